Context: an optimization exercise on an open-source flow, tuned for small area, a short achievable clock period and few clock cycles. The choices shown serve that exercise and are no tape-out recipe.
At most, simulation tests tie the RTL to the original design; equivalence was not proved.
Runs are listed by start time; runs that overlapped did not see each other's results, and the first one shown may already differ from the original design.
Some runs may be left out. An edit can pass the tests and still lose a function that they never use.
For runs 3 to 7, 13 to 16, 22, 23 and 25, only the layout was checked, not whether the RTL still works.

**design/flow/config.mk**
```make
export PLATFORM = sky130hd
export DESIGN_NAME = JAM
export DESIGN_NICKNAME = JAM
export VERILOG_FILES = /design/flow/design.v
export SDC_FILE = /design/flow/constraint.sdc
export NUM_CORES = 4
export LEC_CHECK = 0
export CAP_MARGIN = 20
export CORE_MARGIN = 2
export CORE_UTILIZATION = 40
export SLEW_MARGIN = 20
```
**design/flow/constraint.sdc**
```tcl
create_clock -name core_clock -period 7.0 [get_ports {CLK}]
set_input_delay 1.4000 -clock core_clock [delete_from_list [all_inputs] [get_ports {CLK}]]
set_output_delay 1.4000 -clock core_clock [all_outputs]
set_load 0.01 [all_outputs]
```
**design/flow/design.v**
```verilog
module JAM (
    input CLK,
    input RST,
    output [3:0] MatchCount,
    output [9:0] MinCost,
    output       Valid,
    output [2:0] W,
    output [2:0] J,
    input  [6:0] Cost
);
parameter S_FIND_LEFT   = 0;
parameter S_FIND_RIGHT  = 1;
parameter S_TURN_TO_END = 2;
parameter S_REVERSE     = 3;
parameter S_WAIT_ADDER  = 4;
parameter AS_WAIT_PERM  = 0;
parameter AS_ADD_COST   = 1;
parameter AS_UPDATE_MIN = 2;
parameter MAX_COST = 1023;
integer i;
reg  finished, next_finished;
reg  last_perm;
wire no_perm_left;
wire find_left_swap, find_right_swap;
reg [2:0] perm_state, next_perm_state;
reg [2:0] shift_count, next_shift_count;
reg [2:0] turn_count, next_turn_count;
reg [2:0] perm [0:7], next_perm [0:7];
reg [2:0] perm_ext [0:5], next_perm_ext [0:5];
reg [2:0] perm_turn [0:5], next_perm_turn [0:5];
reg [1:0] adder_state, next_adder_state;
reg [3:0] adder_count, next_adder_count;
reg [9:0] psum, next_psum;
reg [9:0] min_cost, next_min_cost;
reg [3:0] min_count, next_min_count;
reg [2:0] workers [0:7], next_workers [0:7];
reg [2:0] jobs    [0:7], next_jobs    [0:7];
assign MatchCount = min_count;
assign MinCost = min_cost;
assign Valid = finished;
assign W = workers[0];
assign J = jobs[0];
always @(*) begin
    case (perm_state)
        S_FIND_LEFT:   next_perm_state = (find_left_swap)  ? S_FIND_RIGHT : S_FIND_LEFT;
        S_FIND_RIGHT:  next_perm_state = (find_right_swap) ? S_TURN_TO_END : S_FIND_RIGHT;
        S_TURN_TO_END: next_perm_state = (turn_count == 0) ? S_REVERSE : S_TURN_TO_END;
        S_REVERSE: begin
            if (shift_count == 0) begin
                if (adder_state == AS_WAIT_PERM) begin
                    next_perm_state = S_FIND_LEFT;
                end
                else begin
                    next_perm_state = S_WAIT_ADDER;
                end
            end
            else begin
                next_perm_state = S_REVERSE;
            end
        end
        S_WAIT_ADDER: begin
            if (adder_state == AS_WAIT_PERM && !finished) begin
                next_perm_state = S_FIND_LEFT;
            end
            else begin
                next_perm_state = S_WAIT_ADDER;
            end
        end
        default: next_perm_state = S_FIND_LEFT;
    endcase
    case (perm_state)
        S_FIND_LEFT: begin
            if (find_left_swap) begin
                next_shift_count = shift_count;
                next_turn_count = turn_count;
            end
            else begin
                next_shift_count = shift_count + 1;
                next_turn_count = turn_count + 1;
            end
        end
        S_FIND_RIGHT: begin
            next_shift_count = shift_count;
            if (find_right_swap) begin
                next_turn_count = turn_count;
            end
            else begin
                next_turn_count = turn_count - 1;
            end
        end
        S_TURN_TO_END: begin
            next_shift_count = shift_count;
            if (turn_count == 0) begin
                next_turn_count = 0;
            end
            else begin
                next_turn_count = turn_count - 1;
            end
        end
        S_REVERSE: begin
            if (shift_count == 0) begin
                next_shift_count = 0;
            end
            else begin
                next_shift_count = shift_count - 1;
            end
            next_turn_count = turn_count;
        end
        S_WAIT_ADDER: begin
            next_shift_count = 0;
            next_turn_count = 0;
        end
        default: begin
            next_shift_count = 0;
            next_turn_count = 0;
        end
    endcase
end
always @(posedge CLK or posedge RST) begin
    if (RST) begin
        perm_state <= S_WAIT_ADDER;
        shift_count <= 0;
        turn_count <= 0;
    end
    else begin
        perm_state <= next_perm_state;
        shift_count <= next_shift_count;
        turn_count <= next_turn_count;
    end
end
always @(*) begin
    case (adder_state)
        AS_WAIT_PERM: begin
            if (perm_state == S_WAIT_ADDER 
                    || (perm_state == S_REVERSE && shift_count == 0)) begin
                next_adder_state = AS_ADD_COST;
            end
            else begin
                next_adder_state = AS_WAIT_PERM;
            end
        end
        AS_ADD_COST: begin
            if (adder_count == 8) begin
                next_adder_state = AS_UPDATE_MIN;
            end
            else begin
                next_adder_state = AS_ADD_COST;
            end
        end
        AS_UPDATE_MIN: next_adder_state = AS_WAIT_PERM;
        default: next_adder_state = AS_WAIT_PERM;
    endcase
    case (adder_state)
        AS_WAIT_PERM: next_adder_count = 0;
        AS_ADD_COST: begin
            if (adder_count == 8) begin
                next_adder_count = 0;
            end
            else begin
                next_adder_count = adder_count + 1;
            end
        end
        AS_UPDATE_MIN: next_adder_count = 0;
        default: next_adder_count = 0;
    endcase
end
always @(posedge CLK or posedge RST) begin
    if (RST) begin
        adder_state <= AS_WAIT_PERM;
        adder_count <= 0;
    end
    else begin
        adder_state <= next_adder_state;
        adder_count <= next_adder_count;
    end
end
assign no_perm_left = (perm_state == S_FIND_LEFT && shift_count == 6 && !find_left_swap);
assign find_left_swap = (perm[6] < perm[7]);
assign find_right_swap = (perm[6] >= perm_ext[0]);
always @(*) begin
    next_finished = (finished || ((last_perm || no_perm_left) && adder_state == AS_UPDATE_MIN));
    case (perm_state)
        S_FIND_LEFT  : begin
            if (find_left_swap) begin
                for (i = 0; i <= 7; i = i + 1) begin
                    next_perm[i] = perm[i];
                end
                for (i = 0; i <= 5; i = i + 1) begin
                    next_perm_ext[i] = perm_ext[i];
                    next_perm_turn[i] = perm_turn[i];
                end
            end
            else begin
                next_perm[0] = 0;
                for (i = 1; i <= 7; i = i + 1) begin
                    next_perm[i] = perm[i-1];
                end
                next_perm_ext[0] = perm[7];
                for (i = 1; i <= 5; i = i + 1) begin
                    next_perm_ext[i] = perm_ext[i-1];
                end
                for (i = 0; i <= 5; i = i + 1) begin
                    next_perm_turn[i] = perm_turn[i];
                end
            end
        end
        S_FIND_RIGHT : begin
            if (find_right_swap) begin
                for (i = 0; i <= 5; i = i + 1) begin
                    next_perm[i] = perm[i];
                end
                next_perm[6] = perm[7];   
                next_perm[7] = perm[6];   
                for (i = 0; i <= 5; i = i + 1) begin
                    next_perm_ext[i] = perm_ext[i];
                    next_perm_turn[i] = perm_turn[i];
                end
            end
            else begin
                for (i = 0; i <= 6; i = i + 1) begin
                    next_perm[i] = perm[i];
                end
                next_perm[7] = perm_ext[0];
                for (i = 0; i <= 4; i = i + 1) begin
                    next_perm_ext[i] = perm_ext[i+1];
                end
                next_perm_ext[5] = 0;
                next_perm_turn[0] = perm[7];
                for (i = 1; i <= 5; i = i + 1) begin
                    next_perm_turn[i] = perm_turn[i-1];
                end
            end
        end
        S_TURN_TO_END: begin
            for (i = 0; i <= 6; i = i + 1) begin
                next_perm[i] = perm[i];
            end
            if (turn_count == 0) begin
                next_perm[7] = perm[7];
                for (i = 0; i <= 5; i = i + 1) begin
                    next_perm_ext[i] = perm_ext[i];
                    next_perm_turn[i] = perm_turn[i];
                end
            end
            else begin
                next_perm[7] = perm_ext[0];
                for (i = 0; i <= 4; i = i + 1) begin
                    next_perm_ext[i] = perm_ext[i+1];
                end
                next_perm_ext[5] = 0;
                next_perm_turn[0] = perm[7];
                for (i = 1; i <= 5; i = i + 1) begin
                    next_perm_turn[i] = perm_turn[i-1];
                end
            end
        end
        S_REVERSE    : begin
            for (i = 0; i <= 5; i = i + 1) begin
                next_perm_ext[i] = perm_ext[i];
            end
            if (shift_count == 0) begin
                for (i = 0; i <= 7; i = i + 1) begin
                    next_perm[i] = perm[i];
                end
                for (i = 0; i <= 5; i = i + 1) begin
                    next_perm_turn[i] = 0;
                end
            end
            else begin
                for (i = 0; i <= 6; i = i + 1) begin
                    next_perm[i] = perm[i+1];
                end
                next_perm[7] = perm_turn[0];
                for (i = 0; i <= 4; i = i + 1) begin
                    next_perm_turn[i] = perm_turn[i+1];
                end
                next_perm_turn[5] = 0;
            end
        end
        S_WAIT_ADDER : begin
            for (i = 0; i <= 7; i = i + 1) begin
                next_perm[i] = perm[i];
            end
            for (i = 0; i <= 5; i = i + 1) begin
                next_perm_ext[i] = 0;
                next_perm_turn[i] = 0;
            end
        end
        default: begin
            for (i = 0; i <= 7; i = i + 1) begin
                next_perm[i] = perm[i];
            end
            for (i = 0; i <= 5; i = i + 1) begin
                next_perm_ext[i] = 0;
                next_perm_turn[i] = 0;
            end
        end
    endcase
    case (adder_state)
        AS_WAIT_PERM: begin
            if ((perm_state == S_WAIT_ADDER) || 
                    (perm_state == S_REVERSE && shift_count == 0)) begin
                for (i = 0; i <= 7; i = i + 1) begin
                    next_workers[i] = perm[i];
                    next_jobs[i] = i;
                end
            end
            else begin
                for (i = 0; i <= 7; i = i + 1) begin
                    next_workers[i] = workers[i];
                    next_jobs[i] = jobs[i];
                end
            end
        end
        AS_ADD_COST: begin
            for (i = 0; i <= 6; i = i + 1) begin
                next_workers[i] = workers[i+1];
                next_jobs[i] = jobs[i+1];
            end
            next_workers[7] = workers[0];
            next_jobs[7] = jobs[0];
        end
        AS_UPDATE_MIN: begin
            for (i = 0; i <= 7; i = i + 1) begin
                next_workers[i] = workers[i];
                next_jobs[i] = jobs[i];
            end
        end
        default: begin
            for (i = 0; i <= 7; i = i + 1) begin
                next_workers[i] = workers[i];
                next_jobs[i] = jobs[i];
            end
        end
    endcase
    case (adder_state)
        AS_WAIT_PERM:  next_psum = 0;
        AS_ADD_COST: begin
            if (adder_count == 0) begin
                next_psum = psum;
            end
            else begin
                next_psum = psum + Cost;
            end
        end
        AS_UPDATE_MIN: next_psum = psum;
        default: next_psum = 0;
    endcase
    if (adder_state == AS_UPDATE_MIN && !finished) begin
        if (psum < min_cost) begin
            next_min_cost = psum;
            next_min_count = 1;
        end
        else if (psum == min_cost) begin
            next_min_cost = min_cost;
            next_min_count = min_count + 1;
        end
        else begin
            next_min_cost = min_cost;
            next_min_count = min_count;
        end
    end
    else begin
        next_min_cost = min_cost;
        next_min_count = min_count;
    end
end
always @(posedge CLK or posedge RST) begin
    if (RST) begin
        finished <= 0;
        last_perm <= 0;
        for (i = 0; i <= 7; i = i + 1) begin
            perm[i] <= i;
        end
        for (i = 0; i <= 5; i = i + 1) begin
            perm_ext[i]  <= 0;
            perm_turn[i] <= 0;
        end
        for (i = 0; i <= 7; i = i + 1) begin
            workers[i] <= 0;
            jobs[i]    <= i;
        end
        psum <= 0;
        min_cost <= MAX_COST;
        min_count <= 1;
    end 
    else begin
        finished <= next_finished;
        last_perm <= last_perm || no_perm_left;
        for (i = 0; i <= 7; i = i + 1) begin
            perm[i] <= next_perm[i];
        end
        for (i = 0; i <= 5; i = i + 1) begin
            perm_ext[i]  <= next_perm_ext[i];
            perm_turn[i] <= next_perm_turn[i];
        end
        for (i = 0; i <= 7; i = i + 1) begin
            workers[i] <= next_workers[i];
            jobs[i]    <= next_jobs[i];
        end
        psum <= next_psum;
        min_cost <= next_min_cost;
        min_count <= next_min_count;
    end
end
endmodule
```
**design/flow/run.sh**
```bash
#!/bin/bash
# synth_recipe.tcl (not shown) runs the flow's synth.tcl, then flattens the netlist and writes it again
# the make line also repeats each setting of config.mk as NAME=value (left out here)
make -C /OpenROAD-flow-scripts/flow DESIGN_CONFIG=/design/flow/config.mk WORK_HOME=/design/flow/orfs CLKGATE_MAP_FILE= SYNTH_SCRIPT=/design/flow/synth_recipe.tcl finish
```
==> summary.txt, run 1 <==
Setup path
  – R2R Setup Slk: just under 4 ns
  – WP data arrival: about 3.6 ns
  – Setup crit start kind: input pin
  – Critical Path Sink Type: flop
  – Setup CP Type: input pin to flop
  – Crit Path Max Fanout: 3
  – Buffers & Inverters on Critical Path: 2
  – CP delay by family, top: compound AO/OA/AOI/OAI gates
  – CP max stage delay: 0.46 ns
  – Critical path cell sequence: clkdlybuf4s50_1 -> ha_1 -> inv_1 -> fa_1 -> nor2b_1 -> o31a_1 -> o31ai_1 -> a2111oi_0 -> a311o_1
  – Slowest-stage cell, CP: clkdlybuf4s50_1
  – Critical Path RT: between 7 and 8 ns

CTS
  – Num CTS Buffers: 17
  – Clock latency at the later pin of the worst-skew pair: about 0.43 ns
  – CTS root buf: clkbuf_16
  – # clock sinks: 149
  – Post-CTS resize count: 0
  – Post-CTS Setup Inserts: 0
  – Clock Tree Buf Depth: 2
  – Post-CTS Hold Fix Bufs: 0
  – H-tree Lvls: 4
  – Worst-path clk slew: 0.06 ns
  – CTS tree: done

Synthesis
  – Post-synth top area cell: dfrtp_1
  – EDFF count, synth: 0
  – Seq/Total Area, Yosys: roughly half
  – Synthesis Warnings: 11
  – Main synth FF type: dfrtp_1
  – Distinct cells, synth: between 60 and 70
  – Top cell type's share of synthesized area: 37.35%
  – Mean Syn Cell Area: between 9 and 10 sq um
  – Share of flip-flops with an asynchronous set or reset: 100.0%
  – Mapped Nets: roughly 800
  – Synthesis-stage register bit count: between 100 and 150
  – Mapped Area: ~0.0076 sq mm
  – Synth top area cells: dfrtp_1, dfstp_2, nand2_1
  – Synth Instances: around 760

Layout
  – Area Growth Syn to Fin: 13.42%
  – Ant diodes: 0
  – Non-filler cells in the finished layout: 1023
  – Leading cell type in the layout, fill and taps excluded: nand2_1
  – Fin util: approximately 46%
  – Nets: ~800
  – Fill cells: 1778
  – Commonest cells after routing, fill and taps aside: nand2_1, dfrtp_1, o21ai_0
  – Fraction of layout cells with a size suffix above 1: between 15 and 20%

Timing
  – Skew final: 0.008490 ns
  – TNS Setup: 0 ns
  – RSZ-0062 raised after global routing: false
  – Final min period: 3.189 ns
  – # setup viols final: 0
  – Fmax: roughly 0.31 GHz
  – Worst setup margin: between 3 and 4 ns
  – Slew Viols, Final: 0
  – Period utilisation layout: 45.56%
  – Worst rel slew slack: 32.58%
  – Actual slew at the worst max-slew pin: 0.9987 ns
  – Final Hold Fails: 0

Floorplanning
  – # IOs: 30
  – Rows: 50
  – Core area: ~0.019 sq mm
  – Chip height: 141.6 um
  – Die width: about 140 um
  – Initial Utilization: about 41%
  – Die area: roughly 0.02 sq mm

Run
  – Max Cap Viol: 0

Detailed routing
  – Final ANT Viol Nets: 0
  – Vias: 5629
  – Vias per cell: roughly 5.5
  – DR DRC count: 0
  – WL final: about 15000 um
  – Initial DRC Count: around 280
  – Pre-Repair DR Iteration Count: 5
  – WL per Instance: 15.04 um

Place
  – Inst Count DP: approximately 1000
  – RD Place Congestion: approximately 0.87
  – Dpl ws: between 3 and 4 ns
  – I/O Buffers: 29
  – Post-DP HPWL: about 10000 um

GRT
  – Grt total ovfl: 0
  – Largest net degree at the start of global routing: 90
  – Total global-route track usage: 16.32%
  – First-pass GRT wire length: around 26000 um
  – Vias in the first global route: roughly 5.6k
  – Antenna violations before repair: 0

Run status
  – Status: finished clean

Hold path
  – Hold Crit Class: flop to flop
[path summary, 6_finish.rpt]
| check | from | to | cells after the start |
|---|---|---|---|
| max | Cost[0] | psum[8]$_DFFE_PP0P_ | 9 |
| min | last_perm$_DFF_PP0_ | last_perm$_DFF_PP0_ | 1 |
| max reg2reg | perm_state[2]$_DFF_PP1_ | perm[2][2]$_DFFE_PP0P_ | 4 |
| min reg2reg | last_perm$_DFF_PP0_ | last_perm$_DFF_PP0_ | 1 |
| max in group asynchronous | RST | workers[2][2]$_DFFE_PP0P_ | 3 |
| min in group asynchronous | RST | jobs[0][0]$_DFFE_PP0P_ | 2 |
[synthesized netlist by cell type (all sizes together), types with 3 or more instances]
| cell | number |
|---|---|
| a211oi | 4 |
| a21o | 8 |
| a21oi | 21 |
| a22o | 32 |
| a22oi | 17 |
| a31o | 3 |
| a31oi | 32 |
| and2 | 4 |
| buf | 18 |
| clkbuf | 21 |
| dfrtp | 113 |
| dfstp | 36 |
| ha | 33 |
| inv | 39 |
| mux2 | 32 |
| mux2i | 11 |
| nand2 | 157 |
| nand2b | 6 |
| nand3 | 4 |
| nor2 | 45 |
| nor2b | 5 |
| nor3 | 5 |
| o211ai | 4 |
| o21ai | 59 |
| o22a | 13 |
| or2 | 3 |
[cell families (layout without fill, tap and decap cells)]
group	after synthesis	count (layout)	synth area share [%]
simple gates	240	240	13.54
compound gates	214	214	19.86
flops	149	149	49.84
buf+inv	78	106	4.479
mux	43	43	6.214
fa+ha+maj	34	34	5.718
xor+xnor	3	3	0.3471
[per-layer routing]
layer  vias to the layer above  track usage [%]  wire (um)
li1                       2721                -          -
met1                      2819            21.14       7347
met2                        71            26.98       7415
met3                        18            3.577        387
met4                         0            6.053        240
met5                         -                0          0
[flip-flops by register name, indices dropped and copies added (netlist names), 2 cells and up]
signal / cells
adder_state: 2
perm_state: 3
shift_count: 3
min_count: 4
turn_count: 3
perm_ext: 18
workers: 24
psum: 10
adder_count: 4
perm: 24
perm_turn: 18
min_cost: 10
jobs: 24
[metrics by stage]
step                hold WS [ns]  instance area, sq um
global placement          0.4583                  8026
global route              0.5003                  8587
CTS                       0.4727                  8587
detailed placement        0.4555                  8026
finish                    0.4673                  8587
floorplan                 0.4319                  7571
[cell type report]
class | instances | area, sq um | share of cell area, %
sequential | 149 | 3774 | 43.95
multi-input combinational | 534 | 3473 | 40.45
clock buffer | 20 | 456.7 | 5.318
inverter | 39 | 151.4 | 1.763
tap | 234 | 292.8 | 3.410
clock inverter | 12 | 103.9 | 1.209
timing repair buffer | 35 | 335.3 | 3.905
Testbench counts, summed over its fixed seeds: cycles 8,065,242.
Power of run 1 is not shown: the default activity estimate is doubtful for this run.
==> run 2: changes to the inputs <==
==> design/flow/design.v (replaced) <==
module JAM (
    input CLK,
    input RST,
    output [3:0] MatchCount,
    output [9:0] MinCost,
    output       Valid,
    output [2:0] W,
    output [2:0] J,
    input  [6:0] Cost
);
localparam ST_SCAN = 3'd0;
localparam ST_AUG  = 3'd1;
localparam ST_Z    = 3'd2;
localparam ST_RY   = 3'd3;
localparam ST_DONE = 3'd4;
integer k;
reg [2:0] st;
reg [7:0] cnt;
reg [2:0] wr;           
reg [2:0] r;            
reg       first;        
reg       pend;         
reg       pe;           
reg [6:0] dsum;         
reg [6:0] delta;        
reg [8:0] kofs;    
reg [9:0] xh;    
reg [6:0] cost_r;
reg [7:0] dmin;
reg [2:0] j1, j0, p1;
reg       m1;
reg [2:0] cpos;
reg       afirst;
reg [9:0] mincost;
reg [3:0] acc;
reg       valid;
reg [55:0] cNV;    
reg [63:0] cM;     
reg [23:0] cW;     
reg [7:0]  cU;     
reg [23:0] cP;     
reg [7:0]  cMt;    
reg [55:0] rU;     
reg [7:0]  rV;     
assign MatchCount = acc;
assign MinCost    = mincost;
assign Valid      = valid;
assign W          = wr;
assign J          = cnt[2:0];
wire scan = (st == ST_SCAN);
wire zp   = (st == ST_Z);
wire c_rot  = scan ? (cnt >= 8'd1 && cnt <= 8'd8) : zp ? (cnt >= 8'd1 && cnt <= 8'd64) : 1'b0;
wire c_proc = scan ? (cnt >= 8'd2 && cnt <= 8'd9) : zp ? (cnt >= 8'd2 && cnt <= 8'd65) : 1'b0;
wire r_rot  = scan ? (cnt >= 8'd1 && cnt <= 8'd8) : zp ? (cnt[2:0] == 3'd1 && cnt <= 8'd57) : 1'b0;
wire r_proc = scan && (cnt >= 8'd2 && cnt <= 8'd9);
wire [2:0] idx = cnt[2:0] - 3'd2;
wire force0 = scan && (r == 3'd0);
wire [6:0] nv_e = force0 ? 7'd0 : (cNV[13:7] + (cU[1] ? delta : 7'd0));
wire [6:0] u_e  = force0 ? 7'd0 : (rU[13:7]  + (rV[1] ? delta : 7'd0));
wire [9:0] xh_e = {3'b000, nv_e} + {kofs[8], kofs};
wire [9:0] cand = {3'b000, cost_r} + xh;
wire [7:0] sat   = (cand[9] | cand[8]) ? 8'hFF : cand[7:0];
wire usedh = first ? 1'b0 : cU[0];
wire isj0  = !first && (idx == j0);
wire elig  = !usedh && !isj0;
wire [7:0] mold = first ? 8'hFF : cM[7:0];
wire better = elig && (sat < mold);
wire [7:0] mnew = better ? sat : mold;
wire [7:0] din  = (cnt == 8'd2) ? 8'hFF : dmin;
wire take = elig && (mnew < din);
wire [7:0] dmin_n = take ? mnew : din;
wire [2:0] j1_n = take ? idx : j1;
wire [2:0] p1_n = take ? cP[2:0] : p1;
wire       m1_n = take ? cMt[0] : m1;
wire zbit = (cand == {3'b000, rU[6:0]});
wire [7:0]  cM_f  = zp ? {cM[6:0], zbit} : mnew;
wire [2:0]  cW_f  = better ? wr : cW[2:0];
wire        cU_f  = zp ? 1'b0 : (usedh | isj0);
wire        rV_f  = (first ? 1'b0 : rV[0]) | (idx == wr);
wire [2:0] j1pos = j1 + 3'd1;
wire [2:0] apos = afirst ? j1pos : cpos;
reg  [2:0] arw;
reg  [7:0] ahit;
reg  [2:0] aenc;
always @(*) begin
    arw = 3'd0;
    for (k = 0; k < 8; k = k + 1)
        if (apos == k) arw = cW[3*k +: 3];
    for (k = 0; k < 8; k = k + 1)
        ahit[k] = cMt[k] && (cP[3*k +: 3] == arw);
    aenc = 3'd0;
    for (k = 0; k < 8; k = k + 1)
        if (ahit[k]) aenc = k;
end
wire adone = (arw == r);
wire [2:0] wpos = wr + 3'd1;
reg [6:0] u_w;
always @(*) begin
    u_w = 7'd0;
    for (k = 0; k < 8; k = k + 1)
        if (wpos == k) u_w = rU[7*k +: 7];
end
function [3:0] mul4;
    input [3:0] a, b;
    mul4 = a * b;
endfunction
function [2:0] pc7;
    input [6:0] x;
    pc7 = x[0] + x[1] + x[2] + x[3] + x[4] + x[5] + x[6];
endfunction
reg [3:0] ra [0:7];
reg [3:0] rb [0:7];
always @(*) begin
    for (k = 0; k < 8; k = k + 1) begin
        ra[k] = {1'b0, pc7(cM[8*k +: 7] & cnt[6:0])};
        rb[k] = ra[k] + cM[8*k+7];
    end
end
reg [15:0] s1a, s1b;
reg        s1v, s1par;
wire [3:0] pa = mul4(mul4(s1a[3:0], s1a[7:4]), mul4(s1a[11:8], s1a[15:12]));
wire [3:0] pb = mul4(mul4(s1b[3:0], s1b[7:4]), mul4(s1b[11:8], s1b[15:12]));
wire [3:0] term = pa - pb;
always @(posedge CLK) begin
    s1a <= {mul4(ra[6], ra[7]), mul4(ra[4], ra[5]), mul4(ra[2], ra[3]), mul4(ra[0], ra[1])};
    s1b <= {mul4(rb[6], rb[7]), mul4(rb[4], rb[5]), mul4(rb[2], rb[3]), mul4(rb[0], rb[1])};
    s1par <= ^cnt[6:0];
end
always @(posedge CLK) begin
    cost_r <= Cost;
    if (c_rot) begin
        cNV <= {cNV[6:0], cNV[55:14], nv_e};
        cM  <= {(c_proc ? cM_f : cM[7:0]), cM[63:8]};
        cW  <= {(c_proc ? cW_f : cW[2:0]), cW[23:3]};
        cU  <= {(c_proc ? cU_f : cU[0]), cU[7:1]};
        cP  <= {cP[2:0], cP[23:3]};
        xh  <= xh_e;
    end else if (c_proc) begin
        cM[7:0] <= cM_f;
        cW[2:0] <= cW_f;
        cU[0]   <= cU_f;
    end
    if (st == ST_AUG) begin
        for (k = 0; k < 8; k = k + 1)
            if (apos == k) cP[3*k +: 3] <= arw;
    end
    if (r_rot) begin
        rU <= {rU[6:0], rU[55:14], u_e};
        rV <= {(r_proc ? rV_f : rV[0]), rV[7:1]};
    end else if (r_proc) begin
        rV[0] <= rV_f;
    end
    if (c_proc && scan) begin
        dmin <= dmin_n;
        j1 <= j1_n;
        p1 <= p1_n;
        m1 <= m1_n;
    end
    if (pend) begin
        delta <= dmin[6:0] - dsum;
        j0 <= j1;
    end
    if (st == ST_AUG) begin
        afirst <= 1'b0;
        cpos <= aenc;
    end else begin
        afirst <= 1'b1;
    end
end
always @(posedge CLK or posedge RST) begin
    if (RST) begin
        st <= ST_SCAN;
        cnt <= 8'd0;
        wr <= 3'd0;
        r <= 3'd0;
        first <= 1'b1;
        pend <= 1'b0;
        pe <= 1'b0;
        dsum <= 7'd0;
        kofs <= 9'd0;
        mincost <= 10'd0;
        acc <= 4'd0;
        valid <= 1'b0;
        s1v <= 1'b0;
        cMt <= 8'd0;
    end else begin
        pend <= 1'b0;
        s1v <= (st == ST_RY) && !cnt[7];
        if (pend) begin
            if (pe) begin
                dsum <= 7'd0;
                kofs <= 9'd0;
                first <= 1'b1;
                mincost <= mincost + dmin[6:0];
            end else begin
                dsum <= dmin[6:0];
                kofs <= {2'b00, dmin[6:0]} - {2'b00, u_w};
                first <= 1'b0;
            end
        end
        if (c_rot)
            cMt <= {cMt[0], cMt[7:1]};
        case (st)
            ST_SCAN: begin
                if (cnt == 8'd9) begin
                    pend <= 1'b1;
                    pe <= !m1_n;
                    cnt <= 8'd0;
                    if (m1_n) begin
                        wr <= p1_n;
                    end else if (r == 3'd7) begin
                        st <= ST_Z;
                        wr <= 3'd0;
                    end else begin
                        st <= ST_AUG;
                        wr <= r + 3'd1;
                    end
                end else begin
                    cnt <= cnt + 8'd1;
                end
            end
            ST_AUG: begin
                for (k = 0; k < 8; k = k + 1)
                    if (apos == k) cMt[k] <= 1'b1;
                if (adone) begin
                    st <= ST_SCAN;
                    cnt <= 8'd1;
                    r <= r + 3'd1;
                end
            end
            ST_Z: begin
                wr <= cnt[5:3] + {2'b00, (cnt[2:0] == 3'd7)};
                if (cnt == 8'd65) begin
                    st <= ST_RY;
                    cnt <= 8'd0;
                    acc <= 4'd0;
                end else begin
                    cnt <= cnt + 8'd1;
                end
            end
            ST_RY: begin
                if (s1v)
                    acc <= s1par ? (acc - term) : (acc + term);
                if (cnt == 8'd128) begin
                    st <= ST_DONE;
                    valid <= 1'b1;
                end
                cnt <= cnt + 8'd1;
            end
            default: ;
        endcase
    end
end
endmodule
==> run 2 against run 1 <==
Effect of this change: non-clock buffer count up 11; still clean on timing, DRC and antenna; highest routed layer unchanged; register-to-register slack worse by 3.4 ns; global-route usage rose by 0.51 points; critical endpoint is now wr[2]$_DFFE_PP0P_; via count up 130%; die area increased to 2.6 times the previous value; synthesized area rose to 2.7 times the previous value.
==> summary.txt, run 2 <==
Run status
  – Status: finished clean

Layout
  – Fraction of layout cells with a size suffix above 1: 9.286% (-6.3 points)
  – Regs by FF count: cM: 64 flops, cNV: 56 flops, rU: 56 flops
  – Leading cell type in the layout, fill and taps excluded: edfxtp_1
  – Nets: 1990 (+140%)
  – Max reg flops: between 60 and 70
  – Commonest cells after routing, fill and taps aside: edfxtp_1, nand2_1, ha_1
  – Ant diodes: 0 (unchanged)
  – Fill cells: 4534 (+160%)
  – Area Growth Syn to Fin: 12.18%
  – Biggest register: cM

Synthesis
  – Synthesis Warnings: 3 (-8)
  – Top cell type's share of synthesized area: 35.53% (-1.8 points)
  – Main synth FF type: edfxtp_1
  – Distinct cells, synth: 77 (+20%)
  – Most frequent cell after synthesis: edfxtp_1
  – Mapped Area: 0.02037 sq mm (+170%)
  – Synth top area cells: edfxtp_1, ha_1, dfxtp_1
  – Mapped Nets: 1946 (+140%)
  – Mean Syn Cell Area: 11.69 sq um (+18%)
  – Synth Instances: 1742 (+130%)
  – Seq/Total Area, Yosys: 50.45% (+0.60 points)
  – Synth top cells by count: edfxtp_1, nand2_1, ha_1
  – EDFF count, synth: 241 (+241)
  – Synthesis-stage register bit count: 378 (+150%)
  – Share of flip-flops with an asynchronous set or reset: 15.61% (-84 points)
  – Post-synth top area cell: edfxtp_1

Floorplanning
  – Chip height: 229.7 um (+62%)
  – Core area: 0.05017 sq mm (+170%)
  – # IOs: 30 (unchanged)
  – Die area: 0.05275 sq mm (+160%)
  – Rows: 82 (+64%)
  – Die width: 229.7 um (+62%)
  – Initial Utilization: 40.60% (about the same)

Detailed routing
  – Final ANT Viol Nets: 0 (unchanged)
  – DR DRC count: 0 (unchanged)
  – Vias per cell: 5.126 (-6.8%)
  – Pre-Repair DR Iteration Count: 5 (unchanged)
  – WL final: 43590 um (+180%)
  – Vias: 12.78k (+130%)
  – WL per Instance: 17.49 um (+16%)
  – Initial DRC Count: 827 (+190%)

Timing
  – Skew final: 0.01224 ns (+0.003747 ns)
  – WHS: 0.4143 ns (-0.05304 ns)
  – Period utilisation layout: 91.33% (+46 points)
  – TNS Setup: 0 ns (unchanged)
  – # setup viols final: 0 (unchanged)
  – Final Hold Fails: 0 (unchanged)
  – Final min period: 6.393 ns (+3.204 ns)
  – RSZ-0062 raised after global routing: false
  – Actual slew at the worst max-slew pin: 0.9094 ns (-0.08927 ns)
  – Fmax: 0.1564 GHz (-50%)
  – Slew Viols, Final: 0 (unchanged)
  – Worst rel slew slack: 39.37% (+6.8 points)

Setup path
  – CP delay by family, top: compound AO/OA/AOI/OAI gates
  – Critical Path Sink Type: flop
  – WP data arrival: 6.83 ns (+3.28 ns)
  – Setup CP Type: flop to flop
  – Slowest-stage cell, CP: a211oi_1
  – Crit Path Max Fanout: 10 (+7)
  – Setup crit start kind: flop
  – CP max stage delay: 0.43 ns (-0.03 ns)
  – Buffers & Inverters on Critical Path: 2 (unchanged)
  – Critical Path RT: 7.44 ns (+0.08 ns)
  – Crit-path most repeated cell: a21oi_1

CTS
  – Clock latency at the later pin of the worst-skew pair: 0.56 ns (+0.13 ns)
  – Worst-path clk slew: 0.06 ns (about the same)
  – Post-CTS Hold Fix Bufs: 0 (unchanged)
  – CTS root buf: clkbuf_16
  – Post-CTS resize count: 0 (unchanged)
  – Num CTS Buffers: 44 (+27)
  – CTS tree: done
  – Clock Tree Buf Depth: 3 (+1)
  – H-tree Lvls: 2 (-2)
  – Post-CTS Setup Inserts: 0 (unchanged)
  – # clock sinks: 378 (+150%)

GRT
  – Antenna violations before repair: 1 (+1)
  – Vias in the first global route: 12.76k (+130%)
  – First-pass GRT wire length: 70730 um (+170%)
  – Largest net degree at the start of global routing: 96 (+6.7%)
  – Total global-route track usage: 16.83% (+0.51 points)
  – Grt total ovfl: 0 (unchanged)

Place
  – I/O Buffers: 29 (unchanged)
  – RD Place Congestion: 0.8424 (-2.9%)
  – Post-DP HPWL: 31090 um (+200%)

Run
  – Max Cap Viol: 0 (unchanged)

Hold path
  – Hold Crit Class: flop to flop
run 2: area by class of cell:
type	instances	area (sq um)	area share (%)
sequential	378	10280	44.97
multi-input combinational	1199	9492	41.54
clock buffer	67	1269	5.552
tap	672	840.8	3.679
inverter	117	444.2	1.944
timing repair buffer	46	417.9	1.829
clock inverter	13	112.6	0.4928
run 2: through the flow:
stage          setup slack, ns  util (%)  area, sq um  cells
2_1_floorplan           0.9572         -        20370   1742
3_3_place_gp            0.3621     42.72        21430   2412
3_5_place_dp            0.2934     42.72        21430   2412
4_1_cts                 0.2443     45.47        22810   2492
5_1_grt                0.03225     45.55        22850   2492
6_report                0.6069     45.55        22850   2492
run 2: worst reg2reg max path: cells and delay by family (launching register included):
kind                     cells  cell delay, ns
buffers and inverters        2            0.27
adder cells (fa/ha/maj)      4            1.18
multiplexers                 2            0.76
flip-flops                   1            0.33
AO/OA/AOI/OAI               13            2.90
AND/OR/NAND/NOR              5            0.81
run 2: path summary, 6_finish.rpt:
path / from / to / slack [ns] / cells past startpoint
max in group asynchronous: RST / dsum[2]$_DFFE_PP0P_ / 4.97 / 3
max: xh[0]$_DFFE_PP_ / wr[2]$_DFFE_PP0P_ / 0.61 / 26
max reg2reg: xh[0]$_DFFE_PP_ / wr[2]$_DFFE_PP0P_ / 0.61 / 26
min: cNV[51]$_DFFE_PP_ / cNV[44]$_DFFE_PP_ / 0.41 / 0
min reg2reg: cNV[51]$_DFFE_PP_ / cNV[44]$_DFFE_PP_ / 0.41 / 0
min in group asynchronous: RST / cMt[4]$_DFF_PP0_ / 1.42 / 3
run 2: cell families after synthesis:
kind of cell	after synthesis	share of synthesized area (%)
simple gates	475	11.28
flops	378	50.45
compound gates	266	8.673
fa+ha+maj	195	13.75
xor+xnor	167	7.180
buf+inv	165	3.268
mux	96	5.411
run 2: layer usage:
metal | GRT usage [%] | vias to the layer above | part of all wire (%)
li1 | - | 6224 | -
met1 | 24.16 | 6270 | 49
met2 | 26.00 | 218 | 45
met3 | 3.113 | 63 | 4.5
met4 | 4.809 | 0 | 2.1
met5 | 0 | - | 0
Testbench counts for the RTL of run 2, summed over its fixed seeds: cycles 6,730.
Power of run 2 is not shown: default switching activity piles up to over one toggle a cycle in this logic, so the estimate is an artifact.
==> run 3: changes to the inputs <==
==> design/flow/design.v (replaced) <==
module JAM (
    input CLK,
    input RST,
    output [3:0] MatchCount,
    output [9:0] MinCost,
    output       Valid,
    output [2:0] W,
    output [2:0] J,
    input  [6:0] Cost
);
localparam ST_SCAN = 2'd0;
localparam ST_Z    = 2'd1;
localparam ST_FIN  = 2'd2;
localparam ST_DONE = 2'd3;
integer k;
reg [1:0] st;
reg [6:0] cnt;
reg [2:0] rc;           
reg [2:0] jr;           
reg [2:0] wr;           
reg [2:0] r;            
reg       first;        
reg       pend;         
reg       pe;           
reg [6:0] dsum;         
reg [6:0] delta;        
reg [8:0] kofs;         
reg [9:0] xh;           
reg [6:0] cost_r;
reg [7:0] dmin;
reg [2:0] j1, j0, p1;
reg       m1;
reg       aact, afirst;
reg [2:0] ac;
reg [9:0] mincost;
reg       valid;
reg [6:0] uz;
reg [3:0] nrdy;
reg [2:0] lvl;
reg [3:0] ds;
reg [7:0] dused;
reg [20:0] dch;
reg [3:0] dcnt;
reg [55:0] cNV;    
reg [63:0] cM;     
reg [23:0] cW;     
reg [7:0]  cU;     
reg [23:0] cP;     
reg [7:0]  cMt;    
reg [55:0] rU;     
reg [7:0]  rV;     
assign MatchCount = dcnt;
assign MinCost    = mincost;
assign Valid      = valid;
assign W          = wr;
assign J          = jr;
wire scan = (st == ST_SCAN);
wire zp   = (st == ST_Z);
wire hold1 = scan && (cnt == 7'd1) && aact && !adone;
wire s_ent  = scan && ((cnt >= 7'd2 && cnt <= 7'd8) || (cnt == 7'd1 && !hold1));
wire s_proc = scan && (cnt >= 7'd2 && cnt <= 7'd9);
wire z_ent  = zp && (cnt >= 7'd1 && cnt <= 7'd64);
wire z_proc = zp && (cnt >= 7'd2 && cnt <= 7'd65);
wire force0 = s_ent && first && (wr == 3'd0);
wire [6:0] nv_e = force0 ? 7'd0 : (cNV[13:7] + (((s_ent || z_ent) && cU[1]) ? delta : 7'd0));
wire [6:0] u_e  = force0 ? 7'd0 : (rU[13:7]  + ((s_ent && rV[1]) ? delta : 7'd0));
wire [9:0] xh_e = {3'b000, nv_e} + {kofs[8], kofs};
wire [9:0] cand = {3'b000, cost_r} + xh;
wire [7:0] sat   = (cand[9] | cand[8]) ? 8'hFF : cand[7:0];
wire usedh = first ? 1'b0 : cU[0];
wire isj0  = !first && (rc == j0);
wire elig  = !usedh && !isj0;
wire [7:0] mold = first ? 8'hFF : cM[7:0];
wire better = elig && (sat < mold);
wire [7:0] mnew = better ? sat : mold;
wire [7:0] din  = (cnt == 7'd2) ? 8'hFF : dmin;
wire take = elig && (mnew < din);
wire [7:0] dmin_n = take ? mnew : din;
wire [2:0] j1_n = take ? rc : j1;
wire [2:0] p1_n = take ? cP[2:0] : p1;
wire       m1_n = take ? cMt[0] : m1;
wire [6:0] zc = cnt - 7'd2;
wire zbit = (cand == {3'b000, uz});
reg  [7:0] mz;
always @(*) begin
    mz = cM[7:0];
    for (k = 0; k < 8; k = k + 1)
        if (zc[5:3] == k) mz[k] = zbit;
end
wire [7:0] cM_h = z_proc ? mz : s_proc ? mnew : cM[7:0];
wire [2:0] cW_h = (s_proc && better) ? wr : cW[2:0];
wire       cU_h = z_proc ? 1'b0 : s_proc ? (usedh | isj0) : cU[0];
wire       rV_h = s_proc ? ((first ? 1'b0 : rV[0]) | (rc == wr)) : rV[0];
wire [2:0] acol = afirst ? j1 : ac;
wire [2:0] apos = acol - rc;
wire [2:0] rm1  = r - 3'd1;
reg  [2:0] arw;
reg  [2:0] aenc;
always @(*) begin
    arw = 3'd0;
    for (k = 0; k < 8; k = k + 1)
        if (apos == k) arw = cW[3*k +: 3];
    aenc = 3'd0;
    for (k = 0; k < 8; k = k + 1)
        if (cMt[k] && (cP[3*k +: 3] == arw)) aenc = k;
end
wire adone = (arw == rm1);
wire [2:0] awp = apos - 3'd1;    
wire [6:0] zr = cnt - 7'd1;
wire [2:0] usel = (zp ? zr[5:3] : wr) - rc;
reg [6:0] u_w;
reg       v_w;
always @(*) begin
    u_w = 7'd0;
    v_w = 1'b0;
    for (k = 0; k < 8; k = k + 1)
        if (usel == k) begin
            u_w = rU[7*k +: 7];
            v_w = rV[k];
        end
end
reg [7:0] zpos;
always @(*) begin
    for (k = 0; k < 8; k = k + 1)
        zpos[k] = cM[8*k + lvl];
end
wire [7:0] zrot1 = rc[0] ? {zpos[6:0], zpos[7]}   : zpos;
wire [7:0] zrot2 = rc[1] ? {zrot1[5:0], zrot1[7:6]} : zrot1;
wire [7:0] zcol  = rc[2] ? {zrot2[3:0], zrot2[7:4]} : zrot2;
reg  [7:0] gtm;
always @(*) begin
    for (k = 0; k < 8; k = k + 1)
        gtm[k] = ds[3] || (k > ds[2:0]);
end
wire [7:0] dc = zcol & ~dused & gtm;
reg  [2:0] dj;
always @(*) begin
    dj = 3'd0;
    for (k = 7; k >= 0; k = k - 1)
        if (dc[k]) dj = k;
end
wire [2:0] lm1 = lvl - 3'd1;
reg  [2:0] dback;
always @(*) begin
    dback = 3'd0;
    for (k = 0; k < 7; k = k + 1)
        if (lm1 == k) dback = dch[3*k +: 3];
end
wire dgo = (st == ST_Z || st == ST_FIN) && (nrdy > {1'b0, lvl});
wire dhave = (dc != 8'd0);
wire ddesc = dhave && (lvl != 3'd7);
wire dfin  = !ddesc && (lvl == 3'd0);
always @(posedge CLK) begin
    cost_r <= Cost;
    xh <= xh_e;
    cNV <= {cNV[6:0], cNV[55:14], nv_e};
    cM  <= {cM_h, cM[63:8]};
    cW  <= {cW_h, cW[23:3]};
    cU  <= {cU_h, cU[7:1]};
    cP  <= {cP[2:0], cP[23:3]};
    if (aact) begin
        for (k = 0; k < 8; k = k + 1)
            if (awp == k) cP[3*k +: 3] <= arw;
    end
    rU <= {rU[6:0], rU[55:14], u_e};
    rV <= {rV_h, rV[7:1]};
    if (s_proc) begin
        dmin <= dmin_n;
        j1 <= j1_n;
        p1 <= p1_n;
        m1 <= m1_n;
    end
    if (pend) begin
        delta <= dmin[6:0] - dsum;
        j0 <= j1;
    end
    if (aact) begin
        afirst <= 1'b0;
        ac <= aenc + rc;
    end else begin
        afirst <= 1'b1;
    end
    if (zp && zc[2:0] == 3'd7)
        uz <= u_w + (v_w ? delta : 7'd0);
    if (dgo) begin
        if (ddesc) begin
            for (k = 0; k < 7; k = k + 1)
                if (lvl == k) dch[3*k +: 3] <= dj;
        end
    end
end
always @(posedge CLK or posedge RST) begin
    if (RST) begin
        st <= ST_SCAN;
        cnt <= 7'd0;
        rc <= 3'd0;
        jr <= 3'd2;
        wr <= 3'd0;
        r <= 3'd0;
        first <= 1'b1;
        pend <= 1'b0;
        pe <= 1'b0;
        dsum <= 7'd0;
        kofs <= 9'd0;
        mincost <= 10'd0;
        valid <= 1'b0;
        aact <= 1'b0;
        cMt <= 8'd0;
        nrdy <= 4'd0;
        lvl <= 3'd0;
        ds <= 4'hF;
        dused <= 8'd0;
        dcnt <= 4'd0;
    end else begin
        rc <= rc + 3'd1;
        jr <= jr + 3'd1;
        pend <= 1'b0;
        cMt <= {cMt[0], cMt[7:1]};
        if (aact) begin
            for (k = 0; k < 8; k = k + 1)
                if (awp == k) cMt[k] <= 1'b1;
            if (adone)
                aact <= 1'b0;
        end
        if (pend) begin
            if (pe) begin
                dsum <= 7'd0;
                kofs <= 9'd0;
                first <= 1'b1;
                mincost <= mincost + dmin[6:0];
            end else begin
                dsum <= dmin[6:0];
                kofs <= {2'b00, dmin[6:0]} - {2'b00, u_w};
                first <= 1'b0;
            end
        end
        case (st)
            ST_SCAN: begin
                if (cnt == 7'd9) begin
                    pend <= 1'b1;
                    pe <= !m1_n;
                    cnt <= 7'd0;
                    if (m1_n) begin
                        wr <= p1_n;
                    end else if (r == 3'd7) begin
                        st <= ST_Z;
                        wr <= 3'd0;
                    end else begin
                        aact <= 1'b1;
                        r <= r + 3'd1;
                        wr <= r + 3'd1;
                    end
                end else if (!hold1) begin
                    cnt <= cnt + 7'd1;
                end
            end
            ST_Z: begin
                wr <= cnt[5:3] + {2'b00, (cnt[2:0] == 3'd7)};
                if (cnt >= 7'd9 && cnt[2:0] == 3'd1)
                    nrdy <= nrdy + 4'd1;
                if (cnt == 7'd65)
                    st <= ST_FIN;
                cnt <= cnt + 7'd1;
            end
            default: ;
        endcase
        if (dgo) begin
            if (ddesc) begin
                dused <= dused | (8'd1 << dj);
                lvl <= lvl + 3'd1;
                ds <= 4'hF;
            end else if (lvl == 3'd0) begin
                valid <= 1'b1;
                st <= ST_DONE;
            end else begin
                if (lvl == 3'd7 && dhave)
                    dcnt <= dcnt + 4'd1;
                dused <= dused & ~(8'd1 << dback);
                lvl <= lm1;
                ds <= {1'b0, dback};
            end
        end
    end
end
endmodule
==> run 3 against run 2 <==
Effect of this change: synthesized cell count fell by 9.5%; final area fell by 12%; flip-flop and latch count rose by 18; synthesized area fell by 13%; first-iteration DRC count fell by 36%; register-to-register slack improved by 0.05 ns; core utilization rose by 0.59 points; hold slack got worse by 0.091 ns; via count fell by 9.3%; global-route usage rose by 0.17 points; clock-buffer cell count fell by 5; critical endpoint is now r[2]$_DFFE_PP0P_.
==> summary.txt, run 3 <==
Run status
  – Status: finished clean

Layout
  – Multi-input gate area: 0.008110 sq mm (-15%)
  – Area Growth Syn to Fin: 13.25%
  – Leading cell type in the layout, fill and taps excluded: dfxtp_1
  – Sequential cell area: 0.008907 sq mm (-13%)
  – Max reg flops: 64 (unchanged)
  – Ant diodes: 0 (unchanged)
  – Fill cells: 4015 (-11%)
  – Fraction of layout cells with a size suffix above 1: 11.38% (+2.1 points)
  – Regs by FF count: cM: 64 flops, cNV: 56 flops, rU: 56 flops
  – Biggest register: cM
  – Nets: 1738 (-13%)
  – Commonest cells after routing, fill and taps aside: dfxtp_1, nor2_1, ha_1

Synthesis
  – Post-synth top area cell: dfxtp_1
  – Synthesis-stage register bit count: 396 (+4.8%)
  – Main synth FF type: dfxtp_1
  – Top cell type's share of synthesized area: 29.24% (-6.3 points)
  – Mapped Area: 0.01766 sq mm (-13%)
  – Seq/Total Area, Yosys: 50.42% (about the same)
  – Share of flip-flops with an asynchronous set or reset: 20.71% (+5.1 points)
  – Synth top area cells: dfxtp_1, dfrtp_1, edfxtp_1
  – EDFF count, synth: 56 (-77%)
  – Most frequent cell after synthesis: dfxtp_1
  – Synth Instances: 1577 (-9.5%)
  – Mapped Nets: 1696 (-13%)
  – Synthesis Warnings: 1 (-2)
  – Distinct cells, synth: 92 (+19%)
  – Synth top cells by count: dfxtp_1, nor2_1, ha_1, inv_1, nand2_1
  – Mean Syn Cell Area: 11.20 sq um (-4.2%)

Floorplanning
  – Rows: 76 (-7.3%)
  – Initial Utilization: 40.73% (+0.13 points)
  – Core area: 0.04336 sq mm (-14%)
  – Chip height: 214.1 um (-6.8%)
  – # IOs: 30 (unchanged)
  – Die area: 0.04585 sq mm (-13%)
  – Die width: 214.1 um (-6.8%)

GRT
  – GR peak layer: met2
  – Vias in the first global route: 11.64k (-8.8%)
  – Met1 global-route usage: 23.53% (-0.64 points)
  – First-pass GRT wire length: 62760 um (-11%)
  – Met2 usage: 27.00% (+1.0 points)
  – Grt met3 use: 2.965% (-0.15 points)
  – Grt total ovfl: 0 (unchanged)
  – Largest net degree at the start of global routing: 43 (-55%)
  – Total global-route track usage: 17.00% (+0.17 points)
  – Antenna violations before repair: 0 (-1)

CTS
  – CTS tree: done
  – CTS root buf: clkbuf_16
  – Clock latency at the later pin of the worst-skew pair: 0.57 ns (about the same)
  – Clock Tree Buf Depth: 3 (unchanged)
  – Post-CTS resize count: 0 (unchanged)
  – # clock sinks: 396 (+4.8%)
  – Num CTS Buffers: 44 (unchanged)
  – Post-CTS Setup Inserts: 0 (unchanged)
  – H-tree Lvls: 2 (unchanged)
  – Worst-path clk slew: 0.06 ns (about the same)
  – Post-CTS Hold Fix Bufs: 0 (unchanged)

Timing
  – # setup viols final: 0 (unchanged)
  – Slew Viols, Final: 0 (unchanged)
  – Actual slew at the worst max-slew pin: 0.8758 ns (-0.03358 ns)
  – RSZ-0062 raised after global routing: false
  – Skew final: 0.02085 ns (+0.008609 ns)
  – TNS Setup: 0 ns (unchanged)
  – Worst rel slew slack: 41.61% (+2.2 points)
  – Final Hold Fails: 0 (unchanged)
  – Period utilisation layout: 90.69% (-0.64 points)
  – Fmax: 0.1575 GHz (+0.71%)
  – Final min period: 6.348 ns (-0.04501 ns)

Setup path
  – Crit Path Max Fanout: 10 (unchanged)
  – WP data arrival: 6.78 ns (-0.05 ns)
  – Critical Path Sink Type: flop
  – Reg2reg start: xh[0]$_DFF_P_
  – Setup CP Type: flop to flop
  – Setup crit start kind: flop
  – Critical Path RT: 7.43 ns (about the same)
  – Worst setup path start: xh[0]$_DFF_P_

Detailed routing
  – DR DRC count: 0 (unchanged)
  – Final ANT Viol Nets: 0 (unchanged)
  – Initial DRC Count: 527 (-36%)
  – WL per Instance: 17.17 um (-1.9%)
  – Vias per cell: 5.182 (+1.1%)
  – Vias: 11.59k (-9.3%)
  – WL final: 38410 um (-12%)
  – Pre-Repair DR Iteration Count: 5 (unchanged)

Hold path
  – Hold Crit Class: flop to flop
  – Hold_sp: cNV[19]$_DFF_P_

Run
  – Max Cap Viol: 0 (unchanged)

Place
  – I/O Buffers: 29 (unchanged)
  – Post-DP HPWL: 28180 um (-9.4%)
  – RD Place Congestion: 0.8678 (+3.0%)
-- run 3: critical path, stage by stage, from the launching register on --
cell,delay [ns]
dfxtp_1,0.31
ha_1,0.19
inv_1,0.07
fa_1,0.42
nor2b_1,0.17
o31a_1,0.19
o211a_1,0.16
o21ai_0,0.10
a2bb2oi_2,0.37
nor2_1,0.11
inv_1,0.07
ha_1,0.25
a21o_1,0.19
a21oi_1,0.16
o211ai_1,0.18
nor4b_1,0.31
o21bai_1,0.39
mux2i_1,0.37
inv_1,0.08
ha_1,0.32
a21o_1,0.18
a21oi_1,0.15
o21ai_0,0.09
or3_1,0.40
or2_1,0.27
mux2i_1,0.35
mux2_2,0.39
-- run 3: per-layer routing --
layer | vias to the layer above | share of wire, %
met3 | 60 | 4.3
li1 | 5711 | -
met2 | 209 | 45
met4 | 0 | 2.5
met5 | - | 0
met1 | 5612 | 48
-- run 3: layout make-up --
cell class	count	area share [%]
clock buffers	62	6.355
flip-flops and latches	396	44.53
repair buffers	47	2.127
multi-input cells	1029	40.54
clock inverters	17	0.8882
well taps	585	3.659
inverters	101	1.901
-- run 3: final timing paths --
path	endpoint	slack, ns	cells after the start
max in group asynchronous	kofs[1]$_DFFE_PP0P_	4.64	3
worst max-delay path	r[2]$_DFFE_PP0P_	0.65	26
worst min register to register	cNV[12]$_DFF_P_	0.32	0
min in group asynchronous	cMt[5]$_DFF_PP0_	1.27	2
worst max register to register	r[2]$_DFFE_PP0P_	0.65	26
worst min-delay path	cNV[12]$_DFF_P_	0.32	0
-- run 3: kinds of logic (layout without fill, tap and decap cells) --
| logic type | Yosys count | in the layout | share of synthesized area, % |
|---|---|---|---|
| fa+ha+maj | 110 | 110 | 8.260 |
| buf+inv | 152 | 227 | 3.705 |
| xor+xnor | 107 | 107 | 5.391 |
| flops | 396 | 396 | 50.42 |
| compound gates | 325 | 325 | 12.20 |
| mux | 125 | 125 | 9.825 |
| simple gates | 362 | 362 | 10.20 |
-- run 3: metrics by stage --
stage	instance area (sq um)	cells	utilization (%)	setup WS (ns)	hold slack, ns
after floorplan	17660	1577	-	1.200	0.3096
after global placement	18560	2158	42.79	0.8957	0.3100
after detailed placement	18560	2158	42.79	0.7414	0.3121
after CTS	20000	2237	46.13	0.7189	0.3245
after global routing	20000	2237	46.13	0.2189	0.3264
final	20000	2237	46.13	0.6519	0.3229
Power of run 3 is not shown: the default activity estimate is doubtful for this run.
==> run 4: changes to the inputs <==
--- a/design/flow/design.v
+++ b/design/flow/design.v
@@ -28,7 +28,8 @@
 reg [9:0] xh;           
 reg [6:0] cost_r;
 reg [7:0] dmin;
-reg [2:0] j1, j0, p1;
+reg [2:0] j1p, j0p, p1;    
+reg [2:0] wp;           
 reg       m1;
 reg       aact, afirst;
 reg [2:0] ac;
@@ -45,10 +46,12 @@
 reg [63:0] cM;     
 reg [23:0] cW;     
 reg [7:0]  cU;     
+reg [7:0]  cPd;    
 reg [23:0] cP;     
 reg [7:0]  cMt;    
 reg [55:0] rU;     
 reg [7:0]  rV;     
+reg [7:0]  rPd;    
 assign MatchCount = dcnt;
 assign MinCost    = mincost;
 assign Valid      = valid;
@@ -56,29 +59,53 @@
 assign J          = jr;
 wire scan = (st == ST_SCAN);
 wire zp   = (st == ST_Z);
-wire hold1 = scan && (cnt == 7'd1) && aact && !adone;
-wire s_ent  = scan && ((cnt >= 7'd2 && cnt <= 7'd8) || (cnt == 7'd1 && !hold1));
+wire hold1 = scan && (cnt == 7'd1) && aact;
 wire s_proc = scan && (cnt >= 7'd2 && cnt <= 7'd9);
-wire z_ent  = zp && (cnt >= 7'd1 && cnt <= 7'd64);
 wire z_proc = zp && (cnt >= 7'd2 && cnt <= 7'd65);
-wire force0 = s_ent && first && (wr == 3'd0);
-wire [6:0] nv_e = force0 ? 7'd0 : (cNV[13:7] + (((s_ent || z_ent) && cU[1]) ? delta : 7'd0));
-wire [6:0] u_e  = force0 ? 7'd0 : (rU[13:7]  + ((s_ent && rV[1]) ? delta : 7'd0));
-wire [9:0] xh_e = {3'b000, nv_e} + {kofs[8], kofs};
+wire force0 = scan && (r == 3'd0);
+wire [6:0] dsel = cPd[1] ? delta : 7'd0;
+wire [6:0] nv_e = force0 ? 7'd0 : (cNV[13:7] + dsel);
+wire [6:0] u_e  = force0 ? 7'd0 : (rU[13:7]  + (rPd[1] ? delta : 7'd0));
+wire [9:0] xa = force0 ? 10'd0 : {3'b000, cNV[13:7]};
+wire [9:0] xb = force0 ? 10'd0 : {3'b000, dsel};
+wire [9:0] xc = {kofs[8], kofs};
+wire [9:0] xh_e = (xa ^ xb ^ xc) + {((xa[8:0] & xb[8:0]) | (xa[8:0] & xc[8:0]) | (xb[8:0] & xc[8:0])), 1'b0};
 wire [9:0] cand = {3'b000, cost_r} + xh;
-wire [7:0] sat   = (cand[9] | cand[8]) ? 8'hFF : cand[7:0];
 wire usedh = first ? 1'b0 : cU[0];
-wire isj0  = !first && (rc == j0);
+wire isj0  = !first && (j0p == 3'd0);
 wire elig  = !usedh && !isj0;
 wire [7:0] mold = first ? 8'hFF : cM[7:0];
-wire better = elig && (sat < mold);
-wire [7:0] mnew = better ? sat : mold;
-wire [7:0] din  = (cnt == 7'd2) ? 8'hFF : dmin;
-wire take = elig && (mnew < din);
+wire [7:0] din  = dmin;
+function sgn3;
+    input [6:0] a;
+    input [9:0] b;
+    input [7:0] x;
+    reg [10:0] p, q, y, sm, cy;
+    begin
+        p = {4'b0000, a};
+        q = {b[9], b};
+        y = ~{3'b000, x};
+        sm = p ^ q ^ y;
+        cy = {((p[9:0] & q[9:0]) | (p[9:0] & y[9:0]) | (q[9:0] & y[9:0])), 1'b1};
+        sgn3 = (sm + cy) >> 10;
+    end
+endfunction
+wire c1 = sgn3(cost_r, xh, mold);
+wire c2 = sgn3(cost_r, xh, din);
+wire c3 = (mold < din);
+wire better = elig && c1;
+wire [7:0] mnew = better ? cand[7:0] : mold;
+wire take = elig && (c1 ? c2 : c3);
 wire [7:0] dmin_n = take ? mnew : din;
-wire [2:0] j1_n = take ? rc : j1;
 wire [2:0] p1_n = take ? cP[2:0] : p1;
 wire       m1_n = take ? cMt[0] : m1;
+wire [2:0] r1 = r + 3'd1;
+wire [2:0] wnx_t = cMt[0] ? cP[2:0] : r1;
+wire [2:0] wnx_f = m1 ? p1 : r1;
+wire [2:0] wnx = take ? wnx_t : wnx_f;
+wire [2:0] wpx_t = wnx_t - rc - 3'd1;
+wire [2:0] wpx_f = wnx_f - rc - 3'd1;
+wire [2:0] wpx = take ? wpx_t : wpx_f;
 wire [6:0] zc = cnt - 7'd2;
 wire zbit = (cand == {3'b000, uz});
 reg  [7:0] mz;
@@ -90,9 +117,8 @@
 wire [7:0] cM_h = z_proc ? mz : s_proc ? mnew : cM[7:0];
 wire [2:0] cW_h = (s_proc && better) ? wr : cW[2:0];
 wire       cU_h = z_proc ? 1'b0 : s_proc ? (usedh | isj0) : cU[0];
-wire       rV_h = s_proc ? ((first ? 1'b0 : rV[0]) | (rc == wr)) : rV[0];
-wire [2:0] acol = afirst ? j1 : ac;
-wire [2:0] apos = acol - rc;
+wire       rV_h = s_proc ? ((first ? 1'b0 : rV[0]) | (wp == 3'd0)) : rV[0];
+wire [2:0] apos = afirst ? j1p : ac;
 wire [2:0] rm1  = r - 3'd1;
 reg  [2:0] arw;
 reg  [2:0] aenc;
@@ -106,8 +132,7 @@
 end
 wire adone = (arw == rm1);
 wire [2:0] awp = apos - 3'd1;    
-wire [6:0] zr = cnt - 7'd1;
-wire [2:0] usel = (zp ? zr[5:3] : wr) - rc;
+wire [2:0] usel = wp;
 reg [6:0] u_w;
 reg       v_w;
 always @(*) begin
@@ -116,7 +141,7 @@
     for (k = 0; k < 8; k = k + 1)
         if (usel == k) begin
             u_w = rU[7*k +: 7];
-            v_w = rV[k];
+            v_w = rPd[k];
         end
 end
 reg [7:0] zpos;
@@ -164,19 +189,33 @@
     end
     rU <= {rU[6:0], rU[55:14], u_e};
     rV <= {rV_h, rV[7:1]};
+    if (pend) begin
+        cPd <= {cU[0], cU[7:1]};
+        rPd <= {rV[0], rV[7:1]};
+    end else begin
+        cPd <= {cPd[0], cPd[7:2], 1'b0};
+        rPd <= {rPd[0], rPd[7:2], 1'b0};
+    end
+    if (scan && cnt == 7'd1)
+        dmin <= 8'hFF;
     if (s_proc) begin
         dmin <= dmin_n;
-        j1 <= j1_n;
         p1 <= p1_n;
         m1 <= m1_n;
     end
-    if (pend) begin
+    if (s_proc && take)
+        j1p <= 3'd7;
+    else
+        j1p <= j1p - 3'd1;
+    if (pend)
+        j0p <= j1p - 3'd1;
+    else
+        j0p <= j0p - 3'd1;
+    if (pend)
         delta <= dmin[6:0] - dsum;
-        j0 <= j1;
-    end
     if (aact) begin
         afirst <= 1'b0;
-        ac <= aenc + rc;
+        ac <= aenc - 3'd1;
     end else begin
         afirst <= 1'b1;
     end
@@ -196,6 +235,7 @@
         rc <= 3'd0;
         jr <= 3'd2;
         wr <= 3'd0;
+        wp <= 3'd0;
         r <= 3'd0;
         first <= 1'b1;
         pend <= 1'b0;
@@ -213,6 +253,7 @@
         dcnt <= 4'd0;
     end else begin
         rc <= rc + 3'd1;
+        wp <= wp - 3'd1;
         jr <= jr + 3'd1;
         pend <= 1'b0;
         cMt <= {cMt[0], cMt[7:1]};
@@ -240,15 +281,15 @@
                     pend <= 1'b1;
                     pe <= !m1_n;
                     cnt <= 7'd0;
-                    if (m1_n) begin
-                        wr <= p1_n;
-                    end else if (r == 3'd7) begin
-                        st <= ST_Z;
-                        wr <= 3'd0;
-                    end else begin
-                        aact <= 1'b1;
-                        r <= r + 3'd1;
-                        wr <= r + 3'd1;
+                    wr <= wnx;
+                    wp <= wpx;
+                    if (!m1_n) begin
+                        if (r == 3'd7) begin
+                            st <= ST_Z;
+                        end else begin
+                            aact <= 1'b1;
+                            r <= r1;
+                        end
                     end
                 end else if (!hold1) begin
                     cnt <= cnt + 7'd1;
@@ -256,6 +297,7 @@
             end
             ST_Z: begin
                 wr <= cnt[5:3] + {2'b00, (cnt[2:0] == 3'd7)};
+                if (cnt[2:0] == 3'd7) wp <= wp;
                 if (cnt >= 7'd9 && cnt[2:0] == 3'd1)
                     nrdy <= nrdy + 4'd1;
                 if (cnt == 7'd65)
==> run 4 against run 3 <==
Effect of this change: die area up 4.2%; worst setup slack improved by 2.1 ns; register-to-register slack improved by 2.1 ns; final area rose by 3.5%; clock skew increased by 0.0048 ns; non-clock buffer count shrank 5; cell count increased by 6.5%; synthesized area rose by 4.3%; critical path depth decreased by 13; flip-flop and latch count up 19; critical path type unchanged; critical endpoint is now dmin[6]$_SDFFCE_PN1P_; largest cell class unchanged.
==> summary.txt, run 4 <==
Setup path
  – CP max stage delay: 0.57 ns (+0.15 ns)
  – Critical Path Sink Type: flop
  – CP delay by family, top: compound AO/OA/AOI/OAI gates
  – Crit Path Max Fanout: 16 (+6)
  – R2R depth: 13 (-50%)
  – Slowest-stage cell, CP: and3b_1
  – Setup CP Type: flop to flop
  – WP data arrival: 4.42 ns (-2.36 ns)
  – WP depth: 13 (-50%)
  – Reg2reg start: first$_DFFE_PP1P_
  – R2R Setup Slk: 2.78 ns (+2.13 ns)
  – Setup crit start kind: flop
  – Reg2reg end: dmin[6]$_SDFFCE_PN1P_
  – Critical Path RT: 7.20 ns (-0.23 ns)
  – Buffers & Inverters on Critical Path: 1 (-2)
  – Critical path cell sequence: or2_2 -> fa_1 -> inv_1 -> ha_1 -> o21a_1 -> o21a_1 -> o21ai_0 -> a311o_1 -> and3b_1 -> o21ai_0 -> nand2_1 -> nand2_1 -> o21ai_1

GRT
  – Total global-route track usage: 17.79% (+0.78 points)
  – Vias in the first global route: 12.45k (+6.9%)
  – Largest net degree at the start of global routing: 57 (+33%)
  – Antenna violations before repair: 1 (+1)
  – First-pass GRT wire length: 66790 um (+6.4%)
  – Grt total ovfl: 0 (unchanged)

CTS
  – H-tree Lvls: 2 (unchanged)
  – Clock latency at the later pin of the worst-skew pair: 0.58 ns (about the same)
  – Num CTS Buffers: 45 (+2.3%)
  – CTS tree: done
  – Worst-path clk slew: 0.06 ns (about the same)
  – Post-CTS resize count: 0 (unchanged)
  – # clock sinks: 415 (+4.8%)
  – Post-CTS Setup Inserts: 0 (unchanged)
  – Post-CTS Hold Fix Bufs: 0 (unchanged)
  – Clock Tree Buf Depth: 3 (unchanged)
  – CTS root buf: clkbuf_16

Synthesis
  – Seq/Total Area, Yosys: 50.16% (-0.26 points)
  – Most frequent cell after synthesis: dfxtp_1
  – Synth top area cells: dfxtp_1, dfrtp_1, edfxtp_1
  – EDFF count, synth: 50 (-11%)
  – Synthesis-stage register bit count: 415 (+4.8%)
  – Post-synth top area cell: dfxtp_1
  – Mapped Area: 0.01842 sq mm (+4.3%)
  – Top cell type's share of synthesized area: 30.43% (+1.2 points)
  – Synthesis Warnings: 1 (unchanged)
  – Distinct cells, synth: 80 (-13%)
  – Synth top cells by count: dfxtp_1, inv_1, ha_1
  – Share of flip-flops with an asynchronous set or reset: 20.48% (-0.23 points)
  – Mapped Nets: 1869 (+10%)
  – Main synth FF type: dfxtp_1
  – Mean Syn Cell Area: 10.78 sq um (-3.8%)
  – Synth Instances: 1709 (+8.4%)

Detailed routing
  – Vias per cell: 5.186 (about the same)
  – Final ANT Viol Nets: 0 (unchanged)
  – WL per Instance: 17.51 um (+2.0%)
  – DR DRC count: 0 (unchanged)
  – Pre-Repair DR Iteration Count: 5 (unchanged)
  – Vias: 12.35k (+6.6%)
  – WL final: 41700 um (+8.6%)
  – Initial DRC Count: 856 (+62%)

Floorplanning
  – Core area: 0.04538 sq mm (+4.7%)
  – Rows: 78 (+2.6%)
  – # IOs: 30 (unchanged)
  – Chip height: 218.6 um (+2.1%)
  – Initial Utilization: 40.60% (-0.14 points)
  – Die area: 0.04779 sq mm (+4.2%)
  – Die width: 218.6 um (+2.1%)

Hold path
  – Hold Path Depth: 0 (unchanged)
  – Destination of the worst hold path: cNV[26]$_DFF_P_
  – Hold Crit Class: flop to flop
  – Hold_sp: cNV[33]$_DFF_P_

Timing
  – RSZ-0062 raised after global routing: false
  – TNS Setup: 0 ns (unchanged)
  – Skew final: 0.02563 ns (+0.004787 ns)
  – Fmax: 0.2369 GHz (+50%)
  – Period utilisation layout: 60.30% (-30 points)
  – Actual slew at the worst max-slew pin: 0.8162 ns (-0.05963 ns)
  – Worst rel slew slack: 45.01% (+3.4 points)
  – # setup viols final: 0 (unchanged)
  – Final min period: 4.221 ns (-2.127 ns)
  – Final Hold Fails: 0 (unchanged)
  – Slew Viols, Final: 0 (unchanged)

Place
  – Post-DP HPWL: 30260 um (+7.4%)
  – RD Place Congestion: 0.8485 (-2.2%)
  – I/O Buffers: 29 (unchanged)

Layout
  – Fraction of layout cells with a size suffix above 1: 7.692% (-3.7 points)
  – Leading cell type in the layout, fill and taps excluded: dfxtp_1
  – Commonest cells after routing, fill and taps aside: dfxtp_1, inv_1, ha_1
  – Fin util: 45.64% (-0.50 points)
  – Area Growth Syn to Fin: 12.42%
  – Biggest register: cM
  – Nets: 1905 (+9.6%)
  – Fill cells: 4207 (+4.8%)
  – Regs by FF count: cM: 64 flops, cNV: 56 flops, rU: 56 flops
  – Max reg flops: 64 (unchanged)

Run
  – Max Cap Viol: 0 (unchanged)

Run status
  – Status: finished clean
-- run 4: cell types whose count changed after synthesis, sizes merged, moves of 22 or more --
cell,previous run,this run
nand3,15,48
and2,7,41
a22oi,6,35
nor2,108,79
dfxtp,258,280
mux4,35,6
inv,99,138
nand2,91,115
-- run 4: routing by layer --
layer  wire length, um  track usage (%)  part of all wire, %  vias to the layer above
met4              1113            5.828                  2.7                        0
met2             18560            28.33                   45                      241
met1             20050            24.22                   48                     5977
met3              1984            3.479                  4.8                       78
li1                  -                -                    -                     6056
met5                 0                0                    0                        -
-- run 4: per-stage QoR --
stage                     cell area, sq um  setup WS (ns)  hold WS (ns)  cells
after floorplan                      18420          3.391        0.3096   1709
after global placement               19320          2.789        0.3105   2298
after detailed placement             19320          2.699        0.3121   2298
after CTS                            20710          2.687        0.3253   2381
after global routing                 20710          2.439        0.3295   2381
final                                20710          2.779        0.3238   2382
-- run 4: cell type report --
cell class,instances,area (sq um),share of cell area (%)
Multi-Input combinational cell,1101,8414,40.63
Tap cell,600,750.7,3.625
Timing Repair Buffer,42,387.9,1.873
Inverter,140,528.0,2.550
Antenna cell,1,2.502,0.01208
Sequential cell,415,9243,44.63
Clock buffer,65,1274,6.150
Clock inverter,18,110.1,0.5317
-- run 4: worst max-delay path by stage --
stage / startpoint / endpoint
after floorplan: first$_DFFE_PP1P_ / dmin[0]$_SDFFCE_PN1P_
after global placement: dmin[1]$_SDFFCE_PN1P_ / dmin[4]$_SDFFCE_PN1P_
after detailed placement: dmin[1]$_SDFFCE_PN1P_ / dmin[2]$_SDFFCE_PN1P_
after CTS: dmin[1]$_SDFFCE_PN1P_ / dmin[6]$_SDFFCE_PN1P_
after global routing: first$_DFFE_PP1P_ / dmin[6]$_SDFFCE_PN1P_
final: first$_DFFE_PP1P_ / dmin[6]$_SDFFCE_PN1P_
-- run 4: cell families (layout without fill, tap and decap cells) --
kind of cell,Yosys count,in the layout,synth area share (%)
simple gates,415,415,11.26
compound gates,349,349,12.86
fa+ha+maj,151,151,11.52
xor+xnor,101,101,4.802
flops,415,415,50.16
mux,85,85,5.202
other cells,0,1,0
buf+inv,193,265,4.190
Power of run 4 is not shown: the default activity estimate is doubtful for this run.
==> run 5: changes to the inputs <==
--- a/design/flow/design.v
+++ b/design/flow/design.v
@@ -31,7 +31,8 @@
 reg [2:0] j1p, j0p, p1;    
 reg [2:0] wp;           
 reg       m1;
-reg       aact, afirst;
+reg       aact;
+reg [2:0] ar;            
 reg [2:0] ac;
 reg [9:0] mincost;
 reg       valid;
@@ -61,8 +62,9 @@
 wire zp   = (st == ST_Z);
 wire hold1 = scan && (cnt == 7'd1) && aact;
 wire s_proc = scan && (cnt >= 7'd2 && cnt <= 7'd9);
+wire fclr = first && scan && (cnt >= 7'd1 && cnt <= 7'd8);   
 wire z_proc = zp && (cnt >= 7'd2 && cnt <= 7'd65);
-wire force0 = scan && (r == 3'd0);
+wire force0 = scan && (r == 3'd0) && !pend;
 wire [6:0] dsel = cPd[1] ? delta : 7'd0;
 wire [6:0] nv_e = force0 ? 7'd0 : (cNV[13:7] + dsel);
 wire [6:0] u_e  = force0 ? 7'd0 : (rU[13:7]  + (rPd[1] ? delta : 7'd0));
@@ -71,10 +73,10 @@
 wire [9:0] xc = {kofs[8], kofs};
 wire [9:0] xh_e = (xa ^ xb ^ xc) + {((xa[8:0] & xb[8:0]) | (xa[8:0] & xc[8:0]) | (xb[8:0] & xc[8:0])), 1'b0};
 wire [9:0] cand = {3'b000, cost_r} + xh;
-wire usedh = first ? 1'b0 : cU[0];
+wire usedh = cU[0];
 wire isj0  = !first && (j0p == 3'd0);
 wire elig  = !usedh && !isj0;
-wire [7:0] mold = first ? 8'hFF : cM[7:0];
+wire [7:0] mold = cM[7:0];
 wire [7:0] din  = dmin;
 function sgn3;
     input [6:0] a;
@@ -117,8 +119,8 @@
 wire [7:0] cM_h = z_proc ? mz : s_proc ? mnew : cM[7:0];
 wire [2:0] cW_h = (s_proc && better) ? wr : cW[2:0];
 wire       cU_h = z_proc ? 1'b0 : s_proc ? (usedh | isj0) : cU[0];
-wire       rV_h = s_proc ? ((first ? 1'b0 : rV[0]) | (wp == 3'd0)) : rV[0];
-wire [2:0] apos = afirst ? j1p : ac;
+wire       rV_h = s_proc ? (rV[0] | (wp == 3'd0)) : rV[0];
+wire [2:0] apos = ac;
 wire [2:0] rm1  = r - 3'd1;
 reg  [2:0] arw;
 reg  [2:0] aenc;
@@ -130,7 +132,7 @@
     for (k = 0; k < 8; k = k + 1)
         if (cMt[k] && (cP[3*k +: 3] == arw)) aenc = k;
 end
-wire adone = (arw == rm1);
+wire adone = (arw == ar);
 wire [2:0] awp = apos - 3'd1;    
 wire [2:0] usel = wp;
 reg [6:0] u_w;
@@ -179,16 +181,16 @@
     cost_r <= Cost;
     xh <= xh_e;
     cNV <= {cNV[6:0], cNV[55:14], nv_e};
-    cM  <= {cM_h, cM[63:8]};
+    cM  <= {cM_h, cM[63:16], (fclr ? 8'hFF : cM[15:8])};
     cW  <= {cW_h, cW[23:3]};
-    cU  <= {cU_h, cU[7:1]};
+    cU  <= {cU_h, cU[7:2], (cU[1] & !fclr)};
     cP  <= {cP[2:0], cP[23:3]};
     if (aact) begin
         for (k = 0; k < 8; k = k + 1)
             if (awp == k) cP[3*k +: 3] <= arw;
     end
     rU <= {rU[6:0], rU[55:14], u_e};
-    rV <= {rV_h, rV[7:1]};
+    rV <= {rV_h, rV[7:2], (rV[1] & !fclr)};
     if (pend) begin
         cPd <= {cU[0], cU[7:1]};
         rPd <= {rV[0], rV[7:1]};
@@ -213,11 +215,11 @@
         j0p <= j0p - 3'd1;
     if (pend)
         delta <= dmin[6:0] - dsum;
-    if (aact) begin
-        afirst <= 1'b0;
-        ac <= aenc - 3'd1;
+    if (s_proc && cnt == 7'd9) begin
+        ac <= take ? 3'd7 : (j1p - 3'd1);
+        ar <= r;
     end else begin
-        afirst <= 1'b1;
+        ac <= aenc - 3'd1;
     end
     if (zp && zc[2:0] == 3'd7)
         uz <= u_w + (v_w ? delta : 7'd0);
@@ -265,6 +267,11 @@
         end
         if (pend) begin
             if (pe) begin
+                if (r == 3'd7) begin
+                    st <= ST_Z;
+                    cnt <= 7'd1;
+                end
+                r <= r1;
                 dsum <= 7'd0;
                 kofs <= 9'd0;
                 first <= 1'b1;
@@ -283,14 +290,8 @@
                     cnt <= 7'd0;
                     wr <= wnx;
                     wp <= wpx;
-                    if (!m1_n) begin
-                        if (r == 3'd7) begin
-                            st <= ST_Z;
-                        end else begin
-                            aact <= 1'b1;
-                            r <= r1;
-                        end
-                    end
+                    if (!m1_n && r != 3'd7)
+                        aact <= 1'b1;
                 end else if (!hold1) begin
                     cnt <= cnt + 7'd1;
                 end
==> run 5 against run 4 <==
Effect of this change: die area increased by 0.57%; fmax decreased by 5.9%; via count decreased by 0.70%; synthesized cell count increased by 2.9%; non-clock buffer count decreased by 2; clock-buffer cell count increased by 2; worst setup slack got worse by 0.27 ns; sequential share of layout area decreased by 0.37 points; critical path depth unchanged; register-to-register slack got worse by 0.27 ns; flip-flop and latch count increased by 2; critical endpoint is now dmin[2]$_SDFFCE_PN1P_.
==> summary.txt, run 5 <==
Run status
  – Status: finished clean

Place
  – I/O Buffers: 29 (unchanged)
  – RD Place Congestion: 0.8500 (+0.18%)
  – Post-DP HPWL: 28970 um (-4.3%)
  – Inst Count DP: 2340 (+1.8%)

Setup path
  – Setup crit start kind: flop
  – Setup CP Type: flop to flop
  – Critical Path Sink Type: flop
  – WP data arrival: 4.67 ns (+0.25 ns)
  – Critical Path RT: 7.19 ns (about the same)
  – Crit Path Max Fanout: 17 (+1)

Synthesis
  – Mean Syn Cell Area: 10.53 sq um (-2.3%)
  – EDFF count, synth: 50 (unchanged)
  – Synth top area cells: dfxtp_1, dfrtp_1, edfxtp_1
  – Mapped Area: 0.01853 sq mm (+0.58%)
  – Top cell type's share of synthesized area: 30.47% (+0.039 points)
  – Synthesis-stage register bit count: 417 (+0.48%)
  – Most frequent cell after synthesis: dfxtp_1
  – Synthesis Warnings: 1 (unchanged)
  – Distinct cells, synth: 74 (-7.5%)
  – Mapped Nets: 1919 (+2.7%)
  – Synth top cells by count: dfxtp_1, inv_1, nand2_1
  – Post-synth top area cell: dfxtp_1
  – Synth Instances: 1759 (+2.9%)
  – Share of flip-flops with an asynchronous set or reset: 20.38% (-0.098 points)
  – Main synth FF type: dfxtp_1
  – Seq/Total Area, Yosys: 50.09% (-0.075 points)

CTS
  – Clock latency at the later pin of the worst-skew pair: 0.59 ns (about the same)
  – Post-CTS Setup Inserts: 0 (unchanged)
  – CTS root buf: clkbuf_16
  – H-tree Lvls: 2 (unchanged)
  – Post-CTS Hold Fix Bufs: 0 (unchanged)
  – CTS tree: done
  – Num CTS Buffers: 45 (unchanged)
  – Worst-path clk slew: 0.06 ns (about the same)
  – # clock sinks: 417 (+0.48%)
  – Clock Tree Buf Depth: 3 (unchanged)
  – Post-CTS resize count: 0 (unchanged)

Layout
  – Fin util: 46.02% (+0.38 points)
  – Area Growth Syn to Fin: 13.18%
  – Fill cells: 4238 (+0.74%)
  – Biggest register: cM
  – Fraction of layout cells with a size suffix above 1: 8.393% (+0.70 points)
  – Ant diodes: 0 (-1)
  – Commonest cells after routing, fill and taps aside: dfxtp_1, inv_1, nand2_1
  – Regs by FF count: cM: 64 flops, cNV: 56 flops, rU: 56 flops
  – Nets: 1947 (+2.2%)
  – Non-filler cells in the finished layout: 2423 (+1.7%)
  – Leading cell type in the layout, fill and taps excluded: dfxtp_1
  – Max reg flops: 64 (unchanged)

GRT
  – Total global-route track usage: 17.32% (-0.47 points)
  – Grt total ovfl: 0 (unchanged)
  – Largest net degree at the start of global routing: 54 (-5.3%)
  – First-pass GRT wire length: 65650 um (-1.7%)
  – Antenna violations before repair: 0 (-1)
  – Vias in the first global route: 12.33k (-0.93%)

Timing
  – Skew final: 0.03253 ns (+0.006897 ns)
  – Actual slew at the worst max-slew pin: 1.044 ns (+0.2275 ns)
  – RSZ-0062 raised after global routing: false
  – # setup viols final: 0 (unchanged)
  – TNS Setup: 0 ns (unchanged)
  – Final Hold Fails: 0 (unchanged)
  – Worst rel slew slack: 30.42% (-15 points)
  – Fmax: 0.2229 GHz (-5.9%)
  – Slew Viols, Final: 0 (unchanged)
  – Final min period: 4.487 ns (+0.2658 ns)
  – Period utilisation layout: 64.10% (+3.8 points)

Detailed routing
  – Vias: 12.27k (-0.70%)
  – Final ANT Viol Nets: 0 (unchanged)
  – Initial DRC Count: 743 (-13%)
  – Vias per cell: 5.062 (-2.4%)
  – Pre-Repair DR Iteration Count: 5 (unchanged)
  – WL final: 40310 um (-3.3%)
  – DR DRC count: 0 (unchanged)
  – WL per Instance: 16.63 um (-5.0%)

Floorplanning
  – Chip height: 219.2 um (+0.29%)
  – Initial Utilization: 40.66% (+0.062 points)
  – Core area: 0.04558 sq mm (+0.43%)
  – Rows: 78 (unchanged)
  – Die width: 219.2 um (+0.29%)
  – Die area: 0.04806 sq mm (+0.57%)
  – # IOs: 30 (unchanged)

Hold path
  – Hold Crit Class: flop to flop

Run
  – Max Cap Viol: 0 (unchanged)
[run 5: cell types whose count changed after synthesis, moves of 11 or more]
cell / before / now
a21oi_1: 64 / 112
inv_1: 138 / 159
nand2_1: 115 / 135
nand3_1: 48 / 29
xor2_1: 52 / 38
nor2_1: 78 / 89
xnor2_1: 49 / 60
[run 5: cell families after synthesis]
family	synth area share, %
AO/OA/AOI/OAI	12.43
XOR/XNOR	4.754
adder cells (fa/ha/maj)	11.45
buffers and inverters	4.693
flip-flops	50.09
multiplexers	5.550
AND/OR/NAND/NOR	11.03
[run 5: worst paths after layout]
path                            startpoint                     to  slack, ns  depth (start not counted)
setup / recovery             xh[1]$_DFF_P_  dmin[2]$_SDFFCE_PN1P_       2.51                         13
hold / removal             cNV[30]$_DFF_P_        cNV[23]$_DFF_P_       0.32                          0
setup reg to reg             xh[1]$_DFF_P_  dmin[2]$_SDFFCE_PN1P_       2.51                         13
hold reg to reg            cNV[30]$_DFF_P_        cNV[23]$_DFF_P_       0.32                          0
max in group asynchronous              RST      wp[2]$_DFFE_PP0P_       4.66                          3
min in group asynchronous              RST    nrdy[2]$_DFFE_PP0P_       1.19                          2
[run 5: critical path, stage by stage (launching register included)]
cell and delay [ns]:
dfxtp_1 0.38, inv_1 0.11, fa_1 0.54, inv_1 0.04
ha_1 0.25, nor2b_1 0.13, o21a_1 0.16, o211ai_1 0.16
a311oi_1 0.13, a211oi_1 0.50, nand2_1 0.42, o2bb2a_1 0.59
nand2b_1 0.30, o21ai_0 0.42
[run 5: area by class of cell]
class                   count  area, sq um  area share (%)
flip-flops and latches    417         9283           44.26
multi-input cells        1121         8379           39.95
clock buffers              67         1425           6.795
well taps                 600        750.7           3.580
inverters                 162        609.3           2.905
repair buffers             40        372.9           1.778
clock inverters            16        152.6          0.7278
[run 5: metal layers]
metal,global-route usage [%],vias to the layer above,share of wire (%)
met3,2.703,65,4.6
li1,-,6115,-
met4,5.383,0,2.2
met2,27.56,218,45
met1,24.22,5867,48
met5,0,-,0
[run 5: metrics by stage]
step                      cell area, sq um  hold slack (ns)  worst slack, ns
after global routing                 20970           0.3280            2.067
final                                20970           0.3244            2.513
after global placement               19390           0.3096            2.614
after floorplan                      18530           0.3096            3.204
after CTS                            20970           0.3261            2.494
after detailed placement             19390           0.3121            2.510
Power of run 5 is not shown: the default activity estimate is doubtful for this run.
==> run 6: changes to the inputs <==
--- a/design/flow/config.mk
+++ b/design/flow/config.mk
@@ -8,4 +8,5 @@
 export CAP_MARGIN = 20
 export CORE_MARGIN = 2
 export CORE_UTILIZATION = 40
+export SETUP_SLACK_MARGIN = 4.0
 export SLEW_MARGIN = 20
==> run 6 against run 5 <==
Effect of this change: via count up 5.8%; clock skew down 0.0071 ns; synthesized area is the same; flip-flop and latch count stayed put; cell count up 3.9%; worst setup slack improved by 1.2 ns; synthesized cell count unchanged; critical endpoint is now wp[2]$_DFFE_PP0P_; fmax rose by 35%.
==> summary.txt, run 6 <==
Run status
  – Status: finished clean

Layout
  – Fin util: 50.20% (+4.2 points)
  – Sequential cell area: 0.009301 sq mm (+0.20%)
  – Regs by FF count: cM: 64 flops, cNV: 56 flops, rU: 56 flops
  – Biggest register: cM
  – Multi-input gate area: 0.009278 sq mm (+11%)
  – Fill cells: 3952 (-6.7%)
  – Max reg flops: 64 (unchanged)
  – Leading cell type in the layout, fill and taps excluded: dfxtp_1
  – Fraction of layout cells with a size suffix above 1: 21.74% (+13 points)
  – Ant diodes: 0 (unchanged)
  – Area Growth Syn to Fin: 23.47%
  – Nets: 2044 (+5.0%)
  – Commonest cells after routing, fill and taps aside: dfxtp_1, inv_1, nand2_1

CTS
  – Num CTS Buffers: 45 (unchanged)
  – Clock Tree Buf Depth: 3 (unchanged)
  – # clock sinks: 417 (unchanged)
  – Clock latency at the later pin of the worst-skew pair: 0.58 ns (about the same)
  – Worst-path clk slew: 0.06 ns (about the same)
  – CTS tree: done
  – Post-CTS Hold Fix Bufs: 0 (unchanged)
  – H-tree Lvls: 2 (unchanged)
  – CTS root buf: clkbuf_16

Synthesis
  – Share of flip-flops with an asynchronous set or reset: 20.38% (unchanged)
  – Synth top area cells: dfxtp_1, dfrtp_1, edfxtp_1
  – Synthesis Warnings: 1 (unchanged)
  – Post-synth top area cell: dfxtp_1
  – Mapped Area: 0.01853 sq mm (unchanged)
  – Most frequent cell after synthesis: dfxtp_1
  – Mapped Nets: 1919 (unchanged)
  – Main synth FF type: dfxtp_1
  – Synthesis-stage register bit count: 417 (unchanged)
  – Top cell type's share of synthesized area: 30.47% (unchanged)
  – Synth Instances: 1759 (unchanged)
  – Mean Syn Cell Area: 10.53 sq um (unchanged)
  – EDFF count, synth: 50 (unchanged)
  – Distinct cells, synth: 74 (unchanged)
  – Seq/Total Area, Yosys: 50.09% (unchanged)
  – Synth top cells by count: dfxtp_1, inv_1, nand2_1

Detailed routing
  – Final ANT Viol Nets: 0 (unchanged)
  – Max layer used: met4
  – M1 WL: 20210 um (+3.6%)
  – WL per Instance: 17.42 um (+4.7%)
  – Met2 WL: 20630 um (+14%)
  – WL final: 43870 um (+8.8%)
  – Vias per cell: 5.155 (+1.8%)
  – Vias: 12.98k (+5.8%)
  – Initial DRC Count: 740 (-0.40%)
  – Pre-Repair DR Iteration Count: 5 (unchanged)
  – DR DRC count: 0 (unchanged)
  – WL met3: 1820 um (-2.0%)

Floorplanning
  – Core area: 0.04558 sq mm (unchanged)
  – # IOs: 30 (unchanged)
  – Initial Utilization: 40.66% (unchanged)
  – Die area: 0.04806 sq mm (unchanged)
  – Die width: 219.2 um (unchanged)
  – Chip height: 219.2 um (unchanged)
  – Rows: 78 (unchanged)

Run
  – Max Cap Viol: 0 (unchanged)

Timing
  – Worst setup margin: 3.665 ns (+1.152 ns)
  – Final min period: 3.335 ns (-1.152 ns)
  – Slew Viols, Final: 0 (unchanged)
  – Final Hold Fails: 0 (unchanged)
  – RSZ-0062 raised after global routing: true
  – TNS Setup: 0 ns (unchanged)
  – Actual slew at the worst max-slew pin: 0.8097 ns (-0.2340 ns)
  – Skew final: 0.02541 ns (-0.007121 ns)
  – Worst rel slew slack: 45.91% (+15 points)
  – # setup viols final: 0 (unchanged)
  – Period utilisation layout: 47.64% (-16 points)
  – Fmax: 0.2999 GHz (+35%)

GRT
  – Vias in the first global route: 13.27k (+7.6%)
  – First-pass GRT wire length: 70750 um (+7.8%)
  – Grt total ovfl: 0 (unchanged)
  – Total global-route track usage: 18.59% (+1.3 points)
  – Largest net degree at the start of global routing: 50 (-7.4%)
  – Antenna violations before repair: 1 (+1)

Setup path
  – R2R Setup Slk: 3.67 ns (+1.15 ns)
  – Critical Path Sink Type: flop
  – Crit-path most repeated cell: o21a_1
  – CP delay by family, top: compound AO/OA/AOI/OAI gates
  – Buffers & Inverters on Critical Path: 3 (+1)
  – Critical Path RT: 7.46 ns (+0.27 ns)
  – WP data arrival: 3.80 ns (-0.87 ns)
  – Setup crit start kind: flop
  – CP max stage delay: 0.51 ns (-0.08 ns)
  – Critical path cell sequence: fa_1 -> inv_1 -> ha_1 -> o21a_1 -> o21a_1 -> o21ai_0 -> a311oi_2 -> a211oi_2 -> buf_4 -> a21oi_4 -> o2bb2a_4 -> buf_6 -> mux2i_2 -> xnor2_1 -> o31ai_1
  – Setup CP Type: flop to flop
  – Crit Path Max Fanout: 5 (-12)
  – Slowest-stage cell, CP: dfxtp_1

Place
  – Dpl ws: 3.013 ns (+0.5032 ns)
  – I/O Buffers: 29 (unchanged)
  – Post-DP HPWL: 28970 um (about the same)
  – RD Place Congestion: 0.8530 (+0.35%)

Hold path
  – Hold Crit Class: flop to flop
-- run 6: cell counts after synthesis --
No cell type changed its count.
-- run 6: per-stage QoR --
step / area [sq um] / cells / hold slack [ns]
6_report: 22880 / 2518 / 0.3233
5_1_grt: 22880 / 2518 / 0.3320
4_1_cts: 22250 / 2490 / 0.3250
3_5_place_dp: 19510 / 2336 / 0.3121
3_3_place_gp: 19510 / 2336 / 0.3095
2_1_floorplan: 18750 / 1759 / 0.3096
-- run 6: routing by layer --
layer  GRT usage [%]  vias up
met5               0        -
met4           5.856        0
met3           2.952       80
met2           30.93      262
met1           24.79     6330
li1                -     6308
-- run 6: area by class of cell --
class	count	share of cell area, %
clock buffer	64	5.868
sequential	417	40.65
timing repair buffer	137	6.109
clock inverter	17	0.8094
multi-input combinational	1121	40.55
tap	600	3.281
inverter	162	2.729
-- run 6: kinds of logic after synthesis --
family	count (synthesis)	share of synthesized area, %
multiplexers	84	5.550
XOR/XNOR	99	4.754
AO/OA/AOI/OAI	370	12.43
AND/OR/NAND/NOR	417	11.03
flip-flops	417	50.09
adder cells (fa/ha/maj)	151	11.45
buffers and inverters	221	4.693
-- run 6: path summary, 6_finish.rpt --
path | startpoint | endpoint | depth (start not counted)
worst max-delay path | cM[5]$_SDFF_PP1_ | wp[2]$_DFFE_PP0P_ | 15
worst min-delay path | cNV[2]$_SDFF_PP0_ | cNV[51]$_DFF_P_ | 0
worst max register to register | cM[5]$_SDFF_PP1_ | wp[2]$_DFFE_PP0P_ | 15
worst min register to register | cNV[2]$_SDFF_PP0_ | cNV[51]$_DFF_P_ | 0
max in group asynchronous | RST | r[0]$_DFFE_PP0P_ | 3
min in group asynchronous | RST | jr[2]$_DFF_PP0_ | 2
-- run 6: repair_timing --
| item | CTS | global route |
|---|---|---|
| gates resized for setup | 137 | 97 |
| cloned | 2 | 2 |
| pin swaps | 58 | 54 |
| setup buffers | 71 | 26 |
| endpoints found under the setup margin | 128 | 124 |
Power of run 6 is not shown: the default activity estimate is doubtful for this run.
==> run 7: changes to the inputs <==
--- a/design/flow/config.mk
+++ b/design/flow/config.mk
@@ -7,6 +7,6 @@
 export LEC_CHECK = 0
 export CAP_MARGIN = 20
 export CORE_MARGIN = 2
-export CORE_UTILIZATION = 40
+export CORE_UTILIZATION = 65
 export SETUP_SLACK_MARGIN = 4.0
 export SLEW_MARGIN = 20
==> run 7 against run 6 <==
Effect of this change: critical path type unchanged; fmax shrank 4.0%; sequential share of layout area shrank 0.42 points; final area up 1.1%; wire length is 6.7% higher; critical endpoint is now dch[7]$_DFFE_PP_; highest routed layer unchanged; via count up 6.9%.
==> summary.txt, run 7 <==
Layout
  – Fraction of layout cells with a size suffix above 1: 24.92% (+3.2 points)
  – Area Growth Syn to Fin: 24.84%
  – Leading cell type in the layout, fill and taps excluded: dfxtp_1
  – Max reg flops: 64 (unchanged)
  – Biggest register: cM
  – Commonest cells after routing, fill and taps aside: dfxtp_1, inv_1, nand2_1
  – Regs by FF count: cM: 64 flops, cNV: 56 flops, rU: 56 flops
  – Nets: 2089 (+2.2%)

Setup path
  – Reg2reg start: lvl[0]$_DFFE_PP0P_
  – Setup CP Type: flop to flop
  – R2R depth: 13 (-2)
  – Setup crit start kind: flop
  – Critical Path RT: 7.25 ns (-0.21 ns)
  – Worst Setup EP: dch[7]$_DFFE_PP_
  – WP data arrival: 3.72 ns (-0.08 ns)
  – Critical path cell sequence: buf_12 -> mux2i_1 -> a22oi_1 -> nand2_1 -> mux4_2 -> o22ai_2 -> o21bai_4 -> nor4_4 -> buf_4 -> buf_6 -> or2_4 -> inv_4 -> and3_4
  – Worst setup path start: lvl[0]$_DFFE_PP0P_
  – R2R Setup Slk: 3.53 ns (-0.14 ns)
  – Critical Path Sink Type: flop
  – Reg2reg end: dch[7]$_DFFE_PP_
  – Slowest-stage cell, CP: dfrtp_4
  – Crit Path Max Fanout: 6 (+1)
  – CP max stage delay: 0.58 ns (+0.07 ns)

Synthesis
  – Synth Instances: 1759 (unchanged)
  – Synthesis-stage register bit count: 417 (unchanged)
  – Post-synth top area cell: dfxtp_1
  – Synth top cells by count: dfxtp_1, inv_1, nand2_1
  – Main synth FF type: dfxtp_1
  – Distinct cells, synth: 74 (unchanged)
  – Top cell type's share of synthesized area: 30.47% (unchanged)
  – Mapped Area: 0.01853 sq mm (unchanged)
  – Mean Syn Cell Area: 10.53 sq um (unchanged)
  – EDFF count, synth: 50 (unchanged)
  – Synth top area cells: dfxtp_1, dfrtp_1, edfxtp_1
  – Share of flip-flops with an asynchronous set or reset: 20.38% (unchanged)
  – Synthesis Warnings: 1 (unchanged)
  – Most frequent cell after synthesis: dfxtp_1
  – Mapped Nets: 1919 (unchanged)
  – Seq/Total Area, Yosys: 50.09% (unchanged)

Floorplanning
  – Rows: 61 (-22%)
  – Initial Utilization: 66.34% (+26 points)
  – Die width: 172.8 um (-21%)
  – Core area: 0.02793 sq mm (-39%)
  – Chip height: 172.8 um (-21%)
  – Die area: 0.02988 sq mm (-38%)
  – # IOs: 30 (unchanged)

GRT
  – Vias in the first global route: 13.45k (+1.3%)
  – Grt total ovfl: 0 (unchanged)
  – Antenna violations before repair: 1 (unchanged)
  – Total global-route track usage: 29.09% (+11 points)
  – Largest net degree at the start of global routing: 54 (+8.0%)
  – First-pass GRT wire length: 69740 um (-1.4%)

CTS
  – Num CTS Buffers: 42 (-6.7%)
  – H-tree Lvls: 2 (unchanged)
  – Clock latency at the later pin of the worst-skew pair: 0.53 ns (-0.05 ns)
  – CTS tree: done
  – Worst-path clk slew: 0.06 ns (about the same)
  – Post-CTS Hold Fix Bufs: 0 (unchanged)
  – CTS root buf: clkbuf_16
  – Clock Tree Buf Depth: 3 (unchanged)
  – # clock sinks: 417 (unchanged)

Place
  – I/O Buffers: 29 (unchanged)
  – RD Place Congestion: 0.8956 (+5.0%)
  – Post-DP HPWL: 27990 um (-3.4%)

Timing
  – TNS Setup: 0 ns (unchanged)
  – Skew final: 0.01328 ns (-0.01213 ns)
  – Final min period: 3.473 ns (+0.1386 ns)
  – RSZ-0062 raised after global routing: true
  – Period utilisation layout: 49.62% (+2.0 points)
  – Worst rel slew slack: 44.56% (-1.3 points)
  – Actual slew at the worst max-slew pin: 0.8257 ns (+0.01599 ns)
  – # setup viols final: 0 (unchanged)
  – Fmax: 0.2879 GHz (-4.0%)
  – Slew Viols, Final: 0 (unchanged)
  – Final Hold Fails: 0 (unchanged)

Run
  – Max Cap Viol: 0 (unchanged)

Detailed routing
  – WL final: 46810 um (+6.7%)
  – Vias per cell: 5.927 (+15%)
  – Final ANT Viol Nets: 0 (unchanged)
  – Vias: 13.88k (+6.9%)
  – DR DRC count: 0 (unchanged)
  – Pre-Repair DR Iteration Count: 6 (+1)
  – Initial DRC Count: 1166 (+58%)
  – WL per Instance: 20.00 um (+15%)

Hold path
  – Hold Crit Class: flop to flop

Run status
  – Status: finished clean
==> run 7: cell counts after synthesis <==
No cell type changed its count.
==> run 7: logic make-up after synthesis <==
family,Yosys count,synth area share (%)
adder cells (fa/ha/maj),151,11.45
XOR/XNOR,99,4.754
AO/OA/AOI/OAI,370,12.43
flip-flops,417,50.09
multiplexers,84,5.550
AND/OR/NAND/NOR,417,11.03
buffers and inverters,221,4.693
==> run 7: per-stage QoR <==
| step | utilization, % | std cells | hold WS [ns] | cell area, sq um | setup slack, ns |
|---|---|---|---|---|---|
| detailed placement | 68.86 | 2114 | 0.3121 | 19230 | 3.040 |
| finish | 82.81 | 2341 | 0.3213 | 23130 | 3.527 |
| CTS | 78.71 | 2286 | 0.3234 | 21990 | 3.615 |
| global placement | 68.86 | 2114 | 0.3096 | 19230 | 3.149 |
| floorplan | - | 1759 | 0.3096 | 18750 | 3.797 |
| global route | 82.80 | 2340 | 0.3278 | 23130 | 3.449 |
==> run 7: critical path: cells and delay by family, from the launching register on <==
family	cells	cell delay [ns]
AOI/OAI and AO/OA	3	0.73
buffers and inverters	4	0.51
DFF	1	0.58
muxes	2	0.67
and+or+nand+nor	4	0.70
==> run 7: final cells by class <==
type | instances | area [sq um]
multi-input cells | 1121 | 9487
flip-flops and latches | 417 | 9306
fillers | 1575 | 4801
repair buffers | 185 | 1859
clock buffers | 58 | 1205
inverters | 162 | 621.8
well taps | 378 | 473.0
clock inverters | 19 | 178.9
diodes | 1 | 2.502
==> run 7: what timing repair did <==
item                       4_1_cts  5_1_grt
resized for setup              133      157
pin swaps                       57       77
buffers inserted                92       50
setup endpoints to repair      124      130
cloned                           3        4
==> run 7: layer usage <==
layer	wire, um	global-route usage, %	share of wire [%]	up-vias
met1	19960	40.43	43	6794
met4	1606	9.746	3.4	0
met3	3225	5.563	6.9	153
li1	-	-	-	6410
met5	0	0	0	-
met2	22020	46.17	47	518
==> run 7: how the worst min path moves through the flow <==
stage                    start         endpoint  slack (ns)  depth (start not counted)
2_1_floorplan  cNV[17]$_DFF_P_  cNV[10]$_DFF_P_        0.31                          0
3_3_place_gp   cNV[46]$_DFF_P_  cNV[39]$_DFF_P_        0.31                          0
3_5_place_dp   cNV[17]$_DFF_P_  cNV[10]$_DFF_P_        0.31                          0
4_1_cts        cNV[19]$_DFF_P_  cNV[12]$_DFF_P_        0.32                          0
5_1_grt        cNV[33]$_DFF_P_  cNV[26]$_DFF_P_        0.33                          0
6_report       cNV[19]$_DFF_P_  cNV[12]$_DFF_P_        0.32                          0
Power of run 7 is not shown: the default activity estimate is doubtful for this run.
==> run 8: changes to the inputs <==
--- a/design/flow/design.v
+++ b/design/flow/design.v
@@ -37,7 +37,7 @@
 reg [9:0] mincost;
 reg       valid;
 reg [6:0] uz;
-reg [3:0] nrdy;
+reg [6:0] dmore;        
 reg [2:0] lvl;
 reg [3:0] ds;
 reg [7:0] dused;
@@ -116,7 +116,7 @@
     for (k = 0; k < 8; k = k + 1)
         if (zc[5:3] == k) mz[k] = zbit;
 end
-wire [7:0] cM_h = z_proc ? mz : s_proc ? mnew : cM[7:0];
+wire [7:0] cM_h = z_proc ? mz : s_proc ? mnew : pM[7:0];
 wire [2:0] cW_h = (s_proc && better) ? wr : cW[2:0];
 wire       cU_h = z_proc ? 1'b0 : s_proc ? (usedh | isj0) : cU[0];
 wire       rV_h = s_proc ? (rV[0] | (wp == 3'd0)) : rV[0];
@@ -166,22 +166,59 @@
     for (k = 7; k >= 0; k = k - 1)
         if (dc[k]) dj = k;
 end
-wire [2:0] lm1 = lvl - 3'd1;
+wire dgo = (st == ST_FIN);
+wire dhave = (dc != 8'd0);
+wire ddesc = dhave && (lvl != 3'd7);
+wire dtwo  = dhave && !one8(dc);
+reg  [6:0] dlt;
+reg  [2:0] dtl;
+reg        dany;
 reg  [2:0] dback;
+reg  [7:0] dkeep;
 always @(*) begin
-    dback = 3'd0;
     for (k = 0; k < 7; k = k + 1)
-        if (lm1 == k) dback = dch[3*k +: 3];
+        dlt[k] = dmore[k] && (k < lvl);
+    dany = (dlt != 7'd0);
+    dtl = 3'd0;
+    for (k = 0; k < 7; k = k + 1)
+        if (dlt[k]) dtl = k;
+    dback = 3'd0;
+    dkeep = 8'd0;
+    for (k = 0; k < 7; k = k + 1) begin
+        if (dtl == k) dback = dch[3*k +: 3];
+        if (k < dtl) dkeep = dkeep | (8'd1 << dch[3*k +: 3]);
+    end
 end
-wire dgo = (st == ST_Z || st == ST_FIN) && (nrdy > {1'b0, lvl});
-wire dhave = (dc != 8'd0);
-wire ddesc = dhave && (lvl != 3'd7);
-wire dfin  = !ddesc && (lvl == 3'd0);
+reg [7:0] rf;
+reg [7:0] ctk;
+reg [63:0] pM;
+function one8;    
+    input [7:0] x;
+    reg [3:0] o1, t1;
+    reg [1:0] o2, t2;
+    begin
+        o1 = x[7:4] | x[3:0];
+        t1 = x[7:4] & x[3:0];
+        o2 = o1[3:2] | o1[1:0];
+        t2 = (o1[3:2] & o1[1:0]) | t1[3:2] | t1[1:0];
+        one8 = (o2[1] ^ o2[0]) && !(o2[1] & o2[0]) && (t2 == 2'b00)
+            || ((o2[1] ^ o2[0]) && (t2 == 2'b00));
+    end
+endfunction
+always @(*) begin
+    for (k = 0; k < 8; k = k + 1)
+        rf[k] = one8({cM[56+k], cM[48+k], cM[40+k], cM[32+k], cM[24+k], cM[16+k], cM[8+k], cM[k]});
+    for (k = 0; k < 8; k = k + 1)
+        ctk[k] = dgo && ((cM[8*k +: 8] & rf) != 8'd0);
+    for (k = 0; k < 64; k = k + 1)
+        pM[k] = cM[k] && (rf[k % 8] || !ctk[k / 8]);
+end
+wire allf = (rf == 8'hFF);
 always @(posedge CLK) begin
     cost_r <= Cost;
     xh <= xh_e;
     cNV <= {cNV[6:0], cNV[55:14], nv_e};
-    cM  <= {cM_h, cM[63:16], (fclr ? 8'hFF : cM[15:8])};
+    cM  <= {cM_h, pM[63:16], (fclr ? 8'hFF : pM[15:8])};
     cW  <= {cW_h, cW[23:3]};
     cU  <= {cU_h, cU[7:2], (cU[1] & !fclr)};
     cP  <= {cP[2:0], cP[23:3]};
@@ -248,7 +285,7 @@
         valid <= 1'b0;
         aact <= 1'b0;
         cMt <= 8'd0;
-        nrdy <= 4'd0;
+        dmore <= 7'd0;
         lvl <= 3'd0;
         ds <= 4'hF;
         dused <= 8'd0;
@@ -299,8 +336,6 @@
             ST_Z: begin
                 wr <= cnt[5:3] + {2'b00, (cnt[2:0] == 3'd7)};
                 if (cnt[2:0] == 3'd7) wp <= wp;
-                if (cnt >= 7'd9 && cnt[2:0] == 3'd1)
-                    nrdy <= nrdy + 4'd1;
                 if (cnt == 7'd65)
                     st <= ST_FIN;
                 cnt <= cnt + 7'd1;
@@ -308,18 +343,25 @@
             default: ;
         endcase
         if (dgo) begin
-            if (ddesc) begin
+            if (allf) begin
+                dcnt <= 4'd1;
+                valid <= 1'b1;
+                st <= ST_DONE;
+            end else if (ddesc) begin
                 dused <= dused | (8'd1 << dj);
                 lvl <= lvl + 3'd1;
                 ds <= 4'hF;
-            end else if (lvl == 3'd0) begin
-                valid <= 1'b1;
-                st <= ST_DONE;
+                for (k = 0; k < 7; k = k + 1)
+                    if (lvl == k) dmore[k] <= dtwo;
             end else begin
                 if (lvl == 3'd7 && dhave)
                     dcnt <= dcnt + 4'd1;
-                dused <= dused & ~(8'd1 << dback);
-                lvl <= lm1;
+                if (!dany) begin
+                    valid <= 1'b1;
+                    st <= ST_DONE;
+                end
+                dused <= dkeep;
+                lvl <= dtl;
                 ds <= {1'b0, dback};
             end
         end
--- a/design/flow/config.mk
+++ b/design/flow/config.mk
@@ -7,6 +7,6 @@
 export LEC_CHECK = 0
 export CAP_MARGIN = 20
 export CORE_MARGIN = 2
-export CORE_UTILIZATION = 65
+export CORE_UTILIZATION = 40
 export SETUP_SLACK_MARGIN = 4.0
 export SLEW_MARGIN = 20
==> run 8 against run 7 <==
Effect of this change: still clean; hold slack about the same; final area increased by 16%; via count increased by 23%; cell count increased by 30%; synthesized area increased by 15%; core utilization decreased by 32 points; synthesized cell count increased by 23%; worst setup slack got worse by 0.046 ns; clock-buffer cell count increased by 7; non-clock buffer count increased by 22; global-route usage decreased by 7.9 points; critical endpoint is now dmore[1]$_DFFE_PP0P_.
==> summary.txt, run 8 <==
Run status
  – Status: finished clean

Synthesis
  – Mux contribution to synthesized area: 6.923% (+1.4 points)
  – Distinct cells, synth: 98 (+32%)
  – EDFF count, synth: 50 (unchanged)
  – Post-synthesis compound-gate area fraction: 16.49% (+4.1 points)
  – Mapped Nets: 2310 (+20%)
  – Most frequent cell after synthesis: dfxtp_1
  – Top cell type's share of synthesized area: 26.45% (-4.0 points)
  – Synthesis-stage register bit count: 420 (+0.72%)
  – Synth Instances: 2160 (+23%)
  – Share of flip-flops with an asynchronous set or reset: 20.95% (+0.57 points)
  – Synth top area cells: dfxtp_1, dfrtp_1, edfxtp_1
  – Synth top cells by count: dfxtp_1, inv_1, nand2_1
  – Main synth FF type: dfxtp_1
  – Main combinational cell family by area after synthesis: compound AO/OA/AOI/OAI gates
  – Post-synth top area cell: dfxtp_1
  – Synth Area in XOR/XNOR: 4.209% (-0.54 points)
  – Synthesis Warnings: 1 (unchanged)
  – Mapped Area: 0.02134 sq mm (+15%)
  – Adder-cell area share of the yosys netlist: 9.778% (-1.7 points)
  – Post-synthesis simple-gate area fraction: 13.88% (+2.8 points)
  – Seq/Total Area, Yosys: 43.84% (-6.3 points)
  – Mean Syn Cell Area: 9.882 sq um (-6.2%)

CTS
  – CTS root buf: clkbuf_16
  – H-tree Lvls: 2 (unchanged)
  – Clock Tree Buf Depth: 3 (unchanged)
  – Worst-path clk slew: 0.06 ns (about the same)
  – CTS tree: done
  – # clock sinks: 420 (+0.72%)
  – Num CTS Buffers: 47 (+12%)
  – Post-CTS Hold Fix Bufs: 0 (unchanged)
  – Clock latency at the later pin of the worst-skew pair: 0.62 ns (+0.09 ns)

Layout
  – Regs by FF count: cM: 64 flops, cNV: 56 flops, rU: 56 flops
  – Commonest cells after routing, fill and taps aside: dfxtp_1, inv_1, nand2_1
  – Max reg flops: 64 (unchanged)
  – Ant diodes: 0 (-1)
  – Fill cells: 4659 (+200%)
  – Leading cell type in the layout, fill and taps excluded: dfxtp_1
  – Fraction of layout cells with a size suffix above 1: 24.64% (-0.28 points)
  – Nets: 2480 (+19%)
  – Fin util: 50.94% (-32 points)
  – Area Growth Syn to Fin: 25.66%
  – Post-route cell area: 0.02682 sq mm (+16%)
  – Biggest register: cM

Setup path
  – Worst Setup EP: dmore[1]$_DFFE_PP0P_
  – Crit Path Max Fanout: 8 (+2)
  – R2R depth: 12 (-1)
  – Critical Path RT: 7.45 ns (+0.20 ns)
  – Critical Path Sink Type: flop
  – Setup CP Type: flop to flop
  – Worst setup path start: lvl[1]$_DFFE_PP0P_
  – Reg2reg start: lvl[1]$_DFFE_PP0P_
  – R2R Setup Slk: 3.48 ns (-0.05 ns)
  – Setup crit start kind: flop
  – Reg2reg end: dmore[1]$_DFFE_PP0P_
  – WP data arrival: 3.97 ns (+0.25 ns)

Place
  – I/O Buffers: 29 (unchanged)
  – Post-DP HPWL: 39300 um (+40%)
  – Area after DPL: 0.02240 sq mm (+16%)
  – RD Place Congestion: 0.8971 (+0.17%)

Timing
  – TNS Setup: 0 ns (unchanged)
  – Actual slew at the worst max-slew pin: 0.9557 ns (+0.1300 ns)
  – Slew Viols, Final: 0 (unchanged)
  – Worst rel slew slack: 36.29% (-8.3 points)
  – Fmax: 0.2842 GHz (-1.3%)
  – # setup viols final: 0 (unchanged)
  – Final Hold Fails: 0 (unchanged)
  – Skew final: 0.04959 ns (+0.03630 ns)
  – RSZ-0062 raised after global routing: true
  – Final min period: 3.519 ns (+0.04569 ns)
  – Period utilisation layout: 50.27% (+0.65 points)

Floorplanning
  – Rows: 84 (+38%)
  – Die area: 0.05523 sq mm (+85%)
  – # IOs: 30 (unchanged)
  – Initial Utilization: 40.54% (-26 points)
  – Core area: 0.05266 sq mm (+88%)
  – Die width: 235 um (+36%)
  – Chip height: 235 um (+36%)

Run
  – Max Cap Viol: 0 (unchanged)

Detailed routing
  – Vias: 17.03k (+23%)
  – WL final: 60670 um (+30%)
  – Vias per cell: 5.575 (-5.9%)
  – WL per Instance: 19.87 um (-0.65%)
  – Final ANT Viol Nets: 0 (unchanged)
  – Initial DRC Count: 1105 (-5.2%)
  – Pre-Repair DR Iteration Count: 7 (+1)
  – DR DRC count: 0 (unchanged)

GRT
  – Vias in the first global route: 17.06k (+27%)
  – First-pass GRT wire length: 94630 um (+36%)
  – Grt total ovfl: 0 (unchanged)
  – Largest net degree at the start of global routing: 63 (+17%)
  – Antenna violations before repair: 0 (-1)
  – Total global-route track usage: 21.22% (-7.9 points)

Hold path
  – Hold Crit Class: flop to flop
run 8: repair_timing:
action	in CTS	in global routing
cloned	8	2
buffers inserted	101	53
pin swaps	79	61
resized for setup	196	112
endpoints found under the setup margin	186	173
run 8: worst min-delay path by stage:
stage | start | to | slack (ns) | cells after the start
6_report | cNV[30]$_DFF_P_ | cNV[23]$_DFF_P_ | 0.32 | 0
5_1_grt | cNV[33]$_DFF_P_ | cNV[26]$_DFF_P_ | 0.33 | 0
4_1_cts | cNV[30]$_DFF_P_ | cNV[23]$_DFF_P_ | 0.32 | 0
3_5_place_dp | cNV[17]$_DFF_P_ | cNV[10]$_DFF_P_ | 0.31 | 0
3_3_place_gp | cNV[0]$_SDFF_PP0_ | cNV[49]$_DFF_P_ | 0.31 | 0
2_1_floorplan | cNV[17]$_DFF_P_ | cNV[10]$_DFF_P_ | 0.31 | 0
run 8: cell type report:
cell class | count | area, sq um | share of cell area (%)
clock buffer | 65 | 1376 | 5.132
clock inverter | 20 | 227.7 | 0.8490
inverter | 169 | 668.1 | 2.491
multi-input combinational | 1485 | 12180 | 45.42
sequential | 420 | 9390 | 35.01
tap | 688 | 860.8 | 3.210
timing repair buffer | 207 | 2116 | 7.889
run 8: kinds of logic after synthesis:
kind of cell,Yosys count
xor gates and xnor gates,101
DFF,420
and+or+nand+nor,594
adders and majority gates,150
muxes,112
AOI/OAI and AO/OA,526
buffers and inverters,257
run 8: critical path, stage by stage (launching register included):
cell and delay, ns:
dfrtp_4 0.57, buf_12 0.17, mux2i_1 0.16, mux4_2 0.53
nor2b_4 0.15, or4_4 0.52, a31oi_4 0.18, a211oi_4 0.08
a41oi_2 0.23, buf_6 0.18, nor3b_4 0.24, nand2_1 0.08
mux2_2 0.28
run 8: stage by stage:
step | std cells | worst slack, ns | hold slack [ns]
final | 3054 | 3.481 | 0.3217
after detailed placement | 2804 | 2.694 | 0.3121
after CTS | 2998 | 3.531 | 0.3210
after global routing | 3054 | 3.398 | 0.3266
after floorplan | 2160 | 3.731 | 0.3096
after global placement | 2804 | 2.691 | 0.3112
run 8: metal layers:
metal  vias up  GRT usage (%)  wire length [um]
li1       8027              -                 -
met5         -              0                 0
met2       548          34.92             28530
met1      8283          27.56             25710
met4         0          9.609              2709
met3       169          3.207              3716
Testbench counts for the RTL of run 8, summed over its fixed seeds: cycles 4,694.
Power of run 8 is not shown: the default activity estimate is doubtful for this run.
==> run 9: changes to the inputs <==
--- a/design/flow/config.mk
+++ b/design/flow/config.mk
@@ -8,5 +8,5 @@
 export CAP_MARGIN = 20
 export CORE_MARGIN = 2
 export CORE_UTILIZATION = 40
-export SETUP_SLACK_MARGIN = 4.0
+export SETUP_SLACK_MARGIN = 4.5
 export SLEW_MARGIN = 20
==> run 9 against run 8 <==
Effect of this change: final area grew 3.4%; wire length grew 1.5%; first-iteration DRC count grew 11%; clock skew shrank 0.022 ns; critical path type unchanged; critical endpoint is now dused[4]$_DFFE_PP0P_.
==> summary.txt, run 9 <==
Setup path
  – Reg2reg end: dused[4]$_DFFE_PP0P_
  – R2R depth: 14 (+2)
  – Critical Path RT: 7.49 ns (+0.04 ns)
  – Setup CP Type: flop to flop
  – Reg2reg start: lvl[1]$_DFFE_PP0P_
  – R2R Setup Slk: 3.55 ns (+0.07 ns)
  – Critical Path Sink Type: flop
  – WP data arrival: 3.94 ns (-0.03 ns)
  – Setup crit start kind: flop
  – Crit Path Max Fanout: 11 (+3)

Timing
  – Slew Viols, Final: 0 (unchanged)
  – Final min period: 3.451 ns (-0.06848 ns)
  – Skew final: 0.02761 ns (-0.02198 ns)
  – # setup viols final: 0 (unchanged)
  – Final Hold Fails: 0 (unchanged)
  – Fmax: 0.2898 GHz (+2.0%)
  – Actual slew at the worst max-slew pin: 0.8892 ns (-0.06648 ns)
  – TNS Setup: 0 ns (unchanged)
  – RSZ-0062 raised after global routing: true
  – Worst rel slew slack: 40.09% (+3.8 points)
  – Period utilisation layout: 49.29% (-0.98 points)

GRT
  – Total global-route track usage: 21.50% (+0.28 points)
  – Largest net degree at the start of global routing: 54 (-14%)
  – Antenna violations before repair: 1 (+1)
  – Vias in the first global route: 17.08k (+0.11%)
  – First-pass GRT wire length: 95680 um (+1.1%)
  – Grt total ovfl: 0 (unchanged)

CTS
  – Worst-path clk slew: 0.06 ns (about the same)
  – # clock sinks: 420 (unchanged)
  – Clock Tree Buf Depth: 3 (unchanged)
  – CTS tree: done
  – Post-CTS Hold Fix Bufs: 0 (unchanged)
  – Num CTS Buffers: 46 (-2.1%)
  – Clock latency at the later pin of the worst-skew pair: 0.61 ns (about the same)
  – CTS root buf: clkbuf_16
  – H-tree Lvls: 2 (unchanged)

Run
  – Max Cap Viol: 0 (unchanged)

Layout
  – Multi-input gate area: 0.01268 sq mm (+4.1%)
  – Fill cells: 4585 (-1.6%)
  – Commonest cells after routing, fill and taps aside: dfxtp_1, buf_4, inv_1
  – Sequential cell area: 0.009404 sq mm (+0.15%)
  – Biggest register: cM
  – Nets: 2540 (+2.4%)
  – Non-filler cells in the finished layout: 3116 (+2.0%)
  – Leading cell type in the layout, fill and taps excluded: dfxtp_1
  – Ant diodes: 0 (unchanged)
  – Regs by FF count: cM: 64 flops, cNV: 56 flops, rU: 56 flops
  – Fraction of layout cells with a size suffix above 1: 30.23% (+5.6 points)
  – Area Growth Syn to Fin: 29.93%
  – Max reg flops: 64 (unchanged)

Hold path
  – Destination of the worst hold path: cNV[26]$_DFF_P_
  – Hold Path Depth: 0 (unchanged)
  – Hold Crit Class: flop to flop
  – Hold_sp: cNV[33]$_DFF_P_

Floorplanning
  – Rows: 84 (unchanged)
  – Die width: 235 um (unchanged)
  – Die area: 0.05523 sq mm (unchanged)
  – Initial Utilization: 40.54% (unchanged)
  – Core area: 0.05266 sq mm (unchanged)
  – # IOs: 30 (unchanged)
  – Chip height: 235 um (unchanged)

Run status
  – Status: finished clean

Synthesis
  – Top cell type's share of synthesized area: 26.45% (unchanged)
  – Seq/Total Area, Yosys: 43.84% (unchanged)
  – Distinct cells, synth: 98 (unchanged)
  – Mapped Area: 0.02134 sq mm (unchanged)
  – EDFF count, synth: 50 (unchanged)
  – Main synth FF type: dfxtp_1
  – Synthesis-stage register bit count: 420 (unchanged)
  – Synth top area cells: dfxtp_1, dfrtp_1, edfxtp_1
  – Post-synth top area cell: dfxtp_1
  – Most frequent cell after synthesis: dfxtp_1
  – Mean Syn Cell Area: 9.882 sq um (unchanged)
  – Mapped Nets: 2310 (unchanged)
  – Synth top cells by count: dfxtp_1, inv_1, nand2_1
  – Synthesis Warnings: 1 (unchanged)
  – Share of flip-flops with an asynchronous set or reset: 20.95% (unchanged)
  – Synth Instances: 2160 (unchanged)

Detailed routing
  – DR DRC count: 0 (unchanged)
  – Vias per cell: 5.589 (+0.24%)
  – Vias: 17.42k (+2.3%)
  – WL final: 61570 um (+1.5%)
  – WL per Instance: 19.76 um (-0.54%)
  – Final ANT Viol Nets: 0 (unchanged)
  – Pre-Repair DR Iteration Count: 6 (-1)
  – Initial DRC Count: 1223 (+11%)

Place
  – RD Place Congestion: 0.8977 (about the same)
  – Inst Count DP: 2809 (+0.18%)
  – Post-DP HPWL: 39920 um (+1.6%)
  – I/O Buffers: 29 (unchanged)
==> run 9: cell counts after synthesis <==
Identical to the previous run, type by type.
==> run 9: final cells by class <==
cell class	count	share of cell area, %
Multi-Input combinational cell	1486	45.74
Sequential cell	420	33.91
Timing Repair Buffer	267	9.249
Clock buffer	58	4.422
Tap cell	688	3.104
Inverter	169	2.405
Clock inverter	28	1.173
==> run 9: timing repair <==
item                                    in CTS  in global routing
endpoints found under the setup margin     230                224
pin swaps                                  102                 90
gates resized for setup                    339                164
buffers inserted                           153                 59
gates cloned                                 6                  3
==> run 9: worst max-delay path by stage <==
stage                           end  slack [ns]  depth (start not counted)          startpoint
4_1_cts        dmore[2]$_DFFE_PP0P_        3.61                         13  lvl[1]$_DFFE_PP0P_
5_1_grt        dmore[2]$_DFFE_PP0P_        3.46                         13  lvl[1]$_DFFE_PP0P_
6_report       dused[4]$_DFFE_PP0P_        3.55                         14  lvl[1]$_DFFE_PP0P_
3_3_place_gp        st[1]$_DFF_PP0_        2.73                         11  lvl[0]$_DFFE_PP0P_
2_1_floorplan     dch[15]$_DFFE_PP_        3.73                         13  lvl[1]$_DFFE_PP0P_
3_5_place_dp   dused[4]$_DFFE_PP0P_        2.65                         11  lvl[0]$_DFFE_PP0P_
==> run 9: cell families (layout without fill, tap and decap cells) <==
group	Yosys count	after routing	synth area share, %
AO/OA/AOI/OAI	526	527	16.49
XOR/XNOR	101	101	4.209
adder cells (fa/ha/maj)	150	150	9.778
buffers and inverters	257	522	4.883
flip-flops	420	420	43.84
multiplexers	112	112	6.923
AND/OR/NAND/NOR	594	596	13.88
==> run 9: stage by stage <==
stage | worst slack (ns) | util (%) | instance area [sq um] | hold WS [ns]
final | 3.549 | 52.67 | 27730 | 0.3243
after global routing | 3.464 | 52.67 | 27730 | 0.3273
after CTS | 3.606 | 50.29 | 26480 | 0.3264
after detailed placement | 2.649 | 42.87 | 22580 | 0.3121
after global placement | 2.733 | 42.86 | 22570 | 0.3106
after floorplan | 3.731 | - | 21750 | 0.3096
==> run 9: routing by layer <==
layer,wire (um),global-route usage (%)
met2,29500,36.24
met5,0,0
met4,2568,9.455
met1,25890,27.40
met3,3608,3.113
==> run 9: critical path, stage by stage (launching register included) <==
cell and delay [ns]:
dfrtp_2 0.49, buf_6 0.17, buf_16 0.13, mux4_2 0.29, a22o_4 0.25, or3_4 0.38
o211a_4 0.27, a31oi_4 0.21, and3_4 0.23, a41oi_4 0.14, buf_12 0.17, buf_6 0.16
nor2_8 0.15, o311ai_1 0.14, o21a_1 0.14
Power of run 9 is not shown: the default activity estimate is doubtful for this run.
==> run 10: changes to the inputs <==
--- a/design/flow/design.v
+++ b/design/flow/design.v
@@ -30,6 +30,7 @@
 reg [7:0] dmin;
 reg [2:0] j1p, j0p, p1;    
 reg [2:0] wp;           
+reg [2:0] wro, wpo;     
 reg       m1;
 reg       aact;
 reg [2:0] ar;            
@@ -37,6 +38,8 @@
 reg [9:0] mincost;
 reg       valid;
 reg [6:0] uz;
+reg [6:0] ut;
+reg       vt;
 reg [6:0] dmore;        
 reg [2:0] lvl;
 reg [3:0] ds;
@@ -60,14 +63,14 @@
 assign J          = jr;
 wire scan = (st == ST_SCAN);
 wire zp   = (st == ST_Z);
-wire hold1 = scan && (cnt == 7'd1) && aact;
+wire hold1 = scan && (cnt == 7'd1) && aact && !adone;
 wire s_proc = scan && (cnt >= 7'd2 && cnt <= 7'd9);
 wire fclr = first && scan && (cnt >= 7'd1 && cnt <= 7'd8);   
 wire z_proc = zp && (cnt >= 7'd2 && cnt <= 7'd65);
 wire force0 = scan && (r == 3'd0) && !pend;
-wire [6:0] dsel = cPd[1] ? delta : 7'd0;
+wire [6:0] dsel = (cPd[1] && !pend) ? delta : 7'd0;
 wire [6:0] nv_e = force0 ? 7'd0 : (cNV[13:7] + dsel);
-wire [6:0] u_e  = force0 ? 7'd0 : (rU[13:7]  + (rPd[1] ? delta : 7'd0));
+wire [6:0] u_e  = force0 ? 7'd0 : (rU[13:7]  + ((rPd[1] && !pend) ? delta : 7'd0));
 wire [9:0] xa = force0 ? 10'd0 : {3'b000, cNV[13:7]};
 wire [9:0] xb = force0 ? 10'd0 : {3'b000, dsel};
 wire [9:0] xc = {kofs[8], kofs};
@@ -97,11 +100,12 @@
 wire c3 = (mold < din);
 wire better = elig && c1;
 wire [7:0] mnew = better ? cand[7:0] : mold;
-wire take = elig && (c1 ? c2 : c3);
+wire take = elig && (c2 || c3);
 wire [7:0] dmin_n = take ? mnew : din;
 wire [2:0] p1_n = take ? cP[2:0] : p1;
 wire       m1_n = take ? cMt[0] : m1;
 wire [2:0] r1 = r + 3'd1;
+wire pcommit = !(s_proc && (cnt == 7'd9) && take);
 wire [2:0] wnx_t = cMt[0] ? cP[2:0] : r1;
 wire [2:0] wnx_f = m1 ? p1 : r1;
 wire [2:0] wnx = take ? wnx_t : wnx_f;
@@ -117,9 +121,9 @@
         if (zc[5:3] == k) mz[k] = zbit;
 end
 wire [7:0] cM_h = z_proc ? mz : s_proc ? mnew : pM[7:0];
-wire [2:0] cW_h = (s_proc && better) ? wr : cW[2:0];
+wire [2:0] cW_h = (s_proc && better) ? wro : cW[2:0];
 wire       cU_h = z_proc ? 1'b0 : s_proc ? (usedh | isj0) : cU[0];
-wire       rV_h = s_proc ? (rV[0] | (wp == 3'd0)) : rV[0];
+wire       rV_h = s_proc ? (rV[0] | (wpo == 3'd0)) : rV[0];
 wire [2:0] apos = ac;
 wire [2:0] rm1  = r - 3'd1;
 reg  [2:0] arw;
@@ -137,13 +141,16 @@
 wire [2:0] usel = wp;
 reg [6:0] u_w;
 reg       v_w;
+reg       rV_w;
 always @(*) begin
     u_w = 7'd0;
     v_w = 1'b0;
+    rV_w = 1'b0;
     for (k = 0; k < 8; k = k + 1)
         if (usel == k) begin
             u_w = rU[7*k +: 7];
             v_w = rPd[k];
+            rV_w = rV[k];
         end
 end
 reg [7:0] zpos;
@@ -229,8 +236,8 @@
     rU <= {rU[6:0], rU[55:14], u_e};
     rV <= {rV_h, rV[7:2], (rV[1] & !fclr)};
     if (pend) begin
-        cPd <= {cU[0], cU[7:1]};
-        rPd <= {rV[0], rV[7:1]};
+        cPd <= {cU_h, cU[7:1]};
+        rPd <= {rV_h, rV[7:1]};
     end else begin
         cPd <= {cPd[0], cPd[7:2], 1'b0};
         rPd <= {rPd[0], rPd[7:2], 1'b0};
@@ -252,14 +259,18 @@
         j0p <= j0p - 3'd1;
     if (pend)
         delta <= dmin[6:0] - dsum;
-    if (s_proc && cnt == 7'd9) begin
-        ac <= take ? 3'd7 : (j1p - 3'd1);
-        ar <= r;
-    end else begin
+    if (aact) begin
         ac <= aenc - 3'd1;
+    end else begin
+        ac <= (s_proc && take) ? 3'd7 : (j1p - 3'd1);
+        ar <= r;
     end
+    ut <= u_w;
+    wro <= wr;
+    wpo <= wp - 3'd1;
+    vt <= pend ? ((wp == 3'd0) ? rV_h : rV_w) : v_w;
     if (zp && zc[2:0] == 3'd7)
-        uz <= u_w + (v_w ? delta : 7'd0);
+        uz <= ut + (vt ? delta : 7'd0);
     if (dgo) begin
         if (ddesc) begin
             for (k = 0; k < 7; k = k + 1)
@@ -304,31 +315,37 @@
         end
         if (pend) begin
             if (pe) begin
-                if (r == 3'd7) begin
-                    st <= ST_Z;
-                    cnt <= 7'd1;
+                if (pcommit) begin
+                    if (r == 3'd7) begin
+                        st <= ST_Z;
+                        cnt <= 7'd1;
+                    end else begin
+                        aact <= 1'b1;
+                    end
+                    r <= r1;
+                    mincost <= mincost + dmin[6:0];
                 end
-                r <= r1;
-                dsum <= 7'd0;
+                if (pcommit)
+                    dsum <= 7'd0;
                 kofs <= 9'd0;
                 first <= 1'b1;
-                mincost <= mincost + dmin[6:0];
             end else begin
-                dsum <= dmin[6:0];
+                if (pcommit)
+                    dsum <= dmin[6:0];
                 kofs <= {2'b00, dmin[6:0]} - {2'b00, u_w};
                 first <= 1'b0;
             end
         end
         case (st)
             ST_SCAN: begin
-                if (cnt == 7'd9) begin
+                if (cnt == 7'd8 || (cnt == 7'd9 && take)) begin
                     pend <= 1'b1;
                     pe <= !m1_n;
-                    cnt <= 7'd0;
+                    cnt <= (cnt == 7'd8) ? 7'd9 : 7'd0;
                     wr <= wnx;
                     wp <= wpx;
-                    if (!m1_n && r != 3'd7)
-                        aact <= 1'b1;
+                end else if (cnt == 7'd9) begin
+                    cnt <= 7'd1;
                 end else if (!hold1) begin
                     cnt <= cnt + 7'd1;
                 end
--- a/design/flow/config.mk
+++ b/design/flow/config.mk
@@ -8,5 +8,5 @@
 export CAP_MARGIN = 20
 export CORE_MARGIN = 2
 export CORE_UTILIZATION = 40
-export SETUP_SLACK_MARGIN = 4.5
+export SETUP_SLACK_MARGIN = 4.0
 export SLEW_MARGIN = 20
==> run 10 against run 9 <==
Effect of this change: critical path depth down 2; core utilization is 1.1 points lower; fmax barely moved; via count shrank 1.4%; register-to-register slack barely moved; sequential share of layout area rose by 1.6 points; clock skew grew 0.0048 ns; worst setup slack gained 0.00057 ns; final area down 1.7%; critical path type unchanged; largest cell class unchanged.
==> summary.txt, run 10 <==
Layout
  – Ant diodes: 0 (unchanged)
  – Sequential cell area: 0.009672 sq mm (+2.8%)
  – Fraction of layout cells with a size suffix above 1: 25.14% (-5.1 points)
  – Max reg flops: 64 (unchanged)
  – Biggest register: cM
  – Leading cell type in the layout, fill and taps excluded: dfxtp_1
  – Post-route cell area: 0.02726 sq mm (-1.7%)
  – Commonest cells after routing, fill and taps aside: dfxtp_1, nand2_1, inv_1
  – Area Growth Syn to Fin: 26.83%
  – Regs by FF count: cM: 64 flops, cNV: 56 flops, rU: 56 flops
  – Nets: 2461 (-3.1%)
  – Fill cells: 4652 (+1.5%)
  – Non-filler cells in the finished layout: 3039 (-2.5%)
  – Multi-input gate area: 0.01248 sq mm (-1.6%)

Floorplanning
  – # IOs: 30 (unchanged)
  – Core area: 0.05287 sq mm (+0.40%)
  – Die area: 0.05561 sq mm (+0.70%)
  – Initial Utilization: 40.66% (+0.13 points)
  – Rows: 84 (unchanged)
  – Die width: 235.8 um (+0.35%)
  – Chip height: 235.8 um (+0.35%)

Timing
  – Actual slew at the worst max-slew pin: 1.098 ns (+0.2083 ns)
  – Slew Viols, Final: 0 (unchanged)
  – WHS: 0.3203 ns (-0.004042 ns)
  – Skew final: 0.03246 ns (+0.004849 ns)
  – RSZ-0062 raised after global routing: true
  – Final min period: 3.450 ns (-0.0005700 ns)
  – Final Hold Fails: 0 (unchanged)
  – Worst rel slew slack: 26.83% (-13 points)
  – Fmax: 0.2898 GHz (about the same)
  – # setup viols final: 0 (unchanged)
  – TNS Setup: 0 ns (unchanged)
  – Period utilisation layout: 49.29% (about the same)

Setup path
  – Reg2reg end: dmore[2]$_DFFE_PP0P_
  – Slowest-stage cell, CP: mux4_2
  – R2R Setup Slk: 3.55 ns (about the same)
  – WP data arrival: 3.93 ns (about the same)
  – Crit-path most repeated cell: mux4_2
  – CP delay by family, top: multiplexers
  – Critical Path RT: 7.48 ns (about the same)
  – Setup CP Type: flop to flop
  – R2R depth: 12 (-2)
  – Setup crit start kind: flop
  – Reg2reg start: lvl[0]$_DFFE_PP0P_
  – Crit Path Max Fanout: 7 (-4)
  – Buffers & Inverters on Critical Path: 2 (-2)
  – CP max stage delay: 0.54 ns (+0.05 ns)
  – Critical Path Sink Type: flop
  – Critical path cell sequence: buf_8 -> buf_6 -> mux4_2 -> mux2_4 -> o22ai_4 -> mux4_2 -> a311oi_4 -> nor2_4 -> a31oi_4 -> nand2_4 -> nor3b_2 -> mux2_1

Synthesis
  – Synthesis-stage register bit count: 434 (+3.3%)
  – Main synth FF type: dfxtp_1
  – Mean Syn Cell Area: 9.999 sq um (+1.2%)
  – EDFF count, synth: 50 (unchanged)
  – Synth top area cells: dfxtp_1, dfrtp_1, edfxtp_1
  – Synth top cells by count: dfxtp_1, nand2_1, inv_1
  – Most frequent cell after synthesis: dfxtp_1
  – Distinct cells, synth: 95 (-3.1%)
  – Mapped Area: 0.02150 sq mm (+0.72%)
  – Synthesis Warnings: 1 (unchanged)
  – Post-synth top area cell: dfxtp_1
  – Top cell type's share of synthesized area: 27.57% (+1.1 points)
  – Mapped Nets: 2300 (-0.43%)
  – Synth Instances: 2150 (-0.46%)
  – Seq/Total Area, Yosys: 44.83% (+0.99 points)
  – Share of flip-flops with an asynchronous set or reset: 20.28% (-0.68 points)

GRT
  – Largest net degree at the start of global routing: 50 (-7.4%)
  – First-pass GRT wire length: 93630 um (-2.1%)
  – Vias in the first global route: 16.92k (-0.92%)
  – Total global-route track usage: 20.99% (-0.52 points)
  – Grt total ovfl: 0 (unchanged)
  – Antenna violations before repair: 1 (unchanged)

Detailed routing
  – Vias per cell: 5.650 (+1.1%)
  – Initial DRC Count: 1233 (+0.82%)
  – Final ANT Viol Nets: 0 (unchanged)
  – WL per Instance: 19.89 um (+0.68%)
  – WL final: 60450 um (-1.8%)
  – Vias: 17.17k (-1.4%)
  – DR DRC count: 0 (unchanged)
  – Pre-Repair DR Iteration Count: 7 (+1)

CTS
  – Post-CTS Hold Fix Bufs: 0 (unchanged)
  – Clock latency at the later pin of the worst-skew pair: 0.62 ns (about the same)
  – Worst-path clk slew: 0.06 ns (about the same)
  – # clock sinks: 434 (+3.3%)
  – H-tree Lvls: 2 (unchanged)
  – Clock Tree Buf Depth: 3 (unchanged)
  – CTS tree: done
  – Num CTS Buffers: 48 (+4.3%)
  – CTS root buf: clkbuf_16

Run status
  – Status: finished clean

Place
  – Inst Count DP: 2796 (-0.46%)
  – Post-DP HPWL: 39190 um (-1.8%)
  – I/O Buffers: 29 (unchanged)
  – Area after DPL: 0.02252 sq mm (-0.23%)
  – RD Place Congestion: 0.9247 (+3.0%)

Hold path
  – Hold_sp: cNV[41]$_DFF_P_
  – Destination of the worst hold path: cNV[34]$_DFF_P_
  – Hold Crit Class: flop to flop
  – Hold Path Depth: 0 (unchanged)

Run
  – Max Cap Viol: 0 (unchanged)
## run 10: layout make-up
type	instances	share of cell area, %
flip-flops and latches	434	35.47
clock buffers	65	5.236
repair buffers	194	7.141
inverters	145	2.106
clock inverters	25	1.101
multi-input cells	1488	45.78
well taps	688	3.157
## run 10: what timing repair did
action / CTS / global route
gates cloned: 8 / 4
setup endpoints to repair: 203 / 187
gates resized for setup: 239 / 173
setup buffers: 93 / 47
pin swaps: 73 / 77
## run 10: kinds of logic (layout without fill, tap and decap cells)
| family | Yosys count | in the layout | synth area share [%] |
|---|---|---|---|
| AO/OA/AOI/OAI | 508 | 510 | 15.85 |
| XOR/XNOR | 98 | 98 | 3.993 |
| adder cells (fa/ha/maj) | 149 | 149 | 9.662 |
| buffers and inverters | 234 | 429 | 4.319 |
| flip-flops | 434 | 434 | 44.83 |
| multiplexers | 112 | 112 | 6.734 |
| AND/OR/NAND/NOR | 615 | 619 | 14.61 |
## run 10: per-layer routing
layer	wire [um]	vias to the layer above	track usage, %	share of wire (%)
met1	26220	8362	27.69	43
met3	3775	166	4.014	6.2
li1	-	8003	-	-
met4	2062	2	7.373	3.4
met5	15	-	0	0.025
met2	28380	637	34.37	47
## run 10: stage by stage
| stage | util [%] | setup slack, ns |
|---|---|---|
| global placement | 42.60 | 2.541 |
| finish | 51.57 | 3.550 |
| floorplan | - | 3.700 |
| global route | 51.57 | 3.468 |
| CTS | 49.28 | 3.577 |
| detailed placement | 42.60 | 2.410 |
## run 10: worst max path at each step
stage / startpoint / to / depth (start not counted)
2_1_floorplan: lvl[0]$_DFFE_PP0P_ / dch[3]$_DFFE_PP_ / 13
3_3_place_gp: lvl[0]$_DFFE_PP0P_ / dmore[0]$_DFFE_PP0P_ / 10
3_5_place_dp: lvl[0]$_DFFE_PP0P_ / dmore[0]$_DFFE_PP0P_ / 10
4_1_cts: lvl[0]$_DFFE_PP0P_ / dmore[3]$_DFFE_PP0P_ / 12
5_1_grt: cM[6]$_SDFF_PP1_ / dmore[2]$_DFFE_PP0P_ / 10
6_report: lvl[0]$_DFFE_PP0P_ / dmore[2]$_DFFE_PP0P_ / 12
Testbench counts for the RTL of run 10, summed over its fixed seeds: cycles 4,374.
Power of run 10 is not shown: the default activity estimate is doubtful for this run.
==> run 11: changes to the inputs <==
--- a/design/flow/config.mk
+++ b/design/flow/config.mk
@@ -8,5 +8,5 @@
 export CAP_MARGIN = 20
 export CORE_MARGIN = 2
 export CORE_UTILIZATION = 40
-export SETUP_SLACK_MARGIN = 4.0
+export SETUP_SLACK_MARGIN = 3.5
 export SLEW_MARGIN = 20
==> run 11 against run 10 <==
Effect of this change: synthesized area unchanged; final area fell by 8.1%; register-to-register slack worse by 0.05 ns; global-route usage decreased by 0.67 points; fmax down 1.3%; cell count down 3.4%; core utilization is 4.2 points lower; flip-flop and latch count unchanged; critical endpoint is now dch[1]$_DFFE_PP_.
==> summary.txt, run 11 <==
Setup path
  – Critical path cell sequence: clkbuf_16 -> mux4_2 -> and2_1 -> o22ai_2 -> mux4_2 -> a311oi_4 -> nor2_4 -> a31oi_4 -> nand2_4 -> nor3b_4
  – Reg2reg end: dch[1]$_DFFE_PP_
  – CP delay by family, top: multiplexers
  – Buffers & Inverters on Critical Path: 1 (-1)
  – Worst Setup EP: dch[1]$_DFFE_PP_
  – R2R depth: 10 (-2)
  – Reg2reg start: lvl[0]$_DFFE_PP0P_
  – Critical Path RT: 7.29 ns (-0.19 ns)
  – Worst setup path start: lvl[0]$_DFFE_PP0P_
  – Slowest-stage cell, CP: dfrtp_4
  – R2R Setup Slk: 3.50 ns (-0.05 ns)
  – Crit-path most repeated cell: mux4_2
  – Critical Path Sink Type: flop
  – Setup crit start kind: flop
  – Crit Path Max Fanout: 7 (unchanged)
  – WP data arrival: 3.79 ns (-0.14 ns)
  – WP depth: 10 (-2)
  – CP max stage delay: 0.52 ns (-0.02 ns)
  – Setup CP Type: flop to flop

GRT
  – Grt total ovfl: 0 (unchanged)
  – Vias in the first global route: 16.10k (-4.9%)
  – Antenna violations before repair: 1 (unchanged)
  – Total global-route track usage: 20.32% (-0.67 points)
  – First-pass GRT wire length: 90180 um (-3.7%)
  – Largest net degree at the start of global routing: 62 (+24%)

Synthesis
  – Synthesis-stage register bit count: 434 (unchanged)
  – Post-synth top area cell: dfxtp_1
  – Synth top cells by count: dfxtp_1, nand2_1, inv_1
  – Mean Syn Cell Area: 9.999 sq um (unchanged)
  – Share of flip-flops with an asynchronous set or reset: 20.28% (unchanged)
  – Most frequent cell after synthesis: dfxtp_1
  – Main synth FF type: dfxtp_1
  – Top cell type's share of synthesized area: 27.57% (unchanged)
  – Mapped Nets: 2300 (unchanged)
  – Synth Instances: 2150 (unchanged)
  – Mapped Area: 0.02150 sq mm (unchanged)
  – Seq/Total Area, Yosys: 44.83% (unchanged)
  – Synth top area cells: dfxtp_1, dfrtp_1, edfxtp_1
  – Synthesis Warnings: 1 (unchanged)
  – EDFF count, synth: 50 (unchanged)
  – Distinct cells, synth: 95 (unchanged)

Layout
  – Area Growth Syn to Fin: 16.58%
  – Fraction of layout cells with a size suffix above 1: 15.49% (-9.7 points)
  – Multi-input gate area: 0.01150 sq mm (-7.8%)
  – Sequential cell area: 0.009657 sq mm (-0.16%)
  – Nets: 2358 (-4.2%)
  – Ant diodes: 0 (unchanged)
  – Leading cell type in the layout, fill and taps excluded: dfxtp_1
  – Commonest cells after routing, fill and taps aside: dfxtp_1, nand2_1, inv_1
  – Fill cells: 4840 (+4.0%)
  – Regs by FF count: cM: 64 flops, cNV: 56 flops, rU: 56 flops
  – Biggest register: cM
  – Max reg flops: 64 (unchanged)

Detailed routing
  – DR DRC count: 0 (unchanged)
  – Vias: 16.48k (-4.0%)
  – WL per Instance: 19.63 um (-1.3%)
  – Final ANT Viol Nets: 0 (unchanged)
  – Vias per cell: 5.614 (-0.63%)
  – Pre-Repair DR Iteration Count: 7 (unchanged)
  – WL final: 57620 um (-4.7%)
  – Initial DRC Count: 1056 (-14%)

CTS
  – Num CTS Buffers: 47 (-2.1%)
  – # clock sinks: 434 (unchanged)
  – CTS tree: done
  – CTS root buf: clkbuf_16
  – Clock latency at the later pin of the worst-skew pair: 0.61 ns (about the same)
  – Clock Tree Buf Depth: 3 (unchanged)
  – H-tree Lvls: 2 (unchanged)
  – Post-CTS Hold Fix Bufs: 0 (unchanged)
  – Worst-path clk slew: 0.06 ns (about the same)

Timing
  – Worst rel slew slack: 28.40% (+1.6 points)
  – Final min period: 3.497 ns (+0.04678 ns)
  – RSZ-0062 raised after global routing: true
  – WHS: 0.3163 ns (-0.003989 ns)
  – Actual slew at the worst max-slew pin: 1.069 ns (-0.02847 ns)
  – Slew Viols, Final: 0 (unchanged)
  – TNS Setup: 0 ns (unchanged)
  – Fmax: 0.2860 GHz (-1.3%)
  – Skew final: 0.02402 ns (-0.008442 ns)
  – Worst setup margin: 3.503 ns (-0.04678 ns)
  – Final Hold Fails: 0 (unchanged)
  – # setup viols final: 0 (unchanged)
  – Period utilisation layout: 49.96% (+0.67 points)

Place
  – RD Place Congestion: 0.9144 (-1.1%)
  – I/O Buffers: 29 (unchanged)
  – Post-DP HPWL: 40490 um (+3.3%)
  – Dpl ws: 2.171 ns (-0.2390 ns)

Floorplanning
  – # IOs: 30 (unchanged)
  – Rows: 84 (unchanged)
  – Die width: 235.8 um (unchanged)
  – Core area: 0.05287 sq mm (unchanged)
  – Initial Utilization: 40.66% (unchanged)
  – Die area: 0.05561 sq mm (unchanged)
  – Chip height: 235.8 um (unchanged)

Hold path
  – Hold Crit Class: flop to flop

Run status
  – Status: finished clean

Run
  – Max Cap Viol: 0 (unchanged)
run 11: kinds of logic after synthesis:
family	count (synthesis)	synth area share, %
xor gates and xnor gates	98	3.993
adders and majority gates	149	9.662
buffers and inverters	234	4.319
muxes	112	6.734
and+or+nand+nor	615	14.61
DFF	434	44.83
AOI/OAI and AO/OA	508	15.85
run 11: per-stage QoR:
stage          instance area [sq um]  utilization (%)  std cells
3_3_place_gp                   22390            42.36       2794
2_1_floorplan                  21500                -       2150
4_1_cts                        24410            46.17       2902
5_1_grt                        25060            47.41       2935
6_report                       25060            47.41       2935
3_5_place_dp                   22390            42.36       2794
run 11: timing repair:
item | in CTS | in global routing
resized for setup | 60 | 94
gates cloned | 2 | 1
pin swaps | 6 | 24
endpoints found under the setup margin | 153 | 125
buffers inserted | 18 | 32
run 11: worst min path at each step:
stage / from / end / slack [ns] / depth (start not counted)
2_1_floorplan: cNV[17]$_DFF_P_ / cNV[10]$_DFF_P_ / 0.31 / 0
3_3_place_gp: cNV[36]$_DFF_P_ / cNV[29]$_DFF_P_ / 0.31 / 0
3_5_place_dp: cNV[14]$_DFF_P_ / cNV[7]$_DFF_P_ / 0.31 / 0
4_1_cts: cNV[22]$_DFF_P_ / cNV[15]$_DFF_P_ / 0.32 / 0
5_1_grt: cNV[22]$_DFF_P_ / cNV[15]$_DFF_P_ / 0.32 / 0
6_report: cNV[22]$_DFF_P_ / cNV[15]$_DFF_P_ / 0.32 / 0
run 11: cell type report:
type | instances | area share [%]
Inverter | 145 | 2.212
Sequential cell | 434 | 38.53
Multi-Input combinational cell | 1483 | 45.91
Clock inverter | 16 | 0.6990
Clock buffer | 72 | 5.751
Tap cell | 688 | 3.435
Timing Repair Buffer | 97 | 3.465
run 11: layer usage:
| layer | vias to the layer above | track usage, % | wire length (um) |
|---|---|---|---|
| li1 | 7785 | - | - |
| met1 | 8094 | 27.48 | 26000 |
| met2 | 489 | 33.10 | 27000 |
| met3 | 110 | 2.598 | 2800 |
| met4 | 0 | 7.894 | 1825 |
| met5 | - | 0 | 0 |
Power of run 11 is not shown: the default activity estimate is doubtful for this run.
==> run 12: changes to the inputs <==
--- a/design/flow/config.mk
+++ b/design/flow/config.mk
@@ -8,5 +8,5 @@
 export CAP_MARGIN = 20
 export CORE_MARGIN = 2
 export CORE_UTILIZATION = 40
-export SETUP_SLACK_MARGIN = 3.5
+export SETUP_SLACK_MARGIN = 3.0
 export SLEW_MARGIN = 20
==> run 12 against run 11 <==
Effect of this change: still clean; critical path type unchanged; register-to-register slack worse by 0.34 ns; critical path depth rose by 2; die area is the same.
==> summary.txt, run 12 <==
Layout
  – Biggest register: cM
  – Nets: 2315 (-1.8%)
  – Fill cells: 4902 (+1.3%)
  – Max reg flops: 64 (unchanged)
  – Area Growth Syn to Fin: 12.57%
  – Ant diodes: 0 (unchanged)
  – Regs by FF count: cM: 64 flops, cNV: 56 flops, rU: 56 flops
  – Commonest cells after routing, fill and taps aside: dfxtp_1, nand2_1, inv_1
  – Fraction of layout cells with a size suffix above 1: 10.31% (-5.2 points)
  – Leading cell type in the layout, fill and taps excluded: dfxtp_1

Detailed routing
  – DR DRC count: 0 (unchanged)
  – Vias per cell: 5.537 (-1.4%)
  – Vias: 16.00k (-2.9%)
  – Final ANT Viol Nets: 0 (unchanged)
  – Initial DRC Count: 1179 (+12%)
  – WL per Instance: 19.15 um (-2.5%)
  – Pre-Repair DR Iteration Count: 6 (-1)
  – WL final: 55340 um (-4.0%)

Synthesis
  – Mapped Nets: 2300 (unchanged)
  – Mapped Area: 0.02150 sq mm (unchanged)
  – Synth top cells by count: dfxtp_1, nand2_1, inv_1
  – Post-synth top area cell: dfxtp_1
  – EDFF count, synth: 50 (unchanged)
  – Share of flip-flops with an asynchronous set or reset: 20.28% (unchanged)
  – Distinct cells, synth: 95 (unchanged)
  – Mean Syn Cell Area: 9.999 sq um (unchanged)
  – Synthesis-stage register bit count: 434 (unchanged)
  – Synth Instances: 2150 (unchanged)
  – Main synth FF type: dfxtp_1
  – Seq/Total Area, Yosys: 44.83% (unchanged)
  – Synth top area cells: dfxtp_1, dfrtp_1, edfxtp_1
  – Top cell type's share of synthesized area: 27.57% (unchanged)
  – Synthesis Warnings: 1 (unchanged)
  – Most frequent cell after synthesis: dfxtp_1

CTS
  – Num CTS Buffers: 47 (unchanged)
  – Clock latency at the later pin of the worst-skew pair: 0.61 ns (about the same)
  – H-tree Lvls: 2 (unchanged)
  – CTS tree: done
  – # clock sinks: 434 (unchanged)
  – Post-CTS Hold Fix Bufs: 0 (unchanged)
  – Worst-path clk slew: 0.06 ns (about the same)
  – CTS root buf: clkbuf_16
  – Clock Tree Buf Depth: 3 (unchanged)

Timing
  – TNS Setup: 0 ns (unchanged)
  – RSZ-0062 raised after global routing: false
  – Period utilisation layout: 54.81% (+4.9 points)
  – Fmax: 0.2606 GHz (-8.9%)
  – Actual slew at the worst max-slew pin: 1.125 ns (+0.05620 ns)
  – Worst rel slew slack: 24.63% (-3.8 points)
  – Final min period: 3.837 ns (+0.3399 ns)
  – Skew final: 0.03471 ns (+0.01069 ns)
  – WHS: 0.3175 ns (+0.001209 ns)
  – Slew Viols, Final: 0 (unchanged)
  – # setup viols final: 0 (unchanged)
  – Final Hold Fails: 0 (unchanged)

Floorplanning
  – Die area: 0.05561 sq mm (unchanged)
  – Core area: 0.05287 sq mm (unchanged)
  – Rows: 84 (unchanged)
  – Chip height: 235.8 um (unchanged)
  – Initial Utilization: 40.66% (unchanged)
  – Die width: 235.8 um (unchanged)
  – # IOs: 30 (unchanged)

Run status
  – Status: finished clean

Run
  – Max Cap Viol: 0 (unchanged)

Hold path
  – Hold Crit Class: flop to flop

GRT
  – Vias in the first global route: 15.93k (-1.0%)
  – First-pass GRT wire length: 88440 um (-1.9%)
  – Largest net degree at the start of global routing: 61 (-1.6%)
  – Grt total ovfl: 0 (unchanged)
  – Antenna violations before repair: 0 (-1)
  – Total global-route track usage: 19.82% (-0.49 points)

Setup path
  – Setup CP Type: flop to flop
  – Setup crit start kind: flop
  – Crit Path Max Fanout: 15 (+8)
  – Critical Path RT: 7.46 ns (+0.17 ns)
  – WP data arrival: 4.30 ns (+0.51 ns)
  – Critical Path Sink Type: flop

Place
  – RD Place Congestion: 0.9256 (+1.2%)
  – I/O Buffers: 29 (unchanged)
  – Post-DP HPWL: 39860 um (-1.6%)
==> run 12: metrics by stage <==
stage / area (sq um) / setup WS [ns] / cells / utilization, %
finish: 24200 / 3.163 / 2890 / 45.78
global route: 24200 / 3.002 / 2890 / 45.78
CTS: 24080 / 3.028 / 2885 / 45.56
detailed placement: 22400 / 2.161 / 2796 / 42.37
global placement: 22400 / 2.378 / 2796 / 42.37
floorplan: 21500 / 3.331 / 2150 / -
==> run 12: layer usage <==
layer / track usage [%] / routed length [um] / vias to the layer above
li1: - / - / 7697
met1: 26.49 / 25120 / 7733
met2: 32.48 / 25640 / 449
met3: 2.984 / 2719 / 123
met4: 7.392 / 1860 / 0
met5: 0 / 0 / -
==> run 12: worst max-delay path, stage by stage (launching register included) <==
cell and delay (ns):
dfxtp_1 0.30, buf_4 0.19, nor4_1 0.63, nand2b_1 0.17, nor4b_1 0.59, o22a_2 0.46, and2_1 0.17, and4_1 0.35
nor2_2 0.05, buf_4 0.22, nand2_4 0.15, nor3b_2 0.06, mux2_1 0.33
==> run 12: final timing paths <==
check | from | endpoint | slack, ns | cells past startpoint
min | cNV[18]$_DFF_P_ | cNV[11]$_DFF_P_ | 0.32 | 0
min reg2reg | cNV[18]$_DFF_P_ | cNV[11]$_DFF_P_ | 0.32 | 0
min in group asynchronous | RST | dmore[1]$_DFFE_PP0P_ | 1.17 | 2
max reg2reg | cM[4]$_SDFF_PP1_ | dmore[3]$_DFFE_PP0P_ | 3.16 | 12
max in group asynchronous | RST | mincost[7]$_DFFE_PP0P_ | 4.59 | 3
max | cM[4]$_SDFF_PP1_ | dmore[3]$_DFFE_PP0P_ | 3.16 | 12
==> run 12: kinds of logic (layout without fill, tap and decap cells) <==
| logic type | Yosys count | after routing | synth area share, % |
|---|---|---|---|
| AND/OR/NAND/NOR | 615 | 615 | 14.61 |
| AO/OA/AOI/OAI | 508 | 509 | 15.85 |
| flip-flops | 434 | 434 | 44.83 |
| buffers and inverters | 234 | 285 | 4.319 |
| adder cells (fa/ha/maj) | 149 | 149 | 9.662 |
| multiplexers | 112 | 112 | 6.734 |
| XOR/XNOR | 98 | 98 | 3.993 |
==> run 12: timing repair <==
item	CTS	global route
buffers inserted	2	4
endpoints found under the setup margin	107	76
cloned	1	0
pin swaps	1	1
resized for setup	14	17
==> run 12: layout make-up <==
class	instances	area, sq um	share of cell area, %
clock buffer	63	1359	5.615
clock inverter	23	255.2	1.055
inverter	145	550.5	2.275
multi-input combinational	1483	11050	45.66
sequential	434	9642	39.84
tap	688	860.8	3.557
timing repair buffer	54	481.7	1.991
Power of run 12 is not shown: the default activity estimate is doubtful for this run.
==> run 13: changes to the inputs <==
--- a/design/flow/design.v
+++ b/design/flow/design.v
@@ -37,9 +37,8 @@
 reg [2:0] ac;
 reg [9:0] mincost;
 reg       valid;
-reg [6:0] uz;
-reg [6:0] ut;
-reg       vt;
+reg [6:0] xz;           
+reg [2:0] lp;           
 reg [6:0] dmore;        
 reg [2:0] lvl;
 reg [3:0] ds;
@@ -106,19 +105,28 @@
 wire       m1_n = take ? cMt[0] : m1;
 wire [2:0] r1 = r + 3'd1;
 wire pcommit = !(s_proc && (cnt == 7'd9) && take);
-wire [2:0] wnx_t = cMt[0] ? cP[2:0] : r1;
-wire [2:0] wnx_f = m1 ? p1 : r1;
+wire [2:0] rn = (r == 3'd7) ? (rc + 3'd3) : r1;
+wire [2:0] wnx_t = cMt[0] ? cP[2:0] : rn;
+wire [2:0] wnx_f = m1 ? p1 : rn;
 wire [2:0] wnx = take ? wnx_t : wnx_f;
 wire [2:0] wpx_t = wnx_t - rc - 3'd1;
 wire [2:0] wpx_f = wnx_f - rc - 3'd1;
 wire [2:0] wpx = take ? wpx_t : wpx_f;
 wire [6:0] zc = cnt - 7'd2;
-wire zbit = (cand == {3'b000, uz});
+wire [6:0] zn = cnt - 7'd1;
+wire [7:0] zs = {1'b0, cost_r} + {1'b0, xz};
+wire zbit = (zs == {1'b0, rU[6:0]});
+wire [2:0] zcol = rc + zc[5:3];
 reg  [7:0] mz;
+reg  [6:0] nv_z;
+wire [2:0] zsel = zn[5:3] + 3'd1;
 always @(*) begin
     mz = cM[7:0];
     for (k = 0; k < 8; k = k + 1)
-        if (zc[5:3] == k) mz[k] = zbit;
+        if (zcol == k) mz[k] = zbit;
+    nv_z = 7'd0;
+    for (k = 0; k < 8; k = k + 1)
+        if (zsel == k) nv_z = cNV[7*k +: 7];
 end
 wire [7:0] cM_h = z_proc ? mz : s_proc ? mnew : pM[7:0];
 wire [2:0] cW_h = (s_proc && better) ? wro : cW[2:0];
@@ -153,20 +161,18 @@
             rV_w = rV[k];
         end
 end
-reg [7:0] zpos;
+reg [7:0] zrow;
 always @(*) begin
+    zrow = 8'd0;
     for (k = 0; k < 8; k = k + 1)
-        zpos[k] = cM[8*k + lvl];
+        if (lp == k) zrow = cM[8*k +: 8];
 end
-wire [7:0] zrot1 = rc[0] ? {zpos[6:0], zpos[7]}   : zpos;
-wire [7:0] zrot2 = rc[1] ? {zrot1[5:0], zrot1[7:6]} : zrot1;
-wire [7:0] zcol  = rc[2] ? {zrot2[3:0], zrot2[7:4]} : zrot2;
 reg  [7:0] gtm;
 always @(*) begin
     for (k = 0; k < 8; k = k + 1)
         gtm[k] = ds[3] || (k > ds[2:0]);
 end
-wire [7:0] dc = zcol & ~dused & gtm;
+wire [7:0] dc = zrow & ~dused & gtm;
 reg  [2:0] dj;
 always @(*) begin
     dj = 3'd0;
@@ -214,11 +220,11 @@
 endfunction
 always @(*) begin
     for (k = 0; k < 8; k = k + 1)
-        rf[k] = one8({cM[56+k], cM[48+k], cM[40+k], cM[32+k], cM[24+k], cM[16+k], cM[8+k], cM[k]});
+        rf[k] = one8(cM[8*k +: 8]);
     for (k = 0; k < 8; k = k + 1)
-        ctk[k] = dgo && ((cM[8*k +: 8] & rf) != 8'd0);
+        ctk[k] = dgo && ({cM[56+k], cM[48+k], cM[40+k], cM[32+k], cM[24+k], cM[16+k], cM[8+k], cM[k]} & rf) != 8'd0;
     for (k = 0; k < 64; k = k + 1)
-        pM[k] = cM[k] && (rf[k % 8] || !ctk[k / 8]);
+        pM[k] = cM[k] && (rf[k / 8] || !ctk[k % 8]);
 end
 wire allf = (rf == 8'hFF);
 always @(posedge CLK) begin
@@ -265,12 +271,9 @@
         ac <= (s_proc && take) ? 3'd7 : (j1p - 3'd1);
         ar <= r;
     end
-    ut <= u_w;
+    xz <= (zn[5:3] == 3'd0) ? nv_e : nv_z;
     wro <= wr;
     wpo <= wp - 3'd1;
-    vt <= pend ? ((wp == 3'd0) ? rV_h : rV_w) : v_w;
-    if (zp && zc[2:0] == 3'd7)
-        uz <= ut + (vt ? delta : 7'd0);
     if (dgo) begin
         if (ddesc) begin
             for (k = 0; k < 7; k = k + 1)
@@ -298,6 +301,7 @@
         cMt <= 8'd0;
         dmore <= 7'd0;
         lvl <= 3'd0;
+        lp <= 3'd0;
         ds <= 4'hF;
         dused <= 8'd0;
         dcnt <= 4'd0;
@@ -305,6 +309,7 @@
         rc <= rc + 3'd1;
         wp <= wp - 3'd1;
         jr <= jr + 3'd1;
+        lp <= lp - 3'd1;
         pend <= 1'b0;
         cMt <= {cMt[0], cMt[7:1]};
         if (aact) begin
@@ -319,6 +324,7 @@
                     if (r == 3'd7) begin
                         st <= ST_Z;
                         cnt <= 7'd1;
+                        wr <= rc + 3'd3;
                     end else begin
                         aact <= 1'b1;
                     end
@@ -351,8 +357,9 @@
                 end
             end
             ST_Z: begin
-                wr <= cnt[5:3] + {2'b00, (cnt[2:0] == 3'd7)};
-                if (cnt[2:0] == 3'd7) wp <= wp;
+                wr <= rc + 3'd3;
+                if (cnt[2:0] == 3'd7)
+                    jr <= jr + 3'd2;
                 if (cnt == 7'd65)
                     st <= ST_FIN;
                 cnt <= cnt + 7'd1;
@@ -367,6 +374,7 @@
             end else if (ddesc) begin
                 dused <= dused | (8'd1 << dj);
                 lvl <= lvl + 3'd1;
+                lp <= lp;
                 ds <= 4'hF;
                 for (k = 0; k < 7; k = k + 1)
                     if (lvl == k) dmore[k] <= dtwo;
@@ -379,6 +387,7 @@
                 end
                 dused <= dkeep;
                 lvl <= dtl;
+                lp <= dtl - rc - 3'd1;
                 ds <= {1'b0, dback};
             end
         end
--- a/design/flow/config.mk
+++ b/design/flow/config.mk
@@ -8,5 +8,5 @@
 export CAP_MARGIN = 20
 export CORE_MARGIN = 2
 export CORE_UTILIZATION = 40
-export SETUP_SLACK_MARGIN = 3.0
+export SETUP_SLACK_MARGIN = 3.5
 export SLEW_MARGIN = 20
==> run 13 against run 12 <==
Effect of this change: sequential share of layout area is 1.5 points lower; critical path depth stayed put; wire length is 7.3% higher; synthesized area is 0.62% higher; still clean on timing, DRC and antenna; clock skew is 0.0096 ns lower; core utilization is 0.39 points higher.
==> summary.txt, run 13 <==
Run status
  – Status: finished clean

Floorplanning
  – Die width: 236.5 um (+0.30%)
  – Die area: 0.05595 sq mm (+0.60%)
  – Rows: 85 (+1.2%)
  – Core area: 0.05360 sq mm (+1.4%)
  – # IOs: 30 (unchanged)
  – Chip height: 236.5 um (+0.30%)
  – Initial Utilization: 40.35% (-0.31 points)

Detailed routing
  – WL per Instance: 19.72 um (+3.0%)
  – DR DRC count: 0 (unchanged)
  – Vias per cell: 5.614 (+1.4%)
  – Pre-Repair DR Iteration Count: 6 (unchanged)
  – WL final: 59390 um (+7.3%)
  – Final ANT Viol Nets: 0 (unchanged)
  – Vias: 16.91k (+5.7%)
  – Initial DRC Count: 1491 (+26%)

Layout
  – Area Growth Syn to Fin: 14.41%
  – Biggest register: cM
  – Regs by FF count: cM: 64 flops, cNV: 56 flops, rU: 56 flops
  – Non-filler cells in the finished layout: 3012 (+4.2%)
  – Ant diodes: 0 (unchanged)
  – Nets: 2432 (+5.1%)
  – Fill cells: 5066 (+3.3%)
  – Max reg flops: 64 (unchanged)
  – Fraction of layout cells with a size suffix above 1: 11.40% (+1.1 points)
  – Leading cell type in the layout, fill and taps excluded: dfxtp_1
  – Commonest cells after routing, fill and taps aside: dfxtp_1, nand2_1, a21oi_1

GRT
  – Antenna violations before repair: 0 (unchanged)
  – Total global-route track usage: 20.99% (+1.2 points)
  – Vias in the first global route: 16.53k (+3.7%)
  – First-pass GRT wire length: 93470 um (+5.7%)
  – Grt total ovfl: 0 (unchanged)
  – Largest net degree at the start of global routing: 79 (+30%)

CTS
  – # clock sinks: 429 (-1.2%)
  – Post-CTS Hold Fix Bufs: 0 (unchanged)
  – H-tree Lvls: 2 (unchanged)
  – Num CTS Buffers: 48 (+2.1%)
  – CTS tree: done
  – Clock Tree Buf Depth: 3 (unchanged)
  – Worst-path clk slew: 0.06 ns (about the same)
  – CTS root buf: clkbuf_16
  – Clock latency at the later pin of the worst-skew pair: 0.61 ns (about the same)

Setup path
  – WP data arrival: 3.88 ns (-0.42 ns)
  – R2R Setup Slk: 3.59 ns (+0.43 ns)
  – Worst setup path start: lp[0]$_DFFE_PP0P_
  – Critical Path Sink Type: flop
  – Critical Path RT: 7.46 ns (about the same)
  – Critical path cell sequence: inv_1 -> ha_1 -> buf_8 -> nor4bb_1 -> or4_4 -> a211oi_4 -> buf_4 -> o22ai_1 -> a311oi_1 -> nor2_2 -> a31oi_1 -> mux2i_1
  – CP max stage delay: 0.54 ns (-0.09 ns)
  – Crit Path Max Fanout: 37 (+22)
  – Slowest-stage cell, CP: or4_4
  – Reg2reg start: lp[0]$_DFFE_PP0P_
  – Setup crit start kind: flop
  – Setup CP Type: flop to flop

Synthesis
  – EDFF count, synth: 43 (-14%)
  – Seq/Total Area, Yosys: 43.84% (-0.99 points)
  – Synth Instances: 2241 (+4.2%)
  – Mux contribution to synthesized area: 3.835% (-2.9 points)
  – Adder-cell area share of the yosys netlist: 9.788% (+0.13 points)
  – Synth top cells by count: dfxtp_1, nand2_1, a21oi_1
  – Synthesis Warnings: 1 (unchanged)
  – Mapped Nets: 2397 (+4.2%)
  – Top cell type's share of synthesized area: 27.30% (-0.26 points)
  – Synthesis-stage register bit count: 429 (-1.2%)
  – Synth top area cells: dfxtp_1, dfrtp_1, ha_1
  – Most frequent cell after synthesis: dfxtp_1
  – Synth Area in XOR/XNOR: 4.171% (+0.18 points)
  – Share of flip-flops with an asynchronous set or reset: 21.21% (+0.94 points)
  – Mean Syn Cell Area: 9.652 sq um (-3.5%)
  – Post-synth top area cell: dfxtp_1
  – Post-synthesis compound-gate area fraction: 19.15% (+3.3 points)
  – Main synth FF type: dfxtp_1
  – Distinct cells, synth: 101 (+6.3%)
  – Main combinational cell family by area after synthesis: compound AO/OA/AOI/OAI gates
  – Mapped Area: 0.02163 sq mm (+0.62%)
  – Post-synthesis simple-gate area fraction: 14.52% (-0.090 points)

Hold path
  – Hold Crit Class: flop to flop
  – Hold_sp: cNV[23]$_DFF_P_

Timing
  – Worst rel slew slack: 34.27% (+9.6 points)
  – Fmax: 0.2931 GHz (+12%)
  – # setup viols final: 0 (unchanged)
  – TNS Setup: 0 ns (unchanged)
  – RSZ-0062 raised after global routing: true
  – Final min period: 3.412 ns (-0.4252 ns)
  – Slew Viols, Final: 0 (unchanged)
  – Actual slew at the worst max-slew pin: 0.9826 ns (-0.1427 ns)
  – Final Hold Fails: 0 (unchanged)
  – Skew final: 0.02507 ns (-0.009639 ns)
  – Period utilisation layout: 48.74% (-6.1 points)

Place
  – RD Place Congestion: 0.9381 (+1.4%)
  – I/O Buffers: 29 (unchanged)
  – Post-DP HPWL: 42930 um (+7.7%)
  – Inst Count DP: 2890 (+3.4%)

Run
  – Max Cap Viol: 0 (unchanged)
-- run 13: path summary, 6_finish.rpt --
check                                            end  cells past startpoint
worst max-delay path            dused[1]$_DFFE_PP0P_                     12
worst max register to register  dused[1]$_DFFE_PP0P_                     12
max in group asynchronous             pend$_DFF_PP0_                      3
worst min register to register       cNV[16]$_DFF_P_                      0
worst min-delay path                 cNV[16]$_DFF_P_                      0
min in group asynchronous           cMt[6]$_DFF_PP0_                      2
-- run 13: logic make-up after synthesis --
| group | after synthesis |
|---|---|
| and+or+nand+nor | 623 |
| AOI/OAI and AO/OA | 613 |
| DFF | 429 |
| buffers and inverters | 251 |
| adders and majority gates | 150 |
| xor gates and xnor gates | 103 |
| muxes | 72 |
-- run 13: metal layers --
metal / GRT usage [%] / wire length [um]
met1: 28.74 / 27190
met2: 33.69 / 27140
met3: 2.821 / 3172
met4: 8.189 / 1879
met5: 0 / 0
-- run 13: final cells by class --
| cell class | instances | area [sq um] | share of cell area (%) |
|---|---|---|---|
| inverters | 157 | 596.8 | 2.412 |
| multi-input cells | 1561 | 11470 | 46.34 |
| clock buffers | 74 | 1455 | 5.880 |
| repair buffers | 79 | 709.4 | 2.867 |
| well taps | 696 | 870.8 | 3.519 |
| clock inverters | 16 | 151.4 | 0.6118 |
| flip-flops and latches | 429 | 9494 | 38.37 |
-- run 13: timing repair --
item / in CTS / in global routing
endpoints found under the hold margin: 0 / 0
setup buffers: 9 / 23
resized for setup: 38 / 46
endpoints found under the setup margin: 123 / 112
pin swaps: 3 / 8
-- run 13: critical path, delay by kind of cell (launching register included) --
kind | cells | cell delay, ns
compound gates | 4 | 1.09
fa+ha+maj | 1 | 0.23
buf+inv | 3 | 0.51
flops | 1 | 0.41
mux | 1 | 0.09
simple gates | 3 | 0.93
-- run 13: through the flow --
step | util, % | cell area [sq um] | setup slack (ns) | hold slack, ns
floorplan | - | 21640 | 3.610 | 0.3226
global placement | 42.02 | 22520 | 2.859 | 0.3269
detailed placement | 42.02 | 22520 | 2.761 | 0.3340
CTS | 45.44 | 24360 | 3.334 | 0.3455
global route | 46.17 | 24750 | 3.395 | 0.3504
finish | 46.17 | 24750 | 3.588 | 0.3410
Power of run 13 is not shown: the default activity estimate is doubtful for this run.
==> run 14: changes to the inputs <==
--- a/design/flow/design.v
+++ b/design/flow/design.v
@@ -40,6 +40,11 @@
 reg [6:0] xz;           
 reg [2:0] lp;           
 reg [6:0] dmore;        
+reg [7:0] zr;
+reg [2:0] tpos;         
+reg       dst;          
+reg       pendc;        
+reg       ph1;          
 reg [2:0] lvl;
 reg [3:0] ds;
 reg [7:0] dused;
@@ -66,7 +71,7 @@
 wire s_proc = scan && (cnt >= 7'd2 && cnt <= 7'd9);
 wire fclr = first && scan && (cnt >= 7'd1 && cnt <= 7'd8);   
 wire z_proc = zp && (cnt >= 7'd2 && cnt <= 7'd65);
-wire force0 = scan && (r == 3'd0) && !pend;
+wire force0 = ph1 && !pend;
 wire [6:0] dsel = (cPd[1] && !pend) ? delta : 7'd0;
 wire [6:0] nv_e = force0 ? 7'd0 : (cNV[13:7] + dsel);
 wire [6:0] u_e  = force0 ? 7'd0 : (rU[13:7]  + ((rPd[1] && !pend) ? delta : 7'd0));
@@ -161,12 +166,18 @@
             rV_w = rV[k];
         end
 end
-reg [7:0] zrow;
+wire [2:0] lpd = dgo ? (lp + 3'd1) : lp;
+wire [2:0] lpb = tpos;
+reg [7:0] gd, gb;
 always @(*) begin
-    zrow = 8'd0;
-    for (k = 0; k < 8; k = k + 1)
-        if (lp == k) zrow = cM[8*k +: 8];
+    gd = 8'd0;
+    gb = 8'd0;
+    for (k = 0; k < 8; k = k + 1) begin
+        if (lpd == k) gd = cM[8*k +: 8];
+        if (lpb == k) gb = cM[8*k +: 8];
+    end
 end
+wire [7:0] zrow = zr;
 reg  [7:0] gtm;
 always @(*) begin
     for (k = 0; k < 8; k = k + 1)
@@ -179,12 +190,12 @@
     for (k = 7; k >= 0; k = k - 1)
         if (dc[k]) dj = k;
 end
-wire dgo = (st == ST_FIN);
+wire dgo = (st == ST_FIN) && dst;
 wire dhave = (dc != 8'd0);
 wire ddesc = dhave && (lvl != 3'd7);
 wire dtwo  = dhave && !one8(dc);
-reg  [6:0] dlt;
-reg  [2:0] dtl;
+reg  [6:0] dlt, dlt2;
+reg  [2:0] dtl, dtl2;
 reg        dany;
 reg  [2:0] dback;
 reg  [7:0] dkeep;
@@ -195,6 +206,12 @@
     dtl = 3'd0;
     for (k = 0; k < 7; k = k + 1)
         if (dlt[k]) dtl = k;
+    dlt2 = 7'd0;
+    for (k = 0; k < 7; k = k + 1)
+        dlt2[k] = dmore[k] && (k < dtl);
+    dtl2 = 3'd0;
+    for (k = 0; k < 7; k = k + 1)
+        if (dlt2[k]) dtl2 = k;
     dback = 3'd0;
     dkeep = 8'd0;
     for (k = 0; k < 7; k = k + 1) begin
@@ -222,7 +239,7 @@
     for (k = 0; k < 8; k = k + 1)
         rf[k] = one8(cM[8*k +: 8]);
     for (k = 0; k < 8; k = k + 1)
-        ctk[k] = dgo && ({cM[56+k], cM[48+k], cM[40+k], cM[32+k], cM[24+k], cM[16+k], cM[8+k], cM[k]} & rf) != 8'd0;
+        ctk[k] = (st == ST_FIN) && ({cM[56+k], cM[48+k], cM[40+k], cM[32+k], cM[24+k], cM[16+k], cM[8+k], cM[k]} & rf) != 8'd0;
     for (k = 0; k < 64; k = k + 1)
         pM[k] = cM[k] && (rf[k / 8] || !ctk[k % 8]);
 end
@@ -280,6 +297,8 @@
                 if (lvl == k) dch[3*k +: 3] <= dj;
         end
     end
+    zr <= (!dgo || ddesc) ? gd : gb;
+    tpos <= (!dgo || ddesc) ? (((dtwo && dgo) ? lvl : dtl) - rc - 3'd1) : (dtl2 - rc - 3'd1);
 end
 always @(posedge CLK or posedge RST) begin
     if (RST) begin
@@ -305,6 +324,9 @@
         ds <= 4'hF;
         dused <= 8'd0;
         dcnt <= 4'd0;
+        dst <= 1'b0;
+        pendc <= 1'b0;
+        ph1 <= 1'b1;
     end else begin
         rc <= rc + 3'd1;
         wp <= wp - 3'd1;
@@ -318,30 +340,35 @@
             if (adone)
                 aact <= 1'b0;
         end
+        pendc <= pend && pcommit;
+        if (pend)
+            ph1 <= 1'b0;
         if (pend) begin
             if (pe) begin
-                if (pcommit) begin
-                    if (r == 3'd7) begin
-                        st <= ST_Z;
-                        cnt <= 7'd1;
-                        wr <= rc + 3'd3;
-                    end else begin
-                        aact <= 1'b1;
-                    end
-                    r <= r1;
-                    mincost <= mincost + dmin[6:0];
-                end
-                if (pcommit)
-                    dsum <= 7'd0;
+                if (pcommit && r != 3'd7)
+                    aact <= 1'b1;
+                if (r == 3'd7)
+                    wr <= rc + 3'd3;
                 kofs <= 9'd0;
                 first <= 1'b1;
             end else begin
-                if (pcommit)
-                    dsum <= dmin[6:0];
                 kofs <= {2'b00, dmin[6:0]} - {2'b00, u_w};
                 first <= 1'b0;
             end
         end
+        if (pendc) begin
+            if (pe) begin
+                if (r == 3'd7) begin
+                    st <= ST_Z;
+                    wr <= rc + 3'd3;
+                end
+                r <= r1;
+                mincost <= mincost + dmin[6:0];
+                dsum <= 7'd0;
+            end else begin
+                dsum <= dmin[6:0];
+            end
+        end
         case (st)
             ST_SCAN: begin
                 if (cnt == 7'd8 || (cnt == 7'd9 && take)) begin
@@ -366,12 +393,14 @@
             end
             default: ;
         endcase
-        if (dgo) begin
-            if (allf) begin
-                dcnt <= 4'd1;
-                valid <= 1'b1;
-                st <= ST_DONE;
-            end else if (ddesc) begin
+        if (st == ST_FIN)
+            dst <= 1'b1;
+        if (st == ST_FIN && allf) begin
+            dcnt <= 4'd1;
+            valid <= 1'b1;
+            st <= ST_DONE;
+        end else if (dgo) begin
+            if (ddesc) begin
                 dused <= dused | (8'd1 << dj);
                 lvl <= lvl + 3'd1;
                 lp <= lp;
==> run 14 against run 13 <==
Effect of this change: still clean; via count rose by 7.2%; first-iteration DRC count is 14% lower; synthesized cell count grew 7.2%; flip-flop and latch count is 14 higher; wire length grew 6.4%; sequential share of layout area down 0.70 points.
==> summary.txt, run 14 <==
Timing
  – Period utilisation layout: 50.16% (+1.4 points)
  – Actual slew at the worst max-slew pin: 1.090 ns (+0.1075 ns)
  – Skew final: 0.03825 ns (+0.01318 ns)
  – Final min period: 3.511 ns (+0.09936 ns)
  – Fmax: 0.2848 GHz (-2.8%)
  – Final Hold Fails: 0 (unchanged)
  – Worst rel slew slack: 26.89% (-7.4 points)
  – # setup viols final: 0 (unchanged)
  – Slew Viols, Final: 0 (unchanged)
  – RSZ-0062 raised after global routing: true
  – TNS Setup: 0 ns (unchanged)

Layout
  – Fraction of layout cells with a size suffix above 1: 10.45% (-0.95 points)
  – Commonest cells after routing, fill and taps aside: dfxtp_1, nand2_1, a21oi_1
  – Area Growth Syn to Fin: 13.39%
  – Multi-input gate area: 0.01223 sq mm (+6.6%)
  – Leading cell type in the layout, fill and taps excluded: dfxtp_1
  – Ant diodes: 0 (unchanged)
  – Biggest register: cM
  – Max reg flops: 64 (unchanged)
  – Sequential cell area: 0.009779 sq mm (+3.0%)
  – Fill cells: 5343 (+5.5%)
  – Nets: 2581 (+6.1%)
  – Regs by FF count: cM: 64 flops, cNV: 56 flops, rU: 56 flops

Detailed routing
  – Vias: 18.12k (+7.2%)
  – WL final: 63170 um (+6.4%)
  – Final ANT Viol Nets: 0 (unchanged)
  – Vias per cell: 5.618 (about the same)
  – DR DRC count: 0 (unchanged)
  – Initial DRC Count: 1280 (-14%)
  – Pre-Repair DR Iteration Count: 8 (+2)
  – WL per Instance: 19.59 um (-0.66%)

CTS
  – Num CTS Buffers: 51 (+6.3%)
  – Clock Tree Buf Depth: 3 (unchanged)
  – CTS tree: done
  – CTS root buf: clkbuf_16
  – H-tree Lvls: 2 (unchanged)
  – Worst-path clk slew: 0.06 ns (about the same)
  – # clock sinks: 443 (+3.3%)
  – Post-CTS Hold Fix Bufs: 0 (unchanged)
  – Clock latency at the later pin of the worst-skew pair: 0.62 ns (about the same)

Hold path
  – Hold Crit Class: flop to flop
  – Hold_sp: cU[2]$_DFF_P_
  – Destination of the worst hold path: cU[1]$_DFF_P_
  – Hold Path Depth: 0 (unchanged)

Run
  – Max Cap Viol: 0 (unchanged)

Synthesis
  – Most frequent cell after synthesis: dfxtp_1
  – Post-synthesis compound-gate area fraction: 18.11% (-1.0 points)
  – Main combinational cell family by area after synthesis: compound AO/OA/AOI/OAI gates
  – Top cell type's share of synthesized area: 26.75% (-0.55 points)
  – Synth top cells by count: dfxtp_1, nand2_1, a21oi_1
  – Post-synthesis simple-gate area fraction: 15.51% (+0.99 points)
  – Synthesis-stage register bit count: 443 (+3.3%)
  – Mapped Nets: 2557 (+6.7%)
  – Distinct cells, synth: 101 (unchanged)
  – Synthesis Warnings: 1 (unchanged)
  – Synth top area cells: dfxtp_1, dfrtp_1, ha_1
  – Seq/Total Area, Yosys: 42.70% (-1.1 points)
  – Adder-cell area share of the yosys netlist: 9.126% (-0.66 points)
  – Share of flip-flops with an asynchronous set or reset: 21.22% (about the same)
  – Main synth FF type: dfxtp_1
  – Synth Area in XOR/XNOR: 4.016% (-0.15 points)
  – Synth Instances: 2402 (+7.2%)
  – Mapped Area: 0.02290 sq mm (+5.9%)
  – Mux contribution to synthesized area: 6.044% (+2.2 points)
  – Mean Syn Cell Area: 9.532 sq um (-1.2%)
  – Post-synth top area cell: dfxtp_1
  – EDFF count, synth: 43 (unchanged)

Floorplanning
  – Die area: 0.05917 sq mm (+5.8%)
  – Initial Utilization: 40.53% (+0.18 points)
  – # IOs: 30 (unchanged)
  – Chip height: 243.3 um (+2.8%)
  – Core area: 0.05650 sq mm (+5.4%)
  – Die width: 243.3 um (+2.8%)
  – Rows: 87 (+2.4%)

Setup path
  – R2R Setup Slk: 3.49 ns (-0.10 ns)
  – Setup crit start kind: flop
  – Buffers & Inverters on Critical Path: 0 (-3)
  – Slowest-stage cell, CP: dfstp_2
  – CP delay by family, top: simple AND/OR/NAND/NOR gates
  – Crit-path most repeated cell: a41o_1
  – WP data arrival: 4.05 ns (+0.17 ns)
  – Reg2reg end: tpos[2]$_DFF_P_
  – Critical Path Sink Type: flop
  – Setup CP Type: flop to flop
  – Critical Path RT: 7.54 ns (+0.08 ns)
  – Crit Path Max Fanout: 6 (-84%)
  – Reg2reg start: ds[3]$_DFFE_PP1P_
  – CP max stage delay: 0.57 ns (+0.03 ns)
  – R2R depth: 12 (unchanged)
  – Critical path cell sequence: and3b_2 -> or2_4 -> a41o_1 -> a41o_1 -> o21ai_4 -> and2_4 -> mux2_4 -> ha_4 -> fa_2 -> or3_1 -> a221o_1 -> nand4_1

GRT
  – Grt total ovfl: 0 (unchanged)
  – Largest net degree at the start of global routing: 53 (-33%)
  – First-pass GRT wire length: 100100 um (+7.1%)
  – Antenna violations before repair: 0 (unchanged)
  – Total global-route track usage: 21.14% (+0.15 points)
  – Vias in the first global route: 17.65k (+6.8%)

Run status
  – Status: finished clean

Place
  – Post-DP HPWL: 44700 um (+4.1%)
  – RD Place Congestion: 0.9148 (-2.5%)
  – I/O Buffers: 29 (unchanged)
-- run 14: changes by cell type after synthesis, moves of 9 or more --
cell	delta
a21boi_0	-16
a22o_1	-10
dfxtp_1	+11
mux2_1	+13
mux2i_1	+24
nand2_1	+43
nand3_1	+10
nand4_1	+13
nor2_1	-17
nor3_1	+10
o21a_1	+24
o21ai_1	+23
o221ai_1	-11
o31ai_1	-9
-- run 14: timing repair --
action,4_1_cts,5_1_grt
setup buffers,1,22
setup endpoints to repair,15,22
pin swaps,1,5
resized for setup,8,15
cloned,0,0
-- run 14: how the worst max path moves through the flow --
stage	from	cells past startpoint	slack, ns	end
after floorplan	ds[3]$_DFFE_PP1P_	12	3.52	tpos[2]$_DFF_P_
after global placement	ds[3]$_DFFE_PP1P_	12	3.29	tpos[2]$_DFF_P_
after detailed placement	ds[3]$_DFFE_PP1P_	12	3.24	tpos[2]$_DFF_P_
after CTS	ds[3]$_DFFE_PP1P_	12	3.46	tpos[2]$_DFF_P_
after global routing	ds[3]$_DFFE_PP1P_	12	3.37	tpos[2]$_DFF_P_
final	ds[3]$_DFFE_PP1P_	12	3.49	tpos[2]$_DFF_P_
-- run 14: layer usage --
layer,wire (um),vias to the layer above,global-route usage [%]
li1,-,8651,-
met1,28900,8790,29.15
met2,29110,558,34.26
met3,3357,119,3.029
met4,1798,0,6.622
met5,0,-,0
-- run 14: area by class of cell --
cell class,count,area share [%]
tap,756,3.643
timing repair buffer,71,2.395
clock inverter,18,0.8337
inverter,160,2.342
sequential,443,37.67
clock buffer,78,6.014
multi-input combinational,1699,47.11
-- run 14: cell families after synthesis --
logic type	after synthesis
compound gates	630
mux	120
fa+ha+maj	146
simple gates	698
flops	443
xor+xnor	105
buf+inv	260
-- run 14: through the flow --
stage | hold WS [ns] | instance area, sq um | worst slack [ns] | instances | utilization [%]
after global placement | 0.3282 | 23880 | 3.288 | 3104 | 42.27
after floorplan | 0.3241 | 22930 | 3.518 | 2402 | -
after detailed placement | 0.3361 | 23900 | 3.239 | 3105 | 42.30
after global routing | 0.3266 | 25960 | 3.368 | 3225 | 45.96
final | 0.3210 | 25960 | 3.489 | 3225 | 45.96
after CTS | 0.3145 | 25710 | 3.459 | 3202 | 45.50
Power of run 14 is not shown: the default activity estimate is doubtful for this run.
==> run 15: changes to the inputs <==
--- a/design/flow/config.mk
+++ b/design/flow/config.mk
@@ -8,5 +8,5 @@
 export CAP_MARGIN = 20
 export CORE_MARGIN = 2
 export CORE_UTILIZATION = 40
-export SETUP_SLACK_MARGIN = 3.5
+export SETUP_SLACK_MARGIN = 4.0
 export SLEW_MARGIN = 20
==> run 15 against run 14 <==
Effect of this change: still clean; hold slack better by 0.010 ns; critical path depth unchanged; fmax up 1.2%; core utilization up 1.6 points; synthesized cell count unchanged; register-to-register slack better by 0.04 ns; die area unchanged; global-route usage up 0.22 points; clock-buffer cell count down 13; non-clock buffer count up 68; flip-flop and latch count unchanged; worst setup slack better by 0.043 ns; critical path type unchanged.
==> summary.txt, run 15 <==
Run status
  – Status: finished clean

GRT
  – First-pass GRT wire length: 101600 um (+1.5%)
  – Vias in the first global route: 18.12k (+2.6%)
  – Grt total ovfl: 0 (unchanged)
  – Total global-route track usage: 21.36% (+0.22 points)
  – Antenna violations before repair: 0 (unchanged)
  – Largest net degree at the start of global routing: 63 (+19%)

Layout
  – Fill cells: 5174 (-3.2%)
  – Max reg flops: 64 (unchanged)
  – Nets: 2648 (+2.6%)
  – Fraction of layout cells with a size suffix above 1: 16.63% (+6.2 points)
  – Area Growth Syn to Fin: 17.40%
  – Regs by FF count: cM: 64 flops, cNV: 56 flops, rU: 56 flops
  – Non-filler cells in the finished layout: 3288 (+2.0%)
  – Ant diodes: 0 (unchanged)
  – Biggest register: cM
  – Commonest cells after routing, fill and taps aside: dfxtp_1, nand2_1, inv_1
  – Sequential cell area: 0.009818 sq mm (+0.40%)
  – Multi-input gate area: 0.01255 sq mm (+2.6%)
  – Leading cell type in the layout, fill and taps excluded: dfxtp_1

Setup path
  – Critical Path RT: 7.54 ns (about the same)
  – Setup CP Type: flop to flop
  – R2R Setup Slk: 3.53 ns (+0.04 ns)
  – R2R depth: 12 (unchanged)
  – Critical Path Sink Type: flop
  – CP delay by family, top: simple AND/OR/NAND/NOR gates
  – Critical path cell sequence: and3b_2 -> or2_1 -> a41o_1 -> a41o_1 -> o21ai_4 -> and2_4 -> mux2_4 -> ha_4 -> fa_2 -> or3_1 -> a221o_1 -> nand4_1
  – Slowest-stage cell, CP: dfstp_2
  – WP data arrival: 4.01 ns (-0.04 ns)
  – Crit-path most repeated cell: a41o_1
  – Crit Path Max Fanout: 4 (-2)
  – Reg2reg end: tpos[2]$_DFF_P_
  – CP max stage delay: 0.58 ns (about the same)
  – Buffers & Inverters on Critical Path: 0 (unchanged)
  – Setup crit start kind: flop
  – Worst setup path start: ds[3]$_DFFE_PP1P_
  – Reg2reg start: ds[3]$_DFFE_PP1P_

Floorplanning
  – Die area: 0.05917 sq mm (unchanged)
  – Rows: 87 (unchanged)
  – # IOs: 30 (unchanged)
  – Chip height: 243.3 um (unchanged)
  – Die width: 243.3 um (unchanged)
  – Core area: 0.05650 sq mm (unchanged)
  – Initial Utilization: 40.53% (unchanged)

Hold path
  – Hold Path Depth: 0 (unchanged)
  – Hold Crit Class: flop to flop
  – Destination of the worst hold path: rV[2]$_DFF_P_
  – Hold_sp: rV[3]$_DFF_P_

Synthesis
  – Distinct cells, synth: 101 (unchanged)
  – Top cell type's share of synthesized area: 26.75% (unchanged)
  – Synthesis Warnings: 1 (unchanged)
  – Synth top area cells: dfxtp_1, dfrtp_1, ha_1
  – Share of flip-flops with an asynchronous set or reset: 21.22% (unchanged)
  – Mapped Nets: 2557 (unchanged)
  – EDFF count, synth: 43 (unchanged)
  – Synth Instances: 2402 (unchanged)
  – Mean Syn Cell Area: 9.532 sq um (unchanged)
  – Mapped Area: 0.02290 sq mm (unchanged)
  – Synthesis-stage register bit count: 443 (unchanged)
  – Seq/Total Area, Yosys: 42.70% (unchanged)
  – Post-synth top area cell: dfxtp_1
  – Most frequent cell after synthesis: dfxtp_1
  – Synth top cells by count: dfxtp_1, nand2_1, a21oi_1
  – Main synth FF type: dfxtp_1

CTS
  – Worst-path clk slew: 0.06 ns (about the same)
  – CTS tree: done
  – H-tree Lvls: 2 (unchanged)
  – Post-CTS Hold Fix Bufs: 0 (unchanged)
  – Clock Tree Buf Depth: 3 (unchanged)
  – Clock latency at the later pin of the worst-skew pair: 0.61 ns (about the same)
  – # clock sinks: 443 (unchanged)
  – Num CTS Buffers: 49 (-3.9%)
  – CTS root buf: clkbuf_16

Place
  – Dpl ws: 3.276 ns (+0.03737 ns)
  – RD Place Congestion: 0.9525 (+4.1%)
  – Inst Count DP: 3106 (+0.032%)
  – I/O Buffers: 29 (unchanged)
  – Post-DP HPWL: 44110 um (-1.3%)

Timing
  – Final min period: 3.468 ns (-0.04320 ns)
  – Period utilisation layout: 49.54% (-0.62 points)
  – WHS: 0.3314 ns (+0.01034 ns)
  – RSZ-0062 raised after global routing: true
  – Worst setup margin: 3.532 ns (+0.04320 ns)
  – Skew final: 0.02688 ns (-0.01137 ns)
  – Worst rel slew slack: 28.53% (+1.6 points)
  – TNS Setup: 0 ns (unchanged)
  – Final Hold Fails: 0 (unchanged)
  – Actual slew at the worst max-slew pin: 1.071 ns (-0.01951 ns)
  – # setup viols final: 0 (unchanged)
  – Fmax: 0.2884 GHz (+1.2%)
  – Slew Viols, Final: 0 (unchanged)

Detailed routing
  – Vias: 18.51k (+2.2%)
  – DR DRC count: 0 (unchanged)
  – WL final: 64300 um (+1.8%)
  – Initial DRC Count: 1385 (+8.2%)
  – WL per Instance: 19.56 um (-0.15%)
  – Pre-Repair DR Iteration Count: 8 (unchanged)
  – Vias per cell: 5.631 (+0.23%)
  – Final ANT Viol Nets: 0 (unchanged)

Run
  – Max Cap Viol: 0 (unchanged)
## run 15: cell families (layout without fill, tap and decap cells)
| group | after synthesis | count (layout) | share of synthesized area, % |
|---|---|---|---|
| buffers and inverters | 260 | 389 | 4.492 |
| and+or+nand+nor | 698 | 699 | 15.51 |
| AOI/OAI and AO/OA | 630 | 630 | 18.11 |
| xor gates and xnor gates | 105 | 105 | 4.016 |
| muxes | 120 | 120 | 6.044 |
| adders and majority gates | 146 | 146 | 9.126 |
| DFF | 443 | 443 | 42.70 |
## run 15: how the worst max path moves through the flow
stage	cells past startpoint	slack, ns	endpoint
floorplan	12	3.54	tpos[2]$_DFF_P_
global placement	12	3.35	tpos[2]$_DFF_P_
detailed placement	12	3.28	tpos[2]$_DFF_P_
CTS	12	3.56	tpos[2]$_DFF_P_
global route	12	3.46	tpos[2]$_DFF_P_
finish	12	3.53	tpos[2]$_DFF_P_
## run 15: cell type report
cell class | instances | share of cell area (%)
Multi-Input combinational cell | 1700 | 46.68
Inverter | 160 | 2.346
Tap cell | 756 | 3.519
Timing Repair Buffer | 139 | 4.599
Clock inverter | 25 | 1.029
Sequential cell | 443 | 36.52
Clock buffer | 65 | 5.306
## run 15: what timing repair did
item                       in CTS  in global routing
setup endpoints to repair     102                 79
setup buffers                  50                 39
gates resized for setup        83                 90
pin swaps                      14                 38
cloned                          2                  1
## run 15: metal layers
layer	track usage [%]	part of all wire [%]	vias up
li1	-	-	8763
met1	29.22	45	8969
met2	34.27	46	648
met3	3.139	6.1	134
met4	7.813	3.2	0
met5	0	0	-
## run 15: through the flow
step | instance area [sq um] | util, %
final | 26880 | 47.58
after detailed placement | 23920 | 42.33
after floorplan | 22960 | -
after CTS | 26270 | 46.49
after global placement | 23920 | 42.33
after global routing | 26880 | 47.58
Power of run 15 is not shown: the default activity estimate is doubtful for this run.
==> run 16: changes to the inputs <==
--- a/design/flow/design.v
+++ b/design/flow/design.v
@@ -168,6 +168,9 @@
 end
 wire [2:0] lpd = dgo ? (lp + 3'd1) : lp;
 wire [2:0] lpb = tpos;
+wire [2:0] tp_l = lvl - rc - 3'd1;
+wire [2:0] tp_1 = dtl - rc - 3'd1;
+wire [2:0] tp_2 = dtl2 - rc - 3'd1;
 reg [7:0] gd, gb;
 always @(*) begin
     gd = 8'd0;
@@ -298,7 +301,7 @@
         end
     end
     zr <= (!dgo || ddesc) ? gd : gb;
-    tpos <= (!dgo || ddesc) ? (((dtwo && dgo) ? lvl : dtl) - rc - 3'd1) : (dtl2 - rc - 3'd1);
+    tpos <= (!dgo || ddesc) ? ((dtwo && dgo) ? tp_l : tp_1) : tp_2;
 end
 always @(posedge CLK or posedge RST) begin
     if (RST) begin
==> run 16 against run 15 <==
Effect of this change: core utilization about the same; final area is 0.40% lower; clock skew grew 0.011 ns; critical endpoint unchanged; worst setup slack improved by 0.45 ns; synthesized area down 0.91%; still clean; critical path depth increased by 3; sequential share of layout area up 0.15 points; hold slack lost 0.0014 ns; synthesized cell count down 1.5%; fmax up 15%.
==> summary.txt, run 16 <==
Hold path
  – Hold Path Depth: 0 (unchanged)
  – Hold Crit Class: flop to flop

Timing
  – RSZ-0062 raised after global routing: true
  – Slew Viols, Final: 0 (unchanged)
  – # setup viols final: 0 (unchanged)
  – Fmax: 0.3318 GHz (+15%)
  – Period utilisation layout: 43.06% (-6.5 points)
  – Skew final: 0.03790 ns (+0.01103 ns)
  – TNS Setup: 0 ns (unchanged)
  – Final Hold Fails: 0 (unchanged)
  – Worst rel slew slack: 33.88% (+5.3 points)
  – Final min period: 3.014 ns (-0.4538 ns)
  – Actual slew at the worst max-slew pin: 0.9918 ns (-0.07877 ns)

GRT
  – Met2 usage: 35.03% (+0.76 points)
  – Vias in the first global route: 17.92k (-1.1%)
  – Total global-route track usage: 21.45% (+0.090 points)
  – Met1 global-route usage: 29.09% (-0.13 points)
  – Grt met3 use: 3.135% (-0.0044 points)
  – Grt total ovfl: 0 (unchanged)
  – Antenna violations before repair: 0 (unchanged)
  – First-pass GRT wire length: 101200 um (-0.38%)
  – Largest net degree at the start of global routing: 57 (-9.5%)
  – GR peak layer: met2

CTS
  – H-tree Lvls: 2 (unchanged)
  – Clock Tree Buf Depth: 3 (unchanged)
  – Clock latency at the later pin of the worst-skew pair: 0.62 ns (about the same)
  – # clock sinks: 443 (unchanged)
  – Worst-path clk slew: 0.06 ns (about the same)
  – Num CTS Buffers: 50 (+2.0%)
  – CTS root buf: clkbuf_16
  – CTS tree: done

Setup path
  – R2R Setup Slk: 3.99 ns (+0.45 ns)
  – WP depth: 15 (+3)
  – Crit-path most repeated cell: nand2_1
  – Critical Path RT: 7.53 ns (about the same)
  – Critical path cell sequence: or2_2 -> a32oi_2 -> o21a_2 -> o21ai_4 -> nand2_1 -> nand2_1 -> a221oi_1 -> a21o_1 -> ha_1 -> fa_1 -> xor2_1 -> xnor2_1 -> nor2_1 -> a31oi_1 -> a2bb2oi_1
  – CP max stage delay: 0.47 ns (-0.11 ns)
  – Slowest-stage cell, CP: dfrtp_2
  – Setup CP Type: flop to flop
  – Setup crit start kind: flop
  – R2R depth: 15 (+3)
  – Critical Path Sink Type: flop
  – CP delay by family, top: compound AO/OA/AOI/OAI gates
  – Buffers & Inverters on Critical Path: 0 (unchanged)
  – Crit Path Max Fanout: 8 (+4)
  – WP data arrival: 3.54 ns (-0.47 ns)

Layout
  – Leading cell type in the layout, fill and taps excluded: dfxtp_1
  – Sequential cell area: 0.009818 sq mm (unchanged)
  – Area Growth Syn to Fin: 18.00%
  – Max reg flops: 64 (unchanged)
  – Fraction of layout cells with a size suffix above 1: 16.41% (-0.22 points)
  – Multi-input gate area: 0.01241 sq mm (-1.1%)
  – Regs by FF count: cM: 64 flops, cNV: 56 flops, rU: 56 flops
  – Fill cells: 5224 (+0.97%)
  – Nets: 2619 (-1.1%)
  – Biggest register: cM
  – Commonest cells after routing, fill and taps aside: dfxtp_1, nand2_1, nor2_1

Synthesis
  – Mapped Area: 0.02269 sq mm (-0.91%)
  – Synth top area cells: dfxtp_1, dfrtp_1, ha_1
  – Share of flip-flops with an asynchronous set or reset: 21.22% (unchanged)
  – EDFF count, synth: 43 (unchanged)
  – Top cell type's share of synthesized area: 27.00% (+0.24 points)
  – Synthesis-stage register bit count: 443 (unchanged)
  – Synth Instances: 2366 (-1.5%)
  – Seq/Total Area, Yosys: 43.10% (+0.39 points)
  – Mean Syn Cell Area: 9.590 sq um (+0.60%)
  – Main synth FF type: dfxtp_1
  – Distinct cells, synth: 97 (-4.0%)
  – Synthesis Warnings: 1 (unchanged)
  – Mapped Nets: 2522 (-1.4%)
  – Synth top cells by count: dfxtp_1, nand2_1, nor2_1
  – Most frequent cell after synthesis: dfxtp_1
  – Post-synth top area cell: dfxtp_1

Floorplanning
  – Initial Utilization: 40.32% (-0.21 points)
  – Die width: 242.2 um (-0.45%)
  – Core area: 0.05628 sq mm (-0.39%)
  – Rows: 87 (unchanged)
  – Die area: 0.05864 sq mm (-0.89%)
  – # IOs: 30 (unchanged)
  – Chip height: 242.2 um (-0.45%)

Detailed routing
  – WL per Instance: 19.84 um (+1.5%)
  – DR DRC count: 0 (unchanged)
  – Pre-Repair DR Iteration Count: 7 (-1)
  – Final ANT Viol Nets: 0 (unchanged)
  – WL final: 64720 um (+0.65%)
  – Vias per cell: 5.618 (-0.23%)
  – Initial DRC Count: 1603 (+16%)
  – Vias: 18.33k (-1.0%)

Run
  – Max Cap Viol: 0 (unchanged)

Place
  – Post-DP HPWL: 44380 um (+0.60%)
  – I/O Buffers: 29 (unchanged)
  – RD Place Congestion: 0.9166 (-3.8%)

Run status
  – Status: finished clean
[run 16: cell types whose count changed after synthesis, moves of 9 or more]
cell,previous run,this run
mux2i_1,57,44
nand2_1,232,220
o21ai_1,28,18
xnor2_1,66,79
o21ai_0,102,122
o31ai_1,6,20
nand4_1,24,13
nor2_1,137,157
a31o_2,10,1
a21oi_1,162,139
and2_1,38,48
[run 16: per-stage QoR]
step | setup WS [ns] | util [%] | instances | cell area [sq um] | hold WS, ns
floorplan | 4.007 | - | 2366 | 22720 | 0.3231
global placement | 3.367 | 42.26 | 3081 | 23780 | 0.3273
detailed placement | 3.253 | 42.26 | 3081 | 23780 | 0.3307
CTS | 3.924 | 46.33 | 3212 | 26080 | 0.3168
global route | 3.809 | 47.57 | 3261 | 26770 | 0.3210
finish | 3.986 | 47.57 | 3262 | 26770 | 0.3300
[run 16: path summary, 6_finish.rpt]
path	start	to
max	lvl[1]$_DFFE_PP0P_	tpos[2]$_DFF_P_
min in group asynchronous	RST	dmore[3]$_DFFE_PP0P_
min	cNV[22]$_DFF_P_	cNV[15]$_DFF_P_
max reg2reg	lvl[1]$_DFFE_PP0P_	tpos[2]$_DFF_P_
min reg2reg	cNV[22]$_DFF_P_	cNV[15]$_DFF_P_
max in group asynchronous	RST	wp[1]$_DFF_PP0_
[run 16: cell type report]
cell class	instances	area share [%]
repair buffers	143	4.617
flip-flops and latches	443	36.67
clock inverters	30	1.402
well taps	756	3.533
clock buffers	64	5.248
diodes	1	0.009347
multi-input cells	1674	46.34
inverters	151	2.178
[run 16: kinds of logic after synthesis]
logic type / after synthesis / share of synthesized area (%)
fa+ha+maj: 148 / 9.308
xor+xnor: 117 / 4.549
flops: 443 / 43.10
buf+inv: 249 / 4.274
simple gates: 665 / 14.45
compound gates: 643 / 18.79
mux: 101 / 5.531
[run 16: routing by layer]
metal | vias up | wire length, um
met5 | - | 0
met4 | 0 | 1965
met3 | 146 | 3849
met2 | 581 | 29990
met1 | 8947 | 28920
li1 | 8651 | -
[run 16: timing repair]
action,4_1_cts,5_1_grt
setup endpoints to repair,98,108
resized for setup,88,79
hold buffers,0,0
gates cloned,1,1
pin swaps,6,27
buffers inserted,36,48
[run 16: worst reg2reg max path: stages, from the launching register on]
cell       delay, ns
dfrtp_2         0.47
or2_2           0.34
a32oi_2         0.23
o21a_2          0.23
o21ai_4         0.07
nand2_1         0.10
nand2_1         0.06
a221oi_1        0.27
a21o_1          0.13
ha_1            0.17
fa_1            0.19
xor2_1          0.16
xnor2_1         0.13
nor2_1          0.06
a31oi_1         0.15
a2bb2oi_1       0.18
Power of run 16 is not shown: the default activity estimate is doubtful for this run.
==> run 17: changes to the inputs <==
--- a/design/flow/design.v
+++ b/design/flow/design.v
@@ -288,7 +288,7 @@
     if (aact) begin
         ac <= aenc - 3'd1;
     end else begin
-        ac <= (s_proc && take) ? 3'd7 : (j1p - 3'd1);
+        ac <= j1p - 3'd1;    
         ar <= r;
     end
     xz <= (zn[5:3] == 3'd0) ? nv_e : nv_z;
==> run 17 against run 16 <==
Effect of this change: first-iteration DRC count decreased by 1.4%; synthesized area shrank 0.73%; wire length decreased by 0.69%; core utilization down 0.16 points; worst setup slack worse by 0.032 ns; fmax down 1.0%; via count is 0.77% lower; critical path depth fell by 4; register-to-register slack worse by 0.03 ns; clock skew shrank 0.016 ns; critical endpoint is now wr[1]$_DFF_PP0_.
==> summary.txt, run 17 <==
Timing
  – Slew Viols, Final: 0 (unchanged)
  – # setup viols final: 0 (unchanged)
  – Period utilisation layout: 43.51% (+0.46 points)
  – Worst rel slew slack: 34.45% (+0.57 points)
  – TNS Setup: 0 ns (unchanged)
  – Fmax: 0.3283 GHz (-1.0%)
  – RSZ-0062 raised after global routing: true
  – Skew final: 0.02209 ns (-0.01581 ns)
  – Final min period: 3.046 ns (+0.03191 ns)
  – Actual slew at the worst max-slew pin: 0.9763 ns (-0.01552 ns)
  – Final Hold Fails: 0 (unchanged)

Floorplanning
  – # IOs: 30 (unchanged)
  – Die width: 241.3 um (-0.36%)
  – Rows: 86 (-1.1%)
  – Die area: 0.05822 sq mm (-0.72%)
  – Chip height: 241.3 um (-0.36%)
  – Core area: 0.05542 sq mm (-1.5%)
  – Initial Utilization: 40.65% (+0.33 points)

Synthesis
  – Post-synth top area cell: dfxtp_1
  – Distinct cells, synth: 82 (-15%)
  – Seq/Total Area, Yosys: 43.41% (+0.32 points)
  – Synth top cells by count: dfxtp_1, nand2_1, a21oi_1
  – Share of flip-flops with an asynchronous set or reset: 21.22% (unchanged)
  – Synthesis-stage register bit count: 443 (unchanged)
  – Main synth FF type: dfxtp_1
  – Mean Syn Cell Area: 9.440 sq um (-1.6%)
  – EDFF count, synth: 43 (unchanged)
  – Most frequent cell after synthesis: dfxtp_1
  – Mapped Nets: 2542 (+0.79%)
  – Synthesis Warnings: 1 (unchanged)
  – Mapped Area: 0.02252 sq mm (-0.73%)
  – Synth top area cells: dfxtp_1, dfrtp_1, ha_1
  – Top cell type's share of synthesized area: 27.20% (+0.20 points)
  – Synth Instances: 2386 (+0.85%)

CTS
  – CTS tree: done
  – Clock latency at the later pin of the worst-skew pair: 0.61 ns (about the same)
  – CTS root buf: clkbuf_16
  – H-tree Lvls: 2 (unchanged)
  – # clock sinks: 443 (unchanged)
  – Num CTS Buffers: 48 (-4.0%)
  – Post-CTS Hold Fix Bufs: 0 (unchanged)
  – Worst-path clk slew: 0.06 ns (about the same)
  – Clock Tree Buf Depth: 3 (unchanged)

Setup path
  – Crit Path Max Fanout: 3 (-5)
  – Slowest-stage cell, CP: fa_1
  – Setup CP Type: flop to flop
  – Critical Path Sink Type: flop
  – Critical Path RT: 7.51 ns (-0.02 ns)
  – WP data arrival: 3.55 ns (about the same)
  – Critical path cell sequence: fa_1 -> inv_1 -> ha_1 -> nor2b_4 -> nor3_2 -> o21ai_1 -> a2111o_1 -> a21o_1 -> a221o_1 -> a32o_1 -> a21oi_1
  – CP max stage delay: 0.50 ns (+0.03 ns)
  – Setup crit start kind: flop
  – R2R depth: 11 (-4)

GRT
  – Grt total ovfl: 0 (unchanged)
  – First-pass GRT wire length: 100500 um (-0.70%)
  – Largest net degree at the start of global routing: 70 (+23%)
  – Total global-route track usage: 22.09% (+0.64 points)
  – Vias in the first global route: 17.69k (-1.3%)
  – Antenna violations before repair: 2 (+2)

Layout
  – Max reg flops: 64 (unchanged)
  – Ant diodes: 0 (-1)
  – Nets: 2618 (-0.038%)
  – Regs by FF count: cM: 64 flops, cNV: 56 flops, rU: 56 flops
  – Leading cell type in the layout, fill and taps excluded: dfxtp_1
  – Non-filler cells in the finished layout: 3250 (-0.37%)
  – Area Growth Syn to Fin: 16.65%
  – Commonest cells after routing, fill and taps aside: dfxtp_1, nand2_1, a21oi_1
  – Fin util: 47.41% (-0.16 points)
  – Biggest register: cM
  – Fill cells: 5158 (-1.3%)
  – Fraction of layout cells with a size suffix above 1: 14.79% (-1.6 points)

Detailed routing
  – WL per Instance: 19.78 um (-0.32%)
  – Vias: 18.18k (-0.77%)
  – DR DRC count: 0 (unchanged)
  – Initial DRC Count: 1581 (-1.4%)
  – Final ANT Viol Nets: 0 (unchanged)
  – Vias per cell: 5.595 (-0.41%)
  – Pre-Repair DR Iteration Count: 5 (-2)
  – WL final: 64280 um (-0.69%)

Run status
  – Status: finished clean

Hold path
  – Hold Crit Class: flop to flop
  – Hold Path Depth: 0 (unchanged)

Place
  – Inst Count DP: 3085 (+0.13%)
  – I/O Buffers: 29 (unchanged)
  – RD Place Congestion: 0.9386 (+2.4%)
  – Post-DP HPWL: 45160 um (+1.8%)

Run
  – Max Cap Viol: 0 (unchanged)
[run 17: changes by cell type after synthesis, moves of 10 or more]
cell,change
clkbuf_1,+18
nand2b_1,+10
nand2_1,+16
o21ai_1,-17
o21a_1,-48
a222oi_1,-11
and2_1,-13
a21boi_0,+44
a22oi_1,+33
a21oi_1,+44
o31ai_1,-13
[run 17: worst paths after layout]
path / slack (ns) / startpoint / endpoint
max: 3.95 / dmin[1]$_SDFFCE_PN1P_ / wr[1]$_DFF_PP0_
min reg2reg: 0.34 / rV[7]$_DFF_P_ / rV[6]$_DFF_P_
min: 0.34 / rV[7]$_DFF_P_ / rV[6]$_DFF_P_
min in group asynchronous: 1.40 / RST / dcnt[0]$_DFFE_PP0P_
max reg2reg: 3.95 / dmin[1]$_SDFFCE_PN1P_ / wr[1]$_DFF_PP0_
max in group asynchronous: 4.50 / RST / wp[0]$_DFF_PP0_
[run 17: what timing repair did]
action / 4_1_cts / 5_1_grt
buffers inserted: 40 / 34
gates resized for setup: 64 / 82
setup endpoints to repair: 91 / 120
gates cloned: 0 / 1
pin swaps: 12 / 33
[run 17: kinds of logic (layout without fill, tap and decap cells)]
family          after synthesis  after routing  synth area share (%)
compound gates              654            654                 18.67
xor+xnor                    116            117                 4.511
fa+ha+maj                   148            148                 9.377
buf+inv                     254            369                 4.322
flops                       443            443                 43.41
mux                          97             97                 5.066
simple gates                674            674                 14.64
[run 17: per-layer routing]
layer / vias up / share of wire [%] / track usage, %
met5: - / 0 / 0
li1: 8633 / - / -
met2: 616 / 45 / 34.74
met4: 0 / 2.9 / 7.015
met3: 120 / 6.3 / 3.191
met1: 8814 / 46 / 31.31
[run 17: critical path: cells and delay by family (launching register included)]
kind	cells	cell delay [ns]
compound gates	6	1.47
simple gates	2	0.24
fa+ha+maj	2	0.77
flops	1	0.44
buf+inv	1	0.04
[run 17: layout make-up]
cell class / instances / area, sq um / share of cell area (%)
Inverter: 150 / 578.1 / 2.200
Clock buffer: 69 / 1403 / 5.338
Multi-Input combinational cell: 1690 / 12200 / 46.43
Tap cell: 748 / 935.9 / 3.562
Clock inverter: 21 / 229.0 / 0.8714
Timing Repair Buffer: 129 / 1109 / 4.219
Sequential cell: 443 / 9822 / 37.38
[run 17: per-stage QoR]
| step | instance area [sq um] | hold WS (ns) | setup WS (ns) |
|---|---|---|---|
| final | 26280 | 0.3410 | 3.954 |
| after global routing | 26280 | 0.3472 | 3.875 |
| after CTS | 25700 | 0.3432 | 3.900 |
| after detailed placement | 23580 | 0.3325 | 3.130 |
| after global placement | 23570 | 0.3265 | 3.254 |
| after floorplan | 22590 | 0.3226 | 4.007 |
Testbench counts for the RTL of run 17, summed over its fixed seeds: cycles 4,380.
Power of run 17 is not shown: the default activity estimate is doubtful for this run.
==> run 18: changes to the inputs <==
--- a/design/flow/config.mk
+++ b/design/flow/config.mk
@@ -8,5 +8,5 @@
 export CAP_MARGIN = 20
 export CORE_MARGIN = 2
 export CORE_UTILIZATION = 40
-export SETUP_SLACK_MARGIN = 4.0
+export SETUP_SLACK_MARGIN = 4.3
 export SLEW_MARGIN = 20
==> run 18 against run 17 <==
Effect of this change: cell count increased by 2.6%; global-route usage grew 0.93 points; largest cell class unchanged; core utilization rose by 2.7 points; clock-buffer cell count is 1 higher.
==> summary.txt, run 18 <==
Setup path
  – R2R Setup Slk: 3.83 ns (-0.12 ns)
  – Crit Path Max Fanout: 3 (unchanged)
  – Reg2reg end: wr[0]$_DFF_PP0_
  – Setup CP Type: flop to flop
  – Critical Path Sink Type: flop
  – Setup crit start kind: flop
  – WP data arrival: 3.68 ns (+0.13 ns)
  – Worst setup path start: dmin[1]$_SDFFCE_PN1P_
  – Critical Path RT: 7.51 ns (about the same)
  – Reg2reg start: dmin[1]$_SDFFCE_PN1P_
  – R2R depth: 11 (unchanged)

Timing
  – RSZ-0062 raised after global routing: true
  – Final Hold Fails: 0 (unchanged)
  – Slew Viols, Final: 0 (unchanged)
  – WHS: 0.3406 ns (-0.0003440 ns)
  – Fmax: 0.3154 GHz (-3.9%)
  – Skew final: 0.03331 ns (+0.01121 ns)
  – # setup viols final: 0 (unchanged)
  – Worst rel slew slack: 38.45% (+4.0 points)
  – Actual slew at the worst max-slew pin: 0.9167 ns (-0.05954 ns)
  – TNS Setup: 0 ns (unchanged)
  – Final min period: 3.170 ns (+0.1246 ns)
  – Period utilisation layout: 45.29% (+1.8 points)

Layout
  – Ant diodes: 0 (unchanged)
  – Leading cell type in the layout, fill and taps excluded: dfxtp_1
  – Biggest register: cM
  – Max reg flops: 64 (unchanged)
  – Commonest cells after routing, fill and taps aside: dfxtp_1, nand2_1, a21oi_1
  – Nets: 2702 (+3.2%)
  – Multi-input gate area: 0.01285 sq mm (+5.4%)
  – Regs by FF count: cM: 64 flops, cNV: 56 flops, rU: 56 flops
  – Sequential cell area: 0.009864 sq mm (+0.43%)
  – Fraction of layout cells with a size suffix above 1: 22.81% (+8.0 points)
  – Area Growth Syn to Fin: 23.30%
  – Fill cells: 5055 (-2.0%)

GRT
  – Vias in the first global route: 18.31k (+3.5%)
  – First-pass GRT wire length: 104500 um (+4.0%)
  – Antenna violations before repair: 0 (-2)
  – Total global-route track usage: 23.02% (+0.93 points)
  – Largest net degree at the start of global routing: 62 (-11%)
  – Grt total ovfl: 0 (unchanged)

Synthesis
  – Synth top area cells: dfxtp_1, dfrtp_1, ha_1
  – Mapped Area: 0.02252 sq mm (unchanged)
  – Synthesis Warnings: 1 (unchanged)
  – Seq/Total Area, Yosys: 43.41% (unchanged)
  – Main synth FF type: dfxtp_1
  – Most frequent cell after synthesis: dfxtp_1
  – Distinct cells, synth: 82 (unchanged)
  – Synth Instances: 2386 (unchanged)
  – Post-synth top area cell: dfxtp_1
  – Synthesis-stage register bit count: 443 (unchanged)
  – Share of flip-flops with an asynchronous set or reset: 21.22% (unchanged)
  – Top cell type's share of synthesized area: 27.20% (unchanged)
  – Mean Syn Cell Area: 9.440 sq um (unchanged)
  – Synth top cells by count: dfxtp_1, nand2_1, a21oi_1
  – EDFF count, synth: 43 (unchanged)
  – Mapped Nets: 2542 (unchanged)

Detailed routing
  – DR DRC count: 0 (unchanged)
  – WL per Instance: 20.34 um (+2.9%)
  – Vias: 18.66k (+2.6%)
  – Initial DRC Count: 1529 (-3.3%)
  – Final ANT Viol Nets: 0 (unchanged)
  – WL final: 67850 um (+5.6%)
  – Pre-Repair DR Iteration Count: 6 (+1)
  – Vias per cell: 5.594 (about the same)

Floorplanning
  – # IOs: 30 (unchanged)
  – Core area: 0.05542 sq mm (unchanged)
  – Chip height: 241.3 um (unchanged)
  – Rows: 86 (unchanged)
  – Die area: 0.05822 sq mm (unchanged)
  – Initial Utilization: 40.65% (unchanged)
  – Die width: 241.3 um (unchanged)

CTS
  – # clock sinks: 443 (unchanged)
  – Clock Tree Buf Depth: 3 (unchanged)
  – Num CTS Buffers: 49 (+2.1%)
  – Post-CTS Hold Fix Bufs: 0 (unchanged)
  – CTS tree: done
  – CTS root buf: clkbuf_16
  – Clock latency at the later pin of the worst-skew pair: 0.62 ns (about the same)
  – Worst-path clk slew: 0.06 ns (about the same)
  – H-tree Lvls: 2 (unchanged)

Place
  – RD Place Congestion: 0.9724 (+3.6%)
  – I/O Buffers: 29 (unchanged)
  – Post-DP HPWL: 45940 um (+1.7%)

Run
  – Max Cap Viol: 0 (unchanged)

Hold path
  – Hold_sp: cW[18]$_DFF_P_
  – Hold Path Depth: 0 (unchanged)
  – Destination of the worst hold path: cW[15]$_DFF_P_
  – Hold Crit Class: flop to flop

Run status
  – Status: finished clean
run 18: repair_timing:
action / in CTS / in global routing
resized for setup: 189 / 169
setup buffers: 123 / 30
endpoints found under the setup margin: 212 / 201
cloned: 0 / 3
hold endpoints to repair: 0 / 0
pin swaps: 50 / 83
run 18: cell type report:
type	count	area share [%]
inverters	150	2.090
repair buffers	212	6.578
multi-input cells	1690	46.28
flip-flops and latches	443	35.52
clock inverters	22	0.9146
well taps	748	3.370
clock buffers	70	5.249
run 18: stage by stage:
step | worst slack [ns] | utilization [%] | cell area, sq um | cells
after floorplan | 4.062 | - | 22800 | 2386
after global placement | 3.372 | 42.82 | 23730 | 3087
after detailed placement | 3.227 | 42.82 | 23730 | 3087
after CTS | 3.889 | 48.43 | 26840 | 3302
after global routing | 3.724 | 50.12 | 27770 | 3335
final | 3.830 | 50.12 | 27770 | 3335
run 18: worst max-delay path, cell delays in order, from the launching register on:
cell and delay [ns]:
edfxtp_1 0.45, fa_1 0.52, inv_1 0.04, ha_1 0.25, nor2b_1 0.15, nor3_2 0.17, o21ai_2 0.08, a2111o_1 0.52
a21o_1 0.24, a221o_1 0.32, a32o_1 0.21, a21oi_1 0.12
run 18: cell families (layout without fill, tap and decap cells):
group	count (synthesis)	in the layout	synth area share, %
flip-flops	443	443	43.41
adder cells (fa/ha/maj)	148	148	9.377
AO/OA/AOI/OAI	654	655	18.67
buffers and inverters	254	454	4.322
multiplexers	97	97	5.066
AND/OR/NAND/NOR	674	674	14.64
XOR/XNOR	116	116	4.511
run 18: how the worst max path moves through the flow:
| stage | to | slack (ns) | cells after the start |
|---|---|---|---|
| floorplan | xh[9]$_DFF_P_ | 4.06 | 16 |
| global placement | dmore[6]$_DFFE_PP0P_ | 3.37 | 8 |
| detailed placement | ac[2]$_DFF_P_ | 3.23 | 11 |
| CTS | wr[0]$_DFF_PP0_ | 3.89 | 11 |
| global route | wr[0]$_DFF_PP0_ | 3.72 | 11 |
| finish | wr[0]$_DFF_PP0_ | 3.83 | 11 |
run 18: layer usage:
| layer | track usage (%) | share of wire [%] |
|---|---|---|
| met5 | 0 | 0 |
| met4 | 8.043 | 3.1 |
| met3 | 4.490 | 6.6 |
| met2 | 36.01 | 45 |
| met1 | 31.78 | 45 |
Power of run 18 is not shown: the default activity estimate is doubtful for this run.
==> run 19: changes to the inputs <==
--- a/design/flow/config.mk
+++ b/design/flow/config.mk
@@ -8,5 +8,6 @@
 export CAP_MARGIN = 20
 export CORE_MARGIN = 2
 export CORE_UTILIZATION = 40
-export SETUP_SLACK_MARGIN = 4.3
+export PLACE_DENSITY = 0.8
+export SETUP_SLACK_MARGIN = 4.0
 export SLEW_MARGIN = 20
==> run 19 against run 18 <==
Effect of this change: largest cell class unchanged; die area is the same; sequential share of layout area grew 1.6 points; hold slack gained 0.0047 ns; via count shrank 0.93%.
==> summary.txt, run 19 <==
Run status
  – Status: finished clean

Synthesis
  – Mapped Nets: 2542 (unchanged)
  – Post-synth top area cell: dfxtp_1
  – Top cell type's share of synthesized area: 27.20% (unchanged)
  – Synth Instances: 2386 (unchanged)
  – Synthesis Warnings: 1 (unchanged)
  – Main synth FF type: dfxtp_1
  – Mapped Area: 0.02252 sq mm (unchanged)
  – Distinct cells, synth: 82 (unchanged)
  – Mean Syn Cell Area: 9.440 sq um (unchanged)
  – Synth top area cells: dfxtp_1, dfrtp_1, ha_1
  – Synthesis-stage register bit count: 443 (unchanged)
  – Synth top cells by count: dfxtp_1, nand2_1, a21oi_1
  – Share of flip-flops with an asynchronous set or reset: 21.22% (unchanged)
  – EDFF count, synth: 43 (unchanged)
  – Most frequent cell after synthesis: dfxtp_1
  – Seq/Total Area, Yosys: 43.41% (unchanged)

GRT
  – Vias in the first global route: 17.65k (-3.6%)
  – First-pass GRT wire length: 95170 um (-8.9%)
  – Total global-route track usage: 20.54% (-2.5 points)
  – Grt total ovfl: 0 (unchanged)
  – Antenna violations before repair: 1 (+1)
  – Largest net degree at the start of global routing: 71 (+15%)

Detailed routing
  – WL per Instance: 18.75 um (-7.8%)
  – WL final: 61070 um (-10%)
  – Final ANT Viol Nets: 0 (unchanged)
  – DR DRC count: 0 (unchanged)
  – Vias per cell: 5.677 (+1.5%)
  – Vias: 18.48k (-0.93%)
  – Initial DRC Count: 1748 (+14%)
  – Pre-Repair DR Iteration Count: 9 (+3)

Timing
  – Worst setup margin: 3.971 ns (+0.1413 ns)
  – Worst rel slew slack: 30.09% (-8.4 points)
  – Slew Viols, Final: 0 (unchanged)
  – Final Hold Fails: 0 (unchanged)
  – RSZ-0062 raised after global routing: true
  – Final min period: 3.029 ns (-0.1413 ns)
  – Skew final: 0.02373 ns (-0.009577 ns)
  – Fmax: 0.3301 GHz (+4.7%)
  – # setup viols final: 0 (unchanged)
  – TNS Setup: 0 ns (unchanged)
  – Actual slew at the worst max-slew pin: 1.047 ns (+0.1303 ns)
  – Period utilisation layout: 43.27% (-2.0 points)

Place
  – I/O Buffers: 29 (unchanged)
  – Post-DP HPWL: 40980 um (-11%)
  – RD Place Congestion: 1.010 (+3.9%)
  – Inst Count DP: 3081 (-0.19%)
  – Dpl ws: 3.153 ns (-0.07403 ns)

Run
  – Max Cap Viol: 0 (unchanged)

Floorplanning
  – Initial Utilization: 40.65% (unchanged)
  – Rows: 86 (unchanged)
  – Die area: 0.05822 sq mm (unchanged)
  – Chip height: 241.3 um (unchanged)
  – # IOs: 30 (unchanged)
  – Core area: 0.05542 sq mm (unchanged)
  – Die width: 241.3 um (unchanged)

Setup path
  – WP data arrival: 3.54 ns (-0.14 ns)
  – R2R depth: 11 (unchanged)
  – Reg2reg start: xh[2]$_DFF_P_
  – Setup CP Type: flop to flop
  – Critical Path Sink Type: flop
  – Critical Path RT: 7.52 ns (about the same)
  – Crit Path Max Fanout: 3 (unchanged)
  – Reg2reg end: wr[0]$_DFF_PP0_
  – R2R Setup Slk: 3.97 ns (+0.14 ns)
  – Setup crit start kind: flop

Layout
  – Biggest register: cM
  – Nets: 2626 (-2.8%)
  – Fraction of layout cells with a size suffix above 1: 15.95% (-6.9 points)
  – Fin util: 47.77% (-2.3 points)
  – Multi-input gate area: 0.01231 sq mm (-4.2%)
  – Max reg flops: 64 (unchanged)
  – Area Growth Syn to Fin: 17.52%
  – Regs by FF count: cM: 64 flops, cNV: 56 flops, rU: 56 flops
  – Commonest cells after routing, fill and taps aside: dfxtp_1, nand2_1, a21oi_1
  – Ant diodes: 0 (unchanged)
  – Sequential cell area: 0.009828 sq mm (-0.37%)
  – Leading cell type in the layout, fill and taps excluded: dfxtp_1
  – Fill cells: 4872 (-3.6%)
  – Non-filler cells in the finished layout: 3256 (-2.4%)

CTS
  – Clock Tree Buf Depth: 3 (unchanged)
  – # clock sinks: 443 (unchanged)
  – Clock latency at the later pin of the worst-skew pair: 0.61 ns (about the same)
  – CTS tree: done
  – Num CTS Buffers: 47 (-4.1%)
  – CTS root buf: clkbuf_16
  – Worst-path clk slew: 0.06 ns (about the same)
  – H-tree Lvls: 2 (unchanged)
  – Post-CTS Hold Fix Bufs: 0 (unchanged)

Hold path
  – Hold Crit Class: flop to flop
  – Hold Path Depth: 0 (unchanged)
  – Destination of the worst hold path: rV[3]$_DFF_P_
  – Hold_sp: rV[4]$_DFF_P_
run 19: cell counts after synthesis:
No cell type changed its count.
run 19: how the worst max path moves through the flow:
stage | start | end | slack (ns) | cells past startpoint
floorplan | wp[0]$_DFF_PP0_ | kofs[6]$_DFFE_PP0P_ | 4.01 | 17
global placement | ac[0]$_DFF_P_ | ac[2]$_DFF_P_ | 3.32 | 11
detailed placement | ac[0]$_DFF_P_ | ac[2]$_DFF_P_ | 3.15 | 11
CTS | xh[1]$_DFF_P_ | wr[0]$_DFF_PP0_ | 3.88 | 12
global route | pend$_DFF_PP0_ | xh[7]$_DFF_P_ | 3.85 | 15
finish | xh[2]$_DFF_P_ | wr[0]$_DFF_PP0_ | 3.97 | 11
run 19: what timing repair did:
action,4_1_cts,5_1_grt
endpoints found under the setup margin,126,74
gates resized for setup,65,105
buffers inserted,41,45
pin swaps,12,46
hold endpoints to repair,0,0
gates cloned,1,1
run 19: cells by family (layout without fill, tap and decap cells):
group           after synthesis  in the layout  synth area share (%)
compound gates              654            654                 18.67
xor+xnor                    116            117                 4.511
fa+ha+maj                   148            148                 9.377
buf+inv                     254            375                 4.322
flops                       443            443                 43.41
mux                          97             97                 5.066
simple gates                674            674                 14.64
run 19: stage by stage:
step	hold WS [ns]	area, sq um
global placement	0.3291	23560
global route	0.3440	26470
floorplan	0.3226	22590
CTS	0.3401	25740
detailed placement	0.3306	23560
finish	0.3454	26470
run 19: cell type report:
class                      instances  area share [%]
multi-input combinational       1690           46.50
clock buffer                      60           4.973
clock inverter                    27           1.286
sequential                       443           37.13
inverter                         150           2.203
timing repair buffer             138           4.372
tap                              748           3.536
run 19: metal layers:
layer	routed length (um)	part of all wire, %	global-route usage, %	vias to the layer above
met2	27340	45	32.41	889
met1	26120	43	27.74	8783
li1	-	-	-	8627
met5	0	0	0	-
met3	5296	8.7	3.874	184
met4	2315	3.8	8.343	0
run 19: critical path, cell delays in order (launching register included):
cell      delay (ns)
dfxtp_1         0.38
inv_2           0.08
fa_1            0.55
inv_1           0.06
ha_1            0.28
o21ai_2         0.14
o21ai_2         0.09
a2111o_1        0.45
a21o_1          0.22
a221o_1         0.35
a32o_1          0.22
a21oi_1         0.12
Power of run 19 is not shown: the default activity estimate is doubtful for this run.
==> run 20: changes to the inputs <==
--- a/design/flow/config.mk
+++ b/design/flow/config.mk
@@ -8,6 +8,7 @@
 export CAP_MARGIN = 20
 export CORE_MARGIN = 2
 export CORE_UTILIZATION = 40
-export PLACE_DENSITY = 0.8
+export CTS_CLUSTER_DIAMETER = 100
+export CTS_CLUSTER_SIZE = 30
 export SETUP_SLACK_MARGIN = 4.0
 export SLEW_MARGIN = 20
==> run 20 against run 19 <==
Effect of this change: via count fell by 3.2%; largest cell class unchanged; flip-flop and latch count did not move; clock skew fell by 0.0023 ns; wire length rose by 3.9%; cell count fell by 1.5%; still clean.
==> summary.txt, run 20 <==
Run status
  – Status: finished clean

GRT
  – Grt total ovfl: 0 (unchanged)
  – Vias in the first global route: 17.38k (-1.5%)
  – Largest net degree at the start of global routing: 70 (-1.4%)
  – Antenna violations before repair: 1 (unchanged)
  – First-pass GRT wire length: 99250 um (+4.3%)
  – Total global-route track usage: 21.69% (+1.1 points)

Floorplanning
  – # IOs: 30 (unchanged)
  – Die width: 241.3 um (unchanged)
  – Chip height: 241.3 um (unchanged)
  – Initial Utilization: 40.65% (unchanged)
  – Die area: 0.05822 sq mm (unchanged)
  – Rows: 86 (unchanged)
  – Core area: 0.05542 sq mm (unchanged)

CTS
  – Clock latency at the later pin of the worst-skew pair: 0.59 ns (-0.02 ns)
  – # clock sinks: 443 (unchanged)
  – Clock Tree Buf Depth: 3 (unchanged)
  – CTS root buf: clkbuf_16
  – Num CTS Buffers: 21 (-55%)
  – CTS tree: done
  – H-tree Lvls: 1 (-1)
  – Worst-path clk slew: 0.12 ns (+0.06 ns)

Detailed routing
  – Vias: 17.89k (-3.2%)
  – Vias per cell: 5.576 (-1.8%)
  – Initial DRC Count: 1389 (-21%)
  – Final ANT Viol Nets: 0 (unchanged)
  – WL per Instance: 19.78 um (+5.5%)
  – Pre-Repair DR Iteration Count: 6 (-3)
  – DR DRC count: 0 (unchanged)
  – WL final: 63470 um (+3.9%)

Setup path
  – Reg2reg start: dmin[1]$_SDFFCE_PN1P_
  – Critical Path Sink Type: flop
  – Reg2reg end: wr[1]$_DFF_PP0_
  – Crit Path Max Fanout: 3 (unchanged)
  – R2R depth: 11 (unchanged)
  – Worst setup path start: dmin[1]$_SDFFCE_PN1P_
  – Worst Setup EP: wr[1]$_DFF_PP0_
  – R2R Setup Slk: 3.95 ns (-0.02 ns)
  – Setup crit start kind: flop
  – WP data arrival: 3.56 ns (+0.02 ns)
  – Critical Path RT: 7.51 ns (about the same)
  – Setup CP Type: flop to flop

Timing
  – # setup viols final: 0 (unchanged)
  – Slew Viols, Final: 0 (unchanged)
  – Fmax: 0.3279 GHz (-0.68%)
  – Period utilisation layout: 43.57% (+0.29 points)
  – Skew final: 0.02144 ns (-0.002295 ns)
  – RSZ-0062 raised after global routing: true
  – Actual slew at the worst max-slew pin: 0.9789 ns (-0.06817 ns)
  – Final Hold Fails: 0 (unchanged)
  – Final min period: 3.050 ns (+0.02062 ns)
  – Worst rel slew slack: 34.27% (+4.2 points)
  – TNS Setup: 0 ns (unchanged)

Synthesis
  – Seq/Total Area, Yosys: 43.41% (unchanged)
  – Synth top area cells: dfxtp_1, dfrtp_1, ha_1
  – Distinct cells, synth: 82 (unchanged)
  – Mapped Nets: 2542 (unchanged)
  – Top cell type's share of synthesized area: 27.20% (unchanged)
  – Share of flip-flops with an asynchronous set or reset: 21.22% (unchanged)
  – Post-synth top area cell: dfxtp_1
  – Main synth FF type: dfxtp_1
  – Most frequent cell after synthesis: dfxtp_1
  – Synthesis Warnings: 1 (unchanged)
  – Synthesis-stage register bit count: 443 (unchanged)
  – EDFF count, synth: 43 (unchanged)
  – Synth top cells by count: dfxtp_1, nand2_1, a21oi_1
  – Mapped Area: 0.02252 sq mm (unchanged)
  – Mean Syn Cell Area: 9.440 sq um (unchanged)
  – Synth Instances: 2386 (unchanged)

Layout
  – Fraction of layout cells with a size suffix above 1: 13.37% (-2.6 points)
  – Ant diodes: 0 (unchanged)
  – Regs by FF count: cM: 64 flops, cNV: 56 flops, rU: 56 flops
  – Max reg flops: 64 (unchanged)
  – Nets: 2602 (-0.91%)
  – Commonest cells after routing, fill and taps aside: dfxtp_1, nand2_1, a21oi_1
  – Biggest register: cM
  – Fill cells: 5277 (+8.3%)
  – Leading cell type in the layout, fill and taps excluded: dfxtp_1
  – Area Growth Syn to Fin: 12.82%
  – Post-route cell area: 0.02541 sq mm (-4.0%)

Hold path
  – Hold Crit Class: flop to flop
  – Hold Path Depth: 0 (unchanged)

Place
  – I/O Buffers: 29 (unchanged)
  – Area after DPL: 0.02358 sq mm (about the same)
  – Post-DP HPWL: 45160 um (+10%)
  – RD Place Congestion: 0.9386 (-7.1%)

Run
  – Max Cap Viol: 0 (unchanged)
## run 20: worst min path at each step
stage,startpoint,endpoint,slack [ns]
after global routing,cW[17]$_DFF_P_,cW[14]$_DFF_P_,0.36
after floorplan,cNV[3]$_DFF_P_,cNV[52]$_DFF_P_,0.32
after CTS,cW[17]$_DFF_P_,cW[14]$_DFF_P_,0.35
after global placement,rV[5]$_DFF_P_,rV[4]$_DFF_P_,0.33
final,cW[17]$_DFF_P_,cW[14]$_DFF_P_,0.34
after detailed placement,cU[7]$_DFF_P_,cU[6]$_DFF_P_,0.33
## run 20: repair_timing
action	in CTS	in global routing
gates cloned	0	2
gates resized for setup	57	86
pin swaps	10	41
hold buffers	0	0
setup buffers	45	39
setup endpoints to repair	93	120
## run 20: metrics by stage
step	instances	setup WS [ns]	hold slack [ns]	util [%]
after floorplan	2386	4.007	0.3226	-
after global placement	3085	3.254	0.3265	42.54
after detailed placement	3085	3.130	0.3325	42.55
after CTS	3167	3.875	0.3503	44.76
after global routing	3208	3.871	0.3554	45.86
final	3208	3.950	0.3429	45.86
## run 20: final cells by class
type | count | area, sq um | share of cell area [%]
Sequential cell | 443 | 9822 | 38.65
Multi-Input combinational cell | 1690 | 12170 | 47.88
Clock buffer | 26 | 544.3 | 2.142
Tap cell | 748 | 935.9 | 3.683
Clock inverter | 11 | 151.4 | 0.5958
Inverter | 150 | 575.6 | 2.265
Timing Repair Buffer | 140 | 1215 | 4.781
## run 20: critical path, cell delays in order (launching register included)
cell and delay, ns:
edfxtp_1 0.46, fa_1 0.50, inv_1 0.04, ha_1 0.25
nor2b_1 0.13, nor3_2 0.11, o21ai_1 0.09, a2111o_1 0.47
a21o_1 0.23, a221o_1 0.34, a32o_1 0.22, a21oi_1 0.12
## run 20: cell families after synthesis
| family | Yosys count | share of synthesized area (%) |
|---|---|---|
| AND/OR/NAND/NOR | 674 | 14.64 |
| AO/OA/AOI/OAI | 654 | 18.67 |
| flip-flops | 443 | 43.41 |
| buffers and inverters | 254 | 4.322 |
| adder cells (fa/ha/maj) | 148 | 9.377 |
| XOR/XNOR | 116 | 4.511 |
| multiplexers | 97 | 5.066 |
## run 20: metal layers
metal  share of wire [%]  track usage (%)  wire length, um
met5                   0                0                0
met4                 2.7            5.387             1725
met3                 5.9            2.587             3714
met2                  45            34.61            28570
met1                  46            31.24            29460
Power of run 20 is not shown: the default activity estimate is doubtful for this run.
==> run 21: changes to the inputs <==
--- a/design/flow/config.mk
+++ b/design/flow/config.mk
@@ -8,7 +8,8 @@
 export CAP_MARGIN = 20
 export CORE_MARGIN = 2
 export CORE_UTILIZATION = 40
+export CTS_BUF_LIST = sky130_fd_sc_hd__clkbuf_8 sky130_fd_sc_hd__clkbuf_16
 export CTS_CLUSTER_DIAMETER = 100
-export CTS_CLUSTER_SIZE = 30
+export CTS_CLUSTER_SIZE = 24
 export SETUP_SLACK_MARGIN = 4.0
 export SLEW_MARGIN = 20
==> run 21 against run 20 <==
Effect of this change: non-clock buffer count increased by 8; critical path depth unchanged; hold slack got worse by 0.011 ns; synthesized cell count unchanged; clock-buffer cell count unchanged; first-iteration DRC count increased by 2.6%; via count increased by 0.28%; critical path type unchanged.
==> summary.txt, run 21 <==
CTS
  – Clock latency at the later pin of the worst-skew pair: 0.60 ns (about the same)
  – Num CTS Buffers: 25 (+19%)
  – # clock sinks: 443 (unchanged)
  – Clock Tree Buf Depth: 3 (unchanged)
  – H-tree Lvls: 1 (unchanged)
  – Worst-path clk slew: 0.10 ns (-0.02 ns)
  – CTS root buf: clkbuf_16
  – CTS tree: done

Place
  – I/O Buffers: 29 (unchanged)
  – RD Place Congestion: 0.9386 (unchanged)
  – Post-DP HPWL: 45160 um (unchanged)
  – Inst Count DP: 3085 (unchanged)

Detailed routing
  – WL final: 63840 um (+0.59%)
  – WL per Instance: 19.80 um (about the same)
  – Final ANT Viol Nets: 0 (unchanged)
  – DR DRC count: 0 (unchanged)
  – Pre-Repair DR Iteration Count: 5 (-1)
  – Initial DRC Count: 1425 (+2.6%)
  – Vias per cell: 5.562 (-0.25%)
  – Vias: 17.94k (+0.28%)

Synthesis
  – Share of flip-flops with an asynchronous set or reset: 21.22% (unchanged)
  – Mapped Area: 0.02252 sq mm (unchanged)
  – Main synth FF type: dfxtp_1
  – Synthesis-stage register bit count: 443 (unchanged)
  – Seq/Total Area, Yosys: 43.41% (unchanged)
  – Most frequent cell after synthesis: dfxtp_1
  – Synthesis Warnings: 1 (unchanged)
  – Synth top cells by count: dfxtp_1, nand2_1, a21oi_1
  – Top cell type's share of synthesized area: 27.20% (unchanged)
  – Mean Syn Cell Area: 9.440 sq um (unchanged)
  – Post-synth top area cell: dfxtp_1
  – EDFF count, synth: 43 (unchanged)
  – Synth Instances: 2386 (unchanged)
  – Mapped Nets: 2542 (unchanged)
  – Synth top area cells: dfxtp_1, dfrtp_1, ha_1
  – Distinct cells, synth: 82 (unchanged)

Layout
  – Leading cell type in the layout, fill and taps excluded: dfxtp_1
  – Fin util: 46.14% (+0.28 points)
  – Area Growth Syn to Fin: 13.51%
  – Biggest register: cM
  – Fraction of layout cells with a size suffix above 1: 13.81% (+0.44 points)
  – Nets: 2614 (+0.46%)
  – Regs by FF count: cM: 64 flops, cNV: 56 flops, rU: 56 flops
  – Non-filler cells in the finished layout: 3225 (+0.53%)
  – Max reg flops: 64 (unchanged)
  – Commonest cells after routing, fill and taps aside: dfxtp_1, nand2_1, a21oi_1

Hold path
  – Hold Crit Class: flop to flop

Timing
  – # setup viols final: 0 (unchanged)
  – Slew Viols, Final: 0 (unchanged)
  – Worst rel slew slack: 32.54% (-1.7 points)
  – Actual slew at the worst max-slew pin: 1.005 ns (+0.02582 ns)
  – Final Hold Fails: 0 (unchanged)
  – WHS: 0.3316 ns (-0.01128 ns)
  – RSZ-0062 raised after global routing: true
  – Skew final: 0.01899 ns (-0.002445 ns)
  – Final min period: 3.068 ns (+0.01829 ns)
  – TNS Setup: 0 ns (unchanged)
  – Period utilisation layout: 43.83% (+0.26 points)
  – Fmax: 0.3259 GHz (-0.60%)

Floorplanning
  – Die width: 241.3 um (unchanged)
  – Die area: 0.05822 sq mm (unchanged)
  – Initial Utilization: 40.65% (unchanged)
  – Core area: 0.05542 sq mm (unchanged)
  – Rows: 86 (unchanged)
  – Chip height: 241.3 um (unchanged)
  – # IOs: 30 (unchanged)

GRT
  – Antenna violations before repair: 2 (+1)
  – Total global-route track usage: 21.75% (+0.062 points)
  – First-pass GRT wire length: 99530 um (+0.28%)
  – Vias in the first global route: 17.36k (-0.16%)
  – Largest net degree at the start of global routing: 70 (unchanged)
  – Grt total ovfl: 0 (unchanged)

Setup path
  – Critical Path Sink Type: flop
  – Crit Path Max Fanout: 3 (unchanged)
  – Setup crit start kind: flop
  – Setup CP Type: flop to flop
  – Critical Path RT: 7.52 ns (about the same)
  – WP data arrival: 3.59 ns (+0.03 ns)

Run
  – Max Cap Viol: 0 (unchanged)

Run status
  – Status: finished clean
[run 21: cell counts after synthesis]
No cell type changed its count.
[run 21: path summary, 6_finish.rpt]
kind,start,slack [ns],cells past startpoint,endpoint
worst max-delay path,dmin[1]$_SDFFCE_PN1P_,3.93,11,wr[1]$_DFF_PP0_
worst max register to register,dmin[1]$_SDFFCE_PN1P_,3.93,11,wr[1]$_DFF_PP0_
worst min register to register,rV[7]$_DFF_P_,0.33,0,rV[6]$_DFF_P_
max in group asynchronous,RST,4.51,3,pend$_DFF_PP0_
min in group asynchronous,RST,1.39,2,lvl[1]$_DFFE_PP0P_
worst min-delay path,rV[7]$_DFF_P_,0.33,0,rV[6]$_DFF_P_
[run 21: cell type report]
type,count,area (sq um)
fill,5253,29850
multi-input combinational,1690,12180
sequential,443,9821
timing repair buffer,148,1255
tap,748,935.9
clock buffer,26,639.4
inverter,150,573.1
clock inverter,19,158.9
antenna,1,2.502
[run 21: metal layers]
layer	vias to the layer above	GRT usage (%)	routed length, um	share of wire [%]
li1	8579	-	-	-
met1	8730	31.50	29760	47
met2	544	34.72	28760	45
met3	86	2.325	3747	5.9
met4	0	5.406	1574	2.5
met5	-	0	0	0
[run 21: logic make-up (layout without fill, tap and decap cells)]
logic type	count (synthesis)	in the layout	synth area share (%)
flip-flops	443	443	43.41
other	0	1	0
buffers and inverters	254	343	4.322
XOR/XNOR	116	117	4.511
AO/OA/AOI/OAI	654	654	18.67
AND/OR/NAND/NOR	674	674	14.64
adder cells (fa/ha/maj)	148	148	9.377
multiplexers	97	97	5.066
[run 21: through the flow]
| step | worst slack, ns | instance area, sq um |
|---|---|---|
| after detailed placement | 3.130 | 23580 |
| after global placement | 3.254 | 23570 |
| after floorplan | 4.007 | 22590 |
| after CTS | 3.903 | 24910 |
| final | 3.932 | 25570 |
| after global routing | 3.868 | 25560 |
[run 21: worst max-delay path, cell delays in order (launching register included)]
cell	delay (ns)
edfxtp_1	0.45
fa_1	0.50
inv_1	0.04
ha_1	0.27
nor2b_4	0.13
nor3_2	0.11
o21ai_1	0.10
a2111o_1	0.47
a21o_1	0.23
a221o_1	0.35
a32o_1	0.22
a21oi_1	0.12
[run 21: what timing repair did]
| action | CTS | global route |
|---|---|---|
| hold buffers | 0 | 0 |
| endpoints found under the setup margin | 91 | 120 |
| cloned | 0 | 1 |
| pin swaps | 12 | 39 |
| gates resized for setup | 62 | 83 |
| buffers inserted | 46 | 47 |
Power of run 21 is not shown: the default activity estimate is doubtful for this run.
==> run 22: changes to the inputs <==
--- a/design/flow/design.v
+++ b/design/flow/design.v
@@ -48,7 +48,6 @@
 reg [2:0] lvl;
 reg [3:0] ds;
 reg [7:0] dused;
-reg [20:0] dch;
 reg [3:0] dcnt;
 reg [55:0] cNV;    
 reg [63:0] cM;     
@@ -194,6 +193,14 @@
         if (dc[k]) dj = k;
 end
 wire dgo = (st == ST_FIN) && dst;
+wire [20:0] dch = {dsum[5:0], delta, dmin};
+reg  [20:0] dch_n;
+always @(*) begin
+    dch_n = dch;
+    for (k = 0; k < 7; k = k + 1)
+        if (lvl == k) dch_n[3*k +: 3] = dj;
+end
+wire dchwe = dgo && ddesc;
 wire dhave = (dc != 8'd0);
 wire ddesc = dhave && (lvl != 3'd7);
 wire dtwo  = dhave && !one8(dc);
@@ -294,11 +301,9 @@
     xz <= (zn[5:3] == 3'd0) ? nv_e : nv_z;
     wro <= wr;
     wpo <= wp - 3'd1;
-    if (dgo) begin
-        if (ddesc) begin
-            for (k = 0; k < 7; k = k + 1)
-                if (lvl == k) dch[3*k +: 3] <= dj;
-        end
+    if (dchwe) begin
+        dmin <= dch_n[7:0];
+        delta <= dch_n[14:8];
     end
     zr <= (!dgo || ddesc) ? gd : gb;
     tpos <= (!dgo || ddesc) ? ((dtwo && dgo) ? tp_l : tp_1) : tp_2;
@@ -398,6 +403,8 @@
         endcase
         if (st == ST_FIN)
             dst <= 1'b1;
+        if (dchwe)
+            dsum[5:0] <= dch_n[20:15];
         if (st == ST_FIN && allf) begin
             dcnt <= 4'd1;
             valid <= 1'b1;
==> design/flow/config.mk (replaced) <==
export PLATFORM = sky130hd
export DESIGN_NAME = JAM
export DESIGN_NICKNAME = JAM
export VERILOG_FILES = /design/flow/design.v
export SDC_FILE = /design/flow/constraint.sdc
export NUM_CORES = 4
export LEC_CHECK = 0
export CAP_MARGIN = 20
export CORE_MARGIN = 2
export CORE_UTILIZATION = 40
export CTS_CLUSTER_DIAMETER = 90
export CTS_CLUSTER_SIZE = 25
export SETUP_SLACK_MARGIN = 4.0
export SLEW_MARGIN = 20
==> run 22 against run 21 <==
Effect of this change: still clean; clock skew increased by 0.025 ns; flip-flop and latch count decreased by 21; register-to-register slack lost 0.03 ns; cell count shrank 3.3%; first-iteration DRC count rose by 12%; critical endpoint is now dmin[0]$_DFFE_PP_.
==> summary.txt, run 22 <==
Synthesis
  – Synth top area cells: dfxtp_1, dfrtp_1, ha_1
  – Main synth FF type: dfxtp_1
  – EDFF count, synth: 22 (-49%)
  – Distinct cells, synth: 88 (+7.3%)
  – Share of flip-flops with an asynchronous set or reset: 22.27% (+1.1 points)
  – Mapped Area: 0.02202 sq mm (-2.2%)
  – Synthesis Warnings: 1 (unchanged)
  – Synth top cells by count: dfxtp_1, nand2_1, nor2_1
  – Mapped Nets: 2460 (-3.2%)
  – Synth Instances: 2305 (-3.4%)
  – Most frequent cell after synthesis: dfxtp_1
  – Seq/Total Area, Yosys: 41.53% (-1.9 points)
  – Synthesis-stage register bit count: 422 (-4.7%)
  – Mean Syn Cell Area: 9.555 sq um (+1.2%)
  – Top cell type's share of synthesized area: 27.81% (+0.62 points)
  – Post-synth top area cell: dfxtp_1

Layout
  – Max reg flops: 64 (unchanged)
  – Area Growth Syn to Fin: 15.84%
  – Fill cells: 5150 (-2.0%)
  – Commonest cells after routing, fill and taps aside: dfxtp_1, nand2_1, nor2_1
  – Regs by FF count: cM: 64 flops, cNV: 56 flops, rU: 56 flops
  – Nets: 2550 (-2.4%)
  – Leading cell type in the layout, fill and taps excluded: dfxtp_1
  – Biggest register: cM
  – Ant diodes: 0 (-1)
  – Fraction of layout cells with a size suffix above 1: 16.86% (+3.0 points)

GRT
  – Vias in the first global route: 17.69k (+1.9%)
  – Grt total ovfl: 0 (unchanged)
  – Largest net degree at the start of global routing: 55 (-21%)
  – Total global-route track usage: 22.70% (+0.95 points)
  – Antenna violations before repair: 0 (-2)
  – First-pass GRT wire length: 101800 um (+2.3%)

Floorplanning
  – Initial Utilization: 40.21% (-0.43 points)
  – Die width: 238.7 um (-1.1%)
  – # IOs: 30 (unchanged)
  – Rows: 86 (unchanged)
  – Core area: 0.05477 sq mm (-1.2%)
  – Chip height: 238.7 um (-1.1%)
  – Die area: 0.05696 sq mm (-2.2%)

Detailed routing
  – Pre-Repair DR Iteration Count: 6 (+1)
  – DR DRC count: 0 (unchanged)
  – Final ANT Viol Nets: 0 (unchanged)
  – Initial DRC Count: 1601 (+12%)
  – Vias: 17.94k (+0.017%)
  – WL per Instance: 21.07 um (+6.4%)
  – Vias per cell: 5.754 (+3.4%)
  – WL final: 65700 um (+2.9%)

CTS
  – CTS tree: done
  – Worst-path clk slew: 0.10 ns (about the same)
  – Num CTS Buffers: 26 (+4.0%)
  – Clock Tree Buf Depth: 3 (unchanged)
  – # clock sinks: 422 (-4.7%)
  – CTS root buf: clkbuf_16
  – Post-CTS Hold Fix Bufs: 0 (unchanged)
  – Clock latency at the later pin of the worst-skew pair: 0.60 ns (about the same)
  – H-tree Lvls: 1 (unchanged)

Setup path
  – Setup CP Type: flop to flop
  – Buffers & Inverters on Critical Path: 4 (+3)
  – WP data arrival: 3.44 ns (-0.15 ns)
  – Critical path cell sequence: inv_2 -> fa_1 -> inv_1 -> ha_1 -> nor2b_4 -> o21a_1 -> o21a_1 -> o211ai_1 -> a21oi_2 -> nor2_4 -> buf_12 -> buf_4 -> mux2i_2 -> a21oi_1
  – Crit Path Max Fanout: 8 (+5)
  – Crit-path most repeated cell: o21a_1
  – Setup crit start kind: flop
  – Critical Path RT: 7.34 ns (-0.18 ns)
  – Critical Path Sink Type: flop
  – CP delay by family, top: adder cells
  – Slowest-stage cell, CP: fa_1
  – CP max stage delay: 0.54 ns (+0.04 ns)

Timing
  – Fmax: 0.3224 GHz (-1.1%)
  – # setup viols final: 0 (unchanged)
  – Period utilisation layout: 44.31% (+0.48 points)
  – Worst rel slew slack: 37.83% (+5.3 points)
  – Slew Viols, Final: 0 (unchanged)
  – TNS Setup: 0 ns (unchanged)
  – Actual slew at the worst max-slew pin: 0.9285 ns (-0.07617 ns)
  – RSZ-0062 raised after global routing: true
  – Skew final: 0.04424 ns (+0.02524 ns)
  – Final Hold Fails: 0 (unchanged)
  – Final min period: 3.102 ns (+0.03375 ns)

Place
  – Post-DP HPWL: 45710 um (+1.2%)
  – I/O Buffers: 29 (unchanged)
  – RD Place Congestion: 0.9274 (-1.2%)

Hold path
  – Hold Crit Class: flop to flop

Run
  – Max Cap Viol: 0 (unchanged)

Run status
  – Status: finished clean
## run 22: worst paths after layout
| path | startpoint | end | slack (ns) | cells after the start |
|---|---|---|---|---|
| max | xh[1]$_DFF_P_ | dmin[0]$_DFFE_PP_ | 3.90 | 14 |
| max reg2reg | xh[1]$_DFF_P_ | dmin[0]$_DFFE_PP_ | 3.90 | 14 |
| min in group asynchronous | RST | dmore[3]$_DFFE_PP0P_ | 1.13 | 2 |
| min | rU[50]$_DFF_P_ | rU[43]$_DFF_P_ | 0.32 | 0 |
| max in group asynchronous | RST | pend$_DFF_PP0_ | 4.76 | 3 |
| min reg2reg | rU[50]$_DFF_P_ | rU[43]$_DFF_P_ | 0.32 | 0 |
## run 22: area by class of cell
class / instances / area (sq um) / share of cell area [%]
timing repair buffer: 167 / 1481 / 5.806
tap: 704 / 880.8 / 3.453
clock buffer: 36 / 760.7 / 2.982
inverter: 130 / 499.2 / 1.957
sequential: 422 / 9188 / 36.01
clock inverter: 11 / 128.9 / 0.5051
multi-input combinational: 1648 / 12570 / 49.29
## run 22: worst reg2reg max path, cell delays in order (launching register included)
cell      delay, ns
dfxtp_2        0.34
inv_2          0.07
fa_1           0.54
inv_1          0.04
ha_1           0.27
nor2b_4        0.12
o21a_1         0.18
o21a_1         0.19
o211ai_1       0.21
a21oi_2        0.12
nor2_4         0.15
buf_12         0.16
buf_4          0.13
mux2i_2        0.25
a21oi_1        0.10
## run 22: logic make-up after synthesis
group | count (synthesis) | synth area share (%)
AOI/OAI and AO/OA | 625 | 18.74
and+or+nand+nor | 643 | 14.22
muxes | 118 | 7.164
xor gates and xnor gates | 113 | 4.579
adders and majority gates | 148 | 9.578
buffers and inverters | 236 | 4.181
DFF | 422 | 41.53
## run 22: stage by stage
step,util (%),area [sq um],instances,hold WS (ns),setup slack (ns)
after floorplan,-,22040,2305,0.3226,3.968
after global placement,41.97,22990,2959,0.3281,3.295
after detailed placement,41.99,23000,2959,0.3325,3.214
after CTS,45.20,24760,3067,0.3061,3.881
after global routing,46.58,25510,3118,0.3233,3.765
final,46.58,25510,3118,0.3150,3.898
## run 22: timing repair
| item | 4_1_cts | 5_1_grt |
|---|---|---|
| gates resized for setup | 109 | 95 |
| gates cloned | 1 | 1 |
| pin swaps | 25 | 46 |
| setup endpoints to repair | 127 | 97 |
| setup buffers | 60 | 49 |
## run 22: layer usage
metal  vias to the layer above  share of wire (%)  global-route usage, %  wire length [um]
met2                       619                 47                  37.93             30820
met5                         -                  0                      0                 0
met1                      8768                 44                  31.19             29080
met3                       123                5.9                  2.529              3875
met4                         0                2.9                  6.098              1918
li1                       8432                  -                      -                 -
Power of run 22 is not shown: the default activity estimate is doubtful for this run.
==> run 23: changes to the inputs <==
--- a/design/flow/config.mk
+++ b/design/flow/config.mk
@@ -8,7 +8,7 @@
 export CAP_MARGIN = 20
 export CORE_MARGIN = 2
 export CORE_UTILIZATION = 40
-export CTS_CLUSTER_DIAMETER = 90
-export CTS_CLUSTER_SIZE = 25
+export CTS_CLUSTER_DIAMETER = 80
+export CTS_CLUSTER_SIZE = 20
 export SETUP_SLACK_MARGIN = 4.0
 export SLEW_MARGIN = 20
==> run 23 against run 22 <==
Effect of this change: non-clock buffer count decreased by 5; die area unchanged; core utilization about the same; critical path type unchanged.
==> summary.txt, run 23 <==
Layout
  – Post-route cell area: 0.02552 sq mm (about the same)
  – Fill cells: 5134 (-0.31%)
  – Fraction of layout cells with a size suffix above 1: 16.46% (-0.40 points)
  – Biggest register: cM
  – Regs by FF count: cM: 64 flops, cNV: 56 flops, rU: 56 flops
  – Max reg flops: 64 (unchanged)
  – Commonest cells after routing, fill and taps aside: dfxtp_1, nand2_1, nor2_1
  – Area Growth Syn to Fin: 15.88% (about the same)
  – Nets: 2548 (-0.078%)
  – Leading cell type in the layout, fill and taps excluded: dfxtp_1
  – Fin util: 46.60% (about the same)

Floorplanning
  – Die area: 0.05696 sq mm (unchanged)
  – Core area: 0.05477 sq mm (unchanged)
  – Initial Utilization: 40.21% (unchanged)
  – Die width: 238.7 um (unchanged)
  – Chip height: 238.7 um (unchanged)
  – Rows: 86 (unchanged)
  – # IOs: 30 (unchanged)

Synthesis
  – EDFF count, synth: 22 (unchanged)
  – Seq/Total Area, Yosys: 41.53% (unchanged)
  – Synthesis Warnings: 1 (unchanged)
  – Most frequent cell after synthesis: dfxtp_1
  – Mapped Nets: 2460 (unchanged)
  – Post-synth top area cell: dfxtp_1
  – Main synth FF type: dfxtp_1
  – Synthesis-stage register bit count: 422 (unchanged)
  – Mapped Area: 0.02202 sq mm (unchanged)
  – Top cell type's share of synthesized area: 27.81% (unchanged)
  – Synth top cells by count: dfxtp_1, nand2_1, nor2_1
  – Share of flip-flops with an asynchronous set or reset: 22.27% (unchanged)
  – Synth top area cells: dfxtp_1, dfrtp_1, ha_1
  – Distinct cells, synth: 88 (unchanged)
  – Synth Instances: 2305 (unchanged)
  – Mean Syn Cell Area: 9.555 sq um (unchanged)

Timing
  – Final Hold Fails: 0 (unchanged)
  – Actual slew at the worst max-slew pin: 0.9987 ns (+0.07017 ns)
  – Skew final: 0.03232 ns (-0.01192 ns)
  – Period utilisation layout: 44.03% (-0.28 points)
  – WHS: 0.3317 ns (+0.01666 ns)
  – RSZ-0062 raised after global routing: true
  – TNS Setup: 0 ns (unchanged)
  – Final min period: 3.082 ns (-0.01968 ns)
  – # setup viols final: 0 (unchanged)
  – Fmax: 0.3245 GHz (+0.64%)
  – Slew Viols, Final: 0 (unchanged)
  – Worst rel slew slack: 33.13% (-4.7 points)

Place
  – Post-DP HPWL: 45710 um (unchanged)
  – I/O Buffers: 29 (unchanged)
  – RD Place Congestion: 0.9274 (unchanged)
  – Area after DPL: 0.02300 sq mm (unchanged)

CTS
  – Post-CTS Hold Fix Bufs: 0 (unchanged)
  – CTS root buf: clkbuf_16
  – H-tree Lvls: 1 (unchanged)
  – Worst-path clk slew: 0.09 ns (about the same)
  – # clock sinks: 422 (unchanged)
  – Clock Tree Buf Depth: 3 (unchanged)
  – Num CTS Buffers: 29 (+12%)
  – Clock latency at the later pin of the worst-skew pair: 0.62 ns (+0.02 ns)
  – CTS tree: done

GRT
  – Vias in the first global route: 17.74k (+0.27%)
  – Largest net degree at the start of global routing: 55 (unchanged)
  – Grt total ovfl: 0 (unchanged)
  – Antenna violations before repair: 0 (unchanged)
  – Total global-route track usage: 22.70% (about the same)
  – First-pass GRT wire length: 101900 um (about the same)

Detailed routing
  – Vias: 17.89k (-0.28%)
  – WL met3: 3724 um (-3.9%)
  – Max layer used: met4
  – Initial DRC Count: 1575 (-1.6%)
  – WL per Instance: 20.99 um (-0.37%)
  – Met2 WL: 30810 um (about the same)
  – WL final: 65430 um (-0.40%)
  – Pre-Repair DR Iteration Count: 8 (+2)
  – M1 WL: 29130 um (+0.19%)
  – DR DRC count: 0 (unchanged)
  – Vias per cell: 5.740 (-0.25%)
  – Final ANT Viol Nets: 0 (unchanged)

Setup path
  – Setup crit start kind: flop
  – Crit Path Max Fanout: 5 (-3)
  – Worst setup path start: dmin[1]$_DFFE_PP_
  – Critical Path Sink Type: flop
  – Reg2reg start: dmin[1]$_DFFE_PP_
  – WP data arrival: 3.62 ns (+0.18 ns)
  – Critical Path RT: 7.54 ns (+0.20 ns)
  – Setup CP Type: flop to flop

Hold path
  – Hold Crit Class: flop to flop
  – Hold_sp: rU[50]$_DFF_P_

Run status
  – Status: finished clean

Run
  – Max Cap Viol: 0 (unchanged)
-- run 23: kinds of logic (layout without fill, tap and decap cells) --
logic type / Yosys count / count (layout) / share of synthesized area [%]
flip-flops: 422 / 422 / 41.53
other: 0 / 1 / 0
multiplexers: 118 / 118 / 7.164
AND/OR/NAND/NOR: 643 / 643 / 14.22
XOR/XNOR: 113 / 113 / 4.579
buffers and inverters: 236 / 342 / 4.181
adder cells (fa/ha/maj): 148 / 148 / 9.578
AO/OA/AOI/OAI: 625 / 626 / 18.74
-- run 23: per-layer routing --
metal | track usage, % | up-vias
met5 | 0 | -
met4 | 5.966 | 0
met3 | 2.898 | 119
met2 | 37.92 | 605
met1 | 31.01 | 8735
li1 | - | 8433
-- run 23: worst paths after layout --
check,end,slack (ns),cells past startpoint
worst max-delay path,wr[0]$_DFF_PP0_,3.92,11
worst min-delay path,rU[43]$_DFF_P_,0.33,0
worst max register to register,wr[0]$_DFF_PP0_,3.92,11
worst min register to register,rU[43]$_DFF_P_,0.33,0
max in group asynchronous,cnt[5]$_DFFE_PP0P_,4.77,3
min in group asynchronous,dmore[3]$_DFFE_PP0P_,1.10,2
-- run 23: layout make-up --
type                    instances  area, sq um  share of cell area (%)
inverters                     130        498.0                   1.951
flip-flops and latches        422         9190                   36.01
repair buffers                162         1443                   5.652
clock inverters                 9        116.4                  0.4559
clock buffers                  41        792.0                   3.103
diodes                          1        2.502                0.009804
multi-input cells            1648        12600                   49.37
well taps                     704        880.8                   3.451
-- run 23: metrics by stage --
| step | instances | worst slack, ns |
|---|---|---|
| after floorplan | 2305 | 3.968 |
| after detailed placement | 2959 | 3.214 |
| after global placement | 2959 | 3.295 |
| after CTS | 3075 | 3.884 |
| final | 3117 | 3.918 |
| after global routing | 3116 | 3.761 |
-- run 23: worst max-delay path, stage by stage (launching register included) --
cell and delay [ns]:
edfxtp_1 0.51, buf_4 0.21, inv_1 0.32, ha_1 0.32, a21o_1 0.15, a21o_1 0.17, a21oi_1 0.21, o21bai_1 0.21
a21o_1 0.28, a211oi_4 0.26, buf_6 0.15, mux2i_1 0.21
-- run 23: repair_timing --
action                                  4_1_cts  5_1_grt
cloned                                        1        1
endpoints found under the setup margin      132      103
pin swaps                                    26       36
gates resized for setup                     112       96
buffers inserted                             65       39
Power of run 23 is not shown: the default activity estimate is doubtful for this run.
==> run 24: changes to the inputs <==
--- a/design/flow/design.v
+++ b/design/flow/design.v
@@ -48,6 +48,7 @@
 reg [2:0] lvl;
 reg [3:0] ds;
 reg [7:0] dused;
+reg [20:0] dch;
 reg [3:0] dcnt;
 reg [55:0] cNV;    
 reg [63:0] cM;     
@@ -193,14 +194,6 @@
         if (dc[k]) dj = k;
 end
 wire dgo = (st == ST_FIN) && dst;
-wire [20:0] dch = {dsum[5:0], delta, dmin};
-reg  [20:0] dch_n;
-always @(*) begin
-    dch_n = dch;
-    for (k = 0; k < 7; k = k + 1)
-        if (lvl == k) dch_n[3*k +: 3] = dj;
-end
-wire dchwe = dgo && ddesc;
 wire dhave = (dc != 8'd0);
 wire ddesc = dhave && (lvl != 3'd7);
 wire dtwo  = dhave && !one8(dc);
@@ -301,9 +294,11 @@
     xz <= (zn[5:3] == 3'd0) ? nv_e : nv_z;
     wro <= wr;
     wpo <= wp - 3'd1;
-    if (dchwe) begin
-        dmin <= dch_n[7:0];
-        delta <= dch_n[14:8];
+    if (dgo) begin
+        if (ddesc) begin
+            for (k = 0; k < 7; k = k + 1)
+                if (lvl == k) dch[3*k +: 3] <= dj;
+        end
     end
     zr <= (!dgo || ddesc) ? gd : gb;
     tpos <= (!dgo || ddesc) ? ((dtwo && dgo) ? tp_l : tp_1) : tp_2;
@@ -403,8 +398,6 @@
         endcase
         if (st == ST_FIN)
             dst <= 1'b1;
-        if (dchwe)
-            dsum[5:0] <= dch_n[20:15];
         if (st == ST_FIN && allf) begin
             dcnt <= 4'd1;
             valid <= 1'b1;
==> run 24 against run 23 <==
Effect of this change: critical path type unchanged; synthesized area grew 2.3%; critical path depth is the same; still clean; worst setup slack gained 0.028 ns; fmax grew 0.92%; critical endpoint is now wr[1]$_DFF_PP0_; clock skew shrank 0.0072 ns; die area grew 2.2%; register-to-register slack gained 0.03 ns; synthesized cell count grew 3.5%; clock-buffer cell count shrank 2.
==> summary.txt, run 24 <==
Run status
  – Status: finished clean

Hold path
  – Hold_sp: rV[7]$_DFF_P_
  – Hold Crit Class: flop to flop

Timing
  – TNS Setup: 0 ns (unchanged)
  – Final Hold Fails: 0 (unchanged)
  – Final min period: 3.054 ns (-0.02808 ns)
  – Skew final: 0.02517 ns (-0.007152 ns)
  – Actual slew at the worst max-slew pin: 0.9551 ns (-0.04355 ns)
  – Worst rel slew slack: 35.87% (+2.7 points)
  – RSZ-0062 raised after global routing: true
  – # setup viols final: 0 (unchanged)
  – Period utilisation layout: 43.63% (-0.40 points)
  – Fmax: 0.3274 GHz (+0.92%)
  – Slew Viols, Final: 0 (unchanged)

Setup path
  – WP depth: 11 (unchanged)
  – WP data arrival: 3.57 ns (-0.05 ns)
  – Critical path cell sequence: fa_1 -> inv_1 -> ha_1 -> nor2b_4 -> nor3_2 -> o21ai_1 -> a2111o_1 -> a21o_1 -> a221o_1 -> a32o_1 -> a21oi_1
  – Worst Setup EP: wr[1]$_DFF_PP0_
  – CP max stage delay: 0.50 ns (about the same)
  – Reg2reg start: dmin[1]$_SDFFCE_PN1P_
  – Reg2reg end: wr[1]$_DFF_PP0_
  – Slowest-stage cell, CP: fa_1
  – Setup CP Type: flop to flop
  – Setup crit start kind: flop
  – Buffers & Inverters on Critical Path: 1 (-2)
  – Critical Path RT: 7.52 ns (-0.02 ns)
  – Worst setup path start: dmin[1]$_SDFFCE_PN1P_
  – Crit Path Max Fanout: 3 (-2)
  – CP delay by family, top: compound AO/OA/AOI/OAI gates
  – R2R depth: 11 (unchanged)
  – R2R Setup Slk: 3.95 ns (+0.03 ns)
  – Critical Path Sink Type: flop

Synthesis
  – Synth top area cells: dfxtp_1, dfrtp_1, ha_1
  – Synthesis-stage register bit count: 443 (+5.0%)
  – EDFF count, synth: 43 (+95%)
  – Top cell type's share of synthesized area: 27.20% (-0.62 points)
  – Synth top cells by count: dfxtp_1, nand2_1, a21oi_1
  – Main synth FF type: dfxtp_1
  – Mapped Area: 0.02252 sq mm (+2.3%)
  – Synth Instances: 2386 (+3.5%)
  – Distinct cells, synth: 82 (-6.8%)
  – Share of flip-flops with an asynchronous set or reset: 21.22% (-1.1 points)
  – Seq/Total Area, Yosys: 43.41% (+1.9 points)
  – Synthesis Warnings: 1 (unchanged)
  – Most frequent cell after synthesis: dfxtp_1
  – Post-synth top area cell: dfxtp_1
  – Mean Syn Cell Area: 9.440 sq um (-1.2%)
  – Mapped Nets: 2542 (+3.3%)

CTS
  – Worst-path clk slew: 0.09 ns (about the same)
  – Num CTS Buffers: 30 (+3.4%)
  – CTS root buf: clkbuf_16
  – CTS tree: done
  – Clock latency at the later pin of the worst-skew pair: 0.61 ns (about the same)
  – Clock Tree Buf Depth: 3 (unchanged)
  – H-tree Lvls: 1 (unchanged)
  – # clock sinks: 443 (+5.0%)

Floorplanning
  – Chip height: 241.3 um (+1.1%)
  – Rows: 86 (unchanged)
  – # IOs: 30 (unchanged)
  – Die width: 241.3 um (+1.1%)
  – Die area: 0.05822 sq mm (+2.2%)
  – Core area: 0.05542 sq mm (+1.2%)
  – Initial Utilization: 40.65% (+0.43 points)

Layout
  – Leading cell type in the layout, fill and taps excluded: dfxtp_1
  – Post-route cell area: 0.02571 sq mm (+0.75%)
  – Biggest register: cM
  – Commonest cells after routing, fill and taps aside: dfxtp_1, nand2_1, a21oi_1
  – Max reg flops: 64 (unchanged)
  – Area Growth Syn to Fin: 14.16%
  – Regs by FF count: cM: 64 flops, cNV: 56 flops, rU: 56 flops
  – Fraction of layout cells with a size suffix above 1: 14.22% (-2.2 points)
  – Nets: 2612 (+2.5%)

Detailed routing
  – Vias per cell: 5.576 (-2.9%)
  – DR DRC count: 0 (unchanged)
  – Pre-Repair DR Iteration Count: 8 (unchanged)
  – WL final: 63920 um (-2.3%)
  – WL per Instance: 19.82 um (-5.6%)
  – Initial DRC Count: 1575 (unchanged)
  – Vias: 17.98k (+0.50%)
  – Final ANT Viol Nets: 0 (unchanged)

GRT
  – Antenna violations before repair: 2 (+2)
  – Largest net degree at the start of global routing: 70 (+27%)
  – Vias in the first global route: 17.56k (-1.0%)
  – First-pass GRT wire length: 99800 um (-2.0%)
  – Grt total ovfl: 0 (unchanged)
  – Total global-route track usage: 21.77% (-0.93 points)

Place
  – RD Place Congestion: 0.9386 (+1.2%)
  – Area after DPL: 0.02358 sq mm (+2.5%)
  – I/O Buffers: 29 (unchanged)
  – Post-DP HPWL: 45160 um (-1.2%)

Run
  – Max Cap Viol: 0 (unchanged)
-- run 24: routing by layer --
metal	wire length, um	global-route usage [%]	up-vias
met5	0	0	-
met4	1871	5.630	0
met3	4039	3.065	112
met2	28670	34.72	562
met1	29340	31.01	8736
li1	-	-	8571
-- run 24: through the flow --
| step | hold slack, ns | util (%) | instances | worst slack, ns |
|---|---|---|---|---|
| 2_1_floorplan | 0.3226 | - | 2386 | 4.007 |
| 3_3_place_gp | 0.3265 | 42.54 | 3085 | 3.254 |
| 3_5_place_dp | 0.3325 | 42.55 | 3085 | 3.130 |
| 4_1_cts | 0.3417 | 45.28 | 3186 | 3.886 |
| 5_1_grt | 0.3504 | 46.40 | 3224 | 3.844 |
| 6_report | 0.3346 | 46.40 | 3225 | 3.946 |
-- run 24: layout make-up --
type,instances,area [sq um]
clock buffer,39,837.1
timing repair buffer,141,1214
tap,748,935.9
antenna,1,2.502
multi-input combinational,1690,12210
fill,5239,29700
clock inverter,13,117.6
sequential,443,9818
inverter,150,578.1
-- run 24: how the worst min path moves through the flow --
stage,to,depth (start not counted)
global route,cNV[48]$_DFF_P_,0
CTS,rV[6]$_DFF_P_,0
floorplan,cNV[52]$_DFF_P_,0
global placement,rV[4]$_DFF_P_,0
finish,rV[6]$_DFF_P_,0
detailed placement,cU[6]$_DFF_P_,0
-- run 24: cell families after synthesis --
| group | synth area share (%) |
|---|---|
| AND/OR/NAND/NOR | 14.64 |
| AO/OA/AOI/OAI | 18.67 |
| flip-flops | 43.41 |
| buffers and inverters | 4.322 |
| adder cells (fa/ha/maj) | 9.377 |
| XOR/XNOR | 4.511 |
| multiplexers | 5.066 |
-- run 24: timing repair --
| item | 4_1_cts | 5_1_grt |
|---|---|---|
| pin swaps | 12 | 37 |
| buffers inserted | 49 | 37 |
| gates resized for setup | 62 | 88 |
| hold buffers | 0 | 0 |
| cloned | 0 | 1 |
| endpoints found under the setup margin | 93 | 91 |
Testbench counts for the RTL of run 24, summed over its fixed seeds: cycles 4,380.
Power of run 24 is not shown: the default activity estimate is doubtful for this run.
==> run 25: changes to the inputs <==
--- a/design/flow/design.v
+++ b/design/flow/design.v
@@ -110,6 +110,12 @@
 wire       m1_n = take ? cMt[0] : m1;
 wire [2:0] r1 = r + 3'd1;
 wire pcommit = !(s_proc && (cnt == 7'd9) && take);
+wire c8 = scan && (cnt == 7'd8);
+wire tkc = take && scan && (cnt == 7'd8 || cnt == 7'd9);
+wire zw = (pend && pe && r == 3'd7) || (pendc && pe && r == 3'd7) || zp;
+wire [2:0] wr_b = c8 ? wnx_f : zw ? (rc + 3'd3) : wr;
+wire [2:0] wp_b = c8 ? wpx_f : (wp - 3'd1);
+wire       pe_b = c8 ? !m1 : pe;
 wire [2:0] rn = (r == 3'd7) ? (rc + 3'd3) : r1;
 wire [2:0] wnx_t = cMt[0] ? cP[2:0] : rn;
 wire [2:0] wnx_f = m1 ? p1 : rn;
@@ -374,14 +380,12 @@
         end
         case (st)
             ST_SCAN: begin
-                if (cnt == 7'd8 || (cnt == 7'd9 && take)) begin
+                if (cnt == 7'd8) begin
                     pend <= 1'b1;
-                    pe <= !m1_n;
-                    cnt <= (cnt == 7'd8) ? 7'd9 : 7'd0;
-                    wr <= wnx;
-                    wp <= wpx;
+                    cnt <= 7'd9;
                 end else if (cnt == 7'd9) begin
-                    cnt <= 7'd1;
+                    pend <= take;
+                    cnt <= take ? 7'd0 : 7'd1;
                 end else if (!hold1) begin
                     cnt <= cnt + 7'd1;
                 end
@@ -396,6 +400,9 @@
             end
             default: ;
         endcase
+        wr <= tkc ? wnx_t : wr_b;
+        wp <= tkc ? wpx_t : wp_b;
+        pe <= tkc ? !cMt[0] : pe_b;
         if (st == ST_FIN)
             dst <= 1'b1;
         if (st == ST_FIN && allf) begin
==> run 25 against run 24 <==
Effect of this change: critical path depth is 3 higher; die area is 0.52% higher; wire length is 3.7% lower; cell count is 2.1% lower; final area is 0.86% higher; clock skew is 0.010 ns higher; first-iteration DRC count is 1.1% higher; worst setup slack worse by 0.14 ns; non-clock buffer count is 4 higher; hold slack better by 0.010 ns; synthesized cell count is 3.6% lower; flip-flop and latch count stayed put; highest routed layer unchanged.
==> summary.txt, run 25 <==
Detailed routing
  – Vias: 17.62k (-2.0%)
  – Pre-Repair DR Iteration Count: 7 (-1)
  – Vias per cell: 5.581 (about the same)
  – Initial DRC Count: 1593 (+1.1%)
  – DR DRC count: 0 (unchanged)
  – WL per Instance: 19.51 um (-1.6%)
  – WL final: 61590 um (-3.7%)
  – Final ANT Viol Nets: 0 (unchanged)

Layout
  – Fraction of layout cells with a size suffix above 1: 16.08% (+1.9 points)
  – Fill cells: 5286 (+0.90%)
  – Area Growth Syn to Fin: 14.54%
  – Commonest cells after routing, fill and taps aside: dfxtp_1, nand2_1, nor2_1
  – Max reg flops: 64 (unchanged)
  – Biggest register: cM
  – Ant diodes: 0 (-1)
  – Leading cell type in the layout, fill and taps excluded: dfxtp_1
  – Regs by FF count: cM: 64 flops, cNV: 56 flops, rU: 56 flops
  – Nets: 2535 (-2.9%)

Timing
  – Final min period: 3.192 ns (+0.1375 ns)
  – Slew Viols, Final: 0 (unchanged)
  – WHS: 0.3450 ns (+0.01031 ns)
  – Final Hold Fails: 0 (unchanged)
  – Period utilisation layout: 45.59% (+2.0 points)
  – Skew final: 0.03529 ns (+0.01013 ns)
  – Worst rel slew slack: 42.44% (+6.6 points)
  – RSZ-0062 raised after global routing: true
  – # setup viols final: 0 (unchanged)
  – Fmax: 0.3133 GHz (-4.3%)
  – TNS Setup: 0 ns (unchanged)
  – Actual slew at the worst max-slew pin: 0.8602 ns (-0.09494 ns)

Setup path
  – Crit Path Max Fanout: 6 (+3)
  – WP data arrival: 3.70 ns (+0.13 ns)
  – R2R depth: 14 (+3)
  – Critical Path Sink Type: flop
  – Critical Path RT: 7.51 ns (about the same)
  – Setup CP Type: flop to flop
  – Setup crit start kind: flop

Synthesis
  – Seq/Total Area, Yosys: 43.18% (-0.23 points)
  – Synthesis-stage register bit count: 443 (unchanged)
  – Mean Syn Cell Area: 9.840 sq um (+4.2%)
  – Synthesis Warnings: 1 (unchanged)
  – Distinct cells, synth: 93 (+13%)
  – Share of flip-flops with an asynchronous set or reset: 21.22% (unchanged)
  – Most frequent cell after synthesis: dfxtp_1
  – Synth Area in XOR/XNOR: 4.758% (+0.25 points)
  – Top cell type's share of synthesized area: 27.05% (-0.14 points)
  – Post-synthesis simple-gate area fraction: 14.18% (-0.46 points)
  – Synth Instances: 2301 (-3.6%)
  – Post-synth top area cell: dfxtp_1
  – Synth top area cells: dfxtp_1, dfrtp_1, ha_1
  – Synth top cells by count: dfxtp_1, nand2_1, inv_1
  – Main synth FF type: dfxtp_1
  – Mapped Nets: 2457 (-3.3%)
  – Mux contribution to synthesized area: 6.438% (+1.4 points)
  – EDFF count, synth: 43 (unchanged)
  – Mapped Area: 0.02264 sq mm (+0.53%)
  – Main combinational cell family by area after synthesis: compound AO/OA/AOI/OAI gates
  – Post-synthesis compound-gate area fraction: 17.76% (-0.91 points)
  – Adder-cell area share of the yosys netlist: 9.328% (-0.049 points)

CTS
  – Post-CTS Hold Fix Bufs: 0 (unchanged)
  – CTS root buf: clkbuf_16
  – Worst-path clk slew: 0.08 ns (about the same)
  – Num CTS Buffers: 30 (unchanged)
  – Clock Tree Buf Depth: 3 (unchanged)
  – # clock sinks: 443 (unchanged)
  – Clock latency at the later pin of the worst-skew pair: 0.62 ns (about the same)
  – H-tree Lvls: 1 (unchanged)
  – CTS tree: done

Run
  – Max Cap Viol: 0 (unchanged)

GRT
  – Vias in the first global route: 17.40k (-0.89%)
  – Grt total ovfl: 0 (unchanged)
  – Largest net degree at the start of global routing: 58 (-17%)
  – First-pass GRT wire length: 98420 um (-1.4%)
  – Total global-route track usage: 20.67% (-1.1 points)
  – Antenna violations before repair: 0 (-2)

Place
  – RD Place Congestion: 0.9461 (+0.80%)
  – Post-DP HPWL: 43240 um (-4.2%)
  – I/O Buffers: 29 (unchanged)

Floorplanning
  – Core area: 0.05617 sq mm (+1.4%)
  – Rows: 87 (+1.2%)
  – Die area: 0.05853 sq mm (+0.52%)
  – Chip height: 241.9 um (+0.26%)
  – Die width: 241.9 um (+0.26%)
  – Initial Utilization: 40.31% (-0.33 points)
  – # IOs: 30 (unchanged)

Run status
  – Status: finished clean

Hold path
  – Hold Path Depth: 0 (unchanged)
  – Hold Crit Class: flop to flop
-- run 25: cell types whose count changed after synthesis, moves of 13 or more --
| cell | change |
|---|---|
| a21oi_1 | -66 |
| nand2_1 | -35 |
| clkbuf_1 | -28 |
| o21ai_1 | +20 |
| mux2_2 | +17 |
| buf_2 | +16 |
| mux2i_1 | -13 |
-- run 25: layout make-up --
| type | count | area (sq um) | area share, % |
|---|---|---|---|
| Clock buffer | 40 | 819.5 | 3.160 |
| Inverter | 148 | 571.8 | 2.205 |
| Clock inverter | 14 | 130.1 | 0.5017 |
| Multi-Input combinational cell | 1611 | 12410 | 47.83 |
| Tap cell | 756 | 945.9 | 3.647 |
| Sequential cell | 443 | 9813 | 37.84 |
| Timing Repair Buffer | 145 | 1249 | 4.815 |
-- run 25: per-layer routing --
layer  vias to the layer above  GRT usage [%]  wire length, um
li1                       8357              -                -
met1                      8534          29.06            28030
met2                       583          33.33            28280
met3                       145          2.404             3229
met4                         0          6.427             2049
met5                         -              0                0
-- run 25: through the flow --
| step | worst slack (ns) | area, sq um | std cells | util, % |
|---|---|---|---|---|
| floorplan | 3.910 | 22700 | 2301 | - |
| global placement | 3.141 | 23600 | 3003 | 42.01 |
| detailed placement | 3.056 | 23600 | 3003 | 42.01 |
| CTS | 3.768 | 25230 | 3110 | 44.91 |
| global route | 3.747 | 25930 | 3157 | 46.17 |
| finish | 3.808 | 25930 | 3157 | 46.17 |
-- run 25: worst max-delay path, cell delays in order (launching register included) --
cell and delay [ns]:
edfxtp_1 0.45, buf_4 0.17, buf_4 0.16, inv_1 0.27
ha_1 0.30, a21o_1 0.15, a21o_1 0.18, a41oi_1 0.24
o21ai_1 0.21, nand2_1 0.15, and3_4 0.23, buf_6 0.10
buf_6 0.11, mux2i_1 0.09, mux2_4 0.28
-- run 25: cells by family (layout without fill, tap and decap cells) --
family	count (synthesis)	after routing
buf+inv	247	347
xor+xnor	120	120
compound gates	595	595
flops	443	443
fa+ha+maj	148	148
mux	115	115
simple gates	633	633
-- run 25: what timing repair did --
| action | CTS | global route |
|---|---|---|
| gates cloned | 0 | 0 |
| setup endpoints to repair | 111 | 90 |
| hold endpoints to repair | 0 | 0 |
| setup buffers | 53 | 47 |
| resized for setup | 82 | 79 |
| pin swaps | 20 | 27 |
-- run 25: final timing paths --
check,from,endpoint,slack [ns]
min in group asynchronous,RST,cMt[2]$_DFF_PP0_,1.29
min reg2reg,cNV[46]$_DFF_P_,cNV[39]$_DFF_P_,0.34
max reg2reg,dmin[1]$_SDFFCE_PN1P_,wr[2]$_DFFE_PP0P_,3.81
min,cNV[46]$_DFF_P_,cNV[39]$_DFF_P_,0.34
max in group asynchronous,RST,wp[0]$_DFF_PP0_,5.06
max,dmin[1]$_SDFFCE_PN1P_,wr[2]$_DFFE_PP0P_,3.81
Power of run 25 is not shown: the default activity estimate is doubtful for this run.
==> run 26: changes to the inputs <==
--- a/design/flow/design.v
+++ b/design/flow/design.v
@@ -110,12 +110,6 @@
 wire       m1_n = take ? cMt[0] : m1;
 wire [2:0] r1 = r + 3'd1;
 wire pcommit = !(s_proc && (cnt == 7'd9) && take);
-wire c8 = scan && (cnt == 7'd8);
-wire tkc = take && scan && (cnt == 7'd8 || cnt == 7'd9);
-wire zw = (pend && pe && r == 3'd7) || (pendc && pe && r == 3'd7) || zp;
-wire [2:0] wr_b = c8 ? wnx_f : zw ? (rc + 3'd3) : wr;
-wire [2:0] wp_b = c8 ? wpx_f : (wp - 3'd1);
-wire       pe_b = c8 ? !m1 : pe;
 wire [2:0] rn = (r == 3'd7) ? (rc + 3'd3) : r1;
 wire [2:0] wnx_t = cMt[0] ? cP[2:0] : rn;
 wire [2:0] wnx_f = m1 ? p1 : rn;
@@ -380,12 +374,14 @@
         end
         case (st)
             ST_SCAN: begin
-                if (cnt == 7'd8) begin
+                if (cnt == 7'd8 || (cnt == 7'd9 && take)) begin
                     pend <= 1'b1;
-                    cnt <= 7'd9;
+                    pe <= !m1_n;
+                    cnt <= (cnt == 7'd8) ? 7'd9 : 7'd0;
+                    wr <= wnx;
+                    wp <= wpx;
                 end else if (cnt == 7'd9) begin
-                    pend <= take;
-                    cnt <= take ? 7'd0 : 7'd1;
+                    cnt <= 7'd1;
                 end else if (!hold1) begin
                     cnt <= cnt + 7'd1;
                 end
@@ -400,9 +396,6 @@
             end
             default: ;
         endcase
-        wr <= tkc ? wnx_t : wr_b;
-        wp <= tkc ? wpx_t : wp_b;
-        pe <= tkc ? !cMt[0] : pe_b;
         if (st == ST_FIN)
             dst <= 1'b1;
         if (st == ST_FIN && allf) begin
--- a/design/flow/config.mk
+++ b/design/flow/config.mk
@@ -10,5 +10,5 @@
 export CORE_UTILIZATION = 40
 export CTS_CLUSTER_DIAMETER = 80
 export CTS_CLUSTER_SIZE = 20
-export SETUP_SLACK_MARGIN = 4.0
+export SETUP_SLACK_MARGIN = 3.8
 export SLEW_MARGIN = 20
==> run 26 against run 25 <==
Effect of this change: global-route usage is 1.2 points higher; critical path type unchanged; non-clock buffer count is 43 lower; hold slack worse by 0.0041 ns; critical path depth is 3 lower; still clean; cell count is 0.73% higher; first-iteration DRC count is 6.2% higher; worst setup slack better by 0.025 ns.
==> summary.txt, run 26 <==
Run status
  – Status: finished clean

Synthesis
  – Synth top area cells: dfxtp_1, dfrtp_1, ha_1
  – Synthesis Warnings: 1 (unchanged)
  – Mapped Area: 0.02252 sq mm (-0.52%)
  – Post-synth top area cell: dfxtp_1
  – Synth top cells by count: dfxtp_1, nand2_1, a21oi_1
  – Synth Instances: 2386 (+3.7%)
  – Top cell type's share of synthesized area: 27.20% (+0.14 points)
  – Share of flip-flops with an asynchronous set or reset: 21.22% (unchanged)
  – Distinct cells, synth: 82 (-12%)
  – Main synth FF type: dfxtp_1
  – Synthesis-stage register bit count: 443 (unchanged)
  – Seq/Total Area, Yosys: 43.41% (+0.23 points)
  – Mean Syn Cell Area: 9.440 sq um (-4.1%)
  – Most frequent cell after synthesis: dfxtp_1
  – Mapped Nets: 2542 (+3.5%)
  – EDFF count, synth: 43 (unchanged)

Floorplanning
  – Core area: 0.05542 sq mm (-1.3%)
  – Rows: 86 (-1.1%)
  – Chip height: 241.3 um (-0.26%)
  – Die width: 241.3 um (-0.26%)
  – Die area: 0.05822 sq mm (-0.52%)
  – Initial Utilization: 40.65% (+0.33 points)
  – # IOs: 30 (unchanged)

Timing
  – Final Hold Fails: 0 (unchanged)
  – Final min period: 3.166 ns (-0.02543 ns)
  – Slew Viols, Final: 0 (unchanged)
  – Skew final: 0.02263 ns (-0.01266 ns)
  – WHS: 0.3409 ns (-0.004092 ns)
  – Worst setup margin: 3.834 ns (+0.02543 ns)
  – Actual slew at the worst max-slew pin: 0.8714 ns (+0.01123 ns)
  – TNS Setup: 0 ns (unchanged)
  – Fmax: 0.3158 GHz (+0.80%)
  – Worst rel slew slack: 41.46% (-0.98 points)
  – # setup viols final: 0 (unchanged)
  – RSZ-0062 raised after global routing: true
  – Period utilisation layout: 45.23% (-0.36 points)

Place
  – I/O Buffers: 29 (unchanged)
  – Post-DP HPWL: 45390 um (+5.0%)
  – RD Place Congestion: 0.9361 (-1.1%)
  – Dpl ws: 3.195 ns (+0.1390 ns)

Detailed routing
  – Initial DRC Count: 1691 (+6.2%)
  – WL per Instance: 20.15 um (+3.3%)
  – WL final: 64070 um (+4.0%)
  – Final ANT Viol Nets: 0 (unchanged)
  – DR DRC count: 0 (unchanged)
  – Vias: 17.91k (+1.6%)
  – Pre-Repair DR Iteration Count: 6 (-1)
  – Vias per cell: 5.631 (+0.89%)

Layout
  – Fin util: 45.48% (-0.70 points)
  – Sequential cell area: 0.009802 sq mm (-0.11%)
  – Fraction of layout cells with a size suffix above 1: 10.90% (-5.2 points)
  – Ant diodes: 0 (unchanged)
  – Area Growth Syn to Fin: 11.89%
  – Max reg flops: 64 (unchanged)
  – Fill cells: 5298 (+0.23%)
  – Nets: 2571 (+1.4%)
  – Multi-input gate area: 0.01202 sq mm (-3.1%)
  – Regs by FF count: cM: 64 flops, cNV: 56 flops, rU: 56 flops
  – Biggest register: cM
  – Leading cell type in the layout, fill and taps excluded: dfxtp_1
  – Commonest cells after routing, fill and taps aside: dfxtp_1, nand2_1, a21oi_1

Hold path
  – Hold_sp: rV[3]$_DFF_P_
  – Hold Crit Class: flop to flop

Setup path
  – Worst setup path start: dmin[1]$_SDFFCE_PN1P_
  – Critical path cell sequence: fa_1 -> inv_1 -> ha_1 -> nor2b_4 -> nor3_2 -> o21ai_1 -> a2111o_1 -> a21o_1 -> a221o_1 -> a32o_2 -> a21oi_2
  – Reg2reg start: dmin[1]$_SDFFCE_PN1P_
  – Setup CP Type: flop to flop
  – CP delay by family, top: compound AO/OA/AOI/OAI gates
  – Crit Path Max Fanout: 4 (-2)
  – Buffers & Inverters on Critical Path: 1 (-4)
  – Slowest-stage cell, CP: fa_1
  – WP data arrival: 3.70 ns (about the same)
  – Critical Path RT: 7.53 ns (+0.02 ns)
  – Setup crit start kind: flop
  – CP max stage delay: 0.54 ns (+0.09 ns)
  – Critical Path Sink Type: flop

GRT
  – Grt met3 use: 3.236% (+0.83 points)
  – Grt total ovfl: 0 (unchanged)
  – GR peak layer: met2
  – Antenna violations before repair: 0 (unchanged)
  – Total global-route track usage: 21.88% (+1.2 points)
  – Met1 global-route usage: 31.18% (+2.1 points)
  – Largest net degree at the start of global routing: 64 (+10%)
  – Met2 usage: 34.24% (+0.91 points)
  – First-pass GRT wire length: 100000 um (+1.6%)
  – Vias in the first global route: 17.47k (+0.43%)

CTS
  – CTS root buf: clkbuf_16
  – Clock latency at the later pin of the worst-skew pair: 0.60 ns (-0.02 ns)
  – Clock Tree Buf Depth: 3 (unchanged)
  – # clock sinks: 443 (unchanged)
  – H-tree Lvls: 1 (unchanged)
  – Worst-path clk slew: 0.09 ns (about the same)
  – Num CTS Buffers: 29 (-3.3%)
  – CTS tree: done

Run
  – Max Cap Viol: 0 (unchanged)
## run 26: cells by family after synthesis
family	count (synthesis)	share of synthesized area [%]
buffers and inverters	254	4.322
xor gates and xnor gates	116	4.511
and+or+nand+nor	674	14.64
AOI/OAI and AO/OA	654	18.67
adders and majority gates	148	9.377
DFF	443	43.41
muxes	97	5.066
## run 26: repair_timing
action,in CTS,in global routing
hold buffers,0,0
cloned,0,1
resized for setup,35,49
setup endpoints to repair,55,46
buffers inserted,17,25
pin swaps,3,13
## run 26: area by class of cell
cell class,count,area share (%)
clock buffer,43,3.540
sequential,443,38.89
inverter,150,2.259
multi-input combinational,1689,47.71
timing repair buffer,102,3.614
tap,748,3.714
clock inverter,5,0.2731
## run 26: routing by layer
metal	share of wire, %	up-vias	wire length (um)
met4	3.2	0	2055
met3	5.9	124	3770
met5	0	-	0
li1	-	8485	-
met1	46	8721	29720
met2	45	576	28520
## run 26: final timing paths
check | endpoint | slack [ns] | cells after the start
setup / recovery | wr[1]$_DFF_PP0_ | 3.83 | 11
hold reg to reg | rV[2]$_DFF_P_ | 0.34 | 0
hold / removal | rV[2]$_DFF_P_ | 0.34 | 0
max in group asynchronous | pend$_DFF_PP0_ | 4.22 | 3
setup reg to reg | wr[1]$_DFF_PP0_ | 3.83 | 11
min in group asynchronous | dcnt[2]$_DFFE_PP0P_ | 1.41 | 2
## run 26: through the flow
stage / area [sq um] / std cells
after floorplan: 22530 / 2386
after global placement: 23570 / 3088
after detailed placement: 23580 / 3088
after CTS: 24820 / 3153
after global routing: 25200 / 3180
final: 25200 / 3180
Testbench counts for the RTL of run 26, summed over its fixed seeds: cycles 4,380.
Power of run 26 is not shown: the default activity estimate is doubtful for this run.
==> run 27: changes to the inputs <==
--- a/design/flow/config.mk
+++ b/design/flow/config.mk
@@ -7,8 +7,8 @@
 export LEC_CHECK = 0
 export CAP_MARGIN = 20
 export CORE_MARGIN = 2
-export CORE_UTILIZATION = 40
+export CORE_UTILIZATION = 50
 export CTS_CLUSTER_DIAMETER = 80
 export CTS_CLUSTER_SIZE = 20
-export SETUP_SLACK_MARGIN = 3.8
+export SETUP_SLACK_MARGIN = 4.0
 export SLEW_MARGIN = 20
==> run 27 against run 26 <==
Effect of this change: via count is 2.0% higher; critical path depth stayed put; worst setup slack better by 0.0072 ns; clock skew is 0.0038 ns higher; first-iteration DRC count is 5.6% lower; die area is 20% lower; final area is 1.7% higher; cell count is 3.2% lower; fmax is 0.23% higher; flip-flop and latch count stayed put; synthesized area stayed put; sequential share of layout area is 0.57 points lower; critical path type unchanged.
==> summary.txt, run 27 <==
Run status
  – Status: finished clean

Setup path
  – Worst Setup EP: wr[0]$_DFF_PP0_
  – Critical Path RT: 7.54 ns (about the same)
  – Setup crit start kind: flop
  – Reg2reg start: cost_r[4]$_DFF_P_
  – R2R Setup Slk: 3.84 ns (about the same)
  – Critical path cell sequence: inv_1 -> fa_1 -> inv_1 -> ha_1 -> nor3_1 -> nor2_1 -> a2111o_1 -> a21o_1 -> a221o_1 -> a32o_1 -> a21oi_1
  – Reg2reg end: wr[0]$_DFF_PP0_
  – R2R depth: 11 (unchanged)
  – Crit Path Max Fanout: 3 (-1)
  – Critical Path Sink Type: flop
  – Worst setup path start: cost_r[4]$_DFF_P_
  – WP data arrival: 3.70 ns (about the same)
  – Setup CP Type: flop to flop
  – CP max stage delay: 0.51 ns (-0.03 ns)
  – Crit-path most repeated cell: inv_1
  – Slowest-stage cell, CP: fa_1

Synthesis
  – Mean Syn Cell Area: 9.440 sq um (unchanged)
  – Main synth FF type: dfxtp_1
  – Post-synth top area cell: dfxtp_1
  – Mapped Area: 0.02252 sq mm (unchanged)
  – Mapped Nets: 2542 (unchanged)
  – EDFF count, synth: 43 (unchanged)
  – Seq/Total Area, Yosys: 43.41% (unchanged)
  – Synthesis-stage register bit count: 443 (unchanged)
  – Synthesis Warnings: 1 (unchanged)
  – Share of flip-flops with an asynchronous set or reset: 21.22% (unchanged)
  – Most frequent cell after synthesis: dfxtp_1
  – Distinct cells, synth: 82 (unchanged)
  – Synth top area cells: dfxtp_1, dfrtp_1, ha_1
  – Synth top cells by count: dfxtp_1, nand2_1, a21oi_1
  – Top cell type's share of synthesized area: 27.20% (unchanged)
  – Synth Instances: 2386 (unchanged)

Timing
  – Skew final: 0.02641 ns (+0.003778 ns)
  – Slew Viols, Final: 0 (unchanged)
  – Final Hold Fails: 0 (unchanged)
  – Period utilisation layout: 45.13% (-0.10 points)
  – Worst rel slew slack: 35.99% (-5.5 points)
  – # setup viols final: 0 (unchanged)
  – Fmax: 0.3166 GHz (+0.23%)
  – RSZ-0062 raised after global routing: true
  – TNS Setup: 0 ns (unchanged)
  – WHS: 0.3419 ns (+0.001055 ns)
  – Actual slew at the worst max-slew pin: 0.9601 ns (+0.08872 ns)
  – Final min period: 3.159 ns (-0.007180 ns)

CTS
  – CTS tree: done
  – # clock sinks: 443 (unchanged)
  – Clock latency at the later pin of the worst-skew pair: 0.62 ns (+0.02 ns)
  – Worst-path clk slew: 0.09 ns (about the same)
  – Num CTS Buffers: 30 (+3.4%)
  – CTS root buf: clkbuf_16
  – H-tree Lvls: 1 (unchanged)
  – Post-CTS Hold Fix Bufs: 0 (unchanged)
  – Clock Tree Buf Depth: 3 (unchanged)

Layout
  – Nets: 2623 (+2.0%)
  – Non-filler cells in the finished layout: 3078 (-3.2%)
  – Ant diodes: 0 (unchanged)
  – Area Growth Syn to Fin: 13.75%
  – Fin util: 57.81% (+12 points)
  – Fill cells: 3935 (-26%)
  – Max reg flops: 64 (unchanged)
  – Biggest register: cM
  – Regs by FF count: cM: 64 flops, cNV: 56 flops, rU: 56 flops
  – Fraction of layout cells with a size suffix above 1: 14.28% (+3.4 points)
  – Leading cell type in the layout, fill and taps excluded: dfxtp_1
  – Commonest cells after routing, fill and taps aside: dfxtp_1, nand2_1, a21oi_1

Hold path
  – Hold Crit Class: flop to flop

Detailed routing
  – Vias: 18.26k (+2.0%)
  – Initial DRC Count: 1597 (-5.6%)
  – Final ANT Viol Nets: 0 (unchanged)
  – Pre-Repair DR Iteration Count: 6 (unchanged)
  – Vias per cell: 5.932 (+5.3%)
  – DR DRC count: 0 (unchanged)
  – WL per Instance: 20.70 um (+2.8%)
  – WL final: 63720 um (-0.54%)

Floorplanning
  – Initial Utilization: 50.82% (+10 points)
  – Die area: 0.04676 sq mm (-20%)
  – Chip height: 216.2 um (-10%)
  – Core area: 0.04432 sq mm (-20%)
  – Rows: 77 (-10%)
  – # IOs: 30 (unchanged)
  – Die width: 216.2 um (-10%)

Place
  – RD Place Congestion: 0.9660 (+3.2%)
  – Inst Count DP: 2927 (-5.2%)
  – I/O Buffers: 29 (unchanged)
  – Post-DP HPWL: 44580 um (-1.8%)

GRT
  – First-pass GRT wire length: 100100 um (about the same)
  – Largest net degree at the start of global routing: 51 (-20%)
  – Grt met3 use: 3.495% (+0.26 points)
  – Grt total ovfl: 0 (unchanged)
  – Total global-route track usage: 26.94% (+5.1 points)
  – GR peak layer: met2
  – Antenna violations before repair: 0 (unchanged)
  – Met1 global-route usage: 38.69% (+7.5 points)
  – Met2 usage: 42.77% (+8.5 points)
  – Vias in the first global route: 17.71k (+1.3%)

Run
  – Max Cap Viol: 0 (unchanged)
[run 27: through the flow]
step                area, sq um  setup slack, ns
finish                    25620            3.841
global route              25620            3.737
CTS                       24950            3.853
detailed placement        23360            3.146
global placement          23350            3.341
floorplan                 22590            4.007
[run 27: worst min-delay path by stage]
stage,startpoint,to,slack (ns),cells after the start
2_1_floorplan,cNV[3]$_DFF_P_,cNV[52]$_DFF_P_,0.32,0
3_3_place_gp,cU[5]$_DFF_P_,cU[4]$_DFF_P_,0.33,0
3_5_place_dp,cNV[3]$_DFF_P_,cNV[52]$_DFF_P_,0.33,0
4_1_cts,cU[4]$_DFF_P_,cU[3]$_DFF_P_,0.34,0
5_1_grt,cU[4]$_DFF_P_,cU[3]$_DFF_P_,0.35,0
6_report,cU[4]$_DFF_P_,cU[3]$_DFF_P_,0.34,0
[run 27: area by class of cell]
class                           count  area (sq um)  share of cell area (%)
Sequential cell                   443          9818                   38.32
Tap cell                          592         740.7                   2.891
Timing Repair Buffer              153          1289                   5.030
Clock buffer                       40         830.8                   3.243
Clock inverter                     11         152.6                  0.5958
Inverter                          150         575.6                   2.246
Multi-Input combinational cell   1689         12220                   47.68
[run 27: timing repair]
item / in CTS / in global routing
pin swaps: 9 / 32
setup endpoints to repair: 113 / 89
resized for setup: 69 / 88
hold endpoints to repair: 0 / 0
setup buffers: 47 / 53
cloned: 0 / 0
[run 27: metal layers]
| layer | up-vias | wire (um) |
|---|---|---|
| met3 | 142 | 4048 |
| met1 | 8906 | 29390 |
| met2 | 602 | 28640 |
| met5 | - | 0 |
| met4 | 0 | 1643 |
| li1 | 8608 | - |
[run 27: logic make-up after synthesis]
group	Yosys count	share of synthesized area, %
DFF	443	43.41
xor gates and xnor gates	116	4.511
adders and majority gates	148	9.377
buffers and inverters	254	4.322
and+or+nand+nor	674	14.64
muxes	97	5.066
AOI/OAI and AO/OA	654	18.67
[run 27: critical path: cells and delay by family, from the launching register on]
family / cells / cell delay [ns]
compound gates: 5 / 1.42
fa+ha+maj: 2 / 0.77
flops: 1 / 0.44
simple gates: 2 / 0.27
buf+inv: 2 / 0.17
Power of run 27 is not shown: the default activity estimate is doubtful for this run.
==> run 28: changes to the inputs <==
--- a/design/flow/config.mk
+++ b/design/flow/config.mk
@@ -7,8 +7,8 @@
 export LEC_CHECK = 0
 export CAP_MARGIN = 20
 export CORE_MARGIN = 2
-export CORE_UTILIZATION = 50
+export CORE_UTILIZATION = 40
 export CTS_CLUSTER_DIAMETER = 80
 export CTS_CLUSTER_SIZE = 20
-export SETUP_SLACK_MARGIN = 4.0
+export SETUP_SLACK_MARGIN = 4.1
 export SLEW_MARGIN = 20
==> run 28 against run 27 <==
Effect of this change: wire length grew 3.1%; synthesized area is the same; die area grew 25%; first-iteration DRC count shrank 9.0%; worst setup slack lost 0.014 ns; fmax shrank 0.45%; cell count grew 5.4%.
==> summary.txt, run 28 <==
Place
  – RD Place Congestion: 0.9555 (-1.1%)
  – I/O Buffers: 29 (unchanged)
  – Post-DP HPWL: 45720 um (+2.6%)

Synthesis
  – EDFF count, synth: 43 (unchanged)
  – Synthesis-stage register bit count: 443 (unchanged)
  – Synth top area cells: dfxtp_1, dfrtp_1, ha_1
  – Synthesis Warnings: 1 (unchanged)
  – Share of flip-flops with an asynchronous set or reset: 21.22% (unchanged)
  – Mean Syn Cell Area: 9.440 sq um (unchanged)
  – Mapped Area: 0.02252 sq mm (unchanged)
  – Top cell type's share of synthesized area: 27.20% (unchanged)
  – Main synth FF type: dfxtp_1
  – Mapped Nets: 2542 (unchanged)
  – Post-synth top area cell: dfxtp_1
  – Synth Instances: 2386 (unchanged)
  – Synth top cells by count: dfxtp_1, nand2_1, a21oi_1
  – Most frequent cell after synthesis: dfxtp_1
  – Distinct cells, synth: 82 (unchanged)
  – Seq/Total Area, Yosys: 43.41% (unchanged)

Setup path
  – Critical Path RT: 7.56 ns (+0.02 ns)
  – WP data arrival: 3.74 ns (+0.04 ns)
  – CP delay by family, top: compound AO/OA/AOI/OAI gates
  – Critical Path Sink Type: flop
  – CP max stage delay: 0.51 ns (about the same)
  – Setup CP Type: flop to flop
  – Crit Path Max Fanout: 3 (unchanged)
  – Buffers & Inverters on Critical Path: 1 (-1)
  – Slowest-stage cell, CP: fa_1
  – Setup crit start kind: flop
  – Critical path cell sequence: fa_1 -> inv_1 -> ha_1 -> nor2b_4 -> nor3_2 -> o21ai_1 -> a2111o_1 -> a21o_1 -> a221o_1 -> a32o_2 -> a21oi_2

Timing
  – Final Hold Fails: 0 (unchanged)
  – Skew final: 0.02409 ns (-0.002325 ns)
  – Period utilisation layout: 45.33% (+0.21 points)
  – # setup viols final: 0 (unchanged)
  – Fmax: 0.3151 GHz (-0.45%)
  – Actual slew at the worst max-slew pin: 0.8398 ns (-0.1204 ns)
  – Slew Viols, Final: 0 (unchanged)
  – TNS Setup: 0 ns (unchanged)
  – RSZ-0062 raised after global routing: true
  – Worst rel slew slack: 43.50% (+7.5 points)
  – Final min period: 3.173 ns (+0.01444 ns)

GRT
  – First-pass GRT wire length: 100400 um (+0.28%)
  – Grt total ovfl: 0 (unchanged)
  – Total global-route track usage: 22.06% (-4.9 points)
  – Largest net degree at the start of global routing: 61 (+20%)
  – Vias in the first global route: 17.42k (-1.6%)
  – Antenna violations before repair: 0 (unchanged)

Hold path
  – Hold Crit Class: flop to flop

CTS
  – Num CTS Buffers: 31 (+3.3%)
  – Clock latency at the later pin of the worst-skew pair: 0.64 ns (+0.02 ns)
  – Post-CTS Hold Fix Bufs: 0 (unchanged)
  – H-tree Lvls: 1 (unchanged)
  – Clock Tree Buf Depth: 3 (unchanged)
  – CTS root buf: clkbuf_16
  – # clock sinks: 443 (unchanged)
  – CTS tree: done
  – Worst-path clk slew: 0.09 ns (about the same)

Run status
  – Status: finished clean

Detailed routing
  – WL met3: 4111 um (+1.6%)
  – Max layer used: met4
  – DR DRC count: 0 (unchanged)
  – Initial DRC Count: 1454 (-9.0%)
  – Vias: 18.18k (-0.41%)
  – Met2 WL: 29860 um (+4.3%)
  – M1 WL: 30340 um (+3.2%)
  – WL final: 65710 um (+3.1%)
  – Pre-Repair DR Iteration Count: 6 (unchanged)
  – Vias per cell: 5.605 (-5.5%)
  – WL per Instance: 20.26 um (-2.2%)
  – Final ANT Viol Nets: 0 (unchanged)

Layout
  – Nets: 2630 (+0.27%)
  – Ant diodes: 0 (unchanged)
  – Fraction of layout cells with a size suffix above 1: 16.55% (+2.3 points)
  – Max reg flops: 64 (unchanged)
  – Leading cell type in the layout, fill and taps excluded: dfxtp_1
  – Area Growth Syn to Fin: 16.24%
  – Fill cells: 5142 (+31%)
  – Regs by FF count: cM: 64 flops, cNV: 56 flops, rU: 56 flops
  – Commonest cells after routing, fill and taps aside: dfxtp_1, nand2_1, a21oi_1
  – Biggest register: cM

Floorplanning
  – Initial Utilization: 40.65% (-10 points)
  – Chip height: 241.3 um (+12%)
  – # IOs: 30 (unchanged)
  – Die width: 241.3 um (+12%)
  – Core area: 0.05542 sq mm (+25%)
  – Die area: 0.05822 sq mm (+25%)
  – Rows: 86 (+12%)

Run
  – Max Cap Viol: 0 (unchanged)
-- run 28: repair_timing --
| action | 4_1_cts | 5_1_grt |
|---|---|---|
| endpoints found under the setup margin | 126 | 144 |
| resized for setup | 97 | 124 |
| cloned | 0 | 2 |
| setup buffers | 52 | 50 |
| pin swaps | 20 | 56 |
-- run 28: logic make-up after synthesis --
| family | after synthesis | share of synthesized area (%) |
|---|---|---|
| XOR/XNOR | 116 | 4.511 |
| AND/OR/NAND/NOR | 674 | 14.64 |
| AO/OA/AOI/OAI | 654 | 18.67 |
| multiplexers | 97 | 5.066 |
| buffers and inverters | 254 | 4.322 |
| adder cells (fa/ha/maj) | 148 | 9.377 |
| flip-flops | 443 | 43.41 |
-- run 28: through the flow --
step	utilization, %	area [sq um]	cells	setup slack [ns]	hold WS, ns
floorplan	-	22610	2386	4.070	0.3226
global placement	42.56	23590	3085	3.319	0.3266
detailed placement	42.59	23600	3085	3.156	0.3353
CTS	45.64	25290	3192	3.838	0.3419
global route	47.25	26180	3244	3.745	0.3417
finish	47.25	26180	3244	3.827	0.3388
-- run 28: area by class of cell --
type                            instances  area (sq um)  area share, %
Clock buffer                           40         852.1          3.254
Inverter                              150         578.1          2.208
Tap cell                              748         935.9          3.575
Clock inverter                         15         148.9         0.5687
Sequential cell                       443          9821          37.51
Timing Repair Buffer                  157          1341          5.123
Multi-Input combinational cell       1691         12500          47.76
-- run 28: final timing paths --
path                                       start               to  slack, ns  cells past startpoint
max                        dmin[1]$_SDFFCE_PN1P_  wr[1]$_DFF_PP0_       3.83                     11
min                                rV[4]$_DFF_P_    rV[3]$_DFF_P_       0.34                      0
max reg2reg                dmin[1]$_SDFFCE_PN1P_  wr[1]$_DFF_PP0_       3.83                     11
min reg2reg                        rV[4]$_DFF_P_    rV[3]$_DFF_P_       0.34                      0
max in group asynchronous                    RST   pend$_DFF_PP0_       4.49                      3
min in group asynchronous                    RST  dst$_DFFE_PP0N_       1.46                      2
-- run 28: metal layers --
| metal | global-route usage [%] | vias to the layer above |
|---|---|---|
| li1 | - | 8604 |
| met1 | 31.59 | 8883 |
| met2 | 35.48 | 589 |
| met3 | 2.758 | 108 |
| met4 | 5.200 | 0 |
| met5 | 0 | - |
Power of run 28 is not shown: the default activity estimate is doubtful for this run.
==> run 29: changes to the inputs <==
--- a/design/flow/config.mk
+++ b/design/flow/config.mk
@@ -10,5 +10,5 @@
 export CORE_UTILIZATION = 40
 export CTS_CLUSTER_DIAMETER = 80
 export CTS_CLUSTER_SIZE = 20
-export SETUP_SLACK_MARGIN = 4.1
+export SETUP_SLACK_MARGIN = 3.9
 export SLEW_MARGIN = 20
==> run 29 against run 28 <==
Effect of this change: register-to-register slack better by 0.08 ns; die area stayed put; clock skew is 0.0077 ns lower; via count is 0.99% lower; still clean; highest routed layer unchanged; fmax is 2.7% higher; critical endpoint is now wp[2]$_DFF_PP0_; synthesized cell count stayed put; critical path depth stayed put; final area is 2.8% lower.
==> summary.txt, run 29 <==
Run status
  – Status: finished clean

CTS
  – # clock sinks: 443 (unchanged)
  – Worst-path clk slew: 0.08 ns (about the same)
  – H-tree Lvls: 1 (unchanged)
  – CTS root buf: clkbuf_16
  – Post-CTS Hold Fix Bufs: 0 (unchanged)
  – Clock latency at the later pin of the worst-skew pair: 0.61 ns (-0.03 ns)
  – Clock Tree Buf Depth: 3 (unchanged)
  – CTS tree: done
  – Num CTS Buffers: 30 (-3.2%)

Timing
  – Worst rel slew slack: 25.97% (-18 points)
  – Slew Viols, Final: 0 (unchanged)
  – Skew final: 0.01637 ns (-0.007713 ns)
  – TNS Setup: 0 ns (unchanged)
  – # setup viols final: 0 (unchanged)
  – Fmax: 0.3238 GHz (+2.7%)
  – Actual slew at the worst max-slew pin: 1.110 ns (+0.2707 ns)
  – Final min period: 3.089 ns (-0.08470 ns)
  – Period utilisation layout: 44.12% (-1.2 points)
  – RSZ-0062 raised after global routing: true
  – Final Hold Fails: 0 (unchanged)

Setup path
  – Setup CP Type: flop to flop
  – WP data arrival: 3.58 ns (-0.16 ns)
  – Reg2reg end: wp[2]$_DFF_PP0_
  – R2R depth: 11 (unchanged)
  – R2R Setup Slk: 3.91 ns (+0.08 ns)
  – Critical Path RT: 7.49 ns (-0.07 ns)
  – Worst setup path start: dmin[6]$_SDFFCE_PN1P_
  – Setup crit start kind: flop
  – Crit Path Max Fanout: 6 (+3)
  – Reg2reg start: dmin[6]$_SDFFCE_PN1P_
  – Critical Path Sink Type: flop

Synthesis
  – EDFF count, synth: 43 (unchanged)
  – Distinct cells, synth: 82 (unchanged)
  – Synth Area in XOR/XNOR: 4.511% (unchanged)
  – Post-synth top area cell: dfxtp_1
  – Synth top cells by count: dfxtp_1, nand2_1, a21oi_1
  – Mux contribution to synthesized area: 5.066% (unchanged)
  – Synth Instances: 2386 (unchanged)
  – Adder-cell area share of the yosys netlist: 9.377% (unchanged)
  – Top cell type's share of synthesized area: 27.20% (unchanged)
  – Main synth FF type: dfxtp_1
  – Synthesis Warnings: 1 (unchanged)
  – Seq/Total Area, Yosys: 43.41% (unchanged)
  – Mapped Nets: 2542 (unchanged)
  – Mean Syn Cell Area: 9.440 sq um (unchanged)
  – Mapped Area: 0.02252 sq mm (unchanged)
  – Synth top area cells: dfxtp_1, dfrtp_1, ha_1
  – Synthesis-stage register bit count: 443 (unchanged)
  – Most frequent cell after synthesis: dfxtp_1
  – Main combinational cell family by area after synthesis: compound AO/OA/AOI/OAI gates
  – Share of flip-flops with an asynchronous set or reset: 21.22% (unchanged)
  – Post-synthesis compound-gate area fraction: 18.67% (unchanged)
  – Post-synthesis simple-gate area fraction: 14.64% (unchanged)

Layout
  – Area Growth Syn to Fin: 13.02%
  – Commonest cells after routing, fill and taps aside: dfxtp_1, nand2_1, a21oi_1
  – Leading cell type in the layout, fill and taps excluded: dfxtp_1
  – Sequential cell area: 0.009814 sq mm (about the same)
  – Regs by FF count: cM: 64 flops, cNV: 56 flops, rU: 56 flops
  – Fraction of layout cells with a size suffix above 1: 12.23% (-4.3 points)
  – Max reg flops: 64 (unchanged)
  – Nets: 2588 (-1.6%)
  – Multi-input gate area: 0.01210 sq mm (-3.3%)
  – Fill cells: 5194 (+1.0%)
  – Biggest register: cM

Run
  – Max Cap Viol: 0 (unchanged)

Detailed routing
  – Pre-Repair DR Iteration Count: 8 (+2)
  – WL per Instance: 20.12 um (-0.69%)
  – Final ANT Viol Nets: 0 (unchanged)
  – DR DRC count: 0 (unchanged)
  – Initial DRC Count: 1483 (+2.0%)
  – WL final: 64420 um (-2.0%)
  – Vias: 18.00k (-0.99%)
  – Vias per cell: 5.623 (+0.31%)

Hold path
  – Hold Path Depth: 0 (unchanged)
  – Hold Crit Class: flop to flop
  – Hold_sp: rV[4]$_DFF_P_
  – Destination of the worst hold path: rV[3]$_DFF_P_

GRT
  – First-pass GRT wire length: 100100 um (-0.27%)
  – Antenna violations before repair: 0 (unchanged)
  – Vias in the first global route: 17.56k (+0.83%)
  – Grt total ovfl: 0 (unchanged)
  – Total global-route track usage: 21.94% (-0.12 points)
  – Largest net degree at the start of global routing: 64 (+4.9%)

Floorplanning
  – Rows: 86 (unchanged)
  – Chip height: 241.3 um (unchanged)
  – Die width: 241.3 um (unchanged)
  – Die area: 0.05822 sq mm (unchanged)
  – Core area: 0.05542 sq mm (unchanged)
  – # IOs: 30 (unchanged)
  – Initial Utilization: 40.65% (unchanged)

Place
  – RD Place Congestion: 0.9197 (-3.7%)
  – I/O Buffers: 29 (unchanged)
  – Post-DP HPWL: 45610 um (-0.25%)
run 29: cell counts after synthesis:
Identical to the previous run, type by type.
run 29: layer usage:
layer | routed length, um | track usage [%] | part of all wire (%)
met1 | 29540 | 30.51 | 46
met4 | 1748 | 5.948 | 2.7
met5 | 0 | 0 | 0
met2 | 29380 | 35.62 | 46
met3 | 3745 | 3.270 | 5.8
run 29: how the worst max path moves through the flow:
stage	end	slack (ns)	cells after the start
after floorplan	xh[9]$_DFF_P_	3.91	16
after detailed placement	ac[2]$_DFF_P_	3.21	11
final	wp[2]$_DFF_PP0_	3.91	11
after CTS	ac[2]$_DFF_P_	3.85	10
after global routing	wp[2]$_DFF_PP0_	3.79	12
after global placement	ac[2]$_DFF_P_	3.29	11
run 29: cell type report:
| class | count | share of cell area, % |
|---|---|---|
| Clock buffer | 42 | 3.450 |
| Antenna cell | 1 | 0.009830 |
| Multi-Input combinational cell | 1689 | 47.52 |
| Sequential cell | 443 | 38.55 |
| Inverter | 150 | 2.236 |
| Timing Repair Buffer | 118 | 4.040 |
| Clock inverter | 11 | 0.5161 |
| Tap cell | 748 | 3.676 |
run 29: what timing repair did:
action,in CTS,in global routing
gates resized for setup,51,55
cloned,0,1
pin swaps,12,14
buffers inserted,37,23
setup endpoints to repair,98,65
run 29: critical path, cell delays in order (launching register included):
cell and delay, ns:
edfxtp_1 0.59, fa_1 0.56, inv_1 0.04, ha_1 0.26, o2111ai_1 0.10, nor2_1 0.07, a2111o_1 0.49, a21o_1 0.23
buf_4 0.15, nand2_4 0.09, nand2_4 0.09, mux2_2 0.30
run 29: stage by stage:
stage               utilization, %  hold WS, ns  std cells  area (sq um)  setup slack, ns
global placement             42.53       0.3264       3087         23570            3.292
detailed placement           42.57       0.3330       3087         23590            3.214
CTS                          45.25       0.3464       3177         25080            3.853
global route                 45.93       0.3551       3201         25450            3.785
finish                       45.94       0.3400       3202         25460            3.911
floorplan                        -       0.3226       2386         22540            3.913
run 29: cell families after synthesis:
logic type	after synthesis
AO/OA/AOI/OAI	654
XOR/XNOR	116
adder cells (fa/ha/maj)	148
buffers and inverters	254
flip-flops	443
multiplexers	97
AND/OR/NAND/NOR	674
Power of run 29 is not shown: the default activity estimate is doubtful for this run.
==> run 30: changes to the inputs <==
--- a/design/flow/config.mk
+++ b/design/flow/config.mk
@@ -5,10 +5,11 @@
 export SDC_FILE = /design/flow/constraint.sdc
 export NUM_CORES = 4
 export LEC_CHECK = 0
+export ABC_AREA = 1
 export CAP_MARGIN = 20
 export CORE_MARGIN = 2
 export CORE_UTILIZATION = 40
 export CTS_CLUSTER_DIAMETER = 80
 export CTS_CLUSTER_SIZE = 20
-export SETUP_SLACK_MARGIN = 3.9
+export SETUP_SLACK_MARGIN = 4.0
 export SLEW_MARGIN = 20
==> run 30 against run 29 <==
Effect of this change: wire length increased by 3.0%; synthesized cell count increased by 14%; synthesized area decreased by 1.5%; flip-flop and latch count unchanged; final area increased by 0.65%; largest cell class unchanged; highest routed layer unchanged.
==> summary.txt, run 30 <==
Run status
  – Status: finished clean

Synthesis
  – Mean Syn Cell Area: 8.138 sq um (-14%)
  – Post-synthesis simple-gate area fraction: 19.38% (+4.7 points)
  – Mux contribution to synthesized area: 0.6202% (-4.4 points)
  – Post-synthesis compound-gate area fraction: 14.81% (-3.9 points)
  – Synth top area cells: dfxtp_1, dfrtp_1, nand2_1
  – Synthesis-stage register bit count: 443 (unchanged)
  – Top cell type's share of synthesized area: 27.60% (+0.41 points)
  – Synthesis Warnings: 1 (unchanged)
  – Main combinational cell family by area after synthesis: simple AND/OR/NAND/NOR gates
  – Distinct cells, synth: 66 (-20%)
  – Synth Area in XOR/XNOR: 3.468% (-1.0 points)
  – Seq/Total Area, Yosys: 44.06% (+0.65 points)
  – Post-synth top area cell: dfxtp_1
  – Synth top cells by count: nand2_1, inv_1, dfxtp_1
  – Share of flip-flops with an asynchronous set or reset: 21.22% (unchanged)
  – Adder-cell area share of the yosys netlist: 9.517% (+0.14 points)
  – Mapped Nets: 2883 (+13%)
  – Most frequent cell after synthesis: nand2_1
  – EDFF count, synth: 43 (unchanged)
  – Mapped Area: 0.02219 sq mm (-1.5%)
  – Main synth FF type: dfxtp_1
  – Synth Instances: 2727 (+14%)

CTS
  – Clock latency at the later pin of the worst-skew pair: 0.61 ns (about the same)
  – Post-CTS Hold Fix Bufs: 0 (unchanged)
  – Clock Tree Buf Depth: 3 (unchanged)
  – # clock sinks: 443 (unchanged)
  – Num CTS Buffers: 29 (-3.3%)
  – CTS tree: done
  – H-tree Lvls: 1 (unchanged)
  – CTS root buf: clkbuf_16
  – Worst-path clk slew: 0.09 ns (about the same)

Timing
  – Skew final: 0.02459 ns (+0.008216 ns)
  – Worst rel slew slack: 31.59% (+5.6 points)
  – Actual slew at the worst max-slew pin: 1.018 ns (-0.09214 ns)
  – RSZ-0062 raised after global routing: true
  – Final min period: 3.279 ns (+0.1899 ns)
  – Period utilisation layout: 46.84% (+2.7 points)
  – Final Hold Fails: 0 (unchanged)
  – TNS Setup: 0 ns (unchanged)
  – Slew Viols, Final: 0 (unchanged)
  – Fmax: 0.3050 GHz (-5.8%)
  – # setup viols final: 0 (unchanged)

Layout
  – Fraction of layout cells with a size suffix above 1: 11.89% (-0.34 points)
  – Regs by FF count: cM: 64 flops, cNV: 56 flops, rU: 56 flops
  – Max reg flops: 64 (unchanged)
  – Ant diodes: 0 (-1)
  – Nets: 3002 (+16%)
  – Area Growth Syn to Fin: 15.46%
  – Leading cell type in the layout, fill and taps excluded: nand2_1
  – Multi-input gate area: 0.01117 sq mm (-7.7%)
  – Commonest cells after routing, fill and taps aside: nand2_1, inv_1, dfxtp_1
  – Fill cells: 5337 (+2.8%)
  – Sequential cell area: 0.009806 sq mm (about the same)
  – Biggest register: cM

Detailed routing
  – Final ANT Viol Nets: 0 (unchanged)
  – DR DRC count: 0 (unchanged)
  – WL final: 66330 um (+3.0%)
  – Pre-Repair DR Iteration Count: 5 (-3)
  – Vias: 19.10k (+6.1%)
  – Vias per cell: 5.283 (-6.0%)
  – Initial DRC Count: 1300 (-12%)
  – WL per Instance: 18.35 um (-8.8%)

Floorplanning
  – Chip height: 239.5 um (-0.73%)
  – Initial Utilization: 40.36% (-0.29 points)
  – # IOs: 30 (unchanged)
  – Rows: 86 (unchanged)
  – Core area: 0.05499 sq mm (-0.78%)
  – Die area: 0.05738 sq mm (-1.4%)
  – Die width: 239.5 um (-0.73%)

GRT
  – Antenna violations before repair: 1 (+1)
  – Grt total ovfl: 0 (unchanged)
  – Largest net degree at the start of global routing: 73 (+14%)
  – Total global-route track usage: 22.68% (+0.74 points)
  – Vias in the first global route: 18.55k (+5.6%)
  – First-pass GRT wire length: 102500 um (+2.4%)

Setup path
  – Critical Path Sink Type: flop
  – Crit Path Max Fanout: 7 (+1)
  – Setup crit start kind: flop
  – Setup CP Type: flop to flop
  – Critical Path RT: 7.52 ns (+0.03 ns)
  – WP data arrival: 3.79 ns (+0.21 ns)

Place
  – RD Place Congestion: 0.9533 (+3.7%)
  – I/O Buffers: 29 (unchanged)
  – Post-DP HPWL: 49070 um (+7.6%)

Hold path
  – Hold Crit Class: flop to flop

Run
  – Max Cap Viol: 0 (unchanged)
-- run 30: changes by cell type after synthesis, sizes merged, moves of 47 or more --
cell    change
xnor2      -55
a21boi     -47
inv       +269
o21ai      +65
a22oi      -61
nand3      +59
nand2     +305
clkbuf     -62
nor2       +64
nand4      +48
-- run 30: logic make-up (layout without fill, tap and decap cells) --
| group | count (synthesis) | after routing |
|---|---|---|
| buffers and inverters | 466 | 605 |
| AOI/OAI and AO/OA | 567 | 567 |
| muxes | 13 | 13 |
| and+or+nand+nor | 1003 | 1004 |
| adders and majority gates | 148 | 148 |
| DFF | 443 | 443 |
| xor gates and xnor gates | 87 | 87 |
-- run 30: final cells by class --
class	count	share of cell area (%)
Multi-Input combinational cell	1819	43.58
Timing Repair Buffer	129	4.463
Timing Repair inverter	1	0.01465
Inverter	423	6.397
Clock buffer	42	3.023
Sequential cell	443	38.27
Tap cell	748	3.653
Clock inverter	10	0.5958
-- run 30: layer usage --
| metal | share of wire [%] | vias up | global-route usage (%) |
|---|---|---|---|
| li1 | - | 9324 | - |
| met1 | 46 | 9070 | 31.41 |
| met2 | 45 | 572 | 36.25 |
| met3 | 5.3 | 131 | 2.766 |
| met4 | 3.7 | 0 | 8.466 |
| met5 | 0 | - | 0 |
-- run 30: repair_timing --
action,CTS,global route
gates cloned,1,4
pin swaps,12,49
endpoints found under the setup margin,86,95
gates resized for setup,98,133
buffers inserted,48,43
-- run 30: stage by stage --
stage / util, % / setup WS, ns / instance area, sq um / hold WS (ns) / cells
2_1_floorplan: - / 3.997 / 22220 / 0.3241 / 2727
3_3_place_gp: 42.27 / 3.334 / 23240 / 0.3301 / 3465
3_5_place_dp: 42.27 / 3.214 / 23240 / 0.3330 / 3465
4_1_cts: 45.02 / 3.760 / 24760 / 0.3353 / 3566
5_1_grt: 46.60 / 3.494 / 25620 / 0.3515 / 3615
6_report: 46.60 / 3.721 / 25620 / 0.3489 / 3615
-- run 30: final timing paths --
check / start / to / slack (ns) / cells after the start
max in group asynchronous: RST / ph1$_DFFE_PP1P_ / 4.59 / 4
min reg2reg: cNV[21]$_DFF_P_ / cNV[14]$_DFF_P_ / 0.35 / 0
max: wp[0]$_DFF_PP0_ / kofs[7]$_DFFE_PP0P_ / 3.72 / 22
min in group asynchronous: RST / cMt[1]$_DFF_PP0_ / 1.23 / 2
max reg2reg: wp[0]$_DFF_PP0_ / kofs[7]$_DFFE_PP0P_ / 3.72 / 22
min: cNV[21]$_DFF_P_ / cNV[14]$_DFF_P_ / 0.35 / 0
-- run 30: worst max-delay path, stage by stage (launching register included) --
cell      delay (ns)
dfrtp_2         0.47
inv_4           0.10
ha_2            0.22
nand2_4         0.09
buf_4           0.17
a31oi_1         0.20
a21oi_1         0.06
nand3_1         0.07
o211ai_1        0.10
nand3_1         0.12
o21ai_2         0.11
ha_1            0.32
inv_1           0.14
nor2_1          0.07
nor2_1          0.16
nor2_2          0.06
nor2_1          0.10
inv_1           0.06
a21oi_2         0.15
nor2_1          0.07
inv_1           0.11
a21oi_2         0.07
o31ai_2         0.18
Power of run 30 is not shown: the default activity estimate is doubtful for this run.
==> run 31: changes to the inputs <==
--- a/design/flow/design.v
+++ b/design/flow/design.v
@@ -54,12 +54,11 @@
 reg [63:0] cM;     
 reg [23:0] cW;     
 reg [7:0]  cU;     
-reg [7:0]  cPd;    
 reg [23:0] cP;     
 reg [7:0]  cMt;    
 reg [55:0] rU;     
 reg [7:0]  rV;     
-reg [7:0]  rPd;    
+reg [3:0]  win;    
 assign MatchCount = dcnt;
 assign MinCost    = mincost;
 assign Valid      = valid;
@@ -72,9 +71,10 @@
 wire fclr = first && scan && (cnt >= 7'd1 && cnt <= 7'd8);   
 wire z_proc = zp && (cnt >= 7'd2 && cnt <= 7'd65);
 wire force0 = ph1 && !pend;
-wire [6:0] dsel = (cPd[1] && !pend) ? delta : 7'd0;
+wire dwin = (win != 4'd0) && !pend;
+wire [6:0] dsel = (dwin && cU[1]) ? delta : 7'd0;
 wire [6:0] nv_e = force0 ? 7'd0 : (cNV[13:7] + dsel);
-wire [6:0] u_e  = force0 ? 7'd0 : (rU[13:7]  + ((rPd[1] && !pend) ? delta : 7'd0));
+wire [6:0] u_e  = force0 ? 7'd0 : (rU[13:7]  + ((dwin && rV[1]) ? delta : 7'd0));
 wire [9:0] xa = force0 ? 10'd0 : {3'b000, cNV[13:7]};
 wire [9:0] xb = force0 ? 10'd0 : {3'b000, dsel};
 wire [9:0] xc = {kofs[8], kofs};
@@ -162,7 +162,6 @@
     for (k = 0; k < 8; k = k + 1)
         if (usel == k) begin
             u_w = rU[7*k +: 7];
-            v_w = rPd[k];
             rV_w = rV[k];
         end
 end
@@ -261,13 +260,6 @@
     end
     rU <= {rU[6:0], rU[55:14], u_e};
     rV <= {rV_h, rV[7:2], (rV[1] & !fclr)};
-    if (pend) begin
-        cPd <= {cU_h, cU[7:1]};
-        rPd <= {rV_h, rV[7:1]};
-    end else begin
-        cPd <= {cPd[0], cPd[7:2], 1'b0};
-        rPd <= {rPd[0], rPd[7:2], 1'b0};
-    end
     if (scan && cnt == 7'd1)
         dmin <= 8'hFF;
     if (s_proc) begin
@@ -314,6 +306,7 @@
         r <= 3'd0;
         first <= 1'b1;
         pend <= 1'b0;
+        win <= 4'd0;
         pe <= 1'b0;
         dsum <= 7'd0;
         kofs <= 9'd0;
@@ -337,6 +330,7 @@
         lp <= lp - 3'd1;
         pend <= 1'b0;
         cMt <= {cMt[0], cMt[7:1]};
+        win <= pend ? 4'd8 : (dwin ? win - 4'd1 : 4'd0);
         if (aact) begin
             for (k = 0; k < 8; k = k + 1)
                 if (awp == k) cMt[k] <= 1'b1;
--- a/design/flow/config.mk
+++ b/design/flow/config.mk
@@ -5,7 +5,6 @@
 export SDC_FILE = /design/flow/constraint.sdc
 export NUM_CORES = 4
 export LEC_CHECK = 0
-export ABC_AREA = 1
 export CAP_MARGIN = 20
 export CORE_MARGIN = 2
 export CORE_UTILIZATION = 40
==> run 31 against run 30 <==
Effect of this change: still clean; worst setup slack improved by 0.19 ns; hold slack got worse by 0.063 ns; sequential share of layout area fell by 0.47 points; die area fell by 0.55%; synthesized area fell by 0.55%; flip-flop and latch count fell by 12; critical path depth fell by 6; core utilization fell by 0.21 points; final area fell by 0.84%; register-to-register slack improved by 0.19 ns; clock skew rose by 0.054 ns; critical endpoint is now xh[9]$_DFF_P_.
==> summary.txt, run 31 <==
Run status
  – Status: finished clean

Synthesis
  – Synth top cells by count: dfxtp_1, nand2_1, inv_1
  – Distinct cells, synth: 89 (+35%)
  – Synthesis-stage register bit count: 431 (-2.7%)
  – Most frequent cell after synthesis: dfxtp_1
  – EDFF count, synth: 43 (unchanged)
  – Mapped Area: 0.02207 sq mm (-0.55%)
  – Seq/Total Area, Yosys: 43.31% (-0.75 points)
  – Synth Instances: 2191 (-20%)
  – Synthesis Warnings: 1 (unchanged)
  – Top cell type's share of synthesized area: 26.31% (-1.3 points)
  – Share of flip-flops with an asynchronous set or reset: 22.74% (+1.5 points)
  – Mapped Nets: 2349 (-19%)
  – Post-synth top area cell: dfxtp_1
  – Mean Syn Cell Area: 10.07 sq um (+24%)
  – Main synth FF type: dfxtp_1
  – Synth top area cells: dfxtp_1, dfrtp_1, ha_1

GRT
  – Total global-route track usage: 20.98% (-1.7 points)
  – Antenna violations before repair: 1 (unchanged)
  – Vias in the first global route: 16.65k (-10%)
  – First-pass GRT wire length: 94990 um (-7.3%)
  – Grt total ovfl: 0 (unchanged)
  – Largest net degree at the start of global routing: 62 (-15%)

Floorplanning
  – Rows: 86 (unchanged)
  – Initial Utilization: 40.29% (-0.065 points)
  – Core area: 0.05477 sq mm (-0.39%)
  – # IOs: 30 (unchanged)
  – Die width: 238.9 um (-0.27%)
  – Chip height: 238.9 um (-0.27%)
  – Die area: 0.05707 sq mm (-0.55%)

CTS
  – Num CTS Buffers: 28 (-3.4%)
  – H-tree Lvls: 1 (unchanged)
  – CTS tree: done
  – CTS root buf: clkbuf_16
  – Clock latency at the later pin of the worst-skew pair: 0.65 ns (+0.04 ns)
  – # clock sinks: 431 (-2.7%)
  – Post-CTS Hold Fix Bufs: 0 (unchanged)
  – Worst-path clk slew: 0.09 ns (about the same)
  – Clock Tree Buf Depth: 3 (unchanged)

Timing
  – Fmax: 0.3236 GHz (+6.1%)
  – # setup viols final: 0 (unchanged)
  – TNS Setup: 0 ns (unchanged)
  – Skew final: 0.07826 ns (+0.05367 ns)
  – RSZ-0062 raised after global routing: true
  – Worst rel slew slack: 28.35% (-3.2 points)
  – Final Hold Fails: 0 (unchanged)
  – Final min period: 3.091 ns (-0.1879 ns)
  – Actual slew at the worst max-slew pin: 1.074 ns (+0.05531 ns)
  – Period utilisation layout: 44.15% (-2.7 points)
  – Slew Viols, Final: 0 (unchanged)

Layout
  – Nets: 2430 (-19%)
  – Biggest register: cM
  – Sequential cell area: 0.009604 sq mm (-2.1%)
  – Ant diodes: 0 (unchanged)
  – Fraction of layout cells with a size suffix above 1: 16.62% (+4.7 points)
  – Max reg flops: 64 (unchanged)
  – Commonest cells after routing, fill and taps aside: dfxtp_1, nand2_1, inv_1
  – Regs by FF count: cM: 64 flops, cNV: 56 flops, rU: 56 flops
  – Area Growth Syn to Fin: 15.13%
  – Fill cells: 5085 (-4.7%)
  – Multi-input gate area: 0.01221 sq mm (+9.4%)
  – Leading cell type in the layout, fill and taps excluded: dfxtp_1

Setup path
  – Critical Path RT: 7.53 ns (about the same)
  – Critical path cell sequence: inv_2 -> ha_4 -> a21oi_4 -> buf_4 -> and3_4 -> nand2_2 -> fa_1 -> buf_4 -> fa_2 -> inv_2 -> a21oi_2 -> o21bai_1 -> a21oi_1 -> o21bai_1 -> a21oi_2 -> xnor2_1
  – WP depth: 16 (-27%)
  – Setup CP Type: flop to flop
  – Setup crit start kind: flop
  – Buffers & Inverters on Critical Path: 4 (-1)
  – CP max stage delay: 0.46 ns (about the same)
  – WP data arrival: 3.62 ns (-0.17 ns)
  – Slowest-stage cell, CP: fa_1
  – Critical Path Sink Type: flop
  – R2R depth: 16 (-27%)
  – Crit Path Max Fanout: 3 (-4)
  – CP delay by family, top: adder cells
  – R2R Setup Slk: 3.91 ns (+0.19 ns)

Hold path
  – Hold Crit Class: flop to flop
  – Hold Path Depth: 0 (unchanged)

Detailed routing
  – DR DRC count: 0 (unchanged)
  – Final ANT Viol Nets: 0 (unchanged)
  – WL final: 60840 um (-8.3%)
  – Vias: 17.14k (-10%)
  – Pre-Repair DR Iteration Count: 6 (+1)
  – Initial DRC Count: 1514 (+16%)
  – Vias per cell: 5.718 (+8.2%)
  – WL per Instance: 20.30 um (+11%)

Place
  – RD Place Congestion: 0.9487 (-0.48%)
  – Post-DP HPWL: 42750 um (-13%)
  – I/O Buffers: 29 (unchanged)

Run
  – Max Cap Viol: 0 (unchanged)
[run 31: cell count changes after synthesis, sizes merged, moves of 42 or more]
cell	change
nor2	-119
nand4	-42
xnor2	+54
nand3	-66
nand2	-357
mux2i	+46
a21boi	+52
a21oi	-85
inv	-263
o21ai	-89
a22oi	+49
[run 31: cell families (layout without fill, tap and decap cells)]
| group | Yosys count | after routing | share of synthesized area, % |
|---|---|---|---|
| compound gates | 571 | 571 | 18.10 |
| xor+xnor | 110 | 110 | 4.400 |
| fa+ha+maj | 150 | 150 | 9.684 |
| buf+inv | 245 | 346 | 4.411 |
| flops | 431 | 431 | 43.31 |
| mux | 116 | 116 | 7.155 |
| simple gates | 568 | 569 | 12.94 |
[run 31: final timing paths]
path	start	to
setup / recovery	win[0]$_DFF_PP0_	xh[9]$_DFF_P_
hold / removal	cU[6]$_DFF_P_	cU[5]$_DFF_P_
setup reg to reg	win[0]$_DFF_PP0_	xh[9]$_DFF_P_
hold reg to reg	cU[6]$_DFF_P_	cU[5]$_DFF_P_
max in group asynchronous	RST	pend$_DFF_PP0_
min in group asynchronous	RST	cMt[6]$_DFF_PP0_
[run 31: repair_timing]
| action | in CTS | in global routing |
|---|---|---|
| setup buffers | 33 | 55 |
| cloned | 0 | 1 |
| pin swaps | 20 | 54 |
| setup endpoints to repair | 117 | 112 |
| gates resized for setup | 87 | 107 |
[run 31: cell type report]
cell class              instances  area share, %
multi-input cells            1516          48.06
flip-flops and latches        431          37.80
repair buffers                138          4.787
well taps                     704          3.467
clock buffers                  41          3.078
inverters                     157          2.349
clock inverters                10         0.4580
[run 31: metrics by stage]
step | std cells | utilization, % | area (sq um) | worst slack, ns | hold WS [ns]
finish | 2997 | 46.39 | 25410 | 3.909 | 0.2862
detailed placement | 2857 | 42.14 | 23080 | 3.135 | 0.3121
global placement | 2857 | 42.14 | 23080 | 3.151 | 0.3120
CTS | 2941 | 44.80 | 24530 | 3.867 | 0.2927
global route | 2997 | 46.39 | 25410 | 3.742 | 0.3074
floorplan | 2191 | - | 22120 | 4.017 | 0.3096
[run 31: worst reg2reg max path, delay by kind of cell, from the launching register on]
family	cells	cell delay (ns)
compound gates	6	0.83
xor+xnor	1	0.12
fa+ha+maj	3	0.98
buf+inv	4	0.43
flops	1	0.36
simple gates	2	0.25
[run 31: metal layers]
metal  part of all wire, %  global-route usage (%)  routed length (um)
met3                   5.2                   2.067                3167
met5                     0                       0                   0
met4                   3.1                   6.515                1887
met2                    45                   33.60               27670
met1                    46                   29.92               28110
Testbench counts for the RTL of run 31, summed over its fixed seeds: cycles 4,380.
Power of run 31 is not shown: the default activity estimate is doubtful for this run.
==> run 32: changes to the inputs <==
--- a/design/flow/config.mk
+++ b/design/flow/config.mk
@@ -8,7 +8,7 @@
 export CAP_MARGIN = 20
 export CORE_MARGIN = 2
 export CORE_UTILIZATION = 40
-export CTS_CLUSTER_DIAMETER = 80
-export CTS_CLUSTER_SIZE = 20
+export CTS_CLUSTER_DIAMETER = 90
+export CTS_CLUSTER_SIZE = 22
 export SETUP_SLACK_MARGIN = 4.0
 export SLEW_MARGIN = 20
==> run 32 against run 31 <==
Effect of this change: non-clock buffer count increased by 3; synthesized cell count unchanged; critical path depth unchanged; via count decreased by 0.44%; fmax increased by 0.11%.
==> summary.txt, run 32 <==
Synthesis
  – Synthesis-stage register bit count: 431 (unchanged)
  – Mux contribution to synthesized area: 7.155% (unchanged)
  – Post-synthesis compound-gate area fraction: 18.10% (unchanged)
  – Synth top area cells: dfxtp_1, dfrtp_1, ha_1
  – Synth Area in XOR/XNOR: 4.400% (unchanged)
  – Main combinational cell family by area after synthesis: compound AO/OA/AOI/OAI gates
  – Most frequent cell after synthesis: dfxtp_1
  – Post-synth top area cell: dfxtp_1
  – Adder-cell area share of the yosys netlist: 9.684% (unchanged)
  – Top cell type's share of synthesized area: 26.31% (unchanged)
  – Distinct cells, synth: 89 (unchanged)
  – EDFF count, synth: 43 (unchanged)
  – Share of flip-flops with an asynchronous set or reset: 22.74% (unchanged)
  – Synth Instances: 2191 (unchanged)
  – Main synth FF type: dfxtp_1
  – Mapped Nets: 2349 (unchanged)
  – Mapped Area: 0.02207 sq mm (unchanged)
  – Seq/Total Area, Yosys: 43.31% (unchanged)
  – Mean Syn Cell Area: 10.07 sq um (unchanged)
  – Synthesis Warnings: 1 (unchanged)
  – Post-synthesis simple-gate area fraction: 12.94% (unchanged)
  – Synth top cells by count: dfxtp_1, nand2_1, inv_1

Place
  – I/O Buffers: 29 (unchanged)
  – RD Place Congestion: 0.9487 (unchanged)
  – Post-DP HPWL: 42750 um (unchanged)
  – Inst Count DP: 2857 (unchanged)

Setup path
  – Critical path cell sequence: inv_2 -> ha_4 -> a21oi_4 -> buf_4 -> and3_4 -> nand2_2 -> fa_1 -> buf_4 -> fa_2 -> inv_2 -> a21oi_2 -> o21bai_1 -> a21oi_1 -> o21bai_1 -> a21oi_2 -> xnor2_1
  – Setup crit start kind: flop
  – Setup CP Type: flop to flop
  – Slowest-stage cell, CP: fa_1
  – WP data arrival: 3.58 ns (-0.04 ns)
  – Reg2reg end: xh[9]$_DFF_P_
  – R2R Setup Slk: 3.91 ns (about the same)
  – Critical Path Sink Type: flop
  – Crit Path Max Fanout: 3 (unchanged)
  – Critical Path RT: 7.49 ns (-0.04 ns)
  – CP max stage delay: 0.46 ns (about the same)
  – Reg2reg start: win[0]$_DFF_PP0_
  – R2R depth: 16 (unchanged)

CTS
  – # clock sinks: 431 (unchanged)
  – Num CTS Buffers: 26 (-7.1%)
  – Clock latency at the later pin of the worst-skew pair: 0.60 ns (-0.05 ns)
  – CTS root buf: clkbuf_16
  – Clock Tree Buf Depth: 3 (unchanged)
  – Worst-path clk slew: 0.09 ns (about the same)
  – H-tree Lvls: 1 (unchanged)
  – CTS tree: done

Detailed routing
  – Final ANT Viol Nets: 0 (unchanged)
  – Vias: 17.06k (-0.44%)
  – Initial DRC Count: 1471 (-2.8%)
  – DR DRC count: 0 (unchanged)
  – Pre-Repair DR Iteration Count: 6 (unchanged)
  – WL final: 61080 um (+0.39%)
  – Vias per cell: 5.690 (-0.48%)
  – WL per Instance: 20.37 um (+0.36%)

Layout
  – Max reg flops: 64 (unchanged)
  – Non-filler cells in the finished layout: 2998 (+0.033%)
  – Leading cell type in the layout, fill and taps excluded: dfxtp_1
  – Commonest cells after routing, fill and taps aside: dfxtp_1, nand2_1, inv_1
  – Fraction of layout cells with a size suffix above 1: 16.74% (+0.12 points)
  – Biggest register: cM
  – Nets: 2433 (+0.12%)
  – Regs by FF count: cM: 64 flops, cNV: 56 flops, rU: 56 flops
  – Ant diodes: 0 (unchanged)
  – Fill cells: 5054 (-0.61%)
  – Area Growth Syn to Fin: 15.17% (about the same)

Run status
  – Status: finished clean

Timing
  – Worst rel slew slack: 26.28% (-2.1 points)
  – RSZ-0062 raised after global routing: true
  – Fmax: 0.3239 GHz (+0.11%)
  – TNS Setup: 0 ns (unchanged)
  – Actual slew at the worst max-slew pin: 1.105 ns (+0.03113 ns)
  – Slew Viols, Final: 0 (unchanged)
  – Final Hold Fails: 0 (unchanged)
  – Skew final: 0.02389 ns (-0.05437 ns)
  – Final min period: 3.087 ns (-0.003550 ns)
  – # setup viols final: 0 (unchanged)
  – Period utilisation layout: 44.10% (-0.051 points)

GRT
  – Vias in the first global route: 16.60k (-0.33%)
  – Antenna violations before repair: 1 (unchanged)
  – First-pass GRT wire length: 95670 um (+0.71%)
  – Largest net degree at the start of global routing: 62 (unchanged)
  – Grt total ovfl: 0 (unchanged)
  – Total global-route track usage: 21.13% (+0.15 points)

Floorplanning
  – Chip height: 238.9 um (unchanged)
  – Rows: 86 (unchanged)
  – Initial Utilization: 40.29% (unchanged)
  – # IOs: 30 (unchanged)
  – Die width: 238.9 um (unchanged)
  – Die area: 0.05707 sq mm (unchanged)
  – Core area: 0.05477 sq mm (unchanged)

Hold path
  – Hold Crit Class: flop to flop
  – Hold Path Depth: 0 (unchanged)
  – Destination of the worst hold path: cU[5]$_DFF_P_
  – Hold_sp: cU[6]$_DFF_P_

Run
  – Max Cap Viol: 0 (unchanged)
-- run 32: cell counts after synthesis --
Identical to the previous run, type by type.
-- run 32: worst max path at each step --
stage                     startpoint               to  depth (start not counted)
2_1_floorplan         pend$_DFF_PP0_    xh[8]$_DFF_P_                         14
3_3_place_gp   dmin[1]$_SDFFCE_PN1P_  wp[2]$_DFF_PP0_                         11
3_5_place_dp   dmin[1]$_SDFFCE_PN1P_  wp[2]$_DFF_PP0_                         11
4_1_cts        dmin[1]$_SDFFCE_PN1P_  wp[2]$_DFF_PP0_                         12
5_1_grt             win[0]$_DFF_PP0_    xh[9]$_DFF_P_                         17
6_report            win[0]$_DFF_PP0_    xh[9]$_DFF_P_                         16
-- run 32: metrics by stage --
stage                     util [%]  hold slack [ns]  setup WS (ns)  cell area, sq um
after global routing         46.41           0.3246          3.732             25420
final                        46.41           0.3239          3.913             25420
after CTS                    44.96           0.3194          3.873             24620
after detailed placement     42.14           0.3121          3.135             23080
after global placement       42.14           0.3120          3.151             23080
after floorplan                  -           0.3096          4.017             22120
-- run 32: kinds of logic (layout without fill, tap and decap cells) --
logic type | count (synthesis) | in the layout
AND/OR/NAND/NOR | 568 | 570
adder cells (fa/ha/maj) | 150 | 150
XOR/XNOR | 110 | 110
flip-flops | 431 | 431
AO/OA/AOI/OAI | 571 | 572
multiplexers | 116 | 116
buffers and inverters | 245 | 345
-- run 32: worst max-delay path: cells and delay by family (launching register included) --
family	cells	cell delay, ns
fa+ha+maj	3	0.98
buf+inv	4	0.43
compound gates	6	0.83
flops	1	0.36
simple gates	2	0.25
xor+xnor	1	0.13
-- run 32: cell type report --
| class | instances | area (sq um) | share of cell area (%) |
|---|---|---|---|
| sequential | 431 | 9605 | 37.79 |
| timing repair buffer | 141 | 1224 | 4.814 |
| tap | 704 | 880.8 | 3.466 |
| clock inverter | 8 | 120.1 | 0.4726 |
| multi-input combinational | 1518 | 12240 | 48.16 |
| inverter | 157 | 603.1 | 2.373 |
| clock buffer | 39 | 742.0 | 2.919 |
-- run 32: routing by layer --
| layer | global-route usage [%] | vias up | share of wire [%] |
|---|---|---|---|
| met1 | 30.14 | 8348 | 47 |
| met5 | 0 | - | 0 |
| met2 | 34.01 | 507 | 46 |
| met4 | 6.174 | 0 | 2.8 |
| li1 | - | 8099 | - |
| met3 | 2.090 | 106 | 4.6 |
-- run 32: repair_timing --
item                       in CTS  in global routing
resized for setup              94                106
hold buffers                    0                  0
setup endpoints to repair     110                114
pin swaps                      26                 49
cloned                          0                  3
buffers inserted               42                 49
Power of run 32 is not shown: the default activity estimate is doubtful for this run.
==> run 33: changes to the inputs <==
--- a/design/flow/config.mk
+++ b/design/flow/config.mk
@@ -8,7 +8,7 @@
 export CAP_MARGIN = 20
 export CORE_MARGIN = 2
 export CORE_UTILIZATION = 40
-export CTS_CLUSTER_DIAMETER = 90
-export CTS_CLUSTER_SIZE = 22
-export SETUP_SLACK_MARGIN = 4.0
+export CTS_CLUSTER_DIAMETER = 80
+export CTS_CLUSTER_SIZE = 20
+export SETUP_SLACK_MARGIN = 3.9
 export SLEW_MARGIN = 20
==> run 33 against run 32 <==
Effect of this change: critical endpoint is now wr[1]$_DFF_PP0_; critical path depth shrank 4; highest routed layer unchanged; critical path type unchanged; wire length shrank 0.72%; cell count shrank 0.93%; synthesized cell count is the same.
==> summary.txt, run 33 <==
Floorplanning
  – Initial Utilization: 40.29% (unchanged)
  – Chip height: 238.9 um (unchanged)
  – Die width: 238.9 um (unchanged)
  – Die area: 0.05707 sq mm (unchanged)
  – Rows: 86 (unchanged)
  – # IOs: 30 (unchanged)
  – Core area: 0.05477 sq mm (unchanged)

Run
  – Max Cap Viol: 0 (unchanged)

Synthesis
  – Distinct cells, synth: 89 (unchanged)
  – Share of flip-flops with an asynchronous set or reset: 22.74% (unchanged)
  – Main synth FF type: dfxtp_1
  – Mean Syn Cell Area: 10.07 sq um (unchanged)
  – Seq/Total Area, Yosys: 43.31% (unchanged)
  – Synthesis Warnings: 1 (unchanged)
  – EDFF count, synth: 43 (unchanged)
  – Mapped Area: 0.02207 sq mm (unchanged)
  – Mapped Nets: 2349 (unchanged)
  – Post-synth top area cell: dfxtp_1
  – Synth top cells by count: dfxtp_1, nand2_1, inv_1
  – Synth Instances: 2191 (unchanged)
  – Top cell type's share of synthesized area: 26.31% (unchanged)
  – Synth top area cells: dfxtp_1, dfrtp_1, ha_1
  – Synthesis-stage register bit count: 431 (unchanged)
  – Most frequent cell after synthesis: dfxtp_1

Hold path
  – Hold Crit Class: flop to flop
  – Hold Path Depth: 0 (unchanged)
  – Destination of the worst hold path: rU[36]$_DFF_P_
  – Hold_sp: rU[43]$_DFF_P_

Setup path
  – Setup crit start kind: flop
  – WP data arrival: 3.59 ns (about the same)
  – Slowest-stage cell, CP: fa_1
  – CP max stage delay: 0.51 ns (+0.05 ns)
  – R2R Setup Slk: 3.92 ns (about the same)
  – Crit Path Max Fanout: 8 (+5)
  – Setup CP Type: flop to flop
  – Critical Path Sink Type: flop
  – Critical path cell sequence: fa_1 -> inv_1 -> ha_1 -> nor2b_2 -> o21a_1 -> o21a_1 -> o21ai_2 -> a311oi_4 -> buf_6 -> o21a_4 -> a21bo_2 -> a32o_1
  – Crit-path most repeated cell: o21a_1
  – Reg2reg end: wr[1]$_DFF_PP0_
  – R2R depth: 12 (-4)
  – Reg2reg start: dmin[1]$_SDFFCE_PN1P_
  – Critical Path RT: 7.51 ns (+0.02 ns)

Timing
  – Slew Viols, Final: 0 (unchanged)
  – TNS Setup: 0 ns (unchanged)
  – Final min period: 3.078 ns (-0.009270 ns)
  – RSZ-0062 raised after global routing: true
  – Fmax: 0.3249 GHz (+0.30%)
  – WHS: 0.3291 ns (+0.005185 ns)
  – Worst rel slew slack: 24.71% (-1.6 points)
  – Actual slew at the worst max-slew pin: 1.128 ns (+0.02300 ns)
  – # setup viols final: 0 (unchanged)
  – Period utilisation layout: 43.97% (-0.13 points)
  – Final Hold Fails: 0 (unchanged)
  – Skew final: 0.03607 ns (+0.01217 ns)

Place
  – Post-DP HPWL: 43160 um (+0.96%)
  – Inst Count DP: 2855 (-0.070%)
  – RD Place Congestion: 0.9291 (-2.1%)
  – I/O Buffers: 29 (unchanged)

GRT
  – First-pass GRT wire length: 95550 um (-0.12%)
  – Largest net degree at the start of global routing: 62 (unchanged)
  – Grt total ovfl: 0 (unchanged)
  – Total global-route track usage: 21.04% (-0.091 points)
  – Antenna violations before repair: 0 (-1)
  – Vias in the first global route: 16.85k (+1.5%)

CTS
  – H-tree Lvls: 1 (unchanged)
  – # clock sinks: 431 (unchanged)
  – Worst-path clk slew: 0.09 ns (about the same)
  – Clock Tree Buf Depth: 3 (unchanged)
  – Post-CTS Hold Fix Bufs: 0 (unchanged)
  – Clock latency at the later pin of the worst-skew pair: 0.62 ns (+0.02 ns)
  – CTS root buf: clkbuf_16
  – Num CTS Buffers: 31 (+19%)
  – CTS tree: done

Layout
  – Regs by FF count: cM: 64 flops, cNV: 56 flops, rU: 56 flops
  – Non-filler cells in the finished layout: 2970 (-0.93%)
  – Fill cells: 5129 (+1.5%)
  – Max reg flops: 64 (unchanged)
  – Leading cell type in the layout, fill and taps excluded: dfxtp_1
  – Commonest cells after routing, fill and taps aside: dfxtp_1, nand2_1, inv_1
  – Ant diodes: 0 (unchanged)
  – Biggest register: cM
  – Fraction of layout cells with a size suffix above 1: 14.87% (-1.9 points)
  – Area Growth Syn to Fin: 13.53%
  – Nets: 2401 (-1.3%)
  – Fin util: 45.74% (-0.66 points)

Detailed routing
  – Initial DRC Count: 1532 (+4.1%)
  – WL met3: 3268 um (+17%)
  – WL final: 60640 um (-0.72%)
  – Met2 WL: 27410 um (-2.0%)
  – Pre-Repair DR Iteration Count: 6 (unchanged)
  – M1 WL: 28310 um (-0.88%)
  – Vias: 17.05k (-0.088%)
  – DR DRC count: 0 (unchanged)
  – Max layer used: met4
  – WL per Instance: 20.42 um (+0.22%)
  – Vias per cell: 5.739 (+0.85%)
  – Final ANT Viol Nets: 0 (unchanged)

Run status
  – Status: finished clean
==> run 33: cell counts after synthesis <==
No cell type changed its count.
==> run 33: final cells by class <==
class / count / area, sq um / share of cell area (%)
sequential: 431 / 9592 / 38.28
clock buffer: 42 / 828.3 / 3.306
multi-input combinational: 1515 / 12050 / 48.10
clock inverter: 14 / 186.4 / 0.7441
timing repair buffer: 107 / 918.4 / 3.666
tap: 704 / 880.8 / 3.516
inverter: 157 / 596.8 / 2.382
==> run 33: worst max-delay path: cells and delay by family (launching register included) <==
kind / cells / cell delay [ns]
adders and majority gates: 2 / 0.76
buffers and inverters: 2 / 0.25
and+or+nand+nor: 1 / 0.15
DFF: 1 / 0.46
AOI/OAI and AO/OA: 7 / 1.36
==> run 33: how the worst max path moves through the flow <==
stage                                startpoint              end
after floorplan                  pend$_DFF_PP0_    xh[9]$_DFF_P_
after global placement    dmin[1]$_SDFFCE_PN1P_  wp[2]$_DFF_PP0_
after detailed placement  dmin[1]$_SDFFCE_PN1P_  wp[2]$_DFF_PP0_
after CTS                 dmin[6]$_SDFFCE_PN1P_  wp[2]$_DFF_PP0_
after global routing           win[1]$_DFF_PP0_    xh[9]$_DFF_P_
final                     dmin[1]$_SDFFCE_PN1P_  wr[1]$_DFF_PP0_
==> run 33: kinds of logic after synthesis <==
group                      share of synthesized area (%)
DFF                                                43.31
AOI/OAI and AO/OA                                  18.10
xor gates and xnor gates                           4.400
adders and majority gates                          9.684
and+or+nand+nor                                    12.94
muxes                                              7.155
buffers and inverters                              4.411
==> run 33: metrics by stage <==
stage | instance area (sq um) | setup WS, ns
6_report | 25050 | 3.922
5_1_grt | 25050 | 3.800
4_1_cts | 24420 | 3.850
3_5_place_dp | 23040 | 3.062
3_3_place_gp | 23030 | 3.095
2_1_floorplan | 22080 | 3.900
==> run 33: repair_timing <==
item | CTS | global route
gates resized for setup | 56 | 80
endpoints found under the setup margin | 92 | 84
setup buffers | 22 | 37
endpoints found under the hold margin | 0 | 0
pin swaps | 9 | 35
==> run 33: metal layers <==
layer  GRT usage (%)  vias to the layer above
met3           2.794                      105
met1           29.87                     8389
li1                -                     8046
met5               0                        -
met2           33.77                      505
met4           5.511                        0
Power of run 33 is not shown: the default activity estimate is doubtful for this run.
==> run 34: changes to the inputs <==
--- a/design/flow/config.mk
+++ b/design/flow/config.mk
@@ -10,5 +10,5 @@
 export CORE_UTILIZATION = 40
 export CTS_CLUSTER_DIAMETER = 80
 export CTS_CLUSTER_SIZE = 20
-export SETUP_SLACK_MARGIN = 3.9
+export SETUP_SLACK_MARGIN = 3.95
 export SLEW_MARGIN = 20
==> run 34 against run 33 <==
Effect of this change: critical path depth up 3; register-to-register slack improved by 0.07 ns; clock skew is 0.010 ns lower; global-route usage up 0.45 points; first-iteration DRC count shrank 9.5%; worst setup slack better by 0.072 ns; core utilization grew 0.61 points.
==> summary.txt, run 34 <==
Setup path
  – CP max stage delay: 0.47 ns (-0.04 ns)
  – Reg2reg end: kofs[6]$_DFFE_PP0P_
  – Critical Path Sink Type: flop
  – WP data arrival: 3.49 ns (-0.10 ns)
  – Critical Path RT: 7.48 ns (-0.03 ns)
  – Slowest-stage cell, CP: dfrtp_2
  – CP delay by family, top: compound AO/OA/AOI/OAI gates
  – Reg2reg start: wp[0]$_DFF_PP0_
  – Setup crit start kind: flop
  – R2R depth: 15 (+3)
  – Setup CP Type: flop to flop
  – R2R Setup Slk: 3.99 ns (+0.07 ns)
  – Critical path cell sequence: inv_2 -> ha_1 -> nor2b_4 -> buf_4 -> buf_4 -> a22oi_1 -> o22ai_1 -> a22oi_1 -> ha_1 -> a21o_1 -> a21oi_2 -> o21bai_1 -> a21oi_1 -> xor2_1 -> o22ai_1
  – Crit Path Max Fanout: 6 (-2)
  – Buffers & Inverters on Critical Path: 3 (+1)

Synthesis
  – EDFF count, synth: 43 (unchanged)
  – Seq/Total Area, Yosys: 43.31% (unchanged)
  – Synth top cells by count: dfxtp_1, nand2_1, inv_1
  – Synth Instances: 2191 (unchanged)
  – Mapped Nets: 2349 (unchanged)
  – Synthesis-stage register bit count: 431 (unchanged)
  – Most frequent cell after synthesis: dfxtp_1
  – Top cell type's share of synthesized area: 26.31% (unchanged)
  – Synthesis Warnings: 1 (unchanged)
  – Main synth FF type: dfxtp_1
  – Mapped Area: 0.02207 sq mm (unchanged)
  – Share of flip-flops with an asynchronous set or reset: 22.74% (unchanged)
  – Mean Syn Cell Area: 10.07 sq um (unchanged)
  – Post-synth top area cell: dfxtp_1
  – Synth top area cells: dfxtp_1, dfrtp_1, ha_1
  – Distinct cells, synth: 89 (unchanged)

Layout
  – Commonest cells after routing, fill and taps aside: dfxtp_1, nand2_1, inv_1
  – Area Growth Syn to Fin: 15.04%
  – Leading cell type in the layout, fill and taps excluded: dfxtp_1
  – Fill cells: 5051 (-1.5%)
  – Ant diodes: 0 (unchanged)
  – Non-filler cells in the finished layout: 2993 (+0.77%)
  – Max reg flops: 64 (unchanged)
  – Multi-input gate area: 0.01217 sq mm (+0.94%)
  – Biggest register: cM
  – Fraction of layout cells with a size suffix above 1: 16.21% (+1.3 points)
  – Nets: 2427 (+1.1%)
  – Sequential cell area: 0.009603 sq mm (+0.12%)
  – Regs by FF count: cM: 64 flops, cNV: 56 flops, rU: 56 flops

Timing
  – Actual slew at the worst max-slew pin: 1.068 ns (-0.05938 ns)
  – Fmax: 0.3326 GHz (+2.4%)
  – Period utilisation layout: 42.95% (-1.0 points)
  – Final min period: 3.006 ns (-0.07164 ns)
  – TNS Setup: 0 ns (unchanged)
  – WHS: 0.3301 ns (+0.0009920 ns)
  – # setup viols final: 0 (unchanged)
  – Worst rel slew slack: 28.78% (+4.1 points)
  – Skew final: 0.02592 ns (-0.01015 ns)
  – RSZ-0062 raised after global routing: true
  – Slew Viols, Final: 0 (unchanged)
  – Final Hold Fails: 0 (unchanged)

GRT
  – Antenna violations before repair: 1 (+1)
  – First-pass GRT wire length: 96990 um (+1.5%)
  – Grt total ovfl: 0 (unchanged)
  – Total global-route track usage: 21.50% (+0.45 points)
  – Vias in the first global route: 16.94k (+0.50%)
  – Largest net degree at the start of global routing: 61 (-1.6%)

Detailed routing
  – DR DRC count: 0 (unchanged)
  – WL per Instance: 20.69 um (+1.3%)
  – Vias: 17.08k (+0.22%)
  – Vias per cell: 5.708 (-0.55%)
  – WL final: 61930 um (+2.1%)
  – Pre-Repair DR Iteration Count: 5 (-1)
  – Initial DRC Count: 1387 (-9.5%)
  – Final ANT Viol Nets: 0 (unchanged)

Floorplanning
  – Chip height: 238.9 um (unchanged)
  – # IOs: 30 (unchanged)
  – Rows: 86 (unchanged)
  – Initial Utilization: 40.29% (unchanged)
  – Die width: 238.9 um (unchanged)
  – Core area: 0.05477 sq mm (unchanged)
  – Die area: 0.05707 sq mm (unchanged)

Place
  – Inst Count DP: 2855 (unchanged)
  – RD Place Congestion: 0.9285 (about the same)
  – I/O Buffers: 29 (unchanged)
  – Post-DP HPWL: 43190 um (about the same)

Run status
  – Status: finished clean

CTS
  – Clock latency at the later pin of the worst-skew pair: 0.61 ns (about the same)
  – CTS root buf: clkbuf_16
  – Num CTS Buffers: 31 (unchanged)
  – # clock sinks: 431 (unchanged)
  – Post-CTS Hold Fix Bufs: 0 (unchanged)
  – CTS tree: done
  – Worst-path clk slew: 0.09 ns (about the same)
  – Clock Tree Buf Depth: 3 (unchanged)
  – H-tree Lvls: 1 (unchanged)

Hold path
  – Destination of the worst hold path: cU[4]$_DFF_P_
  – Hold Path Depth: 0 (unchanged)
  – Hold Crit Class: flop to flop
  – Hold_sp: cU[5]$_DFF_P_

Run
  – Max Cap Viol: 0 (unchanged)
==> run 34: cell types whose count changed in the layout (fill, tap and decap cells not counted), sizes merged <==
cell / delta
clkdlybuf4s50: -5
clkbuf: -1
dlygate4sd2: +3
bufinv: -1
buf: +23
dlymetal6s2s: +2
inv: +1
a22oi: +1
==> run 34: cells by family (layout without fill, tap and decap cells) <==
logic type | Yosys count | count (layout) | share of synthesized area (%)
flip-flops | 431 | 431 | 43.31
multiplexers | 116 | 116 | 7.155
AO/OA/AOI/OAI | 571 | 572 | 18.10
AND/OR/NAND/NOR | 568 | 568 | 12.94
buffers and inverters | 245 | 342 | 4.411
XOR/XNOR | 110 | 110 | 4.400
adder cells (fa/ha/maj) | 150 | 150 | 9.684
==> run 34: worst max-delay path by stage <==
stage | start | to | slack, ns | cells past startpoint
after floorplan | pend$_DFF_PP0_ | xh[9]$_DFF_P_ | 3.97 | 16
after global placement | wp[1]$_DFF_PP0_ | kofs[6]$_DFFE_PP0P_ | 3.15 | 15
after detailed placement | wp[1]$_DFF_PP0_ | kofs[6]$_DFFE_PP0P_ | 3.01 | 15
after CTS | wp[0]$_DFF_PP0_ | kofs[6]$_DFFE_PP0P_ | 3.86 | 14
after global routing | wp[0]$_DFF_PP0_ | kofs[6]$_DFFE_PP0P_ | 3.81 | 15
final | wp[0]$_DFF_PP0_ | kofs[6]$_DFFE_PP0P_ | 3.99 | 15
==> run 34: area by class of cell <==
cell class / count / area share, %
Tap cell: 704 / 3.470
Clock buffer: 39 / 3.297
Inverter: 157 / 2.351
Timing Repair Buffer: 132 / 4.539
Multi-Input combinational cell: 1516 / 47.92
Sequential cell: 431 / 37.82
Clock inverter: 14 / 0.6013
==> run 34: metal layers <==
metal	vias to the layer above	part of all wire, %	GRT usage [%]
li1	8087	-	-
met1	8416	46	30.40
met2	461	46	35.14
met3	119	4.8	2.102
met4	0	2.8	5.795
met5	-	0	0
==> run 34: stage by stage <==
step,utilization [%],worst slack [ns],area (sq um)
after floorplan,-,3.973,22100
after global placement,42.07,3.150,23040
final,46.35,3.994,25390
after global routing,46.35,3.807,25390
after CTS,44.89,3.863,24580
after detailed placement,42.08,3.006,23050
==> run 34: timing repair <==
action | CTS | global route
hold endpoints to repair | 0 | 0
gates resized for setup | 77 | 88
pin swaps | 11 | 34
buffers inserted | 38 | 45
endpoints found under the setup margin | 114 | 87
cloned | 0 | 1
Power of run 34 is not shown: the default activity estimate is doubtful for this run.
==> run 35: changes to the inputs <==
--- a/design/flow/design.v
+++ b/design/flow/design.v
@@ -99,12 +99,28 @@
         sgn3 = (sm + cy) >> 10;
     end
 endfunction
+function le3;
+    input [6:0] a;
+    input [9:0] b;
+    input [7:0] x;
+    reg [10:0] p, q, y, sm, cy;
+    begin
+        p = {4'b0000, a};
+        q = {b[9], b};
+        y = ~{3'b000, x};
+        sm = p ^ q ^ y;
+        cy = {((p[9:0] & q[9:0]) | (p[9:0] & y[9:0]) | (q[9:0] & y[9:0])), 1'b0};
+        le3 = (sm + cy) >> 10;
+    end
+endfunction
 wire c1 = sgn3(cost_r, xh, mold);
 wire c2 = sgn3(cost_r, xh, din);
 wire c3 = (mold < din);
 wire better = elig && c1;
 wire [7:0] mnew = better ? cand[7:0] : mold;
-wire take = elig && (c2 || c3);
+wire e2 = le3(cost_r, xh, din);
+wire e3 = (mold <= din);
+wire take = elig && (c2 || c3 || ((e2 || e3) && !cMt[0] && m1));
 wire [7:0] dmin_n = take ? mnew : din;
 wire [2:0] p1_n = take ? cP[2:0] : p1;
 wire       m1_n = take ? cMt[0] : m1;
==> run 35 against run 34 <==
Effect of this change: largest cell class unchanged; die area increased by 1.7%; via count up 4.1%; hold slack lost 0.0051 ns; synthesized area increased by 1.7%; non-clock buffer count rose by 26; register-to-register slack lost 0.16 ns; global-route usage grew 0.46 points; still clean on timing, DRC and antenna; wire length is 4.1% higher; fmax fell by 4.9%; critical path depth shrank 1; synthesized cell count rose by 5.5%.
==> summary.txt, run 35 <==
CTS
  – Clock Tree Buf Depth: 3 (unchanged)
  – Post-CTS Hold Fix Bufs: 0 (unchanged)
  – # clock sinks: 431 (unchanged)
  – Worst-path clk slew: 0.08 ns (about the same)
  – Clock latency at the later pin of the worst-skew pair: 0.62 ns (about the same)
  – CTS root buf: clkbuf_16
  – H-tree Lvls: 1 (unchanged)
  – CTS tree: done
  – Num CTS Buffers: 29 (-6.5%)

GRT
  – Grt met3 use: 3.386% (+1.3 points)
  – Grt total ovfl: 0 (unchanged)
  – First-pass GRT wire length: 99930 um (+3.0%)
  – GR peak layer: met2
  – Vias in the first global route: 17.37k (+2.6%)
  – Met2 usage: 35.14% (about the same)
  – Antenna violations before repair: 0 (-1)
  – Total global-route track usage: 21.96% (+0.46 points)
  – Met1 global-route usage: 30.70% (+0.30 points)
  – Largest net degree at the start of global routing: 52 (-15%)

Detailed routing
  – WL per Instance: 20.31 um (-1.8%)
  – Pre-Repair DR Iteration Count: 5 (unchanged)
  – Final ANT Viol Nets: 0 (unchanged)
  – WL final: 64470 um (+4.1%)
  – Vias: 17.79k (+4.1%)
  – Initial DRC Count: 1628 (+17%)
  – DR DRC count: 0 (unchanged)
  – Vias per cell: 5.605 (-1.8%)

Synthesis
  – Mean Syn Cell Area: 9.713 sq um (-3.6%)
  – Distinct cells, synth: 96 (+7.9%)
  – Seq/Total Area, Yosys: 42.58% (-0.73 points)
  – Most frequent cell after synthesis: dfxtp_1
  – Synth top cells by count: dfxtp_1, nand2_1, inv_1
  – Post-synth top area cell: dfxtp_1
  – Mapped Area: 0.02245 sq mm (+1.7%)
  – Synth top area cells: dfxtp_1, dfrtp_1, ha_1
  – Synthesis-stage register bit count: 431 (unchanged)
  – EDFF count, synth: 43 (unchanged)
  – Synthesis Warnings: 1 (unchanged)
  – Share of flip-flops with an asynchronous set or reset: 22.74% (unchanged)
  – Main synth FF type: dfxtp_1
  – Top cell type's share of synthesized area: 25.86% (-0.44 points)
  – Mapped Nets: 2470 (+5.2%)
  – Synth Instances: 2311 (+5.5%)

Layout
  – Ant diodes: 0 (unchanged)
  – Fraction of layout cells with a size suffix above 1: 16.57% (+0.36 points)
  – Regs by FF count: cM: 64 flops, cNV: 56 flops, rU: 56 flops
  – Fill cells: 5204 (+3.0%)
  – Nets: 2565 (+5.7%)
  – Leading cell type in the layout, fill and taps excluded: dfxtp_1
  – Biggest register: cM
  – Non-filler cells in the finished layout: 3174 (+6.0%)
  – Area Growth Syn to Fin: 15.10% (about the same)
  – Max reg flops: 64 (unchanged)
  – Commonest cells after routing, fill and taps aside: dfxtp_1, nand2_1, inv_1

Setup path
  – Reg2reg end: xz[4]$_DFF_P_
  – R2R depth: 14 (-1)
  – Critical Path RT: 7.51 ns (+0.03 ns)
  – Crit Path Max Fanout: 5 (-1)
  – CP max stage delay: 0.45 ns (-0.02 ns)
  – Setup crit start kind: flop
  – Setup CP Type: flop to flop
  – Reg2reg start: win[0]$_DFF_PP0_
  – Slowest-stage cell, CP: mux4_2
  – Critical path cell sequence: inv_2 -> ha_4 -> a21oi_4 -> buf_4 -> buf_8 -> and3_4 -> ha_4 -> fa_2 -> a21o_1 -> a21oi_2 -> xnor2_1 -> nor2_2 -> mux4_2 -> mux2_4
  – Critical Path Sink Type: flop
  – Crit-path most repeated cell: ha_4
  – R2R Setup Slk: 3.84 ns (-0.16 ns)
  – WP data arrival: 3.67 ns (+0.18 ns)

Hold path
  – Destination of the worst hold path: rV[1]$_DFF_P_
  – Hold Path Depth: 0 (unchanged)
  – Hold_sp: rV[2]$_DFF_P_
  – Hold Crit Class: flop to flop

Timing
  – Fmax: 0.3162 GHz (-4.9%)
  – Final Hold Fails: 0 (unchanged)
  – RSZ-0062 raised after global routing: true
  – Slew Viols, Final: 0 (unchanged)
  – Worst setup margin: 3.837 ns (-0.1565 ns)
  – Final min period: 3.163 ns (+0.1565 ns)
  – TNS Setup: 0 ns (unchanged)
  – Worst rel slew slack: 25.04% (-3.7 points)
  – Skew final: 0.01449 ns (-0.01143 ns)
  – Actual slew at the worst max-slew pin: 1.119 ns (+0.05111 ns)
  – Period utilisation layout: 45.18% (+2.2 points)
  – # setup viols final: 0 (unchanged)

Floorplanning
  – Rows: 86 (unchanged)
  – Initial Utilization: 40.59% (+0.29 points)
  – # IOs: 30 (unchanged)
  – Die area: 0.05803 sq mm (+1.7%)
  – Chip height: 240.9 um (+0.84%)
  – Core area: 0.05531 sq mm (+0.98%)
  – Die width: 240.9 um (+0.84%)

Place
  – Post-DP HPWL: 44970 um (+4.1%)
  – Inst Count DP: 3009 (+5.4%)
  – Dpl ws: 3.256 ns (+0.2500 ns)
  – I/O Buffers: 29 (unchanged)
  – RD Place Congestion: 0.9095 (-2.0%)

Run
  – Max Cap Viol: 0 (unchanged)

Run status
  – Status: finished clean
-- run 35: cell types whose count changed in the layout (fill, tap and decap cells not counted), sizes merged, moves of 13 or more --
cell | previous run | this run
a21oi | 93 | 146
nor2 | 101 | 148
nand2 | 184 | 226
buf | 101 | 129
o21ai | 99 | 123
a221oi | 28 | 9
a22o | 18 | 5
nor3 | 43 | 56
-- run 35: per-layer routing --
layer / part of all wire, % / vias to the layer above
met5: 0 / -
met4: 2.5 / 0
met3: 5.5 / 100
met2: 46 / 491
met1: 46 / 8753
li1: - / 8446
-- run 35: cell type report --
type                            instances  area (sq um)  area share (%)
Sequential cell                       431          9610           37.20
Timing Repair Buffer                  158          1409           5.453
Multi-Input combinational cell       1627         12350           47.79
Clock buffer                           37         797.0           3.085
Clock inverter                         14         130.1          0.5036
Inverter                              159         606.8           2.349
Tap cell                              748         935.9           3.622
-- run 35: through the flow --
| step | hold WS [ns] | utilization [%] | instance area, sq um |
|---|---|---|---|
| floorplan | 0.3096 | - | 22500 |
| detailed placement | 0.3143 | 42.33 | 23410 |
| finish | 0.3249 | 46.72 | 25840 |
| global placement | 0.3107 | 42.33 | 23410 |
| global route | 0.3388 | 46.72 | 25840 |
| CTS | 0.3313 | 45.47 | 25150 |
-- run 35: worst max-delay path: cells and delay by family (launching register included) --
| family | cells | cell delay, ns |
|---|---|---|
| multiplexers | 2 | 0.72 |
| adder cells (fa/ha/maj) | 3 | 0.67 |
| AO/OA/AOI/OAI | 3 | 0.48 |
| flip-flops | 1 | 0.39 |
| buffers and inverters | 3 | 0.36 |
| AND/OR/NAND/NOR | 2 | 0.27 |
| XOR/XNOR | 1 | 0.15 |
-- run 35: logic make-up after synthesis --
| kind of cell | Yosys count | share of synthesized area, % |
|---|---|---|
| xor gates and xnor gates | 114 | 4.481 |
| and+or+nand+nor | 660 | 14.98 |
| buffers and inverters | 254 | 4.609 |
| DFF | 431 | 42.58 |
| AOI/OAI and AO/OA | 605 | 17.91 |
| muxes | 97 | 5.908 |
| adders and majority gates | 150 | 9.531 |
-- run 35: repair_timing --
item                       in CTS  in global routing
setup buffers                  67                 46
gates cloned                    0                  1
resized for setup              75                 85
setup endpoints to repair     105                 91
pin swaps                      24                 34
-- run 35: worst max path at each step --
stage	slack (ns)	depth (start not counted)	start	to
after detailed placement	3.26	16	wp[1]$_DFF_PP0_	kofs[7]$_DFFE_PP0P_
after floorplan	3.95	16	pend$_DFF_PP0_	xh[9]$_DFF_P_
after global routing	3.72	16	win[0]$_DFF_PP0_	xh[7]$_DFF_P_
after global placement	3.37	16	wp[1]$_DFF_PP0_	kofs[7]$_DFFE_PP0P_
after CTS	3.92	8	cM[31]$_DFF_P_	cM[57]$_DFF_P_
final	3.84	14	win[0]$_DFF_PP0_	xz[4]$_DFF_P_
Testbench counts for the RTL of run 35, summed over its fixed seeds: cycles 4,191.
Power of run 35 is not shown: the default activity estimate is doubtful for this run.
==> run 36: changes to the inputs <==
--- a/design/flow/config.mk
+++ b/design/flow/config.mk
@@ -10,5 +10,5 @@
 export CORE_UTILIZATION = 40
 export CTS_CLUSTER_DIAMETER = 80
 export CTS_CLUSTER_SIZE = 20
-export SETUP_SLACK_MARGIN = 3.95
+export SETUP_SLACK_MARGIN = 4.0
 export SLEW_MARGIN = 20
==> run 36 against run 35 <==
Effect of this change: core utilization increased by 0.65 points; global-route usage decreased by 0.071 points; die area unchanged; critical path depth unchanged; sequential share of layout area decreased by 0.48 points; flip-flop and latch count unchanged; wire length increased by 0.28%; via count increased by 0.29%; critical endpoint is now xh[7]$_DFF_P_; highest routed layer unchanged.
==> summary.txt, run 36 <==
Layout
  – Ant diodes: 0 (unchanged)
  – Nets: 2578 (+0.51%)
  – Leading cell type in the layout, fill and taps excluded: dfxtp_1
  – Commonest cells after routing, fill and taps aside: dfxtp_1, nand2_1, inv_1
  – Area Growth Syn to Fin: 16.71%
  – Max reg flops: 64 (unchanged)
  – Regs by FF count: cM: 64 flops, cNV: 56 flops, rU: 56 flops
  – Biggest register: cM
  – Fraction of layout cells with a size suffix above 1: 18.16% (+1.6 points)

Synthesis
  – Synthesis-stage register bit count: 431 (unchanged)
  – Mapped Nets: 2470 (unchanged)
  – Post-synth top area cell: dfxtp_1
  – Synth top area cells: dfxtp_1, dfrtp_1, ha_1
  – Share of flip-flops with an asynchronous set or reset: 22.74% (unchanged)
  – Synth Instances: 2311 (unchanged)
  – Synth top cells by count: dfxtp_1, nand2_1, inv_1
  – Most frequent cell after synthesis: dfxtp_1
  – Distinct cells, synth: 96 (unchanged)
  – EDFF count, synth: 43 (unchanged)
  – Seq/Total Area, Yosys: 42.58% (unchanged)
  – Synthesis Warnings: 1 (unchanged)
  – Main synth FF type: dfxtp_1
  – Top cell type's share of synthesized area: 25.86% (unchanged)
  – Mean Syn Cell Area: 9.713 sq um (unchanged)
  – Mapped Area: 0.02245 sq mm (unchanged)

Timing
  – Period utilisation layout: 44.98% (-0.21 points)
  – TNS Setup: 0 ns (unchanged)
  – Slew Viols, Final: 0 (unchanged)
  – Worst rel slew slack: 29.79% (+4.7 points)
  – Final Hold Fails: 0 (unchanged)
  – RSZ-0062 raised after global routing: true
  – Final min period: 3.148 ns (-0.01451 ns)
  – Fmax: 0.3176 GHz (+0.46%)
  – # setup viols final: 0 (unchanged)
  – Skew final: 0.02163 ns (+0.007138 ns)
  – Actual slew at the worst max-slew pin: 1.049 ns (-0.07091 ns)

CTS
  – Clock Tree Buf Depth: 3 (unchanged)
  – Num CTS Buffers: 29 (unchanged)
  – H-tree Lvls: 1 (unchanged)
  – Post-CTS Hold Fix Bufs: 0 (unchanged)
  – CTS tree: done
  – Clock latency at the later pin of the worst-skew pair: 0.61 ns (about the same)
  – CTS root buf: clkbuf_16
  – Worst-path clk slew: 0.08 ns (about the same)
  – # clock sinks: 431 (unchanged)

GRT
  – Total global-route track usage: 21.89% (-0.071 points)
  – Antenna violations before repair: 0 (unchanged)
  – Grt total ovfl: 0 (unchanged)
  – Vias in the first global route: 17.46k (+0.51%)
  – Largest net degree at the start of global routing: 52 (unchanged)
  – First-pass GRT wire length: 99720 um (-0.21%)

Detailed routing
  – Pre-Repair DR Iteration Count: 6 (+1)
  – Vias: 17.84k (+0.29%)
  – Vias per cell: 5.596 (-0.15%)
  – WL per Instance: 20.28 um (-0.16%)
  – Final ANT Viol Nets: 0 (unchanged)
  – WL final: 64650 um (+0.28%)
  – Initial DRC Count: 1408 (-14%)
  – DR DRC count: 0 (unchanged)

Setup path
  – Crit Path Max Fanout: 4 (-1)
  – Worst setup path start: pend$_DFF_PP0_
  – R2R Setup Slk: 3.85 ns (about the same)
  – R2R depth: 14 (unchanged)
  – Critical Path RT: 7.53 ns (+0.02 ns)
  – WP data arrival: 3.68 ns (about the same)
  – Setup crit start kind: flop
  – Reg2reg end: xh[7]$_DFF_P_
  – Reg2reg start: pend$_DFF_PP0_
  – Setup CP Type: flop to flop
  – Critical Path Sink Type: flop

Floorplanning
  – # IOs: 30 (unchanged)
  – Rows: 86 (unchanged)
  – Initial Utilization: 40.59% (unchanged)
  – Core area: 0.05531 sq mm (unchanged)
  – Die width: 240.9 um (unchanged)
  – Chip height: 240.9 um (unchanged)
  – Die area: 0.05803 sq mm (unchanged)

Hold path
  – Hold Crit Class: flop to flop
  – Hold Path Depth: 0 (unchanged)
  – Destination of the worst hold path: cU[1]$_DFF_P_
  – Hold_sp: cU[2]$_DFF_P_

Place
  – I/O Buffers: 29 (unchanged)
  – Post-DP HPWL: 44830 um (-0.29%)
  – RD Place Congestion: 0.9276 (+2.0%)

Run
  – Max Cap Viol: 0 (unchanged)

Run status
  – Status: finished clean
## run 36: worst max path at each step
stage | slack (ns) | cells past startpoint | end
5_1_grt | 3.67 | 16 | xh[7]$_DFF_P_
4_1_cts | 3.98 | 15 | xh[7]$_DFF_P_
6_report | 3.85 | 14 | xh[7]$_DFF_P_
3_3_place_gp | 3.38 | 16 | kofs[7]$_DFFE_PP0P_
2_1_floorplan | 3.96 | 16 | xh[9]$_DFF_P_
3_5_place_dp | 3.26 | 16 | kofs[7]$_DFFE_PP0P_
## run 36: cell type report
class                      instances  area [sq um]
clock buffer                      41         854.6
multi-input combinational       1626         12530
tap                              748         935.9
inverter                         159         606.8
fill                            5224         29110
clock inverter                    11         95.09
timing repair buffer             172          1560
sequential                       431          9618
## run 36: cells by family after synthesis
logic type	share of synthesized area (%)
XOR/XNOR	4.481
multiplexers	5.908
buffers and inverters	4.609
AND/OR/NAND/NOR	14.98
AO/OA/AOI/OAI	17.91
flip-flops	42.58
adder cells (fa/ha/maj)	9.531
## run 36: layer usage
| metal | up-vias | GRT usage [%] | routed length (um) | part of all wire, % |
|---|---|---|---|---|
| li1 | 8460 | - | - | - |
| met1 | 8723 | 30.99 | 29800 | 46 |
| met2 | 542 | 34.83 | 29310 | 45 |
| met3 | 116 | 2.756 | 3461 | 5.4 |
| met4 | 0 | 6.790 | 2080 | 3.2 |
| met5 | - | 0 | 0 | 0 |
## run 36: timing repair
item                                    4_1_cts  5_1_grt
pin swaps                                    25       66
gates cloned                                  0        1
endpoints found under the hold margin         0        0
resized for setup                            89      114
buffers inserted                             73       54
endpoints found under the setup margin      120       95
## run 36: critical path: stages (launching register included)
cell      delay, ns
dfrtp_4        0.52
buf_12         0.14
a21oi_4        0.20
and3_4         0.24
nand2_2        0.06
fa_1           0.48
buf_4          0.16
fa_2           0.36
inv_2          0.06
a21oi_2        0.04
o21bai_1       0.19
a21oi_1        0.11
o21bai_2       0.22
buf_4          0.15
xor2_1         0.14
## run 36: metrics by stage
stage                     utilization [%]  std cells  hold slack (ns)  setup WS [ns]  cell area, sq um
final                               47.37       3188           0.3217          3.852             26200
after global routing                47.37       3188           0.3363          3.673             26200
after CTS                           45.67       3133           0.3275          3.975             25260
after detailed placement            42.33       3008           0.3132          3.256             23410
after global placement              42.33       3008           0.3100          3.381             23410
after floorplan                         -       2311           0.3096          3.955             22510
Power of run 36 is not shown: the default activity estimate is doubtful for this run.
==> run 37: changes to the inputs <==
--- a/design/flow/design.v
+++ b/design/flow/design.v
@@ -89,38 +89,24 @@
     input [6:0] a;
     input [9:0] b;
     input [7:0] x;
+    input       ci;
     reg [10:0] p, q, y, sm, cy;
     begin
         p = {4'b0000, a};
         q = {b[9], b};
         y = ~{3'b000, x};
         sm = p ^ q ^ y;
-        cy = {((p[9:0] & q[9:0]) | (p[9:0] & y[9:0]) | (q[9:0] & y[9:0])), 1'b1};
+        cy = {((p[9:0] & q[9:0]) | (p[9:0] & y[9:0]) | (q[9:0] & y[9:0])), ci};
         sgn3 = (sm + cy) >> 10;
     end
 endfunction
-function le3;
-    input [6:0] a;
-    input [9:0] b;
-    input [7:0] x;
-    reg [10:0] p, q, y, sm, cy;
-    begin
-        p = {4'b0000, a};
-        q = {b[9], b};
-        y = ~{3'b000, x};
-        sm = p ^ q ^ y;
-        cy = {((p[9:0] & q[9:0]) | (p[9:0] & y[9:0]) | (q[9:0] & y[9:0])), 1'b0};
-        le3 = (sm + cy) >> 10;
-    end
-endfunction
-wire c1 = sgn3(cost_r, xh, mold);
-wire c2 = sgn3(cost_r, xh, din);
-wire c3 = (mold < din);
+wire c1 = sgn3(cost_r, xh, mold, 1'b1);
+wire tie = !cMt[0] && m1;
+wire c2 = sgn3(cost_r, xh, din, !tie);
+wire c3 = tie ? (mold <= din) : (mold < din);
 wire better = elig && c1;
 wire [7:0] mnew = better ? cand[7:0] : mold;
-wire e2 = le3(cost_r, xh, din);
-wire e3 = (mold <= din);
-wire take = elig && (c2 || c3 || ((e2 || e3) && !cMt[0] && m1));
+wire take = elig && (c2 || c3);
 wire [7:0] dmin_n = take ? mnew : din;
 wire [2:0] p1_n = take ? cP[2:0] : p1;
 wire       m1_n = take ? cMt[0] : m1;
--- a/design/flow/config.mk
+++ b/design/flow/config.mk
@@ -10,5 +10,5 @@
 export CORE_UTILIZATION = 40
 export CTS_CLUSTER_DIAMETER = 80
 export CTS_CLUSTER_SIZE = 20
-export SETUP_SLACK_MARGIN = 4.0
+export SETUP_SLACK_MARGIN = 3.95
 export SLEW_MARGIN = 20
==> run 37 against run 36 <==
Effect of this change: still clean; first-iteration DRC count down 3.7%; via count down 1.6%; global-route usage down 0.20 points; sequential share of layout area up 1.0 points; synthesized cell count up 0.17%; critical endpoint is now m1$_DFFE_PP_; largest cell class unchanged; highest routed layer unchanged.
==> summary.txt, run 37 <==
Run status
  – Status: finished clean

Place
  – RD Place Congestion: 0.9604 (+3.5%)
  – I/O Buffers: 29 (unchanged)
  – Post-DP HPWL: 44360 um (-1.1%)
  – Dpl ws: 3.162 ns (-0.09405 ns)

Layout
  – Nets: 2554 (-0.93%)
  – Regs by FF count: cM: 64 flops, cNV: 56 flops, rU: 56 flops
  – Ant diodes: 0 (unchanged)
  – Biggest register: cM
  – Fraction of layout cells with a size suffix above 1: 15.29% (-2.9 points)
  – Commonest cells after routing, fill and taps aside: dfxtp_1, nand2_1, inv_1
  – Area Growth Syn to Fin: 14.89%
  – Max reg flops: 64 (unchanged)
  – Leading cell type in the layout, fill and taps excluded: dfxtp_1
  – Fill cells: 5222 (-0.038%)

Synthesis
  – Top cell type's share of synthesized area: 26.22% (+0.35 points)
  – Main combinational cell family by area after synthesis: compound AO/OA/AOI/OAI gates
  – Post-synthesis compound-gate area fraction: 17.42% (-0.49 points)
  – Mux contribution to synthesized area: 5.396% (-0.51 points)
  – Adder-cell area share of the yosys netlist: 9.707% (+0.18 points)
  – Mapped Nets: 2474 (+0.16%)
  – Synth top cells by count: dfxtp_1, nand2_1, inv_1
  – Synthesis-stage register bit count: 431 (unchanged)
  – Mapped Area: 0.02214 sq mm (-1.3%)
  – Synthesis Warnings: 1 (unchanged)
  – Post-synthesis simple-gate area fraction: 15.10% (+0.12 points)
  – Synth top area cells: dfxtp_1, dfrtp_1, ha_1
  – Mean Syn Cell Area: 9.566 sq um (-1.5%)
  – Main synth FF type: dfxtp_1
  – Seq/Total Area, Yosys: 43.16% (+0.58 points)
  – Most frequent cell after synthesis: dfxtp_1
  – EDFF count, synth: 43 (unchanged)
  – Share of flip-flops with an asynchronous set or reset: 22.74% (unchanged)
  – Distinct cells, synth: 85 (-11%)
  – Post-synth top area cell: dfxtp_1
  – Synth Instances: 2315 (+0.17%)
  – Synth Area in XOR/XNOR: 4.865% (+0.38 points)

Floorplanning
  – # IOs: 30 (unchanged)
  – Initial Utilization: 40.35% (-0.23 points)
  – Die area: 0.05726 sq mm (-1.3%)
  – Chip height: 239.3 um (-0.67%)
  – Die width: 239.3 um (-0.67%)
  – Core area: 0.05488 sq mm (-0.78%)
  – Rows: 86 (unchanged)

CTS
  – Num CTS Buffers: 28 (-3.4%)
  – # clock sinks: 431 (unchanged)
  – CTS tree: done
  – Clock Tree Buf Depth: 3 (unchanged)
  – CTS root buf: clkbuf_16
  – Clock latency at the later pin of the worst-skew pair: 0.64 ns (+0.03 ns)
  – Worst-path clk slew: 0.08 ns (about the same)
  – H-tree Lvls: 1 (unchanged)
  – Post-CTS Hold Fix Bufs: 0 (unchanged)

Setup path
  – Reg2reg start: dmin[1]$_SDFFCE_PN1P_
  – Crit-path most repeated cell: buf_4
  – Buffers & Inverters on Critical Path: 3 (-1)
  – Reg2reg end: m1$_DFFE_PP_
  – Setup crit start kind: flop
  – Crit Path Max Fanout: 2 (-2)
  – Critical path cell sequence: fa_1 -> inv_2 -> ha_4 -> a311oi_1 -> o311a_1 -> o21ai_2 -> a21oi_4 -> o31a_4 -> buf_4 -> buf_4 -> mux2_2
  – Critical Path RT: 7.38 ns (-0.15 ns)
  – CP delay by family, top: compound AO/OA/AOI/OAI gates
  – Critical Path Sink Type: flop
  – Slowest-stage cell, CP: fa_1
  – R2R depth: 11 (-3)
  – Setup CP Type: flop to flop
  – CP max stage delay: 0.58 ns (+0.06 ns)
  – R2R Setup Slk: 3.84 ns (about the same)
  – WP data arrival: 3.54 ns (-0.14 ns)

Detailed routing
  – Pre-Repair DR Iteration Count: 5 (-1)
  – Vias: 17.55k (-1.6%)
  – WL final: 62620 um (-3.1%)
  – Initial DRC Count: 1356 (-3.7%)
  – WL per Instance: 20.08 um (-0.96%)
  – Vias per cell: 5.628 (+0.57%)
  – DR DRC count: 0 (unchanged)
  – Final ANT Viol Nets: 0 (unchanged)

Timing
  – Slew Viols, Final: 0 (unchanged)
  – Fmax: 0.3169 GHz (-0.23%)
  – RSZ-0062 raised after global routing: true
  – Actual slew at the worst max-slew pin: 1.042 ns (-0.006547 ns)
  – TNS Setup: 0 ns (unchanged)
  – # setup viols final: 0 (unchanged)
  – Period utilisation layout: 45.08% (+0.10 points)
  – Skew final: 0.05714 ns (+0.03551 ns)
  – Worst rel slew slack: 30.03% (+0.25 points)
  – Final min period: 3.155 ns (+0.007150 ns)
  – Final Hold Fails: 0 (unchanged)
  – Worst setup margin: 3.845 ns (-0.007150 ns)

GRT
  – First-pass GRT wire length: 98550 um (-1.2%)
  – Total global-route track usage: 21.68% (-0.20 points)
  – Vias in the first global route: 17.13k (-1.9%)
  – Antenna violations before repair: 0 (unchanged)
  – Grt total ovfl: 0 (unchanged)
  – Largest net degree at the start of global routing: 57 (+9.6%)

Hold path
  – Destination of the worst hold path: cNV[29]$_DFF_P_
  – Hold Path Depth: 0 (unchanged)
  – Hold Crit Class: flop to flop
  – Hold_sp: cNV[36]$_DFF_P_

Run
  – Max Cap Viol: 0 (unchanged)
-- run 37: cell count changes in the layout (fill, tap and decap cells not counted), sizes merged, moves of 6 or more --
cell    delta
nand2     +23
buf       -22
a21oi     -17
o311ai    -10
a22oi      +9
nor2       -9
a31oi      -8
inv        -8
mux4       -8
nor3       +8
a221o      +7
o21a       +6
o21ai      +6
xor2       +6
-- run 37: repair_timing --
action | 4_1_cts | 5_1_grt
cloned | 1 | 0
setup endpoints to repair | 103 | 85
setup buffers | 51 | 44
gates resized for setup | 99 | 89
pin swaps | 28 | 51
-- run 37: worst max path at each step --
stage                           from             endpoint  slack (ns)  depth (start not counted)
2_1_floorplan        wp[1]$_DFF_PP0_  kofs[7]$_DFFE_PP0P_        3.96                         18
3_3_place_gp           ac[0]$_DFF_P_        ac[2]$_DFF_P_        3.23                         11
3_5_place_dp           ac[0]$_DFF_P_        ac[2]$_DFF_P_        3.16                         11
4_1_cts             win[0]$_DFF_PP0_        xh[9]$_DFF_P_        3.90                         17
5_1_grt                xh[2]$_DFF_P_      wp[2]$_DFF_PP0_        3.74                         14
6_report       dmin[1]$_SDFFCE_PN1P_         m1$_DFFE_PP_        3.84                         11
-- run 37: cell type report --
class,instances,area [sq um],share of cell area (%)
inverter,152,585.6,2.301
timing repair buffer,147,1292,5.080
tap,704,880.8,3.462
clock inverter,10,126.4,0.4967
multi-input combinational,1635,12190,47.91
sequential,431,9605,37.75
clock buffer,39,762.0,2.995
-- run 37: through the flow --
| stage | util, % | hold WS (ns) | area [sq um] | std cells |
|---|---|---|---|---|
| after floorplan | - | 0.3096 | 22160 | 2315 |
| after detailed placement | 42.15 | 0.3121 | 23130 | 2972 |
| final | 46.36 | 0.3208 | 25440 | 3118 |
| after global placement | 42.12 | 0.3111 | 23120 | 2972 |
| after global routing | 46.36 | 0.3190 | 25440 | 3118 |
| after CTS | 45.12 | 0.3091 | 24760 | 3073 |
-- run 37: cells by family after synthesis --
group	Yosys count
buf+inv	250
compound gates	589
flops	431
xor+xnor	123
simple gates	675
fa+ha+maj	151
mux	96
-- run 37: layer usage --
layer	global-route usage, %	part of all wire (%)
met5	0	0
met1	30.13	46
met4	6.875	3.2
met2	35.37	46
met3	2.363	4.8
Testbench counts for the RTL of run 37, summed over its fixed seeds: cycles 4,191.
Power of run 37 is not shown: the default activity estimate is doubtful for this run.
==> run 38: changes to the inputs <==
--- a/design/flow/config.mk
+++ b/design/flow/config.mk
@@ -10,5 +10,5 @@
 export CORE_UTILIZATION = 40
 export CTS_CLUSTER_DIAMETER = 80
 export CTS_CLUSTER_SIZE = 20
-export SETUP_SLACK_MARGIN = 3.95
+export SETUP_SLACK_MARGIN = 4.0
 export SLEW_MARGIN = 20
==> run 38 against run 37 <==
Effect of this change: still clean on timing, DRC and antenna; hold slack better by 0.0061 ns; synthesized cell count unchanged; fmax up 3.5%; clock skew down 0.031 ns; critical path type unchanged; highest routed layer unchanged.
==> summary.txt, run 38 <==
CTS
  – Num CTS Buffers: 29 (+3.6%)
  – Worst-path clk slew: 0.08 ns (about the same)
  – Clock Tree Buf Depth: 3 (unchanged)
  – Clock latency at the later pin of the worst-skew pair: 0.60 ns (-0.04 ns)
  – Post-CTS Hold Fix Bufs: 0 (unchanged)
  – CTS root buf: clkbuf_16
  – CTS tree: done
  – H-tree Lvls: 1 (unchanged)
  – # clock sinks: 431 (unchanged)

Synthesis
  – Most frequent cell after synthesis: dfxtp_1
  – EDFF count, synth: 43 (unchanged)
  – Mapped Area: 0.02214 sq mm (unchanged)
  – Distinct cells, synth: 85 (unchanged)
  – Synthesis Warnings: 1 (unchanged)
  – Post-synth top area cell: dfxtp_1
  – Synth top area cells: dfxtp_1, dfrtp_1, ha_1
  – Share of flip-flops with an asynchronous set or reset: 22.74% (unchanged)
  – Synthesis-stage register bit count: 431 (unchanged)
  – Seq/Total Area, Yosys: 43.16% (unchanged)
  – Main synth FF type: dfxtp_1
  – Top cell type's share of synthesized area: 26.22% (unchanged)
  – Synth Instances: 2315 (unchanged)
  – Mapped Nets: 2474 (unchanged)
  – Synth top cells by count: dfxtp_1, nand2_1, inv_1
  – Mean Syn Cell Area: 9.566 sq um (unchanged)

Place
  – Post-DP HPWL: 43400 um (-2.2%)
  – I/O Buffers: 29 (unchanged)
  – Area after DPL: 0.02315 sq mm (about the same)
  – Dpl ws: 3.306 ns (+0.1446 ns)
  – Inst Count DP: 2972 (unchanged)
  – RD Place Congestion: 0.9387 (-2.3%)

Layout
  – Commonest cells after routing, fill and taps aside: dfxtp_1, nand2_1, inv_1
  – Ant diodes: 0 (unchanged)
  – Multi-input gate area: 0.01227 sq mm (+0.69%)
  – Sequential cell area: 0.009615 sq mm (+0.10%)
  – Nets: 2559 (+0.20%)
  – Area Growth Syn to Fin: 15.76%
  – Max reg flops: 64 (unchanged)
  – Biggest register: cM
  – Post-route cell area: 0.02564 sq mm (+0.76%)
  – Fraction of layout cells with a size suffix above 1: 16.45% (+1.2 points)
  – Leading cell type in the layout, fill and taps excluded: dfxtp_1
  – Non-filler cells in the finished layout: 3124 (+0.19%)
  – Fill cells: 5174 (-0.92%)
  – Regs by FF count: cM: 64 flops, cNV: 56 flops, rU: 56 flops

GRT
  – Largest net degree at the start of global routing: 62 (+8.8%)
  – Grt total ovfl: 0 (unchanged)
  – Antenna violations before repair: 0 (unchanged)
  – Vias in the first global route: 17.17k (+0.27%)
  – First-pass GRT wire length: 97430 um (-1.1%)
  – Total global-route track usage: 21.45% (-0.24 points)

Detailed routing
  – Vias: 17.48k (-0.42%)
  – Initial DRC Count: 1542 (+14%)
  – DR DRC count: 0 (unchanged)
  – WL per Instance: 19.80 um (-1.4%)
  – Vias per cell: 5.594 (-0.61%)
  – Pre-Repair DR Iteration Count: 8 (+3)
  – WL final: 61870 um (-1.2%)
  – Final ANT Viol Nets: 0 (unchanged)

Timing
  – Fmax: 0.3280 GHz (+3.5%)
  – Final Hold Fails: 0 (unchanged)
  – TNS Setup: 0 ns (unchanged)
  – # setup viols final: 0 (unchanged)
  – Period utilisation layout: 43.55% (-1.5 points)
  – Slew Viols, Final: 0 (unchanged)
  – Worst setup margin: 3.952 ns (+0.1071 ns)
  – Skew final: 0.02599 ns (-0.03116 ns)
  – RSZ-0062 raised after global routing: true
  – Final min period: 3.048 ns (-0.1071 ns)
  – Actual slew at the worst max-slew pin: 1.054 ns (+0.01190 ns)
  – Worst rel slew slack: 29.74% (-0.29 points)

Floorplanning
  – Core area: 0.05488 sq mm (unchanged)
  – Initial Utilization: 40.35% (unchanged)
  – Die area: 0.05726 sq mm (unchanged)
  – # IOs: 30 (unchanged)
  – Die width: 239.3 um (unchanged)
  – Rows: 86 (unchanged)
  – Chip height: 239.3 um (unchanged)

Setup path
  – Setup crit start kind: flop
  – Critical Path RT: 7.50 ns (+0.12 ns)
  – Setup CP Type: flop to flop
  – CP max stage delay: 0.51 ns (-0.07 ns)
  – Critical path cell sequence: fa_1 -> inv_1 -> ha_1 -> nand2_1 -> o311a_1 -> o21ai_2 -> a21oi_2 -> o31a_2 -> buf_6 -> buf_4 -> nand4_1 -> o21ai_1 -> nor3_1
  – Slowest-stage cell, CP: fa_1
  – Buffers & Inverters on Critical Path: 3 (unchanged)
  – Crit Path Max Fanout: 7 (+5)
  – CP delay by family, top: compound AO/OA/AOI/OAI gates
  – WP data arrival: 3.55 ns (about the same)
  – Critical Path Sink Type: flop

Run
  – Max Cap Viol: 0 (unchanged)

Run status
  – Status: finished clean

Hold path
  – Hold Crit Class: flop to flop
run 38: cell types whose count changed in the layout (fill, tap and decap cells not counted), sizes merged:
cell / before / now
inv: 154 / 155
clkdlybuf4s50: 20 / 15
nand2b: 27 / 28
clkinvlp: 2 / 5
clkinv: 5 / 3
dlymetal6s2s: 3 / 8
buf: 118 / 121
run 38: cells by family (layout without fill, tap and decap cells):
family / after synthesis / after routing / synth area share [%]
flip-flops: 431 / 431 / 43.16
multiplexers: 96 / 96 / 5.396
AO/OA/AOI/OAI: 589 / 590 / 17.42
adder cells (fa/ha/maj): 151 / 151 / 9.707
buffers and inverters: 250 / 353 / 4.351
XOR/XNOR: 123 / 123 / 4.865
AND/OR/NAND/NOR: 675 / 676 / 15.10
run 38: layer usage:
layer / GRT usage [%] / vias to the layer above / wire, um
li1: - / 8373 / -
met1: 29.69 / 8478 / 28380
met2: 34.85 / 508 / 28570
met3: 2.766 / 116 / 3182
met4: 6.705 / 0 / 1741
met5: 0 / - / 0
run 38: final cells by class:
cell class              instances  share of cell area (%)
multi-input cells            1636                   47.88
inverters                     152                   2.274
repair buffers                150                   5.217
flip-flops and latches        431                   37.51
clock inverters                12                  0.5466
well taps                     704                   3.436
clock buffers                  39                   3.138
run 38: path summary, 6_finish.rpt:
kind | slack, ns | endpoint | cells past startpoint | start
max | 3.95 | wr[2]$_DFF_PP0_ | 13 | dmin[4]$_SDFFCE_PN1P_
min | 0.33 | cU[3]$_DFF_P_ | 0 | cU[4]$_DFF_P_
min reg2reg | 0.33 | cU[3]$_DFF_P_ | 0 | cU[4]$_DFF_P_
min in group asynchronous | 1.43 | dcnt[3]$_DFFE_PP0P_ | 3 | RST
max in group asynchronous | 4.53 | wp[0]$_DFF_PP0_ | 4 | RST
max reg2reg | 3.95 | wr[2]$_DFF_PP0_ | 13 | dmin[4]$_SDFFCE_PN1P_
run 38: stage by stage:
stage	utilization [%]	hold slack, ns
after floorplan	-	0.3096
after global placement	42.14	0.3096
after detailed placement	42.18	0.3135
after CTS	45.47	0.3279
after global routing	46.71	0.3367
final	46.71	0.3270
run 38: what timing repair did:
| action | 4_1_cts | 5_1_grt |
|---|---|---|
| resized for setup | 133 | 87 |
| gates cloned | 2 | 0 |
| endpoints found under the setup margin | 115 | 86 |
| hold endpoints to repair | 0 | 0 |
| pin swaps | 38 | 61 |
| buffers inserted | 59 | 40 |
Power of run 38 is not shown: the default activity estimate is doubtful for this run.
==> run 39: changes to the inputs <==
--- a/design/flow/config.mk
+++ b/design/flow/config.mk
@@ -10,5 +10,5 @@
 export CORE_UTILIZATION = 40
 export CTS_CLUSTER_DIAMETER = 80
 export CTS_CLUSTER_SIZE = 20
-export SETUP_SLACK_MARGIN = 4.0
+export SETUP_SLACK_MARGIN = 3.9
 export SLEW_MARGIN = 20
==> run 39 against run 38 <==
Effect of this change: first-iteration DRC count shrank 4.9%; still clean on timing, DRC and antenna; global-route usage is essentially flat; synthesized cell count is the same; core utilization shrank 0.46 points; worst setup slack lost 0.046 ns; clock skew shrank 0.00090 ns; via count grew 0.71%; largest cell class unchanged.
==> summary.txt, run 39 <==
Detailed routing
  – DR DRC count: 0 (unchanged)
  – Pre-Repair DR Iteration Count: 6 (-2)
  – WL per Instance: 19.77 um (-0.15%)
  – Vias: 17.60k (+0.71%)
  – WL final: 61460 um (-0.66%)
  – Final ANT Viol Nets: 0 (unchanged)
  – Initial DRC Count: 1467 (-4.9%)
  – Vias per cell: 5.662 (+1.2%)

Place
  – I/O Buffers: 29 (unchanged)
  – Post-DP HPWL: 43510 um (+0.25%)
  – RD Place Congestion: 0.9497 (+1.2%)

Floorplanning
  – Core area: 0.05488 sq mm (unchanged)
  – Rows: 86 (unchanged)
  – Die area: 0.05726 sq mm (unchanged)
  – Initial Utilization: 40.35% (unchanged)
  – Die width: 239.3 um (unchanged)
  – Chip height: 239.3 um (unchanged)
  – # IOs: 30 (unchanged)

Synthesis
  – EDFF count, synth: 43 (unchanged)
  – Mapped Nets: 2474 (unchanged)
  – Seq/Total Area, Yosys: 43.16% (unchanged)
  – Most frequent cell after synthesis: dfxtp_1
  – Main synth FF type: dfxtp_1
  – Distinct cells, synth: 85 (unchanged)
  – Mean Syn Cell Area: 9.566 sq um (unchanged)
  – Synthesis-stage register bit count: 431 (unchanged)
  – Top cell type's share of synthesized area: 26.22% (unchanged)
  – Share of flip-flops with an asynchronous set or reset: 22.74% (unchanged)
  – Post-synth top area cell: dfxtp_1
  – Synth top area cells: dfxtp_1, dfrtp_1, ha_1
  – Synth top cells by count: dfxtp_1, nand2_1, inv_1
  – Synth Instances: 2315 (unchanged)
  – Synthesis Warnings: 1 (unchanged)
  – Mapped Area: 0.02214 sq mm (unchanged)

Setup path
  – Buffers & Inverters on Critical Path: 4 (+1)
  – Setup crit start kind: flop
  – Critical path cell sequence: inv_2 -> ha_4 -> a21oi_4 -> and3_4 -> nand2_2 -> fa_1 -> inv_2 -> ha_4 -> inv_2 -> fa_2 -> inv_2 -> a21oi_2 -> o21bai_1 -> a21oi_1 -> o21bai_1 -> a21oi_1 -> xnor2_1
  – Crit-path most repeated cell: inv_2
  – Crit Path Max Fanout: 5 (-2)
  – CP max stage delay: 0.48 ns (-0.03 ns)
  – Critical Path Sink Type: flop
  – Critical Path RT: 7.48 ns (-0.02 ns)
  – WP data arrival: 3.58 ns (+0.03 ns)
  – CP delay by family, top: adder cells
  – Slowest-stage cell, CP: fa_1
  – Setup CP Type: flop to flop

Timing
  – Worst rel slew slack: 29.21% (-0.53 points)
  – Final Hold Fails: 0 (unchanged)
  – Final min period: 3.094 ns (+0.04610 ns)
  – Period utilisation layout: 44.21% (+0.66 points)
  – Slew Viols, Final: 0 (unchanged)
  – Fmax: 0.3232 GHz (-1.5%)
  – WHS: 0.3240 ns (-0.002918 ns)
  – Skew final: 0.02509 ns (-0.0008987 ns)
  – Actual slew at the worst max-slew pin: 1.062 ns (+0.007941 ns)
  – RSZ-0062 raised after global routing: true
  – TNS Setup: 0 ns (unchanged)
  – # setup viols final: 0 (unchanged)

CTS
  – Worst-path clk slew: 0.08 ns (about the same)
  – CTS tree: done
  – H-tree Lvls: 1 (unchanged)
  – Post-CTS Hold Fix Bufs: 0 (unchanged)
  – Num CTS Buffers: 30 (+3.4%)
  – # clock sinks: 431 (unchanged)
  – Clock latency at the later pin of the worst-skew pair: 0.61 ns (about the same)
  – Clock Tree Buf Depth: 3 (unchanged)
  – CTS root buf: clkbuf_16

Run
  – Max Cap Viol: 0 (unchanged)

GRT
  – Antenna violations before repair: 0 (unchanged)
  – Total global-route track usage: 21.41% (-0.031 points)
  – Grt total ovfl: 0 (unchanged)
  – Vias in the first global route: 17.10k (-0.45%)
  – Largest net degree at the start of global routing: 69 (+11%)
  – First-pass GRT wire length: 97720 um (+0.30%)

Layout
  – Leading cell type in the layout, fill and taps excluded: dfxtp_1
  – Area Growth Syn to Fin: 14.62%
  – Fraction of layout cells with a size suffix above 1: 15.14% (-1.3 points)
  – Biggest register: cM
  – Regs by FF count: cM: 64 flops, cNV: 56 flops, rU: 56 flops
  – Ant diodes: 0 (unchanged)
  – Max reg flops: 64 (unchanged)
  – Commonest cells after routing, fill and taps aside: dfxtp_1, nand2_1, inv_1
  – Nets: 2540 (-0.74%)
  – Fill cells: 5173 (-0.019%)
  – Fin util: 46.25% (-0.46 points)

Hold path
  – Hold Crit Class: flop to flop

Run status
  – Status: finished clean
-- run 39: metrics by stage --
step                      instance area [sq um]  cells  setup slack [ns]
after global placement                    23140   2975             3.287
after floorplan                           22150   2315             3.940
after detailed placement                  23150   2975             3.148
final                                     25380   3108             3.906
after CTS                                 24740   3065             3.896
after global routing                      25380   3108             3.733
-- run 39: what timing repair did --
action	4_1_cts	5_1_grt
pin swaps	14	37
endpoints found under the setup margin	98	69
cloned	0	1
hold endpoints to repair	0	0
resized for setup	83	95
setup buffers	35	42
-- run 39: layout make-up --
class / count / area, sq um / share of cell area, %
multi-input combinational: 1635 / 12100 / 47.68
tap: 704 / 880.8 / 3.470
sequential: 431 / 9624 / 37.92
clock inverter: 13 / 115.1 / 0.4535
clock buffer: 42 / 922.1 / 3.633
timing repair buffer: 131 / 1150 / 4.530
inverter: 152 / 588.1 / 2.317
-- run 39: routing by layer --
metal	vias to the layer above	routed length (um)	share of wire (%)	GRT usage, %
met5	-	0	0	0
met1	8615	28790	47	30.83
met3	83	3356	5.5	2.812
met2	561	27950	45	34.10
met4	0	1360	2.2	5.019
li1	8340	-	-	-
-- run 39: final timing paths --
kind	startpoint	to	slack [ns]	depth (start not counted)
worst max-delay path	win[0]$_DFF_PP0_	xh[9]$_DFF_P_	3.91	17
worst min-delay path	rV[7]$_DFF_P_	rV[6]$_DFF_P_	0.32	0
worst max register to register	win[0]$_DFF_PP0_	xh[9]$_DFF_P_	3.91	17
worst min register to register	rV[7]$_DFF_P_	rV[6]$_DFF_P_	0.32	0
max in group asynchronous	RST	lvl[2]$_DFFE_PP0P_	4.52	3
min in group asynchronous	RST	dcnt[3]$_DFFE_PP0P_	1.28	2
-- run 39: logic make-up after synthesis --
logic type	synth area share (%)
mux	5.396
xor+xnor	4.865
compound gates	17.42
flops	43.16
simple gates	15.10
fa+ha+maj	9.707
buf+inv	4.351
Power of run 39 is not shown: the default activity estimate is doubtful for this run.
==> run 40: changes to the inputs <==
--- a/design/flow/config.mk
+++ b/design/flow/config.mk
@@ -8,7 +8,7 @@
 export CAP_MARGIN = 20
 export CORE_MARGIN = 2
 export CORE_UTILIZATION = 40
-export CTS_CLUSTER_DIAMETER = 80
-export CTS_CLUSTER_SIZE = 20
-export SETUP_SLACK_MARGIN = 3.9
+export CTS_CLUSTER_DIAMETER = 90
+export CTS_CLUSTER_SIZE = 22
+export SETUP_SLACK_MARGIN = 4.0
 export SLEW_MARGIN = 20
==> run 40 against run 39 <==
Effect of this change: final area up 1.0%; via count down 0.60%; synthesized cell count unchanged; register-to-register slack about the same; clock-buffer cell count down 8; clock skew up 0.014 ns; non-clock buffer count up 23; critical path type unchanged.
==> summary.txt, run 40 <==
Synthesis
  – Synth Instances: 2315 (unchanged)
  – Synthesis Warnings: 1 (unchanged)
  – Mapped Nets: 2474 (unchanged)
  – Synthesis-stage register bit count: 431 (unchanged)
  – Main synth FF type: dfxtp_1
  – Post-synth top area cell: dfxtp_1
  – Mapped Area: 0.02214 sq mm (unchanged)
  – Top cell type's share of synthesized area: 26.22% (unchanged)
  – Synth top cells by count: dfxtp_1, nand2_1, inv_1
  – Most frequent cell after synthesis: dfxtp_1
  – Share of flip-flops with an asynchronous set or reset: 22.74% (unchanged)
  – Synth top area cells: dfxtp_1, dfrtp_1, ha_1
  – Distinct cells, synth: 85 (unchanged)
  – Mean Syn Cell Area: 9.566 sq um (unchanged)
  – Seq/Total Area, Yosys: 43.16% (unchanged)
  – EDFF count, synth: 43 (unchanged)

Setup path
  – CP max stage delay: 0.51 ns (+0.03 ns)
  – Setup CP Type: flop to flop
  – Crit Path Max Fanout: 8 (+3)
  – Critical Path RT: 7.47 ns (about the same)
  – Setup crit start kind: flop
  – WP data arrival: 3.56 ns (-0.02 ns)
  – Critical Path Sink Type: flop
  – Slowest-stage cell, CP: fa_1
  – Critical path cell sequence: fa_1 -> inv_1 -> ha_1 -> nand2_1 -> o311a_1 -> o21ai_2 -> a21oi_4 -> o31a_4 -> buf_12 -> nand3_4 -> o21ai_2 -> a221o_1
  – Crit-path most repeated cell: o21ai_2

Run status
  – Status: finished clean

Timing
  – Final Hold Fails: 0 (unchanged)
  – Actual slew at the worst max-slew pin: 1.043 ns (-0.01890 ns)
  – Final min period: 3.082 ns (-0.01278 ns)
  – Fmax: 0.3245 GHz (+0.41%)
  – RSZ-0062 raised after global routing: true
  – Worst rel slew slack: 30.47% (+1.3 points)
  – Period utilisation layout: 44.02% (-0.18 points)
  – Skew final: 0.03903 ns (+0.01394 ns)
  – TNS Setup: 0 ns (unchanged)
  – # setup viols final: 0 (unchanged)
  – Slew Viols, Final: 0 (unchanged)

CTS
  – Post-CTS Hold Fix Bufs: 0 (unchanged)
  – Clock latency at the later pin of the worst-skew pair: 0.61 ns (about the same)
  – H-tree Lvls: 1 (unchanged)
  – CTS root buf: clkbuf_16
  – Num CTS Buffers: 27 (-10%)
  – CTS tree: done
  – Worst-path clk slew: 0.09 ns (about the same)
  – Clock Tree Buf Depth: 3 (unchanged)
  – # clock sinks: 431 (unchanged)

Layout
  – Leading cell type in the layout, fill and taps excluded: dfxtp_1
  – Ant diodes: 0 (unchanged)
  – Area Growth Syn to Fin: 15.82%
  – Fill cells: 5135 (-0.73%)
  – Fraction of layout cells with a size suffix above 1: 16.86% (+1.7 points)
  – Multi-input gate area: 0.01233 sq mm (+1.9%)
  – Nets: 2561 (+0.83%)
  – Max reg flops: 64 (unchanged)
  – Regs by FF count: cM: 64 flops, cNV: 56 flops, rU: 56 flops
  – Commonest cells after routing, fill and taps aside: dfxtp_1, nand2_1, inv_1
  – Sequential cell area: 0.009619 sq mm (about the same)
  – Biggest register: cM

GRT
  – Antenna violations before repair: 0 (unchanged)
  – First-pass GRT wire length: 96770 um (-0.98%)
  – Total global-route track usage: 21.31% (-0.11 points)
  – Vias in the first global route: 17.13k (+0.22%)
  – Grt total ovfl: 0 (unchanged)
  – Largest net degree at the start of global routing: 62 (-10%)

Detailed routing
  – Pre-Repair DR Iteration Count: 5 (-1)
  – DR DRC count: 0 (unchanged)
  – Final ANT Viol Nets: 0 (unchanged)
  – WL final: 61880 um (+0.69%)
  – Vias per cell: 5.600 (-1.1%)
  – Vias: 17.49k (-0.60%)
  – Initial DRC Count: 1400 (-4.6%)
  – WL per Instance: 19.81 um (+0.17%)

Place
  – I/O Buffers: 29 (unchanged)
  – Post-DP HPWL: 43400 um (-0.25%)
  – RD Place Congestion: 0.9387 (-1.2%)

Floorplanning
  – Die area: 0.05726 sq mm (unchanged)
  – # IOs: 30 (unchanged)
  – Chip height: 239.3 um (unchanged)
  – Rows: 86 (unchanged)
  – Die width: 239.3 um (unchanged)
  – Initial Utilization: 40.35% (unchanged)
  – Core area: 0.05488 sq mm (unchanged)

Run
  – Max Cap Viol: 0 (unchanged)

Hold path
  – Hold Crit Class: flop to flop
## run 40: what timing repair did
action,CTS,global route
pin swaps,34,62
endpoints found under the setup margin,115,82
buffers inserted,57,46
resized for setup,127,101
cloned,1,1
## run 40: worst max-delay path: cells and delay by family (launching register included)
kind	cells	cell delay [ns]
AO/OA/AOI/OAI	6	1.37
adder cells (fa/ha/maj)	2	0.81
flip-flops	1	0.45
buffers and inverters	2	0.20
AND/OR/NAND/NOR	2	0.12
## run 40: worst paths after layout
kind	startpoint	endpoint	slack, ns	cells past startpoint
worst max-delay path	dmin[4]$_SDFFCE_PN1P_	wr[0]$_DFF_PP0_	3.92	12
min in group asynchronous	RST	dcnt[3]$_DFFE_PP0P_	1.43	3
worst max register to register	dmin[4]$_SDFFCE_PN1P_	wr[0]$_DFF_PP0_	3.92	12
worst min register to register	cU[4]$_DFF_P_	cU[3]$_DFF_P_	0.32	0
max in group asynchronous	RST	wp[0]$_DFF_PP0_	4.52	4
worst min-delay path	cU[4]$_DFF_P_	cU[3]$_DFF_P_	0.32	0
## run 40: metrics by stage
stage          setup WS (ns)  hold WS, ns  cells  utilization (%)  cell area (sq um)
3_3_place_gp           3.300       0.3096   2972            42.14              23120
5_1_grt                3.809       0.3199   3124            46.74              25650
6_report               3.918       0.3163   3124            46.74              25650
3_5_place_dp           3.306       0.3135   2972            42.18              23150
2_1_floorplan          4.000       0.3096   2315                -              22170
4_1_cts                3.953       0.3173   3077            45.35              24890
## run 40: cell families (layout without fill, tap and decap cells)
family | Yosys count | after routing | share of synthesized area (%)
fa+ha+maj | 151 | 151 | 9.707
flops | 431 | 431 | 43.16
buf+inv | 250 | 353 | 4.351
xor+xnor | 123 | 123 | 4.865
simple gates | 675 | 676 | 15.10
mux | 96 | 96 | 5.396
compound gates | 589 | 590 | 17.42
## run 40: layout make-up
| cell class | count | area share [%] |
|---|---|---|
| Clock buffer | 34 | 2.820 |
| Clock inverter | 13 | 0.5171 |
| Inverter | 152 | 2.273 |
| Multi-Input combinational cell | 1636 | 48.06 |
| Sequential cell | 431 | 37.50 |
| Tap cell | 704 | 3.434 |
| Timing Repair Buffer | 154 | 5.391 |
## run 40: layer usage
metal	vias up	global-route usage, %	wire length, um
met5	-	0	0
met1	8471	29.48	28030
met4	0	6.686	1737
li1	8375	-	-
met2	536	34.73	28700
met3	111	2.639	3411
Power of run 40 is not shown: the default activity estimate is doubtful for this run.
==> run 41: changes to the inputs <==
--- a/design/flow/config.mk
+++ b/design/flow/config.mk
@@ -8,7 +8,7 @@
 export CAP_MARGIN = 20
 export CORE_MARGIN = 2
 export CORE_UTILIZATION = 40
-export CTS_CLUSTER_DIAMETER = 90
-export CTS_CLUSTER_SIZE = 22
-export SETUP_SLACK_MARGIN = 4.0
+export CTS_CLUSTER_DIAMETER = 80
+export CTS_CLUSTER_SIZE = 20
+export SETUP_SLACK_MARGIN = 4.05
 export SLEW_MARGIN = 20
==> run 41 against run 40 <==
Effect of this change: still clean; synthesized cell count unchanged; hold slack improved by 0.017 ns; worst setup slack lost 0.029 ns; largest cell class unchanged; highest routed layer unchanged.
==> summary.txt, run 41 <==
Setup path
  – Reg2reg end: cM[57]$_DFF_P_
  – Buffers & Inverters on Critical Path: 2 (unchanged)
  – WP data arrival: 3.55 ns (about the same)
  – R2R depth: 12 (unchanged)
  – Critical Path RT: 7.44 ns (-0.03 ns)
  – Slowest-stage cell, CP: dfxtp_2
  – Reg2reg start: cM[6]$_SDFF_PP1_
  – Critical path cell sequence: fa_1 -> inv_1 -> ha_1 -> o21a_1 -> o21a_1 -> o211ai_1 -> o211a_1 -> o31ai_4 -> buf_4 -> or2_4 -> a311oi_2 -> a21oi_1
  – Critical Path Sink Type: flop
  – CP max stage delay: 0.53 ns (+0.02 ns)
  – Setup CP Type: flop to flop
  – Crit-path most repeated cell: o21a_1
  – CP delay by family, top: compound AO/OA/AOI/OAI gates
  – Setup crit start kind: flop
  – Crit Path Max Fanout: 11 (+3)
  – R2R Setup Slk: 3.89 ns (-0.03 ns)

GRT
  – Vias in the first global route: 17.45k (+1.8%)
  – Antenna violations before repair: 0 (unchanged)
  – Met2 usage: 35.78% (+1.1 points)
  – Total global-route track usage: 21.99% (+0.68 points)
  – Grt met3 use: 2.316% (-0.32 points)
  – Largest net degree at the start of global routing: 56 (-9.7%)
  – First-pass GRT wire length: 99740 um (+3.1%)
  – Grt total ovfl: 0 (unchanged)
  – Met1 global-route usage: 31.03% (+1.5 points)
  – GR peak layer: met2

Timing
  – Worst rel slew slack: 25.84% (-4.6 points)
  – Period utilisation layout: 44.44% (+0.42 points)
  – WHS: 0.3332 ns (+0.01696 ns)
  – Fmax: 0.3214 GHz (-0.94%)
  – Final min period: 3.111 ns (+0.02934 ns)
  – RSZ-0062 raised after global routing: true
  – Slew Viols, Final: 0 (unchanged)
  – Final Hold Fails: 0 (unchanged)
  – Actual slew at the worst max-slew pin: 1.112 ns (+0.06950 ns)
  – Worst setup margin: 3.889 ns (-0.02934 ns)
  – TNS Setup: 0 ns (unchanged)
  – # setup viols final: 0 (unchanged)
  – Skew final: 0.02157 ns (-0.01745 ns)

Detailed routing
  – Final ANT Viol Nets: 0 (unchanged)
  – DR DRC count: 0 (unchanged)
  – WL final: 63130 um (+2.0%)
  – Vias: 17.84k (+2.0%)
  – WL per Instance: 20.09 um (+1.4%)
  – Initial DRC Count: 1515 (+8.2%)
  – Vias per cell: 5.677 (+1.4%)
  – Pre-Repair DR Iteration Count: 6 (+1)

Synthesis
  – Seq/Total Area, Yosys: 43.16% (unchanged)
  – Most frequent cell after synthesis: dfxtp_1
  – Post-synthesis compound-gate area fraction: 17.42% (unchanged)
  – Synth top cells by count: dfxtp_1, nand2_1, inv_1
  – Mean Syn Cell Area: 9.566 sq um (unchanged)
  – Adder-cell area share of the yosys netlist: 9.707% (unchanged)
  – Synthesis-stage register bit count: 431 (unchanged)
  – Main synth FF type: dfxtp_1
  – Synth Instances: 2315 (unchanged)
  – Synthesis Warnings: 1 (unchanged)
  – Mapped Nets: 2474 (unchanged)
  – Distinct cells, synth: 85 (unchanged)
  – Synth Area in XOR/XNOR: 4.865% (unchanged)
  – Synth top area cells: dfxtp_1, dfrtp_1, ha_1
  – Post-synthesis simple-gate area fraction: 15.10% (unchanged)
  – Post-synth top area cell: dfxtp_1
  – Mux contribution to synthesized area: 5.396% (unchanged)
  – Main combinational cell family by area after synthesis: compound AO/OA/AOI/OAI gates
  – EDFF count, synth: 43 (unchanged)
  – Mapped Area: 0.02214 sq mm (unchanged)
  – Share of flip-flops with an asynchronous set or reset: 22.74% (unchanged)
  – Top cell type's share of synthesized area: 26.22% (unchanged)

Layout
  – Fraction of layout cells with a size suffix above 1: 18.33% (+1.5 points)
  – Fill cells: 5090 (-0.88%)
  – Biggest register: cM
  – Max reg flops: 64 (unchanged)
  – Leading cell type in the layout, fill and taps excluded: dfxtp_1
  – Ant diodes: 0 (unchanged)
  – Non-filler cells in the finished layout: 3142 (+0.58%)
  – Area Growth Syn to Fin: 17.37%
  – Nets: 2577 (+0.62%)
  – Regs by FF count: cM: 64 flops, cNV: 56 flops, rU: 56 flops
  – Sequential cell area: 0.009622 sq mm (about the same)
  – Commonest cells after routing, fill and taps aside: dfxtp_1, nand2_1, inv_1
  – Multi-input gate area: 0.01253 sq mm (+1.7%)

Place
  – Post-DP HPWL: 43660 um (+0.59%)
  – I/O Buffers: 29 (unchanged)
  – RD Place Congestion: 0.9498 (+1.2%)
  – Inst Count DP: 2970 (-0.067%)
  – Dpl ws: 3.160 ns (-0.1462 ns)

Hold path
  – Hold_sp: cU[6]$_DFF_P_
  – Destination of the worst hold path: cU[5]$_DFF_P_
  – Hold Path Depth: 0 (unchanged)
  – Hold Crit Class: flop to flop

Floorplanning
  – Die area: 0.05726 sq mm (unchanged)
  – # IOs: 30 (unchanged)
  – Chip height: 239.3 um (unchanged)
  – Die width: 239.3 um (unchanged)
  – Initial Utilization: 40.35% (unchanged)
  – Rows: 86 (unchanged)
  – Core area: 0.05488 sq mm (unchanged)

CTS
  – Num CTS Buffers: 28 (+3.7%)
  – H-tree Lvls: 1 (unchanged)
  – CTS root buf: clkbuf_16
  – Worst-path clk slew: 0.08 ns (about the same)
  – Clock Tree Buf Depth: 3 (unchanged)
  – Clock latency at the later pin of the worst-skew pair: 0.61 ns (about the same)
  – CTS tree: done
  – # clock sinks: 431 (unchanged)
  – Post-CTS Hold Fix Bufs: 0 (unchanged)

Run status
  – Status: finished clean

Run
  – Max Cap Viol: 0 (unchanged)
## run 41: worst reg2reg max path, delay by kind of cell (launching register included)
family / cells / cell delay, ns
AOI/OAI and AO/OA: 7 / 1.23
adders and majority gates: 2 / 0.69
buffers and inverters: 2 / 0.24
DFF: 1 / 0.53
and+or+nand+nor: 1 / 0.26
## run 41: logic make-up after synthesis
logic type	count (synthesis)
flops	431
xor+xnor	123
mux	96
simple gates	675
compound gates	589
buf+inv	250
fa+ha+maj	151
## run 41: per-stage QoR
step           util (%)  instance area [sq um]
6_report          47.36                  25990
5_1_grt           47.36                  25990
4_1_cts           45.87                  25170
3_5_place_dp      42.19                  23150
3_3_place_gp      42.16                  23130
2_1_floorplan         -                  22200
## run 41: repair_timing
action | 4_1_cts | 5_1_grt
cloned | 3 | 0
buffers inserted | 75 | 44
resized for setup | 156 | 111
endpoints found under the setup margin | 135 | 94
pin swaps | 39 | 58
## run 41: how the worst max path moves through the flow
stage,from,to,cells after the start
after CTS,win[1]$_DFF_PP0_,xh[7]$_DFF_P_,17
after global placement,ac[0]$_DFF_P_,ac[2]$_DFF_P_,11
after detailed placement,ac[0]$_DFF_P_,ac[2]$_DFF_P_,11
final,cM[6]$_SDFF_PP1_,cM[57]$_DFF_P_,12
after floorplan,win[0]$_DFF_PP0_,xh[9]$_DFF_P_,17
after global routing,win[1]$_DFF_PP0_,xh[7]$_DFF_P_,17
## run 41: cell type report
cell class,instances,share of cell area (%)
Clock inverter,12,0.7221
Clock buffer,38,2.840
Sequential cell,431,37.02
Timing Repair Buffer,168,5.536
Timing Repair inverter,1,0.02888
Multi-Input combinational cell,1636,48.21
Tap cell,704,3.389
Inverter,152,2.258
## run 41: routing by layer
| metal | wire (um) | share of wire [%] |
|---|---|---|
| met5 | 0 | 0 |
| met4 | 1833 | 2.9 |
| met3 | 3359 | 5.3 |
| met2 | 29080 | 46 |
| met1 | 28860 | 46 |
Power of run 41 is not shown: the default activity estimate is doubtful for this run.

what the ideal ports hide:
Ports are ideal in the flow. The routed layouts listed here were re-timed in OpenROAD.
Step 1, drivers: a clkbuf_16 drives CLK and a buf_2 each remaining input, both assumed.
Step 2 adds t to the input delays and takes it off the output delays; t is the mean of the earliest and latest rising clock arrival at the registers after step 1. Input paths then give back, and output paths get back, about the clock's delay inside the block.
a / b / c = ideal / step 1 / step 2; a / b = the first two.
| run | shift t [ns] | slack for setup (ns) | worst setup path at the end | clock arrival spread, ns | worst register clock-pin slew, ns |
|---|---|---|---|---|---|
| run 1 | 0.462 | 3.811 / 3.829 / 3.367 | input to register | 0.010 / 0.010 | 0.06 / 0.06 |
| run 2 | 0.611 | 0.607 / 0.607 / 0.607 | register to register | 0.012 / 0.012 | 0.06 / 0.06 |
| run 3 | 0.606 | 0.652 / 0.652 / 0.652 | register to register | 0.022 / 0.022 | 0.06 / 0.06 |
| run 4 | 0.623 | 2.779 / 2.779 / 2.779 | register to register | 0.027 / 0.027 | 0.06 / 0.06 |
| run 5 | 0.621 | 2.513 / 2.513 / 2.513 | register to register | 0.041 / 0.041 | 0.07 / 0.07 |
| run 6 | 0.614 | 3.665 / 3.665 / 3.665 | register to register | 0.026 / 0.026 | 0.06 / 0.06 |
| run 7 | 0.579 | 3.527 / 3.527 / 3.527 | register to register | 0.015 / 0.015 | 0.07 / 0.07 |
| run 8 | 0.655 | 3.481 / 3.481 / 3.481 | register to register | 0.051 / 0.051 | 0.07 / 0.07 |
| run 9 | 0.657 | 3.549 / 3.549 / 3.549 | register to register | 0.029 / 0.029 | 0.07 / 0.07 |
| run 10 | 0.659 | 3.550 / 3.550 / 3.550 | register to register | 0.033 / 0.033 | 0.07 / 0.07 |
| run 11 | 0.654 | 3.503 / 3.503 / 3.503 | register to register | 0.024 / 0.024 | 0.06 / 0.06 |
| run 12 | 0.657 | 3.163 / 3.163 / 3.163 | register to register | 0.041 / 0.041 | 0.07 / 0.07 |
| run 13 | 0.659 | 3.588 / 3.588 / 3.588 | register to register | 0.027 / 0.027 | 0.07 / 0.07 |
| run 14 | 0.659 | 3.489 / 3.489 / 3.489 | register to register | 0.047 / 0.047 | 0.07 / 0.07 |
| run 15 | 0.656 | 3.532 / 3.532 / 3.532 | register to register | 0.027 / 0.028 | 0.07 / 0.07 |
| run 16 | 0.655 | 3.986 / 3.986 / 3.986 | register to register | 0.042 / 0.041 | 0.06 / 0.06 |
| run 17 | 0.651 | 3.954 / 3.954 / 3.877 | input, reset recovery | 0.023 / 0.023 | 0.07 / 0.07 |
| run 18 | 0.653 | 3.830 / 3.830 / 3.830 | register to register | 0.038 / 0.039 | 0.06 / 0.06 |
| run 19 | 0.659 | 3.971 / 3.971 / 3.738 | input, reset recovery | 0.023 / 0.024 | 0.07 / 0.07 |
| run 20 | 0.625 | 3.950 / 3.947 / 3.914 | input, reset recovery | 0.028 / 0.029 | 0.12 / 0.12 |
| run 21 | 0.644 | 3.932 / 3.932 / 3.901 | input, reset recovery | 0.023 / 0.024 | 0.10 / 0.10 |
| run 22 | 0.644 | 3.898 / 3.898 / 3.898 | register to register | 0.048 / 0.048 | 0.10 / 0.10 |
| run 23 | 0.658 | 3.918 / 3.918 / 3.918 | register to register | 0.036 / 0.036 | 0.09 / 0.09 |
| run 24 | 0.652 | 3.946 / 3.946 / 3.895 | input, reset recovery | 0.031 / 0.030 | 0.09 / 0.09 |
| run 25 | 0.659 | 3.808 / 3.808 / 3.808 | register to register | 0.036 / 0.037 | 0.09 / 0.09 |
| run 26 | 0.645 | 3.834 / 3.818 / 3.604 | input, reset recovery | 0.033 / 0.034 | 0.09 / 0.09 |
| run 27 | 0.669 | 3.841 / 3.841 / 3.796 | input, reset recovery | 0.027 / 0.027 | 0.09 / 0.09 |
| run 28 | 0.683 | 3.827 / 3.827 / 3.827 | register to register | 0.028 / 0.028 | 0.09 / 0.09 |
| run 29 | 0.659 | 3.911 / 3.890 / 3.557 | input, reset recovery | 0.018 / 0.017 | 0.09 / 0.09 |
| run 30 | 0.653 | 3.721 / 3.721 / 3.721 | register to register | 0.025 / 0.025 | 0.09 / 0.09 |
| run 31 | 0.668 | 3.909 / 3.909 / 3.708 | input, reset recovery | 0.079 / 0.079 | 0.09 / 0.09 |
| run 32 | 0.647 | 3.913 / 3.913 / 3.913 | register to register | 0.031 / 0.030 | 0.10 / 0.10 |
| run 33 | 0.661 | 3.922 / 3.922 / 3.656 | input, reset recovery | 0.040 / 0.041 | 0.09 / 0.09 |
| run 34 | 0.659 | 3.994 / 3.943 / 3.994 | register to register | 0.029 / 0.028 | 0.09 / 0.09 |
| run 35 | 0.671 | 3.837 / 3.837 / 3.708 | input, reset recovery | 0.017 / 0.017 | 0.09 / 0.09 |
| run 36 | 0.654 | 3.852 / 3.852 / 3.772 | input, reset recovery | 0.028 / 0.028 | 0.09 / 0.09 |
| run 37 | 0.662 | 3.845 / 3.845 / 3.726 | input, reset recovery | 0.062 / 0.062 | 0.09 / 0.09 |
| run 38 | 0.645 | 3.952 / 3.952 / 3.924 | input, reset recovery | 0.034 / 0.033 | 0.09 / 0.09 |
| run 39 | 0.655 | 3.906 / 3.906 / 3.899 | input, reset recovery | 0.027 / 0.027 | 0.09 / 0.09 |
| run 40 | 0.650 | 3.918 / 3.918 / 3.906 | input, reset recovery | 0.042 / 0.042 | 0.09 / 0.09 |
| run 41 | 0.654 | 3.889 / 3.889 / 3.877 | input, reset recovery | 0.024 / 0.024 | 0.09 / 0.09 |
After both steps setup and hold are still met in every run listed. For run 1, which loses most, drivers alone change the setup slack by +0.018 ns; drivers and shift together by -0.444 ns. The worst setup slack also covers recovery checks on asynchronous resets.
